Background: an optimization exercise with open tools, aiming at small area. Do not read the settings as production practice.
Where RTL was checked, it was by simulation tests only, not by an equivalence proof against the original.
The runs stand in the order in which they began. Some may have run side by side, so a run need not build on the results above it, and the first need not be the original design.
The series may have gaps, and a smaller design here may also do less where the tests do not look.
For runs 2 to 5, 8, 11 and 12, only the layout was checked, not whether the RTL still works.

<file path="flow/run.sh">
#!/bin/bash
# synth_recipe.tcl (not shown) runs the flow's synth.tcl, then flattens the netlist and writes it again
# the make line also repeats each setting of config.mk as NAME=value (left out here)
make -C /OpenROAD-flow-scripts/flow DESIGN_CONFIG=/design/flow/config.mk WORK_HOME=/design/flow/orfs CLKGATE_MAP_FILE= SYNTH_SCRIPT=/design/flow/synth_recipe.tcl finish
</file>
<file path="flow/config.mk">
export PLATFORM = sky130hd
export DESIGN_NAME = top
export DESIGN_NICKNAME = top
export VERILOG_FILES = /design/flow/design.v
export SDC_FILE = /design/flow/constraint.sdc
export NUM_CORES = 8
export LEC_CHECK = 0
export CAP_MARGIN = 20
export CORE_MARGIN = 2
export CORE_UTILIZATION = 40
export SLEW_MARGIN = 20
</file>
<file path="flow/constraint.sdc">
create_clock -name core_clock -period 13.0 [get_ports {clk}]
set_input_delay 2.6000 -clock core_clock [delete_from_list [all_inputs] [get_ports {clk}]]
set_output_delay 2.6000 -clock core_clock [all_outputs]
set_load 0.01 [all_outputs]
</file>
<file path="flow/design.v">
module top (
    input clk,
    input rst_n,
    input [7:0] pixel_in,
    input pixel_valid,
    output [6:0] hex,
    output finish,
    output signed [11:0] score0,
    output signed [11:0] score1
);
    integer i;
    reg [7:0] pr;
    reg vr;
    always @(posedge clk) pr <= pixel_in;
    always @(posedge clk or negedge rst_n) if (!rst_n) vr <= 1'b0; else vr <= pixel_valid;
    reg [4:0] col;
    reg [3:0] row;
    always @(posedge clk or negedge rst_n)
        if (!rst_n) begin col <= 5'd0; row <= 4'd0; end
        else if (vr) begin
            if (col == 5'd27) begin col <= 5'd0; if (row != 4'd15) row <= row + 4'd1; end
            else col <= col + 5'd1;
        end
    reg [447:0] sr;
    always @(posedge clk) if (vr && col != 5'd26) sr <= {sr[439:0], pr};
    wire [7:0] t20 = sr[15:8], t21 = sr[7:0], t22 = pr;
    wire [7:0] t10 = sr[231:224], t11 = sr[223:216], t12 = sr[215:208];
    wire m00 = (row == 4'd2) && (col == 5'd1);   
    wire [7:0] t00 = m00 ? 8'd0 : sr[447:440];
    wire [7:0] t01 = sr[439:432], t02 = sr[431:424];
    wire [7:0] u00 = t00 ^ 8'h80;
    wire [7:0] u01 = t01 ^ 8'h80;
    wire [7:0] u02 = t02 ^ 8'h80;
    wire [7:0] u10 = t10 ^ 8'h80;
    wire [7:0] u11 = t11 ^ 8'h80;
    wire [7:0] u12 = t12 ^ 8'h80;
    wire [7:0] u20 = t20 ^ 8'h80;
    wire [7:0] u21 = t21 ^ 8'h80;
    wire [7:0] u22 = t22 ^ 8'h80;
    wire [16:0] cs0 = ({9'd0, u00} << 0) + ({9'd0, u00} << 2) + ({9'd0, ~u00} << 5) + ({9'd0, u00} << 7) + ({9'd0, u01} << 0) + ({9'd0, u01} << 3) + ({9'd0, ~u02} << 0) + ({9'd0, u02} << 2) + ({9'd0, u02} << 6) + ({9'd0, u10} << 1) + ({9'd0, u10} << 4) + ({9'd0, ~u10} << 6) + ({9'd0, ~u11} << 2) + ({9'd0, u11} << 4) + ({9'd0, u12} << 1) + ({9'd0, ~u12} << 4) + ({9'd0, u12} << 6) + ({9'd0, u20} << 0) + ({9'd0, u20} << 2) + ({9'd0, u20} << 4) + ({9'd0, ~u20} << 7) + ({9'd0, ~u21} << 1) + ({9'd0, u21} << 3) + ({9'd0, ~u21} << 5) + ({9'd0, ~u22} << 4) + 17'd50215;
    wire [11:0] l1o0 = (!cs0[16] && (|cs0[15:0])) ? cs0[15:4] : 12'd0;
    wire [16:0] cs1 = ({9'd0, ~u00} << 0) + ({9'd0, ~u00} << 2) + ({9'd0, ~u00} << 4) + ({9'd0, u01} << 0) + ({9'd0, ~u01} << 2) + ({9'd0, ~u02} << 0) + ({9'd0, ~u02} << 2) + ({9'd0, u02} << 5) + ({9'd0, ~u10} << 2) + ({9'd0, ~u10} << 4) + ({9'd0, ~u11} << 1) + ({9'd0, ~u11} << 3) + ({9'd0, u12} << 0) + ({9'd0, u12} << 2) + ({9'd0, u12} << 4) + ({9'd0, u20} << 2) + ({9'd0, ~u20} << 4) + ({9'd0, ~u20} << 6) + ({9'd0, ~u21} << 1) + ({9'd0, ~u21} << 4) + ({9'd0, ~u21} << 6) + ({9'd0, u22} << 0) + ({9'd0, ~u22} << 7) + 17'd79070;
    wire [11:0] l1o1 = (!cs1[16] && (|cs1[15:0])) ? cs1[15:4] : 12'd0;
    wire [16:0] cs2 = ({9'd0, ~u00} << 4) + ({9'd0, u00} << 7) + ({9'd0, u01} << 3) + ({9'd0, ~u01} << 5) + ({9'd0, ~u02} << 1) + ({9'd0, ~u10} << 1) + ({9'd0, u10} << 4) + ({9'd0, u10} << 6) + ({9'd0, u11} << 0) + ({9'd0, u11} << 3) + ({9'd0, u11} << 5) + ({9'd0, u12} << 0) + ({9'd0, u12} << 4) + ({9'd0, ~u12} << 6) + ({9'd0, ~u20} << 0) + ({9'd0, u20} << 5) + ({9'd0, u21} << 3) + ({9'd0, u21} << 5) + ({9'd0, u22} << 0) + ({9'd0, u22} << 3) + 17'd70773;
    wire [11:0] l1o2 = (!cs2[16] && (|cs2[15:0])) ? cs2[15:4] : 12'd0;
    wire [35:0] l1v = {l1o2, l1o1, l1o0};
    wire l1ev = vr && !row[0] && (row >= 4'd2) && (row <= 4'd14) && col[0] && (col <= 5'd25);
    wire [2:0] eR = row[3:1] - 3'd1;
    wire [3:0] eC = col[4:1];
    function need_f(input [2:0] R, input [3:0] C);
        begin
            need_f = ({R, C} == 7'd0) | ({R, C} == 7'd1) | ({R, C} == 7'd2) | ({R, C} == 7'd3) | ({R, C} == 7'd4) | ({R, C} == 7'd5) | ({R, C} == 7'd7) | ({R, C} == 7'd8) | ({R, C} == 7'd9) | ({R, C} == 7'd10) | ({R, C} == 7'd11) | ({R, C} == 7'd12) | ({R, C} == 7'd16) | ({R, C} == 7'd17) | ({R, C} == 7'd18) | ({R, C} == 7'd19) | ({R, C} == 7'd20) | ({R, C} == 7'd21) | ({R, C} == 7'd23) | ({R, C} == 7'd24) | ({R, C} == 7'd25) | ({R, C} == 7'd26) | ({R, C} == 7'd27) | ({R, C} == 7'd28) | ({R, C} == 7'd32) | ({R, C} == 7'd33) | ({R, C} == 7'd34) | ({R, C} == 7'd35) | ({R, C} == 7'd36) | ({R, C} == 7'd37) | ({R, C} == 7'd38) | ({R, C} == 7'd39) | ({R, C} == 7'd40) | ({R, C} == 7'd41) | ({R, C} == 7'd42) | ({R, C} == 7'd43) | ({R, C} == 7'd44) | ({R, C} == 7'd48) | ({R, C} == 7'd49) | ({R, C} == 7'd50) | ({R, C} == 7'd51) | ({R, C} == 7'd53) | ({R, C} == 7'd54) | ({R, C} == 7'd55) | ({R, C} == 7'd56) | ({R, C} == 7'd57) | ({R, C} == 7'd58) | ({R, C} == 7'd59) | ({R, C} == 7'd60) | ({R, C} == 7'd64) | ({R, C} == 7'd65) | ({R, C} == 7'd66) | ({R, C} == 7'd67) | ({R, C} == 7'd68) | ({R, C} == 7'd69) | ({R, C} == 7'd70) | ({R, C} == 7'd71) | ({R, C} == 7'd72) | ({R, C} == 7'd73) | ({R, C} == 7'd74) | ({R, C} == 7'd75) | ({R, C} == 7'd76) | ({R, C} == 7'd80) | ({R, C} == 7'd81) | ({R, C} == 7'd83) | ({R, C} == 7'd84) | ({R, C} == 7'd85) | ({R, C} == 7'd86) | ({R, C} == 7'd87) | ({R, C} == 7'd88) | ({R, C} == 7'd89) | ({R, C} == 7'd92) | ({R, C} == 7'd96) | ({R, C} == 7'd97) | ({R, C} == 7'd99) | ({R, C} == 7'd100) | ({R, C} == 7'd101) | ({R, C} == 7'd102) | ({R, C} == 7'd103) | ({R, C} == 7'd104) | ({R, C} == 7'd105);
        end
    endfunction
    wire enq = l1ev && need_f(eR, eC);
    reg [35:0] q0;
    reg [35:0] q1;
    reg [35:0] q2;
    reg [35:0] q3;
    reg [35:0] q4;
    reg [2:0] wp, rp, cnt;
    always @(posedge clk) if (enq && wp == 3'd0) q0 <= l1v;
    always @(posedge clk) if (enq && wp == 3'd1) q1 <= l1v;
    always @(posedge clk) if (enq && wp == 3'd2) q2 <= l1v;
    always @(posedge clk) if (enq && wp == 3'd3) q3 <= l1v;
    always @(posedge clk) if (enq && wp == 3'd4) q4 <= l1v;
    reg [35:0] qh;
    always @* begin
        case (rp)
            3'd0: qh = q0;
            3'd1: qh = q1;
            3'd2: qh = q2;
            3'd3: qh = q3;
            3'd4: qh = q4;
            default: qh = 36'd0;
        endcase
    end
    reg [2:0] hR;
    reg [3:0] hC;
    reg started;
    reg [6:0] pend;
    reg [2:0] fst;   
    wire [6:0] hv = {hR, hC};
    wire [61:0] vtab = ({62{hv == 7'd0}} & 62'd1161928703878365185) | ({62{hv == 7'd1}} & 62'd3476778981083054082) | ({62{hv == 7'd2}} & 62'd1152922054379438083) | ({62{hv == 7'd3}} & 62'd3476779599558344708) | ({62{hv == 7'd4}} & 62'd1152922604135251973) | ({62{hv == 7'd5}} & 62'd1152922604152029191) | ({62{hv == 7'd7}} & 62'd2323857613881606152) | ({62{hv == 7'd8}} & 62'd1152923153891065865) | ({62{hv == 7'd9}} & 62'd3476780836508925962) | ({62{hv == 7'd10}} & 62'd1152923703646879755) | ({62{hv == 7'd11}} & 62'd1152923703663656972) | ({62{hv == 7'd12}} & 62'd576460753108729872) | ({62{hv == 7'd16}} & 62'd36028814198833169) | ({62{hv == 7'd17}} & 62'd612493969649041426) | ({62{hv == 7'd18}} & 62'd36063998570922003) | ({62{hv == 7'd19}} & 62'd612533552067641364) | ({62{hv == 7'd20}} & 62'd36099182943010837) | ({62{hv == 7'd21}} & 62'd36099187237978135) | ({62{hv == 7'd23}} & 62'd576473947248263192) | ({62{hv == 7'd24}} & 62'd36134367315099673) | ({62{hv == 7'd25}} & 62'd612612716904841242) | ({62{hv == 7'd26}} & 62'd36169551687188507) | ({62{hv == 7'd27}} & 62'd36169555982155804) | ({62{hv == 7'd28}} & 62'd2900318505234595872) | ({62{hv == 7'd32}} & 62'd1188953080486428705) | ({62{hv == 7'd33}} & 62'd4307137276456009890) | ({62{hv == 7'd34}} & 62'd1188985516079448099) | ({62{hv == 7'd35}} & 62'd1981627852512170148) | ({62{hv == 7'd36}} & 62'd36099195827912741) | ({62{hv == 7'd37}} & 62'd2504071864641396902) | ({62{hv == 7'd38}} & 62'd1152922054379438119) | ({62{hv == 7'd39}} & 62'd4053253547611914280) | ({62{hv == 7'd40}} & 62'd1189056984335253545) | ({62{hv == 7'd41}} & 62'd4451932718632206506) | ({62{hv == 7'd42}} & 62'd1189092718463156267) | ({62{hv == 7'd43}} & 62'd1693495881040671148) | ({62{hv == 7'd44}} & 62'd576482743341285424) | ({62{hv == 7'd48}} & 62'd36204736059277361) | ({62{hv == 7'd49}} & 62'd612665493462974514) | ({62{hv == 7'd50}} & 62'd36028814198833203) | ({62{hv == 7'd51}} & 62'd36028818493800501) | ({62{hv == 7'd53}} & 62'd576465151155241014) | ({62{hv == 7'd54}} & 62'd36063998570922039) | ({62{hv == 7'd55}} & 62'd612533552067641400) | ({62{hv == 7'd56}} & 62'd36099182943010873) | ({62{hv == 7'd57}} & 62'd612573134486241338) | ({62{hv == 7'd58}} & 62'd36134367315099707) | ({62{hv == 7'd59}} & 62'd36134371610067004) | ({62{hv == 7'd60}} & 62'd2900340426747674688) | ({62{hv == 7'd64}} & 62'd1189128452591059009) | ({62{hv == 7'd65}} & 62'd2269992369082680002) | ({62{hv == 7'd66}} & 62'd36028827083735107) | ({62{hv == 7'd67}} & 62'd2504001427177754820) | ({62{hv == 7'd68}} & 62'd1152921504623624261) | ({62{hv == 7'd69}} & 62'd4053244407921508422) | ({62{hv == 7'd70}} & 62'd1188988264858517575) | ({62{hv == 7'd71}} & 62'd4449603265810006984) | ({62{hv == 7'd72}} & 62'd1189021250207350857) | ({62{hv == 7'd73}} & 62'd2269898360838644938) | ({62{hv == 7'd74}} & 62'd36134380200001611) | ({62{hv == 7'd75}} & 62'd540537542761018828) | ({62{hv == 7'd76}} & 62'd576478345294774352) | ({62{hv == 7'd80}} & 62'd36169551687188561) | ({62{hv == 7'd81}} & 62'd36169555982155859) | ({62{hv == 7'd83}} & 62'd576460753108729940) | ({62{hv == 7'd84}} & 62'd36028814198833237) | ({62{hv == 7'd85}} & 62'd612511561835085910) | ({62{hv == 7'd86}} & 62'd36204736059277399) | ({62{hv == 7'd87}} & 62'd612669891509485656) | ({62{hv == 7'd88}} & 62'd36063998570922073) | ({62{hv == 7'd89}} & 62'd36064002865889372) | ({62{hv == 7'd92}} & 62'd576478346100080736) | ({62{hv == 7'd96}} & 62'd36169564572090465) | ({62{hv == 7'd97}} & 62'd180284756942946531) | ({62{hv == 7'd99}} & 62'd576460753914036324) | ({62{hv == 7'd100}} & 62'd36028827083735141) | ({62{hv == 7'd101}} & 62'd900741951677007590) | ({62{hv == 7'd102}} & 62'd36204748944179303) | ({62{hv == 7'd103}} & 62'd900900281351407592) | ({62{hv == 7'd104}} & 62'd36064011455823977) | ({62{hv == 7'd105}} & 62'd324294391902505088);
    wire [6:0] vmask = vtab[61:55];
    wire [6:0] c_init = vtab[54:48];
    wire [2:0] c_slot0 = vtab[47:45];
    wire [2:0] c_slot4 = vtab[44:42];
    wire [2:0] c_slot5 = vtab[41:39];
    wire [2:0] c_slot6 = vtab[38:36];
    wire [3:0] c_opk0 = vtab[35:32];
    wire [3:0] c_opk4 = vtab[31:28];
    wire [3:0] c_opk5 = vtab[27:24];
    wire [3:0] c_opk6 = vtab[23:20];
    wire [3:0] c_opk1 = vtab[19:16];
    wire [3:0] c_opk2 = vtab[15:12];
    wire [3:0] c_opk3 = vtab[11:8];
    wire [0:0] c_comp = vtab[7:7];
    wire [6:0] nxt = vtab[6:0];
    wire qne = (cnt != 3'd0);
    wire [6:0] wm = started ? pend : vmask;
    wire [6:0] low = wm & (~wm + 7'd1);
    wire [6:0] rest = wm & ~low;
    wire run = (fst == 3'd0);
    wire doop = qne && run;
    wire deq = doop && (rest == 7'd0);
    wire last = (hR == 3'd6) && (hC == 4'd9);
    always @(posedge clk or negedge rst_n)
        if (!rst_n) begin
            wp <= 3'd0; rp <= 3'd0; cnt <= 3'd0; hR <= 3'd0; hC <= 4'd0;
            started <= 1'b0; pend <= 7'd0; fst <= 3'd0;
        end else begin
            if (enq) wp <= (wp == 3'd4) ? 3'd0 : wp + 3'd1;
            if (deq) rp <= (rp == 3'd4) ? 3'd0 : rp + 3'd1;
            if (enq && !deq) cnt <= cnt + 3'd1;
            else if (deq && !enq) cnt <= cnt - 3'd1;
            if (doop) begin started <= (rest != 7'd0); pend <= rest; end
            if (deq) begin hR <= nxt[6:4]; hC <= nxt[3:0]; end
            if (deq && last) fst <= 3'd1;
            else if (fst != 3'd0 && fst != 3'd4) fst <= fst + 3'd1;
        end
    assign finish = (fst == 3'd4);
    wire isL2 = doop && (low[0] | low[4] | low[5] | low[6]);
    wire isL3 = doop && (low[1] | low[2] | low[3]);
    wire isMX = (fst == 3'd1) || (fst == 3'd2);
    wire isFC = (fst == 3'd3);
    wire [2:0] slot = ({3{low[0]}} & c_slot0) | ({3{low[4]}} & c_slot4) | ({3{low[5]}} & c_slot5) | ({3{low[6]}} & c_slot6);
    wire [3:0] opk2 = ({4{low[0]}} & c_opk0) | ({4{low[4]}} & c_opk4) | ({4{low[5]}} & c_opk5) | ({4{low[6]}} & c_opk6);
    wire [3:0] opk3 = ({4{low[1]}} & c_opk1) | ({4{low[2]}} & c_opk2) | ({4{low[3]}} & c_opk3);
    wire [4:0] opk = isL2 ? {1'b0, opk2} : isL3 ? (5'd9 + {1'b0, opk3}) : isFC ? 5'd18 : 5'd31;
    wire init = (doop && |(low & c_init)) || isFC;
    wire comp = doop && low[0] && c_comp;
    wire [3:0] rsel = isL2 ? {1'b0, slot} : isL3 ? (low[1] ? 4'd6 : low[2] ? 4'd7 : 4'd8) : (fst == 3'd1) ? 4'd7 : 4'd8;
    reg [35:0] l2o;
    wire [35:0] l3y;
    wire [35:0] xs = isL2 ? qh : isFC ? l3y : l2o;
    reg [21:0] s0_0, s0_1, s0_2, s0_3, s0_4, s0_5, a0_11, a0_12, a0_16;
    reg [21:0] rd0;
    always @* begin
        case (rsel)
            4'd0: rd0 = s0_0;
            4'd1: rd0 = s0_1;
            4'd2: rd0 = s0_2;
            4'd3: rd0 = s0_3;
            4'd4: rd0 = s0_4;
            4'd5: rd0 = s0_5;
            4'd6: rd0 = a0_11;
            4'd7: rd0 = a0_12;
            default: rd0 = a0_16;
        endcase
    end
    wire [21:0] ai0 = init ? 22'd0 : rd0;
    wire [21:0] o0;
    lane0 u0 (.opk(opk), .x0(xs[11:0]), .x1(xs[23:12]), .x2(xs[35:24]), .acc(ai0), .out(o0));
    wire signed [21:0] rs0 = rd0, as0 = a0_11;
    wire gt0 = rs0 > as0;
    always @(posedge clk) if (isL2 && slot == 3'd0) s0_0 <= o0;
    always @(posedge clk) if (isL2 && slot == 3'd1) s0_1 <= o0;
    always @(posedge clk) if (isL2 && slot == 3'd2) s0_2 <= o0;
    always @(posedge clk) if (isL2 && slot == 3'd3) s0_3 <= o0;
    always @(posedge clk) if (isL2 && slot == 3'd4) s0_4 <= o0;
    always @(posedge clk) if (isL2 && slot == 3'd5) s0_5 <= o0;
    always @(posedge clk) if ((isL3 && low[1]) || (isMX && gt0)) a0_11 <= o0;
    always @(posedge clk) if ((isL3 && low[2]) || isFC) a0_12 <= o0;
    always @(posedge clk) if (isL3 && low[3]) a0_16 <= o0;
    wire [11:0] r2_0 = (!o0[21] && (|o0[20:0])) ? o0[15:4] : 12'd0;
    assign l3y[11:0] = (!a0_11[21] && (|a0_11[20:0])) ? a0_11[18:7] : 12'd0;
    reg [22:0] s1_0, s1_1, s1_2, s1_3, s1_4, s1_5, a1_11, a1_12, a1_16;
    reg [22:0] rd1;
    always @* begin
        case (rsel)
            4'd0: rd1 = s1_0;
            4'd1: rd1 = s1_1;
            4'd2: rd1 = s1_2;
            4'd3: rd1 = s1_3;
            4'd4: rd1 = s1_4;
            4'd5: rd1 = s1_5;
            4'd6: rd1 = a1_11;
            4'd7: rd1 = a1_12;
            default: rd1 = a1_16;
        endcase
    end
    wire [22:0] ai1 = init ? 23'd0 : rd1;
    wire [22:0] o1;
    lane1 u1 (.opk(opk), .x0(xs[11:0]), .x1(xs[23:12]), .x2(xs[35:24]), .acc(ai1), .out(o1));
    wire signed [22:0] rs1 = rd1, as1 = a1_11;
    wire gt1 = rs1 > as1;
    always @(posedge clk) if (isL2 && slot == 3'd0) s1_0 <= o1;
    always @(posedge clk) if (isL2 && slot == 3'd1) s1_1 <= o1;
    always @(posedge clk) if (isL2 && slot == 3'd2) s1_2 <= o1;
    always @(posedge clk) if (isL2 && slot == 3'd3) s1_3 <= o1;
    always @(posedge clk) if (isL2 && slot == 3'd4) s1_4 <= o1;
    always @(posedge clk) if (isL2 && slot == 3'd5) s1_5 <= o1;
    always @(posedge clk) if ((isL3 && low[1]) || (isMX && gt1)) a1_11 <= o1;
    always @(posedge clk) if ((isL3 && low[2]) || isFC) a1_12 <= o1;
    always @(posedge clk) if (isL3 && low[3]) a1_16 <= o1;
    wire [11:0] r2_1 = (!o1[22] && (|o1[21:0])) ? o1[15:4] : 12'd0;
    assign l3y[23:12] = (!a1_11[22] && (|a1_11[21:0])) ? a1_11[18:7] : 12'd0;
    reg [22:0] s2_0, s2_1, s2_2, s2_3, s2_4, s2_5, a2_11, a2_12, a2_16;
    reg [22:0] rd2;
    always @* begin
        case (rsel)
            4'd0: rd2 = s2_0;
            4'd1: rd2 = s2_1;
            4'd2: rd2 = s2_2;
            4'd3: rd2 = s2_3;
            4'd4: rd2 = s2_4;
            4'd5: rd2 = s2_5;
            4'd6: rd2 = a2_11;
            4'd7: rd2 = a2_12;
            default: rd2 = a2_16;
        endcase
    end
    wire [22:0] ai2 = init ? 23'd0 : rd2;
    wire [22:0] o2;
    lane2 u2 (.opk(opk), .x0(xs[11:0]), .x1(xs[23:12]), .x2(xs[35:24]), .acc(ai2), .out(o2));
    wire signed [22:0] rs2 = rd2, as2 = a2_11;
    wire gt2 = rs2 > as2;
    always @(posedge clk) if (isL2 && slot == 3'd0) s2_0 <= o2;
    always @(posedge clk) if (isL2 && slot == 3'd1) s2_1 <= o2;
    always @(posedge clk) if (isL2 && slot == 3'd2) s2_2 <= o2;
    always @(posedge clk) if (isL2 && slot == 3'd3) s2_3 <= o2;
    always @(posedge clk) if (isL2 && slot == 3'd4) s2_4 <= o2;
    always @(posedge clk) if (isL2 && slot == 3'd5) s2_5 <= o2;
    always @(posedge clk) if ((isL3 && low[1]) || (isMX && gt2)) a2_11 <= o2;
    always @(posedge clk) if ((isL3 && low[2])) a2_12 <= o2;
    always @(posedge clk) if (isL3 && low[3]) a2_16 <= o2;
    wire [11:0] r2_2 = (!o2[22] && (|o2[21:0])) ? o2[15:4] : 12'd0;
    assign l3y[35:24] = (!a2_11[22] && (|a2_11[21:0])) ? a2_11[18:7] : 12'd0;
    always @(posedge clk) if (comp) l2o <= {r2_2, r2_1, r2_0};
    assign score0 = a0_12[18:7];
    assign score1 = a1_12[18:7];
    assign hex = !finish ? 7'h7F : (score1 > score0) ? 7'b1000000 : 7'b1111001;
endmodule
module lane0 (
    input [4:0] opk,
    input [11:0] x0, x1, x2,
    input [21:0] acc,
    output [21:0] out
);
    wire [23:0] wv = ({24{opk == 5'd0}} & 24'd1194668) | ({24{opk == 5'd1}} & 24'd15075282) | ({24{opk == 5'd2}} & 24'd13367752) | ({24{opk == 5'd3}} & 24'd1450416) | ({24{opk == 5'd4}} & 24'd912923) | ({24{opk == 5'd5}} & 24'd997907) | ({24{opk == 5'd6}} & 24'd516375) | ({24{opk == 5'd7}} & 24'd3799734) | ({24{opk == 5'd8}} & 24'd2555644) | ({24{opk == 5'd9}} & 24'd193847) | ({24{opk == 5'd10}} & 24'd7470598) | ({24{opk == 5'd11}} & 24'd3212824) | ({24{opk == 5'd12}} & 24'd7079703) | ({24{opk == 5'd13}} & 24'd5629202) | ({24{opk == 5'd14}} & 24'd2675429) | ({24{opk == 5'd15}} & 24'd16455423) | ({24{opk == 5'd16}} & 24'd1194059) | ({24{opk == 5'd17}} & 24'd15933556) | ({24{opk == 5'd18}} & 24'd1671102);
    wire [7:0] w0 = wv[7:0], w1 = wv[15:8], w2 = wv[23:16];
    wire [2:0] b00 = {w0[1], w0[0], 1'b0};
    wire n00 = b00[2] & ~(b00[1] & b00[0]);
    wire o00 = b00[1] ^ b00[0];
    wire t00 = (b00 == 3'b011) | (b00 == 3'b100);
    wire [12:0] m00 = ({13{o00}} & {x0[11], x0}) | ({13{t00}} & {x0, 1'b0});
    wire [12:0] r00 = m00 ^ {13{n00}};
    wire [2:0] b01 = {w0[3], w0[2], w0[1]};
    wire n01 = b01[2] & ~(b01[1] & b01[0]);
    wire o01 = b01[1] ^ b01[0];
    wire t01 = (b01 == 3'b011) | (b01 == 3'b100);
    wire [12:0] m01 = ({13{o01}} & {x0[11], x0}) | ({13{t01}} & {x0, 1'b0});
    wire [12:0] r01 = m01 ^ {13{n01}};
    wire [2:0] b02 = {w0[5], w0[4], w0[3]};
    wire n02 = b02[2] & ~(b02[1] & b02[0]);
    wire o02 = b02[1] ^ b02[0];
    wire t02 = (b02 == 3'b011) | (b02 == 3'b100);
    wire [12:0] m02 = ({13{o02}} & {x0[11], x0}) | ({13{t02}} & {x0, 1'b0});
    wire [12:0] r02 = m02 ^ {13{n02}};
    wire [2:0] b03 = {w0[7], w0[6], w0[5]};
    wire n03 = b03[2] & ~(b03[1] & b03[0]);
    wire o03 = b03[1] ^ b03[0];
    wire t03 = (b03 == 3'b011) | (b03 == 3'b100);
    wire [12:0] m03 = ({13{o03}} & {x0[11], x0}) | ({13{t03}} & {x0, 1'b0});
    wire [12:0] r03 = m03 ^ {13{n03}};
    wire [2:0] b10 = {w1[1], w1[0], 1'b0};
    wire n10 = b10[2] & ~(b10[1] & b10[0]);
    wire o10 = b10[1] ^ b10[0];
    wire t10 = (b10 == 3'b011) | (b10 == 3'b100);
    wire [12:0] m10 = ({13{o10}} & {x1[11], x1}) | ({13{t10}} & {x1, 1'b0});
    wire [12:0] r10 = m10 ^ {13{n10}};
    wire [2:0] b11 = {w1[3], w1[2], w1[1]};
    wire n11 = b11[2] & ~(b11[1] & b11[0]);
    wire o11 = b11[1] ^ b11[0];
    wire t11 = (b11 == 3'b011) | (b11 == 3'b100);
    wire [12:0] m11 = ({13{o11}} & {x1[11], x1}) | ({13{t11}} & {x1, 1'b0});
    wire [12:0] r11 = m11 ^ {13{n11}};
    wire [2:0] b12 = {w1[5], w1[4], w1[3]};
    wire n12 = b12[2] & ~(b12[1] & b12[0]);
    wire o12 = b12[1] ^ b12[0];
    wire t12 = (b12 == 3'b011) | (b12 == 3'b100);
    wire [12:0] m12 = ({13{o12}} & {x1[11], x1}) | ({13{t12}} & {x1, 1'b0});
    wire [12:0] r12 = m12 ^ {13{n12}};
    wire [2:0] b13 = {w1[7], w1[6], w1[5]};
    wire n13 = b13[2] & ~(b13[1] & b13[0]);
    wire o13 = b13[1] ^ b13[0];
    wire t13 = (b13 == 3'b011) | (b13 == 3'b100);
    wire [12:0] m13 = ({13{o13}} & {x1[11], x1}) | ({13{t13}} & {x1, 1'b0});
    wire [12:0] r13 = m13 ^ {13{n13}};
    wire [2:0] b20 = {w2[1], w2[0], 1'b0};
    wire n20 = b20[2] & ~(b20[1] & b20[0]);
    wire o20 = b20[1] ^ b20[0];
    wire t20 = (b20 == 3'b011) | (b20 == 3'b100);
    wire [12:0] m20 = ({13{o20}} & {x2[11], x2}) | ({13{t20}} & {x2, 1'b0});
    wire [12:0] r20 = m20 ^ {13{n20}};
    wire [2:0] b21 = {w2[3], w2[2], w2[1]};
    wire n21 = b21[2] & ~(b21[1] & b21[0]);
    wire o21 = b21[1] ^ b21[0];
    wire t21 = (b21 == 3'b011) | (b21 == 3'b100);
    wire [12:0] m21 = ({13{o21}} & {x2[11], x2}) | ({13{t21}} & {x2, 1'b0});
    wire [12:0] r21 = m21 ^ {13{n21}};
    wire [2:0] b22 = {w2[5], w2[4], w2[3]};
    wire n22 = b22[2] & ~(b22[1] & b22[0]);
    wire o22 = b22[1] ^ b22[0];
    wire t22 = (b22 == 3'b011) | (b22 == 3'b100);
    wire [12:0] m22 = ({13{o22}} & {x2[11], x2}) | ({13{t22}} & {x2, 1'b0});
    wire [12:0] r22 = m22 ^ {13{n22}};
    wire [2:0] b23 = {w2[7], w2[6], w2[5]};
    wire n23 = b23[2] & ~(b23[1] & b23[0]);
    wire o23 = b23[1] ^ b23[0];
    wire t23 = (b23 == 3'b011) | (b23 == 3'b100);
    wire [12:0] m23 = ({13{o23}} & {x2[11], x2}) | ({13{t23}} & {x2, 1'b0});
    wire [12:0] r23 = m23 ^ {13{n23}};
    assign out = acc + ({9'd0, ~r00[12], r00[11:0]} << 0) + ({21'd0, n00} << 0) + ({9'd0, ~r01[12], r01[11:0]} << 2) + ({21'd0, n01} << 2) + ({9'd0, ~r02[12], r02[11:0]} << 4) + ({21'd0, n02} << 4) + ({9'd0, ~r03[12], r03[11:0]} << 6) + ({21'd0, n03} << 6) + ({9'd0, ~r10[12], r10[11:0]} << 0) + ({21'd0, n10} << 0) + ({9'd0, ~r11[12], r11[11:0]} << 2) + ({21'd0, n11} << 2) + ({9'd0, ~r12[12], r12[11:0]} << 4) + ({21'd0, n12} << 4) + ({9'd0, ~r13[12], r13[11:0]} << 6) + ({21'd0, n13} << 6) + ({9'd0, ~r20[12], r20[11:0]} << 0) + ({21'd0, n20} << 0) + ({9'd0, ~r21[12], r21[11:0]} << 2) + ({21'd0, n21} << 2) + ({9'd0, ~r22[12], r22[11:0]} << 4) + ({21'd0, n22} << 4) + ({9'd0, ~r23[12], r23[11:0]} << 6) + ({21'd0, n23} << 6) + 22'd3149824;
endmodule
module lane1 (
    input [4:0] opk,
    input [11:0] x0, x1, x2,
    input [22:0] acc,
    output [22:0] out
);
    wire [23:0] wv = ({24{opk == 5'd0}} & 24'd8340741) | ({24{opk == 5'd1}} & 24'd16749263) | ({24{opk == 5'd2}} & 24'd1753868) | ({24{opk == 5'd3}} & 24'd5702916) | ({24{opk == 5'd4}} & 24'd13023783) | ({24{opk == 5'd5}} & 24'd15186976) | ({24{opk == 5'd6}} & 24'd2704363) | ({24{opk == 5'd7}} & 24'd534510) | ({24{opk == 5'd8}} & 24'd2800833) | ({24{opk == 5'd9}} & 24'd808437) | ({24{opk == 5'd10}} & 24'd13162545) | ({24{opk == 5'd11}} & 24'd16592883) | ({24{opk == 5'd12}} & 24'd144186) | ({24{opk == 5'd13}} & 24'd16121614) | ({24{opk == 5'd14}} & 24'd11537627) | ({24{opk == 5'd15}} & 24'd658179) | ({24{opk == 5'd16}} & 24'd2546420) | ({24{opk == 5'd17}} & 24'd6619349) | ({24{opk == 5'd18}} & 24'd13880339);
    wire [7:0] w0 = wv[7:0], w1 = wv[15:8], w2 = wv[23:16];
    wire [2:0] b00 = {w0[1], w0[0], 1'b0};
    wire n00 = b00[2] & ~(b00[1] & b00[0]);
    wire o00 = b00[1] ^ b00[0];
    wire t00 = (b00 == 3'b011) | (b00 == 3'b100);
    wire [12:0] m00 = ({13{o00}} & {x0[11], x0}) | ({13{t00}} & {x0, 1'b0});
    wire [12:0] r00 = m00 ^ {13{n00}};
    wire [2:0] b01 = {w0[3], w0[2], w0[1]};
    wire n01 = b01[2] & ~(b01[1] & b01[0]);
    wire o01 = b01[1] ^ b01[0];
    wire t01 = (b01 == 3'b011) | (b01 == 3'b100);
    wire [12:0] m01 = ({13{o01}} & {x0[11], x0}) | ({13{t01}} & {x0, 1'b0});
    wire [12:0] r01 = m01 ^ {13{n01}};
    wire [2:0] b02 = {w0[5], w0[4], w0[3]};
    wire n02 = b02[2] & ~(b02[1] & b02[0]);
    wire o02 = b02[1] ^ b02[0];
    wire t02 = (b02 == 3'b011) | (b02 == 3'b100);
    wire [12:0] m02 = ({13{o02}} & {x0[11], x0}) | ({13{t02}} & {x0, 1'b0});
    wire [12:0] r02 = m02 ^ {13{n02}};
    wire [2:0] b03 = {w0[7], w0[6], w0[5]};
    wire n03 = b03[2] & ~(b03[1] & b03[0]);
    wire o03 = b03[1] ^ b03[0];
    wire t03 = (b03 == 3'b011) | (b03 == 3'b100);
    wire [12:0] m03 = ({13{o03}} & {x0[11], x0}) | ({13{t03}} & {x0, 1'b0});
    wire [12:0] r03 = m03 ^ {13{n03}};
    wire [2:0] b10 = {w1[1], w1[0], 1'b0};
    wire n10 = b10[2] & ~(b10[1] & b10[0]);
    wire o10 = b10[1] ^ b10[0];
    wire t10 = (b10 == 3'b011) | (b10 == 3'b100);
    wire [12:0] m10 = ({13{o10}} & {x1[11], x1}) | ({13{t10}} & {x1, 1'b0});
    wire [12:0] r10 = m10 ^ {13{n10}};
    wire [2:0] b11 = {w1[3], w1[2], w1[1]};
    wire n11 = b11[2] & ~(b11[1] & b11[0]);
    wire o11 = b11[1] ^ b11[0];
    wire t11 = (b11 == 3'b011) | (b11 == 3'b100);
    wire [12:0] m11 = ({13{o11}} & {x1[11], x1}) | ({13{t11}} & {x1, 1'b0});
    wire [12:0] r11 = m11 ^ {13{n11}};
    wire [2:0] b12 = {w1[5], w1[4], w1[3]};
    wire n12 = b12[2] & ~(b12[1] & b12[0]);
    wire o12 = b12[1] ^ b12[0];
    wire t12 = (b12 == 3'b011) | (b12 == 3'b100);
    wire [12:0] m12 = ({13{o12}} & {x1[11], x1}) | ({13{t12}} & {x1, 1'b0});
    wire [12:0] r12 = m12 ^ {13{n12}};
    wire [2:0] b13 = {w1[7], w1[6], w1[5]};
    wire n13 = b13[2] & ~(b13[1] & b13[0]);
    wire o13 = b13[1] ^ b13[0];
    wire t13 = (b13 == 3'b011) | (b13 == 3'b100);
    wire [12:0] m13 = ({13{o13}} & {x1[11], x1}) | ({13{t13}} & {x1, 1'b0});
    wire [12:0] r13 = m13 ^ {13{n13}};
    wire [2:0] b20 = {w2[1], w2[0], 1'b0};
    wire n20 = b20[2] & ~(b20[1] & b20[0]);
    wire o20 = b20[1] ^ b20[0];
    wire t20 = (b20 == 3'b011) | (b20 == 3'b100);
    wire [12:0] m20 = ({13{o20}} & {x2[11], x2}) | ({13{t20}} & {x2, 1'b0});
    wire [12:0] r20 = m20 ^ {13{n20}};
    wire [2:0] b21 = {w2[3], w2[2], w2[1]};
    wire n21 = b21[2] & ~(b21[1] & b21[0]);
    wire o21 = b21[1] ^ b21[0];
    wire t21 = (b21 == 3'b011) | (b21 == 3'b100);
    wire [12:0] m21 = ({13{o21}} & {x2[11], x2}) | ({13{t21}} & {x2, 1'b0});
    wire [12:0] r21 = m21 ^ {13{n21}};
    wire [2:0] b22 = {w2[5], w2[4], w2[3]};
    wire n22 = b22[2] & ~(b22[1] & b22[0]);
    wire o22 = b22[1] ^ b22[0];
    wire t22 = (b22 == 3'b011) | (b22 == 3'b100);
    wire [12:0] m22 = ({13{o22}} & {x2[11], x2}) | ({13{t22}} & {x2, 1'b0});
    wire [12:0] r22 = m22 ^ {13{n22}};
    wire [2:0] b23 = {w2[7], w2[6], w2[5]};
    wire n23 = b23[2] & ~(b23[1] & b23[0]);
    wire o23 = b23[1] ^ b23[0];
    wire t23 = (b23 == 3'b011) | (b23 == 3'b100);
    wire [12:0] m23 = ({13{o23}} & {x2[11], x2}) | ({13{t23}} & {x2, 1'b0});
    wire [12:0] r23 = m23 ^ {13{n23}};
    assign out = acc + ({10'd0, ~r00[12], r00[11:0]} << 0) + ({22'd0, n00} << 0) + ({10'd0, ~r01[12], r01[11:0]} << 2) + ({22'd0, n01} << 2) + ({10'd0, ~r02[12], r02[11:0]} << 4) + ({22'd0, n02} << 4) + ({10'd0, ~r03[12], r03[11:0]} << 6) + ({22'd0, n03} << 6) + ({10'd0, ~r10[12], r10[11:0]} << 0) + ({22'd0, n10} << 0) + ({10'd0, ~r11[12], r11[11:0]} << 2) + ({22'd0, n11} << 2) + ({10'd0, ~r12[12], r12[11:0]} << 4) + ({22'd0, n12} << 4) + ({10'd0, ~r13[12], r13[11:0]} << 6) + ({22'd0, n13} << 6) + ({10'd0, ~r20[12], r20[11:0]} << 0) + ({22'd0, n20} << 0) + ({10'd0, ~r21[12], r21[11:0]} << 2) + ({22'd0, n21} << 2) + ({10'd0, ~r22[12], r22[11:0]} << 4) + ({22'd0, n22} << 4) + ({10'd0, ~r23[12], r23[11:0]} << 6) + ({22'd0, n23} << 6) + 23'd7344128;
endmodule
module lane2 (
    input [4:0] opk,
    input [11:0] x0, x1, x2,
    input [22:0] acc,
    output [22:0] out
);
    wire [23:0] wv = ({24{opk == 5'd0}} & 24'd4319348) | ({24{opk == 5'd1}} & 24'd14876169) | ({24{opk == 5'd2}} & 24'd16724015) | ({24{opk == 5'd3}} & 24'd15917061) | ({24{opk == 5'd4}} & 24'd14286815) | ({24{opk == 5'd5}} & 24'd12382183) | ({24{opk == 5'd6}} & 24'd12269800) | ({24{opk == 5'd7}} & 24'd3062) | ({24{opk == 5'd8}} & 24'd13832158) | ({24{opk == 5'd9}} & 24'd1909510) | ({24{opk == 5'd10}} & 24'd4916806) | ({24{opk == 5'd11}} & 24'd13394164) | ({24{opk == 5'd12}} & 24'd15779327) | ({24{opk == 5'd13}} & 24'd14798343) | ({24{opk == 5'd14}} & 24'd14292488) | ({24{opk == 5'd15}} & 24'd5151711) | ({24{opk == 5'd16}} & 24'd2143518) | ({24{opk == 5'd17}} & 24'd2882945) | ({24{opk == 5'd18}} & 24'd0);
    wire [7:0] w0 = wv[7:0], w1 = wv[15:8], w2 = wv[23:16];
    wire [2:0] b00 = {w0[1], w0[0], 1'b0};
    wire n00 = b00[2] & ~(b00[1] & b00[0]);
    wire o00 = b00[1] ^ b00[0];
    wire t00 = (b00 == 3'b011) | (b00 == 3'b100);
    wire [12:0] m00 = ({13{o00}} & {x0[11], x0}) | ({13{t00}} & {x0, 1'b0});
    wire [12:0] r00 = m00 ^ {13{n00}};
    wire [2:0] b01 = {w0[3], w0[2], w0[1]};
    wire n01 = b01[2] & ~(b01[1] & b01[0]);
    wire o01 = b01[1] ^ b01[0];
    wire t01 = (b01 == 3'b011) | (b01 == 3'b100);
    wire [12:0] m01 = ({13{o01}} & {x0[11], x0}) | ({13{t01}} & {x0, 1'b0});
    wire [12:0] r01 = m01 ^ {13{n01}};
    wire [2:0] b02 = {w0[5], w0[4], w0[3]};
    wire n02 = b02[2] & ~(b02[1] & b02[0]);
    wire o02 = b02[1] ^ b02[0];
    wire t02 = (b02 == 3'b011) | (b02 == 3'b100);
    wire [12:0] m02 = ({13{o02}} & {x0[11], x0}) | ({13{t02}} & {x0, 1'b0});
    wire [12:0] r02 = m02 ^ {13{n02}};
    wire [2:0] b03 = {w0[7], w0[6], w0[5]};
    wire n03 = b03[2] & ~(b03[1] & b03[0]);
    wire o03 = b03[1] ^ b03[0];
    wire t03 = (b03 == 3'b011) | (b03 == 3'b100);
    wire [12:0] m03 = ({13{o03}} & {x0[11], x0}) | ({13{t03}} & {x0, 1'b0});
    wire [12:0] r03 = m03 ^ {13{n03}};
    wire [2:0] b10 = {w1[1], w1[0], 1'b0};
    wire n10 = b10[2] & ~(b10[1] & b10[0]);
    wire o10 = b10[1] ^ b10[0];
    wire t10 = (b10 == 3'b011) | (b10 == 3'b100);
    wire [12:0] m10 = ({13{o10}} & {x1[11], x1}) | ({13{t10}} & {x1, 1'b0});
    wire [12:0] r10 = m10 ^ {13{n10}};
    wire [2:0] b11 = {w1[3], w1[2], w1[1]};
    wire n11 = b11[2] & ~(b11[1] & b11[0]);
    wire o11 = b11[1] ^ b11[0];
    wire t11 = (b11 == 3'b011) | (b11 == 3'b100);
    wire [12:0] m11 = ({13{o11}} & {x1[11], x1}) | ({13{t11}} & {x1, 1'b0});
    wire [12:0] r11 = m11 ^ {13{n11}};
    wire [2:0] b12 = {w1[5], w1[4], w1[3]};
    wire n12 = b12[2] & ~(b12[1] & b12[0]);
    wire o12 = b12[1] ^ b12[0];
    wire t12 = (b12 == 3'b011) | (b12 == 3'b100);
    wire [12:0] m12 = ({13{o12}} & {x1[11], x1}) | ({13{t12}} & {x1, 1'b0});
    wire [12:0] r12 = m12 ^ {13{n12}};
    wire [2:0] b13 = {w1[7], w1[6], w1[5]};
    wire n13 = b13[2] & ~(b13[1] & b13[0]);
    wire o13 = b13[1] ^ b13[0];
    wire t13 = (b13 == 3'b011) | (b13 == 3'b100);
    wire [12:0] m13 = ({13{o13}} & {x1[11], x1}) | ({13{t13}} & {x1, 1'b0});
    wire [12:0] r13 = m13 ^ {13{n13}};
    wire [2:0] b20 = {w2[1], w2[0], 1'b0};
    wire n20 = b20[2] & ~(b20[1] & b20[0]);
    wire o20 = b20[1] ^ b20[0];
    wire t20 = (b20 == 3'b011) | (b20 == 3'b100);
    wire [12:0] m20 = ({13{o20}} & {x2[11], x2}) | ({13{t20}} & {x2, 1'b0});
    wire [12:0] r20 = m20 ^ {13{n20}};
    wire [2:0] b21 = {w2[3], w2[2], w2[1]};
    wire n21 = b21[2] & ~(b21[1] & b21[0]);
    wire o21 = b21[1] ^ b21[0];
    wire t21 = (b21 == 3'b011) | (b21 == 3'b100);
    wire [12:0] m21 = ({13{o21}} & {x2[11], x2}) | ({13{t21}} & {x2, 1'b0});
    wire [12:0] r21 = m21 ^ {13{n21}};
    wire [2:0] b22 = {w2[5], w2[4], w2[3]};
    wire n22 = b22[2] & ~(b22[1] & b22[0]);
    wire o22 = b22[1] ^ b22[0];
    wire t22 = (b22 == 3'b011) | (b22 == 3'b100);
    wire [12:0] m22 = ({13{o22}} & {x2[11], x2}) | ({13{t22}} & {x2, 1'b0});
    wire [12:0] r22 = m22 ^ {13{n22}};
    wire [2:0] b23 = {w2[7], w2[6], w2[5]};
    wire n23 = b23[2] & ~(b23[1] & b23[0]);
    wire o23 = b23[1] ^ b23[0];
    wire t23 = (b23 == 3'b011) | (b23 == 3'b100);
    wire [12:0] m23 = ({13{o23}} & {x2[11], x2}) | ({13{t23}} & {x2, 1'b0});
    wire [12:0] r23 = m23 ^ {13{n23}};
    assign out = acc + ({10'd0, ~r00[12], r00[11:0]} << 0) + ({22'd0, n00} << 0) + ({10'd0, ~r01[12], r01[11:0]} << 2) + ({22'd0, n01} << 2) + ({10'd0, ~r02[12], r02[11:0]} << 4) + ({22'd0, n02} << 4) + ({10'd0, ~r03[12], r03[11:0]} << 6) + ({22'd0, n03} << 6) + ({10'd0, ~r10[12], r10[11:0]} << 0) + ({22'd0, n10} << 0) + ({10'd0, ~r11[12], r11[11:0]} << 2) + ({22'd0, n11} << 2) + ({10'd0, ~r12[12], r12[11:0]} << 4) + ({22'd0, n12} << 4) + ({10'd0, ~r13[12], r13[11:0]} << 6) + ({22'd0, n13} << 6) + ({10'd0, ~r20[12], r20[11:0]} << 0) + ({22'd0, n20} << 0) + ({10'd0, ~r21[12], r21[11:0]} << 2) + ({22'd0, n21} << 2) + ({10'd0, ~r22[12], r22[11:0]} << 4) + ({22'd0, n22} << 4) + ({10'd0, ~r23[12], r23[11:0]} << 6) + ({22'd0, n23} << 6) + 23'd7344128;
endmodule
</file>
==> impl_metrics.ini, run 1 <==
[setup_path]
cp_data_arrival_time_ps = 12920
crit_type = flop to flop
cp_slowest_stage_delay_ps = 590
worstPathRequired_ps = 13490
crit_path_max_fanout = 20
start_kind = flop
crit_slowest_cell = fa_1
end_kind = flop
reg2regPathDepth = 44

[min_path]
holdPathStages = 0
min_path_type = flop to flop

[sta]
setup_viol = 0
whs_ps = 377
hold_viol_final = 0
slew_headroom_pct = 21.7
max_slew.worst_pin.slew_ps = 1170
fin_worst_skew_ps = 88.1
fmax_mhz = 80.5
slew_viol_final = 0
fin_crit_sh_pct = 95.6
period_needed_ps = 12430
fin_setup_tns_ps = 0

[cells_and_area]
num-fill-cells = 21900
drive_gt1_share_pct = 10.9
fin_nets = 10200
multi_input_area_um2 = 50200
areaGrowthSynthToFinish_pct = 11.9
stdcell_count = 12100
register_area_um2 = 39400

[synth]
post-synth-top-count-cell = edfxtp_1
ys_types = 121
synth-simple-area-share_pct = 8.15
synth_largest_area_cell = edfxtp_1
synth_top_area_share_pct = 40.0
synth_enable_flop_cells = 1276
yosys.area_share.adder_pct = 25.3
synthTopCellsByCount = 1276 x edfxtp_1, 1141 x inv_1, 883 x fa_1
synth_xor_area_share_pct = 2.19
ys_warn_count = 1
synthesis.nets = 10100
postSynthCellCount = 8645
muxShareOfSynthArea_pct = 1.07
synth_top_family_by_area = adder cells
syn_area_um2 = 95800
ys_seq_elements = 1320
syn_area_per_cell_um2 = 11.1
synth_ff_type = edfxtp_1
synth.top_cells.by_area = edfxtp_1 40%, fa_1 18%, ha_1 6.8%
synth_compound_area_share_pct = 15.1
ys_seq_area_share_pct = 41.1
ys_async_sr_fraction_pct = 2.73

[detailed_routing]
vias_per_cell = 5.86
vias = 70700
drtAntennaViolNets = 0
drtIter0Drc = 10000
firstDrtPassIters = 8
wl_per_cell_um = 27.1
drc_errors = 0
routed_wl_mm = 327

[place]
gp_congestion = 1.01
io_buffers = 41
place_inst = 11800
dp_hpwl_mm = 249

[floorplan]
num_rows = 179
fp.dieW_um = 493
die_h_um = 493
fp.dieArea_um2 = 244000
coreArea_um2 = 238000
start_util_pct = 40.3
num_io_pins = 43

[job]
maxCapViolCount = 0

[clocking]
clkLatencyLatePin_ps = 830
h-tree-depth = 4
clockRootBuffer = clkbuf_16
cts.sinks = 1320
path_clk_slew_ps = 60
hold_buffers = 0
cts_tree = built
clock_path_buffers = 3
numCtsBuffers = 141

[global_routing]
grt_overflow_total = 0
grt_max_degree = 171
grt_pass1_vias = 69100
grt_usage_pct = 26.7
grt_pass1_wl_mm = 480
antenna_found_initial = 9

[status]
status = finished clean
==> timing repair <==
action	CTS	global route
setup buffers	0	10
gates resized for setup	0	49
endpoints found under the setup margin	0	81
==> flip-flops by register name, indices dropped and copies added (netlist names), 36 cells and up <==
register / flops
l2o: 36
q3: 36
q2: 36
sr: 448
q1: 36
q4: 36
q0: 36
==> routing by layer <==
| layer | share of wire, % | global-route usage (%) | wire, um | vias to the layer above |
|---|---|---|---|---|
| li1 | - | - | - | 30700 |
| met1 | 43 | 39.4 | 141000 | 35400 |
| met2 | 42 | 38.5 | 138000 | 3928 |
| met3 | 10 | 5.02 | 32900 | 653 |
| met4 | 4.6 | 10.9 | 15100 | 2 |
| met5 | 0.0040 | 0 | 13 | - |
==> area by class of cell <==
type / instances / share of cell area (%)
clock buffer: 161 / 3.38
timing repair buffer: 574 / 4.37
multi-input combinational: 5608 / 46.9
sequential: 1320 / 36.7
antenna: 7 / 0.0163
clock inverter: 91 / 0.903
inverter: 1149 / 4.03
tap: 3167 / 3.70
==> cell families after synthesis <==
| group | Yosys count |
|---|---|
| XOR/XNOR | 236 |
| multiplexers | 99 |
| buffers and inverters | 1717 |
| adder cells (fa/ha/maj) | 1407 |
| AO/OA/AOI/OAI | 2186 |
| AND/OR/NAND/NOR | 1679 |
| other | 1 |
| flip-flops | 1320 |
==> final timing paths <==
check                              from        to  slack (ps)
worst max-delay path              hR[2]  s0_3[20]         570
worst min-delay path            sr[369]   sr[377]         380
worst max register to register    hR[2]  s0_3[20]         570
worst min register to register  sr[369]   sr[377]         380
max in group asynchronous         rst_n     hC[3]       10640
min in group asynchronous         rst_n    col[1]        1870
==> stage by stage <==
step	cell area (um2)	util [%]	setup slack (ps)
finish	107000	45.0	572
global route	107000	45.0	-4.00
CTS	107000	44.9	334
detailed placement	102000	43.0	463
global placement	102000	43.0	259
floorplan	95800	-	342
==> layout by cell type, fill, tap and decap left out, types with 24 or more instances in the layout <==
cell type        count
a211oi_1           219
a21o_1              69
a21oi_1            442
a21oi_2             24
a221oi_1            26
a222oi_1            27
a22o_1              77
a22oi_1            254
a31oi_1            199
a32o_1              27
and2_1              29
buf_4              506
clkbuf_16          142
clkdlybuf4s50_1     40
clkinv_1            34
dfrtp_1             31
edfxtp_1          1276
fa_1               883
ha_1               520
inv_1             1141
mux2i_1             82
nand2_1            744
nand2b_1            60
nand3_1            130
nand4_1             37
nor2_1             338
nor2b_1             80
nor3_1              48
nor4_1              27
o211ai_1            34
o21a_1              28
o21ai_0            372
o21ai_1             24
o21bai_1            40
o22ai_1            101
xnor2_1            168
xor2_1              62
==> critical path: cells and delay by family (launching register included) <==
kind            cells  cell delay [ps]
compound gates     20             4610
xor+xnor            1              290
fa+ha+maj           8             3740
buf+inv             7             1190
flops               1              580
simple gates        8             1620
Power of run 1 is left out: the tool's default activity adds up to more than one toggle a clock period on the data nets, which glitch-free logic cannot reach.
==> run 2: changes to the inputs <==
--- a/flow/design.v
+++ b/flow/design.v
@@ -28,31 +28,12 @@
     wire m00 = (row == 4'd2) && (col == 5'd1);   
     wire [7:0] t00 = m00 ? 8'd0 : sr[447:440];
     wire [7:0] t01 = sr[439:432], t02 = sr[431:424];
-    wire [7:0] u00 = t00 ^ 8'h80;
-    wire [7:0] u01 = t01 ^ 8'h80;
-    wire [7:0] u02 = t02 ^ 8'h80;
-    wire [7:0] u10 = t10 ^ 8'h80;
-    wire [7:0] u11 = t11 ^ 8'h80;
-    wire [7:0] u12 = t12 ^ 8'h80;
-    wire [7:0] u20 = t20 ^ 8'h80;
-    wire [7:0] u21 = t21 ^ 8'h80;
-    wire [7:0] u22 = t22 ^ 8'h80;
-    wire [16:0] cs0 = ({9'd0, u00} << 0) + ({9'd0, u00} << 2) + ({9'd0, ~u00} << 5) + ({9'd0, u00} << 7) + ({9'd0, u01} << 0) + ({9'd0, u01} << 3) + ({9'd0, ~u02} << 0) + ({9'd0, u02} << 2) + ({9'd0, u02} << 6) + ({9'd0, u10} << 1) + ({9'd0, u10} << 4) + ({9'd0, ~u10} << 6) + ({9'd0, ~u11} << 2) + ({9'd0, u11} << 4) + ({9'd0, u12} << 1) + ({9'd0, ~u12} << 4) + ({9'd0, u12} << 6) + ({9'd0, u20} << 0) + ({9'd0, u20} << 2) + ({9'd0, u20} << 4) + ({9'd0, ~u20} << 7) + ({9'd0, ~u21} << 1) + ({9'd0, u21} << 3) + ({9'd0, ~u21} << 5) + ({9'd0, ~u22} << 4) + 17'd50215;
-    wire [11:0] l1o0 = (!cs0[16] && (|cs0[15:0])) ? cs0[15:4] : 12'd0;
-    wire [16:0] cs1 = ({9'd0, ~u00} << 0) + ({9'd0, ~u00} << 2) + ({9'd0, ~u00} << 4) + ({9'd0, u01} << 0) + ({9'd0, ~u01} << 2) + ({9'd0, ~u02} << 0) + ({9'd0, ~u02} << 2) + ({9'd0, u02} << 5) + ({9'd0, ~u10} << 2) + ({9'd0, ~u10} << 4) + ({9'd0, ~u11} << 1) + ({9'd0, ~u11} << 3) + ({9'd0, u12} << 0) + ({9'd0, u12} << 2) + ({9'd0, u12} << 4) + ({9'd0, u20} << 2) + ({9'd0, ~u20} << 4) + ({9'd0, ~u20} << 6) + ({9'd0, ~u21} << 1) + ({9'd0, ~u21} << 4) + ({9'd0, ~u21} << 6) + ({9'd0, u22} << 0) + ({9'd0, ~u22} << 7) + 17'd79070;
-    wire [11:0] l1o1 = (!cs1[16] && (|cs1[15:0])) ? cs1[15:4] : 12'd0;
-    wire [16:0] cs2 = ({9'd0, ~u00} << 4) + ({9'd0, u00} << 7) + ({9'd0, u01} << 3) + ({9'd0, ~u01} << 5) + ({9'd0, ~u02} << 1) + ({9'd0, ~u10} << 1) + ({9'd0, u10} << 4) + ({9'd0, u10} << 6) + ({9'd0, u11} << 0) + ({9'd0, u11} << 3) + ({9'd0, u11} << 5) + ({9'd0, u12} << 0) + ({9'd0, u12} << 4) + ({9'd0, ~u12} << 6) + ({9'd0, ~u20} << 0) + ({9'd0, u20} << 5) + ({9'd0, u21} << 3) + ({9'd0, u21} << 5) + ({9'd0, u22} << 0) + ({9'd0, u22} << 3) + 17'd70773;
-    wire [11:0] l1o2 = (!cs2[16] && (|cs2[15:0])) ? cs2[15:4] : 12'd0;
-    wire [35:0] l1v = {l1o2, l1o1, l1o0};
+    wire [35:0] l1v;
+    l1eng le (.t00(t00), .t01(t01), .t02(t02), .t10(t10), .t11(t11), .t12(t12), .t20(t20), .t21(t21), .t22(t22), .l1v(l1v));
     wire l1ev = vr && !row[0] && (row >= 4'd2) && (row <= 4'd14) && col[0] && (col <= 5'd25);
     wire [2:0] eR = row[3:1] - 3'd1;
     wire [3:0] eC = col[4:1];
-    function need_f(input [2:0] R, input [3:0] C);
-        begin
-            need_f = ({R, C} == 7'd0) | ({R, C} == 7'd1) | ({R, C} == 7'd2) | ({R, C} == 7'd3) | ({R, C} == 7'd4) | ({R, C} == 7'd5) | ({R, C} == 7'd7) | ({R, C} == 7'd8) | ({R, C} == 7'd9) | ({R, C} == 7'd10) | ({R, C} == 7'd11) | ({R, C} == 7'd12) | ({R, C} == 7'd16) | ({R, C} == 7'd17) | ({R, C} == 7'd18) | ({R, C} == 7'd19) | ({R, C} == 7'd20) | ({R, C} == 7'd21) | ({R, C} == 7'd23) | ({R, C} == 7'd24) | ({R, C} == 7'd25) | ({R, C} == 7'd26) | ({R, C} == 7'd27) | ({R, C} == 7'd28) | ({R, C} == 7'd32) | ({R, C} == 7'd33) | ({R, C} == 7'd34) | ({R, C} == 7'd35) | ({R, C} == 7'd36) | ({R, C} == 7'd37) | ({R, C} == 7'd38) | ({R, C} == 7'd39) | ({R, C} == 7'd40) | ({R, C} == 7'd41) | ({R, C} == 7'd42) | ({R, C} == 7'd43) | ({R, C} == 7'd44) | ({R, C} == 7'd48) | ({R, C} == 7'd49) | ({R, C} == 7'd50) | ({R, C} == 7'd51) | ({R, C} == 7'd53) | ({R, C} == 7'd54) | ({R, C} == 7'd55) | ({R, C} == 7'd56) | ({R, C} == 7'd57) | ({R, C} == 7'd58) | ({R, C} == 7'd59) | ({R, C} == 7'd60) | ({R, C} == 7'd64) | ({R, C} == 7'd65) | ({R, C} == 7'd66) | ({R, C} == 7'd67) | ({R, C} == 7'd68) | ({R, C} == 7'd69) | ({R, C} == 7'd70) | ({R, C} == 7'd71) | ({R, C} == 7'd72) | ({R, C} == 7'd73) | ({R, C} == 7'd74) | ({R, C} == 7'd75) | ({R, C} == 7'd76) | ({R, C} == 7'd80) | ({R, C} == 7'd81) | ({R, C} == 7'd83) | ({R, C} == 7'd84) | ({R, C} == 7'd85) | ({R, C} == 7'd86) | ({R, C} == 7'd87) | ({R, C} == 7'd88) | ({R, C} == 7'd89) | ({R, C} == 7'd92) | ({R, C} == 7'd96) | ({R, C} == 7'd97) | ({R, C} == 7'd99) | ({R, C} == 7'd100) | ({R, C} == 7'd101) | ({R, C} == 7'd102) | ({R, C} == 7'd103) | ({R, C} == 7'd104) | ({R, C} == 7'd105);
-        end
-    endfunction
-    wire enq = l1ev && need_f(eR, eC);
+    wire enq = l1ev;
     reg [35:0] q0;
     reg [35:0] q1;
     reg [35:0] q2;
@@ -80,23 +61,31 @@
     reg started;
     reg [6:0] pend;
     reg [2:0] fst;   
-    wire [6:0] hv = {hR, hC};
-    wire [61:0] vtab = ({62{hv == 7'd0}} & 62'd1161928703878365185) | ({62{hv == 7'd1}} & 62'd3476778981083054082) | ({62{hv == 7'd2}} & 62'd1152922054379438083) | ({62{hv == 7'd3}} & 62'd3476779599558344708) | ({62{hv == 7'd4}} & 62'd1152922604135251973) | ({62{hv == 7'd5}} & 62'd1152922604152029191) | ({62{hv == 7'd7}} & 62'd2323857613881606152) | ({62{hv == 7'd8}} & 62'd1152923153891065865) | ({62{hv == 7'd9}} & 62'd3476780836508925962) | ({62{hv == 7'd10}} & 62'd1152923703646879755) | ({62{hv == 7'd11}} & 62'd1152923703663656972) | ({62{hv == 7'd12}} & 62'd576460753108729872) | ({62{hv == 7'd16}} & 62'd36028814198833169) | ({62{hv == 7'd17}} & 62'd612493969649041426) | ({62{hv == 7'd18}} & 62'd36063998570922003) | ({62{hv == 7'd19}} & 62'd612533552067641364) | ({62{hv == 7'd20}} & 62'd36099182943010837) | ({62{hv == 7'd21}} & 62'd36099187237978135) | ({62{hv == 7'd23}} & 62'd576473947248263192) | ({62{hv == 7'd24}} & 62'd36134367315099673) | ({62{hv == 7'd25}} & 62'd612612716904841242) | ({62{hv == 7'd26}} & 62'd36169551687188507) | ({62{hv == 7'd27}} & 62'd36169555982155804) | ({62{hv == 7'd28}} & 62'd2900318505234595872) | ({62{hv == 7'd32}} & 62'd1188953080486428705) | ({62{hv == 7'd33}} & 62'd4307137276456009890) | ({62{hv == 7'd34}} & 62'd1188985516079448099) | ({62{hv == 7'd35}} & 62'd1981627852512170148) | ({62{hv == 7'd36}} & 62'd36099195827912741) | ({62{hv == 7'd37}} & 62'd2504071864641396902) | ({62{hv == 7'd38}} & 62'd1152922054379438119) | ({62{hv == 7'd39}} & 62'd4053253547611914280) | ({62{hv == 7'd40}} & 62'd1189056984335253545) | ({62{hv == 7'd41}} & 62'd4451932718632206506) | ({62{hv == 7'd42}} & 62'd1189092718463156267) | ({62{hv == 7'd43}} & 62'd1693495881040671148) | ({62{hv == 7'd44}} & 62'd576482743341285424) | ({62{hv == 7'd48}} & 62'd36204736059277361) | ({62{hv == 7'd49}} & 62'd612665493462974514) | ({62{hv == 7'd50}} & 62'd36028814198833203) | ({62{hv == 7'd51}} & 62'd36028818493800501) | ({62{hv == 7'd53}} & 62'd576465151155241014) | ({62{hv == 7'd54}} & 62'd36063998570922039) | ({62{hv == 7'd55}} & 62'd612533552067641400) | ({62{hv == 7'd56}} & 62'd36099182943010873) | ({62{hv == 7'd57}} & 62'd612573134486241338) | ({62{hv == 7'd58}} & 62'd36134367315099707) | ({62{hv == 7'd59}} & 62'd36134371610067004) | ({62{hv == 7'd60}} & 62'd2900340426747674688) | ({62{hv == 7'd64}} & 62'd1189128452591059009) | ({62{hv == 7'd65}} & 62'd2269992369082680002) | ({62{hv == 7'd66}} & 62'd36028827083735107) | ({62{hv == 7'd67}} & 62'd2504001427177754820) | ({62{hv == 7'd68}} & 62'd1152921504623624261) | ({62{hv == 7'd69}} & 62'd4053244407921508422) | ({62{hv == 7'd70}} & 62'd1188988264858517575) | ({62{hv == 7'd71}} & 62'd4449603265810006984) | ({62{hv == 7'd72}} & 62'd1189021250207350857) | ({62{hv == 7'd73}} & 62'd2269898360838644938) | ({62{hv == 7'd74}} & 62'd36134380200001611) | ({62{hv == 7'd75}} & 62'd540537542761018828) | ({62{hv == 7'd76}} & 62'd576478345294774352) | ({62{hv == 7'd80}} & 62'd36169551687188561) | ({62{hv == 7'd81}} & 62'd36169555982155859) | ({62{hv == 7'd83}} & 62'd576460753108729940) | ({62{hv == 7'd84}} & 62'd36028814198833237) | ({62{hv == 7'd85}} & 62'd612511561835085910) | ({62{hv == 7'd86}} & 62'd36204736059277399) | ({62{hv == 7'd87}} & 62'd612669891509485656) | ({62{hv == 7'd88}} & 62'd36063998570922073) | ({62{hv == 7'd89}} & 62'd36064002865889372) | ({62{hv == 7'd92}} & 62'd576478346100080736) | ({62{hv == 7'd96}} & 62'd36169564572090465) | ({62{hv == 7'd97}} & 62'd180284756942946531) | ({62{hv == 7'd99}} & 62'd576460753914036324) | ({62{hv == 7'd100}} & 62'd36028827083735141) | ({62{hv == 7'd101}} & 62'd900741951677007590) | ({62{hv == 7'd102}} & 62'd36204748944179303) | ({62{hv == 7'd103}} & 62'd900900281351407592) | ({62{hv == 7'd104}} & 62'd36064011455823977) | ({62{hv == 7'd105}} & 62'd324294391902505088);
-    wire [6:0] vmask = vtab[61:55];
-    wire [6:0] c_init = vtab[54:48];
-    wire [2:0] c_slot0 = vtab[47:45];
-    wire [2:0] c_slot4 = vtab[44:42];
-    wire [2:0] c_slot5 = vtab[41:39];
-    wire [2:0] c_slot6 = vtab[38:36];
-    wire [3:0] c_opk0 = vtab[35:32];
-    wire [3:0] c_opk4 = vtab[31:28];
-    wire [3:0] c_opk5 = vtab[27:24];
-    wire [3:0] c_opk6 = vtab[23:20];
-    wire [3:0] c_opk1 = vtab[19:16];
-    wire [3:0] c_opk2 = vtab[15:12];
-    wire [3:0] c_opk3 = vtab[11:8];
-    wire [0:0] c_comp = vtab[7:7];
-    wire [6:0] nxt = vtab[6:0];
+    wire cm1 = (hC == 4'd12);             
+    wire [2:0] Rp = hR + {2'd0, cm1};
+    wire reven = ~Rp[0];
+    wire codd = hC[0] | cm1;
+    wire [2:0] Rm1 = Rp - 3'd1;
+    wire [1:0] i2H = Rm1[2:1];
+    wire [1:0] i2L = Rp[2:1];
+    wire hvalid = (Rp != 3'd0);
+    wire [2:0] j2H = hC[3:1];
+    wire [2:0] j2L = cm1 ? 3'd0 : hC[3:1] + 3'd1;
+    wire [1:0] aH = reven ? 2'd2 : 2'd1;
+    wire [1:0] bH = codd ? 2'd2 : 2'd1;
+    function needw(input [1:0] i, input [2:0] j);
+        begin
+            needw = ({i, j} == 5'd0) | ({i, j} == 5'd1) | ({i, j} == 5'd2) | ({i, j} == 5'd4) | ({i, j} == 5'd5) | ({i, j} == 5'd8) | ({i, j} == 5'd9) | ({i, j} == 5'd11) | ({i, j} == 5'd12) | ({i, j} == 5'd13) | ({i, j} == 5'd16) | ({i, j} == 5'd18) | ({i, j} == 5'd19) | ({i, j} == 5'd20);
+        end
+    endfunction
+    wire m0 = hvalid & ~cm1 & needw(i2H, j2H);
+    wire m4 = hvalid & codd & needw(i2H, j2L);
+    wire m5 = reven & ~cm1 & needw(i2L, j2H);
+    wire m6 = reven & codd & needw(i2L, j2L);
+    wire cmp0 = m0 & reven & codd;   
+    wire [4:0] hij = {i2H, j2H};
+    wire [17:0] l3t = ({18{hij == 5'd0}} & 18'd2147) | ({18{hij == 5'd1}} & 18'd197) | ({18{hij == 5'd2}} & 18'd320) | ({18{hij == 5'd4}} & 18'd135175) | ({18{hij == 5'd5}} & 18'd12745) | ({18{hij == 5'd8}} & 18'd21067) | ({18{hij == 5'd9}} & 18'd704) | ({18{hij == 5'd11}} & 18'd28685) | ({18{hij == 5'd12}} & 18'd37711) | ({18{hij == 5'd13}} & 18'd46033) | ({18{hij == 5'd16}} & 18'd1088) | ({18{hij == 5'd18}} & 18'd53248) | ({18{hij == 5'd19}} & 18'd61440) | ({18{hij == 5'd20}} & 18'd69632);
+    wire [6:0] vmask = {m6, m5, m4, cmp0 & l3t[12], cmp0 & l3t[6], cmp0 & l3t[0], m0};
     wire qne = (cnt != 3'd0);
     wire [6:0] wm = started ? pend : vmask;
     wire [6:0] low = wm & (~wm + 7'd1);
@@ -115,7 +104,7 @@
             if (enq && !deq) cnt <= cnt + 3'd1;
             else if (deq && !enq) cnt <= cnt - 3'd1;
             if (doop) begin started <= (rest != 7'd0); pend <= rest; end
-            if (deq) begin hR <= nxt[6:4]; hC <= nxt[3:0]; end
+            if (deq) begin if (hC == 4'd12) begin hC <= 4'd0; hR <= hR + 3'd1; end else hC <= hC + 4'd1; end
             if (deq && last) fst <= 3'd1;
             else if (fst != 3'd0 && fst != 3'd4) fst <= fst + 3'd1;
         end
@@ -124,12 +113,21 @@
     wire isL3 = doop && (low[1] | low[2] | low[3]);
     wire isMX = (fst == 3'd1) || (fst == 3'd2);
     wire isFC = (fst == 3'd3);
-    wire [2:0] slot = ({3{low[0]}} & c_slot0) | ({3{low[4]}} & c_slot4) | ({3{low[5]}} & c_slot5) | ({3{low[6]}} & c_slot6);
-    wire [3:0] opk2 = ({4{low[0]}} & c_opk0) | ({4{low[4]}} & c_opk4) | ({4{low[5]}} & c_opk5) | ({4{low[6]}} & c_opk6);
-    wire [3:0] opk3 = ({4{low[1]}} & c_opk1) | ({4{low[2]}} & c_opk2) | ({4{low[3]}} & c_opk3);
+    wire sH = low[0] | low[4];
+    wire sB = low[0] | low[5];
+    wire [1:0] oa = sH ? aH : 2'd0;
+    wire [1:0] oi = sH ? i2H : i2L;
+    wire [1:0] ob = sB ? bH : 2'd0;
+    wire [2:0] oj = sB ? j2H : j2L;
+    wire [4:0] oij = {oi, oj};
+    wire [2:0] slot = ({3{oij == 5'd1}} & 3'd1) | ({3{oij == 5'd2}} & 3'd2) | ({3{oij == 5'd4}} & 3'd3) | ({3{oij == 5'd5}} & 3'd4) | ({3{oij == 5'd8}} & 3'd5) | ({3{oij == 5'd11}} & 3'd1) | ({3{oij == 5'd12}} & 3'd2) | ({3{oij == 5'd13}} & 3'd3) | ({3{oij == 5'd16}} & 3'd4) | ({3{oij == 5'd19}} & 3'd5) | ({3{oij == 5'd20}} & 3'd1);
+    wire [3:0] opk2 = {oa, 1'b0} + {2'd0, oa} + {2'd0, ob};
+    wire [3:0] opk3 = ({4{low[1]}} & l3t[4:1]) | ({4{low[2]}} & l3t[10:7]) | ({4{low[3]}} & l3t[16:13]);
     wire [4:0] opk = isL2 ? {1'b0, opk2} : isL3 ? (5'd9 + {1'b0, opk3}) : isFC ? 5'd18 : 5'd31;
-    wire init = (doop && |(low & c_init)) || isFC;
-    wire comp = doop && low[0] && c_comp;
+    wire init2 = (oa == 2'd0) && ((ob == 2'd0) || ((ob == 2'd1) && (oij == 5'd0)));
+    wire init3 = (low[1] & l3t[5]) | (low[2] & l3t[11]) | (low[3] & l3t[17]);
+    wire init = (isL2 && init2) || (isL3 && init3) || isFC;
+    wire comp = doop && low[0] && cmp0;
     wire [3:0] rsel = isL2 ? {1'b0, slot} : isL3 ? (low[1] ? 4'd6 : low[2] ? 4'd7 : 4'd8) : (fst == 3'd1) ? 4'd7 : 4'd8;
     reg [35:0] l2o;
     wire [35:0] l3y;
@@ -478,3 +476,21 @@
     wire [12:0] r23 = m23 ^ {13{n23}};
     assign out = acc + ({10'd0, ~r00[12], r00[11:0]} << 0) + ({22'd0, n00} << 0) + ({10'd0, ~r01[12], r01[11:0]} << 2) + ({22'd0, n01} << 2) + ({10'd0, ~r02[12], r02[11:0]} << 4) + ({22'd0, n02} << 4) + ({10'd0, ~r03[12], r03[11:0]} << 6) + ({22'd0, n03} << 6) + ({10'd0, ~r10[12], r10[11:0]} << 0) + ({22'd0, n10} << 0) + ({10'd0, ~r11[12], r11[11:0]} << 2) + ({22'd0, n11} << 2) + ({10'd0, ~r12[12], r12[11:0]} << 4) + ({22'd0, n12} << 4) + ({10'd0, ~r13[12], r13[11:0]} << 6) + ({22'd0, n13} << 6) + ({10'd0, ~r20[12], r20[11:0]} << 0) + ({22'd0, n20} << 0) + ({10'd0, ~r21[12], r21[11:0]} << 2) + ({22'd0, n21} << 2) + ({10'd0, ~r22[12], r22[11:0]} << 4) + ({22'd0, n22} << 4) + ({10'd0, ~r23[12], r23[11:0]} << 6) + ({22'd0, n23} << 6) + 23'd7344128;
 endmodule
+module l1eng (input [7:0] t00, t01, t02, t10, t11, t12, t20, t21, t22, output [35:0] l1v);
+    wire [7:0] u00 = t00 ^ 8'h80;
+    wire [7:0] u01 = t01 ^ 8'h80;
+    wire [7:0] u02 = t02 ^ 8'h80;
+    wire [7:0] u10 = t10 ^ 8'h80;
+    wire [7:0] u11 = t11 ^ 8'h80;
+    wire [7:0] u12 = t12 ^ 8'h80;
+    wire [7:0] u20 = t20 ^ 8'h80;
+    wire [7:0] u21 = t21 ^ 8'h80;
+    wire [7:0] u22 = t22 ^ 8'h80;
+    wire [16:0] cs0 = ({9'd0, u00} << 0) + ({9'd0, u00} << 2) + ({9'd0, ~u00} << 5) + ({9'd0, u00} << 7) + ({9'd0, u01} << 0) + ({9'd0, u01} << 3) + ({9'd0, ~u02} << 0) + ({9'd0, u02} << 2) + ({9'd0, u02} << 6) + ({9'd0, u10} << 1) + ({9'd0, u10} << 4) + ({9'd0, ~u10} << 6) + ({9'd0, ~u11} << 2) + ({9'd0, u11} << 4) + ({9'd0, u12} << 1) + ({9'd0, ~u12} << 4) + ({9'd0, u12} << 6) + ({9'd0, u20} << 0) + ({9'd0, u20} << 2) + ({9'd0, u20} << 4) + ({9'd0, ~u20} << 7) + ({9'd0, ~u21} << 1) + ({9'd0, u21} << 3) + ({9'd0, ~u21} << 5) + ({9'd0, ~u22} << 4) + 17'd50215;
+    wire [11:0] l1o0 = (!cs0[16] && (|cs0[15:0])) ? cs0[15:4] : 12'd0;
+    wire [16:0] cs1 = ({9'd0, ~u00} << 0) + ({9'd0, ~u00} << 2) + ({9'd0, ~u00} << 4) + ({9'd0, u01} << 0) + ({9'd0, ~u01} << 2) + ({9'd0, ~u02} << 0) + ({9'd0, ~u02} << 2) + ({9'd0, u02} << 5) + ({9'd0, ~u10} << 2) + ({9'd0, ~u10} << 4) + ({9'd0, ~u11} << 1) + ({9'd0, ~u11} << 3) + ({9'd0, u12} << 0) + ({9'd0, u12} << 2) + ({9'd0, u12} << 4) + ({9'd0, u20} << 2) + ({9'd0, ~u20} << 4) + ({9'd0, ~u20} << 6) + ({9'd0, ~u21} << 1) + ({9'd0, ~u21} << 4) + ({9'd0, ~u21} << 6) + ({9'd0, u22} << 0) + ({9'd0, ~u22} << 7) + 17'd79070;
+    wire [11:0] l1o1 = (!cs1[16] && (|cs1[15:0])) ? cs1[15:4] : 12'd0;
+    wire [16:0] cs2 = ({9'd0, ~u00} << 4) + ({9'd0, u00} << 7) + ({9'd0, u01} << 3) + ({9'd0, ~u01} << 5) + ({9'd0, ~u02} << 1) + ({9'd0, ~u10} << 1) + ({9'd0, u10} << 4) + ({9'd0, u10} << 6) + ({9'd0, u11} << 0) + ({9'd0, u11} << 3) + ({9'd0, u11} << 5) + ({9'd0, u12} << 0) + ({9'd0, u12} << 4) + ({9'd0, ~u12} << 6) + ({9'd0, ~u20} << 0) + ({9'd0, u20} << 5) + ({9'd0, u21} << 3) + ({9'd0, u21} << 5) + ({9'd0, u22} << 0) + ({9'd0, u22} << 3) + 17'd70773;
+    wire [11:0] l1o2 = (!cs2[16] && (|cs2[15:0])) ? cs2[15:4] : 12'd0;
+    assign l1v = {l1o2, l1o1, l1o0};
+endmodule
==> run 2 against run 1 <==
Hold slack improved by 27 ps. First-iteration DRC count decreased by 6.9%. Design area increased by 2.6%.
==> impl_metrics.ini, run 2 <==
[status]
status = finished clean

[cells_and_area]
layout_commonest_cell = edfxtp_1
largest_reg_flops = 448
fin_nets = 10500
post-route-util_pct = 46.7
areaGrowthSynthToFinish_pct = 16.0
stdcell_count = 12300
most-common-layout-cells = 1276 x edfxtp_1, 1096 x inv_1, 874 x fa_1
num-fill-cells = 21500
final_cell_area_um2 = 110000
top_register = sr
drive_gt1_share_pct = 15.1

[sta]
slew_headroom_pct = 17.1
max_slew.worst_pin.slew_ps = 1230
fmax_mhz = 79.4
setup_viol = 0
hold_viol_final = 0
slew_viol_final = 0
fin_worst_skew_ps = 51.4
period_needed_ps = 12590
fin_setup_tns_ps = 0
fin_crit_sh_pct = 96.9

[global_routing]
grt_pass1_wl_mm = 479
antenna_found_initial = 11
grt_overflow_total = 0
grt_pass1_vias = 68900
grt_max_degree = 181
grt_usage_pct = 26.9

[min_path]
holdPathStages = 0
worstHoldStart = sr[357]
holdPathEnd = sr[365]
min_path_type = flop to flop

[synth]
postSynthCellCount = 8534
synthesis.nets = 9968
ys_warn_count = 1
synth_largest_area_cell = edfxtp_1
synth_ff_type = edfxtp_1
post-synth-top-count-cell = edfxtp_1
synthTopCellsByCount = 1276 x edfxtp_1, 1098 x inv_1, 877 x fa_1
ys_seq_elements = 1320
synth_top_area_share_pct = 40.4
synth_enable_flop_cells = 1276
synth.top_cells.by_area = edfxtp_1 40%, fa_1 19%, ha_1 7.2%
syn_area_per_cell_um2 = 11.1
ys_types = 106
syn_area_um2 = 94800
ys_async_sr_fraction_pct = 2.73
ys_seq_area_share_pct = 41.5

[detailed_routing]
wl_per_cell_um = 26.7
drtIter0Drc = 9340
firstDrtPassIters = 6
routed_wl_mm = 328
drc_errors = 0
vias = 71000
drtAntennaViolNets = 0
vias_per_cell = 5.77

[clocking]
clock_path_buffers = 3
path_clk_slew_ps = 60
cts_tree = built
cts.sinks = 1320
clockRootBuffer = clkbuf_16
hold_buffers = 0
h-tree-depth = 4
clkLatencyLatePin_ps = 790
numCtsBuffers = 137

[setup_path]
crit_slowest_cell = o31ai_1
timing.critical_path.mode_cell = ha_1
rrSetupSlack_ps = 410
crit_path_max_fanout = 7
crit_type = flop to flop
start_kind = flop
reg2regPathDepth = 53
crit-reg2reg-launch = hC[0]
reg2reg_to = l2o[20]
cp_data_arrival_time_ps = 13130
end_kind = flop
worstPathRequired_ps = 13540
cp_slowest_stage_delay_ps = 930

[floorplan]
num_io_pins = 43
start_util_pct = 40.3
num_rows = 178
fp.dieArea_um2 = 241000
coreArea_um2 = 235000
die_h_um = 491
fp.dieW_um = 491

[place]
place_inst = 12000
gp_congestion = 0.979
dp_hpwl_mm = 251
dpl_cell_area_um2 = 105000
io_buffers = 41

[job]
maxCapViolCount = 0
-- run 2: cell count changes after synthesis, moves of 28 or more --
cell	delta
a21oi_1	+65
nor2_1	+89
a21o_1	-33
clkbuf_1	+45
nand3_1	-34
a32oi_1	+28
nor2b_1	-33
nor3_1	+66
o22ai_1	-36
inv_1	-43
buf_2	-47
o21ai_0	-125
nand2b_1	-29
-- run 2: cells by family (layout without fill, tap and decap cells) --
kind of cell	Yosys count	count (layout)	synth area share, %
AO/OA/AOI/OAI	2080	2080	14.5
AND/OR/NAND/NOR	1733	1733	8.16
buffers and inverters	1658	2276	6.81
adder cells (fa/ha/maj)	1423	1423	25.7
flip-flops	1320	1320	41.5
XOR/XNOR	196	196	1.83
multiplexers	123	123	1.37
other	1	6	0.00396
-- run 2: what timing repair did --
action,4_1_cts,5_1_grt
resized for setup,11,139
pin swaps,0,40
gates cloned,0,1
setup buffers,0,16
endpoints found under the setup margin,76,189
-- run 2: per-stage QoR --
step	setup WS (ps)	hold WS, ps
4_1_cts	5.81	406
3_5_place_dp	-163	405
3_3_place_gp	-60.1	400
2_1_floorplan	59.2	400
5_1_grt	-101	411
6_report	408	404
-- run 2: worst max-delay path, delay by kind of cell (launching register included) --
family,cells,cell delay (ps)
AOI/OAI and AO/OA,16,3860
xor gates and xnor gates,2,530
adders and majority gates,16,5180
buffers and inverters,8,890
DFF,1,340
and+or+nand+nor,11,1540
-- run 2: layer usage --
metal	GRT usage, %	share of wire [%]
met5	0	0
met4	7.41	3.0
met3	5.32	10
met2	38.7	42
met1	41.0	44
-- run 2: worst max-delay path by stage --
stage | startpoint | endpoint | slack (ps) | cells after the start
finish | hC[0] | l2o[20] | 410 | 53
global route | hC[0] | l2o[23] | -100 | 60
CTS | hC[1] | l2o[11] | 6 | 56
detailed placement | hC[1] | l2o[14] | -160 | 54
global placement | hC[0] | l2o[14] | -60 | 55
floorplan | hC[1] | l2o[16] | 60 | 60
-- run 2: final cells by class --
class / instances / area [um2] / area share (%)
multi-input cells: 5556 / 50100 / 45.6
well taps: 3150 / 3940 / 3.58
flip-flops and latches: 1320 / 39400 / 35.8
clock inverters: 78 / 978 / 0.890
clock buffers: 166 / 3610 / 3.28
repair buffers: 929 / 7780 / 7.08
diodes: 5 / 12.5 / 0.0114
inverters: 1103 / 4140 / 3.77
Power of run 2 is left out for the same reason.
==> run 3: changes to the inputs <==
--- a/flow/config.mk
+++ b/flow/config.mk
@@ -5,6 +5,7 @@
 export SDC_FILE = /design/flow/constraint.sdc
 export NUM_CORES = 8
 export LEC_CHECK = 0
+export ABC_AREA = 1
 export CAP_MARGIN = 20
 export CORE_MARGIN = 2
 export CORE_UTILIZATION = 40
==> run 3 against run 2 <==
Design area decreased by 2.5%. Routed wire length decreased by 7.8%. Flip-flop and latch count unchanged. First-iteration DRC count shrank 23%. Register-to-register slack better by 170 ps. Critical path depth up 19. Clock skew is 30 ps higher.
==> impl_metrics.ini, run 3 <==
[status]
status = finished clean

[synth]
postSynthCellCount = 8681
ys_seq_elements = 1320
synth_enable_flop_cells = 1276
ys_seq_area_share_pct = 42.5
synth.top_cells.by_area = edfxtp_1 41%, fa_1 19%, ha_1 7.4%
synth_largest_area_cell = edfxtp_1
synth_top_area_share_pct = 41.4
ys_warn_count = 1
syn_area_um2 = 92500
syn_area_per_cell_um2 = 10.7
ys_async_sr_fraction_pct = 2.73
post-synth-top-count-cell = inv_1
synth_ff_type = edfxtp_1
ys_types = 80
synthTopCellsByCount = 1527 x inv_1, 1433 x nand2_1, 1276 x edfxtp_1
synthesis.nets = 10100

[cells_and_area]
multi_input_area_um2 = 46500
num-fill-cells = 21200
top_register = sr
areaGrowthSynthToFinish_pct = 15.9
fin_nets = 10800
largest_reg_flops = 448
drive_gt1_share_pct = 14.8
register_area_um2 = 39400
post-route-util_pct = 46.6
layout_commonest_cell = inv_1
most-common-layout-cells = 1512 x inv_1, 1412 x nand2_1, 1276 x edfxtp_1
stdcell_count = 12500

[setup_path]
cp_slowest_stage_delay_ps = 570
end_kind = flop
crit_path_max_fanout = 12
worstPathRequired_ps = 13520
start_kind = flop
crit_slowest_cell = fa_1
cp_data_arrival_time_ps = 12930
crit_type = flop to flop

[floorplan]
die_h_um = 485
start_util_pct = 40.2
num_rows = 176
fp.dieW_um = 485
fp.dieArea_um2 = 235000
num_io_pins = 43
coreArea_um2 = 230000

[clocking]
h-tree-depth = 4
cts.sinks = 1320
clkLatencyLatePin_ps = 830
path_clk_slew_ps = 60
numCtsBuffers = 137
clock_path_buffers = 3
cts_tree = built
clockRootBuffer = clkbuf_16

[global_routing]
grt_pass1_wl_mm = 447
grt_max_degree = 85
grt_usage_pct = 25.8
antenna_found_initial = 10
grt_overflow_total = 0
grt_pass1_vias = 66800

[detailed_routing]
drtAntennaViolNets = 0
vias = 66700
wl_per_cell_um = 24.2
routed_wl_mm = 303
firstDrtPassIters = 6
drtIter0Drc = 7206
drc_errors = 0
vias_per_cell = 5.33

[sta]
fin_crit_sh_pct = 95.5
fin_worst_skew_ps = 81.1
slew_viol_final = 0
whs_ps = 406
max_slew.worst_pin.slew_ps = 1150
fmax_mhz = 80.5
setup_viol = 0
slew_headroom_pct = 22.5
hold_viol_final = 0
period_needed_ps = 12420

[min_path]
min_path_type = flop to flop

[place]
place_inst = 12200
gp_congestion = 1.02
io_buffers = 41
dp_hpwl_mm = 237

[job]
maxCapViolCount = 0
## run 3: worst max-delay path, delay by kind of cell, from the launching register on
family / cells / cell delay [ps]
compound gates: 10 / 1300
buf+inv: 15 / 1590
fa+ha+maj: 15 / 5200
xor+xnor: 2 / 360
flops: 1 / 360
simple gates: 30 / 3300
## run 3: kinds of logic after synthesis
logic type	synth area share (%)
muxes	0.0473
AOI/OAI and AO/OA	7.48
buffers and inverters	8.16
xor gates and xnor gates	3.52
and+or+nand+nor	11.9
DFF	42.5
other	0.00405
adders and majority gates	26.4
## run 3: metrics by stage
stage | instance area (um2) | TNS, ps | setup slack, ps
6_report | 107000 | 0 | 580
2_1_floorplan | 92600 | 0 | 464
5_1_grt | 107000 | -1360 | -114
3_5_place_dp | 102000 | -11120 | -466
4_1_cts | 106000 | 0 | 4.77
3_3_place_gp | 102000 | -7860 | -365
## run 3: layer usage
metal,track usage (%),wire [um],part of all wire (%)
met2,38.5,131000,43
met4,10.6,14200,4.7
met1,37.3,133000,44
met3,4.14,24300,8.0
met5,0,50,0.017
## run 3: final timing paths
check / cells after the start / slack, ps / to / start
max in group asynchronous: 1 / 10530 / fst[1] / rst_n
hold / removal: 0 / 410 / sr[33] / sr[25]
setup reg to reg: 72 / 580 / a1_11[22] / hC[1]
min in group asynchronous: 1 / 1900 / vr / rst_n
hold reg to reg: 0 / 410 / sr[33] / sr[25]
setup / recovery: 72 / 580 / a1_11[22] / hC[1]
## run 3: cell type report
cell class / count / area share, %
Antenna cell: 1 / 0.00233
Clock buffer: 163 / 3.33
Clock inverter: 88 / 0.966
Inverter: 1612 / 5.66
Multi-Input combinational cell: 5426 / 43.3
Sequential cell: 1320 / 36.7
Tap cell: 3026 / 3.53
Timing Repair Buffer: 867 / 6.46
## run 3: timing repair
action / CTS / global route
pin swaps: 0 / 72
hold buffers: 0 / 0
resized for setup: 14 / 170
cloned: 0 / 1
buffers inserted: 0 / 29
setup endpoints to repair: 42 / 182
Power of run 3 is left out for the same reason.
==> run 4: changes to the inputs <==
--- a/flow/config.mk
+++ b/flow/config.mk
@@ -9,4 +9,5 @@
 export CAP_MARGIN = 20
 export CORE_MARGIN = 2
 export CORE_UTILIZATION = 40
+export GPL_TIMING_DRIVEN = 0
 export SLEW_MARGIN = 20
==> run 4 against run 3 <==
Routed wire length increased by 9.6%. Non-clock buffer count fell by 282. Sequential share of layout area grew 0.22 points. The layout now fails its checks (setup timing). Utilization down 0.27 points. Worst setup slack worse by 710 ps. Critical path type unchanged. Synthesized area stayed put. Highest routed layer is now met4.
==> impl_metrics.ini, run 4 <==
[global_routing]
grt_overflow_total = 0
grt_pass1_wl_mm = 473
antenna_found_initial = 9
grtUsageMet3_pct = 5.50
grt_pass1_vias = 66200
met2_usage_pct = 42.4
met1_usage_pct = 39.7
top_usage_layer = met2
grt_usage_pct = 28.0
grt_max_degree = 56

[min_path]
min_path_type = flop to flop
worstHoldStart = sr[123]
holdPathStages = 0
holdPathEnd = sr[131]

[detailed_routing]
drc_errors = 0
wl_per_cell_um = 27.2
routed_wl_mm = 332
drtIter0Drc = 7881
vias_per_cell = 5.49
drtAntennaViolNets = 0
vias = 67000
firstDrtPassIters = 8

[synth]
ys_warn_count = 1
synth_ff_type = edfxtp_1
synth_top_area_share_pct = 41.4
syn_area_per_cell_um2 = 10.7
synthTopCellsByCount = 1527 x inv_1, 1433 x nand2_1, 1276 x edfxtp_1
synthesis.nets = 10100
synth_xor_area_share_pct = 3.52
synth_top_family_by_area = adder cells
yosys.area_share.adder_pct = 26.4
synth-simple-area-share_pct = 11.9
ys_seq_area_share_pct = 42.5
syn_area_um2 = 92500
postSynthCellCount = 8681
synth.top_cells.by_area = edfxtp_1 41%, fa_1 19%, ha_1 7.4%
ys_types = 80
synth_compound_area_share_pct = 7.48
post-synth-top-count-cell = inv_1
muxShareOfSynthArea_pct = 0.0473
synth_largest_area_cell = edfxtp_1
synth_enable_flop_cells = 1276
ys_async_sr_fraction_pct = 2.73
ys_seq_elements = 1320

[setup_path]
reg2regPathDepth = 60
end_kind = flop
cp_slowest_stage_delay_ps = 680
start_kind = flop
cp_data_arrival_time_ps = 13650
reg2reg_to = a1_11[22]
worstPathRequired_ps = 13530
crit-reg2reg-launch = hC[0]
crit_path_max_fanout = 10
crit_slowest_cell = clkbuf_1
rrSetupSlack_ps = -130
crit_type = flop to flop

[place]
gp_congestion = 0.981
dp_hpwl_mm = 260
io_buffers = 41

[clocking]
path_clk_slew_ps = 60
clkLatencyLatePin_ps = 800
h-tree-depth = 4
clock_path_buffers = 3
numCtsBuffers = 131
cts.sinks = 1320
clockRootBuffer = clkbuf_16
cts_tree = built

[sta]
fin_ws_ps = -126
hold_viol_final = 0
setup_viol = 19
fin_worst_skew_ps = 43.5
rsz0062_at_grt = true
fmax_mhz = 76.2
period_needed_ps = 13130
fin_crit_sh_pct = 101
slew_headroom_pct = 14.0
slew_viol_final = 0
max_slew.worst_pin.slew_ps = 1290

[floorplan]
start_util_pct = 40.2
die_h_um = 485
coreArea_um2 = 230000
fp.dieArea_um2 = 235000
fp.dieW_um = 485
num_rows = 176
num_io_pins = 43

[cells_and_area]
largest_reg_flops = 448
post-route-util_pct = 46.3
layout_commonest_cell = inv_1
top_register = sr
areaGrowthSynthToFinish_pct = 15.2
num-fill-cells = 21000
most-common-layout-cells = 1497 x inv_1, 1360 x nand2_1, 1276 x edfxtp_1
drive_gt1_share_pct = 13.0
fin_nets = 10500

[status]
status = failed layout checks
failed_checks = setup timing

[job]
maxCapViolCount = 0
## run 4: cell counts after synthesis
No cell type changed its count.
## run 4: timing repair
item,in CTS,in global routing
hold buffers,0,0
endpoints found under the setup margin,486,225
resized for setup,399,276
endpoints found under the hold margin,0,0
setup buffers,119,52
pin swaps,79,104
gates cloned,1,1
## run 4: how the worst max path moves through the flow
| stage | from | endpoint | slack, ps |
|---|---|---|---|
| final | hC[0] | a1_11[22] | -130 |
| after global placement | hC[1] | l2o[29] | -4520 |
| after floorplan | hC[1] | l2o[21] | 460 |
| after detailed placement | hC[1] | l2o[18] | -3380 |
| after global routing | hC[0] | l2o[29] | -490 |
| after CTS | hC[0] | a1_11[22] | -10 |
## run 4: cells by family (layout without fill, tap and decap cells)
group | count (synthesis) | in the layout
mux | 3 | 3
xor+xnor | 372 | 372
flops | 1320 | 1320
fa+ha+maj | 1423 | 1423
buf+inv | 1935 | 2436
other cells | 1 | 5
compound gates | 1108 | 1108
simple gates | 2519 | 2519
## run 4: critical path: cells and delay by family (launching register included)
| family | cells | cell delay, ps |
|---|---|---|
| adder cells (fa/ha/maj) | 12 | 4410 |
| AND/OR/NAND/NOR | 23 | 3410 |
| buffers and inverters | 13 | 2740 |
| AO/OA/AOI/OAI | 11 | 1730 |
| flip-flops | 1 | 370 |
| XOR/XNOR | 1 | 160 |
## run 4: per-stage QoR
step                setup TNS [ps]  hold slack (ps)  std cells  cell area, um2  worst slack (ps)
floorplan                        0              400       8681           92600               464
global placement          -1535140              400      11700           96800             -4520
detailed placement         -647520              405      11800           98300             -3380
CTS                          -51.7              402      12200          105000             -11.6
global route                -23320              400      12200          107000              -495
finish                       -1890              396      12200          107000              -126
## run 4: metal layers
| layer | part of all wire, % | wire [um] |
|---|---|---|
| met1 | 42 | 141000 |
| met2 | 44 | 145000 |
| met3 | 9.4 | 31100 |
| met4 | 4.5 | 14800 |
| met5 | 0 | 0 |
## run 4: cell type report
type | instances | area [um2] | area share, %
Buffer | 314 | 1790 | 1.68
Tap cell | 3026 | 3790 | 3.55
Sequential cell | 1320 | 39400 | 36.9
Clock buffer | 159 | 3390 | 3.18
Timing Repair Buffer | 271 | 3180 | 2.99
Inverter | 1612 | 6140 | 5.76
Clock inverter | 80 | 983 | 0.923
Multi-Input combinational cell | 5426 | 47900 | 45.0
Antenna cell | 4 | 10.0 | 0.00939
Power of run 4 is left out for the same reason.
==> run 5: changes to the inputs <==
--- a/flow/design.v
+++ b/flow/design.v
@@ -108,11 +108,8 @@
             if (deq && last) fst <= 3'd1;
             else if (fst != 3'd0 && fst != 3'd4) fst <= fst + 3'd1;
         end
-    assign finish = (fst == 3'd4);
     wire isL2 = doop && (low[0] | low[4] | low[5] | low[6]);
     wire isL3 = doop && (low[1] | low[2] | low[3]);
-    wire isMX = (fst == 3'd1) || (fst == 3'd2);
-    wire isFC = (fst == 3'd3);
     wire sH = low[0] | low[4];
     wire sB = low[0] | low[5];
     wire [1:0] oa = sH ? aH : 2'd0;
@@ -123,19 +120,36 @@
     wire [2:0] slot = ({3{oij == 5'd1}} & 3'd1) | ({3{oij == 5'd2}} & 3'd2) | ({3{oij == 5'd4}} & 3'd3) | ({3{oij == 5'd5}} & 3'd4) | ({3{oij == 5'd8}} & 3'd5) | ({3{oij == 5'd11}} & 3'd1) | ({3{oij == 5'd12}} & 3'd2) | ({3{oij == 5'd13}} & 3'd3) | ({3{oij == 5'd16}} & 3'd4) | ({3{oij == 5'd19}} & 3'd5) | ({3{oij == 5'd20}} & 3'd1);
     wire [3:0] opk2 = {oa, 1'b0} + {2'd0, oa} + {2'd0, ob};
     wire [3:0] opk3 = ({4{low[1]}} & l3t[4:1]) | ({4{low[2]}} & l3t[10:7]) | ({4{low[3]}} & l3t[16:13]);
-    wire [4:0] opk = isL2 ? {1'b0, opk2} : isL3 ? (5'd9 + {1'b0, opk3}) : isFC ? 5'd18 : 5'd31;
     wire init2 = (oa == 2'd0) && ((ob == 2'd0) || ((ob == 2'd1) && (oij == 5'd0)));
     wire init3 = (low[1] & l3t[5]) | (low[2] & l3t[11]) | (low[3] & l3t[17]);
-    wire init = (isL2 && init2) || (isL3 && init3) || isFC;
-    wire comp = doop && low[0] && cmp0;
-    wire [3:0] rsel = isL2 ? {1'b0, slot} : isL3 ? (low[1] ? 4'd6 : low[2] ? 4'd7 : 4'd8) : (fst == 3'd1) ? 4'd7 : 4'd8;
+    wire [3:0] l3sel = low[1] ? 4'd6 : low[2] ? 4'd7 : 4'd8;
+    reg e_l2, e_l3, e_mx, e_fc, e_cmp, e_init;
+    reg [3:0] e_sel;
+    reg [4:0] e_opk;
+    always @(posedge clk or negedge rst_n)
+        if (!rst_n) begin
+            e_l2 <= 1'b0; e_l3 <= 1'b0; e_mx <= 1'b0; e_fc <= 1'b0; e_cmp <= 1'b0;
+        end else begin
+            e_l2 <= isL2; e_l3 <= isL3;
+            e_mx <= (fst == 3'd1) || (fst == 3'd2);
+            e_fc <= (fst == 3'd3);
+            e_cmp <= doop && low[0] && cmp0;
+        end
+    always @(posedge clk) begin
+        e_init <= (isL2 && init2) || (isL3 && init3) || (fst == 3'd3);
+        e_sel <= isL2 ? {1'b0, slot} : isL3 ? l3sel : (fst == 3'd1) ? 4'd7 : 4'd8;
+        e_opk <= isL2 ? {1'b0, opk2} : isL3 ? (5'd9 + {1'b0, opk3}) : (fst == 3'd3) ? 5'd18 : 5'd31;
+    end
+    reg [35:0] qx;
+    always @(posedge clk) qx <= qh;   
     reg [35:0] l2o;
     wire [35:0] l3y;
-    wire [35:0] xs = isL2 ? qh : isFC ? l3y : l2o;
+    wire [35:0] xs = e_l2 ? qx : e_fc ? l3y : l2o;
+    wire e_acc = e_l2 | e_l3;
     reg [21:0] s0_0, s0_1, s0_2, s0_3, s0_4, s0_5, a0_11, a0_12, a0_16;
     reg [21:0] rd0;
     always @* begin
-        case (rsel)
+        case (e_sel)
             4'd0: rd0 = s0_0;
             4'd1: rd0 = s0_1;
             4'd2: rd0 = s0_2;
@@ -147,26 +161,26 @@
             default: rd0 = a0_16;
         endcase
     end
-    wire [21:0] ai0 = init ? 22'd0 : rd0;
+    wire [21:0] ai0 = e_init ? 22'd0 : rd0;
     wire [21:0] o0;
-    lane0 u0 (.opk(opk), .x0(xs[11:0]), .x1(xs[23:12]), .x2(xs[35:24]), .acc(ai0), .out(o0));
+    lane0 u0 (.opk(e_opk), .x0(xs[11:0]), .x1(xs[23:12]), .x2(xs[35:24]), .acc(ai0), .out(o0));
     wire signed [21:0] rs0 = rd0, as0 = a0_11;
     wire gt0 = rs0 > as0;
-    always @(posedge clk) if (isL2 && slot == 3'd0) s0_0 <= o0;
-    always @(posedge clk) if (isL2 && slot == 3'd1) s0_1 <= o0;
-    always @(posedge clk) if (isL2 && slot == 3'd2) s0_2 <= o0;
-    always @(posedge clk) if (isL2 && slot == 3'd3) s0_3 <= o0;
-    always @(posedge clk) if (isL2 && slot == 3'd4) s0_4 <= o0;
-    always @(posedge clk) if (isL2 && slot == 3'd5) s0_5 <= o0;
-    always @(posedge clk) if ((isL3 && low[1]) || (isMX && gt0)) a0_11 <= o0;
-    always @(posedge clk) if ((isL3 && low[2]) || isFC) a0_12 <= o0;
-    always @(posedge clk) if (isL3 && low[3]) a0_16 <= o0;
+    always @(posedge clk) if (e_acc && e_sel == 4'd0) s0_0 <= o0;
+    always @(posedge clk) if (e_acc && e_sel == 4'd1) s0_1 <= o0;
+    always @(posedge clk) if (e_acc && e_sel == 4'd2) s0_2 <= o0;
+    always @(posedge clk) if (e_acc && e_sel == 4'd3) s0_3 <= o0;
+    always @(posedge clk) if (e_acc && e_sel == 4'd4) s0_4 <= o0;
+    always @(posedge clk) if (e_acc && e_sel == 4'd5) s0_5 <= o0;
+    always @(posedge clk) if ((e_acc && e_sel == 4'd6) || (e_mx && gt0)) a0_11 <= o0;
+    always @(posedge clk) if ((e_acc && e_sel == 4'd7) || e_fc) a0_12 <= o0;
+    always @(posedge clk) if (e_acc && e_sel == 4'd8) a0_16 <= o0;
     wire [11:0] r2_0 = (!o0[21] && (|o0[20:0])) ? o0[15:4] : 12'd0;
     assign l3y[11:0] = (!a0_11[21] && (|a0_11[20:0])) ? a0_11[18:7] : 12'd0;
     reg [22:0] s1_0, s1_1, s1_2, s1_3, s1_4, s1_5, a1_11, a1_12, a1_16;
     reg [22:0] rd1;
     always @* begin
-        case (rsel)
+        case (e_sel)
             4'd0: rd1 = s1_0;
             4'd1: rd1 = s1_1;
             4'd2: rd1 = s1_2;
@@ -178,26 +192,26 @@
             default: rd1 = a1_16;
         endcase
     end
-    wire [22:0] ai1 = init ? 23'd0 : rd1;
+    wire [22:0] ai1 = e_init ? 23'd0 : rd1;
     wire [22:0] o1;
-    lane1 u1 (.opk(opk), .x0(xs[11:0]), .x1(xs[23:12]), .x2(xs[35:24]), .acc(ai1), .out(o1));
+    lane1 u1 (.opk(e_opk), .x0(xs[11:0]), .x1(xs[23:12]), .x2(xs[35:24]), .acc(ai1), .out(o1));
     wire signed [22:0] rs1 = rd1, as1 = a1_11;
     wire gt1 = rs1 > as1;
-    always @(posedge clk) if (isL2 && slot == 3'd0) s1_0 <= o1;
-    always @(posedge clk) if (isL2 && slot == 3'd1) s1_1 <= o1;
-    always @(posedge clk) if (isL2 && slot == 3'd2) s1_2 <= o1;
-    always @(posedge clk) if (isL2 && slot == 3'd3) s1_3 <= o1;
-    always @(posedge clk) if (isL2 && slot == 3'd4) s1_4 <= o1;
-    always @(posedge clk) if (isL2 && slot == 3'd5) s1_5 <= o1;
-    always @(posedge clk) if ((isL3 && low[1]) || (isMX && gt1)) a1_11 <= o1;
-    always @(posedge clk) if ((isL3 && low[2]) || isFC) a1_12 <= o1;
-    always @(posedge clk) if (isL3 && low[3]) a1_16 <= o1;
+    always @(posedge clk) if (e_acc && e_sel == 4'd0) s1_0 <= o1;
+    always @(posedge clk) if (e_acc && e_sel == 4'd1) s1_1 <= o1;
+    always @(posedge clk) if (e_acc && e_sel == 4'd2) s1_2 <= o1;
+    always @(posedge clk) if (e_acc && e_sel == 4'd3) s1_3 <= o1;
+    always @(posedge clk) if (e_acc && e_sel == 4'd4) s1_4 <= o1;
+    always @(posedge clk) if (e_acc && e_sel == 4'd5) s1_5 <= o1;
+    always @(posedge clk) if ((e_acc && e_sel == 4'd6) || (e_mx && gt1)) a1_11 <= o1;
+    always @(posedge clk) if ((e_acc && e_sel == 4'd7) || e_fc) a1_12 <= o1;
+    always @(posedge clk) if (e_acc && e_sel == 4'd8) a1_16 <= o1;
     wire [11:0] r2_1 = (!o1[22] && (|o1[21:0])) ? o1[15:4] : 12'd0;
     assign l3y[23:12] = (!a1_11[22] && (|a1_11[21:0])) ? a1_11[18:7] : 12'd0;
     reg [22:0] s2_0, s2_1, s2_2, s2_3, s2_4, s2_5, a2_11, a2_12, a2_16;
     reg [22:0] rd2;
     always @* begin
-        case (rsel)
+        case (e_sel)
             4'd0: rd2 = s2_0;
             4'd1: rd2 = s2_1;
             4'd2: rd2 = s2_2;
@@ -209,23 +223,26 @@
             default: rd2 = a2_16;
         endcase
     end
-    wire [22:0] ai2 = init ? 23'd0 : rd2;
+    wire [22:0] ai2 = e_init ? 23'd0 : rd2;
     wire [22:0] o2;
-    lane2 u2 (.opk(opk), .x0(xs[11:0]), .x1(xs[23:12]), .x2(xs[35:24]), .acc(ai2), .out(o2));
+    lane2 u2 (.opk(e_opk), .x0(xs[11:0]), .x1(xs[23:12]), .x2(xs[35:24]), .acc(ai2), .out(o2));
     wire signed [22:0] rs2 = rd2, as2 = a2_11;
     wire gt2 = rs2 > as2;
-    always @(posedge clk) if (isL2 && slot == 3'd0) s2_0 <= o2;
-    always @(posedge clk) if (isL2 && slot == 3'd1) s2_1 <= o2;
-    always @(posedge clk) if (isL2 && slot == 3'd2) s2_2 <= o2;
-    always @(posedge clk) if (isL2 && slot == 3'd3) s2_3 <= o2;
-    always @(posedge clk) if (isL2 && slot == 3'd4) s2_4 <= o2;
-    always @(posedge clk) if (isL2 && slot == 3'd5) s2_5 <= o2;
-    always @(posedge clk) if ((isL3 && low[1]) || (isMX && gt2)) a2_11 <= o2;
-    always @(posedge clk) if ((isL3 && low[2])) a2_12 <= o2;
-    always @(posedge clk) if (isL3 && low[3]) a2_16 <= o2;
+    always @(posedge clk) if (e_acc && e_sel == 4'd0) s2_0 <= o2;
+    always @(posedge clk) if (e_acc && e_sel == 4'd1) s2_1 <= o2;
+    always @(posedge clk) if (e_acc && e_sel == 4'd2) s2_2 <= o2;
+    always @(posedge clk) if (e_acc && e_sel == 4'd3) s2_3 <= o2;
+    always @(posedge clk) if (e_acc && e_sel == 4'd4) s2_4 <= o2;
+    always @(posedge clk) if (e_acc && e_sel == 4'd5) s2_5 <= o2;
+    always @(posedge clk) if ((e_acc && e_sel == 4'd6) || (e_mx && gt2)) a2_11 <= o2;
+    always @(posedge clk) if ((e_acc && e_sel == 4'd7)) a2_12 <= o2;
+    always @(posedge clk) if (e_acc && e_sel == 4'd8) a2_16 <= o2;
     wire [11:0] r2_2 = (!o2[22] && (|o2[21:0])) ? o2[15:4] : 12'd0;
     assign l3y[35:24] = (!a2_11[22] && (|a2_11[21:0])) ? a2_11[18:7] : 12'd0;
-    always @(posedge clk) if (comp) l2o <= {r2_2, r2_1, r2_0};
+    always @(posedge clk) if (e_cmp) l2o <= {r2_2, r2_1, r2_0};
+    reg fin;
+    always @(posedge clk or negedge rst_n) if (!rst_n) fin <= 1'b0; else if (e_fc) fin <= 1'b1;
+    assign finish = fin;
     assign score0 = a0_12[18:7];
     assign score1 = a1_12[18:7];
     assign hex = !finish ? 7'h7F : (score1 > score0) ? 7'b1000000 : 7'b1111001;
--- a/flow/config.mk
+++ b/flow/config.mk
@@ -9,5 +9,4 @@
 export CAP_MARGIN = 20
 export CORE_MARGIN = 2
 export CORE_UTILIZATION = 40
-export GPL_TIMING_DRIVEN = 0
 export SLEW_MARGIN = 20
==> run 5 against run 4 <==
Now clean on timing, DRC and antenna. First-iteration DRC count shrank 36%. Global-route usage fell by 5.0 points. Non-clock buffer count down 423. Worst setup slack better by 2600 ps. Sequential share of layout area rose by 3.5 points.
==> impl_metrics.ini, run 5 <==
[clocking]
cts.sinks = 1372
cts-resized-gates = 0
hold_buffers = 0
clockRootBuffer = clkbuf_16
path_clk_slew_ps = 60
clock_path_buffers = 3
clkLatencyLatePin_ps = 820
numCtsBuffers = 144
cts_setup_buffers = 0
h-tree-depth = 4
cts_tree = built

[place]
io_buffers = 41
dp_hpwl_mm = 198
place_inst = 10800
gp_congestion = 0.966

[sta]
fin_worst_skew_ps = 39.7
max_slew.worst_pin.slew_ps = 1240
setup_viol = 0
period_needed_ps = 10560
slew_headroom_pct = 16.4
fmax_mhz = 94.7
fin_crit_sh_pct = 81.2
rsz0062_at_grt = false
hold_viol_final = 0
slew_viol_final = 0
fin_setup_tns_ps = 0

[setup_path]
crit_slowest_cell = mux2i_2
crit_path_max_fanout = 14
cp_data_arrival_time_ps = 11220
reg2regPathDepth = 41
timing.critical_path.mode_cell = inv_1
reg2reg_to = l2o[8]
rrSetupSlack_ps = 2440
startpoint = e_opk[0]
crit-reg2reg-launch = e_opk[0]
start_kind = flop
cp_num_buf_inv = 11
crit_type = flop to flop
cpLargestDelayFamily = adder cells
worstPathRequired_ps = 13660
cp_slowest_stage_delay_ps = 650
end_kind = flop

[cells_and_area]
top_register = sr
stdcell_count = 11000
fin_nets = 9326
areaGrowthSynthToFinish_pct = 9.71
num-fill-cells = 20900
drive_gt1_share_pct = 6.46
most-common-layout-cells = 1463 x inv_1, 1276 x edfxtp_1, 878 x fa_1
layout_commonest_cell = inv_1
largest_reg_flops = 448

[detailed_routing]
vias_per_cell = 5.40
firstDrtPassIters = 6
drtIter0Drc = 5036
routed_wl_mm = 267
drtAntennaViolNets = 0
vias = 59500
wl_per_cell_um = 24.2
drc_errors = 0

[global_routing]
grt_usage_pct = 23.1
grt_pass1_wl_mm = 397
grt_max_degree = 162
grt_overflow_total = 0
antenna_found_initial = 10
grt_pass1_vias = 60800

[floorplan]
fp.dieArea_um2 = 232000
num_rows = 175
num_io_pins = 43
start_util_pct = 40.2
die_h_um = 482
fp.dieW_um = 482
coreArea_um2 = 227000

[synth]
syn_area_per_cell_um2 = 11.6
synth_top_area_share_pct = 42.0
syn_area_um2 = 91200
ys_warn_count = 1
ys_types = 74
synth.top_cells.by_area = edfxtp_1 42%, fa_1 19%, ha_1 7.5%
synth_ff_type = edfxtp_1
ys_seq_area_share_pct = 44.3
synth_enable_flop_cells = 1276
post-synth-top-count-cell = inv_1
postSynthCellCount = 7886
ys_seq_elements = 1372
synthesis.nets = 9322
synth_largest_area_cell = edfxtp_1
ys_async_sr_fraction_pct = 3.06
synthTopCellsByCount = 1465 x inv_1, 1276 x edfxtp_1, 878 x fa_1

[status]
status = finished clean

[job]
maxCapViolCount = 0

[min_path]
holdPathEnd = sr[346]
min_path_type = flop to flop
holdPathStages = 0
worstHoldStart = sr[338]
[run 5: per-stage QoR]
stage	hold WS, ps	setup slack (ps)	cell area (um2)	utilization (%)
detailed placement	405	2600	95300	42.0
CTS	402	2570	100000	44.1
global placement	400	2450	95300	42.0
floorplan	400	4210	91200	-
finish	404	2440	100000	44.1
global route	412	1800	100000	44.1
[run 5: logic make-up (layout without fill, tap and decap cells)]
family	Yosys count	after routing	share of synthesized area, %
compound gates	1215	1215	8.56
buf+inv	1816	1938	7.69
mux	19	19	0.213
simple gates	1491	1491	7.17
xor+xnor	547	547	5.25
fa+ha+maj	1425	1425	26.8
other cells	1	2	0.00411
flops	1372	1372	44.3
[run 5: cell type report]
| class | count | area (um2) | share of cell area (%) |
|---|---|---|---|
| multi-input combinational | 4698 | 44100 | 44.0 |
| sequential | 1372 | 40400 | 40.4 |
| inverter | 1512 | 5680 | 5.68 |
| clock buffer | 185 | 3850 | 3.85 |
| tap | 3009 | 3760 | 3.76 |
| timing repair buffer | 162 | 1340 | 1.34 |
| clock inverter | 79 | 932 | 0.931 |
| antenna | 1 | 2.50 | 0.00250 |
[run 5: routing by layer]
| layer | GRT usage (%) | vias to the layer above | share of wire, % |
|---|---|---|---|
| met5 | 0 | - | 0.010 |
| met4 | 10.3 | 4 | 4.9 |
| met3 | 3.37 | 553 | 6.5 |
| met2 | 38.1 | 2296 | 48 |
| met1 | 30.1 | 30200 | 40 |
| li1 | - | 26400 | - |
[run 5: worst max path at each step]
stage                        end  slack (ps)  cells past startpoint
final                     l2o[8]        2440                     41
after CTS                 l2o[8]        2570                     37
after global routing      l2o[7]        1800                     41
after detailed placement  l2o[8]        2600                     37
after global placement    l2o[5]        2450                     37
after floorplan            sr[0]        4210                      3
Power of run 5 is left out for the same reason.
==> run 6: too many edits to list; what changed since run 5 <==
flow/design.v: 513 -> 1600 lines; modules unchanged: 3
  top: edited, 249 -> 213 lines
  l1eng: edited, 18 -> 1141 lines, shown in part
==> module top as of run 6 <==
module top (
    input clk,
    input rst_n,
    input [7:0] pixel_in,
    input pixel_valid,
    output [6:0] hex,
    output finish,
    output signed [11:0] score0,
    output signed [11:0] score1
);
    integer i;
    reg [7:0] pr;
    reg vr;
    always @(posedge clk) pr <= pixel_in;
    always @(posedge clk or negedge rst_n) if (!rst_n) vr <= 1'b0; else vr <= pixel_valid;
    reg [4:0] col;
    reg [3:0] row;
    always @(posedge clk or negedge rst_n)
        if (!rst_n) begin col <= 5'd0; row <= 4'd0; end
        else if (vr) begin
            if (col == 5'd27) begin col <= 5'd0; if (row != 4'd15) row <= row + 4'd1; end
            else col <= col + 5'd1;
        end
    reg [447:0] sr;
    always @(posedge clk) if (vr && col != 5'd26) sr <= {sr[439:0], pr};
    wire [7:0] t20 = sr[15:8], t21 = sr[7:0], t22 = pr;
    wire [7:0] t10 = sr[231:224], t11 = sr[223:216], t12 = sr[215:208];
    wire m00 = (row == 4'd2) && (col == 5'd1);   
    wire [7:0] t00 = m00 ? 8'd0 : sr[447:440];
    wire [7:0] t01 = sr[439:432], t02 = sr[431:424];
    wire [35:0] l1v;
    l1eng le (.t00(t00), .t01(t01), .t02(t02), .t10(t10), .t11(t11), .t12(t12), .t20(t20), .t21(t21), .t22(t22), .l1v(l1v));
    wire l1ev = vr && !row[0] && (row >= 4'd2) && (row <= 4'd14) && col[0] && (col <= 5'd25);
    wire [2:0] eR = row[3:1] - 3'd1;
    wire [3:0] eC = col[4:1];
    wire enq = l1ev;
    reg [35:0] q0;
    reg [35:0] q1;
    reg [35:0] q2;
    reg [35:0] q3;
    reg [35:0] q4;
    reg [2:0] wp, rp, cnt;
    always @(posedge clk) if (enq && wp == 3'd0) q0 <= l1v;
    always @(posedge clk) if (enq && wp == 3'd1) q1 <= l1v;
    always @(posedge clk) if (enq && wp == 3'd2) q2 <= l1v;
    always @(posedge clk) if (enq && wp == 3'd3) q3 <= l1v;
    always @(posedge clk) if (enq && wp == 3'd4) q4 <= l1v;
    reg [35:0] qh;
    always @* begin
        case (rp)
            3'd0: qh = q0;
            3'd1: qh = q1;
            3'd2: qh = q2;
            3'd3: qh = q3;
            3'd4: qh = q4;
            default: qh = 36'd0;
        endcase
    end
    reg [2:0] hR;
    reg [3:0] hC;
    reg started;
    reg [6:0] pend;
    reg [2:0] fst;   
    wire cm1 = (hC == 4'd12);             
    wire [2:0] Rp = hR + {2'd0, cm1};
    wire reven = ~Rp[0];
    wire codd = hC[0] | cm1;
    wire [2:0] Rm1 = Rp - 3'd1;
    wire [1:0] i2H = Rm1[2:1];
    wire [1:0] i2L = Rp[2:1];
    wire hvalid = (Rp != 3'd0);
    wire [2:0] j2H = hC[3:1];
    wire [2:0] j2L = cm1 ? 3'd0 : hC[3:1] + 3'd1;
    wire [1:0] aH = reven ? 2'd2 : 2'd1;
    wire [1:0] bH = codd ? 2'd2 : 2'd1;
    function needw(input [1:0] i, input [2:0] j);
        begin
            needw = ({i, j} == 5'd0) | ({i, j} == 5'd1) | ({i, j} == 5'd2) | ({i, j} == 5'd4) | ({i, j} == 5'd5) | ({i, j} == 5'd8) | ({i, j} == 5'd9) | ({i, j} == 5'd11) | ({i, j} == 5'd12) | ({i, j} == 5'd13) | ({i, j} == 5'd16) | ({i, j} == 5'd18) | ({i, j} == 5'd19) | ({i, j} == 5'd20);
        end
    endfunction
    wire m0 = hvalid & ~cm1 & needw(i2H, j2H);
    wire m4 = hvalid & codd & needw(i2H, j2L);
    wire m5 = reven & ~cm1 & needw(i2L, j2H);
    wire m6 = reven & codd & needw(i2L, j2L);
    wire cmp0 = m0 & reven & codd;   
    wire [4:0] hij = {i2H, j2H};
    wire [17:0] l3t = ({18{hij == 5'd0}} & 18'd2147) | ({18{hij == 5'd1}} & 18'd197) | ({18{hij == 5'd2}} & 18'd320) | ({18{hij == 5'd4}} & 18'd135175) | ({18{hij == 5'd5}} & 18'd12745) | ({18{hij == 5'd8}} & 18'd21067) | ({18{hij == 5'd9}} & 18'd704) | ({18{hij == 5'd11}} & 18'd28685) | ({18{hij == 5'd12}} & 18'd37711) | ({18{hij == 5'd13}} & 18'd46033) | ({18{hij == 5'd16}} & 18'd1088) | ({18{hij == 5'd18}} & 18'd53248) | ({18{hij == 5'd19}} & 18'd61440) | ({18{hij == 5'd20}} & 18'd69632);
    wire [6:0] vmask = {m6, m5, m4, cmp0 & l3t[12], cmp0 & l3t[6], cmp0 & l3t[0], m0};
    wire qne = (cnt != 3'd0);
    wire [6:0] wm = started ? pend : vmask;
    wire [6:0] low = wm & (~wm + 7'd1);
    wire [6:0] rest = wm & ~low;
    wire run = (fst == 3'd0);
    wire doop = qne && run;
    wire deq = doop && (rest == 7'd0);
    wire last = (hR == 3'd6) && (hC == 4'd9);
    always @(posedge clk or negedge rst_n)
        if (!rst_n) begin
            wp <= 3'd0; rp <= 3'd0; cnt <= 3'd0; hR <= 3'd0; hC <= 4'd0;
            started <= 1'b0; pend <= 7'd0; fst <= 3'd0;
        end else begin
            if (enq) wp <= (wp == 3'd4) ? 3'd0 : wp + 3'd1;
            if (deq) rp <= (rp == 3'd4) ? 3'd0 : rp + 3'd1;
            if (enq && !deq) cnt <= cnt + 3'd1;
            else if (deq && !enq) cnt <= cnt - 3'd1;
            if (doop) begin started <= (rest != 7'd0); pend <= rest; end
            if (deq) begin if (hC == 4'd12) begin hC <= 4'd0; hR <= hR + 3'd1; end else hC <= hC + 4'd1; end
            if (deq && last) fst <= 3'd1;
            else if (fst != 3'd0 && fst != 3'd4) fst <= fst + 3'd1;
        end
    wire isL2 = doop && (low[0] | low[4] | low[5] | low[6]);
    wire isL3 = doop && (low[1] | low[2] | low[3]);
    wire sH = low[0] | low[4];
    wire sB = low[0] | low[5];
    wire [1:0] oa = sH ? aH : 2'd0;
    wire [1:0] oi = sH ? i2H : i2L;
    wire [1:0] ob = sB ? bH : 2'd0;
    wire [2:0] oj = sB ? j2H : j2L;
    wire [4:0] oij = {oi, oj};
    wire [2:0] slot = ({3{oij == 5'd1}} & 3'd1) | ({3{oij == 5'd2}} & 3'd2) | ({3{oij == 5'd4}} & 3'd3) | ({3{oij == 5'd5}} & 3'd4) | ({3{oij == 5'd8}} & 3'd5) | ({3{oij == 5'd11}} & 3'd1) | ({3{oij == 5'd12}} & 3'd2) | ({3{oij == 5'd13}} & 3'd3) | ({3{oij == 5'd16}} & 3'd4) | ({3{oij == 5'd19}} & 3'd5) | ({3{oij == 5'd20}} & 3'd1);
    wire [3:0] opk2 = {oa, 1'b0} + {2'd0, oa} + {2'd0, ob};
    wire [3:0] opk3 = ({4{low[1]}} & l3t[4:1]) | ({4{low[2]}} & l3t[10:7]) | ({4{low[3]}} & l3t[16:13]);
    wire init2 = (oa == 2'd0) && ((ob == 2'd0) || ((ob == 2'd1) && (oij == 5'd0)));
    wire init3 = (low[1] & l3t[5]) | (low[2] & l3t[11]) | (low[3] & l3t[17]);
    wire [3:0] l3sel = low[1] ? 4'd6 : low[2] ? 4'd7 : 4'd8;
    reg e_l2, e_l3, e_mx, e_fc, e_cmp, e_init;
    reg [8:0] e_sel;   
    reg [4:0] e_opk;
    reg [8:0] e_wr;
    always @(posedge clk or negedge rst_n)
        if (!rst_n) begin
            e_l2 <= 1'b0; e_l3 <= 1'b0; e_mx <= 1'b0; e_fc <= 1'b0; e_cmp <= 1'b0;
        end else begin
            e_l2 <= isL2; e_l3 <= isL3;
            e_mx <= (fst == 3'd1) || (fst == 3'd2);
            e_fc <= (fst == 3'd3);
            e_cmp <= doop && low[0] && cmp0;
        end
    always @(posedge clk) begin
        e_init <= (isL2 && init2) || (isL3 && init3) || (fst == 3'd3);
        e_sel <= (isL2 && !init2) ? (9'd1 << slot) : (isL3 && !init3) ? (9'd1 << l3sel) : (fst == 3'd1) ? 9'd128 : (fst == 3'd2) ? 9'd256 : 9'd0;
        e_wr <= isL2 ? (9'd1 << slot) : isL3 ? (9'd1 << l3sel) : 9'd0;
        e_opk <= isL2 ? {1'b0, opk2} : isL3 ? (5'd9 + {1'b0, opk3}) : (fst == 3'd3) ? 5'd18 : 5'd31;
    end
    reg [35:0] qx;
    always @(posedge clk) if (e_cmp) qx <= {r2_2, r2_1, r2_0}; else if (isL2) qx <= qh;
    wire [35:0] l3y;
    wire [35:0] xs = e_fc ? l3y : qx;
    wire e_acc = e_l2 | e_l3;
    reg [21:0] s0_0, s0_1, s0_2, s0_3, s0_4, s0_5;
    reg [21:0] a0_11, a0_12, a0_16;
    wire [21:0] ai0 = ({22{e_sel[0]}} & s0_0) | ({22{e_sel[1]}} & s0_1) | ({22{e_sel[2]}} & s0_2) | ({22{e_sel[3]}} & s0_3) | ({22{e_sel[4]}} & s0_4) | ({22{e_sel[5]}} & s0_5) | ({22{e_sel[6]}} & a0_11) | ({22{e_sel[7]}} & a0_12) | ({22{e_sel[8]}} & a0_16);
    wire [21:0] rd0 = ai0;
    wire [21:0] o0;
    lane0 u0 (.opk(e_opk), .x0(xs[11:0]), .x1(xs[23:12]), .x2(xs[35:24]), .acc(ai0), .out(o0));
    wire signed [21:0] rs0 = rd0, as0 = a0_11;
    wire gt0 = rs0 > as0;
    always @(posedge clk) if (e_wr[0]) s0_0 <= o0[21:0];
    always @(posedge clk) if (e_wr[1]) s0_1 <= o0[21:0];
    always @(posedge clk) if (e_wr[2]) s0_2 <= o0[21:0];
    always @(posedge clk) if (e_wr[3]) s0_3 <= o0[21:0];
    always @(posedge clk) if (e_wr[4]) s0_4 <= o0[21:0];
    always @(posedge clk) if (e_wr[5]) s0_5 <= o0[21:0];
    always @(posedge clk) if (e_wr[6] || (e_mx && gt0)) a0_11 <= o0[21:0];
    always @(posedge clk) if (e_wr[7] || e_fc) a0_12 <= o0[21:0];
    always @(posedge clk) if (e_wr[8]) a0_16 <= o0[21:0];
    wire [11:0] r2_0 = (!o0[21] && (|o0[20:0])) ? o0[15:4] : 12'd0;
    assign l3y[11:0] = (!a0_11[21] && (|a0_11[20:0])) ? a0_11[18:7] : 12'd0;
    reg [22:0] s1_0, s1_1, s1_2, s1_3, s1_4, s1_5;
    reg [21:0] a1_11, a1_12, a1_16;
    wire [22:0] ai1 = ({23{e_sel[0]}} & s1_0) | ({23{e_sel[1]}} & s1_1) | ({23{e_sel[2]}} & s1_2) | ({23{e_sel[3]}} & s1_3) | ({23{e_sel[4]}} & s1_4) | ({23{e_sel[5]}} & s1_5) | ({23{e_sel[6]}} & {{1{a1_11[21]}}, a1_11}) | ({23{e_sel[7]}} & {{1{a1_12[21]}}, a1_12}) | ({23{e_sel[8]}} & {{1{a1_16[21]}}, a1_16});
    wire [22:0] rd1 = ai1;
    wire [22:0] o1;
    lane1 u1 (.opk(e_opk), .x0(xs[11:0]), .x1(xs[23:12]), .x2(xs[35:24]), .acc(ai1), .out(o1));
    wire signed [22:0] rs1 = rd1, as1 = {{1{a1_11[21]}}, a1_11};
    wire gt1 = rs1 > as1;
    always @(posedge clk) if (e_wr[0]) s1_0 <= o1[22:0];
    always @(posedge clk) if (e_wr[1]) s1_1 <= o1[22:0];
    always @(posedge clk) if (e_wr[2]) s1_2 <= o1[22:0];
    always @(posedge clk) if (e_wr[3]) s1_3 <= o1[22:0];
    always @(posedge clk) if (e_wr[4]) s1_4 <= o1[22:0];
    always @(posedge clk) if (e_wr[5]) s1_5 <= o1[22:0];
    always @(posedge clk) if (e_wr[6] || (e_mx && gt1)) a1_11 <= o1[21:0];
    always @(posedge clk) if (e_wr[7] || e_fc) a1_12 <= o1[21:0];
    always @(posedge clk) if (e_wr[8]) a1_16 <= o1[21:0];
    wire [11:0] r2_1 = (!o1[22] && (|o1[21:0])) ? o1[15:4] : 12'd0;
    assign l3y[23:12] = (!a1_11[21] && (|a1_11[20:0])) ? a1_11[18:7] : 12'd0;
    reg [21:0] s2_0, s2_1, s2_2, s2_3, s2_4, s2_5;
    reg [22:0] a2_11, a2_12, a2_16;
    wire [22:0] ai2 = ({23{e_sel[0]}} & {{1{s2_0[21]}}, s2_0}) | ({23{e_sel[1]}} & {{1{s2_1[21]}}, s2_1}) | ({23{e_sel[2]}} & {{1{s2_2[21]}}, s2_2}) | ({23{e_sel[3]}} & {{1{s2_3[21]}}, s2_3}) | ({23{e_sel[4]}} & {{1{s2_4[21]}}, s2_4}) | ({23{e_sel[5]}} & {{1{s2_5[21]}}, s2_5}) | ({23{e_sel[6]}} & a2_11) | ({23{e_sel[7]}} & a2_12) | ({23{e_sel[8]}} & a2_16);
    wire [22:0] rd2 = ai2;
    wire [22:0] o2;
    lane2 u2 (.opk(e_opk), .x0(xs[11:0]), .x1(xs[23:12]), .x2(xs[35:24]), .acc(ai2), .out(o2));
    wire signed [22:0] rs2 = rd2, as2 = a2_11;
    wire gt2 = rs2 > as2;
    always @(posedge clk) if (e_wr[0]) s2_0 <= o2[21:0];
    always @(posedge clk) if (e_wr[1]) s2_1 <= o2[21:0];
    always @(posedge clk) if (e_wr[2]) s2_2 <= o2[21:0];
    always @(posedge clk) if (e_wr[3]) s2_3 <= o2[21:0];
    always @(posedge clk) if (e_wr[4]) s2_4 <= o2[21:0];
    always @(posedge clk) if (e_wr[5]) s2_5 <= o2[21:0];
    always @(posedge clk) if (e_wr[6] || (e_mx && gt2)) a2_11 <= o2[22:0];
    always @(posedge clk) if (e_wr[7]) a2_12 <= o2[22:0];
    always @(posedge clk) if (e_wr[8]) a2_16 <= o2[22:0];
    wire [11:0] r2_2 = (!o2[22] && (|o2[21:0])) ? o2[15:4] : 12'd0;
    assign l3y[35:24] = (!a2_11[22] && (|a2_11[21:0])) ? a2_11[18:7] : 12'd0;
    reg fin;
    always @(posedge clk or negedge rst_n) if (!rst_n) fin <= 1'b0; else if (e_fc) fin <= 1'b1;
    assign finish = fin;
    assign score0 = a0_12[18:7];
    assign score1 = a1_12[18:7];
    assign hex = !finish ? 7'h7F : (score1 > score0) ? 7'b1000000 : 7'b1111001;
endmodule
==> module l1eng, changes in run 6, first 26 of 1154 lines <==
@@ -1,18 +1,1141 @@
 module l1eng (input [7:0] t00, t01, t02, t10, t11, t12, t20, t21, t22, output [35:0] l1v);
-    wire [7:0] u00 = t00 ^ 8'h80;
-    wire [7:0] u01 = t01 ^ 8'h80;
-    wire [7:0] u02 = t02 ^ 8'h80;
-    wire [7:0] u10 = t10 ^ 8'h80;
-    wire [7:0] u11 = t11 ^ 8'h80;
-    wire [7:0] u12 = t12 ^ 8'h80;
-    wire [7:0] u20 = t20 ^ 8'h80;
-    wire [7:0] u21 = t21 ^ 8'h80;
-    wire [7:0] u22 = t22 ^ 8'h80;
-    wire [16:0] cs0 = ({9'd0, u00} << 0) + ({9'd0, u00} << 2) + ({9'd0, ~u00} << 5) + ({9'd0, u00} << 7) + ({9'd0, u01} << 0) + ({9'd0, u01} << 3) + ({9'd0, ~u02} << 0) + ({9'd0, u02} << 2) + ({9'd0, u02} << 6) + ({9'd0, u10} << 1) + ({9'd0, u10} << 4) + ({9'd0, ~u10} << 6) + ({9'd0, ~u11} << 2) + ({9'd0, u11} << 4) + ({9'd0, u12} << 1) + ({9'd0, ~u12} << 4) + ({9'd0, u12} << 6) + ({9'd0, u20} << 0) + ({9'd0, u20} << 2) + ({9'd0, u20} << 4) + ({9'd0, ~u20} << 7) + ({9'd0, ~u21} << 1) + ({9'd0, u21} << 3) + ({9'd0, ~u21} << 5) + ({9'd0, ~u22} << 4) + 17'd50215;
+    wire l1 = 1'b1 ^ ~t22[1] ^ ~t21[0];
+    wire l2 = (1'b1 & ~t22[1]) | (1'b1 & ~t21[0]) | (~t22[1] & ~t21[0]);
+    wire l3 = ~t22[2] ^ ~t21[1] ^ t21[3];
+    wire l4 = (~t22[2] & ~t21[1]) | (~t22[2] & t21[3]) | (~t21[1] & t21[3]);
+    wire l5 = ~t21[5] ^ t20[2] ^ t20[4];
+    wire l6 = (~t21[5] & t20[2]) | (~t21[5] & t20[4]) | (t20[2] & t20[4]);
+    wire l7 = t20[6] ^ t12[0];
+    wire l8 = t20[6] & t12[0];
+    wire l9 = ~t22[3] ^ ~t21[2] ^ t21[4];
+    wire l10 = (~t22[3] & ~t21[2]) | (~t22[3] & t21[4]) | (~t21[2] & t21[4]);
+    wire l11 = ~t21[6] ^ ~t20[0] ^ t20[3];
+    wire l12 = (~t21[6] & ~t20[0]) | (~t21[6] & t20[3]) | (~t20[0] & t20[3]);
+    wire l13 = t20[5] ^ ~t20[7] ^ t12[1];
+    wire l14 = (t20[5] & ~t20[7]) | (t20[5] & t12[1]) | (~t20[7] & t12[1]);
--- a/flow/config.mk
+++ b/flow/config.mk
@@ -9,4 +9,7 @@
 export CAP_MARGIN = 20
 export CORE_MARGIN = 2
 export CORE_UTILIZATION = 40
+export CTS_BUF_LIST = sky130_fd_sc_hd__clkbuf_8
+export CTS_CLUSTER_DIAMETER = 80
+export CTS_CLUSTER_SIZE = 12
 export SLEW_MARGIN = 20
==> run 6 against run 5 <==
Worst setup slack got worse by 54 ps. Final cell count fell by 1.1%. Design area fell by 4.5%. Via count fell by 1.7%. Routed wire length rose by 3.3%. Critical path type unchanged. Hold slack got worse by 25 ps. Still clean. Non-clock buffer count rose by 10. Utilization fell by 0.99 points. Synthesized area fell by 2.3%. Highest routed layer unchanged. Die area fell by 2.3%.
==> impl_metrics.ini, run 6 <==
[status]
status = finished clean

[floorplan]
coreArea_um2 = 222000
fp.dieW_um = 476
num_rows = 173
num_io_pins = 43
start_util_pct = 40.2
fp.dieArea_um2 = 227000
die_h_um = 476

[synth]
ys_seq_area_share_pct = 44.5
synth_ff_type = edfxtp_1
synth.top_cells.by_area = edfxtp_1 43%, fa_1 21%, inv_1 6.3%
ys_async_sr_fraction_pct = 2.99
synthesis.nets = 9196
synth_top_area_share_pct = 42.7
ys_types = 67
syn_area_um2 = 89100
synth_enable_flop_cells = 1267
synth_largest_area_cell = edfxtp_1
postSynthCellCount = 7828
post-synth-top-count-cell = inv_1
ys_seq_elements = 1338
synthTopCellsByCount = 1507 x inv_1, 1267 x edfxtp_1, 1049 x nand2_1
ys_warn_count = 1
syn_area_per_cell_um2 = 11.4

[detailed_routing]
routed_wl_mm = 276
vias = 58500
wl_met1_mm = 117
dr_wl_met3_mm = 20.5
highest-signal-layer = met5
firstDrtPassIters = 6
drc_errors = 0
wl_met2_mm = 127
drtIter0Drc = 6104
drtAntennaViolNets = 0
wl_per_cell_um = 25.3
vias_per_cell = 5.37

[clocking]
clockRootBuffer = clkbuf_8
clock_path_buffers = 3
numCtsBuffers = 136
path_clk_slew_ps = 80
cts_setup_buffers = 0
cts.sinks = 1338
cts_tree = built
hold_buffers = 0
h-tree-depth = 4
cts-resized-gates = 0
clkLatencyLatePin_ps = 960

[setup_path]
timing.critical_path.mode_cell = nor2_1
crit_slowest_cell = mux2i_1
cp_data_arrival_time_ps = 11250
cp_slowest_stage_delay_ps = 770
end_kind = flop
cp_num_buf_inv = 9
crit_path_max_fanout = 12
worstPathRequired_ps = 13640
crit_type = flop to flop
start_kind = flop
cpLargestDelayFamily = adder cells

[sta]
fin_worst_skew_ps = 74.8
max_slew.worst_pin.slew_ps = 1160
fin_setup_tns_ps = 0
setup_viol = 0
period_needed_ps = 10610
fmax_mhz = 94.2
slew_headroom_pct = 22.0
hold_viol_final = 0
rsz0062_at_grt = false
slew_viol_final = 0
fin_crit_sh_pct = 81.7

[global_routing]
grt_pass1_wl_mm = 407
antenna_found_initial = 7
grt_max_degree = 211
grt_overflow_total = 0
grt_pass1_vias = 59900
grt_usage_pct = 24.7

[place]
gp_congestion = 0.992
io_buffers = 41
dp_hpwl_mm = 209

[cells_and_area]
most-common-layout-cells = 1557 x inv_1, 1267 x edfxtp_1, 1049 x nand2_1
num-fill-cells = 20800
largest_reg_flops = 448
drive_gt1_share_pct = 5.80
multi_input_area_um2 = 42500
areaGrowthSynthToFinish_pct = 7.25
top_register = sr
fin_nets = 9211
layout_commonest_cell = inv_1
register_area_um2 = 39700

[job]
maxCapViolCount = 0

[min_path]
min_path_type = flop to flop
## run 6: cell families after synthesis
logic type / synth area share (%)
XOR/XNOR: 5.06
multiplexers: 0.157
adder cells (fa/ha/maj): 26.8
buffers and inverters: 7.99
AO/OA/AOI/OAI: 6.20
AND/OR/NAND/NOR: 9.27
other: 0.00421
flip-flops: 44.5
## run 6: per-stage QoR
stage          area, um2  hold WS (ps)  setup slack [ps]  util [%]  std cells
3_5_place_dp       93200           405              2660      42.0      10700
3_3_place_gp       93200           400              2740      42.0      10700
6_report           95600           379              2390      43.1      10900
4_1_cts            95600           380              2610      43.1      10900
5_1_grt            95600           405              1610      43.1      10900
2_1_floorplan      89200           400              3220         -       7828
## run 6: cell type report
cell class / instances / share of cell area [%]
clock inverter: 74 / 0.500
inverter: 1558 / 6.12
multi-input combinational: 4637 / 44.4
timing repair buffer: 172 / 1.52
sequential: 1338 / 41.5
clock buffer: 138 / 1.99
antenna: 4 / 0.0105
tap: 2975 / 3.89
## run 6: path summary, 6_finish.rpt
| path | start | to | slack (ps) | depth (start not counted) |
|---|---|---|---|---|
| worst max-delay path | e_opk[3] | qx[20] | 2390 | 40 |
| worst min-delay path | sr[297] | sr[305] | 380 | 0 |
| worst max register to register | e_opk[3] | qx[20] | 2390 | 40 |
| worst min register to register | sr[297] | sr[305] | 380 | 0 |
| max in group asynchronous | rst_n | e_fc | 10530 | 2 |
| min in group asynchronous | rst_n | fin | 1880 | 2 |
## run 6: per-layer routing
metal	global-route usage [%]	up-vias
met5	0	-
met4	9.69	4
met3	3.71	454
met2	38.8	2430
met1	34.4	29900
li1	-	25700
## run 6: worst reg2reg max path: cells and delay by family, from the launching register on
family / cells / cell delay (ps)
xor+xnor: 1 / 220
buf+inv: 9 / 1000
flops: 1 / 420
compound gates: 6 / 1500
fa+ha+maj: 8 / 3670
simple gates: 15 / 2710
mux: 1 / 770
Power of run 6 is left out for the same reason.
==> run 7: changes to the inputs <==
--- a/flow/config.mk
+++ b/flow/config.mk
@@ -9,7 +9,7 @@
 export CAP_MARGIN = 20
 export CORE_MARGIN = 2
 export CORE_UTILIZATION = 40
-export CTS_BUF_LIST = sky130_fd_sc_hd__clkbuf_8
-export CTS_CLUSTER_DIAMETER = 80
-export CTS_CLUSTER_SIZE = 12
+export CTS_BUF_LIST = sky130_fd_sc_hd__clkbuf_4 sky130_fd_sc_hd__clkbuf_16
+export CTS_CLUSTER_DIAMETER = 70
+export CTS_CLUSTER_SIZE = 10
 export SLEW_MARGIN = 20
==> run 7 against run 6 <==
Non-clock buffer count grew 1. Global-route usage increased by 0.071 points. Flip-flop and latch count unchanged. Synthesized cell count is the same. Critical path depth down 4. Sequential share of layout area fell by 1.1 points. Design area up 2.8%. Via count rose by 0.25%. Die area unchanged. First-iteration DRC count shrank 2.6%. Highest routed layer unchanged.
==> impl_metrics.ini, run 7 <==
[synth]
synth_enable_flop_cells = 1267
synthTopCellsByCount = 1507 x inv_1, 1267 x edfxtp_1, 1049 x nand2_1
synth_xor_area_share_pct = 5.06
muxShareOfSynthArea_pct = 0.157
ys_async_sr_fraction_pct = 2.99
synthesis.nets = 9196
synth_top_area_share_pct = 42.7
ys_seq_elements = 1338
postSynthCellCount = 7828
syn_area_um2 = 89100
ys_warn_count = 1
ys_seq_area_share_pct = 44.5
synth-simple-area-share_pct = 9.27
syn_area_per_cell_um2 = 11.4
post-synth-top-count-cell = inv_1
yosys.area_share.adder_pct = 26.8
synth.top_cells.by_area = edfxtp_1 43%, fa_1 21%, inv_1 6.3%
synth_top_family_by_area = adder cells
synth_largest_area_cell = edfxtp_1
synth_ff_type = edfxtp_1
synth_compound_area_share_pct = 6.20
ys_types = 67

[sta]
fmax_mhz = 93.9
rsz0062_at_grt = false
hold_viol_final = 0
fin_crit_sh_pct = 81.9
period_needed_ps = 10640
slew_viol_final = 0
fin_setup_tns_ps = 0
fin_ws_ps = 2360
max_slew.worst_pin.slew_ps = 1120
slew_headroom_pct = 25.0
fin_worst_skew_ps = 75.0
setup_viol = 0
whs_ps = 372

[cells_and_area]
areaGrowthSynthToFinish_pct = 10.3
layout_commonest_cell = inv_1
largest_reg_flops = 448
fin_nets = 9237
drive_gt1_share_pct = 6.93
most-common-layout-cells = 1507 x inv_1, 1267 x edfxtp_1, 1049 x nand2_1
top_register = sr
final_cell_area_um2 = 98300

[setup_path]
crit-reg2reg-launch = e_opk[3]
end_kind = flop
endpoint = qx[20]
crit_slowest_cell = xor2_1
reg2regPathDepth = 36
cp_slowest_stage_delay_ps = 770
startpoint = e_opk[3]
cp_num_buf_inv = 8
reg2reg_to = qx[20]
worstPathRequired_ps = 13660
cp_data_arrival_time_ps = 11300
cp_num_cells = 36
timing.critical_path.mode_cell = nor2_1
crit_path_max_fanout = 12
cpLargestDelayFamily = adder cells
start_kind = flop
rrSetupSlack_ps = 2360
crit_type = flop to flop

[clocking]
clkLatencyLatePin_ps = 830
cts-resized-gates = 0
clockRootBuffer = clkbuf_16
hold_buffers = 0
clock_path_buffers = 3
h-tree-depth = 4
cts.sinks = 1338
path_clk_slew_ps = 60
cts_setup_buffers = 0
cts_tree = built
numCtsBuffers = 161

[place]
gp_congestion = 0.992
dp_hpwl_mm = 209
place_ws_ps = 2660
io_buffers = 41
dpl_cell_area_um2 = 93200

[detailed_routing]
vias_per_cell = 5.36
firstDrtPassIters = 6
drc_errors = 0
routed_wl_mm = 277
wl_per_cell_um = 25.3
drtIter0Drc = 5946
drtAntennaViolNets = 0
vias = 58700

[min_path]
min_path_type = flop to flop

[global_routing]
grt_pass1_wl_mm = 408
grt_usage_pct = 24.7
antenna_found_initial = 7
grt_pass1_vias = 60200
grt_max_degree = 211
grt_overflow_total = 0

[floorplan]
num_io_pins = 43
num_rows = 173
start_util_pct = 40.2
fp.dieArea_um2 = 227000
coreArea_um2 = 222000
fp.dieW_um = 476
die_h_um = 476

[job]
maxCapViolCount = 0

[status]
status = finished clean
[run 7: area by class of cell]
cell class / count / area (um2)
Antenna cell: 4 / 10.0
Clock buffer: 223 / 4510
Clock inverter: 31 / 513
Fill cell: 20500 / 124000
Inverter: 1558 / 5850
Multi-Input combinational cell: 4637 / 42500
Sequential cell: 1338 / 39700
Tap cell: 2975 / 3720
Timing Repair Buffer: 173 / 1480
[run 7: routing by layer]
metal / global-route usage [%] / part of all wire [%]
met5: 0 / 0.0047
met1: 34.4 / 42
met2: 39.1 / 46
met3: 3.91 / 7.2
met4: 9.17 / 4.0
[run 7: cells by family (layout without fill, tap and decap cells)]
kind of cell | after synthesis | in the layout
mux | 14 | 14
other cells | 1 | 5
simple gates | 1862 | 1862
xor+xnor | 515 | 515
fa+ha+maj | 1357 | 1357
flops | 1338 | 1338
buf+inv | 1853 | 1985
compound gates | 888 | 888
[run 7: worst min-delay path by stage]
stage / from / end / slack (ps) / cells past startpoint
after detailed placement: sr[93] / sr[101] / 400 / 0
after global routing: sr[329] / sr[337] / 370 / 0
final: sr[329] / sr[337] / 370 / 0
after global placement: sr[318] / sr[326] / 400 / 0
after CTS: sr[329] / sr[337] / 360 / 0
after floorplan: sr[92] / sr[100] / 400 / 0
[run 7: through the flow]
step / util, % / instances
2_1_floorplan: - / 7828
3_3_place_gp: 42.0 / 10700
3_5_place_dp: 42.0 / 10700
4_1_cts: 44.3 / 10900
5_1_grt: 44.3 / 10900
6_report: 44.3 / 10900
[run 7: worst register-to-register path, delay by kind of cell (launching register included)]
kind | cells | cell delay [ps]
simple gates | 11 | 2030
xor+xnor | 2 | 990
fa+ha+maj | 8 | 3670
flops | 1 | 410
mux | 1 | 760
buf+inv | 8 | 930
compound gates | 6 | 1660
Power of run 7 is left out for the same reason.
==> run 8: changes to the inputs <==
--- a/flow/design.v
+++ b/flow/design.v
@@ -125,7 +125,7 @@
     wire [3:0] l3sel = low[1] ? 4'd6 : low[2] ? 4'd7 : 4'd8;
     reg e_l2, e_l3, e_mx, e_fc, e_cmp, e_init;
     reg [8:0] e_sel;   
-    reg [4:0] e_opk;
+    reg [18:0] e_opk;   
     reg [8:0] e_wr;
     always @(posedge clk or negedge rst_n)
         if (!rst_n) begin
@@ -140,7 +140,7 @@
         e_init <= (isL2 && init2) || (isL3 && init3) || (fst == 3'd3);
         e_sel <= (isL2 && !init2) ? (9'd1 << slot) : (isL3 && !init3) ? (9'd1 << l3sel) : (fst == 3'd1) ? 9'd128 : (fst == 3'd2) ? 9'd256 : 9'd0;
         e_wr <= isL2 ? (9'd1 << slot) : isL3 ? (9'd1 << l3sel) : 9'd0;
-        e_opk <= isL2 ? {1'b0, opk2} : isL3 ? (5'd9 + {1'b0, opk3}) : (fst == 3'd3) ? 5'd18 : 5'd31;
+        e_opk <= isL2 ? (19'd1 << opk2) : isL3 ? (19'd512 << opk3) : (fst == 3'd3) ? 19'd262144 : 19'd0;
     end
     reg [35:0] qx;
     always @(posedge clk) if (e_cmp) qx <= {r2_2, r2_1, r2_0}; else if (isL2) qx <= qh;
@@ -212,247 +212,205 @@
     assign hex = !finish ? 7'h7F : (score1 > score0) ? 7'b1000000 : 7'b1111001;
 endmodule
 module lane0 (
-    input [4:0] opk,
+    input [18:0] opk,
     input [11:0] x0, x1, x2,
     input [21:0] acc,
     output [21:0] out
 );
-    wire [23:0] wv = ({24{opk == 5'd0}} & 24'd1194668) | ({24{opk == 5'd1}} & 24'd15075282) | ({24{opk == 5'd2}} & 24'd13367752) | ({24{opk == 5'd3}} & 24'd1450416) | ({24{opk == 5'd4}} & 24'd912923) | ({24{opk == 5'd5}} & 24'd997907) | ({24{opk == 5'd6}} & 24'd516375) | ({24{opk == 5'd7}} & 24'd3799734) | ({24{opk == 5'd8}} & 24'd2555644) | ({24{opk == 5'd9}} & 24'd193847) | ({24{opk == 5'd10}} & 24'd7470598) | ({24{opk == 5'd11}} & 24'd3212824) | ({24{opk == 5'd12}} & 24'd7079703) | ({24{opk == 5'd13}} & 24'd5629202) | ({24{opk == 5'd14}} & 24'd2675429) | ({24{opk == 5'd15}} & 24'd16455423) | ({24{opk == 5'd16}} & 24'd1194059) | ({24{opk == 5'd17}} & 24'd15933556) | ({24{opk == 5'd18}} & 24'd1671102);
-    wire [7:0] w0 = wv[7:0], w1 = wv[15:8], w2 = wv[23:16];
-    wire [2:0] b00 = {w0[1], w0[0], 1'b0};
-    wire n00 = b00[2] & ~(b00[1] & b00[0]);
-    wire o00 = b00[1] ^ b00[0];
-    wire t00 = (b00 == 3'b011) | (b00 == 3'b100);
+    wire o00 = opk[4] | opk[5] | opk[6] | opk[9] | opk[12] | opk[14] | opk[15] | opk[16];
+    wire t00 = opk[1] | opk[7] | opk[10] | opk[13] | opk[18];
+    wire n00 = opk[1] | opk[4] | opk[5] | opk[6] | opk[7] | opk[9] | opk[10] | opk[12] | opk[13] | opk[15] | opk[16] | opk[18];
     wire [12:0] m00 = ({13{o00}} & {x0[11], x0}) | ({13{t00}} & {x0, 1'b0});
     wire [12:0] r00 = m00 ^ {13{n00}};
-    wire [2:0] b01 = {w0[3], w0[2], w0[1]};
-    wire n01 = b01[2] & ~(b01[1] & b01[0]);
-    wire o01 = b01[1] ^ b01[0];
-    wire t01 = (b01 == 3'b011) | (b01 == 3'b100);
+    wire o01 = opk[0] | opk[1] | opk[4] | opk[5] | opk[8] | opk[13] | opk[14] | opk[16] | opk[17];
+    wire t01 = opk[2] | opk[6] | opk[7] | opk[9] | opk[10] | opk[11] | opk[12];
+    wire n01 = opk[0] | opk[2] | opk[4] | opk[8] | opk[11] | opk[16];
     wire [12:0] m01 = ({13{o01}} & {x0[11], x0}) | ({13{t01}} & {x0, 1'b0});
     wire [12:0] r01 = m01 ^ {13{n01}};
-    wire [2:0] b02 = {w0[5], w0[4], w0[3]};
-    wire n02 = b02[2] & ~(b02[1] & b02[0]);
-    wire o02 = b02[1] ^ b02[0];
-    wire t02 = (b02 == 3'b011) | (b02 == 3'b100);
+    wire o02 = opk[0] | opk[1] | opk[2] | opk[3] | opk[5] | opk[6] | opk[7] | opk[9] | opk[12] | opk[13] | opk[16] | opk[17];
+    wire t02 = opk[4] | opk[11] | opk[14];
+    wire n02 = opk[0] | opk[3] | opk[7] | opk[9] | opk[14] | opk[17];
     wire [12:0] m02 = ({13{o02}} & {x0[11], x0}) | ({13{t02}} & {x0, 1'b0});
     wire [12:0] r02 = m02 ^ {13{n02}};
-    wire [2:0] b03 = {w0[7], w0[6], w0[5]};
-    wire n03 = b03[2] & ~(b03[1] & b03[0]);
-    wire o03 = b03[1] ^ b03[0];
-    wire t03 = (b03 == 3'b011) | (b03 == 3'b100);
+    wire o03 = opk[0] | opk[1] | opk[2] | opk[3] | opk[7] | opk[9] | opk[16] | opk[18];
+    wire t03 = opk[17];
+    wire n03 = opk[0] | opk[1] | opk[2] | opk[3] | opk[7] | opk[18];
     wire [12:0] m03 = ({13{o03}} & {x0[11], x0}) | ({13{t03}} & {x0, 1'b0});
     wire [12:0] r03 = m03 ^ {13{n03}};
-    wire [2:0] b10 = {w1[1], w1[0], 1'b0};
-    wire n10 = b10[2] & ~(b10[1] & b10[0]);
-    wire o10 = b10[1] ^ b10[0];
-    wire t10 = (b10 == 3'b011) | (b10 == 3'b100);
+    wire o10 = opk[1] | opk[2] | opk[3] | opk[6] | opk[9] | opk[12] | opk[13] | opk[18];
+    wire t10 = opk[0] | opk[4] | opk[5] | opk[7] | opk[8] | opk[10] | opk[11] | opk[14] | opk[15];
+    wire n10 = opk[0] | opk[1] | opk[4] | opk[5] | opk[7] | opk[8] | opk[10] | opk[11] | opk[12] | opk[14] | opk[15] | opk[18];
     wire [12:0] m10 = ({13{o10}} & {x1[11], x1}) | ({13{t10}} & {x1, 1'b0});
     wire [12:0] r10 = m10 ^ {13{n10}};
-    wire [2:0] b11 = {w1[3], w1[2], w1[1]};
-    wire n11 = b11[2] & ~(b11[1] & b11[0]);
-    wire o11 = b11[1] ^ b11[0];
-    wire t11 = (b11 == 3'b011) | (b11 == 3'b100);
+    wire o11 = opk[0] | opk[5] | opk[7] | opk[9] | opk[13] | opk[14];
+    wire t11 = opk[1] | opk[2] | opk[11] | opk[12] | opk[15] | opk[16];
+    wire n11 = opk[0] | opk[2] | opk[5] | opk[7] | opk[16];
     wire [12:0] m11 = ({13{o11}} & {x1[11], x1}) | ({13{t11}} & {x1, 1'b0});
     wire [12:0] r11 = m11 ^ {13{n11}};
-    wire [2:0] b12 = {w1[5], w1[4], w1[3]};
-    wire n12 = b12[2] & ~(b12[1] & b12[0]);
-    wire o12 = b12[1] ^ b12[0];
-    wire t12 = (b12 == 3'b011) | (b12 == 3'b100);
+    wire o12 = opk[4] | opk[9] | opk[14] | opk[15];
+    wire t12 = opk[3] | opk[6] | opk[13] | opk[17];
+    wire n12 = opk[3] | opk[4] | opk[6] | opk[9] | opk[13] | opk[17];
     wire [12:0] m12 = ({13{o12}} & {x1[11], x1}) | ({13{t12}} & {x1, 1'b0});
     wire [12:0] r12 = m12 ^ {13{n12}};
-    wire [2:0] b13 = {w1[7], w1[6], w1[5]};
-    wire n13 = b13[2] & ~(b13[1] & b13[0]);
-    wire o13 = b13[1] ^ b13[0];
-    wire t13 = (b13 == 3'b011) | (b13 == 3'b100);
+    wire o13 = opk[0] | opk[3] | opk[5] | opk[14] | opk[16] | opk[17];
+    wire t13 = opk[18];
+    wire n13 = opk[14];
     wire [12:0] m13 = ({13{o13}} & {x1[11], x1}) | ({13{t13}} & {x1, 1'b0});
     wire [12:0] r13 = m13 ^ {13{n13}};
-    wire [2:0] b20 = {w2[1], w2[0], 1'b0};
-    wire n20 = b20[2] & ~(b20[1] & b20[0]);
-    wire o20 = b20[1] ^ b20[0];
-    wire t20 = (b20 == 3'b011) | (b20 == 3'b100);
+    wire o20 = opk[2] | opk[4] | opk[5] | opk[6] | opk[7] | opk[10] | opk[11] | opk[13] | opk[15] | opk[17] | opk[18];
+    wire t20 = opk[0] | opk[1] | opk[3] | opk[8] | opk[9] | opk[16];
+    wire n20 = opk[0] | opk[1] | opk[2] | opk[3] | opk[5] | opk[6] | opk[8] | opk[9] | opk[15] | opk[16] | opk[17];
     wire [12:0] m20 = ({13{o20}} & {x2[11], x2}) | ({13{t20}} & {x2, 1'b0});
     wire [12:0] r20 = m20 ^ {13{n20}};
-    wire [2:0] b21 = {w2[3], w2[2], w2[1]};
-    wire n21 = b21[2] & ~(b21[1] & b21[0]);
-    wire o21 = b21[1] ^ b21[0];
-    wire t21 = (b21 == 3'b011) | (b21 == 3'b100);
+    wire o21 = opk[0] | opk[2] | opk[4] | opk[9] | opk[12] | opk[13] | opk[15] | opk[16] | opk[17];
+    wire t21 = opk[1] | opk[3] | opk[6] | opk[7] | opk[8] | opk[14] | opk[18];
+    wire n21 = opk[2] | opk[4] | opk[7] | opk[12] | opk[14] | opk[15] | opk[18];
     wire [12:0] m21 = ({13{o21}} & {x2[11], x2}) | ({13{t21}} & {x2, 1'b0});
     wire [12:0] r21 = m21 ^ {13{n21}};
-    wire [2:0] b22 = {w2[5], w2[4], w2[3]};
-    wire n22 = b22[2] & ~(b22[1] & b22[0]);
-    wire o22 = b22[1] ^ b22[0];
-    wire t22 = (b22 == 3'b011) | (b22 == 3'b100);
+    wire o22 = opk[0] | opk[2] | opk[3] | opk[4] | opk[5] | opk[10] | opk[11] | opk[12] | opk[13] | opk[14] | opk[16] | opk[17];
+    wire t22 = opk[1] | opk[8] | opk[18];
+    wire n22 = opk[1] | opk[8] | opk[10] | opk[11] | opk[12] | opk[14] | opk[17];
     wire [12:0] m22 = ({13{o22}} & {x2[11], x2}) | ({13{t22}} & {x2, 1'b0});
     wire [12:0] r22 = m22 ^ {13{n22}};
-    wire [2:0] b23 = {w2[7], w2[6], w2[5]};
-    wire n23 = b23[2] & ~(b23[1] & b23[0]);
-    wire o23 = b23[1] ^ b23[0];
-    wire t23 = (b23 == 3'b011) | (b23 == 3'b100);
+    wire o23 = opk[2] | opk[7] | opk[8] | opk[11] | opk[13] | opk[14];
+    wire t23 = opk[10] | opk[12];
+    wire n23 = opk[2];
     wire [12:0] m23 = ({13{o23}} & {x2[11], x2}) | ({13{t23}} & {x2, 1'b0});
     wire [12:0] r23 = m23 ^ {13{n23}};
     assign out = acc + ({9'd0, ~r00[12], r00[11:0]} << 0) + ({21'd0, n00} << 0) + ({9'd0, ~r01[12], r01[11:0]} << 2) + ({21'd0, n01} << 2) + ({9'd0, ~r02[12], r02[11:0]} << 4) + ({21'd0, n02} << 4) + ({9'd0, ~r03[12], r03[11:0]} << 6) + ({21'd0, n03} << 6) + ({9'd0, ~r10[12], r10[11:0]} << 0) + ({21'd0, n10} << 0) + ({9'd0, ~r11[12], r11[11:0]} << 2) + ({21'd0, n11} << 2) + ({9'd0, ~r12[12], r12[11:0]} << 4) + ({21'd0, n12} << 4) + ({9'd0, ~r13[12], r13[11:0]} << 6) + ({21'd0, n13} << 6) + ({9'd0, ~r20[12], r20[11:0]} << 0) + ({21'd0, n20} << 0) + ({9'd0, ~r21[12], r21[11:0]} << 2) + ({21'd0, n21} << 2) + ({9'd0, ~r22[12], r22[11:0]} << 4) + ({21'd0, n22} << 4) + ({9'd0, ~r23[12], r23[11:0]} << 6) + ({21'd0, n23} << 6) + 22'd3149824;
 endmodule
 module lane1 (
-    input [4:0] opk,
+    input [18:0] opk,
     input [11:0] x0, x1, x2,
     input [22:0] acc,
     output [22:0] out
 );
-    wire [23:0] wv = ({24{opk == 5'd0}} & 24'd8340741) | ({24{opk == 5'd1}} & 24'd16749263) | ({24{opk == 5'd2}} & 24'd1753868) | ({24{opk == 5'd3}} & 24'd5702916) | ({24{opk == 5'd4}} & 24'd13023783) | ({24{opk == 5'd5}} & 24'd15186976) | ({24{opk == 5'd6}} & 24'd2704363) | ({24{opk == 5'd7}} & 24'd534510) | ({24{opk == 5'd8}} & 24'd2800833) | ({24{opk == 5'd9}} & 24'd808437) | ({24{opk == 5'd10}} & 24'd13162545) | ({24{opk == 5'd11}} & 24'd16592883) | ({24{opk == 5'd12}} & 24'd144186) | ({24{opk == 5'd13}} & 24'd16121614) | ({24{opk == 5'd14}} & 24'd11537627) | ({24{opk == 5'd15}} & 24'd658179) | ({24{opk == 5'd16}} & 24'd2546420) | ({24{opk == 5'd17}} & 24'd6619349) | ({24{opk == 5'd18}} & 24'd13880339);
-    wire [7:0] w0 = wv[7:0], w1 = wv[15:8], w2 = wv[23:16];
-    wire [2:0] b00 = {w0[1], w0[0], 1'b0};
-    wire n00 = b00[2] & ~(b00[1] & b00[0]);
-    wire o00 = b00[1] ^ b00[0];
-    wire t00 = (b00 == 3'b011) | (b00 == 3'b100);
+    wire o00 = opk[0] | opk[1] | opk[4] | opk[6] | opk[8] | opk[9] | opk[10] | opk[11] | opk[14] | opk[15] | opk[17] | opk[18];
+    wire t00 = opk[7] | opk[12] | opk[13];
+    wire n00 = opk[1] | opk[4] | opk[6] | opk[7] | opk[11] | opk[12] | opk[13] | opk[14] | opk[15] | opk[18];
     wire [12:0] m00 = ({13{o00}} & {x0[11], x0}) | ({13{t00}} & {x0, 1'b0});
     wire [12:0] r00 = m00 ^ {13{n00}};
-    wire [2:0] b01 = {w0[3], w0[2], w0[1]};
-    wire n01 = b01[2] & ~(b01[1] & b01[0]);
-    wire o01 = b01[1] ^ b01[0];
-    wire t01 = (b01 == 3'b011) | (b01 == 3'b100);
+    wire o01 = opk[0] | opk[2] | opk[3] | opk[6] | opk[9] | opk[11] | opk[12] | opk[14] | opk[15] | opk[16] | opk[17] | opk[18];
+    wire t01 = opk[4];
+    wire n01 = opk[2] | opk[6] | opk[12] | opk[14];
     wire [12:0] m01 = ({13{o01}} & {x0[11], x0}) | ({13{t01}} & {x0, 1'b0});
     wire [12:0] r01 = m01 ^ {13{n01}};
-    wire [2:0] b02 = {w0[5], w0[4], w0[3]};
-    wire n02 = b02[2] & ~(b02[1] & b02[0]);
-    wire o02 = b02[1] ^ b02[0];
-    wire t02 = (b02 == 3'b011) | (b02 == 3'b100);
+    wire o02 = opk[1] | opk[2] | opk[6] | opk[7] | opk[9] | opk[10] | opk[11] | opk[13] | opk[16] | opk[17] | opk[18];
+    wire t02 = opk[4] | opk[5] | opk[14];
+    wire n02 = opk[4] | opk[5] | opk[6] | opk[7] | opk[9] | opk[10] | opk[11] | opk[16];
     wire [12:0] m02 = ({13{o02}} & {x0[11], x0}) | ({13{t02}} & {x0, 1'b0});
     wire [12:0] r02 = m02 ^ {13{n02}};
-    wire [2:0] b03 = {w0[7], w0[6], w0[5]};
-    wire n03 = b03[2] & ~(b03[1] & b03[0]);
-    wire o03 = b03[1] ^ b03[0];
-    wire t03 = (b03 == 3'b011) | (b03 == 3'b100);
+    wire o03 = opk[1] | opk[4] | opk[5] | opk[8] | opk[10] | opk[12] | opk[14] | opk[17];
+    wire t03 = 1'b0;
+    wire n03 = opk[1] | opk[8] | opk[14] | opk[17];
     wire [12:0] m03 = ({13{o03}} & {x0[11], x0}) | ({13{t03}} & {x0, 1'b0});
     wire [12:0] r03 = m03 ^ {13{n03}};
-    wire [2:0] b10 = {w1[1], w1[0], 1'b0};
-    wire n10 = b10[2] & ~(b10[1] & b10[0]);
-    wire o10 = b10[1] ^ b10[0];
-    wire t10 = (b10 == 3'b011) | (b10 == 3'b100);
+    wire o10 = opk[0] | opk[2] | opk[3] | opk[6] | opk[7] | opk[9] | opk[11] | opk[12] | opk[13] | opk[15];
+    wire t10 = opk[1] | opk[4] | opk[16];
+    wire n10 = opk[1] | opk[2] | opk[4] | opk[6] | opk[7] | opk[11] | opk[12] | opk[13] | opk[15] | opk[16];
     wire [12:0] m10 = ({13{o10}} & {x1[11], x1}) | ({13{t10}} & {x1, 1'b0});
     wire [12:0] r10 = m10 ^ {13{n10}};
-    wire [2:0] b11 = {w1[3], w1[2], w1[1]};
-    wire n11 = b11[2] & ~(b11[1] & b11[0]);
-    wire o11 = b11[1] ^ b11[0];
-    wire t11 = (b11 == 3'b011) | (b11 == 3'b100);
+    wire o11 = opk[0] | opk[1] | opk[2] | opk[3] | opk[4] | opk[5] | opk[6] | opk[8] | opk[9] | opk[12] | opk[14] | opk[15] | opk[16] | opk[18];
+    wire t11 = opk[7] | opk[10];
+    wire n11 = opk[4] | opk[5] | opk[8] | opk[10] | opk[14] | opk[15] | opk[16] | opk[18];
     wire [12:0] m11 = ({13{o11}} & {x1[11], x1}) | ({13{t11}} & {x1, 1'b0});
     wire [12:0] r11 = m11 ^ {13{n11}};
-    wire [2:0] b12 = {w1[5], w1[4], w1[3]};
-    wire n12 = b12[2] & ~(b12[1] & b12[0]);
-    wire o12 = b12[1] ^ b12[0];
-    wire t12 = (b12 == 3'b011) | (b12 == 3'b100);
+    wire o12 = opk[1] | opk[9] | opk[11] | opk[12] | opk[14] | opk[15] | opk[18];
+    wire t12 = opk[7] | opk[10] | opk[16];
+    wire n12 = opk[7] | opk[11] | opk[12];
     wire [12:0] m12 = ({13{o12}} & {x1[11], x1}) | ({13{t12}} & {x1, 1'b0});
     wire [12:0] r12 = m12 ^ {13{n12}};
-    wire [2:0] b13 = {w1[7], w1[6], w1[5]};
-    wire n13 = b13[2] & ~(b13[1] & b13[0]);
-    wire o13 = b13[1] ^ b13[0];
-    wire t13 = (b13 == 3'b011) | (b13 == 3'b100);
+    wire o13 = opk[0] | opk[2] | opk[4] | opk[5] | opk[6] | opk[7] | opk[8] | opk[9] | opk[10] | opk[11] | opk[12] | opk[16] | opk[18];
+    wire t13 = opk[1];
+    wire n13 = opk[1] | opk[2] | opk[4] | opk[5] | opk[8] | opk[10] | opk[16] | opk[18];
     wire [12:0] m13 = ({13{o13}} & {x1[11], x1}) | ({13{t13}} & {x1, 1'b0});
     wire [12:0] r13 = m13 ^ {13{n13}};
-    wire [2:0] b20 = {w2[1], w2[0], 1'b0};
-    wire n20 = b20[2] & ~(b20[1] & b20[0]);
-    wire o20 = b20[1] ^ b20[0];
-    wire t20 = (b20 == 3'b011) | (b20 == 3'b100);
+    wire o20 = opk[0] | opk[1] | opk[3] | opk[5] | opk[6] | opk[11] | opk[13] | opk[17] | opk[18];
+    wire t20 = opk[2] | opk[4] | opk[8] | opk[12] | opk[15] | opk[16];
+    wire n20 = opk[0] | opk[1] | opk[2] | opk[3] | opk[4] | opk[5] | opk[8] | opk[12] | opk[15] | opk[16] | opk[18];
     wire [12:0] m20 = ({13{o20}} & {x2[11], x2}) | ({13{t20}} & {x2, 1'b0});
     wire [12:0] r20 = m20 ^ {13{n20}};
-    wire [2:0] b21 = {w2[3], w2[2], w2[1]};
-    wire n21 = b21[2] & ~(b21[1] & b21[0]);
-    wire o21 = b21[1] ^ b21[0];
-    wire t21 = (b21 == 3'b011) | (b21 == 3'b100);
+    wire o21 = opk[2] | opk[8] | opk[9] | opk[11] | opk[12] | opk[13] | opk[15] | opk[17] | opk[18];
+    wire t21 = opk[3] | opk[4] | opk[5] | opk[6] | opk[7] | opk[10] | opk[16];
+    wire n21 = opk[2] | opk[6] | opk[7] | opk[8] | opk[9] | opk[10] | opk[11] | opk[15];
     wire [12:0] m21 = ({13{o21}} & {x2[11], x2}) | ({13{t21}} & {x2, 1'b0});
     wire [12:0] r21 = m21 ^ {13{n21}};
-    wire [2:0] b22 = {w2[5], w2[4], w2[3]};
-    wire n22 = b22[2] & ~(b22[1] & b22[0]);
-    wire o22 = b22[1] ^ b22[0];
-    wire t22 = (b22 == 3'b011) | (b22 == 3'b100);
+    wire o22 = opk[3] | opk[6] | opk[7] | opk[8] | opk[9] | opk[10] | opk[13] | opk[14] | opk[15] | opk[18];
+    wire t22 = opk[2] | opk[5] | opk[16] | opk[17];
+    wire n22 = opk[5] | opk[6] | opk[8] | opk[13] | opk[14] | opk[16] | opk[17];
     wire [12:0] m22 = ({13{o22}} & {x2[11], x2}) | ({13{t22}} & {x2, 1'b0});
     wire [12:0] r22 = m22 ^ {13{n22}};
-    wire [2:0] b23 = {w2[7], w2[6], w2[5]};
-    wire n23 = b23[2] & ~(b23[1] & b23[0]);
-    wire o23 = b23[1] ^ b23[0];
-    wire t23 = (b23 == 3'b011) | (b23 == 3'b100);
+    wire o23 = opk[3] | opk[4] | opk[6] | opk[8] | opk[10] | opk[14] | opk[16] | opk[18];
+    wire t23 = opk[0] | opk[17];
+    wire n23 = opk[4] | opk[10] | opk[14] | opk[18];
     wire [12:0] m23 = ({13{o23}} & {x2[11], x2}) | ({13{t23}} & {x2, 1'b0});
     wire [12:0] r23 = m23 ^ {13{n23}};
     assign out = acc + ({10'd0, ~r00[12], r00[11:0]} << 0) + ({22'd0, n00} << 0) + ({10'd0, ~r01[12], r01[11:0]} << 2) + ({22'd0, n01} << 2) + ({10'd0, ~r02[12], r02[11:0]} << 4) + ({22'd0, n02} << 4) + ({10'd0, ~r03[12], r03[11:0]} << 6) + ({22'd0, n03} << 6) + ({10'd0, ~r10[12], r10[11:0]} << 0) + ({22'd0, n10} << 0) + ({10'd0, ~r11[12], r11[11:0]} << 2) + ({22'd0, n11} << 2) + ({10'd0, ~r12[12], r12[11:0]} << 4) + ({22'd0, n12} << 4) + ({10'd0, ~r13[12], r13[11:0]} << 6) + ({22'd0, n13} << 6) + ({10'd0, ~r20[12], r20[11:0]} << 0) + ({22'd0, n20} << 0) + ({10'd0, ~r21[12], r21[11:0]} << 2) + ({22'd0, n21} << 2) + ({10'd0, ~r22[12], r22[11:0]} << 4) + ({22'd0, n22} << 4) + ({10'd0, ~r23[12], r23[11:0]} << 6) + ({22'd0, n23} << 6) + 23'd7344128;
 endmodule
 module lane2 (
-    input [4:0] opk,
+    input [18:0] opk,
     input [11:0] x0, x1, x2,
     input [22:0] acc,
     output [22:0] out
 );
-    wire [23:0] wv = ({24{opk == 5'd0}} & 24'd4319348) | ({24{opk == 5'd1}} & 24'd14876169) | ({24{opk == 5'd2}} & 24'd16724015) | ({24{opk == 5'd3}} & 24'd15917061) | ({24{opk == 5'd4}} & 24'd14286815) | ({24{opk == 5'd5}} & 24'd12382183) | ({24{opk == 5'd6}} & 24'd12269800) | ({24{opk == 5'd7}} & 24'd3062) | ({24{opk == 5'd8}} & 24'd13832158) | ({24{opk == 5'd9}} & 24'd1909510) | ({24{opk == 5'd10}} & 24'd4916806) | ({24{opk == 5'd11}} & 24'd13394164) | ({24{opk == 5'd12}} & 24'd15779327) | ({24{opk == 5'd13}} & 24'd14798343) | ({24{opk == 5'd14}} & 24'd14292488) | ({24{opk == 5'd15}} & 24'd5151711) | ({24{opk == 5'd16}} & 24'd2143518) | ({24{opk == 5'd17}} & 24'd2882945) | ({24{opk == 5'd18}} & 24'd0);
-    wire [7:0] w0 = wv[7:0], w1 = wv[15:8], w2 = wv[23:16];
-    wire [2:0] b00 = {w0[1], w0[0], 1'b0};
-    wire n00 = b00[2] & ~(b00[1] & b00[0]);
-    wire o00 = b00[1] ^ b00[0];
-    wire t00 = (b00 == 3'b011) | (b00 == 3'b100);
+    wire o00 = opk[1] | opk[2] | opk[3] | opk[4] | opk[5] | opk[12] | opk[13] | opk[15] | opk[17];
+    wire t00 = opk[7] | opk[8] | opk[9] | opk[10] | opk[16];
+    wire n00 = opk[2] | opk[4] | opk[5] | opk[7] | opk[8] | opk[9] | opk[10] | opk[12] | opk[13] | opk[15] | opk[16];
     wire [12:0] m00 = ({13{o00}} & {x0[11], x0}) | ({13{t00}} & {x0, 1'b0});
     wire [12:0] r00 = m00 ^ {13{n00}};
-    wire [2:0] b01 = {w0[3], w0[2], w0[1]};
-    wire n01 = b01[2] & ~(b01[1] & b01[0]);
-    wire o01 = b01[1] ^ b01[0];
-    wire t01 = (b01 == 3'b011) | (b01 == 3'b100);
+    wire o01 = opk[0] | opk[3] | opk[11];
+    wire t01 = opk[1] | opk[5] | opk[6] | opk[7] | opk[9] | opk[10] | opk[13] | opk[14];
+    wire n01 = opk[1] | opk[6] | opk[14];
     wire [12:0] m01 = ({13{o01}} & {x0[11], x0}) | ({13{t01}} & {x0, 1'b0});
     wire [12:0] r01 = m01 ^ {13{n01}};
-    wire [2:0] b02 = {w0[5], w0[4], w0[3]};
-    wire n02 = b02[2] & ~(b02[1] & b02[0]);
-    wire o02 = b02[1] ^ b02[0];
-    wire t02 = (b02 == 3'b011) | (b02 == 3'b100);
+    wire o02 = opk[0] | opk[1] | opk[2] | opk[6] | opk[7] | opk[11] | opk[14];
+    wire t02 = opk[4] | opk[5] | opk[8] | opk[15] | opk[16];
+    wire n02 = opk[0] | opk[2] | opk[5] | opk[6] | opk[7] | opk[11];
     wire [12:0] m02 = ({13{o02}} & {x0[11], x0}) | ({13{t02}} & {x0, 1'b0});
     wire [12:0] r02 = m02 ^ {13{n02}};
-    wire [2:0] b03 = {w0[7], w0[6], w0[5]};
-    wire n03 = b03[2] & ~(b03[1] & b03[0]);
-    wire o03 = b03[1] ^ b03[0];
-    wire t03 = (b03 == 3'b011) | (b03 == 3'b100);
+    wire o03 = opk[2] | opk[4] | opk[8] | opk[10] | opk[15];
+    wire t03 = opk[0] | opk[17];
+    wire n03 = opk[4] | opk[8] | opk[15] | opk[17];
     wire [12:0] m03 = ({13{o03}} & {x0[11], x0}) | ({13{t03}} & {x0, 1'b0});
     wire [12:0] r03 = m03 ^ {13{n03}};
-    wire [2:0] b10 = {w1[1], w1[0], 1'b0};
-    wire n10 = b10[2] & ~(b10[1] & b10[0]);
-    wire o10 = b10[1] ^ b10[0];
-    wire t10 = (b10 == 3'b011) | (b10 == 3'b100);
+    wire o10 = opk[4] | opk[5] | opk[7] | opk[8] | opk[9] | opk[12] | opk[15] | opk[16] | opk[17];
+    wire t10 = opk[1] | opk[10] | opk[13] | opk[14];
+    wire n10 = opk[1] | opk[4] | opk[5] | opk[7] | opk[8] | opk[9] | opk[10] | opk[13] | opk[14] | opk[15];
     wire [12:0] m10 = ({13{o10}} & {x1[11], x1}) | ({13{t10}} & {x1, 1'b0});
     wire [12:0] r10 = m10 ^ {13{n10}};
-    wire [2:0] b11 = {w1[3], w1[2], w1[1]};
-    wire n11 = b11[2] & ~(b11[1] & b11[0]);
-    wire o11 = b11[1] ^ b11[0];
-    wire t11 = (b11 == 3'b011) | (b11 == 3'b100);
+    wire o11 = opk[7] | opk[9] | opk[12] | opk[15] | opk[16] | opk[17];
+    wire t11 = opk[0] | opk[6] | opk[10] | opk[14];
+    wire n11 = opk[0] | opk[6] | opk[7] | opk[15] | opk[17];
     wire [12:0] m11 = ({13{o11}} & {x1[11], x1}) | ({13{t11}} & {x1, 1'b0});
     wire [12:0] r11 = m11 ^ {13{n11}};
-    wire [2:0] b12 = {w1[5], w1[4], w1[3]};
-    wire n12 = b12[2] & ~(b12[1] & b12[0]);
-    wire o12 = b12[1] ^ b12[0];
-    wire t12 = (b12 == 3'b011) | (b12 == 3'b100);
+    wire o12 = opk[0] | opk[2] | opk[5] | opk[7] | opk[8] | opk[13] | opk[14] | opk[16];
+    wire t12 = opk[3] | opk[9] | opk[11] | opk[15];
+    wire n12 = opk[0] | opk[2] | opk[3] | opk[5] | opk[9] | opk[11] | opk[16];
     wire [12:0] m12 = ({13{o12}} & {x1[11], x1}) | ({13{t12}} & {x1, 1'b0});
     wire [12:0] r12 = m12 ^ {13{n12}};
-    wire [2:0] b13 = {w1[7], w1[6], w1[5]};
-    wire n13 = b13[2] & ~(b13[1] & b13[0]);
-    wire o13 = b13[1] ^ b13[0];
-    wire t13 = (b13 == 3'b011) | (b13 == 3'b100);
+    wire o13 = opk[2] | opk[6] | opk[9] | opk[12] | opk[13] | opk[16];
+    wire t13 = opk[11] | opk[15];
+    wire n13 = opk[12] | opk[13] | opk[15] | opk[16];
     wire [12:0] m13 = ({13{o13}} & {x1[11], x1}) | ({13{t13}} & {x1, 1'b0});
     wire [12:0] r13 = m13 ^ {13{n13}};
-    wire [2:0] b20 = {w2[1], w2[0], 1'b0};
-    wire n20 = b20[2] & ~(b20[1] & b20[0]);
-    wire o20 = b20[1] ^ b20[0];
-    wire t20 = (b20 == 3'b011) | (b20 == 3'b100);
+    wire o20 = opk[0] | opk[2] | opk[4] | opk[6] | opk[8] | opk[9] | opk[10] | opk[13] | opk[17];
+    wire t20 = opk[1] | opk[3] | opk[14] | opk[15];
+    wire n20 = opk[1] | opk[2] | opk[3] | opk[6] | opk[8] | opk[10] | opk[14] | opk[15] | opk[17];
     wire [12:0] m20 = ({13{o20}} & {x2[11], x2}) | ({13{t20}} & {x2, 1'b0});
     wire [12:0] r20 = m20 ^ {13{n20}};
-    wire [2:0] b21 = {w2[3], w2[2], w2[1]};
-    wire n21 = b21[2] & ~(b21[1] & b21[0]);
-    wire o21 = b21[1] ^ b21[0];
-    wire t21 = (b21 == 3'b011) | (b21 == 3'b100);
+    wire o21 = opk[1] | opk[3] | opk[5] | opk[6] | opk[8] | opk[9] | opk[10] | opk[11] | opk[14] | opk[17];
+    wire t21 = opk[4];
+    wire n21 = opk[4] | opk[5] | opk[6] | opk[9] | opk[10] | opk[11] | opk[14] | opk[17];
     wire [12:0] m21 = ({13{o21}} & {x2[11], x2}) | ({13{t21}} & {x2, 1'b0});
     wire [12:0] r21 = m21 ^ {13{n21}};
-    wire [2:0] b22 = {w2[5], w2[4], w2[3]};
-    wire n22 = b22[2] & ~(b22[1] & b22[0]);
-    wire o22 = b22[1] ^ b22[0];
-    wire t22 = (b22 == 3'b011) | (b22 == 3'b100);
+    wire o22 = opk[3] | opk[8] | opk[10] | opk[11] | opk[12] | opk[15] | opk[17];
+    wire t22 = opk[1] | opk[4] | opk[9] | opk[13] | opk[14] | opk[16];
+    wire n22 = opk[1] | opk[3] | opk[12] | opk[13] | opk[16] | opk[17];
     wire [12:0] m22 = ({13{o22}} & {x2[11], x2}) | ({13{t22}} & {x2, 1'b0});
     wire [12:0] r22 = m22 ^ {13{n22}};
-    wire [2:0] b23 = {w2[7], w2[6], w2[5]};
-    wire n23 = b23[2] & ~(b23[1] & b23[0]);
-    wire o23 = b23[1] ^ b23[0];
-    wire t23 = (b23 == 3'b011) | (b23 == 3'b100);
+    wire o23 = opk[0] | opk[4] | opk[5] | opk[6] | opk[8] | opk[10] | opk[11] | opk[14] | opk[15] | opk[16] | opk[17];
+    wire t23 = 1'b0;
+    wire n23 = opk[4] | opk[5] | opk[6] | opk[8] | opk[11] | opk[14];
     wire [12:0] m23 = ({13{o23}} & {x2[11], x2}) | ({13{t23}} & {x2, 1'b0});
     wire [12:0] r23 = m23 ^ {13{n23}};
     assign out = acc + ({10'd0, ~r00[12], r00[11:0]} << 0) + ({22'd0, n00} << 0) + ({10'd0, ~r01[12], r01[11:0]} << 2) + ({22'd0, n01} << 2) + ({10'd0, ~r02[12], r02[11:0]} << 4) + ({22'd0, n02} << 4) + ({10'd0, ~r03[12], r03[11:0]} << 6) + ({22'd0, n03} << 6) + ({10'd0, ~r10[12], r10[11:0]} << 0) + ({22'd0, n10} << 0) + ({10'd0, ~r11[12], r11[11:0]} << 2) + ({22'd0, n11} << 2) + ({10'd0, ~r12[12], r12[11:0]} << 4) + ({22'd0, n12} << 4) + ({10'd0, ~r13[12], r13[11:0]} << 6) + ({22'd0, n13} << 6) + ({10'd0, ~r20[12], r20[11:0]} << 0) + ({22'd0, n20} << 0) + ({10'd0, ~r21[12], r21[11:0]} << 2) + ({22'd0, n21} << 2) + ({10'd0, ~r22[12], r22[11:0]} << 4) + ({22'd0, n22} << 4) + ({10'd0, ~r23[12], r23[11:0]} << 6) + ({22'd0, n23} << 6) + 23'd7344128;
--- a/flow/config.mk
+++ b/flow/config.mk
@@ -9,7 +9,7 @@
 export CAP_MARGIN = 20
 export CORE_MARGIN = 2
 export CORE_UTILIZATION = 40
-export CTS_BUF_LIST = sky130_fd_sc_hd__clkbuf_4 sky130_fd_sc_hd__clkbuf_16
-export CTS_CLUSTER_DIAMETER = 70
-export CTS_CLUSTER_SIZE = 10
+export CTS_BUF_LIST = sky130_fd_sc_hd__clkbuf_16
+export CTS_CLUSTER_DIAMETER = 100
+export CTS_CLUSTER_SIZE = 24
 export SLEW_MARGIN = 20
==> run 8 against run 7 <==
Routed wire length shrank 4.7%. Sequential share of layout area grew 2.0 points. Register-to-register slack gained 230 ps. Critical path depth shrank 3. Clock skew shrank 21 ps. Hold slack gained 33 ps. Maximum frequency grew 2.2%. Global-route usage shrank 0.93 points. Count of clock-buffer cells in the layout shrank 150. First-iteration DRC count shrank 0.37%. Largest cell class unchanged.
==> impl_metrics.ini, run 8 <==
[floorplan]
fp.dieW_um = 473
num_rows = 171
start_util_pct = 40.4
die_h_um = 473
coreArea_um2 = 218000
num_io_pins = 43
fp.dieArea_um2 = 223000

[global_routing]
grt_pass1_wl_mm = 392
grt_usage_pct = 23.8
antenna_found_initial = 6
grt_pass1_vias = 57800
grt_overflow_total = 0
grt_max_degree = 200

[detailed_routing]
wl_met2_mm = 123
drc_errors = 0
drtIter0Drc = 5924
drtAntennaViolNets = 0
vias = 56500
routed_wl_mm = 264
vias_per_cell = 5.44
dr_wl_met3_mm = 19.8
wl_met1_mm = 109
highest-signal-layer = met4
firstDrtPassIters = 6
wl_per_cell_um = 25.4

[cells_and_area]
top_register = sr
layout_commonest_cell = inv_1
fin_nets = 8821
largest_reg_flops = 448
drive_gt1_share_pct = 5.16
most-common-layout-cells = 1424 x inv_1, 1267 x edfxtp_1, 955 x nand2_1
areaGrowthSynthToFinish_pct = 7.35

[synth]
synth_top_area_share_pct = 43.3
synth_largest_area_cell = edfxtp_1
synth_ff_type = edfxtp_1
ys_seq_area_share_pct = 45.5
ys_warn_count = 1
ys_seq_elements = 1352
synthesis.nets = 8878
synth_enable_flop_cells = 1267
ys_async_sr_fraction_pct = 2.96
syn_area_um2 = 87800
synthTopCellsByCount = 1417 x inv_1, 1267 x edfxtp_1, 955 x nand2_1
postSynthCellCount = 7564
syn_area_per_cell_um2 = 11.6
ys_types = 71
synth.top_cells.by_area = edfxtp_1 43%, fa_1 21%, inv_1 6.1%
post-synth-top-count-cell = inv_1

[place]
gp_congestion = 0.983
io_buffers = 41
dp_hpwl_mm = 199

[setup_path]
rrSetupSlack_ps = 2580
reg2regPathDepth = 33
crit_path_max_fanout = 11
crit-reg2reg-launch = col[1]
crit_slowest_cell = fa_1
worstPathRequired_ps = 13450
endpoint = q2[16]
cp_data_arrival_time_ps = 10860
reg2reg_to = q2[16]
startpoint = col[1]
end_kind = flop
timing.critical_path.mode_cell = fa_1
start_kind = flop
cp_slowest_stage_delay_ps = 580
crit_type = flop to flop

[sta]
rsz0062_at_grt = false
fin_worst_skew_ps = 53.8
period_needed_ps = 10420
slew_headroom_pct = 19.9
setup_viol = 0
max_slew.worst_pin.slew_ps = 1200
fin_setup_tns_ps = 0
slew_viol_final = 0
hold_viol_final = 0
fin_crit_sh_pct = 80.1
fmax_mhz = 96.0

[clocking]
numCtsBuffers = 73
cts_tree = built
cts_setup_buffers = 0
cts.sinks = 1352
clkLatencyLatePin_ps = 750
cts-resized-gates = 0
path_clk_slew_ps = 90
h-tree-depth = 3
clockRootBuffer = clkbuf_16
clock_path_buffers = 3
hold_buffers = 0

[min_path]
min_path_type = flop to flop
holdPathStages = 0

[job]
maxCapViolCount = 0

[status]
status = finished clean
## run 8: cell count changes in the layout (fill, tap and decap cells not counted), sizes merged, moves of 18 or more
| cell | change |
|---|---|
| nand2 | -102 |
| nor3 | -19 |
| ha | -53 |
| inv | -108 |
| nor2 | -21 |
| xor2 | -19 |
| clkbuf | -150 |
| a221oi | -18 |
| xnor2 | +35 |
## run 8: worst min-delay path by stage
stage | start | end
floorplan | sr[92] | sr[100]
global placement | sr[267] | sr[275]
detailed placement | sr[135] | sr[143]
CTS | sr[378] | sr[386]
global route | sr[310] | sr[318]
finish | sr[415] | sr[423]
## run 8: through the flow
| step | utilization, % | instances | cell area [um2] | hold slack [ps] | worst slack, ps |
|---|---|---|---|---|---|
| 2_1_floorplan | - | 7564 | 87800 | 400 | 3510 |
| 3_3_place_gp | 42.2 | 10300 | 91900 | 402 | 2540 |
| 3_5_place_dp | 42.2 | 10300 | 91900 | 405 | 2570 |
| 4_1_cts | 43.3 | 10400 | 94200 | 416 | 2560 |
| 5_1_grt | 43.3 | 10400 | 94200 | 415 | 2020 |
| 6_report | 43.3 | 10400 | 94300 | 405 | 2580 |
## run 8: cell families after synthesis
group                    count (synthesis)  synth area share, %
AND/OR/NAND/NOR                       1716                 8.56
adder cells (fa/ha/maj)               1303                 26.4
flip-flops                            1352                 45.5
other                                    1              0.00427
XOR/XNOR                               531                 5.30
buffers and inverters                 1768                 7.72
AO/OA/AOI/OAI                          888                 6.40
multiplexers                             5               0.0755
## run 8: cell type report
| class | instances | area [um2] |
|---|---|---|
| diodes | 4 | 10.0 |
| multi-input cells | 4444 | 41400 |
| inverters | 1449 | 5440 |
| fillers | 20000 | 123000 |
| clock buffers | 73 | 1830 |
| well taps | 2854 | 3570 |
| repair buffers | 187 | 1570 |
| flip-flops and latches | 1352 | 40000 |
| clock inverters | 33 | 475 |
## run 8: worst max-delay path, delay by kind of cell, from the launching register on
kind | cells | cell delay (ps)
adders and majority gates | 17 | 6770
and+or+nand+nor | 8 | 2030
buffers and inverters | 8 | 880
DFF | 1 | 440
## run 8: layer usage
layer	up-vias	global-route usage [%]
met1	28900	32.6
met3	434	3.55
met2	2386	38.2
met4	0	9.27
met5	-	0
li1	24800	-
Power of run 8 is left out for the same reason.
==> run 9: changes to the inputs <==
--- a/flow/design.v
+++ b/flow/design.v
@@ -277,7 +277,337 @@
     wire n23 = opk[2];
     wire [12:0] m23 = ({13{o23}} & {x2[11], x2}) | ({13{t23}} & {x2, 1'b0});
     wire [12:0] r23 = m23 ^ {13{n23}};
-    assign out = acc + ({9'd0, ~r00[12], r00[11:0]} << 0) + ({21'd0, n00} << 0) + ({9'd0, ~r01[12], r01[11:0]} << 2) + ({21'd0, n01} << 2) + ({9'd0, ~r02[12], r02[11:0]} << 4) + ({21'd0, n02} << 4) + ({9'd0, ~r03[12], r03[11:0]} << 6) + ({21'd0, n03} << 6) + ({9'd0, ~r10[12], r10[11:0]} << 0) + ({21'd0, n10} << 0) + ({9'd0, ~r11[12], r11[11:0]} << 2) + ({21'd0, n11} << 2) + ({9'd0, ~r12[12], r12[11:0]} << 4) + ({21'd0, n12} << 4) + ({9'd0, ~r13[12], r13[11:0]} << 6) + ({21'd0, n13} << 6) + ({9'd0, ~r20[12], r20[11:0]} << 0) + ({21'd0, n20} << 0) + ({9'd0, ~r21[12], r21[11:0]} << 2) + ({21'd0, n21} << 2) + ({9'd0, ~r22[12], r22[11:0]} << 4) + ({21'd0, n22} << 4) + ({9'd0, ~r23[12], r23[11:0]} << 6) + ({21'd0, n23} << 6) + 22'd3149824;
+    wire z1 = acc[6] ^ n23 ^ r23[0];
+    wire z2 = (acc[6] & n23) | (acc[6] & r23[0]) | (n23 & r23[0]);
+    wire z3 = r22[2] ^ r21[4];
+    wire z4 = r22[2] & r21[4];
+    wire z5 = acc[7] ^ r23[1] ^ r22[3];
+    wire z6 = (acc[7] & r23[1]) | (acc[7] & r22[3]) | (r23[1] & r22[3]);
+    wire z7 = acc[8] ^ r23[2];
+    wire z8 = acc[8] & r23[2];
+    wire z9 = acc[9] ^ r23[3];
+    wire z10 = acc[9] & r23[3];
+    wire z11 = acc[10] ^ r23[4];
+    wire z12 = acc[10] & r23[4];
+    wire z13 = acc[11] ^ r23[5];
+    wire z14 = acc[11] & r23[5];
+    wire z15 = 1'b1 ^ acc[12] ^ r23[6];
+    wire z16 = (1'b1 & acc[12]) | (1'b1 & r23[6]) | (acc[12] & r23[6]);
+    wire z17 = acc[2] ^ n21;
+    wire z18 = acc[2] & n21;
+    wire z19 = acc[4] ^ n22 ^ r22[0];
+    wire z20 = (acc[4] & n22) | (acc[4] & r22[0]) | (n22 & r22[0]);
+    wire z21 = r21[2] ^ r20[4] ^ n12;
+    wire z22 = (r21[2] & r20[4]) | (r21[2] & n12) | (r20[4] & n12);
+    wire z23 = acc[5] ^ r22[1] ^ r21[3];
+    wire z24 = (acc[5] & r22[1]) | (acc[5] & r21[3]) | (r22[1] & r21[3]);
+    wire z25 = r20[5] ^ r12[1];
+    wire z26 = r20[5] & r12[1];
+    wire z27 = z3 ^ z1 ^ r20[6];
+    wire z28 = (z3 & z1) | (z3 & r20[6]) | (z1 & r20[6]);
+    wire z29 = n13 ^ r13[0] ^ r12[2];
+    wire z30 = (n13 & r13[0]) | (n13 & r12[2]) | (r13[0] & r12[2]);
+    wire z31 = r11[4] ^ r10[6] ^ n03;
+    wire z32 = (r11[4] & r10[6]) | (r11[4] & n03) | (r10[6] & n03);
+    wire z33 = z5 ^ z4 ^ z2;
+    wire z34 = (z5 & z4) | (z5 & z2) | (z4 & z2);
+    wire z35 = r21[5] ^ r20[7] ^ r13[1];
+    wire z36 = (r21[5] & r20[7]) | (r21[5] & r13[1]) | (r20[7] & r13[1]);
+    wire z37 = r12[3] ^ r11[5] ^ r10[7];
+    wire z38 = (r12[3] & r11[5]) | (r12[3] & r10[7]) | (r11[5] & r10[7]);
+    wire z39 = r03[1] ^ r02[3];
+    wire z40 = r03[1] & r02[3];
+    wire z41 = z7 ^ z6 ^ r22[4];
+    wire z42 = (z7 & z6) | (z7 & r22[4]) | (z6 & r22[4]);
+    wire z43 = r21[6] ^ r20[8] ^ r13[2];
+    wire z44 = (r21[6] & r20[8]) | (r21[6] & r13[2]) | (r20[8] & r13[2]);
+    wire z45 = r12[4] ^ r11[6] ^ r10[8];
+    wire z46 = (r12[4] & r11[6]) | (r12[4] & r10[8]) | (r11[6] & r10[8]);
+    wire z47 = r03[2] ^ r02[4] ^ r01[6];
+    wire z48 = (r03[2] & r02[4]) | (r03[2] & r01[6]) | (r02[4] & r01[6]);
+    wire z49 = z9 ^ z8 ^ r22[5];
+    wire z50 = (z9 & z8) | (z9 & r22[5]) | (z8 & r22[5]);
+    wire z51 = r21[7] ^ r20[9] ^ r13[3];
+    wire z52 = (r21[7] & r20[9]) | (r21[7] & r13[3]) | (r20[9] & r13[3]);
+    wire z53 = r12[5] ^ r11[7] ^ r10[9];
+    wire z54 = (r12[5] & r11[7]) | (r12[5] & r10[9]) | (r11[7] & r10[9]);
+    wire z55 = r03[3] ^ r02[5] ^ r01[7];
+    wire z56 = (r03[3] & r02[5]) | (r03[3] & r01[7]) | (r02[5] & r01[7]);
+    wire z57 = z11 ^ z10 ^ r22[6];
+    wire z58 = (z11 & z10) | (z11 & r22[6]) | (z10 & r22[6]);
+    wire z59 = r21[8] ^ r20[10] ^ r13[4];
+    wire z60 = (r21[8] & r20[10]) | (r21[8] & r13[4]) | (r20[10] & r13[4]);
+    wire z61 = r12[6] ^ r11[8] ^ r10[10];
+    wire z62 = (r12[6] & r11[8]) | (r12[6] & r10[10]) | (r11[8] & r10[10]);
+    wire z63 = r03[4] ^ r02[6] ^ r01[8];
+    wire z64 = (r03[4] & r02[6]) | (r03[4] & r01[8]) | (r02[6] & r01[8]);
+    wire z65 = z13 ^ z12 ^ r22[7];
+    wire z66 = (z13 & z12) | (z13 & r22[7]) | (z12 & r22[7]);
+    wire z67 = r21[9] ^ r20[11] ^ r13[5];
+    wire z68 = (r21[9] & r20[11]) | (r21[9] & r13[5]) | (r20[11] & r13[5]);
+    wire z69 = r12[7] ^ r11[9] ^ r10[11];
+    wire z70 = (r12[7] & r11[9]) | (r12[7] & r10[11]) | (r11[9] & r10[11]);
+    wire z71 = r03[5] ^ r02[7] ^ r01[9];
+    wire z72 = (r03[5] & r02[7]) | (r03[5] & r01[9]) | (r02[7] & r01[9]);
+    wire z73 = z15 ^ z14 ^ r22[8];
+    wire z74 = (z15 & z14) | (z15 & r22[8]) | (z14 & r22[8]);
+    wire z75 = r21[10] ^ ~r20[12] ^ r13[6];
+    wire z76 = (r21[10] & ~r20[12]) | (r21[10] & r13[6]) | (~r20[12] & r13[6]);
+    wire z77 = r12[8] ^ r11[10] ^ ~r10[12];
+    wire z78 = (r12[8] & r11[10]) | (r12[8] & ~r10[12]) | (r11[10] & ~r10[12]);
+    wire z79 = r03[6] ^ r02[8] ^ r01[10];
+    wire z80 = (r03[6] & r02[8]) | (r03[6] & r01[10]) | (r02[8] & r01[10]);
+    wire z81 = z16 ^ acc[13] ^ r23[7];
+    wire z82 = (z16 & acc[13]) | (z16 & r23[7]) | (acc[13] & r23[7]);
+    wire z83 = r22[9] ^ r21[11] ^ r13[7];
+    wire z84 = (r22[9] & r21[11]) | (r22[9] & r13[7]) | (r21[11] & r13[7]);
+    wire z85 = r12[9] ^ r11[11] ^ r03[7];
+    wire z86 = (r12[9] & r11[11]) | (r12[9] & r03[7]) | (r11[11] & r03[7]);
+    wire z87 = acc[14] ^ r23[8] ^ r22[10];
+    wire z88 = (acc[14] & r23[8]) | (acc[14] & r22[10]) | (r23[8] & r22[10]);
+    wire z89 = ~r21[12] ^ r13[8] ^ r12[10];
+    wire z90 = (~r21[12] & r13[8]) | (~r21[12] & r12[10]) | (r13[8] & r12[10]);
+    wire z91 = acc[0] ^ n20;
+    wire z92 = acc[0] & n20;
+    wire z93 = z17 ^ r21[0] ^ r20[2];
+    wire z94 = (z17 & r21[0]) | (z17 & r20[2]) | (r21[0] & r20[2]);
+    wire z95 = n11 ^ r11[0];
+    wire z96 = n11 & r11[0];
+    wire z97 = z18 ^ acc[3] ^ r21[1];
+    wire z98 = (z18 & acc[3]) | (z18 & r21[1]) | (acc[3] & r21[1]);
+    wire z99 = r20[3] ^ r11[1] ^ r10[3];
+    wire z100 = (r20[3] & r11[1]) | (r20[3] & r10[3]) | (r11[1] & r10[3]);
+    wire z101 = z21 ^ z19 ^ r12[0];
+    wire z102 = (z21 & z19) | (z21 & r12[0]) | (z19 & r12[0]);
+    wire z103 = r11[2] ^ r10[4] ^ n02;
+    wire z104 = (r11[2] & r10[4]) | (r11[2] & n02) | (r10[4] & n02);
+    wire z105 = r02[0] ^ r01[2];
+    wire z106 = r02[0] & r01[2];
+    wire z107 = z25 ^ z23 ^ z22;
+    wire z108 = (z25 & z23) | (z25 & z22) | (z23 & z22);
+    wire z109 = z20 ^ r11[3] ^ r10[5];
+    wire z110 = (z20 & r11[3]) | (z20 & r10[5]) | (r11[3] & r10[5]);
+    wire z111 = r02[1] ^ r01[3] ^ r00[5];
+    wire z112 = (r02[1] & r01[3]) | (r02[1] & r00[5]) | (r01[3] & r00[5]);
+    wire z113 = z31 ^ z29 ^ z27;
+    wire z114 = (z31 & z29) | (z31 & z27) | (z29 & z27);
+    wire z115 = z26 ^ z24 ^ r03[0];
+    wire z116 = (z26 & z24) | (z26 & r03[0]) | (z24 & r03[0]);
+    wire z117 = r02[2] ^ r01[4] ^ r00[6];
+    wire z118 = (r02[2] & r01[4]) | (r02[2] & r00[6]) | (r01[4] & r00[6]);
+    wire z119 = z39 ^ z37 ^ z35;
+    wire z120 = (z39 & z37) | (z39 & z35) | (z37 & z35);
+    wire z121 = z33 ^ z32 ^ z30;
+    wire z122 = (z33 & z32) | (z33 & z30) | (z32 & z30);
+    wire z123 = z28 ^ r01[5] ^ r00[7];
+    wire z124 = (z28 & r01[5]) | (z28 & r00[7]) | (r01[5] & r00[7]);
+    wire z125 = z47 ^ z45 ^ z43;
+    wire z126 = (z47 & z45) | (z47 & z43) | (z45 & z43);
+    wire z127 = z41 ^ z40 ^ z38;
+    wire z128 = (z41 & z40) | (z41 & z38) | (z40 & z38);
+    wire z129 = z36 ^ z34 ^ r00[8];
+    wire z130 = (z36 & z34) | (z36 & r00[8]) | (z34 & r00[8]);
+    wire z131 = z55 ^ z53 ^ z51;
+    wire z132 = (z55 & z53) | (z55 & z51) | (z53 & z51);
+    wire z133 = z49 ^ z48 ^ z46;
+    wire z134 = (z49 & z48) | (z49 & z46) | (z48 & z46);
+    wire z135 = z44 ^ z42 ^ r00[9];
+    wire z136 = (z44 & z42) | (z44 & r00[9]) | (z42 & r00[9]);
+    wire z137 = z63 ^ z61 ^ z59;
+    wire z138 = (z63 & z61) | (z63 & z59) | (z61 & z59);
+    wire z139 = z57 ^ z56 ^ z54;
+    wire z140 = (z57 & z56) | (z57 & z54) | (z56 & z54);
+    wire z141 = z52 ^ z50 ^ r00[10];
+    wire z142 = (z52 & z50) | (z52 & r00[10]) | (z50 & r00[10]);
+    wire z143 = z71 ^ z69 ^ z67;
+    wire z144 = (z71 & z69) | (z71 & z67) | (z69 & z67);
+    wire z145 = z65 ^ z64 ^ z62;
+    wire z146 = (z65 & z64) | (z65 & z62) | (z64 & z62);
+    wire z147 = z60 ^ z58 ^ r00[11];
+    wire z148 = (z60 & z58) | (z60 & r00[11]) | (z58 & r00[11]);
+    wire z149 = z79 ^ z77 ^ z75;
+    wire z150 = (z79 & z77) | (z79 & z75) | (z77 & z75);
+    wire z151 = z73 ^ z72 ^ z70;
+    wire z152 = (z73 & z72) | (z73 & z70) | (z72 & z70);
+    wire z153 = z68 ^ z66 ^ ~r00[12];
+    wire z154 = (z68 & z66) | (z68 & ~r00[12]) | (z66 & ~r00[12]);
+    wire z155 = z85 ^ z83 ^ z81;
+    wire z156 = (z85 & z83) | (z85 & z81) | (z83 & z81);
+    wire z157 = z80 ^ z78 ^ z76;
+    wire z158 = (z80 & z78) | (z80 & z76) | (z78 & z76);
+    wire z159 = z74 ^ r02[9] ^ r01[11];
+    wire z160 = (z74 & r02[9]) | (z74 & r01[11]) | (r02[9] & r01[11]);
+    wire z161 = z89 ^ z87 ^ z86;
+    wire z162 = (z89 & z87) | (z89 & z86) | (z87 & z86);
+    wire z163 = z84 ^ z82 ^ ~r11[12];
+    wire z164 = (z84 & z82) | (z84 & ~r11[12]) | (z82 & ~r11[12]);
+    wire z165 = r03[8] ^ r02[10] ^ ~r01[12];
+    wire z166 = (r03[8] & r02[10]) | (r03[8] & ~r01[12]) | (r02[10] & ~r01[12]);
+    wire z167 = z90 ^ z88 ^ acc[15];
+    wire z168 = (z90 & z88) | (z90 & acc[15]) | (z88 & acc[15]);
+    wire z169 = r23[9] ^ r22[11] ^ r13[9];
+    wire z170 = (r23[9] & r22[11]) | (r23[9] & r13[9]) | (r22[11] & r13[9]);
+    wire z171 = r12[11] ^ r03[9] ^ r02[11];
+    wire z172 = (r12[11] & r03[9]) | (r12[11] & r02[11]) | (r03[9] & r02[11]);
+    wire z173 = acc[16] ^ r23[10] ^ ~r22[12];
+    wire z174 = (acc[16] & r23[10]) | (acc[16] & ~r22[12]) | (r23[10] & ~r22[12]);
+    wire z175 = r13[10] ^ ~r12[12] ^ r03[10];
+    wire z176 = (r13[10] & ~r12[12]) | (r13[10] & r03[10]) | (~r12[12] & r03[10]);
+    wire z177 = z91 ^ r20[0] ^ n10;
+    wire z178 = (z91 & r20[0]) | (z91 & n10) | (r20[0] & n10);
+    wire z179 = z92 ^ acc[1] ^ r20[1];
+    wire z180 = (z92 & acc[1]) | (z92 & r20[1]) | (acc[1] & r20[1]);
+    wire z181 = z95 ^ z93 ^ r10[2];
+    wire z182 = (z95 & z93) | (z95 & r10[2]) | (z93 & r10[2]);
+    wire z183 = n01 ^ r01[0];
+    wire z184 = n01 & r01[0];
+    wire z185 = z99 ^ z97 ^ z96;
+    wire z186 = (z99 & z97) | (z99 & z96) | (z97 & z96);
+    wire z187 = z94 ^ r01[1] ^ r00[3];
+    wire z188 = (z94 & r01[1]) | (z94 & r00[3]) | (r01[1] & r00[3]);
+    wire z189 = z105 ^ z103 ^ z101;
+    wire z190 = (z105 & z103) | (z105 & z101) | (z103 & z101);
+    wire z191 = z100 ^ z98 ^ r00[4];
+    wire z192 = (z100 & z98) | (z100 & r00[4]) | (z98 & r00[4]);
+    wire z193 = z111 ^ z109 ^ z107;
+    wire z194 = (z111 & z109) | (z111 & z107) | (z109 & z107);
+    wire z195 = z106 ^ z104 ^ z102;
+    wire z196 = (z106 & z104) | (z106 & z102) | (z104 & z102);
+    wire z197 = z117 ^ z115 ^ z113;
+    wire z198 = (z117 & z115) | (z117 & z113) | (z115 & z113);
+    wire z199 = z112 ^ z110 ^ z108;
+    wire z200 = (z112 & z110) | (z112 & z108) | (z110 & z108);
+    wire z201 = z123 ^ z121 ^ z119;
+    wire z202 = (z123 & z121) | (z123 & z119) | (z121 & z119);
+    wire z203 = z118 ^ z116 ^ z114;
+    wire z204 = (z118 & z116) | (z118 & z114) | (z116 & z114);
+    wire z205 = z129 ^ z127 ^ z125;
+    wire z206 = (z129 & z127) | (z129 & z125) | (z127 & z125);
+    wire z207 = z124 ^ z122 ^ z120;
+    wire z208 = (z124 & z122) | (z124 & z120) | (z122 & z120);
+    wire z209 = z135 ^ z133 ^ z131;
+    wire z210 = (z135 & z133) | (z135 & z131) | (z133 & z131);
+    wire z211 = z130 ^ z128 ^ z126;
+    wire z212 = (z130 & z128) | (z130 & z126) | (z128 & z126);
+    wire z213 = z141 ^ z139 ^ z137;
+    wire z214 = (z141 & z139) | (z141 & z137) | (z139 & z137);
+    wire z215 = z136 ^ z134 ^ z132;
+    wire z216 = (z136 & z134) | (z136 & z132) | (z134 & z132);
+    wire z217 = z147 ^ z145 ^ z143;
+    wire z218 = (z147 & z145) | (z147 & z143) | (z145 & z143);
+    wire z219 = z142 ^ z140 ^ z138;
+    wire z220 = (z142 & z140) | (z142 & z138) | (z140 & z138);
+    wire z221 = z153 ^ z151 ^ z149;
+    wire z222 = (z153 & z151) | (z153 & z149) | (z151 & z149);
+    wire z223 = z148 ^ z146 ^ z144;
+    wire z224 = (z148 & z146) | (z148 & z144) | (z146 & z144);
+    wire z225 = z159 ^ z157 ^ z155;
+    wire z226 = (z159 & z157) | (z159 & z155) | (z157 & z155);
+    wire z227 = z154 ^ z152 ^ z150;
+    wire z228 = (z154 & z152) | (z154 & z150) | (z152 & z150);
+    wire z229 = z165 ^ z163 ^ z161;
+    wire z230 = (z165 & z163) | (z165 & z161) | (z163 & z161);
+    wire z231 = z160 ^ z158 ^ z156;
+    wire z232 = (z160 & z158) | (z160 & z156) | (z158 & z156);
+    wire z233 = z171 ^ z169 ^ z167;
+    wire z234 = (z171 & z169) | (z171 & z167) | (z169 & z167);
+    wire z235 = z166 ^ z164 ^ z162;
+    wire z236 = (z166 & z164) | (z166 & z162) | (z164 & z162);
+    wire z237 = z175 ^ z173 ^ z172;
+    wire z238 = (z175 & z173) | (z175 & z172) | (z173 & z172);
+    wire z239 = z170 ^ z168 ^ ~r02[12];
+    wire z240 = (z170 & z168) | (z170 & ~r02[12]) | (z168 & ~r02[12]);
+    wire z241 = z176 ^ z174 ^ acc[17];
+    wire z242 = (z176 & z174) | (z176 & acc[17]) | (z174 & acc[17]);
+    wire z243 = r23[11] ^ r13[11] ^ r03[11];
+    wire z244 = (r23[11] & r13[11]) | (r23[11] & r03[11]) | (r13[11] & r03[11]);
+    wire z245 = acc[18] ^ ~r23[12] ^ ~r13[12];
+    wire z246 = (acc[18] & ~r23[12]) | (acc[18] & ~r13[12]) | (~r23[12] & ~r13[12]);
+    wire z247 = z177 ^ r10[0];
+    wire z248 = z177 & r10[0];
+    wire z249 = z179 ^ z178 ^ r10[1];
+    wire z250 = (z179 & z178) | (z179 & r10[1]) | (z178 & r10[1]);
+    wire z251 = z183 ^ z181 ^ z180;
+    wire z252 = (z183 & z181) | (z183 & z180) | (z181 & z180);
+    wire z253 = z187 ^ z185 ^ z184;
+    wire z254 = (z187 & z185) | (z187 & z184) | (z185 & z184);
+    wire z255 = z191 ^ z189 ^ z188;
+    wire z256 = (z191 & z189) | (z191 & z188) | (z189 & z188);
+    wire z257 = z195 ^ z193 ^ z192;
+    wire z258 = (z195 & z193) | (z195 & z192) | (z193 & z192);
+    wire z259 = z199 ^ z197 ^ z196;
+    wire z260 = (z199 & z197) | (z199 & z196) | (z197 & z196);
+    wire z261 = z203 ^ z201 ^ z200;
+    wire z262 = (z203 & z201) | (z203 & z200) | (z201 & z200);
+    wire z263 = z207 ^ z205 ^ z204;
+    wire z264 = (z207 & z205) | (z207 & z204) | (z205 & z204);
+    wire z265 = z211 ^ z209 ^ z208;
+    wire z266 = (z211 & z209) | (z211 & z208) | (z209 & z208);
+    wire z267 = z215 ^ z213 ^ z212;
+    wire z268 = (z215 & z213) | (z215 & z212) | (z213 & z212);
+    wire z269 = z219 ^ z217 ^ z216;
+    wire z270 = (z219 & z217) | (z219 & z216) | (z217 & z216);
+    wire z271 = z223 ^ z221 ^ z220;
+    wire z272 = (z223 & z221) | (z223 & z220) | (z221 & z220);
+    wire z273 = z227 ^ z225 ^ z224;
+    wire z274 = (z227 & z225) | (z227 & z224) | (z225 & z224);
+    wire z275 = z231 ^ z229 ^ z228;
+    wire z276 = (z231 & z229) | (z231 & z228) | (z229 & z228);
+    wire z277 = z235 ^ z233 ^ z232;
+    wire z278 = (z235 & z233) | (z235 & z232) | (z233 & z232);
+    wire z279 = z239 ^ z237 ^ z236;
+    wire z280 = (z239 & z237) | (z239 & z236) | (z237 & z236);
+    wire z281 = z243 ^ z241 ^ z240;
+    wire z282 = (z243 & z241) | (z243 & z240) | (z241 & z240);
+    wire z283 = z245 ^ z244 ^ z242;
+    wire z284 = (z245 & z244) | (z245 & z242) | (z244 & z242);
+    wire z285 = z247 ^ n00;
+    wire z286 = z247 & n00;
+    wire z287 = z249 ^ z248 ^ r00[1];
+    wire z288 = (z249 & z248) | (z249 & r00[1]) | (z248 & r00[1]);
+    wire z289 = z251 ^ z250 ^ r00[2];
+    wire z290 = (z251 & z250) | (z251 & r00[2]) | (z250 & r00[2]);
+    wire z291 = z253 ^ z252 ^ z182;
+    wire z292 = (z253 & z252) | (z253 & z182) | (z252 & z182);
+    wire z293 = z255 ^ z254 ^ z186;
+    wire z294 = (z255 & z254) | (z255 & z186) | (z254 & z186);
+    wire z295 = z257 ^ z256 ^ z190;
+    wire z296 = (z257 & z256) | (z257 & z190) | (z256 & z190);
+    wire z297 = z259 ^ z258 ^ z194;
+    wire z298 = (z259 & z258) | (z259 & z194) | (z258 & z194);
+    wire z299 = z261 ^ z260 ^ z198;
+    wire z300 = (z261 & z260) | (z261 & z198) | (z260 & z198);
+    wire z301 = z263 ^ z262 ^ z202;
+    wire z302 = (z263 & z262) | (z263 & z202) | (z262 & z202);
+    wire z303 = z265 ^ z264 ^ z206;
+    wire z304 = (z265 & z264) | (z265 & z206) | (z264 & z206);
+    wire z305 = z267 ^ z266 ^ z210;
+    wire z306 = (z267 & z266) | (z267 & z210) | (z266 & z210);
+    wire z307 = z269 ^ z268 ^ z214;
+    wire z308 = (z269 & z268) | (z269 & z214) | (z268 & z214);
+    wire z309 = z271 ^ z270 ^ z218;
+    wire z310 = (z271 & z270) | (z271 & z218) | (z270 & z218);
+    wire z311 = z273 ^ z272 ^ z222;
+    wire z312 = (z273 & z272) | (z273 & z222) | (z272 & z222);
+    wire z313 = z275 ^ z274 ^ z226;
+    wire z314 = (z275 & z274) | (z275 & z226) | (z274 & z226);
+    wire z315 = z277 ^ z276 ^ z230;
+    wire z316 = (z277 & z276) | (z277 & z230) | (z276 & z230);
+    wire z317 = z279 ^ z278 ^ z234;
+    wire z318 = (z279 & z278) | (z279 & z234) | (z278 & z234);
+    wire z319 = z281 ^ z280 ^ z238;
+    wire z320 = (z281 & z280) | (z281 & z238) | (z280 & z238);
+    wire z321 = z283 ^ z282 ^ ~r03[12];
+    wire z322 = (z283 & z282) | (z283 & ~r03[12]) | (z282 & ~r03[12]);
+    wire z323 = z284 ^ z246 ^ acc[19];
+    wire z324 = (z284 & z246) | (z284 & acc[19]) | (z246 & acc[19]);
+    wire z325 = 1'b1 ^ acc[20];
+    wire z326 = 1'b1 & acc[20];
+    wire z327 = 1'b1 ^ acc[21];
+    wire z328 = 1'b1 & acc[21];
+    wire [21:0] ra = {z326, z324, z322, z320, z318, z316, z314, z312, z310, z308, z306, z304, z302, z300, z298, z296, z294, z292, z290, z288, z286, r00[0]};
+    wire [21:0] rb = {z327, z325, z323, z321, z319, z317, z315, z313, z311, z309, z307, z305, z303, z301, z299, z297, z295, z293, z291, z289, z287, z285};
+    assign out = ra + rb;
 endmodule
 module lane1 (
     input [18:0] opk,
@@ -345,7 +675,339 @@
     wire n23 = opk[4] | opk[10] | opk[14] | opk[18];
     wire [12:0] m23 = ({13{o23}} & {x2[11], x2}) | ({13{t23}} & {x2, 1'b0});
     wire [12:0] r23 = m23 ^ {13{n23}};
-    assign out = acc + ({10'd0, ~r00[12], r00[11:0]} << 0) + ({22'd0, n00} << 0) + ({10'd0, ~r01[12], r01[11:0]} << 2) + ({22'd0, n01} << 2) + ({10'd0, ~r02[12], r02[11:0]} << 4) + ({22'd0, n02} << 4) + ({10'd0, ~r03[12], r03[11:0]} << 6) + ({22'd0, n03} << 6) + ({10'd0, ~r10[12], r10[11:0]} << 0) + ({22'd0, n10} << 0) + ({10'd0, ~r11[12], r11[11:0]} << 2) + ({22'd0, n11} << 2) + ({10'd0, ~r12[12], r12[11:0]} << 4) + ({22'd0, n12} << 4) + ({10'd0, ~r13[12], r13[11:0]} << 6) + ({22'd0, n13} << 6) + ({10'd0, ~r20[12], r20[11:0]} << 0) + ({22'd0, n20} << 0) + ({10'd0, ~r21[12], r21[11:0]} << 2) + ({22'd0, n21} << 2) + ({10'd0, ~r22[12], r22[11:0]} << 4) + ({22'd0, n22} << 4) + ({10'd0, ~r23[12], r23[11:0]} << 6) + ({22'd0, n23} << 6) + 23'd7344128;
+    wire z1 = acc[6] ^ n23 ^ r23[0];
+    wire z2 = (acc[6] & n23) | (acc[6] & r23[0]) | (n23 & r23[0]);
+    wire z3 = r22[2] ^ r21[4];
+    wire z4 = r22[2] & r21[4];
+    wire z5 = acc[7] ^ r23[1] ^ r22[3];
+    wire z6 = (acc[7] & r23[1]) | (acc[7] & r22[3]) | (r23[1] & r22[3]);
+    wire z7 = acc[8] ^ r23[2];
+    wire z8 = acc[8] & r23[2];
+    wire z9 = acc[9] ^ r23[3];
+    wire z10 = acc[9] & r23[3];
+    wire z11 = acc[10] ^ r23[4];
+    wire z12 = acc[10] & r23[4];
+    wire z13 = acc[11] ^ r23[5];
+    wire z14 = acc[11] & r23[5];
+    wire z15 = 1'b1 ^ acc[12] ^ r23[6];
+    wire z16 = (1'b1 & acc[12]) | (1'b1 & r23[6]) | (acc[12] & r23[6]);
+    wire z17 = acc[2] ^ n21;
+    wire z18 = acc[2] & n21;
+    wire z19 = acc[4] ^ n22 ^ r22[0];
+    wire z20 = (acc[4] & n22) | (acc[4] & r22[0]) | (n22 & r22[0]);
+    wire z21 = r21[2] ^ r20[4] ^ n12;
+    wire z22 = (r21[2] & r20[4]) | (r21[2] & n12) | (r20[4] & n12);
+    wire z23 = acc[5] ^ r22[1] ^ r21[3];
+    wire z24 = (acc[5] & r22[1]) | (acc[5] & r21[3]) | (r22[1] & r21[3]);
+    wire z25 = r20[5] ^ r12[1];
+    wire z26 = r20[5] & r12[1];
+    wire z27 = z3 ^ z1 ^ r20[6];
+    wire z28 = (z3 & z1) | (z3 & r20[6]) | (z1 & r20[6]);
+    wire z29 = n13 ^ r13[0] ^ r12[2];
+    wire z30 = (n13 & r13[0]) | (n13 & r12[2]) | (r13[0] & r12[2]);
+    wire z31 = r11[4] ^ r10[6] ^ n03;
+    wire z32 = (r11[4] & r10[6]) | (r11[4] & n03) | (r10[6] & n03);
+    wire z33 = z5 ^ z4 ^ z2;
+    wire z34 = (z5 & z4) | (z5 & z2) | (z4 & z2);
+    wire z35 = r21[5] ^ r20[7] ^ r13[1];
+    wire z36 = (r21[5] & r20[7]) | (r21[5] & r13[1]) | (r20[7] & r13[1]);
+    wire z37 = r12[3] ^ r11[5] ^ r10[7];
+    wire z38 = (r12[3] & r11[5]) | (r12[3] & r10[7]) | (r11[5] & r10[7]);
+    wire z39 = r03[1] ^ r02[3];
+    wire z40 = r03[1] & r02[3];
+    wire z41 = z7 ^ z6 ^ r22[4];
+    wire z42 = (z7 & z6) | (z7 & r22[4]) | (z6 & r22[4]);
+    wire z43 = r21[6] ^ r20[8] ^ r13[2];
+    wire z44 = (r21[6] & r20[8]) | (r21[6] & r13[2]) | (r20[8] & r13[2]);
+    wire z45 = r12[4] ^ r11[6] ^ r10[8];
+    wire z46 = (r12[4] & r11[6]) | (r12[4] & r10[8]) | (r11[6] & r10[8]);
+    wire z47 = r03[2] ^ r02[4] ^ r01[6];
+    wire z48 = (r03[2] & r02[4]) | (r03[2] & r01[6]) | (r02[4] & r01[6]);
+    wire z49 = z9 ^ z8 ^ r22[5];
+    wire z50 = (z9 & z8) | (z9 & r22[5]) | (z8 & r22[5]);
+    wire z51 = r21[7] ^ r20[9] ^ r13[3];
+    wire z52 = (r21[7] & r20[9]) | (r21[7] & r13[3]) | (r20[9] & r13[3]);
+    wire z53 = r12[5] ^ r11[7] ^ r10[9];
+    wire z54 = (r12[5] & r11[7]) | (r12[5] & r10[9]) | (r11[7] & r10[9]);
+    wire z55 = r03[3] ^ r02[5] ^ r01[7];
+    wire z56 = (r03[3] & r02[5]) | (r03[3] & r01[7]) | (r02[5] & r01[7]);
+    wire z57 = z11 ^ z10 ^ r22[6];
+    wire z58 = (z11 & z10) | (z11 & r22[6]) | (z10 & r22[6]);
+    wire z59 = r21[8] ^ r20[10] ^ r13[4];
+    wire z60 = (r21[8] & r20[10]) | (r21[8] & r13[4]) | (r20[10] & r13[4]);
+    wire z61 = r12[6] ^ r11[8] ^ r10[10];
+    wire z62 = (r12[6] & r11[8]) | (r12[6] & r10[10]) | (r11[8] & r10[10]);
+    wire z63 = r03[4] ^ r02[6] ^ r01[8];
+    wire z64 = (r03[4] & r02[6]) | (r03[4] & r01[8]) | (r02[6] & r01[8]);
+    wire z65 = z13 ^ z12 ^ r22[7];
+    wire z66 = (z13 & z12) | (z13 & r22[7]) | (z12 & r22[7]);
+    wire z67 = r21[9] ^ r20[11] ^ r13[5];
+    wire z68 = (r21[9] & r20[11]) | (r21[9] & r13[5]) | (r20[11] & r13[5]);
+    wire z69 = r12[7] ^ r11[9] ^ r10[11];
+    wire z70 = (r12[7] & r11[9]) | (r12[7] & r10[11]) | (r11[9] & r10[11]);
+    wire z71 = r03[5] ^ r02[7] ^ r01[9];
+    wire z72 = (r03[5] & r02[7]) | (r03[5] & r01[9]) | (r02[7] & r01[9]);
+    wire z73 = z15 ^ z14 ^ r22[8];
+    wire z74 = (z15 & z14) | (z15 & r22[8]) | (z14 & r22[8]);
+    wire z75 = r21[10] ^ ~r20[12] ^ r13[6];
+    wire z76 = (r21[10] & ~r20[12]) | (r21[10] & r13[6]) | (~r20[12] & r13[6]);
+    wire z77 = r12[8] ^ r11[10] ^ ~r10[12];
+    wire z78 = (r12[8] & r11[10]) | (r12[8] & ~r10[12]) | (r11[10] & ~r10[12]);
+    wire z79 = r03[6] ^ r02[8] ^ r01[10];
+    wire z80 = (r03[6] & r02[8]) | (r03[6] & r01[10]) | (r02[8] & r01[10]);
+    wire z81 = z16 ^ acc[13] ^ r23[7];
+    wire z82 = (z16 & acc[13]) | (z16 & r23[7]) | (acc[13] & r23[7]);
+    wire z83 = r22[9] ^ r21[11] ^ r13[7];
+    wire z84 = (r22[9] & r21[11]) | (r22[9] & r13[7]) | (r21[11] & r13[7]);
+    wire z85 = r12[9] ^ r11[11] ^ r03[7];
+    wire z86 = (r12[9] & r11[11]) | (r12[9] & r03[7]) | (r11[11] & r03[7]);
+    wire z87 = acc[14] ^ r23[8] ^ r22[10];
+    wire z88 = (acc[14] & r23[8]) | (acc[14] & r22[10]) | (r23[8] & r22[10]);
+    wire z89 = ~r21[12] ^ r13[8] ^ r12[10];
+    wire z90 = (~r21[12] & r13[8]) | (~r21[12] & r12[10]) | (r13[8] & r12[10]);
+    wire z91 = acc[0] ^ n20;
+    wire z92 = acc[0] & n20;
+    wire z93 = z17 ^ r21[0] ^ r20[2];
+    wire z94 = (z17 & r21[0]) | (z17 & r20[2]) | (r21[0] & r20[2]);
+    wire z95 = n11 ^ r11[0];
+    wire z96 = n11 & r11[0];
+    wire z97 = z18 ^ acc[3] ^ r21[1];
+    wire z98 = (z18 & acc[3]) | (z18 & r21[1]) | (acc[3] & r21[1]);
+    wire z99 = r20[3] ^ r11[1] ^ r10[3];
+    wire z100 = (r20[3] & r11[1]) | (r20[3] & r10[3]) | (r11[1] & r10[3]);
+    wire z101 = z21 ^ z19 ^ r12[0];
+    wire z102 = (z21 & z19) | (z21 & r12[0]) | (z19 & r12[0]);
+    wire z103 = r11[2] ^ r10[4] ^ n02;
+    wire z104 = (r11[2] & r10[4]) | (r11[2] & n02) | (r10[4] & n02);
+    wire z105 = r02[0] ^ r01[2];
+    wire z106 = r02[0] & r01[2];
+    wire z107 = z25 ^ z23 ^ z22;
+    wire z108 = (z25 & z23) | (z25 & z22) | (z23 & z22);
+    wire z109 = z20 ^ r11[3] ^ r10[5];
+    wire z110 = (z20 & r11[3]) | (z20 & r10[5]) | (r11[3] & r10[5]);
+    wire z111 = r02[1] ^ r01[3] ^ r00[5];
+    wire z112 = (r02[1] & r01[3]) | (r02[1] & r00[5]) | (r01[3] & r00[5]);
+    wire z113 = z31 ^ z29 ^ z27;
+    wire z114 = (z31 & z29) | (z31 & z27) | (z29 & z27);
+    wire z115 = z26 ^ z24 ^ r03[0];
+    wire z116 = (z26 & z24) | (z26 & r03[0]) | (z24 & r03[0]);
+    wire z117 = r02[2] ^ r01[4] ^ r00[6];
+    wire z118 = (r02[2] & r01[4]) | (r02[2] & r00[6]) | (r01[4] & r00[6]);
+    wire z119 = z39 ^ z37 ^ z35;
+    wire z120 = (z39 & z37) | (z39 & z35) | (z37 & z35);
+    wire z121 = z33 ^ z32 ^ z30;
+    wire z122 = (z33 & z32) | (z33 & z30) | (z32 & z30);
+    wire z123 = z28 ^ r01[5] ^ r00[7];
+    wire z124 = (z28 & r01[5]) | (z28 & r00[7]) | (r01[5] & r00[7]);
+    wire z125 = z47 ^ z45 ^ z43;
+    wire z126 = (z47 & z45) | (z47 & z43) | (z45 & z43);
+    wire z127 = z41 ^ z40 ^ z38;
+    wire z128 = (z41 & z40) | (z41 & z38) | (z40 & z38);
+    wire z129 = z36 ^ z34 ^ r00[8];
+    wire z130 = (z36 & z34) | (z36 & r00[8]) | (z34 & r00[8]);
+    wire z131 = z55 ^ z53 ^ z51;
+    wire z132 = (z55 & z53) | (z55 & z51) | (z53 & z51);
+    wire z133 = z49 ^ z48 ^ z46;
+    wire z134 = (z49 & z48) | (z49 & z46) | (z48 & z46);
+    wire z135 = z44 ^ z42 ^ r00[9];
+    wire z136 = (z44 & z42) | (z44 & r00[9]) | (z42 & r00[9]);
+    wire z137 = z63 ^ z61 ^ z59;
+    wire z138 = (z63 & z61) | (z63 & z59) | (z61 & z59);
+    wire z139 = z57 ^ z56 ^ z54;
+    wire z140 = (z57 & z56) | (z57 & z54) | (z56 & z54);
+    wire z141 = z52 ^ z50 ^ r00[10];
+    wire z142 = (z52 & z50) | (z52 & r00[10]) | (z50 & r00[10]);
+    wire z143 = z71 ^ z69 ^ z67;
+    wire z144 = (z71 & z69) | (z71 & z67) | (z69 & z67);
+    wire z145 = z65 ^ z64 ^ z62;
+    wire z146 = (z65 & z64) | (z65 & z62) | (z64 & z62);
+    wire z147 = z60 ^ z58 ^ r00[11];
+    wire z148 = (z60 & z58) | (z60 & r00[11]) | (z58 & r00[11]);
+    wire z149 = z79 ^ z77 ^ z75;
+    wire z150 = (z79 & z77) | (z79 & z75) | (z77 & z75);
+    wire z151 = z73 ^ z72 ^ z70;
+    wire z152 = (z73 & z72) | (z73 & z70) | (z72 & z70);
+    wire z153 = z68 ^ z66 ^ ~r00[12];
+    wire z154 = (z68 & z66) | (z68 & ~r00[12]) | (z66 & ~r00[12]);
+    wire z155 = z85 ^ z83 ^ z81;
+    wire z156 = (z85 & z83) | (z85 & z81) | (z83 & z81);
+    wire z157 = z80 ^ z78 ^ z76;
+    wire z158 = (z80 & z78) | (z80 & z76) | (z78 & z76);
+    wire z159 = z74 ^ r02[9] ^ r01[11];
+    wire z160 = (z74 & r02[9]) | (z74 & r01[11]) | (r02[9] & r01[11]);
+    wire z161 = z89 ^ z87 ^ z86;
+    wire z162 = (z89 & z87) | (z89 & z86) | (z87 & z86);
+    wire z163 = z84 ^ z82 ^ ~r11[12];
+    wire z164 = (z84 & z82) | (z84 & ~r11[12]) | (z82 & ~r11[12]);
+    wire z165 = r03[8] ^ r02[10] ^ ~r01[12];
+    wire z166 = (r03[8] & r02[10]) | (r03[8] & ~r01[12]) | (r02[10] & ~r01[12]);
+    wire z167 = z90 ^ z88 ^ acc[15];
+    wire z168 = (z90 & z88) | (z90 & acc[15]) | (z88 & acc[15]);
+    wire z169 = r23[9] ^ r22[11] ^ r13[9];
+    wire z170 = (r23[9] & r22[11]) | (r23[9] & r13[9]) | (r22[11] & r13[9]);
+    wire z171 = r12[11] ^ r03[9] ^ r02[11];
+    wire z172 = (r12[11] & r03[9]) | (r12[11] & r02[11]) | (r03[9] & r02[11]);
+    wire z173 = acc[16] ^ r23[10] ^ ~r22[12];
+    wire z174 = (acc[16] & r23[10]) | (acc[16] & ~r22[12]) | (r23[10] & ~r22[12]);
+    wire z175 = r13[10] ^ ~r12[12] ^ r03[10];
+    wire z176 = (r13[10] & ~r12[12]) | (r13[10] & r03[10]) | (~r12[12] & r03[10]);
+    wire z177 = z91 ^ r20[0] ^ n10;
+    wire z178 = (z91 & r20[0]) | (z91 & n10) | (r20[0] & n10);
+    wire z179 = z92 ^ acc[1] ^ r20[1];
+    wire z180 = (z92 & acc[1]) | (z92 & r20[1]) | (acc[1] & r20[1]);
+    wire z181 = z95 ^ z93 ^ r10[2];
+    wire z182 = (z95 & z93) | (z95 & r10[2]) | (z93 & r10[2]);
+    wire z183 = n01 ^ r01[0];
+    wire z184 = n01 & r01[0];
+    wire z185 = z99 ^ z97 ^ z96;
+    wire z186 = (z99 & z97) | (z99 & z96) | (z97 & z96);
+    wire z187 = z94 ^ r01[1] ^ r00[3];
+    wire z188 = (z94 & r01[1]) | (z94 & r00[3]) | (r01[1] & r00[3]);
+    wire z189 = z105 ^ z103 ^ z101;
+    wire z190 = (z105 & z103) | (z105 & z101) | (z103 & z101);
+    wire z191 = z100 ^ z98 ^ r00[4];
+    wire z192 = (z100 & z98) | (z100 & r00[4]) | (z98 & r00[4]);
+    wire z193 = z111 ^ z109 ^ z107;
+    wire z194 = (z111 & z109) | (z111 & z107) | (z109 & z107);
+    wire z195 = z106 ^ z104 ^ z102;
+    wire z196 = (z106 & z104) | (z106 & z102) | (z104 & z102);
+    wire z197 = z117 ^ z115 ^ z113;
+    wire z198 = (z117 & z115) | (z117 & z113) | (z115 & z113);
+    wire z199 = z112 ^ z110 ^ z108;
+    wire z200 = (z112 & z110) | (z112 & z108) | (z110 & z108);
+    wire z201 = z123 ^ z121 ^ z119;
+    wire z202 = (z123 & z121) | (z123 & z119) | (z121 & z119);
+    wire z203 = z118 ^ z116 ^ z114;
+    wire z204 = (z118 & z116) | (z118 & z114) | (z116 & z114);
+    wire z205 = z129 ^ z127 ^ z125;
+    wire z206 = (z129 & z127) | (z129 & z125) | (z127 & z125);
+    wire z207 = z124 ^ z122 ^ z120;
+    wire z208 = (z124 & z122) | (z124 & z120) | (z122 & z120);
+    wire z209 = z135 ^ z133 ^ z131;
+    wire z210 = (z135 & z133) | (z135 & z131) | (z133 & z131);
+    wire z211 = z130 ^ z128 ^ z126;
+    wire z212 = (z130 & z128) | (z130 & z126) | (z128 & z126);
+    wire z213 = z141 ^ z139 ^ z137;
+    wire z214 = (z141 & z139) | (z141 & z137) | (z139 & z137);
+    wire z215 = z136 ^ z134 ^ z132;
+    wire z216 = (z136 & z134) | (z136 & z132) | (z134 & z132);
+    wire z217 = z147 ^ z145 ^ z143;
+    wire z218 = (z147 & z145) | (z147 & z143) | (z145 & z143);
+    wire z219 = z142 ^ z140 ^ z138;
+    wire z220 = (z142 & z140) | (z142 & z138) | (z140 & z138);
+    wire z221 = z153 ^ z151 ^ z149;
+    wire z222 = (z153 & z151) | (z153 & z149) | (z151 & z149);
+    wire z223 = z148 ^ z146 ^ z144;
+    wire z224 = (z148 & z146) | (z148 & z144) | (z146 & z144);
+    wire z225 = z159 ^ z157 ^ z155;
+    wire z226 = (z159 & z157) | (z159 & z155) | (z157 & z155);
+    wire z227 = z154 ^ z152 ^ z150;
+    wire z228 = (z154 & z152) | (z154 & z150) | (z152 & z150);
+    wire z229 = z165 ^ z163 ^ z161;
+    wire z230 = (z165 & z163) | (z165 & z161) | (z163 & z161);
+    wire z231 = z160 ^ z158 ^ z156;
+    wire z232 = (z160 & z158) | (z160 & z156) | (z158 & z156);
+    wire z233 = z171 ^ z169 ^ z167;
+    wire z234 = (z171 & z169) | (z171 & z167) | (z169 & z167);
+    wire z235 = z166 ^ z164 ^ z162;
+    wire z236 = (z166 & z164) | (z166 & z162) | (z164 & z162);
+    wire z237 = z175 ^ z173 ^ z172;
+    wire z238 = (z175 & z173) | (z175 & z172) | (z173 & z172);
+    wire z239 = z170 ^ z168 ^ ~r02[12];
+    wire z240 = (z170 & z168) | (z170 & ~r02[12]) | (z168 & ~r02[12]);
+    wire z241 = z176 ^ z174 ^ acc[17];
+    wire z242 = (z176 & z174) | (z176 & acc[17]) | (z174 & acc[17]);
+    wire z243 = r23[11] ^ r13[11] ^ r03[11];
+    wire z244 = (r23[11] & r13[11]) | (r23[11] & r03[11]) | (r13[11] & r03[11]);
+    wire z245 = acc[18] ^ ~r23[12] ^ ~r13[12];
+    wire z246 = (acc[18] & ~r23[12]) | (acc[18] & ~r13[12]) | (~r23[12] & ~r13[12]);
+    wire z247 = z177 ^ r10[0];
+    wire z248 = z177 & r10[0];
+    wire z249 = z179 ^ z178 ^ r10[1];
+    wire z250 = (z179 & z178) | (z179 & r10[1]) | (z178 & r10[1]);
+    wire z251 = z183 ^ z181 ^ z180;
+    wire z252 = (z183 & z181) | (z183 & z180) | (z181 & z180);
+    wire z253 = z187 ^ z185 ^ z184;
+    wire z254 = (z187 & z185) | (z187 & z184) | (z185 & z184);
+    wire z255 = z191 ^ z189 ^ z188;
+    wire z256 = (z191 & z189) | (z191 & z188) | (z189 & z188);
+    wire z257 = z195 ^ z193 ^ z192;
+    wire z258 = (z195 & z193) | (z195 & z192) | (z193 & z192);
+    wire z259 = z199 ^ z197 ^ z196;
+    wire z260 = (z199 & z197) | (z199 & z196) | (z197 & z196);
+    wire z261 = z203 ^ z201 ^ z200;
+    wire z262 = (z203 & z201) | (z203 & z200) | (z201 & z200);
+    wire z263 = z207 ^ z205 ^ z204;
+    wire z264 = (z207 & z205) | (z207 & z204) | (z205 & z204);
+    wire z265 = z211 ^ z209 ^ z208;
+    wire z266 = (z211 & z209) | (z211 & z208) | (z209 & z208);
+    wire z267 = z215 ^ z213 ^ z212;
+    wire z268 = (z215 & z213) | (z215 & z212) | (z213 & z212);
+    wire z269 = z219 ^ z217 ^ z216;
+    wire z270 = (z219 & z217) | (z219 & z216) | (z217 & z216);
+    wire z271 = z223 ^ z221 ^ z220;
+    wire z272 = (z223 & z221) | (z223 & z220) | (z221 & z220);
+    wire z273 = z227 ^ z225 ^ z224;
+    wire z274 = (z227 & z225) | (z227 & z224) | (z225 & z224);
+    wire z275 = z231 ^ z229 ^ z228;
+    wire z276 = (z231 & z229) | (z231 & z228) | (z229 & z228);
+    wire z277 = z235 ^ z233 ^ z232;
+    wire z278 = (z235 & z233) | (z235 & z232) | (z233 & z232);
+    wire z279 = z239 ^ z237 ^ z236;
+    wire z280 = (z239 & z237) | (z239 & z236) | (z237 & z236);
+    wire z281 = z243 ^ z241 ^ z240;
+    wire z282 = (z243 & z241) | (z243 & z240) | (z241 & z240);
+    wire z283 = z245 ^ z244 ^ z242;
+    wire z284 = (z245 & z244) | (z245 & z242) | (z244 & z242);
+    wire z285 = z247 ^ n00;
+    wire z286 = z247 & n00;
+    wire z287 = z249 ^ z248 ^ r00[1];
+    wire z288 = (z249 & z248) | (z249 & r00[1]) | (z248 & r00[1]);
+    wire z289 = z251 ^ z250 ^ r00[2];
+    wire z290 = (z251 & z250) | (z251 & r00[2]) | (z250 & r00[2]);
+    wire z291 = z253 ^ z252 ^ z182;
+    wire z292 = (z253 & z252) | (z253 & z182) | (z252 & z182);
+    wire z293 = z255 ^ z254 ^ z186;
+    wire z294 = (z255 & z254) | (z255 & z186) | (z254 & z186);
+    wire z295 = z257 ^ z256 ^ z190;
+    wire z296 = (z257 & z256) | (z257 & z190) | (z256 & z190);
+    wire z297 = z259 ^ z258 ^ z194;
+    wire z298 = (z259 & z258) | (z259 & z194) | (z258 & z194);
+    wire z299 = z261 ^ z260 ^ z198;
+    wire z300 = (z261 & z260) | (z261 & z198) | (z260 & z198);
+    wire z301 = z263 ^ z262 ^ z202;
+    wire z302 = (z263 & z262) | (z263 & z202) | (z262 & z202);
+    wire z303 = z265 ^ z264 ^ z206;
+    wire z304 = (z265 & z264) | (z265 & z206) | (z264 & z206);
+    wire z305 = z267 ^ z266 ^ z210;
+    wire z306 = (z267 & z266) | (z267 & z210) | (z266 & z210);
+    wire z307 = z269 ^ z268 ^ z214;
+    wire z308 = (z269 & z268) | (z269 & z214) | (z268 & z214);
+    wire z309 = z271 ^ z270 ^ z218;
+    wire z310 = (z271 & z270) | (z271 & z218) | (z270 & z218);
+    wire z311 = z273 ^ z272 ^ z222;
+    wire z312 = (z273 & z272) | (z273 & z222) | (z272 & z222);
+    wire z313 = z275 ^ z274 ^ z226;
+    wire z314 = (z275 & z274) | (z275 & z226) | (z274 & z226);
+    wire z315 = z277 ^ z276 ^ z230;
+    wire z316 = (z277 & z276) | (z277 & z230) | (z276 & z230);
+    wire z317 = z279 ^ z278 ^ z234;
+    wire z318 = (z279 & z278) | (z279 & z234) | (z278 & z234);
+    wire z319 = z281 ^ z280 ^ z238;
+    wire z320 = (z281 & z280) | (z281 & z238) | (z280 & z238);
+    wire z321 = z283 ^ z282 ^ ~r03[12];
+    wire z322 = (z283 & z282) | (z283 & ~r03[12]) | (z282 & ~r03[12]);
+    wire z323 = z284 ^ z246 ^ acc[19];
+    wire z324 = (z284 & z246) | (z284 & acc[19]) | (z246 & acc[19]);
+    wire z325 = 1'b1 ^ acc[20];
+    wire z326 = 1'b1 & acc[20];
+    wire z327 = 1'b1 ^ acc[21];
+    wire z328 = 1'b1 & acc[21];
+    wire z329 = 1'b1 ^ acc[22];
+    wire z330 = 1'b1 & acc[22];
+    wire [22:0] ra = {z328, z326, z324, z322, z320, z318, z316, z314, z312, z310, z308, z306, z304, z302, z300, z298, z296, z294, z292, z290, z288, z286, r00[0]};
+    wire [22:0] rb = {z329, z327, z325, z323, z321, z319, z317, z315, z313, z311, z309, z307, z305, z303, z301, z299, z297, z295, z293, z291, z289, z287, z285};
+    assign out = ra + rb;
 endmodule
 module lane2 (
     input [18:0] opk,
@@ -413,7 +1075,339 @@
     wire n23 = opk[4] | opk[5] | opk[6] | opk[8] | opk[11] | opk[14];
     wire [12:0] m23 = ({13{o23}} & {x2[11], x2}) | ({13{t23}} & {x2, 1'b0});
     wire [12:0] r23 = m23 ^ {13{n23}};
-    assign out = acc + ({10'd0, ~r00[12], r00[11:0]} << 0) + ({22'd0, n00} << 0) + ({10'd0, ~r01[12], r01[11:0]} << 2) + ({22'd0, n01} << 2) + ({10'd0, ~r02[12], r02[11:0]} << 4) + ({22'd0, n02} << 4) + ({10'd0, ~r03[12], r03[11:0]} << 6) + ({22'd0, n03} << 6) + ({10'd0, ~r10[12], r10[11:0]} << 0) + ({22'd0, n10} << 0) + ({10'd0, ~r11[12], r11[11:0]} << 2) + ({22'd0, n11} << 2) + ({10'd0, ~r12[12], r12[11:0]} << 4) + ({22'd0, n12} << 4) + ({10'd0, ~r13[12], r13[11:0]} << 6) + ({22'd0, n13} << 6) + ({10'd0, ~r20[12], r20[11:0]} << 0) + ({22'd0, n20} << 0) + ({10'd0, ~r21[12], r21[11:0]} << 2) + ({22'd0, n21} << 2) + ({10'd0, ~r22[12], r22[11:0]} << 4) + ({22'd0, n22} << 4) + ({10'd0, ~r23[12], r23[11:0]} << 6) + ({22'd0, n23} << 6) + 23'd7344128;
+    wire z1 = acc[6] ^ n23 ^ r23[0];
+    wire z2 = (acc[6] & n23) | (acc[6] & r23[0]) | (n23 & r23[0]);
+    wire z3 = r22[2] ^ r21[4];
+    wire z4 = r22[2] & r21[4];
+    wire z5 = acc[7] ^ r23[1] ^ r22[3];
+    wire z6 = (acc[7] & r23[1]) | (acc[7] & r22[3]) | (r23[1] & r22[3]);
+    wire z7 = acc[8] ^ r23[2];
+    wire z8 = acc[8] & r23[2];
+    wire z9 = acc[9] ^ r23[3];
+    wire z10 = acc[9] & r23[3];
+    wire z11 = acc[10] ^ r23[4];
+    wire z12 = acc[10] & r23[4];
+    wire z13 = acc[11] ^ r23[5];
+    wire z14 = acc[11] & r23[5];
+    wire z15 = 1'b1 ^ acc[12] ^ r23[6];
+    wire z16 = (1'b1 & acc[12]) | (1'b1 & r23[6]) | (acc[12] & r23[6]);
+    wire z17 = acc[2] ^ n21;
+    wire z18 = acc[2] & n21;
+    wire z19 = acc[4] ^ n22 ^ r22[0];
+    wire z20 = (acc[4] & n22) | (acc[4] & r22[0]) | (n22 & r22[0]);
+    wire z21 = r21[2] ^ r20[4] ^ n12;
+    wire z22 = (r21[2] & r20[4]) | (r21[2] & n12) | (r20[4] & n12);
+    wire z23 = acc[5] ^ r22[1] ^ r21[3];
+    wire z24 = (acc[5] & r22[1]) | (acc[5] & r21[3]) | (r22[1] & r21[3]);
+    wire z25 = r20[5] ^ r12[1];
+    wire z26 = r20[5] & r12[1];
+    wire z27 = z3 ^ z1 ^ r20[6];
+    wire z28 = (z3 & z1) | (z3 & r20[6]) | (z1 & r20[6]);
+    wire z29 = n13 ^ r13[0] ^ r12[2];
+    wire z30 = (n13 & r13[0]) | (n13 & r12[2]) | (r13[0] & r12[2]);
+    wire z31 = r11[4] ^ r10[6] ^ n03;
+    wire z32 = (r11[4] & r10[6]) | (r11[4] & n03) | (r10[6] & n03);
+    wire z33 = z5 ^ z4 ^ z2;
+    wire z34 = (z5 & z4) | (z5 & z2) | (z4 & z2);
+    wire z35 = r21[5] ^ r20[7] ^ r13[1];
+    wire z36 = (r21[5] & r20[7]) | (r21[5] & r13[1]) | (r20[7] & r13[1]);
+    wire z37 = r12[3] ^ r11[5] ^ r10[7];
+    wire z38 = (r12[3] & r11[5]) | (r12[3] & r10[7]) | (r11[5] & r10[7]);
+    wire z39 = r03[1] ^ r02[3];
+    wire z40 = r03[1] & r02[3];
+    wire z41 = z7 ^ z6 ^ r22[4];
+    wire z42 = (z7 & z6) | (z7 & r22[4]) | (z6 & r22[4]);
+    wire z43 = r21[6] ^ r20[8] ^ r13[2];
+    wire z44 = (r21[6] & r20[8]) | (r21[6] & r13[2]) | (r20[8] & r13[2]);
+    wire z45 = r12[4] ^ r11[6] ^ r10[8];
+    wire z46 = (r12[4] & r11[6]) | (r12[4] & r10[8]) | (r11[6] & r10[8]);
+    wire z47 = r03[2] ^ r02[4] ^ r01[6];
+    wire z48 = (r03[2] & r02[4]) | (r03[2] & r01[6]) | (r02[4] & r01[6]);
+    wire z49 = z9 ^ z8 ^ r22[5];
+    wire z50 = (z9 & z8) | (z9 & r22[5]) | (z8 & r22[5]);
+    wire z51 = r21[7] ^ r20[9] ^ r13[3];
+    wire z52 = (r21[7] & r20[9]) | (r21[7] & r13[3]) | (r20[9] & r13[3]);
+    wire z53 = r12[5] ^ r11[7] ^ r10[9];
+    wire z54 = (r12[5] & r11[7]) | (r12[5] & r10[9]) | (r11[7] & r10[9]);
+    wire z55 = r03[3] ^ r02[5] ^ r01[7];
+    wire z56 = (r03[3] & r02[5]) | (r03[3] & r01[7]) | (r02[5] & r01[7]);
+    wire z57 = z11 ^ z10 ^ r22[6];
+    wire z58 = (z11 & z10) | (z11 & r22[6]) | (z10 & r22[6]);
+    wire z59 = r21[8] ^ r20[10] ^ r13[4];
+    wire z60 = (r21[8] & r20[10]) | (r21[8] & r13[4]) | (r20[10] & r13[4]);
+    wire z61 = r12[6] ^ r11[8] ^ r10[10];
+    wire z62 = (r12[6] & r11[8]) | (r12[6] & r10[10]) | (r11[8] & r10[10]);
+    wire z63 = r03[4] ^ r02[6] ^ r01[8];
+    wire z64 = (r03[4] & r02[6]) | (r03[4] & r01[8]) | (r02[6] & r01[8]);
+    wire z65 = z13 ^ z12 ^ r22[7];
+    wire z66 = (z13 & z12) | (z13 & r22[7]) | (z12 & r22[7]);
+    wire z67 = r21[9] ^ r20[11] ^ r13[5];
+    wire z68 = (r21[9] & r20[11]) | (r21[9] & r13[5]) | (r20[11] & r13[5]);
+    wire z69 = r12[7] ^ r11[9] ^ r10[11];
+    wire z70 = (r12[7] & r11[9]) | (r12[7] & r10[11]) | (r11[9] & r10[11]);
+    wire z71 = r03[5] ^ r02[7] ^ r01[9];
+    wire z72 = (r03[5] & r02[7]) | (r03[5] & r01[9]) | (r02[7] & r01[9]);
+    wire z73 = z15 ^ z14 ^ r22[8];
+    wire z74 = (z15 & z14) | (z15 & r22[8]) | (z14 & r22[8]);
+    wire z75 = r21[10] ^ ~r20[12] ^ r13[6];
+    wire z76 = (r21[10] & ~r20[12]) | (r21[10] & r13[6]) | (~r20[12] & r13[6]);
+    wire z77 = r12[8] ^ r11[10] ^ ~r10[12];
+    wire z78 = (r12[8] & r11[10]) | (r12[8] & ~r10[12]) | (r11[10] & ~r10[12]);
+    wire z79 = r03[6] ^ r02[8] ^ r01[10];
+    wire z80 = (r03[6] & r02[8]) | (r03[6] & r01[10]) | (r02[8] & r01[10]);
+    wire z81 = z16 ^ acc[13] ^ r23[7];
+    wire z82 = (z16 & acc[13]) | (z16 & r23[7]) | (acc[13] & r23[7]);
+    wire z83 = r22[9] ^ r21[11] ^ r13[7];
+    wire z84 = (r22[9] & r21[11]) | (r22[9] & r13[7]) | (r21[11] & r13[7]);
+    wire z85 = r12[9] ^ r11[11] ^ r03[7];
+    wire z86 = (r12[9] & r11[11]) | (r12[9] & r03[7]) | (r11[11] & r03[7]);
+    wire z87 = acc[14] ^ r23[8] ^ r22[10];
+    wire z88 = (acc[14] & r23[8]) | (acc[14] & r22[10]) | (r23[8] & r22[10]);
+    wire z89 = ~r21[12] ^ r13[8] ^ r12[10];
+    wire z90 = (~r21[12] & r13[8]) | (~r21[12] & r12[10]) | (r13[8] & r12[10]);
+    wire z91 = acc[0] ^ n20;
+    wire z92 = acc[0] & n20;
+    wire z93 = z17 ^ r21[0] ^ r20[2];
+    wire z94 = (z17 & r21[0]) | (z17 & r20[2]) | (r21[0] & r20[2]);
+    wire z95 = n11 ^ r11[0];
+    wire z96 = n11 & r11[0];
+    wire z97 = z18 ^ acc[3] ^ r21[1];
+    wire z98 = (z18 & acc[3]) | (z18 & r21[1]) | (acc[3] & r21[1]);
+    wire z99 = r20[3] ^ r11[1] ^ r10[3];
+    wire z100 = (r20[3] & r11[1]) | (r20[3] & r10[3]) | (r11[1] & r10[3]);
+    wire z101 = z21 ^ z19 ^ r12[0];
+    wire z102 = (z21 & z19) | (z21 & r12[0]) | (z19 & r12[0]);
+    wire z103 = r11[2] ^ r10[4] ^ n02;
+    wire z104 = (r11[2] & r10[4]) | (r11[2] & n02) | (r10[4] & n02);
+    wire z105 = r02[0] ^ r01[2];
+    wire z106 = r02[0] & r01[2];
+    wire z107 = z25 ^ z23 ^ z22;
+    wire z108 = (z25 & z23) | (z25 & z22) | (z23 & z22);
+    wire z109 = z20 ^ r11[3] ^ r10[5];
+    wire z110 = (z20 & r11[3]) | (z20 & r10[5]) | (r11[3] & r10[5]);
+    wire z111 = r02[1] ^ r01[3] ^ r00[5];
+    wire z112 = (r02[1] & r01[3]) | (r02[1] & r00[5]) | (r01[3] & r00[5]);
+    wire z113 = z31 ^ z29 ^ z27;
+    wire z114 = (z31 & z29) | (z31 & z27) | (z29 & z27);
+    wire z115 = z26 ^ z24 ^ r03[0];
+    wire z116 = (z26 & z24) | (z26 & r03[0]) | (z24 & r03[0]);
+    wire z117 = r02[2] ^ r01[4] ^ r00[6];
+    wire z118 = (r02[2] & r01[4]) | (r02[2] & r00[6]) | (r01[4] & r00[6]);
+    wire z119 = z39 ^ z37 ^ z35;
+    wire z120 = (z39 & z37) | (z39 & z35) | (z37 & z35);
+    wire z121 = z33 ^ z32 ^ z30;
+    wire z122 = (z33 & z32) | (z33 & z30) | (z32 & z30);
+    wire z123 = z28 ^ r01[5] ^ r00[7];
+    wire z124 = (z28 & r01[5]) | (z28 & r00[7]) | (r01[5] & r00[7]);
+    wire z125 = z47 ^ z45 ^ z43;
+    wire z126 = (z47 & z45) | (z47 & z43) | (z45 & z43);
+    wire z127 = z41 ^ z40 ^ z38;
+    wire z128 = (z41 & z40) | (z41 & z38) | (z40 & z38);
+    wire z129 = z36 ^ z34 ^ r00[8];
+    wire z130 = (z36 & z34) | (z36 & r00[8]) | (z34 & r00[8]);
+    wire z131 = z55 ^ z53 ^ z51;
+    wire z132 = (z55 & z53) | (z55 & z51) | (z53 & z51);
+    wire z133 = z49 ^ z48 ^ z46;
+    wire z134 = (z49 & z48) | (z49 & z46) | (z48 & z46);
+    wire z135 = z44 ^ z42 ^ r00[9];
+    wire z136 = (z44 & z42) | (z44 & r00[9]) | (z42 & r00[9]);
+    wire z137 = z63 ^ z61 ^ z59;
+    wire z138 = (z63 & z61) | (z63 & z59) | (z61 & z59);
+    wire z139 = z57 ^ z56 ^ z54;
+    wire z140 = (z57 & z56) | (z57 & z54) | (z56 & z54);
+    wire z141 = z52 ^ z50 ^ r00[10];
+    wire z142 = (z52 & z50) | (z52 & r00[10]) | (z50 & r00[10]);
+    wire z143 = z71 ^ z69 ^ z67;
+    wire z144 = (z71 & z69) | (z71 & z67) | (z69 & z67);
+    wire z145 = z65 ^ z64 ^ z62;
+    wire z146 = (z65 & z64) | (z65 & z62) | (z64 & z62);
+    wire z147 = z60 ^ z58 ^ r00[11];
+    wire z148 = (z60 & z58) | (z60 & r00[11]) | (z58 & r00[11]);
+    wire z149 = z79 ^ z77 ^ z75;
+    wire z150 = (z79 & z77) | (z79 & z75) | (z77 & z75);
+    wire z151 = z73 ^ z72 ^ z70;
+    wire z152 = (z73 & z72) | (z73 & z70) | (z72 & z70);
+    wire z153 = z68 ^ z66 ^ ~r00[12];
+    wire z154 = (z68 & z66) | (z68 & ~r00[12]) | (z66 & ~r00[12]);
+    wire z155 = z85 ^ z83 ^ z81;
+    wire z156 = (z85 & z83) | (z85 & z81) | (z83 & z81);
+    wire z157 = z80 ^ z78 ^ z76;
+    wire z158 = (z80 & z78) | (z80 & z76) | (z78 & z76);
+    wire z159 = z74 ^ r02[9] ^ r01[11];
+    wire z160 = (z74 & r02[9]) | (z74 & r01[11]) | (r02[9] & r01[11]);
+    wire z161 = z89 ^ z87 ^ z86;
+    wire z162 = (z89 & z87) | (z89 & z86) | (z87 & z86);
+    wire z163 = z84 ^ z82 ^ ~r11[12];
+    wire z164 = (z84 & z82) | (z84 & ~r11[12]) | (z82 & ~r11[12]);
+    wire z165 = r03[8] ^ r02[10] ^ ~r01[12];
+    wire z166 = (r03[8] & r02[10]) | (r03[8] & ~r01[12]) | (r02[10] & ~r01[12]);
+    wire z167 = z90 ^ z88 ^ acc[15];
+    wire z168 = (z90 & z88) | (z90 & acc[15]) | (z88 & acc[15]);
+    wire z169 = r23[9] ^ r22[11] ^ r13[9];
+    wire z170 = (r23[9] & r22[11]) | (r23[9] & r13[9]) | (r22[11] & r13[9]);
+    wire z171 = r12[11] ^ r03[9] ^ r02[11];
+    wire z172 = (r12[11] & r03[9]) | (r12[11] & r02[11]) | (r03[9] & r02[11]);
+    wire z173 = acc[16] ^ r23[10] ^ ~r22[12];
+    wire z174 = (acc[16] & r23[10]) | (acc[16] & ~r22[12]) | (r23[10] & ~r22[12]);
+    wire z175 = r13[10] ^ ~r12[12] ^ r03[10];
+    wire z176 = (r13[10] & ~r12[12]) | (r13[10] & r03[10]) | (~r12[12] & r03[10]);
+    wire z177 = z91 ^ r20[0] ^ n10;
+    wire z178 = (z91 & r20[0]) | (z91 & n10) | (r20[0] & n10);
+    wire z179 = z92 ^ acc[1] ^ r20[1];
+    wire z180 = (z92 & acc[1]) | (z92 & r20[1]) | (acc[1] & r20[1]);
+    wire z181 = z95 ^ z93 ^ r10[2];
+    wire z182 = (z95 & z93) | (z95 & r10[2]) | (z93 & r10[2]);
+    wire z183 = n01 ^ r01[0];
+    wire z184 = n01 & r01[0];
+    wire z185 = z99 ^ z97 ^ z96;
+    wire z186 = (z99 & z97) | (z99 & z96) | (z97 & z96);
+    wire z187 = z94 ^ r01[1] ^ r00[3];
+    wire z188 = (z94 & r01[1]) | (z94 & r00[3]) | (r01[1] & r00[3]);
+    wire z189 = z105 ^ z103 ^ z101;
+    wire z190 = (z105 & z103) | (z105 & z101) | (z103 & z101);
+    wire z191 = z100 ^ z98 ^ r00[4];
+    wire z192 = (z100 & z98) | (z100 & r00[4]) | (z98 & r00[4]);
+    wire z193 = z111 ^ z109 ^ z107;
+    wire z194 = (z111 & z109) | (z111 & z107) | (z109 & z107);
+    wire z195 = z106 ^ z104 ^ z102;
+    wire z196 = (z106 & z104) | (z106 & z102) | (z104 & z102);
+    wire z197 = z117 ^ z115 ^ z113;
+    wire z198 = (z117 & z115) | (z117 & z113) | (z115 & z113);
+    wire z199 = z112 ^ z110 ^ z108;
+    wire z200 = (z112 & z110) | (z112 & z108) | (z110 & z108);
+    wire z201 = z123 ^ z121 ^ z119;
+    wire z202 = (z123 & z121) | (z123 & z119) | (z121 & z119);
+    wire z203 = z118 ^ z116 ^ z114;
+    wire z204 = (z118 & z116) | (z118 & z114) | (z116 & z114);
+    wire z205 = z129 ^ z127 ^ z125;
+    wire z206 = (z129 & z127) | (z129 & z125) | (z127 & z125);
+    wire z207 = z124 ^ z122 ^ z120;
+    wire z208 = (z124 & z122) | (z124 & z120) | (z122 & z120);
+    wire z209 = z135 ^ z133 ^ z131;
+    wire z210 = (z135 & z133) | (z135 & z131) | (z133 & z131);
+    wire z211 = z130 ^ z128 ^ z126;
+    wire z212 = (z130 & z128) | (z130 & z126) | (z128 & z126);
+    wire z213 = z141 ^ z139 ^ z137;
+    wire z214 = (z141 & z139) | (z141 & z137) | (z139 & z137);
+    wire z215 = z136 ^ z134 ^ z132;
+    wire z216 = (z136 & z134) | (z136 & z132) | (z134 & z132);
+    wire z217 = z147 ^ z145 ^ z143;
+    wire z218 = (z147 & z145) | (z147 & z143) | (z145 & z143);
+    wire z219 = z142 ^ z140 ^ z138;
+    wire z220 = (z142 & z140) | (z142 & z138) | (z140 & z138);
+    wire z221 = z153 ^ z151 ^ z149;
+    wire z222 = (z153 & z151) | (z153 & z149) | (z151 & z149);
+    wire z223 = z148 ^ z146 ^ z144;
+    wire z224 = (z148 & z146) | (z148 & z144) | (z146 & z144);
+    wire z225 = z159 ^ z157 ^ z155;
+    wire z226 = (z159 & z157) | (z159 & z155) | (z157 & z155);
+    wire z227 = z154 ^ z152 ^ z150;
+    wire z228 = (z154 & z152) | (z154 & z150) | (z152 & z150);
+    wire z229 = z165 ^ z163 ^ z161;
+    wire z230 = (z165 & z163) | (z165 & z161) | (z163 & z161);
+    wire z231 = z160 ^ z158 ^ z156;
+    wire z232 = (z160 & z158) | (z160 & z156) | (z158 & z156);
+    wire z233 = z171 ^ z169 ^ z167;
+    wire z234 = (z171 & z169) | (z171 & z167) | (z169 & z167);
+    wire z235 = z166 ^ z164 ^ z162;
+    wire z236 = (z166 & z164) | (z166 & z162) | (z164 & z162);
+    wire z237 = z175 ^ z173 ^ z172;
+    wire z238 = (z175 & z173) | (z175 & z172) | (z173 & z172);
+    wire z239 = z170 ^ z168 ^ ~r02[12];
+    wire z240 = (z170 & z168) | (z170 & ~r02[12]) | (z168 & ~r02[12]);
+    wire z241 = z176 ^ z174 ^ acc[17];
+    wire z242 = (z176 & z174) | (z176 & acc[17]) | (z174 & acc[17]);
+    wire z243 = r23[11] ^ r13[11] ^ r03[11];
+    wire z244 = (r23[11] & r13[11]) | (r23[11] & r03[11]) | (r13[11] & r03[11]);
+    wire z245 = acc[18] ^ ~r23[12] ^ ~r13[12];
+    wire z246 = (acc[18] & ~r23[12]) | (acc[18] & ~r13[12]) | (~r23[12] & ~r13[12]);
+    wire z247 = z177 ^ r10[0];
+    wire z248 = z177 & r10[0];
+    wire z249 = z179 ^ z178 ^ r10[1];
+    wire z250 = (z179 & z178) | (z179 & r10[1]) | (z178 & r10[1]);
+    wire z251 = z183 ^ z181 ^ z180;
+    wire z252 = (z183 & z181) | (z183 & z180) | (z181 & z180);
+    wire z253 = z187 ^ z185 ^ z184;
+    wire z254 = (z187 & z185) | (z187 & z184) | (z185 & z184);
+    wire z255 = z191 ^ z189 ^ z188;
+    wire z256 = (z191 & z189) | (z191 & z188) | (z189 & z188);
+    wire z257 = z195 ^ z193 ^ z192;
+    wire z258 = (z195 & z193) | (z195 & z192) | (z193 & z192);
+    wire z259 = z199 ^ z197 ^ z196;
+    wire z260 = (z199 & z197) | (z199 & z196) | (z197 & z196);
+    wire z261 = z203 ^ z201 ^ z200;
+    wire z262 = (z203 & z201) | (z203 & z200) | (z201 & z200);
+    wire z263 = z207 ^ z205 ^ z204;
+    wire z264 = (z207 & z205) | (z207 & z204) | (z205 & z204);
+    wire z265 = z211 ^ z209 ^ z208;
+    wire z266 = (z211 & z209) | (z211 & z208) | (z209 & z208);
+    wire z267 = z215 ^ z213 ^ z212;
+    wire z268 = (z215 & z213) | (z215 & z212) | (z213 & z212);
+    wire z269 = z219 ^ z217 ^ z216;
+    wire z270 = (z219 & z217) | (z219 & z216) | (z217 & z216);
+    wire z271 = z223 ^ z221 ^ z220;
+    wire z272 = (z223 & z221) | (z223 & z220) | (z221 & z220);
+    wire z273 = z227 ^ z225 ^ z224;
+    wire z274 = (z227 & z225) | (z227 & z224) | (z225 & z224);
+    wire z275 = z231 ^ z229 ^ z228;
+    wire z276 = (z231 & z229) | (z231 & z228) | (z229 & z228);
+    wire z277 = z235 ^ z233 ^ z232;
+    wire z278 = (z235 & z233) | (z235 & z232) | (z233 & z232);
+    wire z279 = z239 ^ z237 ^ z236;
+    wire z280 = (z239 & z237) | (z239 & z236) | (z237 & z236);
+    wire z281 = z243 ^ z241 ^ z240;
+    wire z282 = (z243 & z241) | (z243 & z240) | (z241 & z240);
+    wire z283 = z245 ^ z244 ^ z242;
+    wire z284 = (z245 & z244) | (z245 & z242) | (z244 & z242);
+    wire z285 = z247 ^ n00;
+    wire z286 = z247 & n00;
+    wire z287 = z249 ^ z248 ^ r00[1];
+    wire z288 = (z249 & z248) | (z249 & r00[1]) | (z248 & r00[1]);
+    wire z289 = z251 ^ z250 ^ r00[2];
+    wire z290 = (z251 & z250) | (z251 & r00[2]) | (z250 & r00[2]);
+    wire z291 = z253 ^ z252 ^ z182;
+    wire z292 = (z253 & z252) | (z253 & z182) | (z252 & z182);
+    wire z293 = z255 ^ z254 ^ z186;
+    wire z294 = (z255 & z254) | (z255 & z186) | (z254 & z186);
+    wire z295 = z257 ^ z256 ^ z190;
+    wire z296 = (z257 & z256) | (z257 & z190) | (z256 & z190);
+    wire z297 = z259 ^ z258 ^ z194;
+    wire z298 = (z259 & z258) | (z259 & z194) | (z258 & z194);
+    wire z299 = z261 ^ z260 ^ z198;
+    wire z300 = (z261 & z260) | (z261 & z198) | (z260 & z198);
+    wire z301 = z263 ^ z262 ^ z202;
+    wire z302 = (z263 & z262) | (z263 & z202) | (z262 & z202);
+    wire z303 = z265 ^ z264 ^ z206;
+    wire z304 = (z265 & z264) | (z265 & z206) | (z264 & z206);
+    wire z305 = z267 ^ z266 ^ z210;
+    wire z306 = (z267 & z266) | (z267 & z210) | (z266 & z210);
+    wire z307 = z269 ^ z268 ^ z214;
+    wire z308 = (z269 & z268) | (z269 & z214) | (z268 & z214);
+    wire z309 = z271 ^ z270 ^ z218;
+    wire z310 = (z271 & z270) | (z271 & z218) | (z270 & z218);
+    wire z311 = z273 ^ z272 ^ z222;
+    wire z312 = (z273 & z272) | (z273 & z222) | (z272 & z222);
+    wire z313 = z275 ^ z274 ^ z226;
+    wire z314 = (z275 & z274) | (z275 & z226) | (z274 & z226);
+    wire z315 = z277 ^ z276 ^ z230;
+    wire z316 = (z277 & z276) | (z277 & z230) | (z276 & z230);
+    wire z317 = z279 ^ z278 ^ z234;
+    wire z318 = (z279 & z278) | (z279 & z234) | (z278 & z234);
+    wire z319 = z281 ^ z280 ^ z238;
+    wire z320 = (z281 & z280) | (z281 & z238) | (z280 & z238);
+    wire z321 = z283 ^ z282 ^ ~r03[12];
+    wire z322 = (z283 & z282) | (z283 & ~r03[12]) | (z282 & ~r03[12]);
+    wire z323 = z284 ^ z246 ^ acc[19];
+    wire z324 = (z284 & z246) | (z284 & acc[19]) | (z246 & acc[19]);
+    wire z325 = 1'b1 ^ acc[20];
+    wire z326 = 1'b1 & acc[20];
+    wire z327 = 1'b1 ^ acc[21];
+    wire z328 = 1'b1 & acc[21];
+    wire z329 = 1'b1 ^ acc[22];
+    wire z330 = 1'b1 & acc[22];
+    wire [22:0] ra = {z328, z326, z324, z322, z320, z318, z316, z314, z312, z310, z308, z306, z304, z302, z300, z298, z296, z294, z292, z290, z288, z286, r00[0]};
+    wire [22:0] rb = {z329, z327, z325, z323, z321, z319, z317, z315, z313, z311, z309, z307, z305, z303, z301, z299, z297, z295, z293, z291, z289, z287, z285};
+    assign out = ra + rb;
 endmodule
 module l1eng (input [7:0] t00, t01, t02, t10, t11, t12, t20, t21, t22, output [35:0] l1v);
     wire l1 = 1'b1 ^ ~t22[1] ^ ~t21[0];
--- a/flow/config.mk
+++ b/flow/config.mk
@@ -5,7 +5,6 @@
 export SDC_FILE = /design/flow/constraint.sdc
 export NUM_CORES = 8
 export LEC_CHECK = 0
-export ABC_AREA = 1
 export CAP_MARGIN = 20
 export CORE_MARGIN = 2
 export CORE_UTILIZATION = 40
==> run 9 against run 8 <==
First-iteration DRC count up 9.0%. Highest routed layer unchanged. Critical path depth is 5 lower. Maximum frequency down 4.9%. Register-to-register slack worse by 540 ps. Hold slack lost 17 ps. Sequential share of layout area up 1.0 points. Critical endpoint is now q2[19]. Count of clock-buffer cells in the layout is 1 lower.
==> impl_metrics.ini, run 9 <==
[setup_path]
rrSetupSlack_ps = 2040
cp_data_arrival_time_ps = 11400
crit_path_max_fanout = 9
start_kind = flop
crit_slowest_cell = nand2_1
end_kind = flop
timing.critical_path.mode_cell = fa_1
reg2regPathDepth = 28
reg2reg_to = q2[19]
worstPathRequired_ps = 13450
crit-reg2reg-launch = col[1]
crit_type = flop to flop
cp_slowest_stage_delay_ps = 880

[global_routing]
grt_overflow_total = 0
grt_usage_pct = 23.5
grt_max_degree = 181
antenna_found_initial = 4
grt_pass1_vias = 55200
grt_pass1_wl_mm = 379

[cells_and_area]
layout_commonest_cell = edfxtp_1
top_register = sr
most-common-layout-cells = 1267 x edfxtp_1, 1138 x inv_1, 937 x fa_1
num-fill-cells = 19500
fin_nets = 7797
areaGrowthSynthToFinish_pct = 7.07
largest_reg_flops = 448
drive_gt1_share_pct = 5.55
post-route-util_pct = 43.0

[detailed_routing]
wl_per_cell_um = 27.3
drtIter0Drc = 6458
firstDrtPassIters = 7
drtAntennaViolNets = 0
routed_wl_mm = 257
drc_errors = 0
vias_per_cell = 5.68
vias = 53600

[min_path]
min_path_type = flop to flop
worstHoldStart = sr[25]
holdPathStages = 0
holdPathEnd = sr[33]

[clocking]
numCtsBuffers = 71
cts-resized-gates = 0
clkLatencyLatePin_ps = 750
clock_path_buffers = 3
clockRootBuffer = clkbuf_16
cts_tree = built
cts.sinks = 1352
h-tree-depth = 3
path_clk_slew_ps = 100
cts_setup_buffers = 0
hold_buffers = 0

[floorplan]
num_rows = 170
coreArea_um2 = 214000
fp.dieArea_um2 = 219000
die_h_um = 468
fp.dieW_um = 468
start_util_pct = 40.1
num_io_pins = 43

[place]
io_buffers = 41
dp_hpwl_mm = 186
gp_congestion = 0.958
place_ws_ps = 2020

[sta]
fin_worst_skew_ps = 49.4
slew_viol_final = 0
rsz0062_at_grt = false
period_needed_ps = 10960
fin_ws_ps = 2040
slew_headroom_pct = 18.8
hold_viol_final = 0
setup_viol = 0
fmax_mhz = 91.3
fin_setup_tns_ps = 0
fin_crit_sh_pct = 84.3
max_slew.worst_pin.slew_ps = 1210

[synth]
synth.top_cells.by_area = edfxtp_1 44%, fa_1 22%, inv_1 4.9%
ys_seq_area_share_pct = 46.5
ys_types = 94
synth_largest_area_cell = edfxtp_1
post-synth-top-count-cell = edfxtp_1
ys_warn_count = 1
postSynthCellCount = 6671
ys_seq_elements = 1352
synth_enable_flop_cells = 1267
synthesis.nets = 7907
synth_top_area_share_pct = 44.3
ys_async_sr_fraction_pct = 2.96
synth_ff_type = edfxtp_1
syn_area_um2 = 86000
synthTopCellsByCount = 1267 x edfxtp_1, 1116 x inv_1, 937 x fa_1
syn_area_per_cell_um2 = 12.9

[job]
maxCapViolCount = 0

[status]
status = finished clean
## run 9: cell count changes in the layout (fill, tap and decap cells not counted), sizes merged, moves of 168 or more
cell / before / now
nand2: 971 / 213
a22oi: 0 / 530
o22ai: 379 / 2
inv: 1453 / 1149
xor2: 428 / 230
xnor2: 103 / 271
## run 9: how the worst max path moves through the flow
stage          startpoint  endpoint  cells past startpoint
2_1_floorplan       sr[1]    q0[12]                     26
3_3_place_gp       col[1]    q1[19]                     28
3_5_place_dp       col[1]    q4[12]                     28
4_1_cts            col[1]    q2[17]                     28
5_1_grt            col[1]    q3[18]                     28
6_report           col[1]    q2[19]                     28
## run 9: logic make-up after synthesis
| group | synth area share (%) |
|---|---|
| AO/OA/AOI/OAI | 10.5 |
| multiplexers | 0.230 |
| other | 0.00436 |
| adder cells (fa/ha/maj) | 26.0 |
| AND/OR/NAND/NOR | 5.01 |
| XOR/XNOR | 5.11 |
| buffers and inverters | 6.69 |
| flip-flops | 46.5 |
## run 9: critical path: cells and delay by family (launching register included)
| kind | cells | cell delay (ps) |
|---|---|---|
| AO/OA/AOI/OAI | 1 | 320 |
| adder cells (fa/ha/maj) | 16 | 6960 |
| buffers and inverters | 6 | 580 |
| flip-flops | 1 | 430 |
| AND/OR/NAND/NOR | 5 | 2330 |
## run 9: layout make-up
cell class / instances / area (um2) / area share, %
tap: 2838 / 3550 / 3.86
clock inverter: 39 / 383 / 0.416
sequential: 1352 / 40000 / 43.4
antenna: 2 / 5.00 / 0.00544
timing repair buffer: 181 / 1520 / 1.65
clock buffer: 72 / 1800 / 1.96
inverter: 1124 / 4220 / 4.58
multi-input combinational: 3831 / 40600 / 44.1
## run 9: per-layer routing
metal	track usage, %	share of wire [%]	vias to the layer above
met3	3.57	7.8	430
met4	6.87	3.2	0
met1	32.5	41	27900
met5	0	0	-
li1	-	-	22800
met2	38.5	48	2423
## run 9: stage by stage
step	cell area (um2)	hold slack [ps]	std cells
2_1_floorplan	86000	400	6671
5_1_grt	92100	411	9438
3_3_place_gp	89800	401	9325
3_5_place_dp	89800	405	9325
6_report	92100	388	9439
4_1_cts	92000	390	9436
Power of run 9 is left out for the same reason.
==> run 10: changes to the inputs <==
--- a/flow/config.mk
+++ b/flow/config.mk
@@ -9,6 +9,6 @@
 export CORE_MARGIN = 2
 export CORE_UTILIZATION = 40
 export CTS_BUF_LIST = sky130_fd_sc_hd__clkbuf_16
-export CTS_CLUSTER_DIAMETER = 100
-export CTS_CLUSTER_SIZE = 24
+export CTS_CLUSTER_DIAMETER = 110
+export CTS_CLUSTER_SIZE = 28
 export SLEW_MARGIN = 20
==> run 10 against run 9 <==
Still clean. Maximum frequency is essentially flat. Final cell count barely moved. Clock skew grew 15 ps. Die area unchanged. Critical path type unchanged.
==> impl_metrics.ini, run 10 <==
[floorplan]
fp.dieW_um = 468
num_io_pins = 43
start_util_pct = 40.1
num_rows = 170
coreArea_um2 = 214000
fp.dieArea_um2 = 219000
die_h_um = 468

[setup_path]
end_kind = flop
timing.critical_path.mode_cell = fa_1
cp_slowest_stage_delay_ps = 890
worstPathRequired_ps = 13470
cpLargestDelayFamily = adder cells
crit_type = flop to flop
startpoint = col[1]
cp_num_cells = 28
crit_slowest_cell = nand2_1
rrSetupSlack_ps = 2050
crit_path_max_fanout = 9
reg2reg_to = q2[17]
crit-reg2reg-launch = col[1]
cp_num_buf_inv = 6
endpoint = q2[17]
start_kind = flop
reg2regPathDepth = 28
cp_data_arrival_time_ps = 11420

[sta]
period_needed_ps = 10950
max_slew.worst_pin.slew_ps = 1320
slew_headroom_pct = 11.2
fin_worst_skew_ps = 64.9
fin_setup_tns_ps = 0
rsz0062_at_grt = false
slew_viol_final = 0
setup_viol = 0
hold_viol_final = 0
fin_crit_sh_pct = 84.2
fmax_mhz = 91.3

[cells_and_area]
top_register = sr
largest_reg_flops = 448
areaGrowthSynthToFinish_pct = 6.58
register_area_um2 = 40000
num-fill-cells = 19600
fin_nets = 7784
most-common-layout-cells = 1267 x edfxtp_1, 1149 x inv_1, 937 x fa_1
drive_gt1_share_pct = 5.29
multi_input_area_um2 = 40600
layout_commonest_cell = edfxtp_1

[clocking]
numCtsBuffers = 57
path_clk_slew_ps = 110
clock_path_buffers = 3
cts-resized-gates = 0
cts.sinks = 1352
hold_buffers = 0
h-tree-depth = 2
clockRootBuffer = clkbuf_16
cts_setup_buffers = 0
clkLatencyLatePin_ps = 780
cts_tree = built

[global_routing]
antenna_found_initial = 4
grt_pass1_vias = 55100
grt_overflow_total = 0
grt_max_degree = 181
grt_usage_pct = 23.4
grt_pass1_wl_mm = 378

[synth]
ys_seq_area_share_pct = 46.5
yosys.area_share.adder_pct = 26.0
ys_types = 94
synth_top_area_share_pct = 44.3
synthesis.nets = 7907
synthTopCellsByCount = 1267 x edfxtp_1, 1116 x inv_1, 937 x fa_1
muxShareOfSynthArea_pct = 0.230
synth_enable_flop_cells = 1267
ys_warn_count = 1
synth_compound_area_share_pct = 10.5
synth_ff_type = edfxtp_1
ys_async_sr_fraction_pct = 2.96
synth-simple-area-share_pct = 5.01
syn_area_um2 = 86000
syn_area_per_cell_um2 = 12.9
postSynthCellCount = 6671
synth_xor_area_share_pct = 5.11
post-synth-top-count-cell = edfxtp_1
synth_largest_area_cell = edfxtp_1
synth_top_family_by_area = adder cells
ys_seq_elements = 1352
synth.top_cells.by_area = edfxtp_1 44%, fa_1 22%, inv_1 4.9%

[detailed_routing]
vias = 53500
wl_per_cell_um = 27.2
drc_errors = 0
routed_wl_mm = 257
wl_met1_mm = 107
firstDrtPassIters = 6
drtAntennaViolNets = 0
vias_per_cell = 5.68
dr_wl_met3_mm = 19.0
drtIter0Drc = 6303
highest-signal-layer = met5
wl_met2_mm = 122

[place]
dp_hpwl_mm = 186
gp_congestion = 0.958
io_buffers = 41

[job]
maxCapViolCount = 0

[min_path]
min_path_type = flop to flop

[status]
status = finished clean
## run 10: stage by stage
stage / util (%) / worst slack [ps] / hold WS [ps] / std cells / cell area [um2]
detailed placement: 41.9 / 2020 / 405 / 9325 / 89800
global route: 42.8 / 1620 / 426 / 9431 / 91600
finish: 42.8 / 2050 / 397 / 9432 / 91600
CTS: 42.7 / 1970 / 409 / 9428 / 91600
global placement: 41.9 / 2090 / 401 / 9325 / 89800
floorplan: - / 2890 / 400 / 6671 / 86000
## run 10: area by class of cell
class | instances | share of cell area (%)
multi-input cells | 3831 | 44.3
flip-flops and latches | 1352 | 43.6
inverters | 1124 | 4.60
well taps | 2838 | 3.87
repair buffers | 182 | 1.67
clock buffers | 57 | 1.56
clock inverters | 46 | 0.365
diodes | 2 | 0.00546
## run 10: worst min path at each step
stage                        from  endpoint  slack, ps  cells past startpoint
after floorplan            sr[92]   sr[100]        400                      0
after CTS                  sr[25]    sr[33]        410                      0
after detailed placement  sr[104]   sr[112]        400                      0
final                      sr[25]    sr[33]        400                      0
after global routing      sr[423]   sr[431]        430                      0
after global placement    sr[136]   sr[144]        400                      0
## run 10: worst reg2reg max path, delay by kind of cell (launching register included)
kind | cells | cell delay (ps)
AOI/OAI and AO/OA | 1 | 320
adders and majority gates | 16 | 6990
DFF | 1 | 430
and+or+nand+nor | 5 | 2350
buffers and inverters | 6 | 580
## run 10: routing by layer
layer,GRT usage [%],vias to the layer above
met5,0,-
met4,7.07,2
met3,3.25,399
met2,38.2,2344
met1,32.6,28000
li1,-,22800
## run 10: cell families after synthesis
kind of cell	count (synthesis)
AO/OA/AOI/OAI	1208
XOR/XNOR	501
adder cells (fa/ha/maj)	1227
buffers and inverters	1488
flip-flops	1352
multiplexers	19
other	1
AND/OR/NAND/NOR	875
Power of run 10 is left out for the same reason.
==> run 11: changes to the inputs <==
--- a/flow/design.v
+++ b/flow/design.v
@@ -56,23 +56,19 @@
             default: qh = 36'd0;
         endcase
     end
-    reg [2:0] hR;
-    reg [3:0] hC;
+    reg [2:0] hr;
+    reg [3:0] hu;
     reg started;
     reg [6:0] pend;
     reg [2:0] fst;   
-    wire cm1 = (hC == 4'd12);             
-    wire [2:0] Rp = hR + {2'd0, cm1};
-    wire reven = ~Rp[0];
-    wire codd = hC[0] | cm1;
-    wire [2:0] Rm1 = Rp - 3'd1;
-    wire [1:0] i2H = Rm1[2:1];
-    wire [1:0] i2L = Rp[2:1];
-    wire hvalid = (Rp != 3'd0);
-    wire [2:0] j2H = hC[3:1];
-    wire [2:0] j2L = cm1 ? 3'd0 : hC[3:1] + 3'd1;
-    wire [1:0] aH = reven ? 2'd2 : 2'd1;
-    wire [1:0] bH = codd ? 2'd2 : 2'd1;
+    wire cm1 = (hu == 4'd0);
+    wire reven = ~hr[0];
+    wire codd = ~hu[0];
+    wire [1:0] i2L = hr[2:1];
+    wire [1:0] i2H = hr[0] ? hr[2:1] : hr[2:1] - 2'd1;
+    wire hvalid = (hr != 3'd0);
+    wire [2:0] j2L = hu[3:1];
+    wire [2:0] j2H = hu[0] ? hu[3:1] : hu[3:1] - 3'd1;
     function needw(input [1:0] i, input [2:0] j);
         begin
             needw = ({i, j} == 5'd0) | ({i, j} == 5'd1) | ({i, j} == 5'd2) | ({i, j} == 5'd4) | ({i, j} == 5'd5) | ({i, j} == 5'd8) | ({i, j} == 5'd9) | ({i, j} == 5'd11) | ({i, j} == 5'd12) | ({i, j} == 5'd13) | ({i, j} == 5'd16) | ({i, j} == 5'd18) | ({i, j} == 5'd19) | ({i, j} == 5'd20);
@@ -84,8 +80,8 @@
     wire m6 = reven & codd & needw(i2L, j2L);
     wire cmp0 = m0 & reven & codd;   
     wire [4:0] hij = {i2H, j2H};
-    wire [17:0] l3t = ({18{hij == 5'd0}} & 18'd2147) | ({18{hij == 5'd1}} & 18'd197) | ({18{hij == 5'd2}} & 18'd320) | ({18{hij == 5'd4}} & 18'd135175) | ({18{hij == 5'd5}} & 18'd12745) | ({18{hij == 5'd8}} & 18'd21067) | ({18{hij == 5'd9}} & 18'd704) | ({18{hij == 5'd11}} & 18'd28685) | ({18{hij == 5'd12}} & 18'd37711) | ({18{hij == 5'd13}} & 18'd46033) | ({18{hij == 5'd16}} & 18'd1088) | ({18{hij == 5'd18}} & 18'd53248) | ({18{hij == 5'd19}} & 18'd61440) | ({18{hij == 5'd20}} & 18'd69632);
-    wire [6:0] vmask = {m6, m5, m4, cmp0 & l3t[12], cmp0 & l3t[6], cmp0 & l3t[0], m0};
+    wire [32:0] l3t = ({33{hij == 5'd0}} & 33'd10492933) | ({33{hij == 5'd1}} & 33'd8398857) | ({33{hij == 5'd2}} & 33'd8407042) | ({33{hij == 5'd4}} & 33'd4307554321) | ({33{hij == 5'd5}} & 33'd21006369) | ({33{hij == 5'd8}} & 33'd37816385) | ({33{hij == 5'd9}} & 33'd8521730) | ({33{hij == 5'd11}} & 33'd71307393) | ({33{hij == 5'd12}} & 33'd138676481) | ({33{hij == 5'd13}} & 33'd273156609) | ({33{hij == 5'd16}} & 33'd9439234) | ({33{hij == 5'd18}} & 33'd541069314) | ({33{hij == 5'd19}} & 33'd1077940226) | ({33{hij == 5'd20}} & 33'd2151682050);
+    wire [6:0] vmask = {m6, m5, m4, cmp0 & l3t[22], cmp0 & l3t[11], cmp0 & l3t[0], m0};
     wire qne = (cnt != 3'd0);
     wire [6:0] wm = started ? pend : vmask;
     wire [6:0] low = wm & (~wm + 7'd1);
@@ -93,10 +89,10 @@
     wire run = (fst == 3'd0);
     wire doop = qne && run;
     wire deq = doop && (rest == 7'd0);
-    wire last = (hR == 3'd6) && (hC == 4'd9);
+    wire last = (hr == 3'd6) && (hu == 4'd10);
     always @(posedge clk or negedge rst_n)
         if (!rst_n) begin
-            wp <= 3'd0; rp <= 3'd0; cnt <= 3'd0; hR <= 3'd0; hC <= 4'd0;
+            wp <= 3'd0; rp <= 3'd0; cnt <= 3'd0; hr <= 3'd0; hu <= 4'd1;
             started <= 1'b0; pend <= 7'd0; fst <= 3'd0;
         end else begin
             if (enq) wp <= (wp == 3'd4) ? 3'd0 : wp + 3'd1;
@@ -104,7 +100,7 @@
             if (enq && !deq) cnt <= cnt + 3'd1;
             else if (deq && !enq) cnt <= cnt - 3'd1;
             if (doop) begin started <= (rest != 7'd0); pend <= rest; end
-            if (deq) begin if (hC == 4'd12) begin hC <= 4'd0; hR <= hR + 3'd1; end else hC <= hC + 4'd1; end
+            if (deq) begin if (hu == 4'd12) begin hu <= 4'd0; hr <= hr + 3'd1; end else hu <= hu + 4'd1; end
             if (deq && last) fst <= 3'd1;
             else if (fst != 3'd0 && fst != 3'd4) fst <= fst + 3'd1;
         end
@@ -112,17 +108,16 @@
     wire isL3 = doop && (low[1] | low[2] | low[3]);
     wire sH = low[0] | low[4];
     wire sB = low[0] | low[5];
-    wire [1:0] oa = sH ? aH : 2'd0;
     wire [1:0] oi = sH ? i2H : i2L;
-    wire [1:0] ob = sB ? bH : 2'd0;
     wire [2:0] oj = sB ? j2H : j2L;
     wire [4:0] oij = {oi, oj};
-    wire [2:0] slot = ({3{oij == 5'd1}} & 3'd1) | ({3{oij == 5'd2}} & 3'd2) | ({3{oij == 5'd4}} & 3'd3) | ({3{oij == 5'd5}} & 3'd4) | ({3{oij == 5'd8}} & 3'd5) | ({3{oij == 5'd11}} & 3'd1) | ({3{oij == 5'd12}} & 3'd2) | ({3{oij == 5'd13}} & 3'd3) | ({3{oij == 5'd16}} & 3'd4) | ({3{oij == 5'd19}} & 3'd5) | ({3{oij == 5'd20}} & 3'd1);
-    wire [3:0] opk2 = {oa, 1'b0} + {2'd0, oa} + {2'd0, ob};
-    wire [3:0] opk3 = ({4{low[1]}} & l3t[4:1]) | ({4{low[2]}} & l3t[10:7]) | ({4{low[3]}} & l3t[16:13]);
-    wire init2 = (oa == 2'd0) && ((ob == 2'd0) || ((ob == 2'd1) && (oij == 5'd0)));
-    wire init3 = (low[1] & l3t[5]) | (low[2] & l3t[11]) | (low[3] & l3t[17]);
-    wire [3:0] l3sel = low[1] ? 4'd6 : low[2] ? 4'd7 : 4'd8;
+    wire [2:0] ah = {sH & reven, sH & ~reven, ~sH};
+    wire [2:0] bh = {sB & codd, sB & ~codd, ~sB};
+    wire [5:0] sloth = ({6{oij == 5'd0}} & 6'd1) | ({6{oij == 5'd1}} & 6'd2) | ({6{oij == 5'd2}} & 6'd4) | ({6{oij == 5'd4}} & 6'd8) | ({6{oij == 5'd5}} & 6'd16) | ({6{oij == 5'd8}} & 6'd32) | ({6{oij == 5'd9}} & 6'd1) | ({6{oij == 5'd11}} & 6'd2) | ({6{oij == 5'd12}} & 6'd4) | ({6{oij == 5'd13}} & 6'd8) | ({6{oij == 5'd16}} & 6'd16) | ({6{oij == 5'd18}} & 6'd1) | ({6{oij == 5'd19}} & 6'd32) | ({6{oij == 5'd20}} & 6'd2);
+    wire [8:0] p3 = ({9{low[1]}} & l3t[9:1]) | ({9{low[2]}} & l3t[20:12]) | ({9{low[3]}} & l3t[31:23]);
+    wire init2 = ah[0] && (bh[0] || (bh[1] && (oij == 5'd0)));
+    wire init3 = (low[1] & l3t[10]) | (low[2] & l3t[21]) | (low[3] & l3t[32]);
+    wire [2:0] l3h = low[3:1];
     reg e_l2, e_l3, e_mx, e_fc, e_cmp, e_init;
     reg [8:0] e_sel;   
     reg [18:0] e_opk;   
@@ -138,9 +133,9 @@
         end
     always @(posedge clk) begin
         e_init <= (isL2 && init2) || (isL3 && init3) || (fst == 3'd3);
-        e_sel <= (isL2 && !init2) ? (9'd1 << slot) : (isL3 && !init3) ? (9'd1 << l3sel) : (fst == 3'd1) ? 9'd128 : (fst == 3'd2) ? 9'd256 : 9'd0;
-        e_wr <= isL2 ? (9'd1 << slot) : isL3 ? (9'd1 << l3sel) : 9'd0;
-        e_opk <= isL2 ? (19'd1 << opk2) : isL3 ? (19'd512 << opk3) : (fst == 3'd3) ? 19'd262144 : 19'd0;
+        e_sel <= {(fst == 3'd2), (fst == 3'd1), 7'd0} | ({9{isL2 && !init2}} & {3'd0, sloth}) | ({9{isL3 && !init3}} & {l3h, 6'd0});
+        e_wr <= ({9{isL2}} & {3'd0, sloth}) | ({9{isL3}} & {l3h, 6'd0});
+        e_opk <= {(fst == 3'd3), {9{isL3}} & p3, {9{isL2}} & {ah[2] & bh[2] , ah[2] & bh[1] , ah[2] & bh[0] , ah[1] & bh[2] , ah[1] & bh[1] , ah[1] & bh[0] , ah[0] & bh[2] , ah[0] & bh[1] , ah[0] & bh[0]}};
     end
     reg [35:0] qx;
     always @(posedge clk) if (e_cmp) qx <= {r2_2, r2_1, r2_0}; else if (isL2) qx <= qh;
--- a/flow/config.mk
+++ b/flow/config.mk
@@ -7,8 +7,8 @@
 export LEC_CHECK = 0
 export CAP_MARGIN = 20
 export CORE_MARGIN = 2
-export CORE_UTILIZATION = 40
+export CORE_UTILIZATION = 65
 export CTS_BUF_LIST = sky130_fd_sc_hd__clkbuf_16
-export CTS_CLUSTER_DIAMETER = 110
-export CTS_CLUSTER_SIZE = 28
+export CTS_CLUSTER_DIAMETER = 100
+export CTS_CLUSTER_SIZE = 24
 export SLEW_MARGIN = 20
==> run 11 against run 10 <==
Clock skew down 21 ps. Synthesized cell count shrank 0.22%. Via count increased by 1.9%. Critical path depth is 2 higher. Final cell count is 12% lower. Hold slack gained 16 ps. Non-clock buffer count fell by 5. Design area down 1.3%. Routed wire length is 2.6% lower. Flip-flop and latch count stayed put.
==> impl_metrics.ini, run 11 <==
[place]
io_buffers = 41
gp_congestion = 1.01
dp_hpwl_mm = 182
place_inst = 8212

[setup_path]
crit-reg2reg-launch = col[1]
crit_type = flop to flop
crit_slowest_cell = and2_1
start_kind = flop
worstPathRequired_ps = 13430
timing.critical_path.mode_cell = fa_1
cp_slowest_stage_delay_ps = 710
reg2regPathDepth = 30
rrSetupSlack_ps = 2190
crit_path_max_fanout = 9
cpLargestDelayFamily = adder cells
cp_data_arrival_time_ps = 11240
end_kind = flop
reg2reg_to = q4[12]
cp_num_buf_inv = 7

[clocking]
clockRootBuffer = clkbuf_16
hold_buffers = 0
cts-resized-gates = 0
cts_setup_buffers = 0
cts_tree = built
h-tree-depth = 3
path_clk_slew_ps = 90
clkLatencyLatePin_ps = 730
numCtsBuffers = 71
clock_path_buffers = 3
cts.sinks = 1352

[synth]
postSynthCellCount = 6656
ys_warn_count = 1
synth_compound_area_share_pct = 10.2
synth_enable_flop_cells = 1267
ys_async_sr_fraction_pct = 2.96
synth_top_area_share_pct = 44.4
synth_largest_area_cell = edfxtp_1
syn_area_um2 = 85700
post-synth-top-count-cell = edfxtp_1
yosys.area_share.adder_pct = 26.0
synthesis.nets = 7882
synth-simple-area-share_pct = 5.01
ys_seq_area_share_pct = 46.6
synth_top_family_by_area = adder cells
ys_types = 87
ys_seq_elements = 1352
muxShareOfSynthArea_pct = 0.216
synth.top_cells.by_area = edfxtp_1 44%, fa_1 22%, inv_1 4.9%
synthTopCellsByCount = 1267 x edfxtp_1, 1124 x inv_1, 935 x fa_1
syn_area_per_cell_um2 = 12.9
synth_xor_area_share_pct = 5.23
synth_ff_type = edfxtp_1

[detailed_routing]
firstDrtPassIters = 7
vias_per_cell = 6.55
wl_per_cell_um = 30.0
vias = 54500
drtIter0Drc = 7419
routed_wl_mm = 250
drc_errors = 0
drtAntennaViolNets = 0

[sta]
slew_headroom_pct = 19.9
max_slew.worst_pin.slew_ps = 1190
fin_setup_tns_ps = 0
hold_viol_final = 0
whs_ps = 413
setup_viol = 0
fin_crit_sh_pct = 83.2
fin_worst_skew_ps = 44.2
fmax_mhz = 92.5
period_needed_ps = 10810
slew_viol_final = 0
rsz0062_at_grt = false

[global_routing]
grt_pass1_wl_mm = 368
met1_usage_pct = 49.5
grt_usage_pct = 37.5
grtUsageMet3_pct = 7.26
grt_overflow_total = 0
top_usage_layer = met2
grt_pass1_vias = 55500
met2_usage_pct = 60.0
grt_max_degree = 93
antenna_found_initial = 4

[job]
maxCapViolCount = 0

[min_path]
holdPathEnd = sr[340]
min_path_type = flop to flop
worstHoldStart = sr[332]
holdPathStages = 0

[floorplan]
fp.dieW_um = 367
coreArea_um2 = 131000
num_rows = 133
num_io_pins = 43
die_h_um = 367
start_util_pct = 65.4
fp.dieArea_um2 = 135000

[cells_and_area]
areaGrowthSynthToFinish_pct = 5.55
layout_commonest_cell = edfxtp_1
fin_nets = 7760
most-common-layout-cells = 1267 x edfxtp_1, 1146 x inv_1, 935 x fa_1
num-fill-cells = 9402
stdcell_count = 8329
largest_reg_flops = 448
top_register = sr
drive_gt1_share_pct = 5.32

[status]
status = finished clean
-- run 11: kinds of logic after synthesis --
group                      after synthesis
AOI/OAI and AO/OA                     1180
xor gates and xnor gates               511
adders and majority gates             1217
buffers and inverters                 1501
DFF                                   1352
muxes                                   17
other                                    1
and+or+nand+nor                        877
-- run 11: metrics by stage --
step	setup WS [ps]	util, %	area [um2]
2_1_floorplan	2890	-	85700
3_3_place_gp	2430	67.2	88100
3_5_place_dp	2240	67.2	88200
4_1_cts	2190	68.9	90400
5_1_grt	1890	69.0	90500
6_report	2190	69.0	90500
-- run 11: cell type report --
| class | count | area (um2) | area share, % |
|---|---|---|---|
| antenna | 1 | 2.50 | 0.00277 |
| inverter | 1129 | 4240 | 4.68 |
| multi-input combinational | 3803 | 40400 | 44.6 |
| tap | 1755 | 2200 | 2.43 |
| clock buffer | 71 | 1780 | 1.96 |
| sequential | 1352 | 40000 | 44.2 |
| timing repair buffer | 177 | 1480 | 1.63 |
| clock inverter | 41 | 423 | 0.467 |
-- run 11: worst max-delay path by stage --
stage	startpoint	to	slack [ps]	depth (start not counted)
2_1_floorplan	sr[1]	q0[12]	2890	26
3_3_place_gp	col[1]	q0[12]	2430	30
3_5_place_dp	col[1]	q0[15]	2240	30
4_1_cts	col[1]	q3[12]	2190	30
5_1_grt	col[1]	q0[12]	1890	28
6_report	col[1]	q4[12]	2190	30
-- run 11: metal layers --
| layer | wire [um] | vias up |
|---|---|---|
| li1 | - | 22700 |
| met1 | 92500 | 27800 |
| met2 | 118000 | 3198 |
| met3 | 23600 | 781 |
| met4 | 15900 | 6 |
| met5 | 42 | - |
-- run 11: worst reg2reg max path: cells and delay by family, from the launching register on --
kind                       cells  cell delay [ps]
DFF                            1              410
buffers and inverters          7              680
adders and majority gates     17             6940
AOI/OAI and AO/OA              1              400
and+or+nand+nor                5             2090
Power of run 11 is left out for the same reason.
==> run 12: changes to the inputs <==
--- a/flow/config.mk
+++ b/flow/config.mk
@@ -7,7 +7,7 @@
 export LEC_CHECK = 0
 export CAP_MARGIN = 20
 export CORE_MARGIN = 2
-export CORE_UTILIZATION = 65
+export CORE_UTILIZATION = 40
 export CTS_BUF_LIST = sky130_fd_sc_hd__clkbuf_16
 export CTS_CLUSTER_DIAMETER = 100
 export CTS_CLUSTER_SIZE = 24
==> run 12 against run 11 <==
Routed wire length rose by 2.5%. Synthesized area did not move. Synthesized cell count did not move. Register-to-register slack improved by 270 ps. Hold slack got worse by 8.8 ps. Global-route usage fell by 14 points. Non-clock buffer count fell by 1. Largest cell class unchanged.
==> impl_metrics.ini, run 12 <==
[sta]
rsz0062_at_grt = false
fmax_mhz = 94.8
max_slew.worst_pin.slew_ps = 1190
fin_ws_ps = 2450
fin_setup_tns_ps = 0
hold_viol_final = 0
whs_ps = 404
period_needed_ps = 10550
fin_crit_sh_pct = 81.1
setup_viol = 0
fin_worst_skew_ps = 51.2
slew_viol_final = 0
slew_headroom_pct = 20.3

[clocking]
numCtsBuffers = 72
clkLatencyLatePin_ps = 740
clockRootBuffer = clkbuf_16
cts.sinks = 1352
hold_buffers = 0
cts_setup_buffers = 0
h-tree-depth = 3
clock_path_buffers = 3
cts-resized-gates = 0
cts_tree = built
path_clk_slew_ps = 90

[place]
dp_hpwl_mm = 184
gp_congestion = 0.945
io_buffers = 41
place_ws_ps = 2420

[detailed_routing]
drtAntennaViolNets = 0
vias_per_cell = 5.72
drc_errors = 0
vias = 53700
drtIter0Drc = 6285
firstDrtPassIters = 6
routed_wl_mm = 256
wl_per_cell_um = 27.3

[synth]
synth_top_area_share_pct = 44.4
postSynthCellCount = 6656
post-synth-top-count-cell = edfxtp_1
synth_ff_type = edfxtp_1
synth.top_cells.by_area = edfxtp_1 44%, fa_1 22%, inv_1 4.9%
synthTopCellsByCount = 1267 x edfxtp_1, 1124 x inv_1, 935 x fa_1
ys_async_sr_fraction_pct = 2.96
ys_seq_elements = 1352
ys_types = 87
syn_area_per_cell_um2 = 12.9
ys_seq_area_share_pct = 46.6
syn_area_um2 = 85700
ys_warn_count = 1
synth_enable_flop_cells = 1267
synth_largest_area_cell = edfxtp_1
synthesis.nets = 7882

[setup_path]
start_kind = flop
crit_path_max_fanout = 9
rrSetupSlack_ps = 2450
cp_slowest_stage_delay_ps = 720
end_kind = flop
crit_slowest_cell = nand2_1
cp_data_arrival_time_ps = 11000
worstPathRequired_ps = 13460
timing.critical_path.mode_cell = fa_1
crit_type = flop to flop

[floorplan]
num_rows = 169
coreArea_um2 = 213000
start_util_pct = 40.3
fp.dieArea_um2 = 218000
die_h_um = 467
num_io_pins = 43
fp.dieW_um = 467

[cells_and_area]
areaGrowthSynthToFinish_pct = 7.19
most-common-layout-cells = 1267 x edfxtp_1, 1140 x inv_1, 935 x fa_1
layout_commonest_cell = edfxtp_1
drive_gt1_share_pct = 5.48
fin_nets = 7760
top_register = sr
num-fill-cells = 19400
largest_reg_flops = 448

[global_routing]
grt_pass1_wl_mm = 378
grt_max_degree = 172
grt_usage_pct = 23.5
antenna_found_initial = 2
grt_pass1_vias = 55200
grt_overflow_total = 0

[job]
maxCapViolCount = 0

[min_path]
min_path_type = flop to flop

[status]
status = finished clean
run 12: logic make-up (layout without fill, tap and decap cells):
| logic type | Yosys count | after routing | share of synthesized area (%) |
|---|---|---|---|
| flip-flops | 1352 | 1352 | 46.6 |
| XOR/XNOR | 511 | 511 | 5.23 |
| adder cells (fa/ha/maj) | 1217 | 1217 | 26.0 |
| AND/OR/NAND/NOR | 877 | 877 | 5.01 |
| multiplexers | 17 | 17 | 0.216 |
| other | 1 | 3 | 0.00438 |
| buffers and inverters | 1501 | 1417 | 6.72 |
| AO/OA/AOI/OAI | 1180 | 1180 | 10.2 |
run 12: worst max-delay path, delay by kind of cell, from the launching register on:
kind / cells / cell delay (ps)
and+or+nand+nor: 5 / 2050
adders and majority gates: 16 / 6870
AOI/OAI and AO/OA: 1 / 320
buffers and inverters: 6 / 590
DFF: 1 / 420
run 12: final timing paths:
path | start | end | cells past startpoint
max reg2reg | col[1] | q0[15] | 28
max | col[1] | q0[15] | 28
max in group asynchronous | rst_n | e_fc | 2
min reg2reg | sr[116] | sr[124] | 0
min in group asynchronous | rst_n | started | 2
min | sr[116] | sr[124] | 0
run 12: metrics by stage:
step                cells  instance area [um2]  utilization [%]
global placement     9281                89600             42.1
global route         9395                91900             43.2
finish               9395                91900             43.2
CTS                  9393                91800             43.2
detailed placement   9281                89600             42.1
floorplan            6656                85700                -
run 12: layer usage:
layer,vias up,part of all wire [%],GRT usage (%)
li1,22800,-,-
met1,27900,41,32.0
met2,2521,47,38.1
met3,481,7.7,3.59
met4,0,4.3,8.52
met5,-,0,0
run 12: layout make-up:
cell class              instances  area, um2  area share [%]
multi-input cells            3803      40400            44.0
flip-flops and latches       1352      40000            43.5
inverters                    1129       4240            4.61
well taps                    2821       3530            3.84
clock buffers                  72       1800            1.96
repair buffers                176       1510            1.64
clock inverters                40        420           0.458
diodes                          2       5.00         0.00545
Power of run 12 is left out for the same reason.
==> run 13: changes to the inputs <==
--- a/flow/design.v
+++ b/flow/design.v
@@ -148,7 +148,7 @@
     wire [21:0] rd0 = ai0;
     wire [21:0] o0;
     lane0 u0 (.opk(e_opk), .x0(xs[11:0]), .x1(xs[23:12]), .x2(xs[35:24]), .acc(ai0), .out(o0));
-    wire signed [21:0] rs0 = rd0, as0 = a0_11;
+    wire signed [14:0] rs0 = rd0[21:7], as0 = a0_11[21:7];
     wire gt0 = rs0 > as0;
     always @(posedge clk) if (e_wr[0]) s0_0 <= o0[21:0];
     always @(posedge clk) if (e_wr[1]) s0_1 <= o0[21:0];
@@ -159,15 +159,15 @@
     always @(posedge clk) if (e_wr[6] || (e_mx && gt0)) a0_11 <= o0[21:0];
     always @(posedge clk) if (e_wr[7] || e_fc) a0_12 <= o0[21:0];
     always @(posedge clk) if (e_wr[8]) a0_16 <= o0[21:0];
-    wire [11:0] r2_0 = (!o0[21] && (|o0[20:0])) ? o0[15:4] : 12'd0;
-    assign l3y[11:0] = (!a0_11[21] && (|a0_11[20:0])) ? a0_11[18:7] : 12'd0;
+    wire [11:0] r2_0 = o0[21] ? 12'd0 : o0[15:4];   
+    assign l3y[11:0] = a0_11[21] ? 12'd0 : a0_11[18:7];
     reg [22:0] s1_0, s1_1, s1_2, s1_3, s1_4, s1_5;
     reg [21:0] a1_11, a1_12, a1_16;
     wire [22:0] ai1 = ({23{e_sel[0]}} & s1_0) | ({23{e_sel[1]}} & s1_1) | ({23{e_sel[2]}} & s1_2) | ({23{e_sel[3]}} & s1_3) | ({23{e_sel[4]}} & s1_4) | ({23{e_sel[5]}} & s1_5) | ({23{e_sel[6]}} & {{1{a1_11[21]}}, a1_11}) | ({23{e_sel[7]}} & {{1{a1_12[21]}}, a1_12}) | ({23{e_sel[8]}} & {{1{a1_16[21]}}, a1_16});
     wire [22:0] rd1 = ai1;
     wire [22:0] o1;
     lane1 u1 (.opk(e_opk), .x0(xs[11:0]), .x1(xs[23:12]), .x2(xs[35:24]), .acc(ai1), .out(o1));
-    wire signed [22:0] rs1 = rd1, as1 = {{1{a1_11[21]}}, a1_11};
+    wire signed [15:0] rs1 = rd1[22:7], as1 = {{1{a1_11[21]}}, a1_11[21:7]};
     wire gt1 = rs1 > as1;
     always @(posedge clk) if (e_wr[0]) s1_0 <= o1[22:0];
     always @(posedge clk) if (e_wr[1]) s1_1 <= o1[22:0];
@@ -178,15 +178,15 @@
     always @(posedge clk) if (e_wr[6] || (e_mx && gt1)) a1_11 <= o1[21:0];
     always @(posedge clk) if (e_wr[7] || e_fc) a1_12 <= o1[21:0];
     always @(posedge clk) if (e_wr[8]) a1_16 <= o1[21:0];
-    wire [11:0] r2_1 = (!o1[22] && (|o1[21:0])) ? o1[15:4] : 12'd0;
-    assign l3y[23:12] = (!a1_11[21] && (|a1_11[20:0])) ? a1_11[18:7] : 12'd0;
+    wire [11:0] r2_1 = o1[22] ? 12'd0 : o1[15:4];   
+    assign l3y[23:12] = a1_11[21] ? 12'd0 : a1_11[18:7];
     reg [21:0] s2_0, s2_1, s2_2, s2_3, s2_4, s2_5;
     reg [22:0] a2_11, a2_12, a2_16;
     wire [22:0] ai2 = ({23{e_sel[0]}} & {{1{s2_0[21]}}, s2_0}) | ({23{e_sel[1]}} & {{1{s2_1[21]}}, s2_1}) | ({23{e_sel[2]}} & {{1{s2_2[21]}}, s2_2}) | ({23{e_sel[3]}} & {{1{s2_3[21]}}, s2_3}) | ({23{e_sel[4]}} & {{1{s2_4[21]}}, s2_4}) | ({23{e_sel[5]}} & {{1{s2_5[21]}}, s2_5}) | ({23{e_sel[6]}} & a2_11) | ({23{e_sel[7]}} & a2_12) | ({23{e_sel[8]}} & a2_16);
     wire [22:0] rd2 = ai2;
     wire [22:0] o2;
     lane2 u2 (.opk(e_opk), .x0(xs[11:0]), .x1(xs[23:12]), .x2(xs[35:24]), .acc(ai2), .out(o2));
-    wire signed [22:0] rs2 = rd2, as2 = a2_11;
+    wire signed [15:0] rs2 = rd2[22:7], as2 = a2_11[22:7];
     wire gt2 = rs2 > as2;
     always @(posedge clk) if (e_wr[0]) s2_0 <= o2[21:0];
     always @(posedge clk) if (e_wr[1]) s2_1 <= o2[21:0];
@@ -197,8 +197,8 @@
     always @(posedge clk) if (e_wr[6] || (e_mx && gt2)) a2_11 <= o2[22:0];
     always @(posedge clk) if (e_wr[7]) a2_12 <= o2[22:0];
     always @(posedge clk) if (e_wr[8]) a2_16 <= o2[22:0];
-    wire [11:0] r2_2 = (!o2[22] && (|o2[21:0])) ? o2[15:4] : 12'd0;
-    assign l3y[35:24] = (!a2_11[22] && (|a2_11[21:0])) ? a2_11[18:7] : 12'd0;
+    wire [11:0] r2_2 = o2[22] ? 12'd0 : o2[15:4];   
+    assign l3y[35:24] = a2_11[22] ? 12'd0 : a2_11[18:7];
     reg fin;
     always @(posedge clk or negedge rst_n) if (!rst_n) fin <= 1'b0; else if (e_fc) fin <= 1'b1;
     assign finish = fin;
@@ -1818,7 +1818,7 @@
     wire l411 = l346 ^ l378 ^ l410;
     wire l412 = (l346 & l378) | (l346 & l410) | (l378 & l410);
     wire [16:0] cs0 = {l411, l409, l407, l405, l403, l401, l399, l397, l395, l393, l391, l389, l387, l385, l383, l381, l379};
-    wire [11:0] l1o0 = (!cs0[16] && (|cs0[15:0])) ? cs0[15:4] : 12'd0;
+    wire [11:0] l1o0 = cs0[16] ? 12'd0 : cs0[15:4];
     wire l413 = 1'b1 ^ t22[4];
     wire l414 = 1'b1 & t22[4];
     wire l415 = t22[5] ^ ~t21[1] ^ ~t21[4];
@@ -2206,7 +2206,7 @@
     wire l797 = 1'b1 ^ l796;
     wire l798 = 1'b1 & l796;
     wire [16:0] cs1 = {l797, l795, l793, l791, l789, l787, l785, l783, l781, l779, l777, l775, l773, l771, l769, l767, l765};
-    wire [11:0] l1o1 = (!cs1[16] && (|cs1[15:0])) ? cs1[15:4] : 12'd0;
+    wire [11:0] l1o1 = cs1[16] ? 12'd0 : cs1[15:4];
     wire l799 = 1'b1 ^ t22[3];
     wire l800 = 1'b1 & t22[3];
     wire l801 = t22[4] ^ ~t22[7] ^ t21[2];
@@ -2542,6 +2542,6 @@
     wire l1131 = 1'b1 ^ l1130;
     wire l1132 = 1'b1 & l1130;
     wire [16:0] cs2 = {l1131, l1129, l1127, l1125, l1123, l1121, l1119, l1117, l1115, l1113, l1111, l1109, l1107, l1105, l1103, l1101, l1099};
-    wire [11:0] l1o2 = (!cs2[16] && (|cs2[15:0])) ? cs2[15:4] : 12'd0;
+    wire [11:0] l1o2 = cs2[16] ? 12'd0 : cs2[15:4];
     assign l1v = {l1o2, l1o1, l1o0};
 endmodule
==> run 13 against run 12 <==
Via count down 1.3%. Clock skew up 18 ps. Count of clock-buffer cells in the layout up 3. Flip-flop and latch count unchanged. Design area down 0.67%. First-iteration DRC count down 1.6%. Still clean. Critical endpoint is now q0[0]. Non-clock buffer count up 21.
==> impl_metrics.ini, run 13 <==
[status]
status = finished clean

[clocking]
path_clk_slew_ps = 90
hold_buffers = 0
clkLatencyLatePin_ps = 750
h-tree-depth = 3
clockRootBuffer = clkbuf_16
cts_setup_buffers = 0
clock_path_buffers = 3
cts-resized-gates = 0
cts_tree = built
cts.sinks = 1352
numCtsBuffers = 74

[sta]
slew_viol_final = 0
fin_crit_sh_pct = 76.9
max_slew.worst_pin.slew_ps = 1250
rsz0062_at_grt = false
slew_headroom_pct = 16.2
setup_viol = 0
period_needed_ps = 10000
fin_setup_tns_ps = 0
fin_worst_skew_ps = 69.3
fmax_mhz = 100
hold_viol_final = 0

[synth]
synthTopCellsByCount = 1267 x edfxtp_1, 1084 x inv_1, 926 x fa_1
syn_area_per_cell_um2 = 13.0
ys_types = 97
ys_seq_elements = 1352
synth.top_cells.by_area = edfxtp_1 45%, fa_1 22%, inv_1 4.8%
post-synth-top-count-cell = edfxtp_1
ys_seq_area_share_pct = 47.1
synth_enable_flop_cells = 1267
synth_largest_area_cell = edfxtp_1
syn_area_um2 = 84800
synthesis.nets = 7738
ys_async_sr_fraction_pct = 2.96
synth_ff_type = edfxtp_1
synth_top_area_share_pct = 44.9
postSynthCellCount = 6545
ys_warn_count = 1

[detailed_routing]
wl_per_cell_um = 27.9
routed_wl_mm = 260
drtAntennaViolNets = 0
vias = 53000
firstDrtPassIters = 9
vias_per_cell = 5.68
drtIter0Drc = 6182
drc_errors = 0

[global_routing]
grt_pass1_wl_mm = 379
antenna_found_initial = 6
grt_usage_pct = 23.9
grt_overflow_total = 0
grt_max_degree = 209
grt_pass1_vias = 54600

[floorplan]
num_rows = 169
num_io_pins = 43
start_util_pct = 40.1
fp.dieArea_um2 = 216000
coreArea_um2 = 211000
fp.dieW_um = 464
die_h_um = 464

[cells_and_area]
post-route-util_pct = 43.2
multi_input_area_um2 = 39500
largest_reg_flops = 448
top_register = sr
layout_commonest_cell = edfxtp_1
final_cell_area_um2 = 91300
areaGrowthSynthToFinish_pct = 7.60
num-fill-cells = 19500
fin_nets = 7647
most-common-layout-cells = 1267 x edfxtp_1, 1112 x inv_1, 926 x fa_1
drive_gt1_share_pct = 5.72
register_area_um2 = 40000

[setup_path]
start_kind = flop
timing.critical_path.mode_cell = fa_1
cp_data_arrival_time_ps = 10530
worstPathRequired_ps = 13530
crit_path_max_fanout = 12
crit_type = flop to flop
cp_slowest_stage_delay_ps = 660
reg2regPathDepth = 28
crit_slowest_cell = and2_1
end_kind = flop

[job]
maxCapViolCount = 0

[place]
io_buffers = 41
gp_congestion = 0.988
dp_hpwl_mm = 189
dpl_cell_area_um2 = 88800

[min_path]
min_path_type = flop to flop
holdPathStages = 0
run 13: worst paths after layout:
path	start	to	slack (ps)
max	col[1]	q0[0]	3000
min	sr[114]	sr[122]	400
max reg2reg	col[1]	q0[0]	3000
min reg2reg	sr[114]	sr[122]	400
max in group asynchronous	rst_n	col[1]	10410
min in group asynchronous	rst_n	hr[2]	2010
run 13: cells by family (layout without fill, tap and decap cells):
family	Yosys count	after routing	share of synthesized area, %
mux	15	15	0.180
flops	1352	1352	47.1
simple gates	798	798	4.61
other cells	1	9	0.00442
compound gates	1231	1231	10.6
fa+ha+maj	1185	1185	25.7
xor+xnor	504	504	5.22
buf+inv	1459	1417	6.61
run 13: per-layer routing:
metal / part of all wire, % / GRT usage, %
met1: 40 / 32.1
met2: 47 / 38.9
met3: 7.3 / 3.57
met4: 4.8 / 9.65
met5: 0 / 0
run 13: worst max-delay path, delay by kind of cell, from the launching register on:
family,cells,cell delay (ps)
flops,1,410
xor+xnor,1,140
buf+inv,6,710
fa+ha+maj,17,7130
simple gates,4,1390
run 13: cell type report:
type / count / share of cell area (%)
diodes: 8 / 0.0219
clock buffers: 75 / 2.06
clock inverters: 50 / 0.533
inverters: 1095 / 4.50
multi-input cells: 3734 / 43.3
flip-flops and latches: 1352 / 43.8
well taps: 2821 / 3.87
repair buffers: 197 / 1.87
run 13: per-stage QoR:
stage          hold WS [ps]  instances  setup WS (ps)
4_1_cts                 402       9321           2890
6_report                399       9332           3000
3_3_place_gp            402       9195           3050
3_5_place_dp            405       9196           2920
5_1_grt                 418       9328           2450
2_1_floorplan           400       6545           3700
Power of run 13 is left out for the same reason.
==> run 14: changes to the inputs <==
==> flow/flow/run.sh (new file) <==
#!/bin/bash
# Standard layout, with one netlist clean-up between synthesis and floorplan:
# flow/fixinv.py flips full adders (FA is self-dual) so that fewer inverters are
# needed between them. Registers, ports and all other cells are left unchanged.
set -e
bash standard.sh synth > synth.log 2>&1
R=orfs/results/$FLOW_PLATFORM/top/base
cp $R/1_2_yosys.v 1_2_yosys.standard.v
python3 flow/fixinv.py 1_2_yosys.standard.v 1_2_yosys.fixinv.v > fixinv.log 2>&1
cp 1_2_yosys.fixinv.v $R/1_2_yosys.v
rm -f $R/1_synth.odb $R/1_synth.sdc
bash standard.sh finish > layout.log 2>&1
ls -la $R > results_listing.log 2>&1
==> flow/flow/fixinv.py (new file) <==
#!/usr/bin/env python3
"""Remove inverters between full adders in a flat sky130 netlist.

A full adder is self-dual: FA(~a, ~b, ~c) = (~cout, ~sum). Flipping an adder (feeding it the
complements of its inputs, so that its outputs carry complements) changes which of its
neighbours need an inverter. A local search picks the set of adders to flip that needs the
fewest inverters, then the netlist is rewritten. Registers, ports and all other cells stay
as they are.

usage: fixinv.py IN.v OUT.v
"""
import re, sys, random
from collections import defaultdict

FA = 'sky130_fd_sc_hd__fa_1'
INV = 'sky130_fd_sc_hd__inv_1'
OUTPINS = {'X', 'Y', 'Q', 'Q_N', 'COUT', 'SUM', 'HI', 'LO'}
CELL_RE = re.compile(r'^\s*(sky130_fd_sc_hd__\w+)\s+(\S+)\s*\((.*?)\);\s*$', re.S | re.M)

def main(src, dst):
    text = open(src).read()
    cells = []
    for m in CELL_RE.finditer(text):
        pins = [(pm.group(1), pm.group(2).strip()) for pm in re.finditer(r'\.(\w+)\(([^()]*)\)', m.group(3))]
        cells.append({'type': m.group(1), 'name': m.group(2), 'pins': pins, 'span': (m.start(), m.end())})
    first, last = cells[0]['span'][0], cells[-1]['span'][1]
    head, tail = text[:first], text[last:]
    outs = set(m.group(2) for m in re.finditer(r'^\s*output\s+(\[[^\]]*\]\s*)?(\w+);', head, re.M))
    def is_port(net): return net.split('[')[0].strip() in outs

    driver = {}
    for i, c in enumerate(cells):
        for pin, net in c['pins']:
            if pin in OUTPINS: driver[net] = (i, pin)
    inv_of = {}
    for i, c in enumerate(cells):
        if c['type'] == INV:
            p = dict(c['pins'])
            if not is_port(p['Y']): inv_of[p['Y']] = (p['A'], i)
    removable = set(i for (_, i) in inv_of.values())
    def base(net):
        pol = 0
        while net in inv_of:
            net = inv_of[net][0]; pol ^= 1
        return net, pol
    # sinks of each class: (cell, pin index, polarity wanted relative to the base net)
    classes = defaultdict(list)
    for i, c in enumerate(cells):
        if i in removable: continue
        for k, (pin, net) in enumerate(c['pins']):
            if pin in OUTPINS: continue
            b, pol = base(net)
            classes[b].append((i, k, pol))
    # nets that are output ports read the base net with fixed polarity
    portsink = defaultdict(set)
    for net in list(driver.keys()):
        if is_port(net):
            b, pol = base(net)
            portsink[b].add(pol)
    fa_ids = [i for i, c in enumerate(cells) if c['type'] == FA]
    fidx = {i: k for k, i in enumerate(fa_ids)}
    flip = [0] * len(fa_ids)
    def dpol(b):
        d = driver.get(b)
        return flip[fidx[d[0]]] if d and d[0] in fidx else 0
    def want(i, pol):
        return pol ^ flip[fidx[i]] if i in fidx else pol
    def cost(b):
        dp = dpol(b)
        ws = set(want(i, pol) for (i, k, pol) in classes[b]) | portsink.get(b, set())
        return 1 if any(w != dp for w in ws) else 0
    allb = set(classes) | set(portsink)
    touch = defaultdict(set)
    for b in allb:
        d = driver.get(b)
        if d and d[0] in fidx: touch[fidx[d[0]]].add(b)
        for (i, k, pol) in classes.get(b, []):
            if i in fidx: touch[fidx[i]].add(b)
    total = sum(cost(b) for b in allb)
    ninv0 = sum(1 for c in cells if c['type'] == INV)
    print(f'inverters {ninv0}, model {total}', file=sys.stderr)
    rnd = random.Random(1)
    best = total; best_flip = flip[:]
    T = 0.6
    for it in range(60):
        order = list(range(len(fa_ids))); rnd.shuffle(order)
        for k in order:
            bs = touch[k]
            before = sum(cost(b) for b in bs)
            flip[k] ^= 1
            after = sum(cost(b) for b in bs)
            d = after - before
            if d < 0 or (d == 0 and rnd.random() < 0.3) or (T > 0 and d > 0 and rnd.random() < pow(2.718, -d / T)):
                total += d
            else:
                flip[k] ^= 1
        T *= 0.85
        if T < 0.02: T = 0
        if total < best: best, best_flip = total, flip[:]
    flip[:] = best_flip
    total = sum(cost(b) for b in allb)
    print(f'after search: {total}', file=sys.stderr)
    # rewrite
    newcells = []
    extra_wires = []
    invnet = {}
    def get_inv(b):
        if b not in invnet:
            n = f'_fixinv{len(invnet)}_'
            invnet[b] = n
            extra_wires.append(n)
            newcells.append({'type': INV, 'name': f'_fixinv_cell{len(invnet)}_', 'pins': [('A', b), ('Y', n)]})
        return invnet[b]
    for i, c in enumerate(cells):
        if i in removable: continue
        pins = list(c['pins'])
        for k, (pin, net) in enumerate(pins):
            if pin in OUTPINS: continue
            b, pol = base(net)
            w = want(i, pol)
            pins[k] = (pin, b if w == dpol(b) else get_inv(b))
        newcells.append({'type': c['type'], 'name': c['name'], 'pins': pins})
    # output ports driven through the base net: a flipped driver needs an inverter onto the port
    # (only possible if an adder drives a port directly); handled by renaming the adder output
    for b, pols in portsink.items():
        if dpol(b) != 0 or any(p != 0 for p in pols):
            # port net is b itself (pol 0) or an inverter output kept as a port driver
            if dpol(b) != 0:
                raise SystemExit(f'adder driving port net {b} was flipped; refusing')
    body = []
    for c in newcells:
        esc = lambda n: n + ' ' if n.startswith('\\') else n
        body.append(f"  {c['type']} {esc(c['name'])} (\n" + ',\n'.join(f"    .{p}({esc(n)})" for p, n in c['pins']) + '\n  );\n')
    head2 = head.rstrip() + '\n' + ''.join(f'  wire {w};\n' for w in extra_wires)
    open(dst, 'w').write(head2 + ''.join(body) + tail.lstrip('\n') if tail.strip().startswith('endmodule') else head2 + ''.join(body) + tail)
    ninv1 = sum(1 for c in newcells if c['type'] == INV)
    print(f'inverters now {ninv1}', file=sys.stderr)

if __name__ == '__main__':
    main(sys.argv[1], sys.argv[2])
==> flow/standard.sh (new file) <==
#!/bin/bash
# synth_recipe.tcl (not shown) runs the flow's synth.tcl, then flattens the netlist and writes it again
# the make line also repeats each setting of config.mk as NAME=value (left out here)
make -C /OpenROAD-flow-scripts/flow DESIGN_CONFIG=/design/flow/config.mk WORK_HOME=/design/flow/orfs CLKGATE_MAP_FILE= SYNTH_SCRIPT=/design/flow/synth_recipe.tcl "${@:-finish}"
removed: flow/run.sh
==> run 14 against run 13 <==
Register-to-register slack barely moved. Non-clock buffer count rose by 26. First-iteration DRC count fell by 0.89%. Flip-flop and latch count did not move. Count of clock-buffer cells in the layout did not move. Clock skew rose by 7.8 ps. Design area fell by 2.4%. Synthesized cell count fell by 8.6%. Critical path depth fell by 3. Final cell count fell by 7.2%.
==> impl_metrics.ini, run 14 <==
[min_path]
min_path_type = flop to flop
worstHoldStart = sr[319]
holdPathStages = 0
holdPathEnd = sr[327]

[detailed_routing]
routed_wl_mm = 258
vias_per_cell = 5.91
wl_per_cell_um = 29.7
firstDrtPassIters = 7
drc_errors = 0
drtIter0Drc = 6127
vias = 51200
drtAntennaViolNets = 0

[synth]
ys_warn_count = 1
synthesis.nets = 7174
syn_area_per_cell_um2 = 13.8
postSynthCellCount = 5981
syn_area_um2 = 82700

[floorplan]
fp.dieArea_um2 = 210000
coreArea_um2 = 205000
num_rows = 166
num_io_pins = 43
die_h_um = 459
start_util_pct = 40.3
fp.dieW_um = 459

[global_routing]
antenna_found_initial = 1
grt_overflow_total = 0
grt_max_degree = 97
grt_pass1_wl_mm = 375
grt_usage_pct = 24.5
met1_usage_pct = 32.9
grtUsageMet3_pct = 3.81
grt_pass1_vias = 52800
top_usage_layer = met2
met2_usage_pct = 39.9

[sta]
max_slew.worst_pin.slew_ps = 1240
slew_viol_final = 0
fin_crit_sh_pct = 77.0
rsz0062_at_grt = false
setup_viol = 0
fin_worst_skew_ps = 77.1
period_needed_ps = 10010
slew_headroom_pct = 17.2
hold_viol_final = 0
fin_setup_tns_ps = 0
fmax_mhz = 99.9

[clocking]
clock_path_buffers = 3
cts.sinks = 1352
cts-resized-gates = 0
cts_tree = built
clockRootBuffer = clkbuf_16
numCtsBuffers = 74
cts_setup_buffers = 0
hold_buffers = 0
h-tree-depth = 3
path_clk_slew_ps = 90
clkLatencyLatePin_ps = 770

[setup_path]
cp_data_arrival_time_ps = 10460
crit_type = flop to flop
startpoint = col[1]
reg2regPathDepth = 25
reg2reg_to = q0[12]
start_kind = flop
crit-reg2reg-launch = col[1]
rrSetupSlack_ps = 2990
end_kind = flop
crit_path_max_fanout = 12
worstPathRequired_ps = 13450

[place]
io_buffers = 41
gp_congestion = 0.977
dp_hpwl_mm = 187

[job]
maxCapViolCount = 0

[cells_and_area]
most-common-layout-cells = 1267 x edfxtp_1, 926 x fa_1, 556 x inv_1
antennaDiodeCount = 0
areaGrowthSynthToFinish_pct = 7.68
drive_gt1_share_pct = 6.61
fin_nets = 7109
layout_commonest_cell = edfxtp_1
top_register = sr
num-fill-cells = 18400
largest_reg_flops = 448

[status]
status = finished clean
run 14: through the flow:
stage,instances,setup WS (ps),util (%),hold slack (ps),cell area (um2)
after floorplan,5981,4110,-,400,82700
after global placement,8522,3060,42.2,401,86500
after detailed placement,8523,2940,42.2,405,86600
after CTS,8656,2900,43.4,407,89000
after global routing,8661,2580,43.4,406,89000
final,8661,2990,43.4,403,89000
run 14: cell type report:
type                       count  area, um2  share of cell area, %
inverter                     531       1990                   2.24
multi-input combinational   3734      39500                   44.4
clock inverter                58        524                  0.589
tap                         2688       3360                   3.78
sequential                  1352      40000                   44.9
timing repair buffer         223       1810                   2.03
clock buffer                  75       1880                   2.11
run 14: critical path, cell delays in order (launching register included):
cell and delay (ps):
dfrtp_1 430, inv_1 100, ha_1 150, nor2b_1 200, nand4_1 510, and2_1 560
inv_1 430, fa_1 530, fa_1 560, inv_1 60, fa_1 560, fa_1 440
fa_1 490, fa_1 570, fa_1 180, inv_1 50, fa_1 370, fa_1 400
fa_1 460, fa_1 410, fa_1 380, fa_1 390, fa_1 450, fa_1 390
inv_1 410, nor2b_1 190
run 14: worst max-delay path by stage:
stage | to | slack [ps]
2_1_floorplan | q0[10] | 4110
3_3_place_gp | q0[13] | 3060
3_5_place_dp | q2[13] | 2940
4_1_cts | q2[13] | 2900
5_1_grt | q2[21] | 2580
6_report | q0[12] | 2990
run 14: routing by layer:
metal / up-vias / part of all wire (%) / wire length, um
li1: 21400 / - / -
met1: 26800 / 40 / 104000
met2: 2441 / 47 / 122000
met3: 563 / 7.5 / 19400
met4: 2 / 4.7 / 12100
met5: - / 0.0054 / 14
Power of run 14 is left out for the same reason.
==> run 15: changes to the inputs <==
==> flow/flow/run.sh (replaced) <==
#!/bin/bash
# Standard layout, with one netlist clean-up between synthesis and floorplan:
# flow/fixinv.py chooses the polarity of adder and simple two-input cells so that fewer
# inverters are needed (see its header). Registers, ports and all other cells are kept.
set -e
bash standard.sh synth > synth.log 2>&1
R=orfs/results/$FLOW_PLATFORM/top/base
cp $R/1_2_yosys.v 1_2_yosys.standard.v
python3 flow/fixinv.py 1_2_yosys.standard.v 1_2_yosys.fixinv.v > fixinv.log 2>&1
cp 1_2_yosys.fixinv.v $R/1_2_yosys.v
rm -f $R/1_synth.odb $R/1_synth.sdc
bash standard.sh finish > layout.log 2>&1
==> flow/flow/fixinv.py (replaced) <==
#!/usr/bin/env python3
"""Netlist clean-up between synthesis and floorplan: fewer inverters.

Yosys maps adders to full/half-adder cells with inverters between them wherever the two
sides disagree on polarity. Many of those inverters can go:
  * a full adder is self-dual, FA(~a,~b,~c) = (~cout,~sum), so it can be "flipped";
  * an XOR/XNOR gate can take any input or output complemented (swap xor2 <-> xnor2);
  * a two-input AND/OR-type gate can take any polarity by choosing among
    and2/nand2/or2/nor2/nor2b/nand2b;
  * a half adder can be rebuilt from an XOR/XNOR gate and such a two-input gate.
Simulated annealing picks the polarities that minimise total cell area (inverters plus the
area of the chosen cells), then the netlist is rewritten. Registers, ports and all other
cells are kept as they are; the result is logically identical.

usage: fixinv4.py IN.v OUT.v
"""
import re, sys, random, math
from collections import defaultdict

P = 'sky130_fd_sc_hd__'
A_INV = 3.7536
OUTPINS = {'X', 'Y', 'Q', 'Q_N', 'COUT', 'SUM', 'HI', 'LO'}
CELL_RE = re.compile(r'^\s*(sky130_fd_sc_hd__\w+)\s+(\S+)\s*\((.*?)\);\s*$', re.S | re.M)
RESTARTS, SWEEPS = 6, 300
# AND-family: function = ((a^pa) & (b^pb)) ^ po
AND_IMPL = {
    (0, 0, 0): ('and2_1', 6.256, [('A', 'a'), ('B', 'b')], 'X'),
    (0, 0, 1): ('nand2_1', 3.7536, [('A', 'a'), ('B', 'b')], 'Y'),
    (1, 1, 0): ('nor2_1', 3.7536, [('A', 'a'), ('B', 'b')], 'Y'),
    (1, 1, 1): ('or2_1', 6.256, [('A', 'a'), ('B', 'b')], 'X'),
    (1, 0, 0): ('nor2b_1', 6.256, [('A', 'a'), ('B_N', 'b')], 'Y'),
    (0, 1, 0): ('nor2b_1', 6.256, [('A', 'b'), ('B_N', 'a')], 'Y'),
    (1, 0, 1): ('nand2b_1', 6.256, [('A_N', 'a'), ('B', 'b')], 'Y'),
    (0, 1, 1): ('nand2b_1', 6.256, [('A_N', 'b'), ('B', 'a')], 'Y'),
}
# original AND-family cells: (pin a, pin b, out pin, (pa, pb, po), area)
AND_CELLS = {
    'and2_0': ('A', 'B', 'X', (0, 0, 0), 6.256), 'and2_1': ('A', 'B', 'X', (0, 0, 0), 6.256),
    'nand2_1': ('A', 'B', 'Y', (0, 0, 1), 3.7536),
    'or2_0': ('A', 'B', 'X', (1, 1, 1), 6.256), 'or2_1': ('A', 'B', 'X', (1, 1, 1), 6.256),
    'nor2_1': ('A', 'B', 'Y', (1, 1, 0), 3.7536),
    'nor2b_1': ('A', 'B_N', 'Y', (1, 0, 0), 6.256), 'and2b_1': ('A_N', 'B', 'X', (1, 0, 0), 7.5072),
    'nand2b_1': ('A_N', 'B', 'Y', (1, 0, 1), 6.256), 'or2b_1': ('A', 'B_N', 'X', (1, 0, 1), 7.5072),
}
XOR_CELLS = {'xor2_1': ('A', 'B', 'X', 0), 'xnor2_1': ('A', 'B', 'Y', 1)}

def main(src, dst):
    text = open(src).read()
    cells = []
    for m in CELL_RE.finditer(text):
        pins = [(pm.group(1), pm.group(2).strip()) for pm in re.finditer(r'\.(\w+)\(([^()]*)\)', m.group(3))]
        cells.append({'type': m.group(1), 'name': m.group(2), 'pins': pins, 'span': (m.start(), m.end())})
    head, tail = text[:cells[0]['span'][0]], text[cells[-1]['span'][1]:]
    outs = set(m.group(2) for m in re.finditer(r'^\s*output\s+(\[[^\]]*\]\s*)?(\w+);', head, re.M))
    def is_port(net): return net.split('[')[0].strip() in outs
    driver = {}
    for i, c in enumerate(cells):
        for pin, net in c['pins']:
            if pin in OUTPINS: driver[net] = (i, pin)
    inv_of = {}
    for i, c in enumerate(cells):
        if c['type'] == P + 'inv_1':
            p = dict(c['pins'])
            if not is_port(p['Y']): inv_of[p['Y']] = (p['A'], i)
    removable = set(i for (_, i) in inv_of.values())
    def base(net):
        pol = 0
        while net in inv_of:
            net = inv_of[net][0]; pol ^= 1
        return net, pol
    # ---- nodes ----
    nv = 0
    in_var = {}    # (cell, pin) -> var   (pin receives complement when var = 1)
    out_var = {}   # (cell, pin) -> var   (output carries complement when var = 1)
    node_vars = {}
    kind = {}
    for i, c in enumerate(cells):
        t = c['type'][len(P):]
        if i in removable: continue
        if t == 'fa_1':
            v = nv; nv += 1
            for pin in ('A', 'B', 'CIN'): in_var[(i, pin)] = v
            for pin in ('COUT', 'SUM'): out_var[(i, pin)] = v
            kind[i] = 'fa'; node_vars[i] = [v]
        elif t == 'ha_1':
            va, vb, vs, vc = nv, nv + 1, nv + 2, nv + 3; nv += 4
            in_var[(i, 'A')] = va; in_var[(i, 'B')] = vb
            out_var[(i, 'SUM')] = vs; out_var[(i, 'COUT')] = vc
            kind[i] = 'ha'; node_vars[i] = [va, vb, vs, vc]
        elif t in XOR_CELLS:
            pa, pb, po, _ = XOR_CELLS[t]
            va, vb, vo = nv, nv + 1, nv + 2; nv += 3
            in_var[(i, pa)] = va; in_var[(i, pb)] = vb; out_var[(i, po)] = vo
            kind[i] = 'xor'; node_vars[i] = [va, vb, vo]
        elif t in AND_CELLS:
            pa, pb, po, pol, area = AND_CELLS[t]
            va, vb, vo = nv, nv + 1, nv + 2; nv += 3
            in_var[(i, pa)] = va; in_var[(i, pb)] = vb; out_var[(i, po)] = vo
            kind[i] = 'and'; node_vars[i] = [va, vb, vo]
    x = [0] * nv
    def node_cost(i):
        k = kind[i]
        if k == 'fa' or k == 'xor': return 0.0
        vs = [x[v] for v in node_vars[i]]
        if k == 'ha':
            if vs == [0, 0, 0, 0]: return 12.512
            return 8.7584 + AND_IMPL[(vs[0], vs[1], vs[3])][1]
        t = cells[i]['type'][len(P):]
        pa, pb, po, pol, area = AND_CELLS[t]
        if vs == [0, 0, 0]: return area
        return AND_IMPL[(pol[0] ^ vs[0], pol[1] ^ vs[1], pol[2] ^ vs[2])][1]
    # ---- classes ----
    cls_drv = {}; cls_sinks = defaultdict(list); cls_fixed = defaultdict(set)
    for i, c in enumerate(cells):
        if i in removable: continue
        for pin, net in c['pins']:
            if pin in OUTPINS: continue
            b, pol = base(net)
            v = in_var.get((i, pin), -1)
            if v < 0: cls_fixed[b].add(pol)
            else: cls_sinks[b].append((v, pol))
    for net in list(driver.keys()):
        if is_port(net):
            b, pol = base(net); cls_fixed[b].add(pol)
    blist = sorted(set(cls_sinks) | set(cls_fixed))
    C_drv = []
    for b in blist:
        d = driver.get(b)
        C_drv.append(out_var.get(d, -1) if d else -1)
    C_sinks = [cls_sinks[b] for b in blist]
    C_fixed = [cls_fixed[b] for b in blist]
    bidx = {b: k for k, b in enumerate(blist)}
    touch = defaultdict(list)
    for k, b in enumerate(blist):
        vs = set([C_drv[k]] if C_drv[k] >= 0 else []) | set(v for v, _ in C_sinks[k])
        for v in vs: touch[v].append(k)
    var_node = {}
    for i, vs in node_vars.items():
        for v in vs: var_node[v] = i
    def ccost(k):
        dv = C_drv[k]; dp = x[dv] if dv >= 0 else 0
        for w in C_fixed[k]:
            if w != dp: return A_INV
        for (v, pol) in C_sinks[k]:
            if (pol ^ x[v]) != dp: return A_INV
        return 0.0
    def total_cost():
        return sum(ccost(k) for k in range(len(blist))) + sum(node_cost(i) for i in node_vars)
    t0 = total_cost()
    print(f'inverters {sum(1 for c in cells if c["type"] == P + "inv_1")}, model {t0:.1f}', file=sys.stderr)
    best, best_x = t0, x[:]
    for seed in range(RESTARTS):
        rnd = random.Random(seed + 1)
        x[:] = [0] * nv
        tot = total_cost()
        for it in range(SWEEPS):
            T = 8.0 * (0.08 / 8.0) ** (it / (SWEEPS - 1)) if it < SWEEPS - 20 else 0.0
            order = list(range(nv)); rnd.shuffle(order)
            for v in order:
                ks = touch[v]; ni = var_node[v]
                before = sum(ccost(k) for k in ks) + node_cost(ni)
                x[v] ^= 1
                d = sum(ccost(k) for k in ks) + node_cost(ni) - before
                if d <= 1e-9 or (T > 0 and rnd.random() < math.exp(-d / T)):
                    tot += d
                else:
                    x[v] ^= 1
            if tot < best - 1e-9: best, best_x = tot, x[:]
        print(f'restart {seed}: {tot:.1f} (best {best:.1f})', file=sys.stderr)
    x[:] = best_x
    # ---- rewrite ----
    newcells, extra_wires, invnet = [], [], {}
    def get_inv(b):
        if b not in invnet:
            n = f'_fixinv{len(invnet)}_'
            invnet[b] = n; extra_wires.append(n)
            newcells.append({'type': P + 'inv_1', 'name': f'_fixinv_cell{len(invnet)}_', 'pins': [('A', b), ('Y', n)]})
        return invnet[b]
    def dpol(b):
        k = bidx.get(b)
        if k is None: return 0
        dv = C_drv[k]
        return x[dv] if dv >= 0 else 0
    def actual(net, want_rel):
        b, pol = base(net)
        return b if (pol ^ want_rel) == dpol(b) else get_inv(b)
    changed = 0
    for i, c in enumerate(cells):
        if i in removable: continue
        k = kind.get(i); p = dict(c['pins'])
        if k is None:
            newcells.append({'type': c['type'], 'name': c['name'],
                             'pins': [(pin, net if pin in OUTPINS else actual(net, 0)) for pin, net in c['pins']]})
        elif k == 'fa':
            f = x[node_vars[i][0]]
            newcells.append({'type': c['type'], 'name': c['name'],
                             'pins': [(pin, net if pin in OUTPINS else actual(net, f)) for pin, net in c['pins']]})
        elif k == 'ha':
            na, nb, ns, nc = [x[v] for v in node_vars[i]]
            a = actual(p['A'], na); b = actual(p['B'], nb)
            if [na, nb, ns, nc] == [0, 0, 0, 0]:
                newcells.append({'type': c['type'], 'name': c['name'], 'pins': [('A', a), ('B', b), ('COUT', p['COUT']), ('SUM', p['SUM'])]})
            else:
                changed += 1
                sx = na ^ nb ^ ns
                newcells.append({'type': P + ('xnor2_1' if sx else 'xor2_1'), 'name': c['name'] + '_s',
                                 'pins': [('A', a), ('B', b), ('Y' if sx else 'X', p['SUM'])]})
                cell, area, pm, op = AND_IMPL[(na, nb, nc)]
                newcells.append({'type': P + cell, 'name': c['name'] + '_c',
                                 'pins': [(pn, a if s_ == 'a' else b) for pn, s_ in pm] + [(op, p['COUT'])]})
        elif k == 'xor':
            t = c['type'][len(P):]
            pa, pb, po, inv0 = XOR_CELLS[t]
            na, nb, no = [x[v] for v in node_vars[i]]
            a = actual(p[pa], na); b = actual(p[pb], nb)
            sx = inv0 ^ na ^ nb ^ no
            if (na, nb, no) != (0, 0, 0): changed += 1
            newcells.append({'type': P + ('xnor2_1' if sx else 'xor2_1'), 'name': c['name'],
                             'pins': [('A', a), ('B', b), ('Y' if sx else 'X', p[po])]})
        else:
            t = c['type'][len(P):]
            pa, pb, po, pol, area = AND_CELLS[t]
            na, nb, no = [x[v] for v in node_vars[i]]
            a = actual(p[pa], na); b = actual(p[pb], nb)
            if (na, nb, no) == (0, 0, 0):
                newcells.append({'type': c['type'], 'name': c['name'],
                                 'pins': [(pin, net if pin in OUTPINS else actual(net, 0)) for pin, net in c['pins']]})
            else:
                changed += 1
                cell, area2, pm, op = AND_IMPL[(pol[0] ^ na, pol[1] ^ nb, pol[2] ^ no)]
                newcells.append({'type': P + cell, 'name': c['name'],
                                 'pins': [(pn, a if s_ == 'a' else b) for pn, s_ in pm] + [(op, p[po])]})
    for net in list(driver.keys()):
        if is_port(net):
            b, pol = base(net)
            if b == net and dpol(b) != 0: raise SystemExit(f'port net {net} would carry a complement')
    esc = lambda n: n + ' ' if n.startswith('\\') else n
    body = ''.join(f"  {c['type']} {esc(c['name'])} (\n" + ',\n'.join(f"    .{pp}({esc(n)})" for pp, n in c['pins']) + '\n  );\n' for c in newcells)
    open(dst, 'w').write(head.rstrip() + '\n' + ''.join(f'  wire {w};\n' for w in extra_wires) + body + tail)
    print(f'inverters now {sum(1 for c in newcells if c["type"] == P + "inv_1")}, cells changed {changed}', file=sys.stderr)

if __name__ == '__main__':
    main(sys.argv[1], sys.argv[2])
==> run 15 against run 14 <==
Still clean on timing, DRC and antenna. First-iteration DRC count rose by 3.6%. Synthesized cell count shrank 2.9%. Final cell count decreased by 2.5%. Sequential share of layout area up 0.82 points. Flip-flop and latch count stayed put. Global-route usage increased by 0.71 points. Critical path type unchanged.
==> impl_metrics.ini, run 15 <==
[global_routing]
met2_usage_pct = 40.1
grt_pass1_vias = 51400
antenna_found_initial = 11
grt_pass1_wl_mm = 374
grtUsageMet3_pct = 4.79
met1_usage_pct = 34.3
grt_overflow_total = 0
top_usage_layer = met2
grt_max_degree = 168
grt_usage_pct = 25.2

[floorplan]
num_rows = 165
start_util_pct = 40.2
fp.dieArea_um2 = 207000
coreArea_um2 = 202000
fp.dieW_um = 455
die_h_um = 455
num_io_pins = 43

[clocking]
clockRootBuffer = clkbuf_16
cts_setup_buffers = 0
numCtsBuffers = 71
clock_path_buffers = 3
cts-resized-gates = 0
cts_tree = built
path_clk_slew_ps = 90
clkLatencyLatePin_ps = 740
h-tree-depth = 3
hold_buffers = 0
cts.sinks = 1352

[sta]
fin_crit_sh_pct = 77.5
rsz0062_at_grt = false
fmax_mhz = 99.3
hold_viol_final = 0
setup_viol = 0
fin_setup_tns_ps = 0
fin_ws_ps = 2930
period_needed_ps = 10070
slew_headroom_pct = 13.9
slew_viol_final = 0
max_slew.worst_pin.slew_ps = 1290
fin_worst_skew_ps = 49.1

[detailed_routing]
drc_errors = 0
wl_per_cell_um = 30.9
vias = 50500
drtIter0Drc = 6348
drtAntennaViolNets = 0
routed_wl_mm = 261
vias_per_cell = 5.98
firstDrtPassIters = 8

[setup_path]
crit_path_max_fanout = 12
timing.critical_path.mode_cell = fa_1
end_kind = flop
reg2reg_to = q3[21]
worstPathRequired_ps = 13540
reg2regPathDepth = 23
crit-reg2reg-launch = col[1]
startpoint = col[1]
rrSetupSlack_ps = 2930
crit_type = flop to flop
crit_slowest_cell = nand2_1
cp_slowest_stage_delay_ps = 670
crit_chain = inv_1, nand2_1, nor2_1, nand4_1, nand2_1, inv_1, fa_1, fa_1, fa_1, fa_1, fa_1, fa_1, fa_1, fa_1, fa_1, fa_1, fa_1, fa_1, fa_1, fa_1, fa_1, fa_1, nor2_1
cp_data_arrival_time_ps = 10610
start_kind = flop

[cells_and_area]
areaGrowthSynthToFinish_pct = 7.56
post-route-util_pct = 43.3
most-common-layout-cells = 1267 x edfxtp_1, 926 x fa_1, 386 x a22oi_1
fin_nets = 6732
layout_commonest_cell = edfxtp_1
largest_reg_flops = 448
drive_gt1_share_pct = 6.61
top_register = sr

[min_path]
worstHoldStart = sr[78]
holdPathStages = 0
min_path_type = flop to flop
holdPathEnd = sr[86]

[synth]
syn_area_um2 = 81300
syn_area_per_cell_um2 = 14.0
postSynthCellCount = 5809
ys_warn_count = 1
synthesis.nets = 6811

[place]
io_buffers = 41
place_ws_ps = 2900
gp_congestion = 1.02
dp_hpwl_mm = 192

[status]
status = finished clean

[job]
maxCapViolCount = 0
==> run 15: worst max-delay path by stage <==
stage | depth (start not counted) | slack, ps | to
6_report | 23 | 2930 | q3[21]
5_1_grt | 23 | 2500 | q0[19]
4_1_cts | 23 | 2870 | q3[21]
3_5_place_dp | 23 | 2900 | q1[21]
3_3_place_gp | 23 | 2940 | q0[23]
2_1_floorplan | 23 | 3890 | q0[10]
==> run 15: cell type report <==
class	count	area, um2
tap	2672	3340
sequential	1352	40000
antenna	3	7.51
multi-input combinational	3894	39400
clock inverter	39	449
timing repair buffer	212	1710
clock buffer	72	1800
inverter	199	747
fill	18100	115000
==> run 15: per-layer routing <==
layer | vias up | wire, um
met5 | - | 46
met4 | 8 | 11300
met3 | 446 | 21400
met2 | 2352 | 122000
met1 | 26600 | 106000
li1 | 21100 | -
==> run 15: metrics by stage <==
stage	area (um2)	instances	hold WS, ps
after CTS	87400	8440	421
after global routing	87500	8441	430
after global placement	85100	8329	400
after detailed placement	85100	8329	405
final	87500	8443	416
after floorplan	81300	5809	400
==> run 15: worst max-delay path: cells and delay by family, from the launching register on <==
family,cells,cell delay (ps)
fa+ha+maj,16,7190
simple gates,5,1730
buf+inv,2,520
flops,1,410
Power of run 15 is left out for the same reason.
==> run 16: changes to the inputs <==
==> flow/flow/run.sh (replaced) <==
#!/bin/bash
# Standard layout with two changes to how the netlist is made (registers are untouched):
#  1. synthesis maps the logic with flow/abc.script, an area-oriented ABC script (the
#     standard one also buffers and upsizes for speed, which this design does not need);
#  2. flow/fixinv.py then chooses the polarity of adder and simple two-input cells so that
#     fewer inverters are needed (see its header).
# Floorplan through finish are the standard steps (standard.sh).
set -e
W=$PWD
rm -rf "$W/scripts_abc"
cp -r "$FLOW_HOME/scripts" "$W/scripts_abc"
cp flow/abc.script "$W/scripts_abc/abc_speed.script"
sed "s|make -C |make SCRIPTS_DIR=$W/scripts_abc -C |" standard.sh > standard_abc.sh
bash standard_abc.sh synth > synth.log 2>&1
R=orfs/results/$FLOW_PLATFORM/top/base
cp $R/1_2_yosys.v 1_2_yosys.abc.v
python3 flow/fixinv.py 1_2_yosys.abc.v 1_2_yosys.fixinv.v > fixinv.log 2>&1
cp 1_2_yosys.fixinv.v $R/1_2_yosys.v
rm -f $R/1_synth.odb $R/1_synth.sdc
bash standard.sh finish > layout.log 2>&1
==> flow/flow/abc.script (new file) <==
&get -n
&st
&dch
&nf -a
&st
&syn2
&dch -f
&nf -a
&st
&synch2
&nf -a
&st
&dch -f
&nf -a
&put
--- a/flow/flow/fixinv.py
+++ b/flow/flow/fixinv.py
@@ -59,7 +59,7 @@
             if pin in OUTPINS: driver[net] = (i, pin)
     inv_of = {}
     for i, c in enumerate(cells):
-        if c['type'] == P + 'inv_1':
+        if c['type'] in (P + 'inv_1', P + 'clkinv_1'):
             p = dict(c['pins'])
             if not is_port(p['Y']): inv_of[p['Y']] = (p['A'], i)
     removable = set(i for (_, i) in inv_of.values())
@@ -147,7 +147,7 @@
     def total_cost():
         return sum(ccost(k) for k in range(len(blist))) + sum(node_cost(i) for i in node_vars)
     t0 = total_cost()
-    print(f'inverters {sum(1 for c in cells if c["type"] == P + "inv_1")}, model {t0:.1f}', file=sys.stderr)
+    print(f'inverters {sum(1 for c in cells if c["type"] in (P + "inv_1", P + "clkinv_1"))}, model {t0:.1f}', file=sys.stderr)
     best, best_x = t0, x[:]
     for seed in range(RESTARTS):
         rnd = random.Random(seed + 1)
==> run 16 against run 15 <==
Utilization increased by 0.60 points. Hold slack worse by 7.2 ps. Critical path depth is the same. Still clean. Critical endpoint is now q3[17]. Critical path type unchanged.
==> impl_metrics.ini, run 16 <==
[clocking]
clockRootBuffer = clkbuf_16
cts_setup_buffers = 0
cts.sinks = 1352
hold_buffers = 0
clkLatencyLatePin_ps = 740
path_clk_slew_ps = 90
cts_tree = built
cts-resized-gates = 0
h-tree-depth = 3
clock_path_buffers = 3
numCtsBuffers = 71

[place]
gp_congestion = 0.993
dp_hpwl_mm = 178
dpl_cell_area_um2 = 84000
place_inst = 8177
io_buffers = 41

[cells_and_area]
most-common-layout-cells = 1267 x edfxtp_1, 926 x fa_1, 351 x xnor2_1
stdcell_count = 8291
fin_nets = 6636
layout_commonest_cell = edfxtp_1
areaGrowthSynthToFinish_pct = 9.38
top_register = sr
largest_reg_flops = 448
final_cell_area_um2 = 86300
drive_gt1_share_pct = 5.79

[setup_path]
rrSetupSlack_ps = 2970
end_kind = flop
timing.critical_path.mode_cell = fa_1
crit_type = flop to flop
crit_slowest_cell = nand2_1
crit-reg2reg-launch = col[1]
cp_slowest_stage_delay_ps = 660
start_kind = flop
reg2regPathDepth = 23
cp_data_arrival_time_ps = 10530
crit_chain = inv_1, nand2_1, nor2_1, nand4b_1, nand2_1, inv_1, fa_1, fa_1, fa_1, fa_1, fa_1, fa_1, fa_1, fa_1, fa_1, fa_1, fa_1, fa_1, fa_1, fa_1, fa_1, fa_1, nor2_1
crit_path_max_fanout = 12
reg2reg_to = q3[17]
worstPathRequired_ps = 13500

[detailed_routing]
drc_errors = 0
vias = 48800
vias_per_cell = 5.89
drtAntennaViolNets = 0
routed_wl_mm = 247
wl_per_cell_um = 29.8
firstDrtPassIters = 9
drtIter0Drc = 6450

[floorplan]
num_rows = 163
num_io_pins = 43
coreArea_um2 = 197000
start_util_pct = 40.1
fp.dieArea_um2 = 201000
die_h_um = 448
fp.dieW_um = 448

[sta]
whs_ps = 409
rsz0062_at_grt = false
max_slew.worst_pin.slew_ps = 1180
fin_worst_skew_ps = 55.1
hold_viol_final = 0
slew_viol_final = 0
fmax_mhz = 99.7
setup_viol = 0
period_needed_ps = 10030
fin_crit_sh_pct = 77.1
slew_headroom_pct = 21.7
fin_setup_tns_ps = 0

[global_routing]
grt_pass1_wl_mm = 359
grt_overflow_total = 0
antenna_found_initial = 9
grt_max_degree = 176
grt_pass1_vias = 50800
grt_usage_pct = 24.7

[min_path]
worstHoldStart = sr[105]
holdPathEnd = sr[113]
holdPathStages = 0
min_path_type = flop to flop

[synth]
syn_area_um2 = 78900
syn_area_per_cell_um2 = 14.7
ys_warn_count = 1
synthesis.nets = 6380
postSynthCellCount = 5357

[status]
status = finished clean

[job]
maxCapViolCount = 0
[run 16: final cells by class]
type | count | area [um2]
clock buffer | 72 | 1800
fill | 17600 | 110000
multi-input combinational | 3704 | 38000
clock inverter | 38 | 424
sequential | 1352 | 40000
tap | 2640 | 3300
timing repair buffer | 212 | 1780
antenna | 1 | 2.50
inverter | 272 | 1020
[run 16: critical path, delay by kind of cell, from the launching register on]
kind	cells	cell delay (ps)
adder cells (fa/ha/maj)	16	7200
buffers and inverters	2	440
flip-flops	1	430
AND/OR/NAND/NOR	5	1700
[run 16: worst max path at each step]
stage / startpoint / endpoint / slack [ps]
final: col[1] / q3[17] / 2970
after global routing: col[1] / q1[13] / 2520
after CTS: col[1] / q2[17] / 2910
after detailed placement: col[1] / q1[17] / 2950
after global placement: col[1] / q0[13] / 3020
after floorplan: sr[8] / q0[0] / 3610
[run 16: metal layers]
layer	GRT usage (%)	wire [um]
met5	0	0
met4	9.95	11400
met3	4.06	19700
met2	40.1	118000
met1	33.1	98200
[run 16: through the flow]
| step | utilization [%] | setup WS (ps) |
|---|---|---|
| finish | 43.9 | 2970 |
| detailed placement | 42.7 | 2950 |
| floorplan | - | 3610 |
| global route | 43.9 | 2520 |
| global placement | 42.7 | 3020 |
| CTS | 43.8 | 2910 |
Power of run 16 is left out for the same reason.
==> run 17: changes to the inputs <==
--- a/flow/config.mk
+++ b/flow/config.mk
@@ -11,4 +11,5 @@
 export CTS_BUF_LIST = sky130_fd_sc_hd__clkbuf_16
 export CTS_CLUSTER_DIAMETER = 100
 export CTS_CLUSTER_SIZE = 24
+export GPL_TIMING_DRIVEN = 0
 export SLEW_MARGIN = 20
==> run 17 against run 16 <==
Still clean on timing, DRC and antenna. Count of clock-buffer cells in the layout fell by 2. Flip-flop and latch count did not move. Design area rose by 1.2%.
==> impl_metrics.ini, run 17 <==
[cells_and_area]
layout_commonest_cell = edfxtp_1
fin_nets = 6612
stdcell_count = 8259
num-fill-cells = 17500
largest_reg_flops = 448
areaGrowthSynthToFinish_pct = 10.7
top_register = sr
drive_gt1_share_pct = 6.41
antennaDiodeCount = 0
most-common-layout-cells = 1267 x edfxtp_1, 926 x fa_1, 346 x xnor2_1

[sta]
rsz0062_at_grt = false
hold_viol_final = 0
fin_worst_skew_ps = 41.7
period_needed_ps = 11020
setup_viol = 0
slew_viol_final = 0
fin_setup_tns_ps = 0
fin_crit_sh_pct = 84.8
fmax_mhz = 90.7
max_slew.worst_pin.slew_ps = 1250
whs_ps = 416
slew_headroom_pct = 16.5

[place]
io_buffers = 41
dp_hpwl_mm = 171
place_inst = 8155
gp_congestion = 0.972

[global_routing]
grt_pass1_wl_mm = 345
antenna_found_initial = 7
grt_pass1_vias = 51400
grt_usage_pct = 23.4
grt_max_degree = 49
grt_overflow_total = 0

[detailed_routing]
drc_errors = 0
firstDrtPassIters = 9
wl_per_cell_um = 28.3
vias = 48900
drtIter0Drc = 6525
vias_per_cell = 5.92
drtAntennaViolNets = 0
routed_wl_mm = 233

[setup_path]
cp_slowest_stage_delay_ps = 900
start_kind = flop
crit_type = flop to flop
crit_path_max_fanout = 12
timing.critical_path.mode_cell = fa_1
worstPathRequired_ps = 13390
end_kind = flop
cp_data_arrival_time_ps = 11420
crit_slowest_cell = nand2_1

[clocking]
h-tree-depth = 3
cts-resized-gates = 0
cts_tree = built
hold_buffers = 0
cts.sinks = 1352
clockRootBuffer = clkbuf_16
clock_path_buffers = 3
cts_setup_buffers = 0
clkLatencyLatePin_ps = 740
numCtsBuffers = 69
path_clk_slew_ps = 90

[floorplan]
coreArea_um2 = 197000
num_rows = 163
fp.dieArea_um2 = 201000
die_h_um = 448
num_io_pins = 43
fp.dieW_um = 448
start_util_pct = 40.1

[synth]
synthesis.nets = 6380
ys_warn_count = 1
syn_area_per_cell_um2 = 14.7
postSynthCellCount = 5357
syn_area_um2 = 78900

[status]
status = finished clean

[min_path]
min_path_type = flop to flop

[job]
maxCapViolCount = 0
-- run 17: final cells by class --
type	count	area, um2	share of cell area, %
flip-flops and latches	1352	40000	45.8
multi-input cells	3704	38300	43.8
well taps	2640	3300	3.78
repair buffers	161	2520	2.88
clock buffers	70	1750	2.00
inverters	272	1020	1.17
clock inverters	31	303	0.346
plain buffers	29	218	0.249
-- run 17: routing by layer --
metal | wire (um) | share of wire [%] | vias to the layer above | track usage [%]
li1 | - | - | 20500 | -
met1 | 93700 | 40 | 25600 | 31.6
met2 | 110000 | 47 | 2306 | 37.8
met3 | 19600 | 8.4 | 488 | 4.44
met4 | 10200 | 4.4 | 4 | 8.86
met5 | 30 | 0.013 | - | 0
-- run 17: final timing paths --
path                               from       to  slack, ps  cells after the start
max in group asynchronous         rst_n     e_fc      10580                      2
worst max register to register   col[1]    q3[5]       1980                     28
min in group asynchronous         rst_n    hu[3]       1880                      1
worst max-delay path             col[1]    q3[5]       1980                     28
worst min-delay path            sr[130]  sr[138]        420                      0
worst min register to register  sr[130]  sr[138]        420                      0
-- run 17: worst max-delay path: cells and delay by family, from the launching register on --
family | cells | cell delay (ps)
buffers and inverters | 4 | 760
flip-flops | 1 | 440
AO/OA/AOI/OAI | 1 | 130
adder cells (fa/ha/maj) | 16 | 6700
XOR/XNOR | 1 | 620
AND/OR/NAND/NOR | 6 | 2080
-- run 17: through the flow --
| stage | cell area, um2 | util (%) | worst slack [ps] |
|---|---|---|---|
| 2_1_floorplan | 79000 | - | 3610 |
| 3_3_place_gp | 82700 | 42.0 | 75.7 |
| 3_5_place_dp | 85300 | 43.3 | 1810 |
| 4_1_cts | 87300 | 44.4 | 1790 |
| 5_1_grt | 87400 | 44.4 | 1540 |
| 6_report | 87400 | 44.4 | 1980 |
Power of run 17 is left out for the same reason.
==> run 18: changes to the inputs <==
--- a/flow/config.mk
+++ b/flow/config.mk
@@ -8,8 +8,7 @@
 export CAP_MARGIN = 20
 export CORE_MARGIN = 2
 export CORE_UTILIZATION = 40
-export CTS_BUF_LIST = sky130_fd_sc_hd__clkbuf_16
-export CTS_CLUSTER_DIAMETER = 100
-export CTS_CLUSTER_SIZE = 24
-export GPL_TIMING_DRIVEN = 0
+export CTS_BUF_LIST = sky130_fd_sc_hd__clkbuf_8 sky130_fd_sc_hd__clkbuf_16
+export CTS_CLUSTER_DIAMETER = 90
+export CTS_CLUSTER_SIZE = 20
 export SLEW_MARGIN = 20
==> run 18 against run 17 <==
Critical path depth decreased by 5. Register-to-register slack improved by 970 ps. Sequential share of layout area grew 0.29 points. Worst setup slack better by 970 ps. Non-clock buffer count rose by 21. Synthesized area stayed put. Design area is 0.72% lower. Die area is the same. Count of clock-buffer cells in the layout is 17 higher. Flip-flop and latch count is the same. Maximum frequency increased by 9.6%. Critical endpoint is now q4[13]. Via count grew 0.34%.
==> impl_metrics.ini, run 18 <==
[floorplan]
fp.dieW_um = 448
start_util_pct = 40.1
num_rows = 163
coreArea_um2 = 197000
die_h_um = 448
fp.dieArea_um2 = 201000
num_io_pins = 43

[setup_path]
timing.critical_path.mode_cell = fa_1
reg2regPathDepth = 23
crit-reg2reg-launch = col[1]
cp_data_arrival_time_ps = 10610
rrSetupSlack_ps = 2940
crit_slowest_cell = nand2_1
crit_chain = inv_1, nand2_1, nor2_1, nand4b_1, nand2_1, inv_1, fa_1, fa_1, fa_1, fa_1, fa_1, fa_1, fa_1, fa_1, fa_1, fa_1, fa_1, fa_1, fa_1, fa_1, fa_1, fa_1, nor2_1
end_kind = flop
crit_type = flop to flop
worstPathRequired_ps = 13560
reg2reg_to = q4[13]
crit_path_max_fanout = 12
startpoint = col[1]
start_kind = flop
endpoint = q4[13]
cp_slowest_stage_delay_ps = 670

[job]
maxCapViolCount = 0

[cells_and_area]
largest_reg_flops = 448
antennaDiodeCount = 0
num-fill-cells = 17600
most-common-layout-cells = 1267 x edfxtp_1, 926 x fa_1, 351 x xnor2_1
top_register = sr
fin_nets = 6651
areaGrowthSynthToFinish_pct = 9.93
drive_gt1_share_pct = 6.17
layout_commonest_cell = edfxtp_1

[global_routing]
grt_usage_pct = 24.8
grt_pass1_vias = 51000
grt_overflow_total = 0
grt_pass1_wl_mm = 360
grt_max_degree = 176
antenna_found_initial = 9

[place]
place_ws_ps = 2950
dp_hpwl_mm = 178
io_buffers = 41
gp_congestion = 0.993

[synth]
syn_area_per_cell_um2 = 14.7
synthesis.nets = 6380
syn_area_um2 = 78900
postSynthCellCount = 5357
ys_warn_count = 1

[sta]
slew_viol_final = 0
fin_worst_skew_ps = 43.2
fin_ws_ps = 2940
fmax_mhz = 99.5
whs_ps = 410
hold_viol_final = 0
slew_headroom_pct = 24.8
setup_viol = 0
fin_crit_sh_pct = 77.3
rsz0062_at_grt = false
period_needed_ps = 10060
max_slew.worst_pin.slew_ps = 1120
fin_setup_tns_ps = 0

[clocking]
clock_path_buffers = 3
cts_setup_buffers = 0
numCtsBuffers = 87
hold_buffers = 0
h-tree-depth = 3
clockRootBuffer = clkbuf_16
clkLatencyLatePin_ps = 770
cts-resized-gates = 0
cts.sinks = 1352
cts_tree = built
path_clk_slew_ps = 80

[detailed_routing]
drc_errors = 0
routed_wl_mm = 247
drtAntennaViolNets = 0
wl_per_cell_um = 29.8
vias_per_cell = 5.90
vias = 49100
firstDrtPassIters = 7
drtIter0Drc = 6211

[min_path]
min_path_type = flop to flop
holdPathStages = 0

[status]
status = finished clean
run 18: layout make-up:
| type | instances | area [um2] | share of cell area [%] |
|---|---|---|---|
| flip-flops and latches | 1352 | 40000 | 46.1 |
| multi-input cells | 3704 | 38000 | 43.8 |
| well taps | 2640 | 3300 | 3.81 |
| clock buffers | 87 | 2180 | 2.51 |
| repair buffers | 211 | 1760 | 2.03 |
| inverters | 272 | 1020 | 1.18 |
| clock inverters | 49 | 505 | 0.582 |
run 18: per-layer routing:
layer | global-route usage (%) | up-vias | share of wire (%)
met1 | 33.1 | 25600 | 40
li1 | - | 20500 | -
met2 | 40.2 | 2446 | 47
met3 | 4.20 | 468 | 8.1
met5 | 0 | - | 0
met4 | 10.4 | 0 | 4.8
run 18: critical path: cells and delay by family (launching register included):
| family | cells | cell delay (ps) |
|---|---|---|
| fa+ha+maj | 16 | 7220 |
| simple gates | 5 | 1720 |
| buf+inv | 2 | 450 |
| flops | 1 | 430 |
run 18: through the flow:
stage / cell area [um2] / utilization, % / std cells
floorplan: 79000 / - / 5357
global placement: 84000 / 42.7 / 8177
detailed placement: 84000 / 42.7 / 8177
CTS: 86700 / 44.1 / 8313
global route: 86800 / 44.1 / 8315
finish: 86800 / 44.1 / 8315
run 18: how the worst min path moves through the flow:
stage          slack (ps)       to     from
3_5_place_dp          400  sr[250]  sr[242]
6_report              410  sr[281]  sr[273]
2_1_floorplan         400  sr[100]   sr[92]
4_1_cts               410  sr[281]  sr[273]
3_3_place_gp          400  sr[162]  sr[154]
5_1_grt               420  sr[281]  sr[273]
Power of run 18 is left out for the same reason.
==> run 19: changes to the inputs <==
--- a/flow/design.v
+++ b/flow/design.v
@@ -9,10 +9,8 @@
     output signed [11:0] score1
 );
     integer i;
-    reg [7:0] pr;
-    reg vr;
-    always @(posedge clk) pr <= pixel_in;
-    always @(posedge clk or negedge rst_n) if (!rst_n) vr <= 1'b0; else vr <= pixel_valid;
+    wire [7:0] pr = pixel_in;
+    wire vr = pixel_valid;
     reg [4:0] col;
     reg [3:0] row;
     always @(posedge clk or negedge rst_n)
--- a/flow/config.mk
+++ b/flow/config.mk
@@ -8,7 +8,7 @@
 export CAP_MARGIN = 20
 export CORE_MARGIN = 2
 export CORE_UTILIZATION = 40
-export CTS_BUF_LIST = sky130_fd_sc_hd__clkbuf_8 sky130_fd_sc_hd__clkbuf_16
-export CTS_CLUSTER_DIAMETER = 90
-export CTS_CLUSTER_SIZE = 20
+export CTS_BUF_LIST = sky130_fd_sc_hd__clkbuf_16
+export CTS_CLUSTER_DIAMETER = 100
+export CTS_CLUSTER_SIZE = 24
 export SLEW_MARGIN = 20
==> run 19 against run 18 <==
Critical endpoint is now q2[2]. Global-route usage about the same. Synthesized area down 0.36%. Worst setup slack worse by 1300 ps. Maximum frequency down 12%. Non-clock buffer count down 4. Register-to-register slack worse by 630 ps. Sequential share of layout area up 0.30 points. Still clean on timing, DRC and antenna. Routed wire length down 0.24%. Largest cell class unchanged. Synthesized cell count about the same. Final cell count down 0.64%. Design area down 1.1%.
==> impl_metrics.ini, run 19 <==
[setup_path]
crit-reg2reg-launch = e_opk[10]
crit_path_max_fanout = 12
rrSetupSlack_ps = 2310
worstPathRequired_ps = 13520
end_kind = flop
crit_type = input pin to flop
startpoint = pixel_in[1]
start_kind = input pin
cp_data_arrival_time_ps = 11930

[sta]
fin_worst_skew_ps = 55.1
max_slew.worst_pin.slew_ps = 1200
slew_headroom_pct = 19.5
hold_viol_final = 0
setup_viol = 0
period_needed_ps = 11400
fin_crit_sh_pct = 87.7
slew_viol_final = 0
fmax_mhz = 87.7
fin_setup_tns_ps = 0
rsz0062_at_grt = false

[detailed_routing]
drtIter0Drc = 6445
drc_errors = 0
vias_per_cell = 5.97
routed_wl_mm = 247
vias = 49300
firstDrtPassIters = 6
drtAntennaViolNets = 0
wl_per_cell_um = 29.9

[clocking]
clock_path_buffers = 3
cts-resized-gates = 0
numCtsBuffers = 70
cts_tree = built
hold_buffers = 0
cts_setup_buffers = 0
cts.sinks = 1343
clkLatencyLatePin_ps = 750
h-tree-depth = 3
path_clk_slew_ps = 90
clockRootBuffer = clkbuf_16

[cells_and_area]
fin_nets = 6593
top_register = sr
drive_gt1_share_pct = 5.69
stdcell_count = 8262
most-common-layout-cells = 1267 x edfxtp_1, 926 x fa_1, 408 x xor2_1
post-route-util_pct = 44.0
layout_commonest_cell = edfxtp_1
largest_reg_flops = 448
areaGrowthSynthToFinish_pct = 9.12
final_cell_area_um2 = 85800
num-fill-cells = 17500

[synth]
synthesis.nets = 6343
ys_warn_count = 1
syn_area_per_cell_um2 = 14.7
syn_area_um2 = 78700
postSynthCellCount = 5354

[place]
place_inst = 8155
io_buffers = 41
gp_congestion = 0.996
dpl_cell_area_um2 = 83700
dp_hpwl_mm = 175

[floorplan]
die_h_um = 447
num_io_pins = 43
fp.dieW_um = 447
fp.dieArea_um2 = 200000
num_rows = 162
start_util_pct = 40.3
coreArea_um2 = 195000

[global_routing]
grt_pass1_wl_mm = 359
grt_usage_pct = 24.8
grt_max_degree = 177
grt_pass1_vias = 51100
grt_overflow_total = 0
antenna_found_initial = 1

[job]
maxCapViolCount = 0

[min_path]
min_path_type = flop to flop
worstHoldStart = sr[137]

[status]
status = finished clean
[run 19: final cells by class]
| class | count | area [um2] | share of cell area [%] |
|---|---|---|---|
| antenna | 1 | 2.50 | 0.00292 |
| clock buffer | 70 | 1750 | 2.04 |
| clock inverter | 35 | 385 | 0.449 |
| inverter | 274 | 1030 | 1.20 |
| multi-input combinational | 3708 | 37900 | 44.1 |
| sequential | 1343 | 39800 | 46.4 |
| tap | 2624 | 3280 | 3.82 |
| timing repair buffer | 207 | 1700 | 1.98 |
[run 19: metal layers]
layer / GRT usage [%] / routed length (um)
met1: 32.9 / 97400
met2: 40.0 / 116000
met5: 0 / 0
met3: 4.51 / 20400
met4: 10.5 / 12500
[run 19: final timing paths]
| path | end | cells after the start |
|---|---|---|
| setup / recovery | q2[2] | 23 |
| hold / removal | sr[145] | 0 |
| setup reg to reg | qx[23] | 31 |
| hold reg to reg | sr[145] | 0 |
| max in group asynchronous | e_fc | 2 |
| min in group asynchronous | fin | 2 |
[run 19: worst max-delay path, cell delays in order]
cell and delay (ps):
clkdlybuf4s50_1 640, inv_1 120, xnor2_1 590, fa_1 540
fa_1 530, fa_1 430, fa_1 520, fa_1 450
fa_1 510, fa_1 420, fa_1 390, fa_1 400
fa_1 390, fa_1 430, fa_1 400, fa_1 390
fa_1 400, fa_1 390, fa_1 380, fa_1 380
xor2_1 170, buf_4 190, nor2_1 240
[run 19: through the flow]
| stage | hold WS (ps) | setup slack (ps) |
|---|---|---|
| 3_3_place_gp | 401 | 828 |
| 2_1_floorplan | 400 | 1880 |
| 3_5_place_dp | 405 | 853 |
| 4_1_cts | 414 | 1620 |
| 6_report | 402 | 1600 |
| 5_1_grt | 416 | 1280 |
Power of run 19 is left out for the same reason.
==> run 20: changes to the inputs <==
--- a/flow/config.mk
+++ b/flow/config.mk
@@ -5,10 +5,10 @@
 export SDC_FILE = /design/flow/constraint.sdc
 export NUM_CORES = 8
 export LEC_CHECK = 0
-export CAP_MARGIN = 20
+export CAP_MARGIN = 5
 export CORE_MARGIN = 2
 export CORE_UTILIZATION = 40
 export CTS_BUF_LIST = sky130_fd_sc_hd__clkbuf_16
 export CTS_CLUSTER_DIAMETER = 100
 export CTS_CLUSTER_SIZE = 24
-export SLEW_MARGIN = 20
+export SLEW_MARGIN = 5
==> run 20 against run 19 <==
Synthesized area unchanged. Worst setup slack worse by 32 ps. Hold slack worse by 11 ps. Critical endpoint is now q3[6]. Final cell count about the same. Critical path depth unchanged. Flip-flop and latch count unchanged. Via count up 0.17%. Utilization down 0.058 points. Sequential share of layout area up 0.062 points.
==> impl_metrics.ini, run 20 <==
[setup_path]
crit_slowest_cell = clkdlybuf4s50_1
timing.critical_path.mode_cell = fa_1
cp_data_arrival_time_ps = 11940
crit_chain = clkdlybuf4s50_1, inv_1, xnor2_1, fa_1, fa_1, fa_1, fa_1, fa_1, fa_1, fa_1, fa_1, fa_1, fa_1, fa_1, fa_1, fa_1, fa_1, fa_1, fa_1, fa_1, xor2_1, buf_4, nor2_1
crit_type = input pin to flop
cpLargestDelayFamily = adder cells
crit_path_max_fanout = 12
rrSetupSlack_ps = 2350
start_kind = input pin
startpoint = pixel_in[1]
reg2regPathDepth = 29
worstPathRequired_ps = 13510
crit-reg2reg-launch = e_opk[4]
end_kind = flop
cp_num_buf_inv = 3
reg2reg_to = qx[19]
cp_slowest_stage_delay_ps = 630

[status]
status = finished clean

[clocking]
path_clk_slew_ps = 90
cts_tree = built
hold_buffers = 0
cts_setup_buffers = 0
clock_path_buffers = 3
clockRootBuffer = clkbuf_16
h-tree-depth = 3
cts-resized-gates = 0
cts.sinks = 1343
numCtsBuffers = 70
clkLatencyLatePin_ps = 740

[cells_and_area]
num-fill-cells = 17400
layout_commonest_cell = edfxtp_1
top_register = sr
most-common-layout-cells = 1267 x edfxtp_1, 926 x fa_1, 414 x xor2_1
areaGrowthSynthToFinish_pct = 8.98
largest_reg_flops = 448
post-route-util_pct = 43.9
fin_nets = 6590
final_cell_area_um2 = 85700
drive_gt1_share_pct = 5.48

[synth]
synthesis.nets = 6343
syn_area_per_cell_um2 = 14.7
syn_area_um2 = 78700
postSynthCellCount = 5354
ys_warn_count = 1

[detailed_routing]
drc_errors = 0
vias = 49400
vias_per_cell = 5.98
drtAntennaViolNets = 0
drtIter0Drc = 6410
wl_per_cell_um = 29.8
firstDrtPassIters = 9
routed_wl_mm = 246

[floorplan]
coreArea_um2 = 195000
num_rows = 162
die_h_um = 447
fp.dieArea_um2 = 200000
start_util_pct = 40.3
fp.dieW_um = 447
num_io_pins = 43

[global_routing]
grt_overflow_total = 0
grt_max_degree = 177
grt_pass1_vias = 51000
antenna_found_initial = 1
grt_pass1_wl_mm = 359
grt_usage_pct = 24.7

[min_path]
holdPathEnd = sr[145]
min_path_type = flop to flop
holdPathStages = 0
worstHoldStart = sr[137]

[place]
dpl_cell_area_um2 = 83600
gp_congestion = 0.996
dp_hpwl_mm = 175
io_buffers = 41

[sta]
fin_worst_skew_ps = 54.3
period_needed_ps = 11440
slew_viol_final = 0
max_slew.worst_pin.slew_ps = 1340
hold_viol_final = 0
setup_viol = 0
rsz0062_at_grt = false
fin_setup_tns_ps = 0
slew_headroom_pct = 10.4
fmax_mhz = 87.5
fin_crit_sh_pct = 88.0

[job]
maxCapViolCount = 0
[run 20: how the worst max path moves through the flow]
stage          slack [ps]  endpoint  cells after the start
2_1_floorplan        1880     q0[0]                     20
3_3_place_gp          830    q2[11]                     23
3_5_place_dp          810     q1[4]                     23
4_1_cts              1590     q1[4]                     23
5_1_grt              1220     q4[5]                     23
6_report             1560     q3[6]                     23
[run 20: layer usage]
layer | track usage [%] | up-vias | wire length (um) | part of all wire [%]
li1 | - | 20400 | - | -
met1 | 33.2 | 25900 | 97300 | 40
met2 | 39.8 | 2484 | 116000 | 47
met3 | 4.34 | 573 | 20800 | 8.4
met4 | 10.1 | 0 | 12100 | 4.9
met5 | 0 | - | 0 | 0
[run 20: final cells by class]
type                            instances  area (um2)  share of cell area (%)
Clock inverter                         35         363                   0.423
Multi-Input combinational cell       3708       37800                    44.1
Antenna cell                            1        2.50                 0.00292
Inverter                              274        1030                    1.20
Clock buffer                           70        1750                    2.04
Sequential cell                      1343       39800                    46.4
Timing Repair Buffer                  204        1670                    1.94
Tap cell                             2624        3280                    3.83
[run 20: per-stage QoR]
step | hold slack [ps] | setup WS, ps | cells
2_1_floorplan | 400 | 1880 | 5354
3_3_place_gp | 401 | 828 | 8153
3_5_place_dp | 405 | 808 | 8153
4_1_cts | 402 | 1590 | 8258
5_1_grt | 405 | 1220 | 8258
6_report | 392 | 1560 | 8259
Power of run 20 is left out for the same reason.
==> run 21: changes to the inputs <==
==> flow/config.mk (replaced) <==
export PLATFORM = sky130hd
export DESIGN_NAME = top
export DESIGN_NICKNAME = top
export VERILOG_FILES = /design/flow/design.v
export SDC_FILE = /design/flow/constraint.sdc
export NUM_CORES = 8
export LEC_CHECK = 0
export CAP_MARGIN = 20
export CORE_MARGIN = 2
export CORE_UTILIZATION = 40
export CTS_BUF_LIST = sky130_fd_sc_hd__clkbuf_16
export CTS_CLUSTER_DIAMETER = 100
export CTS_CLUSTER_SIZE = 26
export SLEW_MARGIN = 20
==> run 21 against run 20 <==
Still clean on timing, DRC and antenna. Routed wire length is essentially flat. Die area is the same. Global-route usage shrank 0.056 points. Design area shrank 0.17%. Count of clock-buffer cells in the layout shrank 9. Critical path depth is the same. Via count shrank 0.29%. Worst setup slack gained 84 ps. First-iteration DRC count grew 0.31%. Sequential share of layout area grew 0.081 points. Critical endpoint is now q0[2]. Largest cell class unchanged. Highest routed layer is now met5.
==> impl_metrics.ini, run 21 <==
[cells_and_area]
post-route-util_pct = 43.8
antennaDiodeCount = 0
layout_commonest_cell = edfxtp_1
areaGrowthSynthToFinish_pct = 8.79
num-fill-cells = 17500
top_register = sr
drive_gt1_share_pct = 5.43
fin_nets = 6583
most-common-layout-cells = 1267 x edfxtp_1, 926 x fa_1, 408 x xor2_1
largest_reg_flops = 448

[sta]
rsz0062_at_grt = false
hold_viol_final = 0
fmax_mhz = 88.1
setup_viol = 0
period_needed_ps = 11350
slew_viol_final = 0
fin_crit_sh_pct = 87.3
slew_headroom_pct = 18.1
fin_setup_tns_ps = 0
fin_worst_skew_ps = 61.3
max_slew.worst_pin.slew_ps = 1220

[clocking]
clockRootBuffer = clkbuf_16
cts.sinks = 1343
path_clk_slew_ps = 100
hold_buffers = 0
cts_tree = built
clkLatencyLatePin_ps = 760
clock_path_buffers = 3
h-tree-depth = 2
cts_setup_buffers = 0
numCtsBuffers = 61
cts-resized-gates = 0

[job]
maxCapViolCount = 0

[setup_path]
end_kind = flop
start_kind = input pin
cp_slowest_stage_delay_ps = 630
timing.critical_path.mode_cell = fa_1
cp_data_arrival_time_ps = 11900
crit_type = input pin to flop
crit_chain = clkdlybuf4s50_1, inv_1, xnor2_1, fa_1, fa_1, fa_1, fa_1, fa_1, fa_1, fa_1, fa_1, fa_1, fa_1, fa_1, fa_1, fa_1, fa_1, fa_1, fa_1, fa_1, xor2_1, buf_4, nor2_1
crit_path_max_fanout = 12
worstPathRequired_ps = 13550
crit_slowest_cell = clkdlybuf4s50_1

[global_routing]
grt_pass1_wl_mm = 358
grt_overflow_total = 0
grt_pass1_vias = 51100
grt_usage_pct = 24.7
grt_max_degree = 177
antenna_found_initial = 2

[synth]
syn_area_um2 = 78700
postSynthCellCount = 5354
ys_warn_count = 1
synthesis.nets = 6343
syn_area_per_cell_um2 = 14.7

[place]
gp_congestion = 0.996
dp_hpwl_mm = 175
io_buffers = 41

[floorplan]
fp.dieArea_um2 = 200000
die_h_um = 447
num_io_pins = 43
fp.dieW_um = 447
coreArea_um2 = 195000
start_util_pct = 40.3
num_rows = 162

[detailed_routing]
vias_per_cell = 5.96
firstDrtPassIters = 9
drtAntennaViolNets = 0
drc_errors = 0
routed_wl_mm = 246
vias = 49300
drtIter0Drc = 6430
wl_per_cell_um = 29.8

[status]
status = finished clean

[min_path]
min_path_type = flop to flop
-- run 21: cell count changes in the layout (fill, tap and decap cells not counted), moves of 2 or more --
cell       delta
inv_1        +14
xor2_2        +6
xor2_1        -6
inv_6         -3
clkinv_8      -2
clkbuf_16     -9
-- run 21: final timing paths --
path,slack (ps),cells past startpoint,endpoint,start
worst max register to register,2290,29,qx[23],e_opk[4]
max in group asynchronous,10460,2,rp[2],rst_n
min in group asynchronous,1920,2,fin,rst_n
worst min-delay path,420,0,sr[366],sr[358]
worst max-delay path,1650,23,q0[2],pixel_in[1]
worst min register to register,420,0,sr[366],sr[358]
-- run 21: metrics by stage --
| step | hold slack [ps] | cells | setup slack (ps) | area [um2] |
|---|---|---|---|---|
| finish | 420 | 8260 | 1650 | 85600 |
| global route | 431 | 8260 | 1310 | 85600 |
| CTS | 421 | 8260 | 1660 | 85500 |
| detailed placement | 405 | 8155 | 853 | 83700 |
| global placement | 401 | 8153 | 828 | 83600 |
| floorplan | 400 | 5354 | 1880 | 78700 |
-- run 21: layer usage --
metal,track usage (%),vias up,share of wire (%)
met5,0,-,0.012
met4,10.4,4,5.0
met3,4.44,583,8.6
met2,39.9,2535,47
met1,32.8,25800,39
li1,-,20400,-
-- run 21: area by class of cell --
class	count	area, um2	share of cell area, %
Clock buffer	61	1530	1.78
Clock inverter	44	348	0.406
Inverter	274	1030	1.20
Multi-Input combinational cell	3708	37900	44.3
Sequential cell	1343	39800	46.5
Tap cell	2624	3280	3.84
Timing Repair Buffer	206	1700	1.98
-- run 21: worst max-delay path, delay by kind of cell --
| kind | cells | cell delay, ps |
|---|---|---|
| xor gates and xnor gates | 2 | 760 |
| and+or+nand+nor | 1 | 240 |
| buffers and inverters | 3 | 950 |
| adders and majority gates | 17 | 7360 |
Power of run 21 is left out for the same reason.
==> run 22: changes to the inputs <==
--- a/flow/config.mk
+++ b/flow/config.mk
@@ -10,5 +10,5 @@
 export CORE_UTILIZATION = 40
 export CTS_BUF_LIST = sky130_fd_sc_hd__clkbuf_16
 export CTS_CLUSTER_DIAMETER = 100
-export CTS_CLUSTER_SIZE = 26
+export CTS_CLUSTER_SIZE = 28
 export SLEW_MARGIN = 20
==> run 22 against run 21 <==
Utilization down 0.060 points. Synthesized cell count unchanged. Critical path depth stayed put. First-iteration DRC count up 1.9%. Final cell count is essentially flat. Design area down 0.14%. Critical path type unchanged. Register-to-register slack better by 30 ps.
==> impl_metrics.ini, run 22 <==
[setup_path]
crit_type = input pin to flop
crit_chain = clkdlybuf4s50_1, inv_1, xnor2_1, fa_1, fa_1, fa_1, fa_1, fa_1, fa_1, fa_1, fa_1, fa_1, fa_1, fa_1, fa_1, fa_1, fa_1, fa_1, fa_1, fa_1, xor2_1, buf_4, nor2_1
timing.critical_path.mode_cell = fa_1
cpLargestDelayFamily = adder cells
end_kind = flop
cp_num_buf_inv = 3
cp_data_arrival_time_ps = 11920
worstPathRequired_ps = 13570
crit_path_max_fanout = 12
crit_slowest_cell = clkdlybuf4s50_1
start_kind = input pin
cp_slowest_stage_delay_ps = 640

[cells_and_area]
antennaDiodeCount = 0
post-route-util_pct = 43.8
register_area_um2 = 39800
final_cell_area_um2 = 85500
areaGrowthSynthToFinish_pct = 8.64
num-fill-cells = 17500
top_register = sr
drive_gt1_share_pct = 5.38
layout_commonest_cell = edfxtp_1
fin_nets = 6580
largest_reg_flops = 448
multi_input_area_um2 = 37900
most-common-layout-cells = 1267 x edfxtp_1, 926 x fa_1, 407 x xor2_1

[detailed_routing]
drtAntennaViolNets = 0
routed_wl_mm = 246
drtIter0Drc = 6550
vias_per_cell = 5.99
drc_errors = 0
vias = 49400
firstDrtPassIters = 8
wl_per_cell_um = 29.8

[sta]
period_needed_ps = 11360
rsz0062_at_grt = false
max_slew.worst_pin.slew_ps = 1190
fin_setup_tns_ps = 0
slew_headroom_pct = 20.6
slew_viol_final = 0
hold_viol_final = 0
fin_ws_ps = 1640
fin_worst_skew_ps = 58.3
setup_viol = 0
fmax_mhz = 88.0
fin_crit_sh_pct = 87.4

[clocking]
numCtsBuffers = 57
hold_buffers = 0
h-tree-depth = 2
cts.sinks = 1343
clockRootBuffer = clkbuf_16
clkLatencyLatePin_ps = 760
clock_path_buffers = 3
cts-resized-gates = 0
cts_tree = built
cts_setup_buffers = 0
path_clk_slew_ps = 100

[synth]
synthesis.nets = 6343
postSynthCellCount = 5354
ys_warn_count = 1
syn_area_per_cell_um2 = 14.7
syn_area_um2 = 78700

[floorplan]
coreArea_um2 = 195000
die_h_um = 447
num_rows = 162
num_io_pins = 43
fp.dieArea_um2 = 200000
fp.dieW_um = 447
start_util_pct = 40.3

[global_routing]
grt_overflow_total = 0
grt_pass1_wl_mm = 358
antenna_found_initial = 1
grt_pass1_vias = 51000
grt_max_degree = 177
grt_usage_pct = 24.6

[place]
gp_congestion = 0.996
io_buffers = 41
dpl_cell_area_um2 = 83700
place_ws_ps = 853
dp_hpwl_mm = 175

[job]
maxCapViolCount = 0

[status]
status = finished clean

[min_path]
min_path_type = flop to flop
-- run 22: final timing paths --
kind                        startpoint      end  slack (ps)  cells after the start
min in group asynchronous        rst_n      fin        1930                      2
max in group asynchronous        rst_n     e_fc       10440                      2
max reg2reg                   e_opk[4]   qx[23]        2320                     29
max                        pixel_in[1]    q0[8]        1640                     23
min reg2reg                    sr[348]  sr[356]         420                      0
min                            sr[348]  sr[356]         420                      0
-- run 22: metrics by stage --
step | std cells | hold slack (ps)
final | 8256 | 422
after global routing | 8256 | 432
after CTS | 8255 | 420
after detailed placement | 8155 | 405
after global placement | 8153 | 401
after floorplan | 5354 | 400
-- run 22: cell type report --
type	count	share of cell area, %
clock buffer	57	1.67
multi-input combinational	3708	44.3
inverter	274	1.20
tap	2624	3.84
sequential	1343	46.6
clock inverter	43	0.382
timing repair buffer	207	1.99
-- run 22: per-layer routing --
metal / routed length (um) / GRT usage, % / share of wire, % / up-vias
met4: 12700 / 10.6 / 5.1 / 2
li1: - / - / - / 20400
met3: 19900 / 4.10 / 8.1 / 574
met5: 13 / 0 / 0.0053 / -
met1: 97500 / 32.9 / 40 / 26000
met2: 116000 / 39.9 / 47 / 2473
Power of run 22 is left out for the same reason.
==> run 23: changes to the inputs <==
--- a/flow/flow/fixinv.py
+++ b/flow/flow/fixinv.py
@@ -12,7 +12,7 @@
 area of the chosen cells), then the netlist is rewritten. Registers, ports and all other
 cells are kept as they are; the result is logically identical.
 
-usage: fixinv4.py IN.v OUT.v
+usage: fixinv.py IN.v OUT.v
 """
 import re, sys, random, math
 from collections import defaultdict
@@ -21,7 +21,7 @@
 A_INV = 3.7536
 OUTPINS = {'X', 'Y', 'Q', 'Q_N', 'COUT', 'SUM', 'HI', 'LO'}
 CELL_RE = re.compile(r'^\s*(sky130_fd_sc_hd__\w+)\s+(\S+)\s*\((.*?)\);\s*$', re.S | re.M)
-RESTARTS, SWEEPS = 6, 300
+RESTARTS, SWEEPS = 12, 500
 # AND-family: function = ((a^pa) & (b^pb)) ^ po
 AND_IMPL = {
     (0, 0, 0): ('and2_1', 6.256, [('A', 'a'), ('B', 'b')], 'X'),
--- a/flow/config.mk
+++ b/flow/config.mk
@@ -10,5 +10,5 @@
 export CORE_UTILIZATION = 40
 export CTS_BUF_LIST = sky130_fd_sc_hd__clkbuf_16
 export CTS_CLUSTER_DIAMETER = 100
-export CTS_CLUSTER_SIZE = 28
+export CTS_CLUSTER_SIZE = 26
 export SLEW_MARGIN = 20
==> run 23 against run 22 <==
Count of clock-buffer cells in the layout grew 13. Largest cell class unchanged. Still clean. Routed wire length decreased by 3.7%. Highest routed layer is now met4. Maximum frequency fell by 0.67%. Critical endpoint is now q3[18]. Flip-flop and latch count unchanged. Die area down 0.11%. Final cell count barely moved.
==> impl_metrics.ini, run 23 <==
[cells_and_area]
antennaDiodeCount = 0
fin_nets = 6578
largest_reg_flops = 448
top_register = sr
stdcell_count = 8264
drive_gt1_share_pct = 5.74
most-common-layout-cells = 1267 x edfxtp_1, 926 x fa_1, 373 x xnor2_1
layout_commonest_cell = edfxtp_1
areaGrowthSynthToFinish_pct = 9.20

[min_path]
min_path_type = flop to flop
holdPathStages = 0

[clocking]
cts_tree = built
numCtsBuffers = 67
clkLatencyLatePin_ps = 730
h-tree-depth = 3
hold_buffers = 0
cts_setup_buffers = 0
cts-resized-gates = 0
path_clk_slew_ps = 90
cts.sinks = 1343
clockRootBuffer = clkbuf_16
clock_path_buffers = 3

[global_routing]
antenna_found_initial = 0
grt_pass1_vias = 50600
grt_overflow_total = 0
grt_max_degree = 205
grt_pass1_wl_mm = 349
grt_usage_pct = 24.0

[floorplan]
coreArea_um2 = 195000
fp.dieW_um = 447
fp.dieArea_um2 = 200000
num_rows = 162
num_io_pins = 43
die_h_um = 447
start_util_pct = 40.3

[setup_path]
crit_chain = clkdlybuf4s50_1, inv_1, fa_1, fa_1, fa_1, fa_1, fa_1, fa_1, fa_1, fa_1, fa_1, fa_1, fa_1, fa_1, fa_1, fa_1, fa_1, fa_1, fa_1, fa_1, nor2_1
cp_data_arrival_time_ps = 11940
worstPathRequired_ps = 13510
end_kind = flop
reg2regPathDepth = 23
cp_num_buf_inv = 2
cp_num_cells = 21
start_kind = input pin
crit_path_max_fanout = 12
timing.critical_path.mode_cell = fa_1
crit_slowest_cell = fa_1
cp_slowest_stage_delay_ps = 610
crit_type = input pin to flop
cpLargestDelayFamily = adder cells

[sta]
fin_ws_ps = 1570
slew_headroom_pct = 18.1
period_needed_ps = 11430
fmax_mhz = 87.5
rsz0062_at_grt = false
setup_viol = 0
fin_crit_sh_pct = 88.0
fin_setup_tns_ps = 0
hold_viol_final = 0
slew_viol_final = 0
fin_worst_skew_ps = 43.8
max_slew.worst_pin.slew_ps = 1220

[detailed_routing]
routed_wl_mm = 237
vias = 48700
drc_errors = 0
drtAntennaViolNets = 0
drtIter0Drc = 6237
firstDrtPassIters = 9
vias_per_cell = 5.89
wl_per_cell_um = 28.7

[synth]
syn_area_um2 = 78600
postSynthCellCount = 5359
synthesis.nets = 6330
syn_area_per_cell_um2 = 14.7
ys_warn_count = 1

[place]
gp_congestion = 0.983
place_inst = 8162
io_buffers = 41
dp_hpwl_mm = 169
place_ws_ps = 827

[status]
status = finished clean

[job]
maxCapViolCount = 0
run 23: layout make-up:
class,instances,area (um2)
tap,2624,3280
fill,17600,109000
inverter,262,983
sequential,1343,39800
timing repair buffer,208,1710
clock buffer,70,1750
multi-input combinational,3725,37800
clock inverter,32,434
run 23: final timing paths:
path	from	endpoint	slack (ps)
worst max-delay path	pixel_in[5]	q3[18]	1570
worst min-delay path	sr[315]	sr[323]	410
worst max register to register	col[1]	q3[18]	2420
worst min register to register	sr[315]	sr[323]	410
max in group asynchronous	rst_n	e_fc	10570
min in group asynchronous	rst_n	fin	1970
run 23: metal layers:
metal,vias to the layer above,GRT usage [%],wire (um)
li1,20400,-,-
met1,25300,31.9,93600
met2,2411,39.1,113000
met3,531,3.93,19100
met4,0,9.63,11300
met5,-,0,0
run 23: per-stage QoR:
stage | area [um2] | hold slack, ps | utilization [%]
after floorplan | 78600 | 400 | -
after global placement | 83600 | 401 | 42.9
after detailed placement | 83600 | 405 | 42.9
after CTS | 85800 | 416 | 44.0
after global routing | 85800 | 421 | 44.0
final | 85800 | 413 | 44.0
Power of run 23 is left out for the same reason.
==> run 24: changes to the inputs <==
--- a/flow/config.mk
+++ b/flow/config.mk
@@ -10,5 +10,5 @@
 export CORE_UTILIZATION = 40
 export CTS_BUF_LIST = sky130_fd_sc_hd__clkbuf_16
 export CTS_CLUSTER_DIAMETER = 100
-export CTS_CLUSTER_SIZE = 26
+export CTS_CLUSTER_SIZE = 28
 export SLEW_MARGIN = 20
==> run 24 against run 23 <==
Still clean on timing, DRC and antenna. Synthesized area stayed put. Global-route usage about the same. Worst setup slack better by 6.2 ps. Count of clock-buffer cells in the layout decreased by 2. Final cell count hardly changed. Design area barely moved. Critical endpoint is now q2[18].
==> impl_metrics.ini, run 24 <==
[floorplan]
num_rows = 162
coreArea_um2 = 195000
fp.dieArea_um2 = 200000
fp.dieW_um = 447
die_h_um = 447
start_util_pct = 40.3
num_io_pins = 43

[cells_and_area]
areaGrowthSynthToFinish_pct = 9.21
antennaDiodeCount = 0
top_register = sr
multi_input_area_um2 = 37800
fin_nets = 6577
layout_commonest_cell = edfxtp_1
register_area_um2 = 39800
post-route-util_pct = 44.0
largest_reg_flops = 448
num-fill-cells = 17600
most-common-layout-cells = 1267 x edfxtp_1, 926 x fa_1, 372 x xnor2_1
drive_gt1_share_pct = 5.73

[synth]
postSynthCellCount = 5359
syn_area_um2 = 78600
ys_warn_count = 1
syn_area_per_cell_um2 = 14.7
synthesis.nets = 6330

[setup_path]
timing.critical_path.mode_cell = fa_1
end_kind = flop
start_kind = input pin
cp_data_arrival_time_ps = 11930
cp_num_buf_inv = 2
cpLargestDelayFamily = adder cells
worstPathRequired_ps = 13500
crit_path_max_fanout = 12
crit_chain = clkdlybuf4s50_1, inv_1, fa_1, fa_1, fa_1, fa_1, fa_1, fa_1, fa_1, fa_1, fa_1, fa_1, fa_1, fa_1, fa_1, fa_1, fa_1, fa_1, fa_1, fa_1, nor2_1
cp_slowest_stage_delay_ps = 610
crit_slowest_cell = fa_1
crit_type = input pin to flop

[sta]
period_needed_ps = 11430
fin_worst_skew_ps = 49.9
fmax_mhz = 87.5
slew_viol_final = 0
setup_viol = 0
hold_viol_final = 0
rsz0062_at_grt = false
max_slew.worst_pin.slew_ps = 1190
slew_headroom_pct = 20.1
fin_setup_tns_ps = 0
fin_crit_sh_pct = 87.9

[clocking]
cts_setup_buffers = 0
cts-resized-gates = 0
path_clk_slew_ps = 100
numCtsBuffers = 66
clockRootBuffer = clkbuf_16
clkLatencyLatePin_ps = 730
h-tree-depth = 3
cts.sinks = 1343
clock_path_buffers = 3
hold_buffers = 0
cts_tree = built

[place]
gp_congestion = 0.983
dp_hpwl_mm = 169
io_buffers = 41

[min_path]
min_path_type = flop to flop

[status]
status = finished clean

[global_routing]
grt_max_degree = 205
grt_overflow_total = 0
grt_usage_pct = 23.9
grt_pass1_vias = 50600
antenna_found_initial = 2
grt_pass1_wl_mm = 348

[detailed_routing]
firstDrtPassIters = 10
drtIter0Drc = 6329
routed_wl_mm = 236
drc_errors = 0
vias_per_cell = 5.92
vias = 48900
drtAntennaViolNets = 0
wl_per_cell_um = 28.6

[job]
maxCapViolCount = 0
-- run 24: cell count changes in the layout (fill, tap and decap cells not counted), moves of 2 or more --
cell and delta:
inv_16 +5, clkinv_16 +3, bufinv_16 -2, clkbuf_16 -2, clkinv_8 -2, inv_6 -2
-- run 24: final cells by class --
cell class / instances / share of cell area, %
Tap cell: 2624 / 3.83
Timing Repair Buffer: 208 / 1.99
Inverter: 262 / 1.15
Clock inverter: 32 / 0.570
Sequential cell: 1343 / 46.4
Multi-Input combinational cell: 3725 / 44.1
Clock buffer: 68 / 1.98
-- run 24: through the flow --
stage / hold slack, ps / area (um2) / instances / setup slack (ps)
after floorplan: 400 / 78600 / 5359 / 1880
after global placement: 401 / 83600 / 8162 / 946
after detailed placement: 405 / 83600 / 8162 / 827
after CTS: 404 / 85800 / 8262 / 1630
after global routing: 412 / 85800 / 8262 / 1310
final: 410 / 85800 / 8262 / 1570
-- run 24: worst reg2reg max path, cell delays in order, from the launching register on --
cell and delay [ps]:
dfrtp_1 390, inv_1 140, nand2_1 70, nor2_1 130, nand4_1 710, nand2_1 850
inv_1 430, ha_1 420, fa_1 530, fa_1 580, fa_1 450, fa_1 500
fa_1 510, fa_1 430, fa_1 390, fa_1 390, fa_1 390, fa_1 420
fa_1 430, fa_1 410, fa_1 410, fa_1 390, fa_1 610, nor2_1 370
-- run 24: path summary, 6_finish.rpt --
check,startpoint,end,slack (ps),cells past startpoint
worst max register to register,col[1],q2[18],2420,23
max in group asynchronous,rst_n,e_fc,10570,2
worst min-delay path,sr[336],sr[344],410,0
worst min register to register,sr[336],sr[344],410,0
min in group asynchronous,rst_n,col[2],1950,2
worst max-delay path,pixel_in[5],q2[18],1570,21
-- run 24: layer usage --
metal / vias up / GRT usage, % / part of all wire, %
met5: - / 0 / 0
met1: 25400 / 32.0 / 39
met2: 2526 / 39.0 / 48
met4: 0 / 9.56 / 4.8
met3: 551 / 3.91 / 8.3
li1: 20400 / - / -
Power of run 24 is left out for the same reason.

-- port drivers added, routing unchanged --
Ports are ideal in the flow. The routed layouts listed here were re-timed in OpenROAD. Step 1, drivers: a clkbuf_16 drives clk and a buf_2 each remaining input, both assumed. Step 2 moves the port delays by t, midway between the first and last clock arrival at a register: inputs arrive t later, outputs are due t later. That takes back most of the time a late clock gives input paths. Three values: ideal ports, drivers, drivers and shift; two values: the first two.
run	shift t [ns]	slack for setup (ns)	worst setup path at the end	latest minus earliest clock arrival (ns)	worst data-port slew with drivers (ns)
run 1	0.870	0.572 / 0.572 / 0.572	register to register	0.088 / 0.088	0.08
run 2	0.855	0.408 / 0.408 / 0.408	register to register	0.055 / 0.055	0.03
run 3	0.879	0.580 / 0.580 / 0.580	register to register	0.081 / 0.081	0.08
run 4	0.872	-0.126 / -0.126 / -0.126	register to register	0.048 / 0.048	0.05
run 5	0.891	2.439 / 2.439 / 2.439	register to register	0.041 / 0.040	0.04
run 6	1.003	2.385 / 2.385 / 2.385	register to register	0.075 / 0.075	0.06
run 7	0.881	2.355 / 2.355 / 2.355	register to register	0.079 / 0.079	0.06
run 8	0.815	2.585 / 2.585 / 2.585	register to register	0.056 / 0.057	0.06
run 9	0.799	2.044 / 2.044 / 2.044	register to register	0.074 / 0.074	0.08
run 10	0.835	2.052 / 2.052 / 2.052	register to register	0.067 / 0.067	0.08
run 11	0.791	2.187 / 2.187 / 2.187	register to register	0.051 / 0.051	0.07
run 12	0.809	2.454 / 2.454 / 2.454	register to register	0.054 / 0.055	0.09
run 13	0.802	3.002 / 3.002 / 3.002	register to register	0.083 / 0.083	0.06
run 14	0.806	2.990 / 2.990 / 2.990	register to register	0.078 / 0.077	0.07
run 15	0.801	2.930 / 2.930 / 2.930	register to register	0.054 / 0.054	0.07
run 16	0.802	2.971 / 2.971 / 2.971	register to register	0.055 / 0.055	0.07
run 17	0.800	1.977 / 1.977 / 1.977	register to register	0.046 / 0.047	0.07
run 18	0.843	2.945 / 2.945 / 2.945	register to register	0.045 / 0.045	0.07
run 19	0.806	1.597 / 1.656 / 0.850	input to register	0.055 / 0.056	0.07
run 20	0.804	1.565 / 1.630 / 0.826	input to register	0.054 / 0.054	0.08
run 21	0.812	1.649 / 1.712 / 0.899	input to register	0.064 / 0.063	0.07
run 22	0.818	1.642 / 1.704 / 0.886	input to register	0.062 / 0.062	0.07
run 23	0.794	1.565 / 1.630 / 0.836	input to register	0.043 / 0.043	0.07
run 24	0.794	1.571 / 1.636 / 0.842	input to register	0.055 / 0.055	0.07
The setup slack of run 22, which loses most, moves by +0.062 ns with the drivers and by -0.756 ns with both steps.
